Source: an optimization exercise on an open RTL-to-GDS flow (aim: small area, a short achievable clock period and few clock cycles). Production flows keep margins and buffers that such runs may drop. Where RTL was checked, it was by simulation tests only, not by an equivalence proof against the original. The runs stand in the order in which they began. Some may have run side by side, so a run need not build on the results above it, and the first need not be the original design. The series may have gaps, and a smaller design here may also do less where the tests do not look. Function not checked in runs 2 to 11, 18, 19, 25 and 30 to 32: the RTL went through the layout flow alone. The clock input has no modelled driver; a real chip could not lean on it and would need a root buffer or a full tree. Power is estimated from default activity; no workload was simulated.

<file path="flow/design.v">
`timescale 1ns/1ps
module conv2d_3x3_lb #(
    parameter MAX_W = 16
)(
    input         clk,
    input         reset,
    input         start,
    input  [7:0]  base_a,
    input  [7:0]  base_b,
    input  [7:0]  base_c,
    input  [4:0]  tile_w,    
    input  [4:0]  tile_h,    
    output reg    busy,
    output reg    done,
    output            a_en,
    output            a_we,          
    output reg  [7:0] a_addr,
    output      [31:0] a_di,         
    input       [31:0] a_dout,
    output            b_en,
    output            b_we,          
    output reg  [7:0] b_addr,
    output      [31:0] b_di,         
    input       [31:0] b_dout,
    output            c_en,
    output            c_we,
    output reg  [7:0] c_addr,
    output reg [31:0] c_di,
    input       [31:0] c_dout        
);
    assign a_we = 1'b0;
    assign b_we = 1'b0;
    assign a_di = 32'd0;
    assign b_di = 32'd0;
    reg        rd_en;       
    reg        wr_en;       
    assign a_en = rd_en;
    assign b_en = rd_en;
    assign c_en = wr_en;
    assign c_we = wr_en;
    reg  [7:0] win;         
    reg  [1:0] kj, ki;      
    reg  [4:0] ox_left;     
    reg  [4:0] oy_left;     
    reg        f1, f2;
    reg        l1, l2, l3;
    reg [31:0] A_r, B_r;
    reg [31:0] acc_s, acc_c;
    wire [31:0] nxt_s, nxt_c;
  wire bneg0 = B_r[1];
  wire bone0 = B_r[0] ^ 1'b0;
  wire btwo0 = (B_r[1] & ~B_r[0] & ~1'b0) | (~B_r[1] & B_r[0] & 1'b0);
  wire pp0_0 = (bone0 & A_r[0]) ^ bneg0;
  wire pp0_1 = ((bone0 & A_r[1]) | (btwo0 & A_r[0])) ^ bneg0;
  wire pp0_2 = ((bone0 & A_r[2]) | (btwo0 & A_r[1])) ^ bneg0;
  wire pp0_3 = ((bone0 & A_r[3]) | (btwo0 & A_r[2])) ^ bneg0;
  wire pp0_4 = ((bone0 & A_r[4]) | (btwo0 & A_r[3])) ^ bneg0;
  wire pp0_5 = ((bone0 & A_r[5]) | (btwo0 & A_r[4])) ^ bneg0;
  wire pp0_6 = ((bone0 & A_r[6]) | (btwo0 & A_r[5])) ^ bneg0;
  wire pp0_7 = ((bone0 & A_r[7]) | (btwo0 & A_r[6])) ^ bneg0;
  wire pp0_8 = ((bone0 & A_r[8]) | (btwo0 & A_r[7])) ^ bneg0;
  wire pp0_9 = ((bone0 & A_r[9]) | (btwo0 & A_r[8])) ^ bneg0;
  wire pp0_10 = ((bone0 & A_r[10]) | (btwo0 & A_r[9])) ^ bneg0;
  wire pp0_11 = ((bone0 & A_r[11]) | (btwo0 & A_r[10])) ^ bneg0;
  wire pp0_12 = ((bone0 & A_r[12]) | (btwo0 & A_r[11])) ^ bneg0;
  wire pp0_13 = ((bone0 & A_r[13]) | (btwo0 & A_r[12])) ^ bneg0;
  wire pp0_14 = ((bone0 & A_r[14]) | (btwo0 & A_r[13])) ^ bneg0;
  wire pp0_15 = ((bone0 & A_r[15]) | (btwo0 & A_r[14])) ^ bneg0;
  wire pp0_16 = ((bone0 & A_r[16]) | (btwo0 & A_r[15])) ^ bneg0;
  wire pp0_17 = ((bone0 & A_r[17]) | (btwo0 & A_r[16])) ^ bneg0;
  wire pp0_18 = ((bone0 & A_r[18]) | (btwo0 & A_r[17])) ^ bneg0;
  wire pp0_19 = ((bone0 & A_r[19]) | (btwo0 & A_r[18])) ^ bneg0;
  wire pp0_20 = ((bone0 & A_r[20]) | (btwo0 & A_r[19])) ^ bneg0;
  wire pp0_21 = ((bone0 & A_r[21]) | (btwo0 & A_r[20])) ^ bneg0;
  wire pp0_22 = ((bone0 & A_r[22]) | (btwo0 & A_r[21])) ^ bneg0;
  wire pp0_23 = ((bone0 & A_r[23]) | (btwo0 & A_r[22])) ^ bneg0;
  wire pp0_24 = ((bone0 & A_r[24]) | (btwo0 & A_r[23])) ^ bneg0;
  wire pp0_25 = ((bone0 & A_r[25]) | (btwo0 & A_r[24])) ^ bneg0;
  wire pp0_26 = ((bone0 & A_r[26]) | (btwo0 & A_r[25])) ^ bneg0;
  wire pp0_27 = ((bone0 & A_r[27]) | (btwo0 & A_r[26])) ^ bneg0;
  wire pp0_28 = ((bone0 & A_r[28]) | (btwo0 & A_r[27])) ^ bneg0;
  wire pp0_29 = ((bone0 & A_r[29]) | (btwo0 & A_r[28])) ^ bneg0;
  wire pp0_30 = ((bone0 & A_r[30]) | (btwo0 & A_r[29])) ^ bneg0;
  wire pp0_31 = ((bone0 & A_r[31]) | (btwo0 & A_r[30])) ^ bneg0;
  wire bneg1 = B_r[3];
  wire bone1 = B_r[2] ^ B_r[1];
  wire btwo1 = (B_r[3] & ~B_r[2] & ~B_r[1]) | (~B_r[3] & B_r[2] & B_r[1]);
  wire pp1_0 = (bone1 & A_r[0]) ^ bneg1;
  wire pp1_1 = ((bone1 & A_r[1]) | (btwo1 & A_r[0])) ^ bneg1;
  wire pp1_2 = ((bone1 & A_r[2]) | (btwo1 & A_r[1])) ^ bneg1;
  wire pp1_3 = ((bone1 & A_r[3]) | (btwo1 & A_r[2])) ^ bneg1;
  wire pp1_4 = ((bone1 & A_r[4]) | (btwo1 & A_r[3])) ^ bneg1;
  wire pp1_5 = ((bone1 & A_r[5]) | (btwo1 & A_r[4])) ^ bneg1;
  wire pp1_6 = ((bone1 & A_r[6]) | (btwo1 & A_r[5])) ^ bneg1;
  wire pp1_7 = ((bone1 & A_r[7]) | (btwo1 & A_r[6])) ^ bneg1;
  wire pp1_8 = ((bone1 & A_r[8]) | (btwo1 & A_r[7])) ^ bneg1;
  wire pp1_9 = ((bone1 & A_r[9]) | (btwo1 & A_r[8])) ^ bneg1;
  wire pp1_10 = ((bone1 & A_r[10]) | (btwo1 & A_r[9])) ^ bneg1;
  wire pp1_11 = ((bone1 & A_r[11]) | (btwo1 & A_r[10])) ^ bneg1;
  wire pp1_12 = ((bone1 & A_r[12]) | (btwo1 & A_r[11])) ^ bneg1;
  wire pp1_13 = ((bone1 & A_r[13]) | (btwo1 & A_r[12])) ^ bneg1;
  wire pp1_14 = ((bone1 & A_r[14]) | (btwo1 & A_r[13])) ^ bneg1;
  wire pp1_15 = ((bone1 & A_r[15]) | (btwo1 & A_r[14])) ^ bneg1;
  wire pp1_16 = ((bone1 & A_r[16]) | (btwo1 & A_r[15])) ^ bneg1;
  wire pp1_17 = ((bone1 & A_r[17]) | (btwo1 & A_r[16])) ^ bneg1;
  wire pp1_18 = ((bone1 & A_r[18]) | (btwo1 & A_r[17])) ^ bneg1;
  wire pp1_19 = ((bone1 & A_r[19]) | (btwo1 & A_r[18])) ^ bneg1;
  wire pp1_20 = ((bone1 & A_r[20]) | (btwo1 & A_r[19])) ^ bneg1;
  wire pp1_21 = ((bone1 & A_r[21]) | (btwo1 & A_r[20])) ^ bneg1;
  wire pp1_22 = ((bone1 & A_r[22]) | (btwo1 & A_r[21])) ^ bneg1;
  wire pp1_23 = ((bone1 & A_r[23]) | (btwo1 & A_r[22])) ^ bneg1;
  wire pp1_24 = ((bone1 & A_r[24]) | (btwo1 & A_r[23])) ^ bneg1;
  wire pp1_25 = ((bone1 & A_r[25]) | (btwo1 & A_r[24])) ^ bneg1;
  wire pp1_26 = ((bone1 & A_r[26]) | (btwo1 & A_r[25])) ^ bneg1;
  wire pp1_27 = ((bone1 & A_r[27]) | (btwo1 & A_r[26])) ^ bneg1;
  wire pp1_28 = ((bone1 & A_r[28]) | (btwo1 & A_r[27])) ^ bneg1;
  wire pp1_29 = ((bone1 & A_r[29]) | (btwo1 & A_r[28])) ^ bneg1;
  wire bneg2 = B_r[5];
  wire bone2 = B_r[4] ^ B_r[3];
  wire btwo2 = (B_r[5] & ~B_r[4] & ~B_r[3]) | (~B_r[5] & B_r[4] & B_r[3]);
  wire pp2_0 = (bone2 & A_r[0]) ^ bneg2;
  wire pp2_1 = ((bone2 & A_r[1]) | (btwo2 & A_r[0])) ^ bneg2;
  wire pp2_2 = ((bone2 & A_r[2]) | (btwo2 & A_r[1])) ^ bneg2;
  wire pp2_3 = ((bone2 & A_r[3]) | (btwo2 & A_r[2])) ^ bneg2;
  wire pp2_4 = ((bone2 & A_r[4]) | (btwo2 & A_r[3])) ^ bneg2;
  wire pp2_5 = ((bone2 & A_r[5]) | (btwo2 & A_r[4])) ^ bneg2;
  wire pp2_6 = ((bone2 & A_r[6]) | (btwo2 & A_r[5])) ^ bneg2;
  wire pp2_7 = ((bone2 & A_r[7]) | (btwo2 & A_r[6])) ^ bneg2;
  wire pp2_8 = ((bone2 & A_r[8]) | (btwo2 & A_r[7])) ^ bneg2;
  wire pp2_9 = ((bone2 & A_r[9]) | (btwo2 & A_r[8])) ^ bneg2;
  wire pp2_10 = ((bone2 & A_r[10]) | (btwo2 & A_r[9])) ^ bneg2;
  wire pp2_11 = ((bone2 & A_r[11]) | (btwo2 & A_r[10])) ^ bneg2;
  wire pp2_12 = ((bone2 & A_r[12]) | (btwo2 & A_r[11])) ^ bneg2;
  wire pp2_13 = ((bone2 & A_r[13]) | (btwo2 & A_r[12])) ^ bneg2;
  wire pp2_14 = ((bone2 & A_r[14]) | (btwo2 & A_r[13])) ^ bneg2;
  wire pp2_15 = ((bone2 & A_r[15]) | (btwo2 & A_r[14])) ^ bneg2;
  wire pp2_16 = ((bone2 & A_r[16]) | (btwo2 & A_r[15])) ^ bneg2;
  wire pp2_17 = ((bone2 & A_r[17]) | (btwo2 & A_r[16])) ^ bneg2;
  wire pp2_18 = ((bone2 & A_r[18]) | (btwo2 & A_r[17])) ^ bneg2;
  wire pp2_19 = ((bone2 & A_r[19]) | (btwo2 & A_r[18])) ^ bneg2;
  wire pp2_20 = ((bone2 & A_r[20]) | (btwo2 & A_r[19])) ^ bneg2;
  wire pp2_21 = ((bone2 & A_r[21]) | (btwo2 & A_r[20])) ^ bneg2;
  wire pp2_22 = ((bone2 & A_r[22]) | (btwo2 & A_r[21])) ^ bneg2;
  wire pp2_23 = ((bone2 & A_r[23]) | (btwo2 & A_r[22])) ^ bneg2;
  wire pp2_24 = ((bone2 & A_r[24]) | (btwo2 & A_r[23])) ^ bneg2;
  wire pp2_25 = ((bone2 & A_r[25]) | (btwo2 & A_r[24])) ^ bneg2;
  wire pp2_26 = ((bone2 & A_r[26]) | (btwo2 & A_r[25])) ^ bneg2;
  wire pp2_27 = ((bone2 & A_r[27]) | (btwo2 & A_r[26])) ^ bneg2;
  wire bneg3 = B_r[7];
  wire bone3 = B_r[6] ^ B_r[5];
  wire btwo3 = (B_r[7] & ~B_r[6] & ~B_r[5]) | (~B_r[7] & B_r[6] & B_r[5]);
  wire pp3_0 = (bone3 & A_r[0]) ^ bneg3;
  wire pp3_1 = ((bone3 & A_r[1]) | (btwo3 & A_r[0])) ^ bneg3;
  wire pp3_2 = ((bone3 & A_r[2]) | (btwo3 & A_r[1])) ^ bneg3;
  wire pp3_3 = ((bone3 & A_r[3]) | (btwo3 & A_r[2])) ^ bneg3;
  wire pp3_4 = ((bone3 & A_r[4]) | (btwo3 & A_r[3])) ^ bneg3;
  wire pp3_5 = ((bone3 & A_r[5]) | (btwo3 & A_r[4])) ^ bneg3;
  wire pp3_6 = ((bone3 & A_r[6]) | (btwo3 & A_r[5])) ^ bneg3;
  wire pp3_7 = ((bone3 & A_r[7]) | (btwo3 & A_r[6])) ^ bneg3;
  wire pp3_8 = ((bone3 & A_r[8]) | (btwo3 & A_r[7])) ^ bneg3;
  wire pp3_9 = ((bone3 & A_r[9]) | (btwo3 & A_r[8])) ^ bneg3;
  wire pp3_10 = ((bone3 & A_r[10]) | (btwo3 & A_r[9])) ^ bneg3;
  wire pp3_11 = ((bone3 & A_r[11]) | (btwo3 & A_r[10])) ^ bneg3;
  wire pp3_12 = ((bone3 & A_r[12]) | (btwo3 & A_r[11])) ^ bneg3;
  wire pp3_13 = ((bone3 & A_r[13]) | (btwo3 & A_r[12])) ^ bneg3;
  wire pp3_14 = ((bone3 & A_r[14]) | (btwo3 & A_r[13])) ^ bneg3;
  wire pp3_15 = ((bone3 & A_r[15]) | (btwo3 & A_r[14])) ^ bneg3;
  wire pp3_16 = ((bone3 & A_r[16]) | (btwo3 & A_r[15])) ^ bneg3;
  wire pp3_17 = ((bone3 & A_r[17]) | (btwo3 & A_r[16])) ^ bneg3;
  wire pp3_18 = ((bone3 & A_r[18]) | (btwo3 & A_r[17])) ^ bneg3;
  wire pp3_19 = ((bone3 & A_r[19]) | (btwo3 & A_r[18])) ^ bneg3;
  wire pp3_20 = ((bone3 & A_r[20]) | (btwo3 & A_r[19])) ^ bneg3;
  wire pp3_21 = ((bone3 & A_r[21]) | (btwo3 & A_r[20])) ^ bneg3;
  wire pp3_22 = ((bone3 & A_r[22]) | (btwo3 & A_r[21])) ^ bneg3;
  wire pp3_23 = ((bone3 & A_r[23]) | (btwo3 & A_r[22])) ^ bneg3;
  wire pp3_24 = ((bone3 & A_r[24]) | (btwo3 & A_r[23])) ^ bneg3;
  wire pp3_25 = ((bone3 & A_r[25]) | (btwo3 & A_r[24])) ^ bneg3;
  wire bneg4 = B_r[9];
  wire bone4 = B_r[8] ^ B_r[7];
  wire btwo4 = (B_r[9] & ~B_r[8] & ~B_r[7]) | (~B_r[9] & B_r[8] & B_r[7]);
  wire pp4_0 = (bone4 & A_r[0]) ^ bneg4;
  wire pp4_1 = ((bone4 & A_r[1]) | (btwo4 & A_r[0])) ^ bneg4;
  wire pp4_2 = ((bone4 & A_r[2]) | (btwo4 & A_r[1])) ^ bneg4;
  wire pp4_3 = ((bone4 & A_r[3]) | (btwo4 & A_r[2])) ^ bneg4;
  wire pp4_4 = ((bone4 & A_r[4]) | (btwo4 & A_r[3])) ^ bneg4;
  wire pp4_5 = ((bone4 & A_r[5]) | (btwo4 & A_r[4])) ^ bneg4;
  wire pp4_6 = ((bone4 & A_r[6]) | (btwo4 & A_r[5])) ^ bneg4;
  wire pp4_7 = ((bone4 & A_r[7]) | (btwo4 & A_r[6])) ^ bneg4;
  wire pp4_8 = ((bone4 & A_r[8]) | (btwo4 & A_r[7])) ^ bneg4;
  wire pp4_9 = ((bone4 & A_r[9]) | (btwo4 & A_r[8])) ^ bneg4;
  wire pp4_10 = ((bone4 & A_r[10]) | (btwo4 & A_r[9])) ^ bneg4;
  wire pp4_11 = ((bone4 & A_r[11]) | (btwo4 & A_r[10])) ^ bneg4;
  wire pp4_12 = ((bone4 & A_r[12]) | (btwo4 & A_r[11])) ^ bneg4;
  wire pp4_13 = ((bone4 & A_r[13]) | (btwo4 & A_r[12])) ^ bneg4;
  wire pp4_14 = ((bone4 & A_r[14]) | (btwo4 & A_r[13])) ^ bneg4;
  wire pp4_15 = ((bone4 & A_r[15]) | (btwo4 & A_r[14])) ^ bneg4;
  wire pp4_16 = ((bone4 & A_r[16]) | (btwo4 & A_r[15])) ^ bneg4;
  wire pp4_17 = ((bone4 & A_r[17]) | (btwo4 & A_r[16])) ^ bneg4;
  wire pp4_18 = ((bone4 & A_r[18]) | (btwo4 & A_r[17])) ^ bneg4;
  wire pp4_19 = ((bone4 & A_r[19]) | (btwo4 & A_r[18])) ^ bneg4;
  wire pp4_20 = ((bone4 & A_r[20]) | (btwo4 & A_r[19])) ^ bneg4;
  wire pp4_21 = ((bone4 & A_r[21]) | (btwo4 & A_r[20])) ^ bneg4;
  wire pp4_22 = ((bone4 & A_r[22]) | (btwo4 & A_r[21])) ^ bneg4;
  wire pp4_23 = ((bone4 & A_r[23]) | (btwo4 & A_r[22])) ^ bneg4;
  wire bneg5 = B_r[11];
  wire bone5 = B_r[10] ^ B_r[9];
  wire btwo5 = (B_r[11] & ~B_r[10] & ~B_r[9]) | (~B_r[11] & B_r[10] & B_r[9]);
  wire pp5_0 = (bone5 & A_r[0]) ^ bneg5;
  wire pp5_1 = ((bone5 & A_r[1]) | (btwo5 & A_r[0])) ^ bneg5;
  wire pp5_2 = ((bone5 & A_r[2]) | (btwo5 & A_r[1])) ^ bneg5;
  wire pp5_3 = ((bone5 & A_r[3]) | (btwo5 & A_r[2])) ^ bneg5;
  wire pp5_4 = ((bone5 & A_r[4]) | (btwo5 & A_r[3])) ^ bneg5;
  wire pp5_5 = ((bone5 & A_r[5]) | (btwo5 & A_r[4])) ^ bneg5;
  wire pp5_6 = ((bone5 & A_r[6]) | (btwo5 & A_r[5])) ^ bneg5;
  wire pp5_7 = ((bone5 & A_r[7]) | (btwo5 & A_r[6])) ^ bneg5;
  wire pp5_8 = ((bone5 & A_r[8]) | (btwo5 & A_r[7])) ^ bneg5;
  wire pp5_9 = ((bone5 & A_r[9]) | (btwo5 & A_r[8])) ^ bneg5;
  wire pp5_10 = ((bone5 & A_r[10]) | (btwo5 & A_r[9])) ^ bneg5;
  wire pp5_11 = ((bone5 & A_r[11]) | (btwo5 & A_r[10])) ^ bneg5;
  wire pp5_12 = ((bone5 & A_r[12]) | (btwo5 & A_r[11])) ^ bneg5;
  wire pp5_13 = ((bone5 & A_r[13]) | (btwo5 & A_r[12])) ^ bneg5;
  wire pp5_14 = ((bone5 & A_r[14]) | (btwo5 & A_r[13])) ^ bneg5;
  wire pp5_15 = ((bone5 & A_r[15]) | (btwo5 & A_r[14])) ^ bneg5;
  wire pp5_16 = ((bone5 & A_r[16]) | (btwo5 & A_r[15])) ^ bneg5;
  wire pp5_17 = ((bone5 & A_r[17]) | (btwo5 & A_r[16])) ^ bneg5;
  wire pp5_18 = ((bone5 & A_r[18]) | (btwo5 & A_r[17])) ^ bneg5;
  wire pp5_19 = ((bone5 & A_r[19]) | (btwo5 & A_r[18])) ^ bneg5;
  wire pp5_20 = ((bone5 & A_r[20]) | (btwo5 & A_r[19])) ^ bneg5;
  wire pp5_21 = ((bone5 & A_r[21]) | (btwo5 & A_r[20])) ^ bneg5;
  wire bneg6 = B_r[13];
  wire bone6 = B_r[12] ^ B_r[11];
  wire btwo6 = (B_r[13] & ~B_r[12] & ~B_r[11]) | (~B_r[13] & B_r[12] & B_r[11]);
  wire pp6_0 = (bone6 & A_r[0]) ^ bneg6;
  wire pp6_1 = ((bone6 & A_r[1]) | (btwo6 & A_r[0])) ^ bneg6;
  wire pp6_2 = ((bone6 & A_r[2]) | (btwo6 & A_r[1])) ^ bneg6;
  wire pp6_3 = ((bone6 & A_r[3]) | (btwo6 & A_r[2])) ^ bneg6;
  wire pp6_4 = ((bone6 & A_r[4]) | (btwo6 & A_r[3])) ^ bneg6;
  wire pp6_5 = ((bone6 & A_r[5]) | (btwo6 & A_r[4])) ^ bneg6;
  wire pp6_6 = ((bone6 & A_r[6]) | (btwo6 & A_r[5])) ^ bneg6;
  wire pp6_7 = ((bone6 & A_r[7]) | (btwo6 & A_r[6])) ^ bneg6;
  wire pp6_8 = ((bone6 & A_r[8]) | (btwo6 & A_r[7])) ^ bneg6;
  wire pp6_9 = ((bone6 & A_r[9]) | (btwo6 & A_r[8])) ^ bneg6;
  wire pp6_10 = ((bone6 & A_r[10]) | (btwo6 & A_r[9])) ^ bneg6;
  wire pp6_11 = ((bone6 & A_r[11]) | (btwo6 & A_r[10])) ^ bneg6;
  wire pp6_12 = ((bone6 & A_r[12]) | (btwo6 & A_r[11])) ^ bneg6;
  wire pp6_13 = ((bone6 & A_r[13]) | (btwo6 & A_r[12])) ^ bneg6;
  wire pp6_14 = ((bone6 & A_r[14]) | (btwo6 & A_r[13])) ^ bneg6;
  wire pp6_15 = ((bone6 & A_r[15]) | (btwo6 & A_r[14])) ^ bneg6;
  wire pp6_16 = ((bone6 & A_r[16]) | (btwo6 & A_r[15])) ^ bneg6;
  wire pp6_17 = ((bone6 & A_r[17]) | (btwo6 & A_r[16])) ^ bneg6;
  wire pp6_18 = ((bone6 & A_r[18]) | (btwo6 & A_r[17])) ^ bneg6;
  wire pp6_19 = ((bone6 & A_r[19]) | (btwo6 & A_r[18])) ^ bneg6;
  wire bneg7 = B_r[15];
  wire bone7 = B_r[14] ^ B_r[13];
  wire btwo7 = (B_r[15] & ~B_r[14] & ~B_r[13]) | (~B_r[15] & B_r[14] & B_r[13]);
  wire pp7_0 = (bone7 & A_r[0]) ^ bneg7;
  wire pp7_1 = ((bone7 & A_r[1]) | (btwo7 & A_r[0])) ^ bneg7;
  wire pp7_2 = ((bone7 & A_r[2]) | (btwo7 & A_r[1])) ^ bneg7;
  wire pp7_3 = ((bone7 & A_r[3]) | (btwo7 & A_r[2])) ^ bneg7;
  wire pp7_4 = ((bone7 & A_r[4]) | (btwo7 & A_r[3])) ^ bneg7;
  wire pp7_5 = ((bone7 & A_r[5]) | (btwo7 & A_r[4])) ^ bneg7;
  wire pp7_6 = ((bone7 & A_r[6]) | (btwo7 & A_r[5])) ^ bneg7;
  wire pp7_7 = ((bone7 & A_r[7]) | (btwo7 & A_r[6])) ^ bneg7;
  wire pp7_8 = ((bone7 & A_r[8]) | (btwo7 & A_r[7])) ^ bneg7;
  wire pp7_9 = ((bone7 & A_r[9]) | (btwo7 & A_r[8])) ^ bneg7;
  wire pp7_10 = ((bone7 & A_r[10]) | (btwo7 & A_r[9])) ^ bneg7;
  wire pp7_11 = ((bone7 & A_r[11]) | (btwo7 & A_r[10])) ^ bneg7;
  wire pp7_12 = ((bone7 & A_r[12]) | (btwo7 & A_r[11])) ^ bneg7;
  wire pp7_13 = ((bone7 & A_r[13]) | (btwo7 & A_r[12])) ^ bneg7;
  wire pp7_14 = ((bone7 & A_r[14]) | (btwo7 & A_r[13])) ^ bneg7;
  wire pp7_15 = ((bone7 & A_r[15]) | (btwo7 & A_r[14])) ^ bneg7;
  wire pp7_16 = ((bone7 & A_r[16]) | (btwo7 & A_r[15])) ^ bneg7;
  wire pp7_17 = ((bone7 & A_r[17]) | (btwo7 & A_r[16])) ^ bneg7;
  wire bneg8 = B_r[17];
  wire bone8 = B_r[16] ^ B_r[15];
  wire btwo8 = (B_r[17] & ~B_r[16] & ~B_r[15]) | (~B_r[17] & B_r[16] & B_r[15]);
  wire pp8_0 = (bone8 & A_r[0]) ^ bneg8;
  wire pp8_1 = ((bone8 & A_r[1]) | (btwo8 & A_r[0])) ^ bneg8;
  wire pp8_2 = ((bone8 & A_r[2]) | (btwo8 & A_r[1])) ^ bneg8;
  wire pp8_3 = ((bone8 & A_r[3]) | (btwo8 & A_r[2])) ^ bneg8;
  wire pp8_4 = ((bone8 & A_r[4]) | (btwo8 & A_r[3])) ^ bneg8;
  wire pp8_5 = ((bone8 & A_r[5]) | (btwo8 & A_r[4])) ^ bneg8;
  wire pp8_6 = ((bone8 & A_r[6]) | (btwo8 & A_r[5])) ^ bneg8;
  wire pp8_7 = ((bone8 & A_r[7]) | (btwo8 & A_r[6])) ^ bneg8;
  wire pp8_8 = ((bone8 & A_r[8]) | (btwo8 & A_r[7])) ^ bneg8;
  wire pp8_9 = ((bone8 & A_r[9]) | (btwo8 & A_r[8])) ^ bneg8;
  wire pp8_10 = ((bone8 & A_r[10]) | (btwo8 & A_r[9])) ^ bneg8;
  wire pp8_11 = ((bone8 & A_r[11]) | (btwo8 & A_r[10])) ^ bneg8;
  wire pp8_12 = ((bone8 & A_r[12]) | (btwo8 & A_r[11])) ^ bneg8;
  wire pp8_13 = ((bone8 & A_r[13]) | (btwo8 & A_r[12])) ^ bneg8;
  wire pp8_14 = ((bone8 & A_r[14]) | (btwo8 & A_r[13])) ^ bneg8;
  wire pp8_15 = ((bone8 & A_r[15]) | (btwo8 & A_r[14])) ^ bneg8;
  wire bneg9 = B_r[19];
  wire bone9 = B_r[18] ^ B_r[17];
  wire btwo9 = (B_r[19] & ~B_r[18] & ~B_r[17]) | (~B_r[19] & B_r[18] & B_r[17]);
  wire pp9_0 = (bone9 & A_r[0]) ^ bneg9;
  wire pp9_1 = ((bone9 & A_r[1]) | (btwo9 & A_r[0])) ^ bneg9;
  wire pp9_2 = ((bone9 & A_r[2]) | (btwo9 & A_r[1])) ^ bneg9;
  wire pp9_3 = ((bone9 & A_r[3]) | (btwo9 & A_r[2])) ^ bneg9;
  wire pp9_4 = ((bone9 & A_r[4]) | (btwo9 & A_r[3])) ^ bneg9;
  wire pp9_5 = ((bone9 & A_r[5]) | (btwo9 & A_r[4])) ^ bneg9;
  wire pp9_6 = ((bone9 & A_r[6]) | (btwo9 & A_r[5])) ^ bneg9;
  wire pp9_7 = ((bone9 & A_r[7]) | (btwo9 & A_r[6])) ^ bneg9;
  wire pp9_8 = ((bone9 & A_r[8]) | (btwo9 & A_r[7])) ^ bneg9;
  wire pp9_9 = ((bone9 & A_r[9]) | (btwo9 & A_r[8])) ^ bneg9;
  wire pp9_10 = ((bone9 & A_r[10]) | (btwo9 & A_r[9])) ^ bneg9;
  wire pp9_11 = ((bone9 & A_r[11]) | (btwo9 & A_r[10])) ^ bneg9;
  wire pp9_12 = ((bone9 & A_r[12]) | (btwo9 & A_r[11])) ^ bneg9;
  wire pp9_13 = ((bone9 & A_r[13]) | (btwo9 & A_r[12])) ^ bneg9;
  wire bneg10 = B_r[21];
  wire bone10 = B_r[20] ^ B_r[19];
  wire btwo10 = (B_r[21] & ~B_r[20] & ~B_r[19]) | (~B_r[21] & B_r[20] & B_r[19]);
  wire pp10_0 = (bone10 & A_r[0]) ^ bneg10;
  wire pp10_1 = ((bone10 & A_r[1]) | (btwo10 & A_r[0])) ^ bneg10;
  wire pp10_2 = ((bone10 & A_r[2]) | (btwo10 & A_r[1])) ^ bneg10;
  wire pp10_3 = ((bone10 & A_r[3]) | (btwo10 & A_r[2])) ^ bneg10;
  wire pp10_4 = ((bone10 & A_r[4]) | (btwo10 & A_r[3])) ^ bneg10;
  wire pp10_5 = ((bone10 & A_r[5]) | (btwo10 & A_r[4])) ^ bneg10;
  wire pp10_6 = ((bone10 & A_r[6]) | (btwo10 & A_r[5])) ^ bneg10;
  wire pp10_7 = ((bone10 & A_r[7]) | (btwo10 & A_r[6])) ^ bneg10;
  wire pp10_8 = ((bone10 & A_r[8]) | (btwo10 & A_r[7])) ^ bneg10;
  wire pp10_9 = ((bone10 & A_r[9]) | (btwo10 & A_r[8])) ^ bneg10;
  wire pp10_10 = ((bone10 & A_r[10]) | (btwo10 & A_r[9])) ^ bneg10;
  wire pp10_11 = ((bone10 & A_r[11]) | (btwo10 & A_r[10])) ^ bneg10;
  wire bneg11 = B_r[23];
  wire bone11 = B_r[22] ^ B_r[21];
  wire btwo11 = (B_r[23] & ~B_r[22] & ~B_r[21]) | (~B_r[23] & B_r[22] & B_r[21]);
  wire pp11_0 = (bone11 & A_r[0]) ^ bneg11;
  wire pp11_1 = ((bone11 & A_r[1]) | (btwo11 & A_r[0])) ^ bneg11;
  wire pp11_2 = ((bone11 & A_r[2]) | (btwo11 & A_r[1])) ^ bneg11;
  wire pp11_3 = ((bone11 & A_r[3]) | (btwo11 & A_r[2])) ^ bneg11;
  wire pp11_4 = ((bone11 & A_r[4]) | (btwo11 & A_r[3])) ^ bneg11;
  wire pp11_5 = ((bone11 & A_r[5]) | (btwo11 & A_r[4])) ^ bneg11;
  wire pp11_6 = ((bone11 & A_r[6]) | (btwo11 & A_r[5])) ^ bneg11;
  wire pp11_7 = ((bone11 & A_r[7]) | (btwo11 & A_r[6])) ^ bneg11;
  wire pp11_8 = ((bone11 & A_r[8]) | (btwo11 & A_r[7])) ^ bneg11;
  wire pp11_9 = ((bone11 & A_r[9]) | (btwo11 & A_r[8])) ^ bneg11;
  wire bneg12 = B_r[25];
  wire bone12 = B_r[24] ^ B_r[23];
  wire btwo12 = (B_r[25] & ~B_r[24] & ~B_r[23]) | (~B_r[25] & B_r[24] & B_r[23]);
  wire pp12_0 = (bone12 & A_r[0]) ^ bneg12;
  wire pp12_1 = ((bone12 & A_r[1]) | (btwo12 & A_r[0])) ^ bneg12;
  wire pp12_2 = ((bone12 & A_r[2]) | (btwo12 & A_r[1])) ^ bneg12;
  wire pp12_3 = ((bone12 & A_r[3]) | (btwo12 & A_r[2])) ^ bneg12;
  wire pp12_4 = ((bone12 & A_r[4]) | (btwo12 & A_r[3])) ^ bneg12;
  wire pp12_5 = ((bone12 & A_r[5]) | (btwo12 & A_r[4])) ^ bneg12;
  wire pp12_6 = ((bone12 & A_r[6]) | (btwo12 & A_r[5])) ^ bneg12;
  wire pp12_7 = ((bone12 & A_r[7]) | (btwo12 & A_r[6])) ^ bneg12;
  wire bneg13 = B_r[27];
  wire bone13 = B_r[26] ^ B_r[25];
  wire btwo13 = (B_r[27] & ~B_r[26] & ~B_r[25]) | (~B_r[27] & B_r[26] & B_r[25]);
  wire pp13_0 = (bone13 & A_r[0]) ^ bneg13;
  wire pp13_1 = ((bone13 & A_r[1]) | (btwo13 & A_r[0])) ^ bneg13;
  wire pp13_2 = ((bone13 & A_r[2]) | (btwo13 & A_r[1])) ^ bneg13;
  wire pp13_3 = ((bone13 & A_r[3]) | (btwo13 & A_r[2])) ^ bneg13;
  wire pp13_4 = ((bone13 & A_r[4]) | (btwo13 & A_r[3])) ^ bneg13;
  wire pp13_5 = ((bone13 & A_r[5]) | (btwo13 & A_r[4])) ^ bneg13;
  wire bneg14 = B_r[29];
  wire bone14 = B_r[28] ^ B_r[27];
  wire btwo14 = (B_r[29] & ~B_r[28] & ~B_r[27]) | (~B_r[29] & B_r[28] & B_r[27]);
  wire pp14_0 = (bone14 & A_r[0]) ^ bneg14;
  wire pp14_1 = ((bone14 & A_r[1]) | (btwo14 & A_r[0])) ^ bneg14;
  wire pp14_2 = ((bone14 & A_r[2]) | (btwo14 & A_r[1])) ^ bneg14;
  wire pp14_3 = ((bone14 & A_r[3]) | (btwo14 & A_r[2])) ^ bneg14;
  wire bneg15 = B_r[31];
  wire bone15 = B_r[30] ^ B_r[29];
  wire btwo15 = (B_r[31] & ~B_r[30] & ~B_r[29]) | (~B_r[31] & B_r[30] & B_r[29]);
  wire pp15_0 = (bone15 & A_r[0]) ^ bneg15;
  wire pp15_1 = ((bone15 & A_r[1]) | (btwo15 & A_r[0])) ^ bneg15;
  wire as0 = acc_s[0] & ~f2;
  wire ac0 = acc_c[0] & ~f2;
  wire as1 = acc_s[1] & ~f2;
  wire ac1 = acc_c[1] & ~f2;
  wire as2 = acc_s[2] & ~f2;
  wire ac2 = acc_c[2] & ~f2;
  wire as3 = acc_s[3] & ~f2;
  wire ac3 = acc_c[3] & ~f2;
  wire as4 = acc_s[4] & ~f2;
  wire ac4 = acc_c[4] & ~f2;
  wire as5 = acc_s[5] & ~f2;
  wire ac5 = acc_c[5] & ~f2;
  wire as6 = acc_s[6] & ~f2;
  wire ac6 = acc_c[6] & ~f2;
  wire as7 = acc_s[7] & ~f2;
  wire ac7 = acc_c[7] & ~f2;
  wire as8 = acc_s[8] & ~f2;
  wire ac8 = acc_c[8] & ~f2;
  wire as9 = acc_s[9] & ~f2;
  wire ac9 = acc_c[9] & ~f2;
  wire as10 = acc_s[10] & ~f2;
  wire ac10 = acc_c[10] & ~f2;
  wire as11 = acc_s[11] & ~f2;
  wire ac11 = acc_c[11] & ~f2;
  wire as12 = acc_s[12] & ~f2;
  wire ac12 = acc_c[12] & ~f2;
  wire as13 = acc_s[13] & ~f2;
  wire ac13 = acc_c[13] & ~f2;
  wire as14 = acc_s[14] & ~f2;
  wire ac14 = acc_c[14] & ~f2;
  wire as15 = acc_s[15] & ~f2;
  wire ac15 = acc_c[15] & ~f2;
  wire as16 = acc_s[16] & ~f2;
  wire ac16 = acc_c[16] & ~f2;
  wire as17 = acc_s[17] & ~f2;
  wire ac17 = acc_c[17] & ~f2;
  wire as18 = acc_s[18] & ~f2;
  wire ac18 = acc_c[18] & ~f2;
  wire as19 = acc_s[19] & ~f2;
  wire ac19 = acc_c[19] & ~f2;
  wire as20 = acc_s[20] & ~f2;
  wire ac20 = acc_c[20] & ~f2;
  wire as21 = acc_s[21] & ~f2;
  wire ac21 = acc_c[21] & ~f2;
  wire as22 = acc_s[22] & ~f2;
  wire ac22 = acc_c[22] & ~f2;
  wire as23 = acc_s[23] & ~f2;
  wire ac23 = acc_c[23] & ~f2;
  wire as24 = acc_s[24] & ~f2;
  wire ac24 = acc_c[24] & ~f2;
  wire as25 = acc_s[25] & ~f2;
  wire ac25 = acc_c[25] & ~f2;
  wire as26 = acc_s[26] & ~f2;
  wire ac26 = acc_c[26] & ~f2;
  wire as27 = acc_s[27] & ~f2;
  wire ac27 = acc_c[27] & ~f2;
  wire as28 = acc_s[28] & ~f2;
  wire ac28 = acc_c[28] & ~f2;
  wire as29 = acc_s[29] & ~f2;
  wire ac29 = acc_c[29] & ~f2;
  wire as30 = acc_s[30] & ~f2;
  wire ac30 = acc_c[30] & ~f2;
  wire as31 = acc_s[31] & ~f2;
  wire ac31 = acc_c[31] & ~f2;
  wire s1 = bneg0 ^ ac0 ^ as0;
  wire c2 = (bneg0 & ac0) | (bneg0 & as0) | (ac0 & as0);
  assign nxt_s[0] = pp0_0;
  assign nxt_c[0] = s1;
  wire s3 = ac1 ^ as1 ^ pp0_1;
  wire c4 = (ac1 & as1) | (ac1 & pp0_1) | (as1 & pp0_1);
  assign nxt_s[1] = c2;
  assign nxt_c[1] = s3;
  wire s5 = bneg1 ^ ac2 ^ as2;
  wire c6 = (bneg1 & ac2) | (bneg1 & as2) | (ac2 & as2);
  wire s7 = pp0_2 ^ pp1_0 ^ s5;
  wire c8 = (pp0_2 & pp1_0) | (pp0_2 & s5) | (pp1_0 & s5);
  assign nxt_s[2] = c4;
  assign nxt_c[2] = s7;
  wire s9 = ac3 ^ as3 ^ pp0_3;
  wire c10 = (ac3 & as3) | (ac3 & pp0_3) | (as3 & pp0_3);
  wire s11 = pp1_1 ^ c6 ^ s9;
  wire c12 = (pp1_1 & c6) | (pp1_1 & s9) | (c6 & s9);
  assign nxt_s[3] = c8;
  assign nxt_c[3] = s11;
  wire s13 = bneg2 ^ ac4 ^ as4;
  wire c14 = (bneg2 & ac4) | (bneg2 & as4) | (ac4 & as4);
  wire s15 = pp0_4 ^ pp1_2 ^ pp2_0;
  wire c16 = (pp0_4 & pp1_2) | (pp0_4 & pp2_0) | (pp1_2 & pp2_0);
  wire s17 = s13 ^ c10 ^ s15;
  wire c18 = (s13 & c10) | (s13 & s15) | (c10 & s15);
  assign nxt_s[4] = c12;
  assign nxt_c[4] = s17;
  wire s19 = ac5 ^ as5 ^ pp0_5;
  wire c20 = (ac5 & as5) | (ac5 & pp0_5) | (as5 & pp0_5);
  wire s21 = pp1_3 ^ pp2_1 ^ c14;
  wire c22 = (pp1_3 & pp2_1) | (pp1_3 & c14) | (pp2_1 & c14);
  wire s23 = c16 ^ s19 ^ s21;
  wire c24 = (c16 & s19) | (c16 & s21) | (s19 & s21);
  assign nxt_s[5] = c18;
  assign nxt_c[5] = s23;
  wire s25 = bneg3 ^ ac6 ^ as6;
  wire c26 = (bneg3 & ac6) | (bneg3 & as6) | (ac6 & as6);
  wire s27 = pp0_6 ^ pp1_4 ^ pp2_2;
  wire c28 = (pp0_6 & pp1_4) | (pp0_6 & pp2_2) | (pp1_4 & pp2_2);
  wire s29 = pp3_0 ^ s25 ^ c20;
  wire c30 = (pp3_0 & s25) | (pp3_0 & c20) | (s25 & c20);
  wire s31 = s27 ^ c22 ^ s29;
  wire c32 = (s27 & c22) | (s27 & s29) | (c22 & s29);
  assign nxt_s[6] = c24;
  assign nxt_c[6] = s31;
  wire s33 = ac7 ^ as7 ^ pp0_7;
  wire c34 = (ac7 & as7) | (ac7 & pp0_7) | (as7 & pp0_7);
  wire s35 = pp1_5 ^ pp2_3 ^ pp3_1;
  wire c36 = (pp1_5 & pp2_3) | (pp1_5 & pp3_1) | (pp2_3 & pp3_1);
  wire s37 = c26 ^ c28 ^ s33;
  wire c38 = (c26 & c28) | (c26 & s33) | (c28 & s33);
  wire s39 = s35 ^ c30 ^ s37;
  wire c40 = (s35 & c30) | (s35 & s37) | (c30 & s37);
  assign nxt_s[7] = c32;
  assign nxt_c[7] = s39;
  wire s41 = bneg4 ^ ac8 ^ as8;
  wire c42 = (bneg4 & ac8) | (bneg4 & as8) | (ac8 & as8);
  wire s43 = pp0_8 ^ pp1_6 ^ pp2_4;
  wire c44 = (pp0_8 & pp1_6) | (pp0_8 & pp2_4) | (pp1_6 & pp2_4);
  wire s45 = pp3_2 ^ pp4_0 ^ s41;
  wire c46 = (pp3_2 & pp4_0) | (pp3_2 & s41) | (pp4_0 & s41);
  wire s47 = c34 ^ c36 ^ s43;
  wire c48 = (c34 & c36) | (c34 & s43) | (c36 & s43);
  wire s49 = s45 ^ c38 ^ s47;
  wire c50 = (s45 & c38) | (s45 & s47) | (c38 & s47);
  assign nxt_s[8] = c40;
  assign nxt_c[8] = s49;
  wire s51 = ac9 ^ as9 ^ pp0_9;
  wire c52 = (ac9 & as9) | (ac9 & pp0_9) | (as9 & pp0_9);
  wire s53 = pp1_7 ^ pp2_5 ^ pp3_3;
  wire c54 = (pp1_7 & pp2_5) | (pp1_7 & pp3_3) | (pp2_5 & pp3_3);
  wire s55 = pp4_1 ^ c42 ^ c44;
  wire c56 = (pp4_1 & c42) | (pp4_1 & c44) | (c42 & c44);
  wire s57 = s51 ^ s53 ^ c46;
  wire c58 = (s51 & s53) | (s51 & c46) | (s53 & c46);
  wire s59 = s55 ^ c48 ^ s57;
  wire c60 = (s55 & c48) | (s55 & s57) | (c48 & s57);
  assign nxt_s[9] = c50;
  assign nxt_c[9] = s59;
  wire s61 = bneg5 ^ ac10 ^ as10;
  wire c62 = (bneg5 & ac10) | (bneg5 & as10) | (ac10 & as10);
  wire s63 = pp0_10 ^ pp1_8 ^ pp2_6;
  wire c64 = (pp0_10 & pp1_8) | (pp0_10 & pp2_6) | (pp1_8 & pp2_6);
  wire s65 = pp3_4 ^ pp4_2 ^ pp5_0;
  wire c66 = (pp3_4 & pp4_2) | (pp3_4 & pp5_0) | (pp4_2 & pp5_0);
  wire s67 = s61 ^ c52 ^ c54;
  wire c68 = (s61 & c52) | (s61 & c54) | (c52 & c54);
  wire s69 = s63 ^ s65 ^ c56;
  wire c70 = (s63 & s65) | (s63 & c56) | (s65 & c56);
  wire s71 = s67 ^ c58 ^ s69;
  wire c72 = (s67 & c58) | (s67 & s69) | (c58 & s69);
  assign nxt_s[10] = c60;
  assign nxt_c[10] = s71;
  wire s73 = ac11 ^ as11 ^ pp0_11;
  wire c74 = (ac11 & as11) | (ac11 & pp0_11) | (as11 & pp0_11);
  wire s75 = pp1_9 ^ pp2_7 ^ pp3_5;
  wire c76 = (pp1_9 & pp2_7) | (pp1_9 & pp3_5) | (pp2_7 & pp3_5);
  wire s77 = pp4_3 ^ pp5_1 ^ c62;
  wire c78 = (pp4_3 & pp5_1) | (pp4_3 & c62) | (pp5_1 & c62);
  wire s79 = c64 ^ c66 ^ s73;
  wire c80 = (c64 & c66) | (c64 & s73) | (c66 & s73);
  wire s81 = s75 ^ s77 ^ c68;
  wire c82 = (s75 & s77) | (s75 & c68) | (s77 & c68);
  wire s83 = s79 ^ c70 ^ s81;
  wire c84 = (s79 & c70) | (s79 & s81) | (c70 & s81);
  assign nxt_s[11] = c72;
  assign nxt_c[11] = s83;
  wire s85 = bneg6 ^ ac12 ^ as12;
  wire c86 = (bneg6 & ac12) | (bneg6 & as12) | (ac12 & as12);
  wire s87 = pp0_12 ^ pp1_10 ^ pp2_8;
  wire c88 = (pp0_12 & pp1_10) | (pp0_12 & pp2_8) | (pp1_10 & pp2_8);
  wire s89 = pp3_6 ^ pp4_4 ^ pp5_2;
  wire c90 = (pp3_6 & pp4_4) | (pp3_6 & pp5_2) | (pp4_4 & pp5_2);
  wire s91 = pp6_0 ^ s85 ^ c74;
  wire c92 = (pp6_0 & s85) | (pp6_0 & c74) | (s85 & c74);
  wire s93 = c76 ^ s87 ^ s89;
  wire c94 = (c76 & s87) | (c76 & s89) | (s87 & s89);
  wire s95 = c78 ^ s91 ^ c80;
  wire c96 = (c78 & s91) | (c78 & c80) | (s91 & c80);
  wire s97 = s93 ^ c82 ^ s95;
  wire c98 = (s93 & c82) | (s93 & s95) | (c82 & s95);
  assign nxt_s[12] = c84;
  assign nxt_c[12] = s97;
  wire s99 = ac13 ^ as13 ^ pp0_13;
  wire c100 = (ac13 & as13) | (ac13 & pp0_13) | (as13 & pp0_13);
  wire s101 = pp1_11 ^ pp2_9 ^ pp3_7;
  wire c102 = (pp1_11 & pp2_9) | (pp1_11 & pp3_7) | (pp2_9 & pp3_7);
  wire s103 = pp4_5 ^ pp5_3 ^ pp6_1;
  wire c104 = (pp4_5 & pp5_3) | (pp4_5 & pp6_1) | (pp5_3 & pp6_1);
  wire s105 = c86 ^ c88 ^ c90;
  wire c106 = (c86 & c88) | (c86 & c90) | (c88 & c90);
  wire s107 = s101 ^ s103 ^ s99;
  wire c108 = (s101 & s103) | (s101 & s99) | (s103 & s99);
  wire s109 = c92 ^ s105 ^ c94;
  wire c110 = (c92 & s105) | (c92 & c94) | (s105 & c94);
  wire s111 = s107 ^ c96 ^ s109;
  wire c112 = (s107 & c96) | (s107 & s109) | (c96 & s109);
  assign nxt_s[13] = c98;
  assign nxt_c[13] = s111;
  wire s113 = bneg7 ^ ac14 ^ as14;
  wire c114 = (bneg7 & ac14) | (bneg7 & as14) | (ac14 & as14);
  wire s115 = pp0_14 ^ pp1_12 ^ pp2_10;
  wire c116 = (pp0_14 & pp1_12) | (pp0_14 & pp2_10) | (pp1_12 & pp2_10);
  wire s117 = pp3_8 ^ pp4_6 ^ pp5_4;
  wire c118 = (pp3_8 & pp4_6) | (pp3_8 & pp5_4) | (pp4_6 & pp5_4);
  wire s119 = pp6_2 ^ pp7_0 ^ s113;
  wire c120 = (pp6_2 & pp7_0) | (pp6_2 & s113) | (pp7_0 & s113);
  wire s121 = c100 ^ c102 ^ c104;
  wire c122 = (c100 & c102) | (c100 & c104) | (c102 & c104);
  wire s123 = s115 ^ s117 ^ s119;
  wire c124 = (s115 & s117) | (s115 & s119) | (s117 & s119);
  wire s125 = c106 ^ s121 ^ c108;
  wire c126 = (c106 & s121) | (c106 & c108) | (s121 & c108);
  wire s127 = s123 ^ c110 ^ s125;
  wire c128 = (s123 & c110) | (s123 & s125) | (c110 & s125);
  assign nxt_s[14] = c112;
  assign nxt_c[14] = s127;
  wire s129 = ac15 ^ as15 ^ pp0_15;
  wire c130 = (ac15 & as15) | (ac15 & pp0_15) | (as15 & pp0_15);
  wire s131 = pp1_13 ^ pp2_11 ^ pp3_9;
  wire c132 = (pp1_13 & pp2_11) | (pp1_13 & pp3_9) | (pp2_11 & pp3_9);
  wire s133 = pp4_7 ^ pp5_5 ^ pp6_3;
  wire c134 = (pp4_7 & pp5_5) | (pp4_7 & pp6_3) | (pp5_5 & pp6_3);
  wire s135 = pp7_1 ^ c114 ^ c116;
  wire c136 = (pp7_1 & c114) | (pp7_1 & c116) | (c114 & c116);
  wire s137 = c118 ^ s129 ^ s131;
  wire c138 = (c118 & s129) | (c118 & s131) | (s129 & s131);
  wire s139 = s133 ^ c120 ^ c122;
  wire c140 = (s133 & c120) | (s133 & c122) | (c120 & c122);
  wire s141 = s135 ^ s137 ^ c124;
  wire c142 = (s135 & s137) | (s135 & c124) | (s137 & c124);
  wire s143 = c126 ^ s139 ^ s141;
  wire c144 = (c126 & s139) | (c126 & s141) | (s139 & s141);
  assign nxt_s[15] = c128;
  assign nxt_c[15] = s143;
  wire s145 = bneg8 ^ ac16 ^ as16;
  wire c146 = (bneg8 & ac16) | (bneg8 & as16) | (ac16 & as16);
  wire s147 = pp0_16 ^ pp1_14 ^ pp2_12;
  wire c148 = (pp0_16 & pp1_14) | (pp0_16 & pp2_12) | (pp1_14 & pp2_12);
  wire s149 = pp3_10 ^ pp4_8 ^ pp5_6;
  wire c150 = (pp3_10 & pp4_8) | (pp3_10 & pp5_6) | (pp4_8 & pp5_6);
  wire s151 = pp6_4 ^ pp7_2 ^ pp8_0;
  wire c152 = (pp6_4 & pp7_2) | (pp6_4 & pp8_0) | (pp7_2 & pp8_0);
  wire s153 = s145 ^ c130 ^ c132;
  wire c154 = (s145 & c130) | (s145 & c132) | (c130 & c132);
  wire s155 = c134 ^ s147 ^ s149;
  wire c156 = (c134 & s147) | (c134 & s149) | (s147 & s149);
  wire s157 = s151 ^ c136 ^ s153;
  wire c158 = (s151 & c136) | (s151 & s153) | (c136 & s153);
  wire s159 = c138 ^ s155 ^ c140;
  wire c160 = (c138 & s155) | (c138 & c140) | (s155 & c140);
  wire s161 = s157 ^ c142 ^ s159;
  wire c162 = (s157 & c142) | (s157 & s159) | (c142 & s159);
  assign nxt_s[16] = c144;
  assign nxt_c[16] = s161;
  wire s163 = ac17 ^ as17 ^ pp0_17;
  wire c164 = (ac17 & as17) | (ac17 & pp0_17) | (as17 & pp0_17);
  wire s165 = pp1_15 ^ pp2_13 ^ pp3_11;
  wire c166 = (pp1_15 & pp2_13) | (pp1_15 & pp3_11) | (pp2_13 & pp3_11);
  wire s167 = pp4_9 ^ pp5_7 ^ pp6_5;
  wire c168 = (pp4_9 & pp5_7) | (pp4_9 & pp6_5) | (pp5_7 & pp6_5);
  wire s169 = pp7_3 ^ pp8_1 ^ c146;
  wire c170 = (pp7_3 & pp8_1) | (pp7_3 & c146) | (pp8_1 & c146);
  wire s171 = c148 ^ c150 ^ c152;
  wire c172 = (c148 & c150) | (c148 & c152) | (c150 & c152);
  wire s173 = s163 ^ s165 ^ s167;
  wire c174 = (s163 & s165) | (s163 & s167) | (s165 & s167);
  wire s175 = s169 ^ c154 ^ s171;
  wire c176 = (s169 & c154) | (s169 & s171) | (c154 & s171);
  wire s177 = c156 ^ s173 ^ c158;
  wire c178 = (c156 & s173) | (c156 & c158) | (s173 & c158);
  wire s179 = s175 ^ c160 ^ s177;
  wire c180 = (s175 & c160) | (s175 & s177) | (c160 & s177);
  assign nxt_s[17] = c162;
  assign nxt_c[17] = s179;
  wire s181 = bneg9 ^ ac18 ^ as18;
  wire c182 = (bneg9 & ac18) | (bneg9 & as18) | (ac18 & as18);
  wire s183 = pp0_18 ^ pp1_16 ^ pp2_14;
  wire c184 = (pp0_18 & pp1_16) | (pp0_18 & pp2_14) | (pp1_16 & pp2_14);
  wire s185 = pp3_12 ^ pp4_10 ^ pp5_8;
  wire c186 = (pp3_12 & pp4_10) | (pp3_12 & pp5_8) | (pp4_10 & pp5_8);
  wire s187 = pp6_6 ^ pp7_4 ^ pp8_2;
  wire c188 = (pp6_6 & pp7_4) | (pp6_6 & pp8_2) | (pp7_4 & pp8_2);
  wire s189 = pp9_0 ^ s181 ^ c164;
  wire c190 = (pp9_0 & s181) | (pp9_0 & c164) | (s181 & c164);
  wire s191 = c166 ^ c168 ^ s183;
  wire c192 = (c166 & c168) | (c166 & s183) | (c168 & s183);
  wire s193 = s185 ^ s187 ^ c170;
  wire c194 = (s185 & s187) | (s185 & c170) | (s187 & c170);
  wire s195 = c172 ^ s189 ^ c174;
  wire c196 = (c172 & s189) | (c172 & c174) | (s189 & c174);
  wire s197 = s191 ^ s193 ^ c176;
  wire c198 = (s191 & s193) | (s191 & c176) | (s193 & c176);
  wire s199 = s195 ^ c178 ^ s197;
  wire c200 = (s195 & c178) | (s195 & s197) | (c178 & s197);
  assign nxt_s[18] = c180;
  assign nxt_c[18] = s199;
  wire s201 = ac19 ^ as19 ^ pp0_19;
  wire c202 = (ac19 & as19) | (ac19 & pp0_19) | (as19 & pp0_19);
  wire s203 = pp1_17 ^ pp2_15 ^ pp3_13;
  wire c204 = (pp1_17 & pp2_15) | (pp1_17 & pp3_13) | (pp2_15 & pp3_13);
  wire s205 = pp4_11 ^ pp5_9 ^ pp6_7;
  wire c206 = (pp4_11 & pp5_9) | (pp4_11 & pp6_7) | (pp5_9 & pp6_7);
  wire s207 = pp7_5 ^ pp8_3 ^ pp9_1;
  wire c208 = (pp7_5 & pp8_3) | (pp7_5 & pp9_1) | (pp8_3 & pp9_1);
  wire s209 = c182 ^ c184 ^ c186;
  wire c210 = (c182 & c184) | (c182 & c186) | (c184 & c186);
  wire s211 = c188 ^ s201 ^ s203;
  wire c212 = (c188 & s201) | (c188 & s203) | (s201 & s203);
  wire s213 = s205 ^ s207 ^ c190;
  wire c214 = (s205 & s207) | (s205 & c190) | (s207 & c190);
  wire s215 = s209 ^ c192 ^ c194;
  wire c216 = (s209 & c192) | (s209 & c194) | (c192 & c194);
  wire s217 = s211 ^ c196 ^ s213;
  wire c218 = (s211 & c196) | (s211 & s213) | (c196 & s213);
  wire s219 = s215 ^ c198 ^ s217;
  wire c220 = (s215 & c198) | (s215 & s217) | (c198 & s217);
  assign nxt_s[19] = c200;
  assign nxt_c[19] = s219;
  wire s221 = bneg10 ^ ac20 ^ as20;
  wire c222 = (bneg10 & ac20) | (bneg10 & as20) | (ac20 & as20);
  wire s223 = pp0_20 ^ pp10_0 ^ pp1_18;
  wire c224 = (pp0_20 & pp10_0) | (pp0_20 & pp1_18) | (pp10_0 & pp1_18);
  wire s225 = pp2_16 ^ pp3_14 ^ pp4_12;
  wire c226 = (pp2_16 & pp3_14) | (pp2_16 & pp4_12) | (pp3_14 & pp4_12);
  wire s227 = pp5_10 ^ pp6_8 ^ pp7_6;
  wire c228 = (pp5_10 & pp6_8) | (pp5_10 & pp7_6) | (pp6_8 & pp7_6);
  wire s229 = pp8_4 ^ pp9_2 ^ s221;
  wire c230 = (pp8_4 & pp9_2) | (pp8_4 & s221) | (pp9_2 & s221);
  wire s231 = c202 ^ c204 ^ c206;
  wire c232 = (c202 & c204) | (c202 & c206) | (c204 & c206);
  wire s233 = c208 ^ s223 ^ s225;
  wire c234 = (c208 & s223) | (c208 & s225) | (s223 & s225);
  wire s235 = s227 ^ s229 ^ c210;
  wire c236 = (s227 & s229) | (s227 & c210) | (s229 & c210);
  wire s237 = s231 ^ c212 ^ s233;
  wire c238 = (s231 & c212) | (s231 & s233) | (c212 & s233);
  wire s239 = c214 ^ s235 ^ c216;
  wire c240 = (c214 & s235) | (c214 & c216) | (s235 & c216);
  wire s241 = s237 ^ c218 ^ s239;
  wire c242 = (s237 & c218) | (s237 & s239) | (c218 & s239);
  assign nxt_s[20] = c220;
  assign nxt_c[20] = s241;
  wire s243 = ac21 ^ as21 ^ pp0_21;
  wire c244 = (ac21 & as21) | (ac21 & pp0_21) | (as21 & pp0_21);
  wire s245 = pp10_1 ^ pp1_19 ^ pp2_17;
  wire c246 = (pp10_1 & pp1_19) | (pp10_1 & pp2_17) | (pp1_19 & pp2_17);
  wire s247 = pp3_15 ^ pp4_13 ^ pp5_11;
  wire c248 = (pp3_15 & pp4_13) | (pp3_15 & pp5_11) | (pp4_13 & pp5_11);
  wire s249 = pp6_9 ^ pp7_7 ^ pp8_5;
  wire c250 = (pp6_9 & pp7_7) | (pp6_9 & pp8_5) | (pp7_7 & pp8_5);
  wire s251 = pp9_3 ^ c222 ^ c224;
  wire c252 = (pp9_3 & c222) | (pp9_3 & c224) | (c222 & c224);
  wire s253 = c226 ^ c228 ^ s243;
  wire c254 = (c226 & c228) | (c226 & s243) | (c228 & s243);
  wire s255 = s245 ^ s247 ^ s249;
  wire c256 = (s245 & s247) | (s245 & s249) | (s247 & s249);
  wire s257 = c230 ^ c232 ^ s251;
  wire c258 = (c230 & c232) | (c230 & s251) | (c232 & s251);
  wire s259 = c234 ^ s253 ^ s255;
  wire c260 = (c234 & s253) | (c234 & s255) | (s253 & s255);
  wire s261 = c236 ^ c238 ^ s257;
  wire c262 = (c236 & c238) | (c236 & s257) | (c238 & s257);
  wire s263 = s259 ^ c240 ^ s261;
  wire c264 = (s259 & c240) | (s259 & s261) | (c240 & s261);
  assign nxt_s[21] = c242;
  assign nxt_c[21] = s263;
  wire s265 = bneg11 ^ ac22 ^ as22;
  wire c266 = (bneg11 & ac22) | (bneg11 & as22) | (ac22 & as22);
  wire s267 = pp0_22 ^ pp10_2 ^ pp11_0;
  wire c268 = (pp0_22 & pp10_2) | (pp0_22 & pp11_0) | (pp10_2 & pp11_0);
  wire s269 = pp1_20 ^ pp2_18 ^ pp3_16;
  wire c270 = (pp1_20 & pp2_18) | (pp1_20 & pp3_16) | (pp2_18 & pp3_16);
  wire s271 = pp4_14 ^ pp5_12 ^ pp6_10;
  wire c272 = (pp4_14 & pp5_12) | (pp4_14 & pp6_10) | (pp5_12 & pp6_10);
  wire s273 = pp7_8 ^ pp8_6 ^ pp9_4;
  wire c274 = (pp7_8 & pp8_6) | (pp7_8 & pp9_4) | (pp8_6 & pp9_4);
  wire s275 = s265 ^ c244 ^ c246;
  wire c276 = (s265 & c244) | (s265 & c246) | (c244 & c246);
  wire s277 = c248 ^ c250 ^ s267;
  wire c278 = (c248 & c250) | (c248 & s267) | (c250 & s267);
  wire s279 = s269 ^ s271 ^ s273;
  wire c280 = (s269 & s271) | (s269 & s273) | (s271 & s273);
  wire s281 = c252 ^ s275 ^ c254;
  wire c282 = (c252 & s275) | (c252 & c254) | (s275 & c254);
  wire s283 = c256 ^ s277 ^ s279;
  wire c284 = (c256 & s277) | (c256 & s279) | (s277 & s279);
  wire s285 = c258 ^ c260 ^ s281;
  wire c286 = (c258 & c260) | (c258 & s281) | (c260 & s281);
  wire s287 = s283 ^ c262 ^ s285;
  wire c288 = (s283 & c262) | (s283 & s285) | (c262 & s285);
  assign nxt_s[22] = c264;
  assign nxt_c[22] = s287;
  wire s289 = ac23 ^ as23 ^ pp0_23;
  wire c290 = (ac23 & as23) | (ac23 & pp0_23) | (as23 & pp0_23);
  wire s291 = pp10_3 ^ pp11_1 ^ pp1_21;
  wire c292 = (pp10_3 & pp11_1) | (pp10_3 & pp1_21) | (pp11_1 & pp1_21);
  wire s293 = pp2_19 ^ pp3_17 ^ pp4_15;
  wire c294 = (pp2_19 & pp3_17) | (pp2_19 & pp4_15) | (pp3_17 & pp4_15);
  wire s295 = pp5_13 ^ pp6_11 ^ pp7_9;
  wire c296 = (pp5_13 & pp6_11) | (pp5_13 & pp7_9) | (pp6_11 & pp7_9);
  wire s297 = pp8_7 ^ pp9_5 ^ c266;
  wire c298 = (pp8_7 & pp9_5) | (pp8_7 & c266) | (pp9_5 & c266);
  wire s299 = c268 ^ c270 ^ c272;
  wire c300 = (c268 & c270) | (c268 & c272) | (c270 & c272);
  wire s301 = c274 ^ s289 ^ s291;
  wire c302 = (c274 & s289) | (c274 & s291) | (s289 & s291);
  wire s303 = s293 ^ s295 ^ s297;
  wire c304 = (s293 & s295) | (s293 & s297) | (s295 & s297);
  wire s305 = c276 ^ s299 ^ c278;
  wire c306 = (c276 & s299) | (c276 & c278) | (s299 & c278);
  wire s307 = c280 ^ s301 ^ s303;
  wire c308 = (c280 & s301) | (c280 & s303) | (s301 & s303);
  wire s309 = c282 ^ c284 ^ s305;
  wire c310 = (c282 & c284) | (c282 & s305) | (c284 & s305);
  wire s311 = s307 ^ c286 ^ s309;
  wire c312 = (s307 & c286) | (s307 & s309) | (c286 & s309);
  assign nxt_s[23] = c288;
  assign nxt_c[23] = s311;
  wire s313 = bneg12 ^ ac24 ^ as24;
  wire c314 = (bneg12 & ac24) | (bneg12 & as24) | (ac24 & as24);
  wire s315 = pp0_24 ^ pp10_4 ^ pp11_2;
  wire c316 = (pp0_24 & pp10_4) | (pp0_24 & pp11_2) | (pp10_4 & pp11_2);
  wire s317 = pp12_0 ^ pp1_22 ^ pp2_20;
  wire c318 = (pp12_0 & pp1_22) | (pp12_0 & pp2_20) | (pp1_22 & pp2_20);
  wire s319 = pp3_18 ^ pp4_16 ^ pp5_14;
  wire c320 = (pp3_18 & pp4_16) | (pp3_18 & pp5_14) | (pp4_16 & pp5_14);
  wire s321 = pp6_12 ^ pp7_10 ^ pp8_8;
  wire c322 = (pp6_12 & pp7_10) | (pp6_12 & pp8_8) | (pp7_10 & pp8_8);
  wire s323 = pp9_6 ^ s313 ^ c290;
  wire c324 = (pp9_6 & s313) | (pp9_6 & c290) | (s313 & c290);
  wire s325 = c292 ^ c294 ^ c296;
  wire c326 = (c292 & c294) | (c292 & c296) | (c294 & c296);
  wire s327 = s315 ^ s317 ^ s319;
  wire c328 = (s315 & s317) | (s315 & s319) | (s317 & s319);
  wire s329 = s321 ^ c298 ^ c300;
  wire c330 = (s321 & c298) | (s321 & c300) | (c298 & c300);
  wire s331 = s323 ^ s325 ^ c302;
  wire c332 = (s323 & s325) | (s323 & c302) | (s325 & c302);
  wire s333 = s327 ^ c304 ^ c306;
  wire c334 = (s327 & c304) | (s327 & c306) | (c304 & c306);
  wire s335 = s329 ^ s331 ^ c308;
  wire c336 = (s329 & s331) | (s329 & c308) | (s331 & c308);
  wire s337 = c310 ^ s333 ^ s335;
  wire c338 = (c310 & s333) | (c310 & s335) | (s333 & s335);
  assign nxt_s[24] = c312;
  assign nxt_c[24] = s337;
  wire s339 = ac25 ^ as25 ^ pp0_25;
  wire c340 = (ac25 & as25) | (ac25 & pp0_25) | (as25 & pp0_25);
  wire s341 = pp10_5 ^ pp11_3 ^ pp12_1;
  wire c342 = (pp10_5 & pp11_3) | (pp10_5 & pp12_1) | (pp11_3 & pp12_1);
  wire s343 = pp1_23 ^ pp2_21 ^ pp3_19;
  wire c344 = (pp1_23 & pp2_21) | (pp1_23 & pp3_19) | (pp2_21 & pp3_19);
  wire s345 = pp4_17 ^ pp5_15 ^ pp6_13;
  wire c346 = (pp4_17 & pp5_15) | (pp4_17 & pp6_13) | (pp5_15 & pp6_13);
  wire s347 = pp7_11 ^ pp8_9 ^ pp9_7;
  wire c348 = (pp7_11 & pp8_9) | (pp7_11 & pp9_7) | (pp8_9 & pp9_7);
  wire s349 = c314 ^ c316 ^ c318;
  wire c350 = (c314 & c316) | (c314 & c318) | (c316 & c318);
  wire s351 = c320 ^ c322 ^ s339;
  wire c352 = (c320 & c322) | (c320 & s339) | (c322 & s339);
  wire s353 = s341 ^ s343 ^ s345;
  wire c354 = (s341 & s343) | (s341 & s345) | (s343 & s345);
  wire s355 = s347 ^ c324 ^ c326;
  wire c356 = (s347 & c324) | (s347 & c326) | (c324 & c326);
  wire s357 = s349 ^ c328 ^ s351;
  wire c358 = (s349 & c328) | (s349 & s351) | (c328 & s351);
  wire s359 = s353 ^ c330 ^ c332;
  wire c360 = (s353 & c330) | (s353 & c332) | (c330 & c332);
  wire s361 = s355 ^ s357 ^ c334;
  wire c362 = (s355 & s357) | (s355 & c334) | (s357 & c334);
  wire s363 = s359 ^ c336 ^ s361;
  wire c364 = (s359 & c336) | (s359 & s361) | (c336 & s361);
  assign nxt_s[25] = c338;
  assign nxt_c[25] = s363;
  wire s365 = bneg13 ^ ac26 ^ as26;
  wire c366 = (bneg13 & ac26) | (bneg13 & as26) | (ac26 & as26);
  wire s367 = pp0_26 ^ pp10_6 ^ pp11_4;
  wire c368 = (pp0_26 & pp10_6) | (pp0_26 & pp11_4) | (pp10_6 & pp11_4);
  wire s369 = pp12_2 ^ pp13_0 ^ pp1_24;
  wire c370 = (pp12_2 & pp13_0) | (pp12_2 & pp1_24) | (pp13_0 & pp1_24);
  wire s371 = pp2_22 ^ pp3_20 ^ pp4_18;
  wire c372 = (pp2_22 & pp3_20) | (pp2_22 & pp4_18) | (pp3_20 & pp4_18);
  wire s373 = pp5_16 ^ pp6_14 ^ pp7_12;
  wire c374 = (pp5_16 & pp6_14) | (pp5_16 & pp7_12) | (pp6_14 & pp7_12);
  wire s375 = pp8_10 ^ pp9_8 ^ s365;
  wire c376 = (pp8_10 & pp9_8) | (pp8_10 & s365) | (pp9_8 & s365);
  wire s377 = c340 ^ c342 ^ c344;
  wire c378 = (c340 & c342) | (c340 & c344) | (c342 & c344);
  wire s379 = c346 ^ c348 ^ s367;
  wire c380 = (c346 & c348) | (c346 & s367) | (c348 & s367);
  wire s381 = s369 ^ s371 ^ s373;
  wire c382 = (s369 & s371) | (s369 & s373) | (s371 & s373);
  wire s383 = s375 ^ c350 ^ s377;
  wire c384 = (s375 & c350) | (s375 & s377) | (c350 & s377);
  wire s385 = c352 ^ c354 ^ s379;
  wire c386 = (c352 & c354) | (c352 & s379) | (c354 & s379);
  wire s387 = s381 ^ c356 ^ c358;
  wire c388 = (s381 & c356) | (s381 & c358) | (c356 & c358);
  wire s389 = s383 ^ s385 ^ c360;
  wire c390 = (s383 & s385) | (s383 & c360) | (s385 & c360);
  wire s391 = s387 ^ c362 ^ s389;
  wire c392 = (s387 & c362) | (s387 & s389) | (c362 & s389);
  assign nxt_s[26] = c364;
  assign nxt_c[26] = s391;
  wire s393 = ac27 ^ as27 ^ pp0_27;
  wire c394 = (ac27 & as27) | (ac27 & pp0_27) | (as27 & pp0_27);
  wire s395 = pp10_7 ^ pp11_5 ^ pp12_3;
  wire c396 = (pp10_7 & pp11_5) | (pp10_7 & pp12_3) | (pp11_5 & pp12_3);
  wire s397 = pp13_1 ^ pp1_25 ^ pp2_23;
  wire c398 = (pp13_1 & pp1_25) | (pp13_1 & pp2_23) | (pp1_25 & pp2_23);
  wire s399 = pp3_21 ^ pp4_19 ^ pp5_17;
  wire c400 = (pp3_21 & pp4_19) | (pp3_21 & pp5_17) | (pp4_19 & pp5_17);
  wire s401 = pp6_15 ^ pp7_13 ^ pp8_11;
  wire c402 = (pp6_15 & pp7_13) | (pp6_15 & pp8_11) | (pp7_13 & pp8_11);
  wire s403 = pp9_9 ^ c366 ^ c368;
  wire c404 = (pp9_9 & c366) | (pp9_9 & c368) | (c366 & c368);
  wire s405 = c370 ^ c372 ^ c374;
  wire c406 = (c370 & c372) | (c370 & c374) | (c372 & c374);
  wire s407 = s393 ^ s395 ^ s397;
  wire c408 = (s393 & s395) | (s393 & s397) | (s395 & s397);
  wire s409 = s399 ^ s401 ^ c376;
  wire c410 = (s399 & s401) | (s399 & c376) | (s401 & c376);
  wire s411 = c378 ^ s403 ^ s405;
  wire c412 = (c378 & s403) | (c378 & s405) | (s403 & s405);
  wire s413 = c380 ^ c382 ^ s407;
  wire c414 = (c380 & c382) | (c380 & s407) | (c382 & s407);
  wire s415 = s409 ^ c384 ^ c386;
  wire c416 = (s409 & c384) | (s409 & c386) | (c384 & c386);
  wire s417 = s411 ^ s413 ^ c388;
  wire c418 = (s411 & s413) | (s411 & c388) | (s413 & c388);
  wire s419 = s415 ^ c390 ^ s417;
  wire c420 = (s415 & c390) | (s415 & s417) | (c390 & s417);
  assign nxt_s[27] = c392;
  assign nxt_c[27] = s419;
  wire s421 = bneg14 ^ ac28 ^ as28;
  wire c422 = (bneg14 & ac28) | (bneg14 & as28) | (ac28 & as28);
  wire s423 = pp0_28 ^ pp10_8 ^ pp11_6;
  wire c424 = (pp0_28 & pp10_8) | (pp0_28 & pp11_6) | (pp10_8 & pp11_6);
  wire s425 = pp12_4 ^ pp13_2 ^ pp14_0;
  wire c426 = (pp12_4 & pp13_2) | (pp12_4 & pp14_0) | (pp13_2 & pp14_0);
  wire s427 = pp1_26 ^ pp2_24 ^ pp3_22;
  wire c428 = (pp1_26 & pp2_24) | (pp1_26 & pp3_22) | (pp2_24 & pp3_22);
  wire s429 = pp4_20 ^ pp5_18 ^ pp6_16;
  wire c430 = (pp4_20 & pp5_18) | (pp4_20 & pp6_16) | (pp5_18 & pp6_16);
  wire s431 = pp7_14 ^ pp8_12 ^ pp9_10;
  wire c432 = (pp7_14 & pp8_12) | (pp7_14 & pp9_10) | (pp8_12 & pp9_10);
  wire s433 = s421 ^ c394 ^ c396;
  wire c434 = (s421 & c394) | (s421 & c396) | (c394 & c396);
  wire s435 = c398 ^ c400 ^ c402;
  wire c436 = (c398 & c400) | (c398 & c402) | (c400 & c402);
  wire s437 = s423 ^ s425 ^ s427;
  wire c438 = (s423 & s425) | (s423 & s427) | (s425 & s427);
  wire s439 = s429 ^ s431 ^ c404;
  wire c440 = (s429 & s431) | (s429 & c404) | (s431 & c404);
  wire s441 = c406 ^ s433 ^ s435;
  wire c442 = (c406 & s433) | (c406 & s435) | (s433 & s435);
  wire s443 = c408 ^ s437 ^ c410;
  wire c444 = (c408 & s437) | (c408 & c410) | (s437 & c410);
  wire s445 = c412 ^ s439 ^ c414;
  wire c446 = (c412 & s439) | (c412 & c414) | (s439 & c414);
  wire s447 = s441 ^ s443 ^ c416;
  wire c448 = (s441 & s443) | (s441 & c416) | (s443 & c416);
  wire s449 = s445 ^ c418 ^ s447;
  wire c450 = (s445 & c418) | (s445 & s447) | (c418 & s447);
  assign nxt_s[28] = c420;
  assign nxt_c[28] = s449;
  wire s451 = ac29 ^ as29 ^ pp0_29;
  wire c452 = (ac29 & as29) | (ac29 & pp0_29) | (as29 & pp0_29);
  wire s453 = pp10_9 ^ pp11_7 ^ pp12_5;
  wire c454 = (pp10_9 & pp11_7) | (pp10_9 & pp12_5) | (pp11_7 & pp12_5);
  wire s455 = pp13_3 ^ pp14_1 ^ pp1_27;
  wire c456 = (pp13_3 & pp14_1) | (pp13_3 & pp1_27) | (pp14_1 & pp1_27);
  wire s457 = pp2_25 ^ pp3_23 ^ pp4_21;
  wire c458 = (pp2_25 & pp3_23) | (pp2_25 & pp4_21) | (pp3_23 & pp4_21);
  wire s459 = pp5_19 ^ pp6_17 ^ pp7_15;
  wire c460 = (pp5_19 & pp6_17) | (pp5_19 & pp7_15) | (pp6_17 & pp7_15);
  wire s461 = pp8_13 ^ pp9_11 ^ c422;
  wire c462 = (pp8_13 & pp9_11) | (pp8_13 & c422) | (pp9_11 & c422);
  wire s463 = c424 ^ c426 ^ c428;
  wire c464 = (c424 & c426) | (c424 & c428) | (c426 & c428);
  wire s465 = c430 ^ c432 ^ s451;
  wire c466 = (c430 & c432) | (c430 & s451) | (c432 & s451);
  wire s467 = s453 ^ s455 ^ s457;
  wire c468 = (s453 & s455) | (s453 & s457) | (s455 & s457);
  wire s469 = s459 ^ s461 ^ c434;
  wire c470 = (s459 & s461) | (s459 & c434) | (s461 & c434);
  wire s471 = c436 ^ s463 ^ c438;
  wire c472 = (c436 & s463) | (c436 & c438) | (s463 & c438);
  wire s473 = s465 ^ s467 ^ c440;
  wire c474 = (s465 & s467) | (s465 & c440) | (s467 & c440);
  wire s475 = c442 ^ s469 ^ s471;
  wire c476 = (c442 & s469) | (c442 & s471) | (s469 & s471);
  wire s477 = c444 ^ s473 ^ c446;
  wire c478 = (c444 & s473) | (c444 & c446) | (s473 & c446);
  wire s479 = s475 ^ c448 ^ s477;
  wire c480 = (s475 & c448) | (s475 & s477) | (c448 & s477);
  assign nxt_s[29] = c450;
  assign nxt_c[29] = s479;
  wire s481 = bneg15 ^ ac30 ^ as30;
  wire c482 = (bneg15 & ac30) | (bneg15 & as30) | (ac30 & as30);
  wire s483 = pp0_30 ^ pp10_10 ^ pp11_8;
  wire c484 = (pp0_30 & pp10_10) | (pp0_30 & pp11_8) | (pp10_10 & pp11_8);
  wire s485 = pp12_6 ^ pp13_4 ^ pp14_2;
  wire c486 = (pp12_6 & pp13_4) | (pp12_6 & pp14_2) | (pp13_4 & pp14_2);
  wire s487 = pp15_0 ^ pp1_28 ^ pp2_26;
  wire c488 = (pp15_0 & pp1_28) | (pp15_0 & pp2_26) | (pp1_28 & pp2_26);
  wire s489 = pp3_24 ^ pp4_22 ^ pp5_20;
  wire c490 = (pp3_24 & pp4_22) | (pp3_24 & pp5_20) | (pp4_22 & pp5_20);
  wire s491 = pp6_18 ^ pp7_16 ^ pp8_14;
  wire c492 = (pp6_18 & pp7_16) | (pp6_18 & pp8_14) | (pp7_16 & pp8_14);
  wire s493 = pp9_12 ^ s481 ^ c452;
  wire c494 = (pp9_12 & s481) | (pp9_12 & c452) | (s481 & c452);
  wire s495 = c454 ^ c456 ^ c458;
  wire c496 = (c454 & c456) | (c454 & c458) | (c456 & c458);
  wire s497 = c460 ^ s483 ^ s485;
  wire c498 = (c460 & s483) | (c460 & s485) | (s483 & s485);
  wire s499 = s487 ^ s489 ^ s491;
  wire c500 = (s487 & s489) | (s487 & s491) | (s489 & s491);
  wire s501 = c462 ^ c464 ^ s493;
  wire c502 = (c462 & c464) | (c462 & s493) | (c464 & s493);
  wire s503 = s495 ^ c466 ^ c468;
  wire c504 = (s495 & c466) | (s495 & c468) | (c466 & c468);
  wire s505 = s497 ^ s499 ^ c470;
  wire c506 = (s497 & s499) | (s497 & c470) | (s499 & c470);
  wire s507 = c472 ^ s501 ^ s503;
  wire c508 = (c472 & s501) | (c472 & s503) | (s501 & s503);
  wire s509 = c474 ^ s505 ^ c476;
  wire c510 = (c474 & s505) | (c474 & c476) | (s505 & c476);
  wire s511 = s507 ^ c478 ^ s509;
  wire c512 = (s507 & c478) | (s507 & s509) | (c478 & s509);
  assign nxt_s[30] = c480;
  assign nxt_c[30] = s511;
  wire s513 = ac31 ^ as31 ^ pp0_31;
  wire s515 = pp10_11 ^ pp11_9 ^ pp12_7;
  wire s517 = pp13_5 ^ pp14_3 ^ pp15_1;
  wire s519 = pp1_29 ^ pp2_27 ^ pp3_25;
  wire s521 = pp4_23 ^ pp5_21 ^ pp6_19;
  wire s523 = pp7_17 ^ pp8_15 ^ pp9_13;
  wire s525 = c482 ^ c484 ^ c486;
  wire s527 = c488 ^ c490 ^ c492;
  wire s529 = s513 ^ s515 ^ s517;
  wire s531 = s519 ^ s521 ^ s523;
  wire s533 = c494 ^ c496 ^ s525;
  wire s535 = s527 ^ c498 ^ c500;
  wire s537 = s529 ^ s531 ^ c502;
  wire s539 = c504 ^ s533 ^ s535;
  wire s541 = c506 ^ c508 ^ s537;
  wire s543 = s539 ^ c510 ^ s541;
  assign nxt_s[31] = c512;
  assign nxt_c[31] = s543;
    always @(posedge clk) begin
        A_r   <= a_dout;
        B_r   <= b_dout;
        acc_s <= nxt_s;
        acc_c <= nxt_c;
        c_di  <= acc_s + acc_c;
        f1    <= (kj == 2'd0) && (ki == 2'd0);
        f2    <= f1;
    end
    always @(posedge clk) begin
        if (reset) begin
            busy  <= 1'b0;
            done  <= 1'b0;
            rd_en <= 1'b0;
            wr_en <= 1'b0;
            l1 <= 1'b0; l2 <= 1'b0; l3 <= 1'b0;
        end else begin
            done  <= 1'b0;
            l1    <= rd_en && (kj == 2'd2) && (ki == 2'd2);
            l2    <= l1;
            l3    <= l2;
            wr_en <= l3;
            if (!busy) begin
                if (start) begin
                    busy    <= 1'b1;
                    rd_en   <= 1'b1;
                    a_addr  <= base_a;
                    win     <= base_a;
                    b_addr  <= base_b;
                    c_addr  <= base_c;
                    kj      <= 2'd0;
                    ki      <= 2'd0;
                    ox_left <= tile_w - 5'd3;
                    oy_left <= tile_h - 5'd3;
                end
            end else begin
                if (wr_en) begin
                    c_addr <= c_addr + 8'd1;
                    if (!rd_en && !l3) begin
                        busy <= 1'b0;
                        done <= 1'b1;
                    end
                end
                if (rd_en) begin
                    if (kj != 2'd2) begin
                        kj     <= kj + 2'd1;
                        a_addr <= a_addr + 8'd1;
                        b_addr <= b_addr + 8'd1;
                    end else if (ki != 2'd2) begin
                        kj     <= 2'd0;
                        ki     <= ki + 2'd1;
                        a_addr <= a_addr + {3'd0, tile_w} - 8'd2;
                        b_addr <= b_addr + 8'd1;
                    end else begin
                        kj     <= 2'd0;
                        ki     <= 2'd0;
                        b_addr <= base_b;
                        if (ox_left != 5'd0) begin
                            ox_left <= ox_left - 5'd1;
                            a_addr  <= win + 8'd1;
                            win     <= win + 8'd1;
                        end else begin
                            ox_left <= tile_w - 5'd3;
                            a_addr  <= win + 8'd3;
                            win     <= win + 8'd3;
                            if (oy_left == 5'd0)
                                rd_en <= 1'b0;
                            else
                                oy_left <= oy_left - 5'd1;
                        end
                    end
                end
            end
        end
    end
endmodule
</file>
<file path="flow/run.sh">
#!/bin/bash
# synth_recipe.tcl (not shown) runs the flow's synth.tcl, then flattens the netlist and writes it again
# the make line also repeats each setting of config.mk as NAME=value (left out here)
make -C /OpenROAD-flow-scripts/flow DESIGN_CONFIG=/design/flow/config.mk WORK_HOME=/design/flow/orfs CLKGATE_MAP_FILE= SYNTH_SCRIPT=/design/flow/synth_recipe.tcl finish
</file>
<file path="flow/config.mk">
export PLATFORM = sky130hd
export DESIGN_NAME = conv2d_3x3_lb
export DESIGN_NICKNAME = conv2d_3x3_lb
export VERILOG_FILES = /design/flow/design.v
export SDC_FILE = /design/flow/constraint.sdc
export NUM_CORES = 4
export LEC_CHECK = 0
export CAP_MARGIN = 20
export CORE_MARGIN = 2
export CORE_UTILIZATION = 40
export SLEW_MARGIN = 20
</file>
<file path="flow/constraint.sdc">
create_clock -name core_clock -period 15.0 [get_ports {clk}]
set_input_delay 3.0000 -clock core_clock [delete_from_list [all_inputs] [get_ports {clk}]]
set_output_delay 3.0000 -clock core_clock [all_outputs]
set_load 0.01 [all_outputs]
</file>
==> flow_summary_export.csv, run 1 <==
group,metric,value,unit
timing,rsz0062_at_grt,"no",
setup_path,crit_path_category,"flip-flop to flip-flop",
floorplanning,rows,91,
drt,dr.first_iter.drc_count,2612,
synthesis,syn_area_per_cell,7.98,sq um
setup_path,rr_startpoint,"B_r[3]",
drt,drt_pass1_iterations,6,
floorplanning,die_y,253,um
setup_path,timing.critical_path.fanout_max,76,
floorplanning,area_of_the_core,61500,sq um
setup_path,worstRegToRegCells,20,
worst_hold_path,hp-start,"f1",
synthesis,area_fraction_in_compound_gates_after_synthesis,0.230,
timing,totalNegativeSetupSlack,0,ps
timing,fmaxAchievable,181,MHz
flow_run,cap_viol_max_count,0,
synthesis,largest_family_of_logic_cells_by_synthesized_area,"adder cells",
floorplanning,pin_count,261,
timing,finClkSkew,27.7,ps
clock_tree,clock-sinks,215,
synthesis,synth_enable_flop_cells,46,
drt,drc_errors,0,
synthesis,synth-warning-count,1,
clock_tree,insertion_delay,620,ps
clock_tree,hold_buffers,0,
power_and_ir_drop,static-leakage-power,0.0111,uW
synthesis,share_of_async_settable_or_async_resettable_flops_after_synthesis,0,
synthesis,yosysUniqueCellTypes,64,
clock_tree,post_cts_gate_resize_count,0,
grt,grt_max_degree,77,
timing,maxSlewHeadroom,0.330,
setup_path,critical_path.startpoint_type,"flip-flop",
drt,routedWlPerCell,20.6,um
timing,final_hold_viol_count,0,
synthesis,synthFlopType,"dfxtp_1",
floorplanning,die-width,253,um
drt,antenna_left,0,
finish,layout.filler_cells,6048,
setup_path,startpoint,"B_r[3]",
worst_hold_path,worstHoldPathCells,0,
synthesis,seq_area_frac_synth,0.192,
drt,route.vias.total,22078,
clock_tree,cts-htree-levels,1,
setup_path,worst-endpoint-required,15520,ps
place,dpl.hpwl,56.7,mm
place,placed_cells_incl_taps,3785,
floorplanning,die-area,63900,sq um
setup_path,r2r_slack,9490,ps
timing,fin_crit,5510,ps
setup_path,rr_endpoint,"acc_c[31]",
clock_tree,post-cts-setup-buffer-count,0,
timing,setup_viol,0,
worst_hold_path,min_path_type,"flip-flop to flip-flop",
finish,synthToLayoutAreaGrowth,10.6,%
place,port_buffers,162,
finish,layout_net_count,3474,
place,pre_cts_ws,9080,ps
clock_tree,cts.path.max_buffers,3,
power_and_ir_drop,vdd_ir_drop_max,0.113,mV
timing,final_ws_setup,9490,ps
synthesis,ys_ff_latch,215,
finish,finalNonFillerCells,3841,
place,gp_congestion,0.903,
power_and_ir_drop,powerDensity,194,nW/um^2
finish,utilization_after_layout,0.446,
setup_path,end_kind,"flip-flop",
synthesis,post_synth_xor_area_fraction,0.0518,
grt,number_of_global_route_vias_before_repair,20855,
synthesis,yosys.area_share.simple,0.141,
synthesis,synth_fa_ha_area_frac,0.268,
synthesis,synth.area.mux_share,0.00434,
finish,most_frequent_cells_in_the_layout,"nand2_1 (352), inv_1 (281), a21oi_1 (270)",
timing,worstMarginPinSlew,1000,ps
grt,grt.overflow.total,0,
worst_hold_path,hold_path_end,"f2",
setup_path,critical_path_data_arrival_time,6030,ps
finish,final_layout_size_suffix_gt1_frac,0.0476,
grt,grt_first_pass_wirelength,123,mm
drt,route.final.wire_length,79.0,mm
clock_tree,clock-root-buffer,"clkbuf_16",
floorplanning,initial_standard_cell_utilization_of_the_core,0.403,
clock_tree,tritoncts,"done",
grt,track_usage,0.246,
drt,detail_route.vias_per_cell,5.75,
grt,initial_antenna_violation_count,6,
finish,most_common_library_cell_in_the_layout_ignoring_fill_and_taps,"nand2_1",
run_status,status,"no timing/DRC/antenna violations",
clock_tree,cts_buffers,29,
synthesis,synth_cell_area,24800,sq um
synthesis,post_synth_inst_count,3106,
clock_tree,clk_pin_slew_worst_paths,60,ps
timing,final_max_slew_viol_count,0,
timing,timing.final.crit_share,0.367,
## cells by family (layout without fill, tap and decap cells)
group | Yosys count | after routing
AND/OR/NAND/NOR | 774 | 774
AO/OA/AOI/OAI | 898 | 898
XOR/XNOR | 145 | 145
buffers and inverters | 673 | 551
other | 1 | 68
multiplexers | 10 | 10
adder cells (fa/ha/maj) | 390 | 390
flip-flops | 215 | 215
## critical path: stages (launching register included)
cell	delay [ps]
dfxtp_2	310
buf_4	630
and2_1	600
nand2_1	110
a21oi_1	150
nor2_1	50
a221oi_1	300
fa_1	570
fa_1	450
inv_1	90
fa_1	390
inv_1	110
fa_1	200
inv_1	60
fa_1	450
xnor2_1	180
xnor2_1	150
xnor2_1	160
xnor2_1	150
xnor2_1	150
xnor2_1	140
## sequential cells by signal, summed over array words and instances, names as in the netlist, 2 cells and up
name     count
a_addr       8
ki           2
c_di        32
ox_left      5
acc_c       32
kj           2
win          8
b_addr       8
c_addr       8
A_r         32
acc_s       32
B_r         32
oy_left      5
## metal layers
layer | track usage | vias up | wire, um
met1 | 0.329 | 10603 | 32100
met5 | 0 | - | 51
met3 | 0.0358 | 158 | 6650
li1 | - | 10210 | -
met2 | 0.397 | 1099 | 36800
met4 | 0.102 | 8 | 3460
## report_power, final
group | internal (uW) | switching (uW)
clock network | 458 | 313
registers | 848 | 96.5
logic | 1580 | 2010
## cells in the mapped netlist, drive strengths merged (4+ instances only)
| cell | instances | share of area |
|---|---|---|
| ha | 56 | 0.028 |
| maj3 | 75 | 0.030 |
| mux2 | 6 | 0.0027 |
| dfxtp | 169 | 0.14 |
| xor2 | 53 | 0.019 |
| o21a | 4 | 0.0012 |
| nand3b | 5 | 0.0015 |
| o311a | 16 | 0.0065 |
| nand2 | 353 | 0.053 |
| o31ai | 8 | 0.0024 |
| nor2 | 167 | 0.025 |
| and3 | 14 | 0.0035 |
| a22oi | 121 | 0.037 |
| fa | 259 | 0.21 |
| nor3 | 12 | 0.0024 |
| o211ai | 13 | 0.0041 |
| o21ai | 170 | 0.034 |
| and2 | 25 | 0.0063 |
| a221oi | 61 | 0.022 |
| a31oi | 27 | 0.0074 |
| nand2b | 63 | 0.016 |
| edfxtp | 46 | 0.056 |
| a211oi | 34 | 0.010 |
| inv | 281 | 0.043 |
| nor2b | 84 | 0.021 |
| o22ai | 101 | 0.026 |
| mux2i | 4 | 0.0016 |
| a32oi | 5 | 0.0018 |
| o21bai | 5 | 0.0015 |
| clkbuf | 261 | 0.040 |
| o211a | 4 | 0.0016 |
| xnor2 | 91 | 0.032 |
| o221ai | 24 | 0.0085 |
| buf | 131 | 0.031 |
| nand3 | 42 | 0.0085 |
| a21oi | 273 | 0.056 |
| a21o | 23 | 0.0070 |
## final cells by class
cell class                 instances  area [sq um]  share of cell area
timing repair buffer             216          2030              0.0740
clock inverter                    23           300              0.0110
sequential                       215          4790               0.175
tap                              790           988              0.0361
antenna                            2          5.00            0.000183
multi-input combinational       2283         17500               0.638
clock buffer                      31           754              0.0275
inverter                         281          1050              0.0385
## how the worst max path moves through the flow
stage	endpoint	slack (ps)	cells after the start
final	acc_c[31]	9490	20
after global routing	acc_c[31]	9170	20
after CTS	acc_c[31]	9270	20
after detailed placement	a_addr[7]	9080	16
after global placement	a_addr[7]	9070	16
after floorplan	a_addr[7]	9900	15
## through the flow
step                      hold slack (ps)  cell area, sq um  total power [uW]
after floorplan                       310             25000              3580
after global placement                314             26300              4480
after detailed placement              322             26300              4560
after CTS                             333             27400              5390
after global routing                  339             27400              5960
final                                 330             27400              5300
Testbench counts, summed over its fixed seeds: cycles 205,773.
==> run 2, diff against run 1 <==
--- a/flow/design.v
+++ b/flow/design.v
@@ -38,335 +38,301 @@
     assign b_en = rd_en;
     assign c_en = wr_en;
     assign c_we = wr_en;
-    reg  [7:0] win;         
     reg  [1:0] kj, ki;      
     reg  [4:0] ox_left;     
     reg  [4:0] oy_left;     
     reg        f1, f2;
     reg        l1, l2, l3;
-    reg [31:0] A_r, B_r;
-    reg [31:0] acc_s, acc_c;
+    reg [31:0] A_r;                   
+    reg [15:0] bneg, bone, btwo;      
+    reg [31:0] acc_s, acc_c;          
     wire [31:0] nxt_s, nxt_c;
-  wire bneg0 = B_r[1];
-  wire bone0 = B_r[0] ^ 1'b0;
-  wire btwo0 = (B_r[1] & ~B_r[0] & ~1'b0) | (~B_r[1] & B_r[0] & 1'b0);
-  wire pp0_0 = (bone0 & A_r[0]) ^ bneg0;
-  wire pp0_1 = ((bone0 & A_r[1]) | (btwo0 & A_r[0])) ^ bneg0;
-  wire pp0_2 = ((bone0 & A_r[2]) | (btwo0 & A_r[1])) ^ bneg0;
-  wire pp0_3 = ((bone0 & A_r[3]) | (btwo0 & A_r[2])) ^ bneg0;
-  wire pp0_4 = ((bone0 & A_r[4]) | (btwo0 & A_r[3])) ^ bneg0;
-  wire pp0_5 = ((bone0 & A_r[5]) | (btwo0 & A_r[4])) ^ bneg0;
-  wire pp0_6 = ((bone0 & A_r[6]) | (btwo0 & A_r[5])) ^ bneg0;
-  wire pp0_7 = ((bone0 & A_r[7]) | (btwo0 & A_r[6])) ^ bneg0;
-  wire pp0_8 = ((bone0 & A_r[8]) | (btwo0 & A_r[7])) ^ bneg0;
-  wire pp0_9 = ((bone0 & A_r[9]) | (btwo0 & A_r[8])) ^ bneg0;
-  wire pp0_10 = ((bone0 & A_r[10]) | (btwo0 & A_r[9])) ^ bneg0;
-  wire pp0_11 = ((bone0 & A_r[11]) | (btwo0 & A_r[10])) ^ bneg0;
-  wire pp0_12 = ((bone0 & A_r[12]) | (btwo0 & A_r[11])) ^ bneg0;
-  wire pp0_13 = ((bone0 & A_r[13]) | (btwo0 & A_r[12])) ^ bneg0;
-  wire pp0_14 = ((bone0 & A_r[14]) | (btwo0 & A_r[13])) ^ bneg0;
-  wire pp0_15 = ((bone0 & A_r[15]) | (btwo0 & A_r[14])) ^ bneg0;
-  wire pp0_16 = ((bone0 & A_r[16]) | (btwo0 & A_r[15])) ^ bneg0;
-  wire pp0_17 = ((bone0 & A_r[17]) | (btwo0 & A_r[16])) ^ bneg0;
-  wire pp0_18 = ((bone0 & A_r[18]) | (btwo0 & A_r[17])) ^ bneg0;
-  wire pp0_19 = ((bone0 & A_r[19]) | (btwo0 & A_r[18])) ^ bneg0;
-  wire pp0_20 = ((bone0 & A_r[20]) | (btwo0 & A_r[19])) ^ bneg0;
-  wire pp0_21 = ((bone0 & A_r[21]) | (btwo0 & A_r[20])) ^ bneg0;
-  wire pp0_22 = ((bone0 & A_r[22]) | (btwo0 & A_r[21])) ^ bneg0;
-  wire pp0_23 = ((bone0 & A_r[23]) | (btwo0 & A_r[22])) ^ bneg0;
-  wire pp0_24 = ((bone0 & A_r[24]) | (btwo0 & A_r[23])) ^ bneg0;
-  wire pp0_25 = ((bone0 & A_r[25]) | (btwo0 & A_r[24])) ^ bneg0;
-  wire pp0_26 = ((bone0 & A_r[26]) | (btwo0 & A_r[25])) ^ bneg0;
-  wire pp0_27 = ((bone0 & A_r[27]) | (btwo0 & A_r[26])) ^ bneg0;
-  wire pp0_28 = ((bone0 & A_r[28]) | (btwo0 & A_r[27])) ^ bneg0;
-  wire pp0_29 = ((bone0 & A_r[29]) | (btwo0 & A_r[28])) ^ bneg0;
-  wire pp0_30 = ((bone0 & A_r[30]) | (btwo0 & A_r[29])) ^ bneg0;
-  wire pp0_31 = ((bone0 & A_r[31]) | (btwo0 & A_r[30])) ^ bneg0;
-  wire bneg1 = B_r[3];
-  wire bone1 = B_r[2] ^ B_r[1];
-  wire btwo1 = (B_r[3] & ~B_r[2] & ~B_r[1]) | (~B_r[3] & B_r[2] & B_r[1]);
-  wire pp1_0 = (bone1 & A_r[0]) ^ bneg1;
-  wire pp1_1 = ((bone1 & A_r[1]) | (btwo1 & A_r[0])) ^ bneg1;
-  wire pp1_2 = ((bone1 & A_r[2]) | (btwo1 & A_r[1])) ^ bneg1;
-  wire pp1_3 = ((bone1 & A_r[3]) | (btwo1 & A_r[2])) ^ bneg1;
-  wire pp1_4 = ((bone1 & A_r[4]) | (btwo1 & A_r[3])) ^ bneg1;
-  wire pp1_5 = ((bone1 & A_r[5]) | (btwo1 & A_r[4])) ^ bneg1;
-  wire pp1_6 = ((bone1 & A_r[6]) | (btwo1 & A_r[5])) ^ bneg1;
-  wire pp1_7 = ((bone1 & A_r[7]) | (btwo1 & A_r[6])) ^ bneg1;
-  wire pp1_8 = ((bone1 & A_r[8]) | (btwo1 & A_r[7])) ^ bneg1;
-  wire pp1_9 = ((bone1 & A_r[9]) | (btwo1 & A_r[8])) ^ bneg1;
-  wire pp1_10 = ((bone1 & A_r[10]) | (btwo1 & A_r[9])) ^ bneg1;
-  wire pp1_11 = ((bone1 & A_r[11]) | (btwo1 & A_r[10])) ^ bneg1;
-  wire pp1_12 = ((bone1 & A_r[12]) | (btwo1 & A_r[11])) ^ bneg1;
-  wire pp1_13 = ((bone1 & A_r[13]) | (btwo1 & A_r[12])) ^ bneg1;
-  wire pp1_14 = ((bone1 & A_r[14]) | (btwo1 & A_r[13])) ^ bneg1;
-  wire pp1_15 = ((bone1 & A_r[15]) | (btwo1 & A_r[14])) ^ bneg1;
-  wire pp1_16 = ((bone1 & A_r[16]) | (btwo1 & A_r[15])) ^ bneg1;
-  wire pp1_17 = ((bone1 & A_r[17]) | (btwo1 & A_r[16])) ^ bneg1;
-  wire pp1_18 = ((bone1 & A_r[18]) | (btwo1 & A_r[17])) ^ bneg1;
-  wire pp1_19 = ((bone1 & A_r[19]) | (btwo1 & A_r[18])) ^ bneg1;
-  wire pp1_20 = ((bone1 & A_r[20]) | (btwo1 & A_r[19])) ^ bneg1;
-  wire pp1_21 = ((bone1 & A_r[21]) | (btwo1 & A_r[20])) ^ bneg1;
-  wire pp1_22 = ((bone1 & A_r[22]) | (btwo1 & A_r[21])) ^ bneg1;
-  wire pp1_23 = ((bone1 & A_r[23]) | (btwo1 & A_r[22])) ^ bneg1;
-  wire pp1_24 = ((bone1 & A_r[24]) | (btwo1 & A_r[23])) ^ bneg1;
-  wire pp1_25 = ((bone1 & A_r[25]) | (btwo1 & A_r[24])) ^ bneg1;
-  wire pp1_26 = ((bone1 & A_r[26]) | (btwo1 & A_r[25])) ^ bneg1;
-  wire pp1_27 = ((bone1 & A_r[27]) | (btwo1 & A_r[26])) ^ bneg1;
-  wire pp1_28 = ((bone1 & A_r[28]) | (btwo1 & A_r[27])) ^ bneg1;
-  wire pp1_29 = ((bone1 & A_r[29]) | (btwo1 & A_r[28])) ^ bneg1;
-  wire bneg2 = B_r[5];
-  wire bone2 = B_r[4] ^ B_r[3];
-  wire btwo2 = (B_r[5] & ~B_r[4] & ~B_r[3]) | (~B_r[5] & B_r[4] & B_r[3]);
-  wire pp2_0 = (bone2 & A_r[0]) ^ bneg2;
-  wire pp2_1 = ((bone2 & A_r[1]) | (btwo2 & A_r[0])) ^ bneg2;
-  wire pp2_2 = ((bone2 & A_r[2]) | (btwo2 & A_r[1])) ^ bneg2;
-  wire pp2_3 = ((bone2 & A_r[3]) | (btwo2 & A_r[2])) ^ bneg2;
-  wire pp2_4 = ((bone2 & A_r[4]) | (btwo2 & A_r[3])) ^ bneg2;
-  wire pp2_5 = ((bone2 & A_r[5]) | (btwo2 & A_r[4])) ^ bneg2;
-  wire pp2_6 = ((bone2 & A_r[6]) | (btwo2 & A_r[5])) ^ bneg2;
-  wire pp2_7 = ((bone2 & A_r[7]) | (btwo2 & A_r[6])) ^ bneg2;
-  wire pp2_8 = ((bone2 & A_r[8]) | (btwo2 & A_r[7])) ^ bneg2;
-  wire pp2_9 = ((bone2 & A_r[9]) | (btwo2 & A_r[8])) ^ bneg2;
-  wire pp2_10 = ((bone2 & A_r[10]) | (btwo2 & A_r[9])) ^ bneg2;
-  wire pp2_11 = ((bone2 & A_r[11]) | (btwo2 & A_r[10])) ^ bneg2;
-  wire pp2_12 = ((bone2 & A_r[12]) | (btwo2 & A_r[11])) ^ bneg2;
-  wire pp2_13 = ((bone2 & A_r[13]) | (btwo2 & A_r[12])) ^ bneg2;
-  wire pp2_14 = ((bone2 & A_r[14]) | (btwo2 & A_r[13])) ^ bneg2;
-  wire pp2_15 = ((bone2 & A_r[15]) | (btwo2 & A_r[14])) ^ bneg2;
-  wire pp2_16 = ((bone2 & A_r[16]) | (btwo2 & A_r[15])) ^ bneg2;
-  wire pp2_17 = ((bone2 & A_r[17]) | (btwo2 & A_r[16])) ^ bneg2;
-  wire pp2_18 = ((bone2 & A_r[18]) | (btwo2 & A_r[17])) ^ bneg2;
-  wire pp2_19 = ((bone2 & A_r[19]) | (btwo2 & A_r[18])) ^ bneg2;
-  wire pp2_20 = ((bone2 & A_r[20]) | (btwo2 & A_r[19])) ^ bneg2;
-  wire pp2_21 = ((bone2 & A_r[21]) | (btwo2 & A_r[20])) ^ bneg2;
-  wire pp2_22 = ((bone2 & A_r[22]) | (btwo2 & A_r[21])) ^ bneg2;
-  wire pp2_23 = ((bone2 & A_r[23]) | (btwo2 & A_r[22])) ^ bneg2;
-  wire pp2_24 = ((bone2 & A_r[24]) | (btwo2 & A_r[23])) ^ bneg2;
-  wire pp2_25 = ((bone2 & A_r[25]) | (btwo2 & A_r[24])) ^ bneg2;
-  wire pp2_26 = ((bone2 & A_r[26]) | (btwo2 & A_r[25])) ^ bneg2;
-  wire pp2_27 = ((bone2 & A_r[27]) | (btwo2 & A_r[26])) ^ bneg2;
-  wire bneg3 = B_r[7];
-  wire bone3 = B_r[6] ^ B_r[5];
-  wire btwo3 = (B_r[7] & ~B_r[6] & ~B_r[5]) | (~B_r[7] & B_r[6] & B_r[5]);
-  wire pp3_0 = (bone3 & A_r[0]) ^ bneg3;
-  wire pp3_1 = ((bone3 & A_r[1]) | (btwo3 & A_r[0])) ^ bneg3;
-  wire pp3_2 = ((bone3 & A_r[2]) | (btwo3 & A_r[1])) ^ bneg3;
-  wire pp3_3 = ((bone3 & A_r[3]) | (btwo3 & A_r[2])) ^ bneg3;
-  wire pp3_4 = ((bone3 & A_r[4]) | (btwo3 & A_r[3])) ^ bneg3;
-  wire pp3_5 = ((bone3 & A_r[5]) | (btwo3 & A_r[4])) ^ bneg3;
-  wire pp3_6 = ((bone3 & A_r[6]) | (btwo3 & A_r[5])) ^ bneg3;
-  wire pp3_7 = ((bone3 & A_r[7]) | (btwo3 & A_r[6])) ^ bneg3;
-  wire pp3_8 = ((bone3 & A_r[8]) | (btwo3 & A_r[7])) ^ bneg3;
-  wire pp3_9 = ((bone3 & A_r[9]) | (btwo3 & A_r[8])) ^ bneg3;
-  wire pp3_10 = ((bone3 & A_r[10]) | (btwo3 & A_r[9])) ^ bneg3;
-  wire pp3_11 = ((bone3 & A_r[11]) | (btwo3 & A_r[10])) ^ bneg3;
-  wire pp3_12 = ((bone3 & A_r[12]) | (btwo3 & A_r[11])) ^ bneg3;
-  wire pp3_13 = ((bone3 & A_r[13]) | (btwo3 & A_r[12])) ^ bneg3;
-  wire pp3_14 = ((bone3 & A_r[14]) | (btwo3 & A_r[13])) ^ bneg3;
-  wire pp3_15 = ((bone3 & A_r[15]) | (btwo3 & A_r[14])) ^ bneg3;
-  wire pp3_16 = ((bone3 & A_r[16]) | (btwo3 & A_r[15])) ^ bneg3;
-  wire pp3_17 = ((bone3 & A_r[17]) | (btwo3 & A_r[16])) ^ bneg3;
-  wire pp3_18 = ((bone3 & A_r[18]) | (btwo3 & A_r[17])) ^ bneg3;
-  wire pp3_19 = ((bone3 & A_r[19]) | (btwo3 & A_r[18])) ^ bneg3;
-  wire pp3_20 = ((bone3 & A_r[20]) | (btwo3 & A_r[19])) ^ bneg3;
-  wire pp3_21 = ((bone3 & A_r[21]) | (btwo3 & A_r[20])) ^ bneg3;
-  wire pp3_22 = ((bone3 & A_r[22]) | (btwo3 & A_r[21])) ^ bneg3;
-  wire pp3_23 = ((bone3 & A_r[23]) | (btwo3 & A_r[22])) ^ bneg3;
-  wire pp3_24 = ((bone3 & A_r[24]) | (btwo3 & A_r[23])) ^ bneg3;
-  wire pp3_25 = ((bone3 & A_r[25]) | (btwo3 & A_r[24])) ^ bneg3;
-  wire bneg4 = B_r[9];
-  wire bone4 = B_r[8] ^ B_r[7];
-  wire btwo4 = (B_r[9] & ~B_r[8] & ~B_r[7]) | (~B_r[9] & B_r[8] & B_r[7]);
-  wire pp4_0 = (bone4 & A_r[0]) ^ bneg4;
-  wire pp4_1 = ((bone4 & A_r[1]) | (btwo4 & A_r[0])) ^ bneg4;
-  wire pp4_2 = ((bone4 & A_r[2]) | (btwo4 & A_r[1])) ^ bneg4;
-  wire pp4_3 = ((bone4 & A_r[3]) | (btwo4 & A_r[2])) ^ bneg4;
-  wire pp4_4 = ((bone4 & A_r[4]) | (btwo4 & A_r[3])) ^ bneg4;
-  wire pp4_5 = ((bone4 & A_r[5]) | (btwo4 & A_r[4])) ^ bneg4;
-  wire pp4_6 = ((bone4 & A_r[6]) | (btwo4 & A_r[5])) ^ bneg4;
-  wire pp4_7 = ((bone4 & A_r[7]) | (btwo4 & A_r[6])) ^ bneg4;
-  wire pp4_8 = ((bone4 & A_r[8]) | (btwo4 & A_r[7])) ^ bneg4;
-  wire pp4_9 = ((bone4 & A_r[9]) | (btwo4 & A_r[8])) ^ bneg4;
-  wire pp4_10 = ((bone4 & A_r[10]) | (btwo4 & A_r[9])) ^ bneg4;
-  wire pp4_11 = ((bone4 & A_r[11]) | (btwo4 & A_r[10])) ^ bneg4;
-  wire pp4_12 = ((bone4 & A_r[12]) | (btwo4 & A_r[11])) ^ bneg4;
-  wire pp4_13 = ((bone4 & A_r[13]) | (btwo4 & A_r[12])) ^ bneg4;
-  wire pp4_14 = ((bone4 & A_r[14]) | (btwo4 & A_r[13])) ^ bneg4;
-  wire pp4_15 = ((bone4 & A_r[15]) | (btwo4 & A_r[14])) ^ bneg4;
-  wire pp4_16 = ((bone4 & A_r[16]) | (btwo4 & A_r[15])) ^ bneg4;
-  wire pp4_17 = ((bone4 & A_r[17]) | (btwo4 & A_r[16])) ^ bneg4;
-  wire pp4_18 = ((bone4 & A_r[18]) | (btwo4 & A_r[17])) ^ bneg4;
-  wire pp4_19 = ((bone4 & A_r[19]) | (btwo4 & A_r[18])) ^ bneg4;
-  wire pp4_20 = ((bone4 & A_r[20]) | (btwo4 & A_r[19])) ^ bneg4;
-  wire pp4_21 = ((bone4 & A_r[21]) | (btwo4 & A_r[20])) ^ bneg4;
-  wire pp4_22 = ((bone4 & A_r[22]) | (btwo4 & A_r[21])) ^ bneg4;
-  wire pp4_23 = ((bone4 & A_r[23]) | (btwo4 & A_r[22])) ^ bneg4;
-  wire bneg5 = B_r[11];
-  wire bone5 = B_r[10] ^ B_r[9];
-  wire btwo5 = (B_r[11] & ~B_r[10] & ~B_r[9]) | (~B_r[11] & B_r[10] & B_r[9]);
-  wire pp5_0 = (bone5 & A_r[0]) ^ bneg5;
-  wire pp5_1 = ((bone5 & A_r[1]) | (btwo5 & A_r[0])) ^ bneg5;
-  wire pp5_2 = ((bone5 & A_r[2]) | (btwo5 & A_r[1])) ^ bneg5;
-  wire pp5_3 = ((bone5 & A_r[3]) | (btwo5 & A_r[2])) ^ bneg5;
-  wire pp5_4 = ((bone5 & A_r[4]) | (btwo5 & A_r[3])) ^ bneg5;
-  wire pp5_5 = ((bone5 & A_r[5]) | (btwo5 & A_r[4])) ^ bneg5;
-  wire pp5_6 = ((bone5 & A_r[6]) | (btwo5 & A_r[5])) ^ bneg5;
-  wire pp5_7 = ((bone5 & A_r[7]) | (btwo5 & A_r[6])) ^ bneg5;
-  wire pp5_8 = ((bone5 & A_r[8]) | (btwo5 & A_r[7])) ^ bneg5;
-  wire pp5_9 = ((bone5 & A_r[9]) | (btwo5 & A_r[8])) ^ bneg5;
-  wire pp5_10 = ((bone5 & A_r[10]) | (btwo5 & A_r[9])) ^ bneg5;
-  wire pp5_11 = ((bone5 & A_r[11]) | (btwo5 & A_r[10])) ^ bneg5;
-  wire pp5_12 = ((bone5 & A_r[12]) | (btwo5 & A_r[11])) ^ bneg5;
-  wire pp5_13 = ((bone5 & A_r[13]) | (btwo5 & A_r[12])) ^ bneg5;
-  wire pp5_14 = ((bone5 & A_r[14]) | (btwo5 & A_r[13])) ^ bneg5;
-  wire pp5_15 = ((bone5 & A_r[15]) | (btwo5 & A_r[14])) ^ bneg5;
-  wire pp5_16 = ((bone5 & A_r[16]) | (btwo5 & A_r[15])) ^ bneg5;
-  wire pp5_17 = ((bone5 & A_r[17]) | (btwo5 & A_r[16])) ^ bneg5;
-  wire pp5_18 = ((bone5 & A_r[18]) | (btwo5 & A_r[17])) ^ bneg5;
-  wire pp5_19 = ((bone5 & A_r[19]) | (btwo5 & A_r[18])) ^ bneg5;
-  wire pp5_20 = ((bone5 & A_r[20]) | (btwo5 & A_r[19])) ^ bneg5;
-  wire pp5_21 = ((bone5 & A_r[21]) | (btwo5 & A_r[20])) ^ bneg5;
-  wire bneg6 = B_r[13];
-  wire bone6 = B_r[12] ^ B_r[11];
-  wire btwo6 = (B_r[13] & ~B_r[12] & ~B_r[11]) | (~B_r[13] & B_r[12] & B_r[11]);
-  wire pp6_0 = (bone6 & A_r[0]) ^ bneg6;
-  wire pp6_1 = ((bone6 & A_r[1]) | (btwo6 & A_r[0])) ^ bneg6;
-  wire pp6_2 = ((bone6 & A_r[2]) | (btwo6 & A_r[1])) ^ bneg6;
-  wire pp6_3 = ((bone6 & A_r[3]) | (btwo6 & A_r[2])) ^ bneg6;
-  wire pp6_4 = ((bone6 & A_r[4]) | (btwo6 & A_r[3])) ^ bneg6;
-  wire pp6_5 = ((bone6 & A_r[5]) | (btwo6 & A_r[4])) ^ bneg6;
-  wire pp6_6 = ((bone6 & A_r[6]) | (btwo6 & A_r[5])) ^ bneg6;
-  wire pp6_7 = ((bone6 & A_r[7]) | (btwo6 & A_r[6])) ^ bneg6;
-  wire pp6_8 = ((bone6 & A_r[8]) | (btwo6 & A_r[7])) ^ bneg6;
-  wire pp6_9 = ((bone6 & A_r[9]) | (btwo6 & A_r[8])) ^ bneg6;
-  wire pp6_10 = ((bone6 & A_r[10]) | (btwo6 & A_r[9])) ^ bneg6;
-  wire pp6_11 = ((bone6 & A_r[11]) | (btwo6 & A_r[10])) ^ bneg6;
-  wire pp6_12 = ((bone6 & A_r[12]) | (btwo6 & A_r[11])) ^ bneg6;
-  wire pp6_13 = ((bone6 & A_r[13]) | (btwo6 & A_r[12])) ^ bneg6;
-  wire pp6_14 = ((bone6 & A_r[14]) | (btwo6 & A_r[13])) ^ bneg6;
-  wire pp6_15 = ((bone6 & A_r[15]) | (btwo6 & A_r[14])) ^ bneg6;
-  wire pp6_16 = ((bone6 & A_r[16]) | (btwo6 & A_r[15])) ^ bneg6;
-  wire pp6_17 = ((bone6 & A_r[17]) | (btwo6 & A_r[16])) ^ bneg6;
-  wire pp6_18 = ((bone6 & A_r[18]) | (btwo6 & A_r[17])) ^ bneg6;
-  wire pp6_19 = ((bone6 & A_r[19]) | (btwo6 & A_r[18])) ^ bneg6;
-  wire bneg7 = B_r[15];
-  wire bone7 = B_r[14] ^ B_r[13];
-  wire btwo7 = (B_r[15] & ~B_r[14] & ~B_r[13]) | (~B_r[15] & B_r[14] & B_r[13]);
-  wire pp7_0 = (bone7 & A_r[0]) ^ bneg7;
-  wire pp7_1 = ((bone7 & A_r[1]) | (btwo7 & A_r[0])) ^ bneg7;
-  wire pp7_2 = ((bone7 & A_r[2]) | (btwo7 & A_r[1])) ^ bneg7;
-  wire pp7_3 = ((bone7 & A_r[3]) | (btwo7 & A_r[2])) ^ bneg7;
-  wire pp7_4 = ((bone7 & A_r[4]) | (btwo7 & A_r[3])) ^ bneg7;
-  wire pp7_5 = ((bone7 & A_r[5]) | (btwo7 & A_r[4])) ^ bneg7;
-  wire pp7_6 = ((bone7 & A_r[6]) | (btwo7 & A_r[5])) ^ bneg7;
-  wire pp7_7 = ((bone7 & A_r[7]) | (btwo7 & A_r[6])) ^ bneg7;
-  wire pp7_8 = ((bone7 & A_r[8]) | (btwo7 & A_r[7])) ^ bneg7;
-  wire pp7_9 = ((bone7 & A_r[9]) | (btwo7 & A_r[8])) ^ bneg7;
-  wire pp7_10 = ((bone7 & A_r[10]) | (btwo7 & A_r[9])) ^ bneg7;
-  wire pp7_11 = ((bone7 & A_r[11]) | (btwo7 & A_r[10])) ^ bneg7;
-  wire pp7_12 = ((bone7 & A_r[12]) | (btwo7 & A_r[11])) ^ bneg7;
-  wire pp7_13 = ((bone7 & A_r[13]) | (btwo7 & A_r[12])) ^ bneg7;
-  wire pp7_14 = ((bone7 & A_r[14]) | (btwo7 & A_r[13])) ^ bneg7;
-  wire pp7_15 = ((bone7 & A_r[15]) | (btwo7 & A_r[14])) ^ bneg7;
-  wire pp7_16 = ((bone7 & A_r[16]) | (btwo7 & A_r[15])) ^ bneg7;
-  wire pp7_17 = ((bone7 & A_r[17]) | (btwo7 & A_r[16])) ^ bneg7;
-  wire bneg8 = B_r[17];
-  wire bone8 = B_r[16] ^ B_r[15];
-  wire btwo8 = (B_r[17] & ~B_r[16] & ~B_r[15]) | (~B_r[17] & B_r[16] & B_r[15]);
-  wire pp8_0 = (bone8 & A_r[0]) ^ bneg8;
-  wire pp8_1 = ((bone8 & A_r[1]) | (btwo8 & A_r[0])) ^ bneg8;
-  wire pp8_2 = ((bone8 & A_r[2]) | (btwo8 & A_r[1])) ^ bneg8;
-  wire pp8_3 = ((bone8 & A_r[3]) | (btwo8 & A_r[2])) ^ bneg8;
-  wire pp8_4 = ((bone8 & A_r[4]) | (btwo8 & A_r[3])) ^ bneg8;
-  wire pp8_5 = ((bone8 & A_r[5]) | (btwo8 & A_r[4])) ^ bneg8;
-  wire pp8_6 = ((bone8 & A_r[6]) | (btwo8 & A_r[5])) ^ bneg8;
-  wire pp8_7 = ((bone8 & A_r[7]) | (btwo8 & A_r[6])) ^ bneg8;
-  wire pp8_8 = ((bone8 & A_r[8]) | (btwo8 & A_r[7])) ^ bneg8;
-  wire pp8_9 = ((bone8 & A_r[9]) | (btwo8 & A_r[8])) ^ bneg8;
-  wire pp8_10 = ((bone8 & A_r[10]) | (btwo8 & A_r[9])) ^ bneg8;
-  wire pp8_11 = ((bone8 & A_r[11]) | (btwo8 & A_r[10])) ^ bneg8;
-  wire pp8_12 = ((bone8 & A_r[12]) | (btwo8 & A_r[11])) ^ bneg8;
-  wire pp8_13 = ((bone8 & A_r[13]) | (btwo8 & A_r[12])) ^ bneg8;
-  wire pp8_14 = ((bone8 & A_r[14]) | (btwo8 & A_r[13])) ^ bneg8;
-  wire pp8_15 = ((bone8 & A_r[15]) | (btwo8 & A_r[14])) ^ bneg8;
-  wire bneg9 = B_r[19];
-  wire bone9 = B_r[18] ^ B_r[17];
-  wire btwo9 = (B_r[19] & ~B_r[18] & ~B_r[17]) | (~B_r[19] & B_r[18] & B_r[17]);
-  wire pp9_0 = (bone9 & A_r[0]) ^ bneg9;
-  wire pp9_1 = ((bone9 & A_r[1]) | (btwo9 & A_r[0])) ^ bneg9;
-  wire pp9_2 = ((bone9 & A_r[2]) | (btwo9 & A_r[1])) ^ bneg9;
-  wire pp9_3 = ((bone9 & A_r[3]) | (btwo9 & A_r[2])) ^ bneg9;
-  wire pp9_4 = ((bone9 & A_r[4]) | (btwo9 & A_r[3])) ^ bneg9;
-  wire pp9_5 = ((bone9 & A_r[5]) | (btwo9 & A_r[4])) ^ bneg9;
-  wire pp9_6 = ((bone9 & A_r[6]) | (btwo9 & A_r[5])) ^ bneg9;
-  wire pp9_7 = ((bone9 & A_r[7]) | (btwo9 & A_r[6])) ^ bneg9;
-  wire pp9_8 = ((bone9 & A_r[8]) | (btwo9 & A_r[7])) ^ bneg9;
-  wire pp9_9 = ((bone9 & A_r[9]) | (btwo9 & A_r[8])) ^ bneg9;
-  wire pp9_10 = ((bone9 & A_r[10]) | (btwo9 & A_r[9])) ^ bneg9;
-  wire pp9_11 = ((bone9 & A_r[11]) | (btwo9 & A_r[10])) ^ bneg9;
-  wire pp9_12 = ((bone9 & A_r[12]) | (btwo9 & A_r[11])) ^ bneg9;
-  wire pp9_13 = ((bone9 & A_r[13]) | (btwo9 & A_r[12])) ^ bneg9;
-  wire bneg10 = B_r[21];
-  wire bone10 = B_r[20] ^ B_r[19];
-  wire btwo10 = (B_r[21] & ~B_r[20] & ~B_r[19]) | (~B_r[21] & B_r[20] & B_r[19]);
-  wire pp10_0 = (bone10 & A_r[0]) ^ bneg10;
-  wire pp10_1 = ((bone10 & A_r[1]) | (btwo10 & A_r[0])) ^ bneg10;
-  wire pp10_2 = ((bone10 & A_r[2]) | (btwo10 & A_r[1])) ^ bneg10;
-  wire pp10_3 = ((bone10 & A_r[3]) | (btwo10 & A_r[2])) ^ bneg10;
-  wire pp10_4 = ((bone10 & A_r[4]) | (btwo10 & A_r[3])) ^ bneg10;
-  wire pp10_5 = ((bone10 & A_r[5]) | (btwo10 & A_r[4])) ^ bneg10;
-  wire pp10_6 = ((bone10 & A_r[6]) | (btwo10 & A_r[5])) ^ bneg10;
-  wire pp10_7 = ((bone10 & A_r[7]) | (btwo10 & A_r[6])) ^ bneg10;
-  wire pp10_8 = ((bone10 & A_r[8]) | (btwo10 & A_r[7])) ^ bneg10;
-  wire pp10_9 = ((bone10 & A_r[9]) | (btwo10 & A_r[8])) ^ bneg10;
-  wire pp10_10 = ((bone10 & A_r[10]) | (btwo10 & A_r[9])) ^ bneg10;
-  wire pp10_11 = ((bone10 & A_r[11]) | (btwo10 & A_r[10])) ^ bneg10;
-  wire bneg11 = B_r[23];
-  wire bone11 = B_r[22] ^ B_r[21];
-  wire btwo11 = (B_r[23] & ~B_r[22] & ~B_r[21]) | (~B_r[23] & B_r[22] & B_r[21]);
-  wire pp11_0 = (bone11 & A_r[0]) ^ bneg11;
-  wire pp11_1 = ((bone11 & A_r[1]) | (btwo11 & A_r[0])) ^ bneg11;
-  wire pp11_2 = ((bone11 & A_r[2]) | (btwo11 & A_r[1])) ^ bneg11;
-  wire pp11_3 = ((bone11 & A_r[3]) | (btwo11 & A_r[2])) ^ bneg11;
-  wire pp11_4 = ((bone11 & A_r[4]) | (btwo11 & A_r[3])) ^ bneg11;
-  wire pp11_5 = ((bone11 & A_r[5]) | (btwo11 & A_r[4])) ^ bneg11;
-  wire pp11_6 = ((bone11 & A_r[6]) | (btwo11 & A_r[5])) ^ bneg11;
-  wire pp11_7 = ((bone11 & A_r[7]) | (btwo11 & A_r[6])) ^ bneg11;
-  wire pp11_8 = ((bone11 & A_r[8]) | (btwo11 & A_r[7])) ^ bneg11;
-  wire pp11_9 = ((bone11 & A_r[9]) | (btwo11 & A_r[8])) ^ bneg11;
-  wire bneg12 = B_r[25];
-  wire bone12 = B_r[24] ^ B_r[23];
-  wire btwo12 = (B_r[25] & ~B_r[24] & ~B_r[23]) | (~B_r[25] & B_r[24] & B_r[23]);
-  wire pp12_0 = (bone12 & A_r[0]) ^ bneg12;
-  wire pp12_1 = ((bone12 & A_r[1]) | (btwo12 & A_r[0])) ^ bneg12;
-  wire pp12_2 = ((bone12 & A_r[2]) | (btwo12 & A_r[1])) ^ bneg12;
-  wire pp12_3 = ((bone12 & A_r[3]) | (btwo12 & A_r[2])) ^ bneg12;
-  wire pp12_4 = ((bone12 & A_r[4]) | (btwo12 & A_r[3])) ^ bneg12;
-  wire pp12_5 = ((bone12 & A_r[5]) | (btwo12 & A_r[4])) ^ bneg12;
-  wire pp12_6 = ((bone12 & A_r[6]) | (btwo12 & A_r[5])) ^ bneg12;
-  wire pp12_7 = ((bone12 & A_r[7]) | (btwo12 & A_r[6])) ^ bneg12;
-  wire bneg13 = B_r[27];
-  wire bone13 = B_r[26] ^ B_r[25];
-  wire btwo13 = (B_r[27] & ~B_r[26] & ~B_r[25]) | (~B_r[27] & B_r[26] & B_r[25]);
-  wire pp13_0 = (bone13 & A_r[0]) ^ bneg13;
-  wire pp13_1 = ((bone13 & A_r[1]) | (btwo13 & A_r[0])) ^ bneg13;
-  wire pp13_2 = ((bone13 & A_r[2]) | (btwo13 & A_r[1])) ^ bneg13;
-  wire pp13_3 = ((bone13 & A_r[3]) | (btwo13 & A_r[2])) ^ bneg13;
-  wire pp13_4 = ((bone13 & A_r[4]) | (btwo13 & A_r[3])) ^ bneg13;
-  wire pp13_5 = ((bone13 & A_r[5]) | (btwo13 & A_r[4])) ^ bneg13;
-  wire bneg14 = B_r[29];
-  wire bone14 = B_r[28] ^ B_r[27];
-  wire btwo14 = (B_r[29] & ~B_r[28] & ~B_r[27]) | (~B_r[29] & B_r[28] & B_r[27]);
-  wire pp14_0 = (bone14 & A_r[0]) ^ bneg14;
-  wire pp14_1 = ((bone14 & A_r[1]) | (btwo14 & A_r[0])) ^ bneg14;
-  wire pp14_2 = ((bone14 & A_r[2]) | (btwo14 & A_r[1])) ^ bneg14;
-  wire pp14_3 = ((bone14 & A_r[3]) | (btwo14 & A_r[2])) ^ bneg14;
-  wire bneg15 = B_r[31];
-  wire bone15 = B_r[30] ^ B_r[29];
-  wire btwo15 = (B_r[31] & ~B_r[30] & ~B_r[29]) | (~B_r[31] & B_r[30] & B_r[29]);
-  wire pp15_0 = (bone15 & A_r[0]) ^ bneg15;
-  wire pp15_1 = ((bone15 & A_r[1]) | (btwo15 & A_r[0])) ^ bneg15;
+    wire [31:0] acc_sum;
+    wire [32:0] bx = {b_dout, 1'b0};
+    wire [15:0] enc_neg, enc_one, enc_two;
+    genvar gi;
+    generate for (gi = 0; gi < 16; gi = gi + 1) begin : benc
+        assign enc_neg[gi] = bx[2*gi+2];
+        assign enc_one[gi] = bx[2*gi+1] ^ bx[2*gi];
+        assign enc_two[gi] = (bx[2*gi+2] & ~bx[2*gi+1] & ~bx[2*gi]) |
+                             (~bx[2*gi+2] & bx[2*gi+1] & bx[2*gi]);
+    end endgenerate
+    wire       row_end = (ox_left == 5'd0);
+    wire [7:0] a_step  = (kj != 2'd2) ? 8'd1 :
+                         (ki != 2'd2) ? {3'd0, tile_w} - 8'd2 :
+                         {2'b11, ~tile_w, 1'b1} + {6'd0, row_end, 1'b0};
+  wire pp0_0 = (bone[0] & A_r[0]) ^ bneg[0];
+  wire pp0_1 = ((bone[0] & A_r[1]) | (btwo[0] & A_r[0])) ^ bneg[0];
+  wire pp0_2 = ((bone[0] & A_r[2]) | (btwo[0] & A_r[1])) ^ bneg[0];
+  wire pp0_3 = ((bone[0] & A_r[3]) | (btwo[0] & A_r[2])) ^ bneg[0];
+  wire pp0_4 = ((bone[0] & A_r[4]) | (btwo[0] & A_r[3])) ^ bneg[0];
+  wire pp0_5 = ((bone[0] & A_r[5]) | (btwo[0] & A_r[4])) ^ bneg[0];
+  wire pp0_6 = ((bone[0] & A_r[6]) | (btwo[0] & A_r[5])) ^ bneg[0];
+  wire pp0_7 = ((bone[0] & A_r[7]) | (btwo[0] & A_r[6])) ^ bneg[0];
+  wire pp0_8 = ((bone[0] & A_r[8]) | (btwo[0] & A_r[7])) ^ bneg[0];
+  wire pp0_9 = ((bone[0] & A_r[9]) | (btwo[0] & A_r[8])) ^ bneg[0];
+  wire pp0_10 = ((bone[0] & A_r[10]) | (btwo[0] & A_r[9])) ^ bneg[0];
+  wire pp0_11 = ((bone[0] & A_r[11]) | (btwo[0] & A_r[10])) ^ bneg[0];
+  wire pp0_12 = ((bone[0] & A_r[12]) | (btwo[0] & A_r[11])) ^ bneg[0];
+  wire pp0_13 = ((bone[0] & A_r[13]) | (btwo[0] & A_r[12])) ^ bneg[0];
+  wire pp0_14 = ((bone[0] & A_r[14]) | (btwo[0] & A_r[13])) ^ bneg[0];
+  wire pp0_15 = ((bone[0] & A_r[15]) | (btwo[0] & A_r[14])) ^ bneg[0];
+  wire pp0_16 = ((bone[0] & A_r[16]) | (btwo[0] & A_r[15])) ^ bneg[0];
+  wire pp0_17 = ((bone[0] & A_r[17]) | (btwo[0] & A_r[16])) ^ bneg[0];
+  wire pp0_18 = ((bone[0] & A_r[18]) | (btwo[0] & A_r[17])) ^ bneg[0];
+  wire pp0_19 = ((bone[0] & A_r[19]) | (btwo[0] & A_r[18])) ^ bneg[0];
+  wire pp0_20 = ((bone[0] & A_r[20]) | (btwo[0] & A_r[19])) ^ bneg[0];
+  wire pp0_21 = ((bone[0] & A_r[21]) | (btwo[0] & A_r[20])) ^ bneg[0];
+  wire pp0_22 = ((bone[0] & A_r[22]) | (btwo[0] & A_r[21])) ^ bneg[0];
+  wire pp0_23 = ((bone[0] & A_r[23]) | (btwo[0] & A_r[22])) ^ bneg[0];
+  wire pp0_24 = ((bone[0] & A_r[24]) | (btwo[0] & A_r[23])) ^ bneg[0];
+  wire pp0_25 = ((bone[0] & A_r[25]) | (btwo[0] & A_r[24])) ^ bneg[0];
+  wire pp0_26 = ((bone[0] & A_r[26]) | (btwo[0] & A_r[25])) ^ bneg[0];
+  wire pp0_27 = ((bone[0] & A_r[27]) | (btwo[0] & A_r[26])) ^ bneg[0];
+  wire pp0_28 = ((bone[0] & A_r[28]) | (btwo[0] & A_r[27])) ^ bneg[0];
+  wire pp0_29 = ((bone[0] & A_r[29]) | (btwo[0] & A_r[28])) ^ bneg[0];
+  wire pp0_30 = ((bone[0] & A_r[30]) | (btwo[0] & A_r[29])) ^ bneg[0];
+  wire pp0_31 = ((bone[0] & A_r[31]) | (btwo[0] & A_r[30])) ^ bneg[0];
+  wire pp1_0 = (bone[1] & A_r[0]) ^ bneg[1];
+  wire pp1_1 = ((bone[1] & A_r[1]) | (btwo[1] & A_r[0])) ^ bneg[1];
+  wire pp1_2 = ((bone[1] & A_r[2]) | (btwo[1] & A_r[1])) ^ bneg[1];
+  wire pp1_3 = ((bone[1] & A_r[3]) | (btwo[1] & A_r[2])) ^ bneg[1];
+  wire pp1_4 = ((bone[1] & A_r[4]) | (btwo[1] & A_r[3])) ^ bneg[1];
+  wire pp1_5 = ((bone[1] & A_r[5]) | (btwo[1] & A_r[4])) ^ bneg[1];
+  wire pp1_6 = ((bone[1] & A_r[6]) | (btwo[1] & A_r[5])) ^ bneg[1];
+  wire pp1_7 = ((bone[1] & A_r[7]) | (btwo[1] & A_r[6])) ^ bneg[1];
+  wire pp1_8 = ((bone[1] & A_r[8]) | (btwo[1] & A_r[7])) ^ bneg[1];
+  wire pp1_9 = ((bone[1] & A_r[9]) | (btwo[1] & A_r[8])) ^ bneg[1];
+  wire pp1_10 = ((bone[1] & A_r[10]) | (btwo[1] & A_r[9])) ^ bneg[1];
+  wire pp1_11 = ((bone[1] & A_r[11]) | (btwo[1] & A_r[10])) ^ bneg[1];
+  wire pp1_12 = ((bone[1] & A_r[12]) | (btwo[1] & A_r[11])) ^ bneg[1];
+  wire pp1_13 = ((bone[1] & A_r[13]) | (btwo[1] & A_r[12])) ^ bneg[1];
+  wire pp1_14 = ((bone[1] & A_r[14]) | (btwo[1] & A_r[13])) ^ bneg[1];
+  wire pp1_15 = ((bone[1] & A_r[15]) | (btwo[1] & A_r[14])) ^ bneg[1];
+  wire pp1_16 = ((bone[1] & A_r[16]) | (btwo[1] & A_r[15])) ^ bneg[1];
+  wire pp1_17 = ((bone[1] & A_r[17]) | (btwo[1] & A_r[16])) ^ bneg[1];
+  wire pp1_18 = ((bone[1] & A_r[18]) | (btwo[1] & A_r[17])) ^ bneg[1];
+  wire pp1_19 = ((bone[1] & A_r[19]) | (btwo[1] & A_r[18])) ^ bneg[1];
+  wire pp1_20 = ((bone[1] & A_r[20]) | (btwo[1] & A_r[19])) ^ bneg[1];
+  wire pp1_21 = ((bone[1] & A_r[21]) | (btwo[1] & A_r[20])) ^ bneg[1];
+  wire pp1_22 = ((bone[1] & A_r[22]) | (btwo[1] & A_r[21])) ^ bneg[1];
+  wire pp1_23 = ((bone[1] & A_r[23]) | (btwo[1] & A_r[22])) ^ bneg[1];
+  wire pp1_24 = ((bone[1] & A_r[24]) | (btwo[1] & A_r[23])) ^ bneg[1];
+  wire pp1_25 = ((bone[1] & A_r[25]) | (btwo[1] & A_r[24])) ^ bneg[1];
+  wire pp1_26 = ((bone[1] & A_r[26]) | (btwo[1] & A_r[25])) ^ bneg[1];
+  wire pp1_27 = ((bone[1] & A_r[27]) | (btwo[1] & A_r[26])) ^ bneg[1];
+  wire pp1_28 = ((bone[1] & A_r[28]) | (btwo[1] & A_r[27])) ^ bneg[1];
+  wire pp1_29 = ((bone[1] & A_r[29]) | (btwo[1] & A_r[28])) ^ bneg[1];
+  wire pp2_0 = (bone[2] & A_r[0]) ^ bneg[2];
+  wire pp2_1 = ((bone[2] & A_r[1]) | (btwo[2] & A_r[0])) ^ bneg[2];
+  wire pp2_2 = ((bone[2] & A_r[2]) | (btwo[2] & A_r[1])) ^ bneg[2];
+  wire pp2_3 = ((bone[2] & A_r[3]) | (btwo[2] & A_r[2])) ^ bneg[2];
+  wire pp2_4 = ((bone[2] & A_r[4]) | (btwo[2] & A_r[3])) ^ bneg[2];
+  wire pp2_5 = ((bone[2] & A_r[5]) | (btwo[2] & A_r[4])) ^ bneg[2];
+  wire pp2_6 = ((bone[2] & A_r[6]) | (btwo[2] & A_r[5])) ^ bneg[2];
+  wire pp2_7 = ((bone[2] & A_r[7]) | (btwo[2] & A_r[6])) ^ bneg[2];
+  wire pp2_8 = ((bone[2] & A_r[8]) | (btwo[2] & A_r[7])) ^ bneg[2];
+  wire pp2_9 = ((bone[2] & A_r[9]) | (btwo[2] & A_r[8])) ^ bneg[2];
+  wire pp2_10 = ((bone[2] & A_r[10]) | (btwo[2] & A_r[9])) ^ bneg[2];
+  wire pp2_11 = ((bone[2] & A_r[11]) | (btwo[2] & A_r[10])) ^ bneg[2];
+  wire pp2_12 = ((bone[2] & A_r[12]) | (btwo[2] & A_r[11])) ^ bneg[2];
+  wire pp2_13 = ((bone[2] & A_r[13]) | (btwo[2] & A_r[12])) ^ bneg[2];
+  wire pp2_14 = ((bone[2] & A_r[14]) | (btwo[2] & A_r[13])) ^ bneg[2];
+  wire pp2_15 = ((bone[2] & A_r[15]) | (btwo[2] & A_r[14])) ^ bneg[2];
+  wire pp2_16 = ((bone[2] & A_r[16]) | (btwo[2] & A_r[15])) ^ bneg[2];
+  wire pp2_17 = ((bone[2] & A_r[17]) | (btwo[2] & A_r[16])) ^ bneg[2];
+  wire pp2_18 = ((bone[2] & A_r[18]) | (btwo[2] & A_r[17])) ^ bneg[2];
+  wire pp2_19 = ((bone[2] & A_r[19]) | (btwo[2] & A_r[18])) ^ bneg[2];
+  wire pp2_20 = ((bone[2] & A_r[20]) | (btwo[2] & A_r[19])) ^ bneg[2];
+  wire pp2_21 = ((bone[2] & A_r[21]) | (btwo[2] & A_r[20])) ^ bneg[2];
+  wire pp2_22 = ((bone[2] & A_r[22]) | (btwo[2] & A_r[21])) ^ bneg[2];
+  wire pp2_23 = ((bone[2] & A_r[23]) | (btwo[2] & A_r[22])) ^ bneg[2];
+  wire pp2_24 = ((bone[2] & A_r[24]) | (btwo[2] & A_r[23])) ^ bneg[2];
+  wire pp2_25 = ((bone[2] & A_r[25]) | (btwo[2] & A_r[24])) ^ bneg[2];
+  wire pp2_26 = ((bone[2] & A_r[26]) | (btwo[2] & A_r[25])) ^ bneg[2];
+  wire pp2_27 = ((bone[2] & A_r[27]) | (btwo[2] & A_r[26])) ^ bneg[2];
+  wire pp3_0 = (bone[3] & A_r[0]) ^ bneg[3];
+  wire pp3_1 = ((bone[3] & A_r[1]) | (btwo[3] & A_r[0])) ^ bneg[3];
+  wire pp3_2 = ((bone[3] & A_r[2]) | (btwo[3] & A_r[1])) ^ bneg[3];
+  wire pp3_3 = ((bone[3] & A_r[3]) | (btwo[3] & A_r[2])) ^ bneg[3];
+  wire pp3_4 = ((bone[3] & A_r[4]) | (btwo[3] & A_r[3])) ^ bneg[3];
+  wire pp3_5 = ((bone[3] & A_r[5]) | (btwo[3] & A_r[4])) ^ bneg[3];
+  wire pp3_6 = ((bone[3] & A_r[6]) | (btwo[3] & A_r[5])) ^ bneg[3];
+  wire pp3_7 = ((bone[3] & A_r[7]) | (btwo[3] & A_r[6])) ^ bneg[3];
+  wire pp3_8 = ((bone[3] & A_r[8]) | (btwo[3] & A_r[7])) ^ bneg[3];
+  wire pp3_9 = ((bone[3] & A_r[9]) | (btwo[3] & A_r[8])) ^ bneg[3];
+  wire pp3_10 = ((bone[3] & A_r[10]) | (btwo[3] & A_r[9])) ^ bneg[3];
+  wire pp3_11 = ((bone[3] & A_r[11]) | (btwo[3] & A_r[10])) ^ bneg[3];
+  wire pp3_12 = ((bone[3] & A_r[12]) | (btwo[3] & A_r[11])) ^ bneg[3];
+  wire pp3_13 = ((bone[3] & A_r[13]) | (btwo[3] & A_r[12])) ^ bneg[3];
+  wire pp3_14 = ((bone[3] & A_r[14]) | (btwo[3] & A_r[13])) ^ bneg[3];
+  wire pp3_15 = ((bone[3] & A_r[15]) | (btwo[3] & A_r[14])) ^ bneg[3];
+  wire pp3_16 = ((bone[3] & A_r[16]) | (btwo[3] & A_r[15])) ^ bneg[3];
+  wire pp3_17 = ((bone[3] & A_r[17]) | (btwo[3] & A_r[16])) ^ bneg[3];
+  wire pp3_18 = ((bone[3] & A_r[18]) | (btwo[3] & A_r[17])) ^ bneg[3];
+  wire pp3_19 = ((bone[3] & A_r[19]) | (btwo[3] & A_r[18])) ^ bneg[3];
+  wire pp3_20 = ((bone[3] & A_r[20]) | (btwo[3] & A_r[19])) ^ bneg[3];
+  wire pp3_21 = ((bone[3] & A_r[21]) | (btwo[3] & A_r[20])) ^ bneg[3];
+  wire pp3_22 = ((bone[3] & A_r[22]) | (btwo[3] & A_r[21])) ^ bneg[3];
+  wire pp3_23 = ((bone[3] & A_r[23]) | (btwo[3] & A_r[22])) ^ bneg[3];
+  wire pp3_24 = ((bone[3] & A_r[24]) | (btwo[3] & A_r[23])) ^ bneg[3];
+  wire pp3_25 = ((bone[3] & A_r[25]) | (btwo[3] & A_r[24])) ^ bneg[3];
+  wire pp4_0 = (bone[4] & A_r[0]) ^ bneg[4];
+  wire pp4_1 = ((bone[4] & A_r[1]) | (btwo[4] & A_r[0])) ^ bneg[4];
+  wire pp4_2 = ((bone[4] & A_r[2]) | (btwo[4] & A_r[1])) ^ bneg[4];
+  wire pp4_3 = ((bone[4] & A_r[3]) | (btwo[4] & A_r[2])) ^ bneg[4];
+  wire pp4_4 = ((bone[4] & A_r[4]) | (btwo[4] & A_r[3])) ^ bneg[4];
+  wire pp4_5 = ((bone[4] & A_r[5]) | (btwo[4] & A_r[4])) ^ bneg[4];
+  wire pp4_6 = ((bone[4] & A_r[6]) | (btwo[4] & A_r[5])) ^ bneg[4];
+  wire pp4_7 = ((bone[4] & A_r[7]) | (btwo[4] & A_r[6])) ^ bneg[4];
+  wire pp4_8 = ((bone[4] & A_r[8]) | (btwo[4] & A_r[7])) ^ bneg[4];
+  wire pp4_9 = ((bone[4] & A_r[9]) | (btwo[4] & A_r[8])) ^ bneg[4];
+  wire pp4_10 = ((bone[4] & A_r[10]) | (btwo[4] & A_r[9])) ^ bneg[4];
+  wire pp4_11 = ((bone[4] & A_r[11]) | (btwo[4] & A_r[10])) ^ bneg[4];
+  wire pp4_12 = ((bone[4] & A_r[12]) | (btwo[4] & A_r[11])) ^ bneg[4];
+  wire pp4_13 = ((bone[4] & A_r[13]) | (btwo[4] & A_r[12])) ^ bneg[4];
+  wire pp4_14 = ((bone[4] & A_r[14]) | (btwo[4] & A_r[13])) ^ bneg[4];
+  wire pp4_15 = ((bone[4] & A_r[15]) | (btwo[4] & A_r[14])) ^ bneg[4];
+  wire pp4_16 = ((bone[4] & A_r[16]) | (btwo[4] & A_r[15])) ^ bneg[4];
+  wire pp4_17 = ((bone[4] & A_r[17]) | (btwo[4] & A_r[16])) ^ bneg[4];
+  wire pp4_18 = ((bone[4] & A_r[18]) | (btwo[4] & A_r[17])) ^ bneg[4];
+  wire pp4_19 = ((bone[4] & A_r[19]) | (btwo[4] & A_r[18])) ^ bneg[4];
+  wire pp4_20 = ((bone[4] & A_r[20]) | (btwo[4] & A_r[19])) ^ bneg[4];
+  wire pp4_21 = ((bone[4] & A_r[21]) | (btwo[4] & A_r[20])) ^ bneg[4];
+  wire pp4_22 = ((bone[4] & A_r[22]) | (btwo[4] & A_r[21])) ^ bneg[4];
+  wire pp4_23 = ((bone[4] & A_r[23]) | (btwo[4] & A_r[22])) ^ bneg[4];
+  wire pp5_0 = (bone[5] & A_r[0]) ^ bneg[5];
+  wire pp5_1 = ((bone[5] & A_r[1]) | (btwo[5] & A_r[0])) ^ bneg[5];
+  wire pp5_2 = ((bone[5] & A_r[2]) | (btwo[5] & A_r[1])) ^ bneg[5];
+  wire pp5_3 = ((bone[5] & A_r[3]) | (btwo[5] & A_r[2])) ^ bneg[5];
+  wire pp5_4 = ((bone[5] & A_r[4]) | (btwo[5] & A_r[3])) ^ bneg[5];
+  wire pp5_5 = ((bone[5] & A_r[5]) | (btwo[5] & A_r[4])) ^ bneg[5];
+  wire pp5_6 = ((bone[5] & A_r[6]) | (btwo[5] & A_r[5])) ^ bneg[5];
+  wire pp5_7 = ((bone[5] & A_r[7]) | (btwo[5] & A_r[6])) ^ bneg[5];
+  wire pp5_8 = ((bone[5] & A_r[8]) | (btwo[5] & A_r[7])) ^ bneg[5];
+  wire pp5_9 = ((bone[5] & A_r[9]) | (btwo[5] & A_r[8])) ^ bneg[5];
+  wire pp5_10 = ((bone[5] & A_r[10]) | (btwo[5] & A_r[9])) ^ bneg[5];
+  wire pp5_11 = ((bone[5] & A_r[11]) | (btwo[5] & A_r[10])) ^ bneg[5];
+  wire pp5_12 = ((bone[5] & A_r[12]) | (btwo[5] & A_r[11])) ^ bneg[5];
+  wire pp5_13 = ((bone[5] & A_r[13]) | (btwo[5] & A_r[12])) ^ bneg[5];
+  wire pp5_14 = ((bone[5] & A_r[14]) | (btwo[5] & A_r[13])) ^ bneg[5];
+  wire pp5_15 = ((bone[5] & A_r[15]) | (btwo[5] & A_r[14])) ^ bneg[5];
+  wire pp5_16 = ((bone[5] & A_r[16]) | (btwo[5] & A_r[15])) ^ bneg[5];
+  wire pp5_17 = ((bone[5] & A_r[17]) | (btwo[5] & A_r[16])) ^ bneg[5];
+  wire pp5_18 = ((bone[5] & A_r[18]) | (btwo[5] & A_r[17])) ^ bneg[5];
+  wire pp5_19 = ((bone[5] & A_r[19]) | (btwo[5] & A_r[18])) ^ bneg[5];
+  wire pp5_20 = ((bone[5] & A_r[20]) | (btwo[5] & A_r[19])) ^ bneg[5];
+  wire pp5_21 = ((bone[5] & A_r[21]) | (btwo[5] & A_r[20])) ^ bneg[5];
+  wire pp6_0 = (bone[6] & A_r[0]) ^ bneg[6];
+  wire pp6_1 = ((bone[6] & A_r[1]) | (btwo[6] & A_r[0])) ^ bneg[6];
+  wire pp6_2 = ((bone[6] & A_r[2]) | (btwo[6] & A_r[1])) ^ bneg[6];
+  wire pp6_3 = ((bone[6] & A_r[3]) | (btwo[6] & A_r[2])) ^ bneg[6];
+  wire pp6_4 = ((bone[6] & A_r[4]) | (btwo[6] & A_r[3])) ^ bneg[6];
+  wire pp6_5 = ((bone[6] & A_r[5]) | (btwo[6] & A_r[4])) ^ bneg[6];
+  wire pp6_6 = ((bone[6] & A_r[6]) | (btwo[6] & A_r[5])) ^ bneg[6];
+  wire pp6_7 = ((bone[6] & A_r[7]) | (btwo[6] & A_r[6])) ^ bneg[6];
+  wire pp6_8 = ((bone[6] & A_r[8]) | (btwo[6] & A_r[7])) ^ bneg[6];
+  wire pp6_9 = ((bone[6] & A_r[9]) | (btwo[6] & A_r[8])) ^ bneg[6];
+  wire pp6_10 = ((bone[6] & A_r[10]) | (btwo[6] & A_r[9])) ^ bneg[6];
+  wire pp6_11 = ((bone[6] & A_r[11]) | (btwo[6] & A_r[10])) ^ bneg[6];
+  wire pp6_12 = ((bone[6] & A_r[12]) | (btwo[6] & A_r[11])) ^ bneg[6];
+  wire pp6_13 = ((bone[6] & A_r[13]) | (btwo[6] & A_r[12])) ^ bneg[6];
+  wire pp6_14 = ((bone[6] & A_r[14]) | (btwo[6] & A_r[13])) ^ bneg[6];
+  wire pp6_15 = ((bone[6] & A_r[15]) | (btwo[6] & A_r[14])) ^ bneg[6];
+  wire pp6_16 = ((bone[6] & A_r[16]) | (btwo[6] & A_r[15])) ^ bneg[6];
+  wire pp6_17 = ((bone[6] & A_r[17]) | (btwo[6] & A_r[16])) ^ bneg[6];
+  wire pp6_18 = ((bone[6] & A_r[18]) | (btwo[6] & A_r[17])) ^ bneg[6];
+  wire pp6_19 = ((bone[6] & A_r[19]) | (btwo[6] & A_r[18])) ^ bneg[6];
+  wire pp7_0 = (bone[7] & A_r[0]) ^ bneg[7];
+  wire pp7_1 = ((bone[7] & A_r[1]) | (btwo[7] & A_r[0])) ^ bneg[7];
+  wire pp7_2 = ((bone[7] & A_r[2]) | (btwo[7] & A_r[1])) ^ bneg[7];
+  wire pp7_3 = ((bone[7] & A_r[3]) | (btwo[7] & A_r[2])) ^ bneg[7];
+  wire pp7_4 = ((bone[7] & A_r[4]) | (btwo[7] & A_r[3])) ^ bneg[7];
+  wire pp7_5 = ((bone[7] & A_r[5]) | (btwo[7] & A_r[4])) ^ bneg[7];
+  wire pp7_6 = ((bone[7] & A_r[6]) | (btwo[7] & A_r[5])) ^ bneg[7];
+  wire pp7_7 = ((bone[7] & A_r[7]) | (btwo[7] & A_r[6])) ^ bneg[7];
+  wire pp7_8 = ((bone[7] & A_r[8]) | (btwo[7] & A_r[7])) ^ bneg[7];
+  wire pp7_9 = ((bone[7] & A_r[9]) | (btwo[7] & A_r[8])) ^ bneg[7];
+  wire pp7_10 = ((bone[7] & A_r[10]) | (btwo[7] & A_r[9])) ^ bneg[7];
+  wire pp7_11 = ((bone[7] & A_r[11]) | (btwo[7] & A_r[10])) ^ bneg[7];
+  wire pp7_12 = ((bone[7] & A_r[12]) | (btwo[7] & A_r[11])) ^ bneg[7];
+  wire pp7_13 = ((bone[7] & A_r[13]) | (btwo[7] & A_r[12])) ^ bneg[7];
+  wire pp7_14 = ((bone[7] & A_r[14]) | (btwo[7] & A_r[13])) ^ bneg[7];
+  wire pp7_15 = ((bone[7] & A_r[15]) | (btwo[7] & A_r[14])) ^ bneg[7];
+  wire pp7_16 = ((bone[7] & A_r[16]) | (btwo[7] & A_r[15])) ^ bneg[7];
+  wire pp7_17 = ((bone[7] & A_r[17]) | (btwo[7] & A_r[16])) ^ bneg[7];
+  wire pp8_0 = (bone[8] & A_r[0]) ^ bneg[8];
+  wire pp8_1 = ((bone[8] & A_r[1]) | (btwo[8] & A_r[0])) ^ bneg[8];
+  wire pp8_2 = ((bone[8] & A_r[2]) | (btwo[8] & A_r[1])) ^ bneg[8];
+  wire pp8_3 = ((bone[8] & A_r[3]) | (btwo[8] & A_r[2])) ^ bneg[8];
+  wire pp8_4 = ((bone[8] & A_r[4]) | (btwo[8] & A_r[3])) ^ bneg[8];
+  wire pp8_5 = ((bone[8] & A_r[5]) | (btwo[8] & A_r[4])) ^ bneg[8];
+  wire pp8_6 = ((bone[8] & A_r[6]) | (btwo[8] & A_r[5])) ^ bneg[8];
+  wire pp8_7 = ((bone[8] & A_r[7]) | (btwo[8] & A_r[6])) ^ bneg[8];
+  wire pp8_8 = ((bone[8] & A_r[8]) | (btwo[8] & A_r[7])) ^ bneg[8];
+  wire pp8_9 = ((bone[8] & A_r[9]) | (btwo[8] & A_r[8])) ^ bneg[8];
+  wire pp8_10 = ((bone[8] & A_r[10]) | (btwo[8] & A_r[9])) ^ bneg[8];
+  wire pp8_11 = ((bone[8] & A_r[11]) | (btwo[8] & A_r[10])) ^ bneg[8];
+  wire pp8_12 = ((bone[8] & A_r[12]) | (btwo[8] & A_r[11])) ^ bneg[8];
+  wire pp8_13 = ((bone[8] & A_r[13]) | (btwo[8] & A_r[12])) ^ bneg[8];
+  wire pp8_14 = ((bone[8] & A_r[14]) | (btwo[8] & A_r[13])) ^ bneg[8];
+  wire pp8_15 = ((bone[8] & A_r[15]) | (btwo[8] & A_r[14])) ^ bneg[8];
+  wire pp9_0 = (bone[9] & A_r[0]) ^ bneg[9];
+  wire pp9_1 = ((bone[9] & A_r[1]) | (btwo[9] & A_r[0])) ^ bneg[9];
+  wire pp9_2 = ((bone[9] & A_r[2]) | (btwo[9] & A_r[1])) ^ bneg[9];
+  wire pp9_3 = ((bone[9] & A_r[3]) | (btwo[9] & A_r[2])) ^ bneg[9];
+  wire pp9_4 = ((bone[9] & A_r[4]) | (btwo[9] & A_r[3])) ^ bneg[9];
+  wire pp9_5 = ((bone[9] & A_r[5]) | (btwo[9] & A_r[4])) ^ bneg[9];
+  wire pp9_6 = ((bone[9] & A_r[6]) | (btwo[9] & A_r[5])) ^ bneg[9];
+  wire pp9_7 = ((bone[9] & A_r[7]) | (btwo[9] & A_r[6])) ^ bneg[9];
+  wire pp9_8 = ((bone[9] & A_r[8]) | (btwo[9] & A_r[7])) ^ bneg[9];
+  wire pp9_9 = ((bone[9] & A_r[9]) | (btwo[9] & A_r[8])) ^ bneg[9];
+  wire pp9_10 = ((bone[9] & A_r[10]) | (btwo[9] & A_r[9])) ^ bneg[9];
+  wire pp9_11 = ((bone[9] & A_r[11]) | (btwo[9] & A_r[10])) ^ bneg[9];
+  wire pp9_12 = ((bone[9] & A_r[12]) | (btwo[9] & A_r[11])) ^ bneg[9];
+  wire pp9_13 = ((bone[9] & A_r[13]) | (btwo[9] & A_r[12])) ^ bneg[9];
+  wire pp10_0 = (bone[10] & A_r[0]) ^ bneg[10];
+  wire pp10_1 = ((bone[10] & A_r[1]) | (btwo[10] & A_r[0])) ^ bneg[10];
+  wire pp10_2 = ((bone[10] & A_r[2]) | (btwo[10] & A_r[1])) ^ bneg[10];
+  wire pp10_3 = ((bone[10] & A_r[3]) | (btwo[10] & A_r[2])) ^ bneg[10];
+  wire pp10_4 = ((bone[10] & A_r[4]) | (btwo[10] & A_r[3])) ^ bneg[10];
+  wire pp10_5 = ((bone[10] & A_r[5]) | (btwo[10] & A_r[4])) ^ bneg[10];
+  wire pp10_6 = ((bone[10] & A_r[6]) | (btwo[10] & A_r[5])) ^ bneg[10];
+  wire pp10_7 = ((bone[10] & A_r[7]) | (btwo[10] & A_r[6])) ^ bneg[10];
+  wire pp10_8 = ((bone[10] & A_r[8]) | (btwo[10] & A_r[7])) ^ bneg[10];
+  wire pp10_9 = ((bone[10] & A_r[9]) | (btwo[10] & A_r[8])) ^ bneg[10];
+  wire pp10_10 = ((bone[10] & A_r[10]) | (btwo[10] & A_r[9])) ^ bneg[10];
+  wire pp10_11 = ((bone[10] & A_r[11]) | (btwo[10] & A_r[10])) ^ bneg[10];
+  wire pp11_0 = (bone[11] & A_r[0]) ^ bneg[11];
+  wire pp11_1 = ((bone[11] & A_r[1]) | (btwo[11] & A_r[0])) ^ bneg[11];
+  wire pp11_2 = ((bone[11] & A_r[2]) | (btwo[11] & A_r[1])) ^ bneg[11];
+  wire pp11_3 = ((bone[11] & A_r[3]) | (btwo[11] & A_r[2])) ^ bneg[11];
+  wire pp11_4 = ((bone[11] & A_r[4]) | (btwo[11] & A_r[3])) ^ bneg[11];
+  wire pp11_5 = ((bone[11] & A_r[5]) | (btwo[11] & A_r[4])) ^ bneg[11];
+  wire pp11_6 = ((bone[11] & A_r[6]) | (btwo[11] & A_r[5])) ^ bneg[11];
+  wire pp11_7 = ((bone[11] & A_r[7]) | (btwo[11] & A_r[6])) ^ bneg[11];
+  wire pp11_8 = ((bone[11] & A_r[8]) | (btwo[11] & A_r[7])) ^ bneg[11];
+  wire pp11_9 = ((bone[11] & A_r[9]) | (btwo[11] & A_r[8])) ^ bneg[11];
+  wire pp12_0 = (bone[12] & A_r[0]) ^ bneg[12];
+  wire pp12_1 = ((bone[12] & A_r[1]) | (btwo[12] & A_r[0])) ^ bneg[12];
+  wire pp12_2 = ((bone[12] & A_r[2]) | (btwo[12] & A_r[1])) ^ bneg[12];
+  wire pp12_3 = ((bone[12] & A_r[3]) | (btwo[12] & A_r[2])) ^ bneg[12];
+  wire pp12_4 = ((bone[12] & A_r[4]) | (btwo[12] & A_r[3])) ^ bneg[12];
+  wire pp12_5 = ((bone[12] & A_r[5]) | (btwo[12] & A_r[4])) ^ bneg[12];
+  wire pp12_6 = ((bone[12] & A_r[6]) | (btwo[12] & A_r[5])) ^ bneg[12];
+  wire pp12_7 = ((bone[12] & A_r[7]) | (btwo[12] & A_r[6])) ^ bneg[12];
+  wire pp13_0 = (bone[13] & A_r[0]) ^ bneg[13];
+  wire pp13_1 = ((bone[13] & A_r[1]) | (btwo[13] & A_r[0])) ^ bneg[13];
+  wire pp13_2 = ((bone[13] & A_r[2]) | (btwo[13] & A_r[1])) ^ bneg[13];
+  wire pp13_3 = ((bone[13] & A_r[3]) | (btwo[13] & A_r[2])) ^ bneg[13];
+  wire pp13_4 = ((bone[13] & A_r[4]) | (btwo[13] & A_r[3])) ^ bneg[13];
+  wire pp13_5 = ((bone[13] & A_r[5]) | (btwo[13] & A_r[4])) ^ bneg[13];
+  wire pp14_0 = (bone[14] & A_r[0]) ^ bneg[14];
+  wire pp14_1 = ((bone[14] & A_r[1]) | (btwo[14] & A_r[0])) ^ bneg[14];
+  wire pp14_2 = ((bone[14] & A_r[2]) | (btwo[14] & A_r[1])) ^ bneg[14];
+  wire pp14_3 = ((bone[14] & A_r[3]) | (btwo[14] & A_r[2])) ^ bneg[14];
+  wire pp15_0 = (bone[15] & A_r[0]) ^ bneg[15];
+  wire pp15_1 = ((bone[15] & A_r[1]) | (btwo[15] & A_r[0])) ^ bneg[15];
   wire as0 = acc_s[0] & ~f2;
   wire ac0 = acc_c[0] & ~f2;
   wire as1 = acc_s[1] & ~f2;
@@ -431,16 +397,16 @@
   wire ac30 = acc_c[30] & ~f2;
   wire as31 = acc_s[31] & ~f2;
   wire ac31 = acc_c[31] & ~f2;
-  wire s1 = bneg0 ^ ac0 ^ as0;
-  wire c2 = (bneg0 & ac0) | (bneg0 & as0) | (ac0 & as0);
+  wire s1 = bneg[0] ^ ac0 ^ as0;
+  wire c2 = (bneg[0] & ac0) | (bneg[0] & as0) | (ac0 & as0);
   assign nxt_s[0] = pp0_0;
   assign nxt_c[0] = s1;
   wire s3 = ac1 ^ as1 ^ pp0_1;
   wire c4 = (ac1 & as1) | (ac1 & pp0_1) | (as1 & pp0_1);
   assign nxt_s[1] = c2;
   assign nxt_c[1] = s3;
-  wire s5 = bneg1 ^ ac2 ^ as2;
-  wire c6 = (bneg1 & ac2) | (bneg1 & as2) | (ac2 & as2);
+  wire s5 = bneg[1] ^ ac2 ^ as2;
+  wire c6 = (bneg[1] & ac2) | (bneg[1] & as2) | (ac2 & as2);
   wire s7 = pp0_2 ^ pp1_0 ^ s5;
   wire c8 = (pp0_2 & pp1_0) | (pp0_2 & s5) | (pp1_0 & s5);
   assign nxt_s[2] = c4;
@@ -451,8 +417,8 @@
   wire c12 = (pp1_1 & c6) | (pp1_1 & s9) | (c6 & s9);
   assign nxt_s[3] = c8;
   assign nxt_c[3] = s11;
-  wire s13 = bneg2 ^ ac4 ^ as4;
-  wire c14 = (bneg2 & ac4) | (bneg2 & as4) | (ac4 & as4);
+  wire s13 = bneg[2] ^ ac4 ^ as4;
+  wire c14 = (bneg[2] & ac4) | (bneg[2] & as4) | (ac4 & as4);
   wire s15 = pp0_4 ^ pp1_2 ^ pp2_0;
   wire c16 = (pp0_4 & pp1_2) | (pp0_4 & pp2_0) | (pp1_2 & pp2_0);
   wire s17 = s13 ^ c10 ^ s15;
@@ -467,8 +433,8 @@
   wire c24 = (c16 & s19) | (c16 & s21) | (s19 & s21);
   assign nxt_s[5] = c18;
   assign nxt_c[5] = s23;
-  wire s25 = bneg3 ^ ac6 ^ as6;
-  wire c26 = (bneg3 & ac6) | (bneg3 & as6) | (ac6 & as6);
+  wire s25 = bneg[3] ^ ac6 ^ as6;
+  wire c26 = (bneg[3] & ac6) | (bneg[3] & as6) | (ac6 & as6);
   wire s27 = pp0_6 ^ pp1_4 ^ pp2_2;
   wire c28 = (pp0_6 & pp1_4) | (pp0_6 & pp2_2) | (pp1_4 & pp2_2);
   wire s29 = pp3_0 ^ s25 ^ c20;
@@ -487,8 +453,8 @@
   wire c40 = (s35 & c30) | (s35 & s37) | (c30 & s37);
   assign nxt_s[7] = c32;
   assign nxt_c[7] = s39;
-  wire s41 = bneg4 ^ ac8 ^ as8;
-  wire c42 = (bneg4 & ac8) | (bneg4 & as8) | (ac8 & as8);
+  wire s41 = bneg[4] ^ ac8 ^ as8;
+  wire c42 = (bneg[4] & ac8) | (bneg[4] & as8) | (ac8 & as8);
   wire s43 = pp0_8 ^ pp1_6 ^ pp2_4;
   wire c44 = (pp0_8 & pp1_6) | (pp0_8 & pp2_4) | (pp1_6 & pp2_4);
   wire s45 = pp3_2 ^ pp4_0 ^ s41;
@@ -511,8 +477,8 @@
   wire c60 = (s55 & c48) | (s55 & s57) | (c48 & s57);
   assign nxt_s[9] = c50;
   assign nxt_c[9] = s59;
-  wire s61 = bneg5 ^ ac10 ^ as10;
-  wire c62 = (bneg5 & ac10) | (bneg5 & as10) | (ac10 & as10);
+  wire s61 = bneg[5] ^ ac10 ^ as10;
+  wire c62 = (bneg[5] & ac10) | (bneg[5] & as10) | (ac10 & as10);
   wire s63 = pp0_10 ^ pp1_8 ^ pp2_6;
   wire c64 = (pp0_10 & pp1_8) | (pp0_10 & pp2_6) | (pp1_8 & pp2_6);
   wire s65 = pp3_4 ^ pp4_2 ^ pp5_0;
@@ -539,8 +505,8 @@
   wire c84 = (s79 & c70) | (s79 & s81) | (c70 & s81);
   assign nxt_s[11] = c72;
   assign nxt_c[11] = s83;
-  wire s85 = bneg6 ^ ac12 ^ as12;
-  wire c86 = (bneg6 & ac12) | (bneg6 & as12) | (ac12 & as12);
+  wire s85 = bneg[6] ^ ac12 ^ as12;
+  wire c86 = (bneg[6] & ac12) | (bneg[6] & as12) | (ac12 & as12);
   wire s87 = pp0_12 ^ pp1_10 ^ pp2_8;
   wire c88 = (pp0_12 & pp1_10) | (pp0_12 & pp2_8) | (pp1_10 & pp2_8);
   wire s89 = pp3_6 ^ pp4_4 ^ pp5_2;
@@ -571,8 +537,8 @@
   wire c112 = (s107 & c96) | (s107 & s109) | (c96 & s109);
   assign nxt_s[13] = c98;
   assign nxt_c[13] = s111;
-  wire s113 = bneg7 ^ ac14 ^ as14;
-  wire c114 = (bneg7 & ac14) | (bneg7 & as14) | (ac14 & as14);
+  wire s113 = bneg[7] ^ ac14 ^ as14;
+  wire c114 = (bneg[7] & ac14) | (bneg[7] & as14) | (ac14 & as14);
   wire s115 = pp0_14 ^ pp1_12 ^ pp2_10;
   wire c116 = (pp0_14 & pp1_12) | (pp0_14 & pp2_10) | (pp1_12 & pp2_10);
   wire s117 = pp3_8 ^ pp4_6 ^ pp5_4;
@@ -607,8 +573,8 @@
   wire c144 = (c126 & s139) | (c126 & s141) | (s139 & s141);
   assign nxt_s[15] = c128;
   assign nxt_c[15] = s143;
-  wire s145 = bneg8 ^ ac16 ^ as16;
-  wire c146 = (bneg8 & ac16) | (bneg8 & as16) | (ac16 & as16);
+  wire s145 = bneg[8] ^ ac16 ^ as16;
+  wire c146 = (bneg[8] & ac16) | (bneg[8] & as16) | (ac16 & as16);
   wire s147 = pp0_16 ^ pp1_14 ^ pp2_12;
   wire c148 = (pp0_16 & pp1_14) | (pp0_16 & pp2_12) | (pp1_14 & pp2_12);
   wire s149 = pp3_10 ^ pp4_8 ^ pp5_6;
@@ -647,8 +613,8 @@
   wire c180 = (s175 & c160) | (s175 & s177) | (c160 & s177);
   assign nxt_s[17] = c162;
   assign nxt_c[17] = s179;
-  wire s181 = bneg9 ^ ac18 ^ as18;
-  wire c182 = (bneg9 & ac18) | (bneg9 & as18) | (ac18 & as18);
+  wire s181 = bneg[9] ^ ac18 ^ as18;
+  wire c182 = (bneg[9] & ac18) | (bneg[9] & as18) | (ac18 & as18);
   wire s183 = pp0_18 ^ pp1_16 ^ pp2_14;
   wire c184 = (pp0_18 & pp1_16) | (pp0_18 & pp2_14) | (pp1_16 & pp2_14);
   wire s185 = pp3_12 ^ pp4_10 ^ pp5_8;
@@ -691,8 +657,8 @@
   wire c220 = (s215 & c198) | (s215 & s217) | (c198 & s217);
   assign nxt_s[19] = c200;
   assign nxt_c[19] = s219;
-  wire s221 = bneg10 ^ ac20 ^ as20;
-  wire c222 = (bneg10 & ac20) | (bneg10 & as20) | (ac20 & as20);
+  wire s221 = bneg[10] ^ ac20 ^ as20;
+  wire c222 = (bneg[10] & ac20) | (bneg[10] & as20) | (ac20 & as20);
   wire s223 = pp0_20 ^ pp10_0 ^ pp1_18;
   wire c224 = (pp0_20 & pp10_0) | (pp0_20 & pp1_18) | (pp10_0 & pp1_18);
   wire s225 = pp2_16 ^ pp3_14 ^ pp4_12;
@@ -739,8 +705,8 @@
   wire c264 = (s259 & c240) | (s259 & s261) | (c240 & s261);
   assign nxt_s[21] = c242;
   assign nxt_c[21] = s263;
-  wire s265 = bneg11 ^ ac22 ^ as22;
-  wire c266 = (bneg11 & ac22) | (bneg11 & as22) | (ac22 & as22);
+  wire s265 = bneg[11] ^ ac22 ^ as22;
+  wire c266 = (bneg[11] & ac22) | (bneg[11] & as22) | (ac22 & as22);
   wire s267 = pp0_22 ^ pp10_2 ^ pp11_0;
   wire c268 = (pp0_22 & pp10_2) | (pp0_22 & pp11_0) | (pp10_2 & pp11_0);
   wire s269 = pp1_20 ^ pp2_18 ^ pp3_16;
@@ -791,8 +757,8 @@
   wire c312 = (s307 & c286) | (s307 & s309) | (c286 & s309);
   assign nxt_s[23] = c288;
   assign nxt_c[23] = s311;
-  wire s313 = bneg12 ^ ac24 ^ as24;
-  wire c314 = (bneg12 & ac24) | (bneg12 & as24) | (ac24 & as24);
+  wire s313 = bneg[12] ^ ac24 ^ as24;
+  wire c314 = (bneg[12] & ac24) | (bneg[12] & as24) | (ac24 & as24);
   wire s315 = pp0_24 ^ pp10_4 ^ pp11_2;
   wire c316 = (pp0_24 & pp10_4) | (pp0_24 & pp11_2) | (pp10_4 & pp11_2);
   wire s317 = pp12_0 ^ pp1_22 ^ pp2_20;
@@ -847,8 +813,8 @@
   wire c364 = (s359 & c336) | (s359 & s361) | (c336 & s361);
   assign nxt_s[25] = c338;
   assign nxt_c[25] = s363;
-  wire s365 = bneg13 ^ ac26 ^ as26;
-  wire c366 = (bneg13 & ac26) | (bneg13 & as26) | (ac26 & as26);
+  wire s365 = bneg[13] ^ ac26 ^ as26;
+  wire c366 = (bneg[13] & ac26) | (bneg[13] & as26) | (ac26 & as26);
   wire s367 = pp0_26 ^ pp10_6 ^ pp11_4;
   wire c368 = (pp0_26 & pp10_6) | (pp0_26 & pp11_4) | (pp10_6 & pp11_4);
   wire s369 = pp12_2 ^ pp13_0 ^ pp1_24;
@@ -907,8 +873,8 @@
   wire c420 = (s415 & c390) | (s415 & s417) | (c390 & s417);
   assign nxt_s[27] = c392;
   assign nxt_c[27] = s419;
-  wire s421 = bneg14 ^ ac28 ^ as28;
-  wire c422 = (bneg14 & ac28) | (bneg14 & as28) | (ac28 & as28);
+  wire s421 = bneg[14] ^ ac28 ^ as28;
+  wire c422 = (bneg[14] & ac28) | (bneg[14] & as28) | (ac28 & as28);
   wire s423 = pp0_28 ^ pp10_8 ^ pp11_6;
   wire c424 = (pp0_28 & pp10_8) | (pp0_28 & pp11_6) | (pp10_8 & pp11_6);
   wire s425 = pp12_4 ^ pp13_2 ^ pp14_0;
@@ -971,8 +937,8 @@
   wire c480 = (s475 & c448) | (s475 & s477) | (c448 & s477);
   assign nxt_s[29] = c450;
   assign nxt_c[29] = s479;
-  wire s481 = bneg15 ^ ac30 ^ as30;
-  wire c482 = (bneg15 & ac30) | (bneg15 & as30) | (ac30 & as30);
+  wire s481 = bneg[15] ^ ac30 ^ as30;
+  wire c482 = (bneg[15] & ac30) | (bneg[15] & as30) | (ac30 & as30);
   wire s483 = pp0_30 ^ pp10_10 ^ pp11_8;
   wire c484 = (pp0_30 & pp10_10) | (pp0_30 & pp11_8) | (pp10_10 & pp11_8);
   wire s485 = pp12_6 ^ pp13_4 ^ pp14_2;
@@ -1023,12 +989,100 @@
   wire s543 = s539 ^ c510 ^ s541;
   assign nxt_s[31] = c512;
   assign nxt_c[31] = s543;
+  wire [31:0] ad_p = acc_s ^ acc_c;
+  wire [31:0] ad_g = acc_s & acc_c;
+  wire adG1 = ad_g[1] | (ad_p[1] & ad_g[0]);
+  wire adG2 = ad_g[3] | (ad_p[3] & ad_g[2]);
+  wire adP2 = ad_p[3] & ad_p[2];
+  wire adG3 = ad_g[5] | (ad_p[5] & ad_g[4]);
+  wire adP3 = ad_p[5] & ad_p[4];
+  wire adG4 = ad_g[7] | (ad_p[7] & ad_g[6]);
+  wire adP4 = ad_p[7] & ad_p[6];
+  wire adG5 = ad_g[9] | (ad_p[9] & ad_g[8]);
+  wire adP5 = ad_p[9] & ad_p[8];
+  wire adG6 = ad_g[11] | (ad_p[11] & ad_g[10]);
+  wire adP6 = ad_p[11] & ad_p[10];
+  wire adG7 = ad_g[13] | (ad_p[13] & ad_g[12]);
+  wire adP7 = ad_p[13] & ad_p[12];
+  wire adG8 = ad_g[15] | (ad_p[15] & ad_g[14]);
+  wire adP8 = ad_p[15] & ad_p[14];
+  wire adG9 = ad_g[17] | (ad_p[17] & ad_g[16]);
+  wire adP9 = ad_p[17] & ad_p[16];
+  wire adG10 = ad_g[19] | (ad_p[19] & ad_g[18]);
+  wire adP10 = ad_p[19] & ad_p[18];
+  wire adG11 = ad_g[21] | (ad_p[21] & ad_g[20]);
+  wire adP11 = ad_p[21] & ad_p[20];
+  wire adG12 = ad_g[23] | (ad_p[23] & ad_g[22]);
+  wire adP12 = ad_p[23] & ad_p[22];
+  wire adG13 = ad_g[25] | (ad_p[25] & ad_g[24]);
+  wire adP13 = ad_p[25] & ad_p[24];
+  wire adG14 = ad_g[27] | (ad_p[27] & ad_g[26]);
+  wire adP14 = ad_p[27] & ad_p[26];
+  wire adG15 = ad_g[29] | (ad_p[29] & ad_g[28]);
+  wire adP15 = ad_p[29] & ad_p[28];
+  wire adG16 = ad_g[31] | (ad_p[31] & ad_g[30]);
+  wire adP16 = ad_p[31] & ad_p[30];
+  wire adG17 = adG2 | (adP2 & adG1);
+  wire adG18 = adG4 | (adP4 & adG3);
+  wire adP18 = adP4 & adP3;
+  wire adG19 = adG6 | (adP6 & adG5);
+  wire adP19 = adP6 & adP5;
+  wire adG20 = adG8 | (adP8 & adG7);
+  wire adP20 = adP8 & adP7;
+  wire adG21 = adG10 | (adP10 & adG9);
+  wire adP21 = adP10 & adP9;
+  wire adG22 = adG12 | (adP12 & adG11);
+  wire adP22 = adP12 & adP11;
+  wire adG23 = adG14 | (adP14 & adG13);
+  wire adP23 = adP14 & adP13;
+  wire adG24 = adG16 | (adP16 & adG15);
+  wire adP24 = adP16 & adP15;
+  wire adG25 = adG18 | (adP18 & adG17);
+  wire adG26 = adG20 | (adP20 & adG19);
+  wire adP26 = adP20 & adP19;
+  wire adG27 = adG22 | (adP22 & adG21);
+  wire adP27 = adP22 & adP21;
+  wire adG28 = adG24 | (adP24 & adG23);
+  wire adP28 = adP24 & adP23;
+  wire adG29 = adG26 | (adP26 & adG25);
+  wire adG30 = adG28 | (adP28 & adG27);
+  wire adP30 = adP28 & adP27;
+  wire adG31 = adG30 | (adP30 & adG29);
+  wire adG32 = adG27 | (adP27 & adG29);
+  wire adG33 = adG19 | (adP19 & adG25);
+  wire adG34 = adG21 | (adP21 & adG29);
+  wire adG35 = adG23 | (adP23 & adG32);
+  wire adG36 = adG3 | (adP3 & adG17);
+  wire adG37 = adG5 | (adP5 & adG25);
+  wire adG38 = adG7 | (adP7 & adG33);
+  wire adG39 = adG9 | (adP9 & adG29);
+  wire adG40 = adG11 | (adP11 & adG34);
+  wire adG41 = adG13 | (adP13 & adG32);
+  wire adG42 = adG15 | (adP15 & adG35);
+  wire adG43 = ad_g[2] | (ad_p[2] & adG1);
+  wire adG44 = ad_g[4] | (ad_p[4] & adG17);
+  wire adG45 = ad_g[6] | (ad_p[6] & adG36);
+  wire adG46 = ad_g[8] | (ad_p[8] & adG25);
+  wire adG47 = ad_g[10] | (ad_p[10] & adG37);
+  wire adG48 = ad_g[12] | (ad_p[12] & adG33);
+  wire adG49 = ad_g[14] | (ad_p[14] & adG38);
+  wire adG50 = ad_g[16] | (ad_p[16] & adG29);
+  wire adG51 = ad_g[18] | (ad_p[18] & adG39);
+  wire adG52 = ad_g[20] | (ad_p[20] & adG34);
+  wire adG53 = ad_g[22] | (ad_p[22] & adG40);
+  wire adG54 = ad_g[24] | (ad_p[24] & adG32);
+  wire adG55 = ad_g[26] | (ad_p[26] & adG41);
+  wire adG56 = ad_g[28] | (ad_p[28] & adG35);
+  wire adG57 = ad_g[30] | (ad_p[30] & adG42);
+  assign acc_sum = ad_p ^ {adG57, adG42, adG56, adG35, adG55, adG41, adG54, adG32, adG53, adG40, adG52, adG34, adG51, adG39, adG50, adG29, adG49, adG38, adG48, adG33, adG47, adG37, adG46, adG25, adG45, adG36, adG44, adG17, adG43, adG1, ad_g[0], 1'b0};
     always @(posedge clk) begin
         A_r   <= a_dout;
-        B_r   <= b_dout;
+        bneg  <= enc_neg;
+        bone  <= enc_one;
+        btwo  <= enc_two;
         acc_s <= nxt_s;
         acc_c <= nxt_c;
-        c_di  <= acc_s + acc_c;
+        c_di  <= acc_sum;
         f1    <= (kj == 2'd0) && (ki == 2'd0);
         f2    <= f1;
     end
@@ -1050,7 +1104,6 @@
                     busy    <= 1'b1;
                     rd_en   <= 1'b1;
                     a_addr  <= base_a;
-                    win     <= base_a;
                     b_addr  <= base_b;
                     c_addr  <= base_c;
                     kj      <= 2'd0;
@@ -1067,27 +1120,22 @@
                     end
                 end
                 if (rd_en) begin
+                    a_addr <= a_addr + a_step;
                     if (kj != 2'd2) begin
                         kj     <= kj + 2'd1;
-                        a_addr <= a_addr + 8'd1;
                         b_addr <= b_addr + 8'd1;
                     end else if (ki != 2'd2) begin
                         kj     <= 2'd0;
                         ki     <= ki + 2'd1;
-                        a_addr <= a_addr + {3'd0, tile_w} - 8'd2;
                         b_addr <= b_addr + 8'd1;
                     end else begin
                         kj     <= 2'd0;
                         ki     <= 2'd0;
                         b_addr <= base_b;
-                        if (ox_left != 5'd0) begin
+                        if (!row_end) begin
                             ox_left <= ox_left - 5'd1;
-                            a_addr  <= win + 8'd1;
-                            win     <= win + 8'd1;
                         end else begin
                             ox_left <= tile_w - 5'd3;
-                            a_addr  <= win + 8'd3;
-                            win     <= win + 8'd3;
                             if (oy_left == 5'd0)
                                 rd_en <= 1'b0;
                             else
==> flow_summary_export.csv, run 2 <==
group,metric,value,unit
timing,setup_viol,0,
timing,final_hold_viol_count,0,
grt,grt_first_pass_wirelength,85.2,mm
worst_hold_path,hold_path_end,"f2",
floorplanning,die_y,228,um
grt,track_usage,0.208,
floorplanning,area_of_the_core,49900,sq um
timing,rsz0062_at_grt,"no",
power_and_ir_drop,total_power,5240,uW
clock_tree,tritoncts,"done",
place,dpl.hpwl,39.7,mm
clock_tree,hold_buffers,0,
floorplanning,initial_standard_cell_utilization_of_the_core,0.402,
clock_tree,cts_buffers,27,
power_and_ir_drop,static-leakage-power,0.00955,uW
synthesis,post_synth_inst_count,1976,
drt,drc_errors,0,
synthesis,synth.top_cells.by_area,"fa_1 (27%), dfxtp_1 (18%), a22oi_1 (9.6%), xnor2_1 (9.1%), xor2_1 (7.0%)",
clock_tree,post-cts-setup-buffer-count,0,
drt,detail_route.vias_per_cell,5.11,
grt,initial_antenna_violation_count,4,
setup_path,worstRegToRegCells,12,
clock_tree,cts-htree-levels,1,
drt,dr.first_iter.drc_count,1006,
drt,antenna_left,0,
timing,timing.final.crit_share,0.362,
grt,grt_max_degree,64,
clock_tree,cts.path.max_buffers,3,
clock_tree,insertion_delay,570,ps
setup_path,crit_path_category,"input port to flip-flop",
power_and_ir_drop,power_switching_share,0.453,
place,port_buffers,162,
finish,synthToLayoutAreaGrowth,13.9,%
power_and_ir_drop,clock_power_share,0.125,
worst_hold_path,worstHoldPathCells,0,
power_and_ir_drop,p_comb_frac,0.681,
floorplanning,pin_count,261,
power_and_ir_drop,p_sw,2370,uW
setup_path,worst-endpoint-required,15300,ps
clock_tree,post_cts_gate_resize_count,0,
run_status,status,"no timing/DRC/antenna violations",
timing,fin_crit,5430,ps
drt,drt_pass1_iterations,8,
synthesis,most_numerous_cell_in_the_yosys_netlist,"fa_1",
floorplanning,rows,82,
timing,finClkSkew,11.4,ps
power_and_ir_drop,internal_power,2860,uW
timing,fmaxAchievable,184,MHz
timing,final_max_slew_viol_count,0,
synthesis,synth_area_leader_cell,"fa_1",
synthesis,synth_cell_area,20100,sq um
timing,maxSlewHeadroom,0.326,
clock_tree,clock-root-buffer,"clkbuf_16",
drt,route.final.wire_length,54.0,mm
setup_path,startpoint,"tile_w[0]",
setup_path,r2r_slack,9690,ps
finish,final-seq-area,4850,sq um
synthesis,share_of_async_settable_or_async_resettable_flops_after_synthesis,0,
finish,layout_net_count,2511,
synthesis,synthFlopType,"dfxtp_1",
synthesis,yosysTopAreaCellShare,0.273,
synthesis,ys_ff_latch,223,
worst_hold_path,min_path_type,"flip-flop to flip-flop",
clock_tree,clk_pin_slew_worst_paths,60,ps
synthesis,synth-warning-count,1,
timing,totalNegativeSetupSlack,0,ps
power_and_ir_drop,powerDensity,229,nW/um^2
setup_path,critical_path.startpoint_type,"input port",
synthesis,seq_area_frac_synth,0.242,
grt,number_of_global_route_vias_before_repair,14646,
setup_path,critical_path_data_arrival_time,5730,ps
finish,layout.filler_cells,4796,
timing,worstMarginPinSlew,1010,ps
drt,routedWlPerCell,19.6,um
grt,grt.overflow.total,0,
flow_run,cap_viol_max_count,0,
finish,final_layout_size_suffix_gt1_frac,0.0477,
setup_path,rr_endpoint,"acc_c[31]",
finish,most_common_library_cell_in_the_layout_ignoring_fill_and_taps,"fa_1",
setup_path,timing.critical_path.fanout_max,5,
floorplanning,die-area,51900,sq um
finish,most_frequent_cells_in_the_layout,"fa_1 (273), a22oi_1 (256), inv_1 (256)",
setup_path,end_kind,"flip-flop",
synthesis,yosysUniqueCellTypes,53,
synthesis,syn_area_per_cell,10.1,sq um
drt,route.vias.total,14046,
clock_tree,clock-sinks,223,
place,gp_congestion,0.870,
synthesis,synth_enable_flop_cells,38,
worst_hold_path,hp-start,"f1",
power_and_ir_drop,vdd_ir_drop_max,0.170,mV
setup_path,rr_startpoint,"bneg[6]",
finish,area_of_the_multi_input_gates,13400,sq um
synthesis,synth_commonest_cells,"fa_1 (273), a22oi_1 (256), inv_1 (256)",
power_and_ir_drop,p_seq_frac,0.194,
floorplanning,die-width,228,um
## run 2: cell types whose count changed in the layout (fill, tap and decap cells not counted), moves of 117 or more
cell / previous run / this run
nand2_1: 352 / 35
a21oi_1: 270 / 43
o21ai_0: 168 / 23
a22oi_1: 121 / 256
nor2_1: 163 / 43
xnor2_1: 91 / 208
## run 2: logic make-up after synthesis
group	after synthesis	synth area share
xor+xnor	368	0.161
other cells	1	0.000187
mux	9	0.00499
flops	223	0.242
fa+ha+maj	324	0.304
buf+inv	477	0.104
compound gates	356	0.126
simple gates	218	0.0585
## run 2: worst max-delay path by stage
stage	to
after floorplan	a_addr[7]
after global placement	a_addr[7]
after detailed placement	a_addr[7]
after CTS	a_addr[7]
after global routing	a_addr[7]
final	a_addr[7]
## run 2: power groups by stage
stage | Sequential [uW] | Clock, uW | Combinational [uW]
6_report | 1010 | 657 | 3560
5_1_grt | 1040 | 700 | 4200
4_1_cts | 1020 | 678 | 3670
3_5_place_dp | 1030 | 0 | 3660
3_3_place_gp | 1020 | 0 | 3530
2_1_floorplan | 1000 | 0 | 2660
## run 2: layout make-up
cell class / count / share of cell area
multi-input cells: 1341 / 0.585
clock inverters: 10 / 0.00438
flip-flops and latches: 223 / 0.212
diodes: 3 / 0.000329
inverters: 261 / 0.0429
well taps: 672 / 0.0368
repair buffers: 200 / 0.0835
clock buffers: 39 / 0.0346
## run 2: per-stage QoR
stage	util	std cells	hold slack, ps	setup WS, ps	cell area, sq um
CTS	0.458	2746	335	9580	22800
floorplan	-	2041	310	9740	20300
finish	0.458	2749	332	9570	22800
global route	0.458	2746	340	9370	22800
detailed placement	0.440	2697	320	8990	21900
global placement	0.440	2697	312	8990	21900
## run 2: per-layer routing
metal	GRT usage	wire [um]	vias to the layer above
li1	-	-	6387
met1	0.276	22400	6941
met2	0.341	25100	607
met3	0.0474	4920	107
met4	0.0588	1530	4
met5	0	26	-
## run 2: critical path, stage by stage
cell and delay (ps):
clkdlybuf4s50_1 550, inv_1 60, ha_1 290, nand2_1 60
o21ai_0 90, nand2_1 130, inv_1 50, ha_1 270
a21o_1 170, a21oi_1 200, o21bai_1 90, a21oi_1 240
o21bai_1 90, a21oi_1 180, xnor2_1 150, a21oi_1 80
==> run 3, diff against run 2 <==
==> flow/flow/run.sh (new file) <==
#!/bin/bash
# Standard ORFS layout (standard.sh, unchanged synthesis), with
# timing repair aimed well below the clock period, and plain buffers on the
# ports instead of delay buffers.
set -euo pipefail
bash standard.sh \
  SETUP_SLACK_MARGIN=11 \
  BUFFER_PORTS_ARGS="-buffer_cell sky130_fd_sc_hd__buf_2" \
  finish > standard.log 2>&1
==> flow/standard.sh (new file) <==
#!/bin/bash
# synth_recipe.tcl (not shown) runs the flow's synth.tcl, then flattens the netlist and writes it again
# the make line also repeats each setting of config.mk as NAME=value (left out here)
make -C /OpenROAD-flow-scripts/flow DESIGN_CONFIG=/design/flow/config.mk WORK_HOME=/design/flow/orfs CLKGATE_MAP_FILE= SYNTH_SCRIPT=/design/flow/synth_recipe.tcl "${@:-finish}"
removed: flow/run.sh
==> flow_summary_export.csv, run 3 <==
group,metric,value,unit
power_and_ir_drop,power_switching_share,0.452,
setup_path,r2r_slack,10850,ps
drt,route.final.wire_length,57.6,mm
timing,final_ws_setup,10330,ps
synthesis,yosysUniqueCellTypes,53,
synthesis,synth_cell_area,20100,sq um
drt,met1_length,23.3,mm
floorplanning,pin_count,261,
synthesis,ys_ff_latch,223,
setup_path,worstRegToRegCells,15,
place,port_buffers,162,
floorplanning,die-width,228,um
synthesis,synthFlopType,"dfxtp_1",
finish,most_frequent_cells_in_the_layout,"fa_1 (258), inv_1 (250), a22oi_1 (244)",
run_status,status,"no timing/DRC/antenna violations",
place,placed_cells_incl_taps,2693,
power_and_ir_drop,vdd_ir_drop_max,0.148,mV
power_and_ir_drop,static-leakage-power,0.0102,uW
drt,wl_met2,26.3,mm
clock_tree,clock-root-buffer,"clkbuf_16",
drt,routedWlPerCell,20.5,um
finish,finalNonFillerCells,2810,
synthesis,synth-warning-count,1,
power_and_ir_drop,internal_power,2960,uW
worst_hold_path,worstHoldPathCells,0,
power_and_ir_drop,p_seq_frac,0.192,
setup_path,rr_endpoint,"acc_c[31]",
drt,antenna_left,0,
setup_path,worst_setup_path_endpoint,"a_addr[6]",
clock_tree,hold_buffers,0,
place,pre_cts_ws,9600,ps
floorplanning,die-area,51900,sq um
synthesis,syn_area_per_cell,10.1,sq um
setup_path,rr_startpoint,"A_r[0]",
drt,met3_wirelength,5.42,mm
worst_hold_path,min_path_type,"flip-flop to flip-flop",
power_and_ir_drop,total_power,5400,uW
synthesis,yosysTopAreaCellShare,0.273,
setup_path,timing.critical_path.fanout_max,5,
synthesis,synth_area_leader_cell,"fa_1",
place,dpl.hpwl,40.2,mm
power_and_ir_drop,p_comb_frac,0.675,
finish,final_layout_size_suffix_gt1_frac,0.213,
grt,initial_antenna_violation_count,7,
floorplanning,area_of_the_core,49900,sq um
timing,fmaxAchievable,214,MHz
power_and_ir_drop,clock_power_share,0.132,
timing,finClkSkew,16.2,ps
finish,layout_net_count,2571,
floorplanning,initial_standard_cell_utilization_of_the_core,0.402,
timing,fin_crit,4670,ps
timing,final_max_slew_viol_count,0,
finish,most_common_library_cell_in_the_layout_ignoring_fill_and_taps,"fa_1",
finish,utilization_after_layout,0.476,
synthesis,share_of_async_settable_or_async_resettable_flops_after_synthesis,0,
synthesis,seq_area_frac_synth,0.242,
drt,detail_route.vias_per_cell,5.21,
setup_path,critical_path_data_arrival_time,5010,ps
place,gp_congestion,0.873,
clock_tree,clk_pin_slew_worst_paths,60,ps
drt,dr.first_iter.drc_count,1208,
synthesis,post_synth_inst_count,1976,
grt,grt_first_pass_wirelength,87.2,mm
setup_path,end_kind,"flip-flop",
power_and_ir_drop,p_sw,2440,uW
drt,drt_pass1_iterations,6,
drt,drc_errors,0,
synthesis,synth_enable_flop_cells,38,
clock_tree,clock-sinks,223,
timing,totalNegativeSetupSlack,0,ps
grt,grt_max_degree,33,
synthesis,most_numerous_cell_in_the_yosys_netlist,"fa_1",
finish,synthToLayoutAreaGrowth,18.3,%
synthesis,synth_commonest_cells,"fa_1 (273), a22oi_1 (256), inv_1 (256)",
setup_path,critical_path.startpoint_type,"input port",
setup_path,startpoint,"tile_w[0]",
clock_tree,cts.path.max_buffers,3,
floorplanning,rows,82,
clock_tree,cts-htree-levels,1,
synthesis,synth.top_cells.by_area,"fa_1 (27%), dfxtp_1 (18%), a22oi_1 (9.6%), xnor2_1 (9.1%), xor2_1 (7.0%)",
timing,timing.final.crit_share,0.311,
clock_tree,insertion_delay,590,ps
clock_tree,cts_buffers,27,
timing,worstMarginPinSlew,801,ps
timing,setup_viol,0,
drt,topRoutingLayerUsed,"met5",
timing,rsz0062_at_grt,"yes",
grt,grt.overflow.total,0,
timing,maxSlewHeadroom,0.466,
timing,final_hold_viol_count,0,
clock_tree,tritoncts,"done",
power_and_ir_drop,powerDensity,228,nW/um^2
setup_path,worst-endpoint-required,15340,ps
floorplanning,die_y,228,um
grt,number_of_global_route_vias_before_repair,15467,
flow_run,cap_viol_max_count,0,
drt,route.vias.total,14648,
setup_path,crit_path_category,"input port to flip-flop",
grt,track_usage,0.212,
-- run 3: how the worst min path moves through the flow --
stage          start  slack (ps)  end
2_1_floorplan     f1         310   f2
3_3_place_gp      f1         320   f2
3_5_place_dp      f1         320   f2
4_1_cts           f1         330   f2
5_1_grt           f1         340   f2
6_report          f1         330   f2
-- run 3: critical path, cell delays in order --
cell and delay (ps):
buf_8 90, inv_4 30, ha_4 240, nand2_1 40
o21ai_1 110, nand2_1 90, buf_4 150, fa_2 350
inv_2 50, a21oi_1 60, o21bai_1 190, a21oi_1 90
nor2_1 90, nor2_1 60, xnor2_1 120, mux2_2 260
-- run 3: cell type report --
cell class | count | area, sq um
diodes | 3 | 7.51
clock buffers | 38 | 778
clock inverters | 12 | 193
fillers | 4666 | 26100
inverters | 261 | 1030
multi-input cells | 1341 | 13600
flip-flops and latches | 223 | 5020
well taps | 672 | 841
repair buffers | 260 | 2250
-- run 3: timing repair --
item                                    in CTS  in global routing
cloned                                       3                  6
endpoints found under the setup margin     104                 84
resized for setup                          142                137
setup buffers                               27                 28
pin swaps                                   14                 19
-- run 3: metrics by stage --
stage / hold slack [ps] / instance area, sq um
final: 329 / 23700
after global routing: 345 / 23700
after CTS: 334 / 22900
after detailed placement: 322 / 21200
after global placement: 316 / 21200
after floorplan: 310 / 20500
-- run 3: power groups by stage --
stage               clock (uW)  sequential [uW]  combinational [uW]
global route               756             1060                4300
floorplan                    0             1000                2660
finish                     715             1040                3650
detailed placement           0             1040                3600
global placement             0             1030                3460
CTS                        731             1030                3660
-- run 3: cell families after synthesis --
group,synth area share
muxes,0.00499
adders and majority gates,0.304
AOI/OAI and AO/OA,0.126
and+or+nand+nor,0.0585
DFF,0.242
other,0.000187
buffers and inverters,0.104
xor gates and xnor gates,0.161
-- run 3: routing by layer --
metal	track usage	up-vias
li1	-	6521
met1	0.278	7287
met2	0.349	698
met3	0.0481	136
met4	0.0676	6
met5	0.00276	-
==> run 4, diff against run 3 <==
--- a/flow/design.v
+++ b/flow/design.v
@@ -41,6 +41,7 @@
     reg  [1:0] kj, ki;      
     reg  [4:0] ox_left;     
     reg  [4:0] oy_left;     
+    reg  [4:0] wr;          
     reg        f1, f2;
     reg        l1, l2, l3;
     reg [31:0] A_r;                   
@@ -59,8 +60,8 @@
     end endgenerate
     wire       row_end = (ox_left == 5'd0);
     wire [7:0] a_step  = (kj != 2'd2) ? 8'd1 :
-                         (ki != 2'd2) ? {3'd0, tile_w} - 8'd2 :
-                         {2'b11, ~tile_w, 1'b1} + {6'd0, row_end, 1'b0};
+                         (ki != 2'd2) ? {3'd0, wr} - 8'd2 :
+                         {2'b11, ~wr, 1'b1} + {6'd0, row_end, 1'b0};
   wire pp0_0 = (bone[0] & A_r[0]) ^ bneg[0];
   wire pp0_1 = ((bone[0] & A_r[1]) | (btwo[0] & A_r[0])) ^ bneg[0];
   wire pp0_2 = ((bone[0] & A_r[2]) | (btwo[0] & A_r[1])) ^ bneg[0];
@@ -971,24 +972,40 @@
   wire c512 = (s507 & c478) | (s507 & s509) | (c478 & s509);
   assign nxt_s[30] = c480;
   assign nxt_c[30] = s511;
-  wire s513 = ac31 ^ as31 ^ pp0_31;
-  wire s515 = pp10_11 ^ pp11_9 ^ pp12_7;
-  wire s517 = pp13_5 ^ pp14_3 ^ pp15_1;
-  wire s519 = pp1_29 ^ pp2_27 ^ pp3_25;
-  wire s521 = pp4_23 ^ pp5_21 ^ pp6_19;
-  wire s523 = pp7_17 ^ pp8_15 ^ pp9_13;
-  wire s525 = c482 ^ c484 ^ c486;
-  wire s527 = c488 ^ c490 ^ c492;
-  wire s529 = s513 ^ s515 ^ s517;
-  wire s531 = s519 ^ s521 ^ s523;
-  wire s533 = c494 ^ c496 ^ s525;
-  wire s535 = s527 ^ c498 ^ c500;
-  wire s537 = s529 ^ s531 ^ c502;
-  wire s539 = c504 ^ s533 ^ s535;
-  wire s541 = c506 ^ c508 ^ s537;
-  wire s543 = s539 ^ c510 ^ s541;
-  assign nxt_s[31] = c512;
-  assign nxt_c[31] = s543;
+  wire x513 = ac31 ^ as31;
+  wire x514 = x513 ^ pp0_31;
+  wire x515 = pp10_11 ^ pp11_9;
+  wire x516 = pp12_7 ^ pp13_5;
+  wire x517 = pp14_3 ^ pp15_1;
+  wire x518 = pp1_29 ^ pp2_27;
+  wire x519 = pp3_25 ^ pp4_23;
+  wire x520 = pp5_21 ^ pp6_19;
+  wire x521 = pp7_17 ^ pp8_15;
+  wire x522 = pp9_13 ^ c482;
+  wire x523 = x514 ^ x515;
+  wire x524 = x516 ^ x517;
+  wire x525 = x518 ^ x519;
+  wire x526 = x520 ^ x521;
+  wire x527 = x522 ^ c484;
+  wire x528 = c486 ^ c488;
+  wire x529 = c490 ^ c492;
+  wire x530 = x523 ^ x524;
+  wire x531 = x525 ^ x526;
+  wire x532 = x527 ^ x528;
+  wire x533 = x529 ^ x530;
+  wire x534 = x531 ^ c494;
+  wire x535 = c496 ^ c498;
+  wire x536 = c500 ^ x532;
+  wire x537 = x533 ^ x534;
+  wire x538 = x535 ^ x536;
+  wire x539 = c502 ^ c504;
+  wire x540 = x537 ^ x538;
+  wire x541 = x539 ^ c506;
+  wire x542 = x540 ^ c508;
+  wire x543 = x541 ^ x542;
+  wire x544 = c510 ^ x543;
+  assign nxt_s[31] = x544;
+  assign nxt_c[31] = c512;
   wire [31:0] ad_p = acc_s ^ acc_c;
   wire [31:0] ad_g = acc_s & acc_c;
   wire adG1 = ad_g[1] | (ad_p[1] & ad_g[0]);
@@ -1110,6 +1127,7 @@
                     ki      <= 2'd0;
                     ox_left <= tile_w - 5'd3;
                     oy_left <= tile_h - 5'd3;
+                    wr      <= tile_w;
                 end
             end else begin
                 if (wr_en) begin
@@ -1135,7 +1153,7 @@
                         if (!row_end) begin
                             ox_left <= ox_left - 5'd1;
                         end else begin
-                            ox_left <= tile_w - 5'd3;
+                            ox_left <= wr - 5'd3;
                             if (oy_left == 5'd0)
                                 rd_en <= 1'b0;
                             else
--- a/flow/flow/run.sh
+++ b/flow/flow/run.sh
@@ -6,4 +6,5 @@
 bash standard.sh \
   SETUP_SLACK_MARGIN=11 \
   BUFFER_PORTS_ARGS="-buffer_cell sky130_fd_sc_hd__buf_2" \
+  CTS_CLUSTER_SIZE=40 CTS_CLUSTER_DIAMETER=80 \
   finish > standard.log 2>&1
==> flow_summary_export.csv, run 4 <==
group,metric,value,unit
clock_tree,clk_pin_slew_worst_paths,110,ps
floorplanning,die-area,52700,sq um
finish,layout_net_count,2600,
synthesis,post_synth_inst_count,1997,
synthesis,synth_area_leader_cell,"fa_1",
drt,dr.first_iter.drc_count,1241,
clock_tree,cts_buffers,17,
clock_tree,cts.path.max_buffers,3,
synthesis,synthFlopType,"dfxtp_1",
setup_path,worstRegToRegCells,16,
synthesis,ys_ff_latch,228,
drt,route.vias.total,14846,
clock_tree,clock-sinks,228,
synthesis,most_numerous_cell_in_the_yosys_netlist,"fa_1",
run_status,status,"no timing/DRC/antenna violations",
timing,final_ws_setup,10830,ps
synthesis,synth_enable_flop_cells,43,
grt,number_of_global_route_vias_before_repair,15442,
setup_path,startpoint,"bone[3]",
place,dpl.hpwl,39.9,mm
synthesis,yosysUniqueCellTypes,53,
setup_path,worst-endpoint-required,15440,ps
power_and_ir_drop,vdd_ir_drop_max,0.190,mV
synthesis,synth_commonest_cells,"fa_1 (273), inv_1 (255), a22oi_1 (252)",
drt,drt_pass1_iterations,7,
setup_path,rr_startpoint,"bone[3]",
finish,final_layout_size_suffix_gt1_frac,0.207,
synthesis,yosysTopAreaCellShare,0.268,
drt,route.final.wire_length,58.3,mm
clock_tree,clock-root-buffer,"clkbuf_16",
grt,grt.overflow.total,0,
timing,fmaxAchievable,240,MHz
finish,most_frequent_cells_in_the_layout,"fa_1 (261), inv_1 (252), a22oi_1 (237)",
synthesis,share_of_async_settable_or_async_resettable_flops_after_synthesis,0,
grt,initial_antenna_violation_count,4,
setup_path,critical_path_data_arrival_time,4600,ps
floorplanning,initial_standard_cell_utilization_of_the_core,0.406,
floorplanning,rows,82,
power_and_ir_drop,static-leakage-power,0.0103,uW
drt,antenna_left,0,
grt,grt_first_pass_wirelength,88.7,mm
synthesis,seq_area_frac_synth,0.245,
grt,grt_max_degree,55,
timing,final_hold_viol_count,0,
setup_path,rr_endpoint,"acc_s[31]",
flow_run,cap_viol_max_count,0,
worst_hold_path,min_path_type,"flip-flop to flip-flop",
setup_path,r2r_slack,10830,ps
floorplanning,area_of_the_core,50200,sq um
timing,rsz0062_at_grt,"yes",
setup_path,crit_path_category,"flip-flop to flip-flop",
synthesis,synth_cell_area,20400,sq um
floorplanning,die-width,230,um
clock_tree,cts-htree-levels,1,
timing,final_max_slew_viol_count,0,
timing,setup_viol,0,
setup_path,end_kind,"flip-flop",
synthesis,syn_area_per_cell,10.2,sq um
finish,synthToLayoutAreaGrowth,16.9,%
timing,fin_crit,4170,ps
setup_path,timing.critical_path.fanout_max,13,
synthesis,synth-warning-count,1,
setup_path,critical_path.startpoint_type,"flip-flop",
drt,detail_route.vias_per_cell,5.25,
synthesis,synth.top_cells.by_area,"fa_1 (27%), dfxtp_1 (18%), a22oi_1 (9.3%), xnor2_1 (9.2%), xor2_1 (6.6%)",
drt,routedWlPerCell,20.6,um
clock_tree,tritoncts,"done",
timing,finClkSkew,32.6,ps
timing,worstMarginPinSlew,790,ps
place,pre_cts_ws,9690,ps
place,port_buffers,162,
timing,timing.final.crit_share,0.278,
drt,drc_errors,0,
grt,track_usage,0.215,
place,gp_congestion,0.864,
setup_path,worst_setup_path_endpoint,"acc_s[31]",
floorplanning,pin_count,261,
timing,maxSlewHeadroom,0.473,
power_and_ir_drop,powerDensity,219,nW/um^2
clock_tree,insertion_delay,550,ps
floorplanning,die_y,230,um
timing,totalNegativeSetupSlack,0,ps
finish,most_common_library_cell_in_the_layout_ignoring_fill_and_taps,"fa_1",
-- run 4: cell families after synthesis --
group | share of synthesized area
multiplexers | 0.00596
AO/OA/AOI/OAI | 0.126
buffers and inverters | 0.104
flip-flops | 0.245
AND/OR/NAND/NOR | 0.0578
other | 0.000184
adder cells (fa/ha/maj) | 0.300
XOR/XNOR | 0.160
-- run 4: final cells by class --
type	instances	area, sq um
diodes	2	5.00
clock buffers	17	425
clock inverters	13	165
fillers	4648	26400
inverters	260	1010
multi-input cells	1360	13700
flip-flops and latches	228	5180
well taps	672	841
repair buffers	275	2470
-- run 4: where the power goes --
group / internal, uW / switching (uW)
Sequential: 907 / 137
Clock: 229 / 270
Combinational: 1650 / 2010
Total: 2790 / 2420
-- run 4: per-stage QoR --
stage	instances	util	cell area (sq um)	hold WS [ps]	total power, uW
floorplan	2062	-	20800	310	3700
detailed placement	2716	0.427	21400	314	4680
finish	2827	0.474	23800	327	5210
CTS	2791	0.462	23200	328	5280
global route	2825	0.474	23800	351	5940
global placement	2716	0.427	21400	318	4550
-- run 4: critical path, cell delays in order, from the launching register on --
cell and delay, ps:
dfxtp_4 390, buf_12 160, a22oi_2 170, xor2_2 120, fa_2 540, inv_2 60
fa_2 360, fa_1 480, inv_1 50, fa_2 330, fa_2 360, xnor2_2 140
xnor2_1 210, xnor2_1 160, xnor2_1 160, xnor2_1 110, xnor2_1 240
-- run 4: repair_timing --
item                                    4_1_cts  5_1_grt
endpoints found under the setup margin       83       72
cloned                                       10        5
pin swaps                                    12       20
resized for setup                           178       81
buffers inserted                             35       29
hold buffers                                  0        0
-- run 4: how the worst min path moves through the flow --
stage                     slack [ps]  start  endpoint  depth (start not counted)
after detailed placement         310     f1        f2                          0
after CTS                        330     f1        f2                          0
after floorplan                  310     f1        f2                          0
after global placement           320     f1        f2                          0
final                            330     f1        f2                          0
after global routing             350     f1        f2                          0
-- run 4: per-layer routing --
metal / up-vias / GRT usage / share of wire
met5: - / 0 / 0.00094
met4: 8 / 0.0802 / 0.038
met3: 118 / 0.0426 / 0.084
met2: 691 / 0.361 / 0.48
met1: 7427 / 0.275 / 0.40
li1: 6602 / - / -
==> run 5, diff against run 4 <==
--- a/flow/flow/run.sh
+++ b/flow/flow/run.sh
@@ -6,5 +6,4 @@
 bash standard.sh \
   SETUP_SLACK_MARGIN=11 \
   BUFFER_PORTS_ARGS="-buffer_cell sky130_fd_sc_hd__buf_2" \
-  CTS_CLUSTER_SIZE=40 CTS_CLUSTER_DIAMETER=80 \
   finish > standard.log 2>&1
==> flow_summary_export.csv, run 5 <==
group,metric,value,unit
run_status,status,"no timing/DRC/antenna violations",
floorplanning,die-area,52700,sq um
clock_tree,cts_buffers,27,
floorplanning,rows,82,
setup_path,startpoint,"bone[1]",
synthesis,synth_commonest_cells,"fa_1 (273), inv_1 (255), a22oi_1 (252)",
synthesis,synth_enable_flop_cells,43,
floorplanning,initial_standard_cell_utilization_of_the_core,0.406,
power_and_ir_drop,total_power,5380,uW
setup_path,worst-endpoint-required,15480,ps
drt,routedWlPerCell,20.6,um
setup_path,crit_path_category,"flip-flop to flip-flop",
grt,number_of_global_route_vias_before_repair,15527,
synthesis,post_synth_inst_count,1997,
clock_tree,clk_pin_slew_worst_paths,60,ps
timing,setup_viol,0,
synthesis,ys_ff_latch,228,
finish,finalNonFillerCells,2831,
synthesis,seq_area_frac_synth,0.245,
synthesis,share_of_async_settable_or_async_resettable_flops_after_synthesis,0,
finish,final-seq-area,5180,sq um
finish,layout_net_count,2595,
grt,grt_max_degree,33,
timing,fin_crit,4190,ps
timing,final_ws_setup,10810,ps
worst_hold_path,hp-start,"f1",
timing,rsz0062_at_grt,"yes",
place,placed_cells_incl_taps,2716,
drt,route.final.wire_length,58.3,mm
clock_tree,hold_buffers,0,
setup_path,path_common_cell,"xnor2_1",
grt,grt_first_pass_wirelength,88.3,mm
place,gp_congestion,0.864,
place,pre_cts_ws,9690,ps
floorplanning,die-width,230,um
clock_tree,cts-htree-levels,1,
worst_hold_path,min_path_type,"flip-flop to flip-flop",
clock_tree,tritoncts,"done",
finish,area_of_the_multi_input_gates,13700,sq um
setup_path,timing.critical_path.fanout_max,15,
drt,dr.first_iter.drc_count,1208,
drt,route.vias.total,14803,
timing,final_hold_viol_count,0,
synthesis,synth_area_leader_cell,"fa_1",
finish,most_common_library_cell_in_the_layout_ignoring_fill_and_taps,"fa_1",
power_and_ir_drop,powerDensity,225,nW/um^2
power_and_ir_drop,vdd_ir_drop_max,0.194,mV
flow_run,cap_viol_max_count,0,
place,dpl.hpwl,39.9,mm
drt,drt_pass1_iterations,6,
grt,initial_antenna_violation_count,4,
synthesis,synth_cell_area,20400,sq um
floorplanning,pin_count,261,
clock_tree,insertion_delay,580,ps
synthesis,yosysUniqueCellTypes,53,
clock_tree,clock-root-buffer,"clkbuf_16",
setup_path,end_kind,"flip-flop",
setup_path,worst_path_max_delay_cell,"fa_1",
drt,antenna_left,0,
finish,utilization_after_layout,0.478,
synthesis,synth.top_cells.by_area,"fa_1 (27%), dfxtp_1 (18%), a22oi_1 (9.3%), xnor2_1 (9.2%), xor2_1 (6.6%)",
setup_path,critical_path.max_stage_delay,510,ps
setup_path,rr_startpoint,"bone[1]",
setup_path,critical_path.startpoint_type,"flip-flop",
grt,track_usage,0.214,
power_and_ir_drop,static-leakage-power,0.0103,uW
timing,timing.final.crit_share,0.279,
drt,detail_route.vias_per_cell,5.23,
finish,final_layout_size_suffix_gt1_frac,0.209,
drt,drc_errors,0,
synthesis,yosysTopAreaCellShare,0.268,
synthesis,syn_area_per_cell,10.2,sq um
timing,maxSlewHeadroom,0.477,
timing,totalNegativeSetupSlack,0,ps
floorplanning,die_y,230,um
finish,most_frequent_cells_in_the_layout,"fa_1 (256), inv_1 (254), a22oi_1 (235)",
timing,fmaxAchievable,239,MHz
grt,grt.overflow.total,0,
finish,synthToLayoutAreaGrowth,17.7,%
finish,layout.filler_cells,4621,
synthesis,most_numerous_cell_in_the_yosys_netlist,"fa_1",
synthesis,synth-warning-count,1,
clock_tree,cts.path.max_buffers,3,
floorplanning,area_of_the_core,50200,sq um
timing,final_max_slew_viol_count,0,
clock_tree,clock-sinks,228,
synthesis,synthFlopType,"dfxtp_1",
timing,finClkSkew,14.9,ps
setup_path,critical_path_data_arrival_time,4670,ps
setup_path,crit_chain,"buf_12 -> a22oi_2 -> xor2_1 -> fa_1 -> inv_2 -> fa_1 -> fa_1 -> inv_1 -> fa_2 -> fa_2 -> xnor2_2 -> xnor2_1 -> xnor2_1 -> xnor2_1 -> xnor2_1 -> xnor2_1",
timing,worstMarginPinSlew,784,ps
place,port_buffers,162,
==> run 5: cell counts after synthesis <==
No cell type changed its count.
==> run 5: repair_timing <==
action / CTS / global route
cloned: 7 / 6
pin swaps: 6 / 18
gates resized for setup: 162 / 105
setup buffers: 34 / 17
endpoints found under the setup margin: 97 / 76
==> run 5: final timing paths <==
kind	slack, ps	to	cells after the start
hold / removal	330	f2	0
setup / recovery	10810	acc_s[31]	16
setup reg to reg	10810	acc_s[31]	16
hold reg to reg	330	f2	0
==> run 5: layer usage <==
| layer | vias up | part of all wire | track usage |
|---|---|---|---|
| met5 | - | 0.00086 | 0 |
| met4 | 8 | 0.042 | 0.0842 |
| met3 | 143 | 0.071 | 0.0406 |
| met2 | 605 | 0.48 | 0.358 |
| met1 | 7452 | 0.40 | 0.273 |
| li1 | 6595 | - | - |
==> run 5: critical path: cells and delay by family (launching register included) <==
kind,cells,cell delay [ps]
XOR/XNOR,7,1140
flip-flops,1,370
adder cells (fa/ha/maj),5,2110
AO/OA/AOI/OAI,1,170
buffers and inverters,3,320
==> run 5: cell families after synthesis <==
group,Yosys count,share of synthesized area
flip-flops,228,0.245
XOR/XNOR,371,0.160
other,1,0.000184
AO/OA/AOI/OAI,366,0.126
multiplexers,11,0.00596
buffers and inverters,474,0.104
adder cells (fa/ha/maj),325,0.300
AND/OR/NAND/NOR,221,0.0578
==> run 5: report_power, final <==
part           internal (uW)  switching (uW)
sequential               910             143
clock                    387             273
combinational           1660            2010
total                   2960            2430
==> run 5: area by class of cell <==
class	count	area share
diodes	1	0.000104
clock buffers	36	0.0313
clock inverters	14	0.00600
inverters	260	0.0422
multi-input cells	1360	0.572
flip-flops and latches	228	0.216
well taps	672	0.0351
repair buffers	260	0.0974
==> run 5: through the flow <==
stage	cell area (sq um)	hold slack (ps)
final	24000	328
after global routing	24000	341
after CTS	23300	327
after detailed placement	21400	314
after global placement	21400	318
after floorplan	20800	310
==> run 6: too many edits to list; what changed since run 5 <==
flow/design.v: 1167 -> 1177 lines; modules unchanged: 0
  conv2d_3x3_lb: edited, 1166 -> 1166 lines, not shown
  fa3: new, 10 lines
==> module fa3 as of run 6 <==
module fa3 (
    input  a,
    input  b,
    input  c,
    output s,
    output co
);
    assign s  = a ^ b ^ c;
    assign co = (a & b) | (a & c) | (b & c);
endmodule
--- a/flow/flow/run.sh
+++ b/flow/flow/run.sh
@@ -6,4 +6,5 @@
 bash standard.sh \
   SETUP_SLACK_MARGIN=11 \
   BUFFER_PORTS_ARGS="-buffer_cell sky130_fd_sc_hd__buf_2" \
+  CTS_CLUSTER_SIZE=40 CTS_CLUSTER_DIAMETER=80 \
   finish > standard.log 2>&1
--- a/flow/config.mk
+++ b/flow/config.mk
@@ -9,3 +9,5 @@
 export CORE_MARGIN = 2
 export CORE_UTILIZATION = 40
 export SLEW_MARGIN = 20
+export SYNTH_HIERARCHICAL = 1
+export SYNTH_MINIMUM_KEEP_SIZE = 0
==> flow_summary_export.csv, run 6 <==
group,metric,value,unit
run_status,status,"no timing/DRC/antenna violations",
floorplanning,die_y,225,um
drt,routedWlPerCell,22.4,um
synthesis,synth_commonest_cells,"xnor2_1 (321), fa_1 (273), a22oi_1 (253)",
finish,layout.filler_cells,4445,
synthesis,synth-warning-count,7,
drt,drt_pass1_iterations,8,
clock_tree,clk_pin_slew_worst_paths,80,ps
synthesis,synth.top_cells.by_area,"fa_1 (28%), dfxtp_1 (19%), xnor2_1 (14%), a22oi_1 (9.7%), edfxtp_1 (6.6%)",
floorplanning,initial_standard_cell_utilization_of_the_core,0.402,
timing,fin_crit,4250,ps
clock_tree,cts_buffers,22,
clock_tree,clock-root-buffer,"clkbuf_16",
setup_path,crit_chain,"buf_8 -> xnor2_1 -> fa_1 -> fa_1 -> fa_1 -> fa_2 -> xnor2_2 -> xnor2_1 -> xnor2_1 -> xnor2_1 -> xnor2_1 -> xnor2_1",
drt,antenna_left,0,
synthesis,synth_cell_area,19600,sq um
synthesis,synth_enable_flop_cells,43,
synthesis,syn_area_per_cell,10.9,sq um
synthesis,seq_area_frac_synth,0.255,
timing,fmaxAchievable,235,MHz
synthesis,most_numerous_cell_in_the_yosys_netlist,"xnor2_1",
setup_path,critical_path_data_arrival_time,4700,ps
power_and_ir_drop,static-leakage-power,0.00908,uW
finish,final_layout_size_suffix_gt1_frac,0.236,
grt,track_usage,0.228,
drt,drc_errors,0,
floorplanning,rows,81,
synthesis,synthFlopType,"dfxtp_1",
timing,totalNegativeSetupSlack,0,ps
place,port_buffers,162,
finish,most_frequent_cells_in_the_layout,"xnor2_1 (309), fa_1 (258), a22oi_1 (232)",
synthesis,yosysTopAreaCellShare,0.279,
power_and_ir_drop,vdd_ir_drop_max,0.160,mV
setup_path,worst-endpoint-required,15450,ps
place,gp_congestion,0.942,
drt,detail_route.vias_per_cell,5.59,
setup_path,timing.critical_path.max_delay_family,"adder cells",
setup_path,path_common_cell,"xnor2_1",
worst_hold_path,min_path_type,"flip-flop to flip-flop",
drt,route.final.wire_length,58.0,mm
clock_tree,cts.path.max_buffers,3,
finish,synthToLayoutAreaGrowth,18.4,%
setup_path,critical_path.max_stage_delay,590,ps
drt,dr.first_iter.drc_count,1564,
setup_path,end_kind,"flip-flop",
setup_path,critical_path.startpoint_type,"flip-flop",
timing,worstMarginPinSlew,992,ps
synthesis,yosysUniqueCellTypes,53,
timing,rsz0062_at_grt,"yes",
setup_path,worst_path_max_delay_cell,"dfxtp_2",
setup_path,timing.critical_path.fanout_max,22,
grt,initial_antenna_violation_count,6,
floorplanning,area_of_the_core,48600,sq um
clock_tree,cts-htree-levels,1,
clock_tree,hold_buffers,0,
grt,grt_first_pass_wirelength,88.3,mm
drt,route.vias.total,14458,
clock_tree,insertion_delay,560,ps
floorplanning,die-area,50700,sq um
timing,finClkSkew,15.5,ps
floorplanning,pin_count,261,
grt,number_of_global_route_vias_before_repair,15058,
power_and_ir_drop,powerDensity,226,nW/um^2
synthesis,synth_area_leader_cell,"fa_1",
setup_path,r2r_slack,10750,ps
grt,grt.overflow.total,0,
synthesis,post_synth_inst_count,1794,
timing,maxSlewHeadroom,0.339,
timing,setup_viol,0,
timing,final_max_slew_viol_count,0,
place,dpl.hpwl,38.2,mm
clock_tree,clock-sinks,228,
setup_path,critical_path_buf_inv_count,1,
flow_run,cap_viol_max_count,0,
timing,timing.final.crit_share,0.283,
setup_path,crit_path_category,"flip-flop to flip-flop",
floorplanning,die-width,225,um
clock_tree,tritoncts,"done",
grt,grt_max_degree,64,
synthesis,ys_ff_latch,228,
synthesis,share_of_async_settable_or_async_resettable_flops_after_synthesis,0,
finish,most_common_library_cell_in_the_layout_ignoring_fill_and_taps,"xnor2_1",
timing,hold_slack,328,ps
finish,layout_net_count,2405,
timing,final_hold_viol_count,0,
-- run 6: cell count changes in the layout (fill, tap and decap cells not counted), moves of 11 or more --
cell      delta
a21oi_1     -17
buf_2       +11
buf_4       +25
buf_6       -12
inv_1      -201
nand2b_1    -34
nor2b_1     +16
xnor2_1    +102
xor2_1     -106
-- run 6: through the flow --
stage	setup WS (ps)	area, sq um	total power [uW]	cells	util
floorplan	10970	19900	3610	1859	-
global placement	10210	20600	4460	2462	0.423
detailed placement	10200	20600	4560	2462	0.423
CTS	10730	22800	5310	2560	0.468
global route	10730	23200	5870	2585	0.476
finish	10750	23200	5240	2586	0.477
-- run 6: Yosys stat by module (local to each module, per instance) --
module         flip-flops and latches  cells
conv2d_3x3_lb                     228   1538
fa3                                 0      1
-- run 6: path summary, 6_finish.rpt --
kind,from,end,depth (start not counted)
worst max-delay path,bneg[2],acc_s[31],12
worst min-delay path,f1,f2,0
worst max register to register,bneg[2],acc_s[31],12
worst min register to register,f1,f2,0
-- run 6: cells by family (layout without fill, tap and decap cells) --
family	Yosys count	count (layout)	share of synthesized area
xor gates and xnor gates	371	371	0.167
AOI/OAI and AO/OA	361	361	0.131
adders and majority gates	326	326	0.313
buffers and inverters	275	378	0.0691
DFF	228	228	0.255
and+or+nand+nor	221	221	0.0585
muxes	11	11	0.00614
other	1	68	0.000192
-- run 6: per-layer routing --
metal  part of all wire  GRT usage
met1               0.40      0.300
met2               0.46      0.367
met5            0.00041          0
met4              0.042     0.0848
met3              0.098     0.0533
-- run 6: area by class of cell --
| type | instances | area (sq um) | area share |
|---|---|---|---|
| sequential | 228 | 5160 | 0.223 |
| antenna | 2 | 5.00 | 0.000216 |
| multi-input combinational | 1356 | 13700 | 0.592 |
| inverter | 54 | 206 | 0.00891 |
| clock buffer | 23 | 564 | 0.0243 |
| clock inverter | 17 | 254 | 0.0110 |
| timing repair buffer | 284 | 2480 | 0.107 |
| tap | 622 | 778 | 0.0336 |
-- run 6: report_power, final --
group / total, uW / internal [uW] / leakage, uW / switching (uW)
Sequential: 1030 / 906 / 0.00197 / 124
Clock: 619 / 306 / 0.000390 / 313
Combinational: 3590 / 1740 / 0.00672 / 1850
Total: 5240 / 2950 / 0.00908 / 2290
-- run 6: timing repair --
action	4_1_cts	5_1_grt
buffers inserted	46	22
pin swaps	26	25
endpoints found under the setup margin	78	68
gates resized for setup	201	41
gates cloned	12	2
==> run 7: too many edits to list; what changed since run 6 <==
flow/design.v: 1177 -> 1093 lines; modules unchanged: 1
  conv2d_3x3_lb: edited, 1166 -> 1073 lines, shown in part
  ha2: new, 9 lines
==> module conv2d_3x3_lb as of run 7, first 25 of 1073 lines <==
module conv2d_3x3_lb #(
    parameter MAX_W = 16
)(
    input         clk,
    input         reset,
    input         start,
    input  [7:0]  base_a,
    input  [7:0]  base_b,
    input  [7:0]  base_c,
    input  [4:0]  tile_w,    
    input  [4:0]  tile_h,    
    output reg    busy,
    output reg    done,
    output            a_en,
    output            a_we,          
    output reg  [7:0] a_addr,
    output      [31:0] a_di,         
    input       [31:0] a_dout,
    output            b_en,
    output            b_we,          
    output reg  [7:0] b_addr,
    output      [31:0] b_di,         
    input       [31:0] b_dout,
    output            c_en,
    output            c_we,
==> module ha2 as of run 7 <==
module ha2 (
    input  a,
    input  b,
    output s,
    output co
);
    assign s  = a ^ b;
    assign co = a & b;
endmodule
new, not shown: flow/flow/post_cts.tcl
==> flow/flow/run.sh (replaced) <==
#!/bin/bash
# Standard ORFS layout (standard.sh, unchanged synthesis), with
# timing repair aimed well below the clock period, plain buffers on the ports
# instead of delay buffers, and a two-level clock tree (see post_cts.tcl).
set -euo pipefail
here=$(pwd)
bash standard.sh \
  SETUP_SLACK_MARGIN=11 \
  BUFFER_PORTS_ARGS="-buffer_cell sky130_fd_sc_hd__buf_2" \
  CTS_ARGS="-sink_clustering_enable -repair_clock_nets -sink_clustering_size 30 -sink_clustering_max_diameter 150 -dont_use_dummy_load" \
  POST_CTS_TCL="$here/flow/post_cts.tcl" \
  finish > standard.log 2>&1
==> flow_summary_export.csv, run 7 <==
group,metric,value,unit
run_status,status,"no timing/DRC/antenna violations",
drt,detail_route.vias_per_cell,5.53,
finish,synthToLayoutAreaGrowth,16.8,%
timing,fmaxAchievable,220,MHz
synthesis,yosysUniqueCellTypes,56,
place,placed_cells_incl_taps,2429,
finish,most_frequent_cells_in_the_layout,"xnor2_1 (316), a22oi_1 (231), fa_1 (227)",
power_and_ir_drop,total_power,4980,uW
grt,initial_antenna_violation_count,5,
finish,post-route-cell-area,22300,sq um
synthesis,synth-warning-count,7,
synthesis,synthFlopType,"dfxtp_1",
timing,setup_viol,0,
setup_path,worst-endpoint-required,15340,ps
place,dpl_cell_area,20200,sq um
grt,top_usage_layer,"met2",
synthesis,post_synth_inst_count,1752,
timing,final_hold_viol_count,0,
drt,drc_errors,0,
floorplanning,area_of_the_core,47400,sq um
worst_hold_path,min_path_type,"flip-flop to flip-flop",
timing,timing.final.crit_share,0.303,
synthesis,synth_area_leader_cell,"fa_1",
drt,route.vias.total,13926,
power_and_ir_drop,vdd_ir_drop_max,0.189,mV
timing,final_max_slew_viol_count,0,
synthesis,synth_enable_flop_cells,43,
setup_path,critical_path.startpoint_type,"flip-flop",
timing,fin_crit,4540,ps
clock_tree,clock-sinks,215,
clock_tree,insertion_delay,440,ps
synthesis,synth.top_cells.by_area,"fa_1 (27%), dfxtp_1 (18%), xnor2_1 (15%), a22oi_1 (9.8%), edfxtp_1 (6.8%)",
grt,grt_max_degree,55,
floorplanning,rows,80,
setup_path,crit_path_category,"flip-flop to flip-flop",
floorplanning,initial_standard_cell_utilization_of_the_core,0.403,
place,gp_congestion,0.912,
synthesis,yosysTopAreaCellShare,0.268,
floorplanning,pin_count,261,
finish,finalNonFillerCells,2517,
synthesis,synth_fa_ha_area_frac,0.314,
timing,worstMarginPinSlew,582,ps
place,port_buffers,162,
setup_path,critical_path_data_arrival_time,4880,ps
floorplanning,die-area,49600,sq um
finish,layout_net_count,2359,
grt,grt.overflow.total,0,
grt,globalRouteMet3Util,0.0569,
synthesis,post_synth_xor_area_fraction,0.170,
synthesis,share_of_async_settable_or_async_resettable_flops_after_synthesis,0,
finish,most_common_library_cell_in_the_layout_ignoring_fill_and_taps,"xnor2_1",
grt,grt_first_pass_wirelength,85.7,mm
drt,dr.first_iter.drc_count,1177,
grt,use_met1,0.278,
setup_path,timing.critical_path.fanout_max,12,
synthesis,seq_area_frac_synth,0.248,
floorplanning,die-width,223,um
timing,totalNegativeSetupSlack,0,ps
power_and_ir_drop,static-leakage-power,0.00862,uW
drt,route.final.wire_length,57.0,mm
grt,met2_usage,0.376,
finish,reg.largest.list,"A_r: 32 flops, c_di: 32 flops, p_s: 32 flops",
synthesis,syn_area_per_cell,10.9,sq um
floorplanning,die_y,223,um
drt,antenna_left,0,
synthesis,ys_ff_latch,215,
timing,rsz0062_at_grt,"yes",
clock_tree,clk_pin_slew_worst_paths,110,ps
drt,drt_pass1_iterations,5,
setup_path,end_kind,"flip-flop",
finish,layout.filler_cells,4411,
synthesis,area_fraction_in_compound_gates_after_synthesis,0.138,
grt,track_usage,0.228,
power_and_ir_drop,powerDensity,223,nW/um^2
synthesis,synth.area.mux_share,0.00628,
synthesis,yosys.area_share.simple,0.0540,
finish,final_layout_size_suffix_gt1_frac,0.247,
timing,maxSlewHeadroom,0.612,
synthesis,synth_cell_area,19100,sq um
timing,hold_slack,333,ps
grt,number_of_global_route_vias_before_repair,14586,
synthesis,synth_commonest_cells,"xnor2_1 (323), fa_1 (256), a22oi_1 (249)",
synthesis,largest_family_of_logic_cells_by_synthesized_area,"adder cells",
place,dpl.hpwl,36.3,mm
drt,routedWlPerCell,22.7,um
timing,finClkSkew,69.9,ps
synthesis,most_numerous_cell_in_the_yosys_netlist,"xnor2_1",
flow_run,cap_viol_max_count,0,
run 7: cell types whose count changed in the layout (fill, tap and decap cells not counted), moves of 13 or more:
cell,change
nor2b_1,-24
clkbuf_16,-13
fa_1,-31
nor2_1,-19
fa_2,+14
buf_4,-13
dfxtp_1,-19
conb_1,+14
run 7: routing by layer:
metal | share of wire | routed length (um) | vias to the layer above
met5 | 0 | 0 | -
met4 | 0.048 | 2760 | 0
met3 | 0.089 | 5100 | 171
met2 | 0.47 | 26900 | 725
met1 | 0.39 | 22200 | 6943
li1 | - | - | 6087
run 7: cell type report:
cell class / count / area [sq um] / area share
antenna: 4 / 10.0 / 0.000448
clock buffer: 9 / 225 / 0.0101
inverter: 51 / 195 / 0.00874
multi-input combinational: 1349 / 13800 / 0.616
sequential: 215 / 4920 / 0.220
tap: 615 / 769 / 0.0345
timing repair buffer: 274 / 2460 / 0.110
run 7: logic make-up after synthesis:
logic type | Yosys count
AOI/OAI and AO/OA | 363
adders and majority gates | 326
buffers and inverters | 267
and+or+nand+nor | 197
muxes | 11
other | 1
DFF | 215
xor gates and xnor gates | 372
run 7: critical path, stage by stage, from the launching register on:
cell     delay (ps)
dfxtp_4         370
buf_12          160
a22oi_2         170
xnor2_1         160
fa_1            490
fa_1            480
fa_2            360
fa_2            350
fa_1            470
fa_2            350
xor2_1          160
xnor2_1         140
xnor2_1         230
xnor2_1         190
xnor2_1         190
xnor2_2         180
run 7: report_power, final:
part	switching (uW)	total (uW)	internal, uW
logic	1930	3750	1820
clock network	179	288	109
registers	108	943	835
total	2220	4980	2760
run 7: worst paths after layout:
path,startpoint,endpoint,slack (ps),depth (start not counted)
worst min-delay path,f2,f3,330,0
worst max-delay path,A_r[8],p_s[31],10460,15
worst min register to register,f2,f3,330,0
worst max register to register,A_r[8],p_s[31],10460,15
run 7: Yosys stat by module (local to each module, per instance):
| module | area [sq um] | cells | copies in the design |
|---|---|---|---|
| fa3 | 20.0 | 1 | 240 |
| ha2 | 12.5 | 1 | 16 |
| conv2d_3x3_lb | 14100 | 1496 | 1 |
run 7: per-stage QoR:
step                setup WS [ps]   util
floorplan                   10790      -
global placement             9730  0.426
detailed placement           9710  0.426
global route                10340  0.471
finish                      10460  0.471
==> run 8, diff against run 7 <==
==> flow/flow/run.sh (replaced) <==
#!/bin/bash
# Standard ORFS layout (standard.sh, unchanged synthesis), with
# timing repair aimed well below the clock period, and plain buffers on the
# ports instead of delay buffers.
set -euo pipefail
bash standard.sh \
  SETUP_SLACK_MARGIN=11 \
  BUFFER_PORTS_ARGS="-buffer_cell sky130_fd_sc_hd__buf_2" \
  CTS_CLUSTER_SIZE=40 CTS_CLUSTER_DIAMETER=80 \
  finish > standard.log 2>&1
removed: flow/flow/post_cts.tcl
==> flow_summary_export.csv, run 8 <==
group,metric,value,unit
synthesis,synth_commonest_cells,"xnor2_1 (323), fa_1 (256), a22oi_1 (249)",
grt,grt.overflow.total,0,
synthesis,most_numerous_cell_in_the_yosys_netlist,"xnor2_1",
synthesis,post_synth_inst_count,1752,
drt,drc_errors,0,
timing,setup_viol,0,
timing,final_hold_viol_count,0,
setup_path,crit_chain,"a22oi_1 -> xnor2_1 -> fa_1 -> fa_1 -> fa_2 -> fa_2 -> fa_1 -> fa_2 -> xor2_1 -> xnor2_1 -> xnor2_1 -> xnor2_1 -> xnor2_1 -> xnor2_2",
drt,routedWlPerCell,22.4,um
place,dpl.hpwl,36.3,mm
timing,timing.final.crit_share,0.307,
setup_path,rr_startpoint,"bone[6]",
timing,final_max_slew_viol_count,0,
synthesis,synth.area.mux_share,0.00628,
clock_tree,cts_buffers,15,
synthesis,ys_ff_latch,215,
worst_hold_path,hp-start,"f2",
finish,most_frequent_cells_in_the_layout,"xnor2_1 (314), a22oi_1 (227), fa_1 (224)",
setup_path,crit_path_category,"flip-flop to flip-flop",
finish,reg.largest.list,"A_r: 32 flops, c_di: 32 flops, p_s: 32 flops",
floorplanning,die-area,49600,sq um
setup_path,worst-endpoint-required,15410,ps
grt,track_usage,0.222,
setup_path,critical_path_buf_inv_count,0,
grt,initial_antenna_violation_count,4,
drt,route.vias.total,14051,
synthesis,yosysTopAreaCellShare,0.268,
setup_path,critical_path.max_stage_delay,560,ps
grt,grt_max_degree,55,
clock_tree,clock-root-buffer,"clkbuf_16",
setup_path,worst_path_max_delay_cell,"dfxtp_4",
synthesis,synth_cell_area,19100,sq um
synthesis,synth_area_leader_cell,"fa_1",
setup_path,timing.critical_path.max_delay_family,"adder cells",
worst_hold_path,min_path_type,"flip-flop to flip-flop",
finish,layout_net_count,2368,
setup_path,critical_path.startpoint_type,"flip-flop",
finish,final-seq-area,4940,sq um
clock_tree,insertion_delay,550,ps
setup_path,number_of_cells_on_the_critical_path,14,
setup_path,worstRegToRegCells,14,
synthesis,synth.top_cells.by_area,"fa_1 (27%), dfxtp_1 (18%), xnor2_1 (15%), a22oi_1 (9.8%), edfxtp_1 (6.8%)",
timing,worstMarginPinSlew,811,ps
timing,rsz0062_at_grt,"yes",
synthesis,synth_enable_flop_cells,43,
synthesis,share_of_async_settable_or_async_resettable_flops_after_synthesis,0,
finish,layout.filler_cells,4379,
timing,finClkSkew,44.9,ps
drt,dr.first_iter.drc_count,1056,
flow_run,cap_viol_max_count,0,
setup_path,critical_path_data_arrival_time,5020,ps
clock_tree,cts.path.max_buffers,3,
finish,area_of_the_multi_input_gates,13800,sq um
worst_hold_path,hold_path_end,"f3",
setup_path,r2r_slack,10400,ps
clock_tree,hold_buffers,0,
power_and_ir_drop,static-leakage-power,0.00880,uW
drt,detail_route.vias_per_cell,5.54,
synthesis,synth_fa_ha_area_frac,0.314,
power_and_ir_drop,powerDensity,229,nW/um^2
run_status,status,"no timing/DRC/antenna violations",
power_and_ir_drop,total_power,5200,uW
grt,number_of_global_route_vias_before_repair,14702,
synthesis,area_fraction_in_compound_gates_after_synthesis,0.138,
synthesis,seq_area_frac_synth,0.248,
floorplanning,die_y,223,um
clock_tree,clock-sinks,215,
finish,most_common_library_cell_in_the_layout_ignoring_fill_and_taps,"xnor2_1",
place,gp_congestion,0.912,
setup_path,timing.critical_path.fanout_max,20,
clock_tree,cts-htree-levels,1,
power_and_ir_drop,vdd_ir_drop_max,0.193,mV
floorplanning,pin_count,261,
timing,fmaxAchievable,217,MHz
finish,utilization_after_layout,0.480,
clock_tree,clk_pin_slew_worst_paths,100,ps
floorplanning,rows,80,
finish,final_layout_size_suffix_gt1_frac,0.264,
setup_path,startpoint,"bone[6]",
worst_hold_path,worstHoldPathCells,0,
finish,synthToLayoutAreaGrowth,18.9,%
floorplanning,area_of_the_core,47400,sq um
setup_path,rr_endpoint,"p_s[31]",
synthesis,largest_family_of_logic_cells_by_synthesized_area,"adder cells",
clock_tree,tritoncts,"done",
synthesis,synthFlopType,"dfxtp_1",
synthesis,yosys.area_share.simple,0.0540,
synthesis,synth-warning-count,7,
setup_path,path_common_cell,"xnor2_1",
timing,fin_crit,4600,ps
drt,route.final.wire_length,56.9,mm
timing,maxSlewHeadroom,0.460,
drt,antenna_left,0,
synthesis,post_synth_xor_area_fraction,0.170,
floorplanning,die-width,223,um
grt,grt_first_pass_wirelength,84.8,mm
synthesis,syn_area_per_cell,10.9,sq um
place,port_buffers,162,
drt,drt_pass1_iterations,7,
timing,totalNegativeSetupSlack,0,ps
synthesis,yosysUniqueCellTypes,56,
floorplanning,initial_standard_cell_utilization_of_the_core,0.403,
setup_path,end_kind,"flip-flop",
## run 8: power breakdown
group	internal, uW	leakage, uW	switching (uW)
logic	1830	0.00668	1960
clock network	208	0.000260	255
registers	839	0.00186	114
## run 8: worst max path at each step
stage / slack (ps) / to
global placement: 9730 / p_s[31]
CTS: 10380 / p_s[31]
detailed placement: 9710 / p_s[31]
finish: 10400 / p_s[31]
floorplan: 10790 / p_s[31]
global route: 10320 / p_s[31]
## run 8: kinds of logic (layout without fill, tap and decap cells)
| family | count (synthesis) | in the layout |
|---|---|---|
| XOR/XNOR | 372 | 372 |
| AO/OA/AOI/OAI | 363 | 363 |
| adder cells (fa/ha/maj) | 326 | 326 |
| buffers and inverters | 267 | 354 |
| flip-flops | 215 | 215 |
| AND/OR/NAND/NOR | 197 | 197 |
| multiplexers | 11 | 11 |
| other | 1 | 84 |
## run 8: layout make-up
| class | count | share of cell area |
|---|---|---|
| multi-input cells | 1349 | 0.605 |
| flip-flops and latches | 215 | 0.217 |
| repair buffers | 277 | 0.112 |
| well taps | 615 | 0.0338 |
| clock buffers | 16 | 0.0167 |
| inverters | 51 | 0.00858 |
| clock inverters | 10 | 0.00682 |
| diodes | 4 | 0.000440 |
## run 8: modules after synthesis, one instance, submodules excluded
module         cells  area [sq um]  copies in the design
fa3                1          20.0                   240
ha2                1          12.5                    16
conv2d_3x3_lb   1496         14100                     1
## run 8: metrics by stage
step           setup slack, ps  area (sq um)  hold WS, ps  std cells
2_1_floorplan            10790         19600          310       1831
3_3_place_gp              9730         20200          314       2429
3_5_place_dp              9710         20200          314       2429
4_1_cts                  10380         22000          333       2497
5_1_grt                  10320         22700          337       2535
6_report                 10400         22800          332       2537
## run 8: layer usage
metal  GRT usage  wire [um]  share of wire
met1       0.271      22100           0.39
met2       0.366      26600           0.47
met3      0.0485       5230          0.092
met4       0.121       3020          0.053
met5           0          0              0
## run 8: worst register-to-register path: cells and delay by family (launching register included)
family,cells,cell delay (ps)
adder cells (fa/ha/maj),6,2490
XOR/XNOR,7,1290
flip-flops,1,560
AO/OA/AOI/OAI,1,160
## run 8: what timing repair did
action / 4_1_cts / 5_1_grt
setup buffers: 33 / 31
cloned: 9 / 5
resized for setup: 218 / 100
endpoints found under the setup margin: 101 / 70
pin swaps: 13 / 36
==> run 9, diff against run 8 <==
--- a/flow/design.v
+++ b/flow/design.v
@@ -389,9 +389,9 @@
   wire s35, c36;
   fa3 u_s35 (pp3_3, pp4_1, c26, s35, c36);
   wire s37, c38;
-  fa3 u_s37 (c28, s33, s35, s37, c38);
+  fa3 u_s37 (c28, s33, c30, s37, c38);
   wire s39, c40;
-  fa3 u_s39 (c30, hc32, s37, s39, c40);
+  fa3 u_s39 (s35, hc32, s37, s39, c40);
   assign nxt_s[9] = s39;
   assign nxt_c[9] = 1'b0;
   wire s41, c42;
@@ -414,10 +414,10 @@
   fa3 u_s55 (c42, c44, s51, s55, c56);
   wire s57, c58;
   fa3 u_s57 (s53, c46, s55, s57, c58);
-  wire s59, c60;
-  fa3 u_s59 (c48, s57, c50, s59, c60);
-  assign nxt_s[11] = s59;
-  assign nxt_c[11] = 1'b0;
+  wire h59, hc60;
+  ha2 u_h59 (c48, s57, h59, hc60);
+  assign nxt_s[11] = h59;
+  assign nxt_c[11] = c50;
   wire s61, c62;
   fa3 u_s61 (bneg[6], pp0_12, pp1_10, s61, c62);
   wire s63, c64;
@@ -427,11 +427,11 @@
   wire s67, c68;
   fa3 u_s67 (c54, s61, s63, s67, c68);
   wire s69, c70;
-  fa3 u_s69 (s65, c56, s67, s69, c70);
-  wire h71, hc72;
-  ha2 u_h71 (c58, s69, h71, hc72);
-  assign nxt_s[12] = h71;
-  assign nxt_c[12] = c60;
+  fa3 u_s69 (c56, s65, s67, s69, c70);
+  wire s71, c72;
+  fa3 u_s71 (c58, s69, hc60, s71, c72);
+  assign nxt_s[12] = s71;
+  assign nxt_c[12] = 1'b0;
   wire s73, c74;
   fa3 u_s73 (pp0_13, pp1_11, pp2_9, s73, c74);
   wire s75, c76;
@@ -441,11 +441,11 @@
   wire s79, c80;
   fa3 u_s79 (s73, s75, c66, s79, c80);
   wire s81, c82;
-  fa3 u_s81 (s77, c68, s79, s81, c82);
-  wire s83, c84;
-  fa3 u_s83 (c70, hc72, s81, s83, c84);
-  assign nxt_s[13] = s83;
-  assign nxt_c[13] = 1'b0;
+  fa3 u_s81 (c68, s77, s79, s81, c82);
+  wire h83, hc84;
+  ha2 u_h83 (c70, s81, h83, hc84);
+  assign nxt_s[13] = h83;
+  assign nxt_c[13] = c72;
   wire s85, c86;
   fa3 u_s85 (bneg[7], pp0_14, pp1_12, s85, c86);
   wire s87, c88;
@@ -459,7 +459,7 @@
   wire s95, c96;
   fa3 u_s95 (s91, c80, s93, s95, c96);
   wire s97, c98;
-  fa3 u_s97 (c82, s95, c84, s97, c98);
+  fa3 u_s97 (c82, s95, hc84, s97, c98);
   assign nxt_s[14] = s97;
   assign nxt_c[14] = 1'b0;
   wire s99, c100;
@@ -471,7 +471,7 @@
   wire s105, c106;
   fa3 u_s105 (c88, c90, s101, s105, c106);
   wire s107, c108;
-  fa3 u_s107 (s99, s103, c92, s107, c108);
+  fa3 u_s107 (s99, c92, s103, s107, c108);
   wire s109, c110;
   fa3 u_s109 (s105, c94, s107, s109, c110);
   wire h111, hc112;
@@ -489,13 +489,13 @@
   wire s121, c122;
   fa3 u_s121 (s113, s115, s117, s121, c122);
   wire s123, c124;
-  fa3 u_s123 (c104, s119, c106, s123, c124);
+  fa3 u_s123 (c104, c106, s119, s123, c124);
   wire s125, c126;
   fa3 u_s125 (s121, c108, s123, s125, c126);
-  wire s127, c128;
-  fa3 u_s127 (c110, s125, hc112, s127, c128);
-  assign nxt_s[16] = s127;
-  assign nxt_c[16] = 1'b0;
+  wire h127, hc128;
+  ha2 u_h127 (c110, s125, h127, hc128);
+  assign nxt_s[16] = hc112;
+  assign nxt_c[16] = h127;
   wire s129, c130;
   fa3 u_s129 (pp0_17, pp1_15, pp2_13, s129, c130);
   wire s131, c132;
@@ -507,13 +507,13 @@
   wire s137, c138;
   fa3 u_s137 (s129, s131, s133, s137, c138);
   wire s139, c140;
-  fa3 u_s139 (c120, s135, c122, s139, c140);
+  fa3 u_s139 (c120, c122, s135, s139, c140);
   wire s141, c142;
   fa3 u_s141 (s137, c124, s139, s141, c142);
   wire h143, hc144;
   ha2 u_h143 (c126, s141, h143, hc144);
-  assign nxt_s[17] = h143;
-  assign nxt_c[17] = c128;
+  assign nxt_s[17] = hc128;
+  assign nxt_c[17] = h143;
   wire s145, c146;
   fa3 u_s145 (bneg[9], pp0_18, pp1_16, s145, c146);
   wire s147, c148;
@@ -527,13 +527,13 @@
   wire s155, c156;
   fa3 u_s155 (s147, s149, c136, s155, c156);
   wire s157, c158;
-  fa3 u_s157 (s151, c138, s153, s157, c158);
+  fa3 u_s157 (c138, s151, s153, s157, c158);
   wire s159, c160;
   fa3 u_s159 (c140, s155, s157, s159, c160);
-  wire s161, c162;
-  fa3 u_s161 (c142, s159, hc144, s161, c162);
-  assign nxt_s[18] = s161;
-  assign nxt_c[18] = 1'b0;
+  wire h161, hc162;
+  ha2 u_h161 (c142, s159, h161, hc162);
+  assign nxt_s[18] = hc144;
+  assign nxt_c[18] = h161;
   wire s163, c164;
   fa3 u_s163 (pp0_19, pp1_17, pp2_15, s163, c164);
   wire s165, c166;
@@ -545,15 +545,15 @@
   wire s171, c172;
   fa3 u_s171 (c150, s163, s165, s171, c172);
   wire s173, c174;
-  fa3 u_s173 (s167, c152, s169, s173, c174);
+  fa3 u_s173 (s167, c152, c154, s173, c174);
   wire s175, c176;
-  fa3 u_s175 (c154, s171, c156, s175, c176);
+  fa3 u_s175 (s169, s171, c156, s175, c176);
   wire s177, c178;
   fa3 u_s177 (c158, s173, s175, s177, c178);
   wire h179, hc180;
   ha2 u_h179 (c160, s177, h179, hc180);
-  assign nxt_s[19] = h179;
-  assign nxt_c[19] = c162;
+  assign nxt_s[19] = hc162;
+  assign nxt_c[19] = h179;
   wire s181, c182;
   fa3 u_s181 (bneg[10], pp0_20, pp10_0, s181, c182);
   wire s183, c184;
@@ -567,9 +567,9 @@
   wire s191, c192;
   fa3 u_s191 (s181, s183, s185, s191, c192);
   wire s193, c194;
-  fa3 u_s193 (s187, c170, s189, s193, c194);
+  fa3 u_s193 (s187, c170, c172, s193, c194);
   wire s195, c196;
-  fa3 u_s195 (c172, s191, c174, s195, c196);
+  fa3 u_s195 (s189, s191, c174, s195, c196);
   wire s197, c198;
   fa3 u_s197 (s193, c176, s195, s197, c198);
   wire h199, hc200;
@@ -589,9 +589,9 @@
   wire s211, c212;
   fa3 u_s211 (s201, s203, s205, s211, c212);
   wire s213, c214;
-  fa3 u_s213 (c190, s207, s209, s213, c214);
+  fa3 u_s213 (c190, c192, s207, s213, c214);
   wire s215, c216;
-  fa3 u_s215 (c192, s211, c194, s215, c216);
+  fa3 u_s215 (s209, s211, c194, s215, c216);
   wire s217, c218;
   fa3 u_s217 (s213, c196, s215, s217, c218);
   wire h219, hc220;
@@ -613,7 +613,7 @@
   wire s233, c234;
   fa3 u_s233 (s225, s227, c208, s233, c234);
   wire s235, c236;
-  fa3 u_s235 (c210, s229, c212, s235, c236);
+  fa3 u_s235 (c210, c212, s229, s235, c236);
   wire s237, c238;
   fa3 u_s237 (s231, c214, s233, s237, c238);
   wire s239, c240;
@@ -637,7 +637,7 @@
   wire s255, c256;
   fa3 u_s255 (s247, s249, c230, s255, c256);
   wire s257, c258;
-  fa3 u_s257 (s251, c232, s253, s257, c258);
+  fa3 u_s257 (c232, s251, s253, s257, c258);
   wire s259, c260;
   fa3 u_s259 (c234, c236, s255, s259, c260);
   wire s261, c262;
@@ -661,9 +661,9 @@
   wire s277, c278;
   fa3 u_s277 (s265, s267, s269, s277, c278);
   wire s279, c280;
-  fa3 u_s279 (s271, c252, s273, s279, c280);
+  fa3 u_s279 (s271, c252, c254, s279, c280);
   wire s281, c282;
-  fa3 u_s281 (s275, c254, s277, s281, c282);
+  fa3 u_s281 (s273, s275, s277, s281, c282);
   wire s283, c284;
   fa3 u_s283 (c256, c258, s279, s283, c284);
   wire s285, c286;
@@ -687,9 +687,9 @@
   wire s301, c302;
   fa3 u_s301 (s291, s293, s295, s301, c302);
   wire s303, c304;
-  fa3 u_s303 (c274, c276, s297, s303, c304);
+  fa3 u_s303 (c274, c276, c278, s303, c304);
   wire s305, c306;
-  fa3 u_s305 (c278, s299, s301, s305, c306);
+  fa3 u_s305 (s297, s299, s301, s305, c306);
   wire s307, c308;
   fa3 u_s307 (c280, c282, s303, s307, c308);
   wire s309, c310;
@@ -715,9 +715,9 @@
   wire s327, c328;
   fa3 u_s327 (s317, s319, s321, s327, c328);
   wire s329, c330;
-  fa3 u_s329 (c298, s323, c300, s329, c330);
+  fa3 u_s329 (c298, c300, c302, s329, c330);
   wire s331, c332;
-  fa3 u_s331 (c302, s325, s327, s331, c332);
+  fa3 u_s331 (s323, s325, s327, s331, c332);
   wire s333, c334;
   fa3 u_s333 (c304, c306, s329, s333, c334);
   wire s335, c336;
@@ -743,9 +743,9 @@
   wire s353, c354;
   fa3 u_s353 (s343, s345, c324, s353, c354);
   wire s355, c356;
-  fa3 u_s355 (s347, s349, c326, s355, c356);
+  fa3 u_s355 (c326, c328, s347, s355, c356);
   wire s357, c358;
-  fa3 u_s357 (c328, s351, c330, s357, c358);
+  fa3 u_s357 (s349, s351, c330, s357, c358);
   wire s359, c360;
   fa3 u_s359 (s353, c332, s355, s359, c360);
   wire s361, c362;
@@ -773,7 +773,7 @@
   wire s381, c382;
   fa3 u_s381 (s373, c348, c350, s381, c382);
   wire s383, c384;
-  fa3 u_s383 (s375, c352, s377, s383, c384);
+  fa3 u_s383 (c352, s375, s377, s383, c384);
   wire s385, c386;
   fa3 u_s385 (s379, c354, c356, s385, c386);
   wire s387, c388;
@@ -781,8 +781,8 @@
   wire s389, c390;
   fa3 u_s389 (c360, s385, s387, s389, c390);
   wire h391, hc392;
-  ha2 u_h391 (c362, hc364, h391, hc392);
-  assign nxt_s[28] = s389;
+  ha2 u_h391 (c362, s389, h391, hc392);
+  assign nxt_s[28] = hc364;
   assign nxt_c[28] = h391;
   wire s393, c394;
   fa3 u_s393 (pp0_29, pp10_9, pp11_7, s393, c394);
@@ -801,9 +801,9 @@
   wire s407, c408;
   fa3 u_s407 (s395, s397, s399, s407, c408);
   wire s409, c410;
-  fa3 u_s409 (s401, c376, s403, s409, c410);
+  fa3 u_s409 (s401, c376, c378, s409, c410);
   wire s411, c412;
-  fa3 u_s411 (c378, c380, s405, s411, c412);
+  fa3 u_s411 (c380, s403, s405, s411, c412);
   wire s413, c414;
   fa3 u_s413 (s407, c382, c384, s413, c414);
   wire s415, c416;
@@ -833,9 +833,9 @@
   wire s437, c438;
   fa3 u_s437 (s425, s427, s429, s437, c438);
   wire s439, c440;
-  fa3 u_s439 (c404, s431, s433, s439, c440);
+  fa3 u_s439 (c404, c406, c408, s439, c440);
   wire s441, c442;
-  fa3 u_s441 (c406, c408, s435, s441, c442);
+  fa3 u_s441 (s431, s433, s435, s441, c442);
   wire s443, c444;
   fa3 u_s443 (s437, c410, c412, s443, c444);
   wire s445, c446;
@@ -846,35 +846,64 @@
   ha2 u_h449 (c418, s447, h449, hc450);
   assign nxt_s[30] = hc420;
   assign nxt_c[30] = h449;
-  wire x451 = pp0_31 ^ pp10_11;
-  wire x452 = pp11_9 ^ pp12_7;
-  wire x453 = pp13_5 ^ pp14_3;
-  wire x454 = pp15_1 ^ pp1_29;
-  wire x455 = pp2_27 ^ pp3_25;
-  wire x456 = pp4_23 ^ pp5_21;
-  wire x457 = pp6_19 ^ pp7_17;
-  wire x458 = pp8_15 ^ pp9_13;
-  wire x459 = x451 ^ x452;
-  wire x460 = x453 ^ x454;
-  wire x461 = x455 ^ x456;
-  wire x462 = x457 ^ x458;
-  wire x463 = c422 ^ c424;
-  wire x464 = c426 ^ c428;
-  wire x465 = c430 ^ x459;
-  wire x466 = x460 ^ x461;
-  wire x467 = x462 ^ x463;
-  wire x468 = x464 ^ x465;
-  wire x469 = x466 ^ c432;
-  wire x470 = c434 ^ c436;
-  wire x471 = c438 ^ x467;
-  wire x472 = x468 ^ x469;
-  wire x473 = x470 ^ x471;
-  wire x474 = c440 ^ c442;
-  wire x475 = x472 ^ x473;
-  wire x476 = x474 ^ x475;
-  wire x477 = c444 ^ x476;
-  wire x478 = c446 ^ x477;
-  wire x479 = x478 ^ c448;
+  wire x451;
+  xo2 u_x451 (pp0_31, pp10_11, x451);
+  wire x452;
+  xo2 u_x452 (pp11_9, pp12_7, x452);
+  wire x453;
+  xo2 u_x453 (pp13_5, pp14_3, x453);
+  wire x454;
+  xo2 u_x454 (pp15_1, pp1_29, x454);
+  wire x455;
+  xo2 u_x455 (pp2_27, pp3_25, x455);
+  wire x456;
+  xo2 u_x456 (pp4_23, pp5_21, x456);
+  wire x457;
+  xo2 u_x457 (pp6_19, pp7_17, x457);
+  wire x458;
+  xo2 u_x458 (pp8_15, pp9_13, x458);
+  wire x459;
+  xo2 u_x459 (x451, x452, x459);
+  wire x460;
+  xo2 u_x460 (x453, x454, x460);
+  wire x461;
+  xo2 u_x461 (x455, x456, x461);
+  wire x462;
+  xo2 u_x462 (x457, x458, x462);
+  wire x463;
+  xo2 u_x463 (c422, c424, x463);
+  wire x464;
+  xo2 u_x464 (c426, c428, x464);
+  wire x465;
+  xo2 u_x465 (c430, x459, x465);
+  wire x466;
+  xo2 u_x466 (x460, x461, x466);
+  wire x467;
+  xo2 u_x467 (x462, x463, x467);
+  wire x468;
+  xo2 u_x468 (x464, x465, x468);
+  wire x469;
+  xo2 u_x469 (x466, c432, x469);
+  wire x470;
+  xo2 u_x470 (c434, x467, x470);
+  wire x471;
+  xo2 u_x471 (x468, c436, x471);
+  wire x472;
+  xo2 u_x472 (c438, x469, x472);
+  wire x473;
+  xo2 u_x473 (x470, x471, x473);
+  wire x474;
+  xo2 u_x474 (x472, c440, x474);
+  wire x475;
+  xo2 u_x475 (x473, c442, x475);
+  wire x476;
+  xo2 u_x476 (x474, x475, x476);
+  wire x477;
+  xo2 u_x477 (c444, x476, x477);
+  wire x478;
+  xo2 u_x478 (x477, c446, x478);
+  wire x479;
+  xo2 u_x479 (x478, c448, x479);
   assign nxt_s[31] = x479;
   assign nxt_c[31] = hc450;
   wire [31:0] accm = c_di & {32{~f3}};
@@ -1091,3 +1120,10 @@
     assign s  = a ^ b;
     assign co = a & b;
 endmodule
+module xo2 (
+    input  a,
+    input  b,
+    output y
+);
+    assign y = a ^ b;
+endmodule
==> flow_summary_export.csv, run 9 <==
group,metric,value,unit
synthesis,synthFlopType,"dfxtp_1",
drt,antenna_left,0,
timing,final_max_slew_viol_count,0,
power_and_ir_drop,p_sw,2200,uW
setup_path,startpoint,"c_addr[4]",
power_and_ir_drop,p_seq_frac,0.192,
timing,worstMarginPinSlew,782,ps
floorplanning,die-width,222,um
synthesis,ys_ff_latch,218,
worst_hold_path,min_path_type,"flip-flop to flip-flop",
power_and_ir_drop,power_switching_share,0.444,
setup_path,timing.critical_path.max_delay_family,"flip-flops",
clock_tree,cts_buffers,17,
synthesis,yosysUniqueCellTypes,49,
setup_path,crit_path_category,"flip-flop to output pin",
synthesis,share_of_async_settable_or_async_resettable_flops_after_synthesis,0,
clock_tree,tritoncts,"done",
grt,initial_antenna_violation_count,3,
drt,drc_errors,0,
setup_path,critical_path_buf_inv_count,1,
power_and_ir_drop,p_comb_frac,0.707,
clock_tree,insertion_delay,530,ps
drt,dr.first_iter.drc_count,1160,
worst_hold_path,hp-start,"f2",
setup_path,timing.critical_path.fanout_max,3,
setup_path,crit_chain,"buf_2",
drt,route.vias.total,13946,
finish,most_common_library_cell_in_the_layout_ignoring_fill_and_taps,"xnor2_1",
drt,drt_pass1_iterations,17,
synthesis,yosysTopAreaCellShare,0.267,
finish,reg.largest.list,"A_r: 32 flops, c_di: 32 flops, p_s: 32 flops",
synthesis,syn_area_per_cell,10.9,sq um
drt,routedWlPerCell,21.9,um
place,dpl.hpwl,35.7,mm
setup_path,end_kind,"output pin",
timing,maxSlewHeadroom,0.478,
floorplanning,die-area,49200,sq um
place,gp_congestion,0.873,
power_and_ir_drop,powerDensity,218,nW/um^2
finish,final_layout_size_suffix_gt1_frac,0.247,
floorplanning,rows,79,
clock_tree,cts-htree-levels,1,
synthesis,synth_cell_area,19000,sq um
floorplanning,initial_standard_cell_utilization_of_the_core,0.407,
synthesis,post_synth_inst_count,1744,
clock_tree,clock-root-buffer,"clkbuf_16",
power_and_ir_drop,total_power,4960,uW
power_and_ir_drop,vdd_ir_drop_max,0.160,mV
grt,track_usage,0.216,
power_and_ir_drop,internal_power,2760,uW
grt,number_of_global_route_vias_before_repair,14674,
clock_tree,clk_pin_slew_worst_paths,90,ps
place,port_buffers,162,
timing,timing.final.crit_share,0.275,
flow_run,cap_viol_max_count,0,
finish,utilization_after_layout,0.487,
floorplanning,pin_count,261,
synthesis,synth.top_cells.by_area,"fa_1 (27%), dfxtp_1 (18%), xnor2_1 (14%), a22oi_1 (10%), edfxtp_1 (6.8%)",
setup_path,rr_startpoint,"bneg[0]",
setup_path,critical_path.max_stage_delay,440,ps
grt,grt.overflow.total,0,
setup_path,critical_path.startpoint_type,"flip-flop",
run_status,status,"no timing/DRC/antenna violations",
setup_path,worst-endpoint-required,12000,ps
floorplanning,area_of_the_core,46700,sq um
synthesis,most_numerous_cell_in_the_yosys_netlist,"xnor2_1",
timing,final_hold_viol_count,0,
clock_tree,clock-sinks,218,
synthesis,synth_commonest_cells,"xnor2_1 (301), a22oi_1 (256), fa_1 (253)",
synthesis,synth_area_leader_cell,"fa_1",
timing,rsz0062_at_grt,"yes",
finish,most_frequent_cells_in_the_layout,"xnor2_1 (289), a22oi_1 (236), fa_1 (236)",
setup_path,worst_path_max_delay_cell,"edfxtp_1",
timing,setup_viol,0,
drt,route.final.wire_length,55.2,mm
timing,finClkSkew,23.0,ps
timing,hold_slack,337,ps
finish,layout.filler_cells,4185,
timing,fin_crit,4130,ps
power_and_ir_drop,static-leakage-power,0.00897,uW
clock_tree,hold_buffers,0,
grt,grt_first_pass_wirelength,83.2,mm
finish,synthToLayoutAreaGrowth,19.9,%
grt,grt_max_degree,55,
power_and_ir_drop,clock_power_share,0.101,
timing,totalNegativeSetupSlack,0,ps
timing,fmaxAchievable,242,MHz
finish,layout_net_count,2358,
drt,detail_route.vias_per_cell,5.53,
synthesis,synth_enable_flop_cells,43,
synthesis,synth-warning-count,7,
setup_path,r2r_slack,10980,ps
clock_tree,cts.path.max_buffers,3,
synthesis,seq_area_frac_synth,0.253,
setup_path,critical_path_data_arrival_time,1130,ps
floorplanning,die_y,222,um
==> run 9: cell count changes after synthesis, sizes merged, moves of 3 or more <==
cell / delta
a21o: +5
dfxtp: +3
xnor2: -22
buf: -38
clkbuf: +39
nor3: -5
fa: -3
xor2: +22
o2111ai: -4
ha: +3
nand3: -4
==> run 9: final cells by class <==
type                    instances  area, sq um  area share
inverters                      49          188     0.00825
flip-flops and latches        218         4960       0.218
well taps                     607          759      0.0334
clock buffers                  18          439      0.0193
diodes                          3         7.51    0.000330
repair buffers                277         2660       0.117
multi-input cells            1336        13600       0.596
clock inverters                12          166     0.00732
==> run 9: kinds of logic after synthesis <==
group / after synthesis / share of synthesized area
and+or+nand+nor: 186 / 0.0517
buffers and inverters: 266 / 0.0662
other: 1 / 0.000198
adders and majority gates: 326 / 0.315
muxes: 11 / 0.00633
DFF: 218 / 0.253
AOI/OAI and AO/OA: 364 / 0.136
xor gates and xnor gates: 372 / 0.172
==> run 9: repair_timing <==
action | CTS | global route
gates cloned | 8 | 9
pin swaps | 15 | 27
endpoints found under the setup margin | 91 | 71
resized for setup | 207 | 100
setup buffers | 31 | 28
==> run 9: modules after synthesis (local to each module, per instance) <==
| module | cell area [sq um] | cells | copies in the design | flops+latches |
|---|---|---|---|---|
| ha2 | 12.5 | 1 | 19 | 0 |
| fa3 | 20.0 | 1 | 237 | 0 |
| xo2 | 8.76 | 1 | 29 | 0 |
| conv2d_3x3_lb | 13700 | 1459 | 1 | 218 |
==> run 9: power by group through the flow <==
stage	registers [uW]	logic [uW]	clock network, uW
6_report	955	3510	500
3_5_place_dp	946	3280	0
3_3_place_gp	945	3170	0
4_1_cts	953	3460	514
2_1_floorplan	937	2340	0
5_1_grt	972	4030	537
==> run 9: layer usage <==
| layer | global-route usage | up-vias | wire length (um) |
|---|---|---|---|
| met5 | 0 | - | 13 |
| met4 | 0.0957 | 2 | 2150 |
| met3 | 0.0462 | 153 | 5200 |
| met2 | 0.367 | 734 | 26600 |
| met1 | 0.263 | 6973 | 21200 |
| li1 | - | 6084 | - |
==> run 9: per-stage QoR <==
stage          cells  worst slack [ps]  cell area, sq um
3_5_place_dp    2411             10390             20100
3_3_place_gp    2411             10450             20100
6_report        2520             10870             22700
2_1_floorplan   1820             11000             19300
5_1_grt         2517             10830             22700
4_1_cts         2480             10850             21900
==> run 9: worst paths after layout <==
path / cells past startpoint / to
setup / recovery: 1 / c_addr[4]
hold / removal: 0 / f3
setup reg to reg: 9 / p_c[30]
hold reg to reg: 0 / f3
==> run 10, diff against run 9 <==
==> flow/flow/run.sh (replaced) <==
#!/bin/bash
# Standard ORFS layout (standard.sh, unchanged synthesis), with
# timing repair aimed well below the clock period, plain buffers on the ports
# instead of delay buffers, and a two-level clock tree (see post_cts.tcl).
set -euo pipefail
here=$(pwd)
bash standard.sh \
  SETUP_SLACK_MARGIN=11 \
  BUFFER_PORTS_ARGS="-buffer_cell sky130_fd_sc_hd__buf_2" \
  CTS_ARGS="-sink_clustering_enable -repair_clock_nets -sink_clustering_size 30 -sink_clustering_max_diameter 150 -dont_use_dummy_load" \
  POST_CTS_TCL="$here/flow/post_cts.tcl" \
  finish > standard.log 2>&1
==> flow/flow/post_cts.tcl (new file) <==
# Runs at the end of ORFS's CTS step (POST_CTS_TCL hook).
# TritonCTS builds a root buffer, H-tree buffers and leaf (sink cluster)
# buffers. This design has few registers, so the H-tree level is removed: the
# root buffer drives every leaf buffer directly. Every register's clock still
# comes through two clkbuf_16, with nearly the same latency for all of them.
set block [ord::get_db_block]
set clk_net [[$block findBTerm clk] getNet]
proc is_clkbuf {inst} {
  return [string match "sky130_fd_sc_hd__clkbuf_*" [[$inst getMaster] getName]]
}
set root ""
set leaves {}
set middles {}
foreach inst [$block getInsts] {
  if {![is_clkbuf $inst]} { continue }
  set out [[$inst findITerm X] getNet]
  set in [[$inst findITerm A] getNet]
  if {$out == "NULL" || $in == "NULL"} { continue }
  if {[$out getSigType] != "CLOCK"} { continue }
  if {[$in getName] == [$clk_net getName]} { set root $inst; continue }
  set drives_buf 0
  foreach it [$out getITerms] {
    if {[$it isInputSignal] && [is_clkbuf [$it getInst]]} { set drives_buf 1 }
  }
  if {$drives_buf} { lappend middles $inst } else { lappend leaves $inst }
}
puts "post_cts: root [expr {$root == "" ? "none" : [$root getName]}], [llength $middles] middle buffers, [llength $leaves] leaf buffers"
if {$root != "" && [llength $middles] >= 1 && [llength $leaves] <= 12} {
  set root_net [[$root findITerm X] getNet]
  foreach inst $leaves {
    set a [$inst findITerm A]
    $a disconnect
    $a connect $root_net
  }
  foreach inst $middles {
    set out [[$inst findITerm X] getNet]
    odb::dbInst_destroy $inst
    if {[llength [$out getITerms]] == 0} { odb::dbNet_destroy $out }
  }
  puts "post_cts: the root buffer now drives the leaf buffers directly"
  estimate_parasitics -placement
  repair_timing_helper
  detailed_placement
  check_placement -verbose
  report_clock_latency
}
==> flow_summary_export.csv, run 10 <==
group,metric,value,unit
floorplanning,area_of_the_core,46700,sq um
drt,routedWlPerCell,21.9,um
worst_hold_path,min_path_type,"flip-flop to flip-flop",
setup_path,timing.critical_path.max_delay_family,"flip-flops",
timing,final_max_slew_viol_count,0,
drt,drt_pass1_iterations,18,
synthesis,yosysTopAreaCellShare,0.267,
synthesis,most_numerous_cell_in_the_yosys_netlist,"xnor2_1",
power_and_ir_drop,powerDensity,212,nW/um^2
floorplanning,die-area,49200,sq um
synthesis,share_of_async_settable_or_async_resettable_flops_after_synthesis,0,
finish,layout_net_count,2349,
floorplanning,die_y,222,um
synthesis,synth_commonest_cells,"xnor2_1 (301), a22oi_1 (256), fa_1 (253)",
setup_path,critical_path.max_stage_delay,440,ps
synthesis,synth_cell_area,19000,sq um
timing,final_hold_viol_count,0,
setup_path,timing.critical_path.fanout_max,2,
place,dpl.hpwl,35.7,mm
synthesis,synth_enable_flop_cells,43,
timing,rsz0062_at_grt,"yes",
power_and_ir_drop,total_power,4710,uW
synthesis,seq_area_frac_synth,0.253,
finish,synthToLayoutAreaGrowth,17.2,%
synthesis,synth_area_leader_cell,"fa_1",
grt,track_usage,0.220,
synthesis,syn_area_per_cell,10.9,sq um
grt,grt_first_pass_wirelength,83.6,mm
setup_path,startpoint,"a_addr[2]",
drt,route.final.wire_length,54.6,mm
power_and_ir_drop,static-leakage-power,0.00876,uW
timing,totalNegativeSetupSlack,0,ps
clock_tree,insertion_delay,440,ps
clock_tree,clock-sinks,218,
timing,finClkSkew,49.0,ps
clock_tree,clk_pin_slew_worst_paths,120,ps
setup_path,critical_path_data_arrival_time,1050,ps
setup_path,crit_chain,"buf_2",
drt,route.vias.total,13666,
finish,most_common_library_cell_in_the_layout_ignoring_fill_and_taps,"xnor2_1",
synthesis,ys_ff_latch,218,
finish,layout.filler_cells,4220,
flow_run,cap_viol_max_count,0,
setup_path,worst-endpoint-required,12000,ps
timing,fmaxAchievable,247,MHz
setup_path,crit_path_category,"flip-flop to output pin",
synthesis,synth-warning-count,7,
timing,worstMarginPinSlew,792,ps
floorplanning,initial_standard_cell_utilization_of_the_core,0.407,
finish,final_layout_size_suffix_gt1_frac,0.228,
setup_path,critical_path_buf_inv_count,1,
grt,grt.overflow.total,0,
power_and_ir_drop,vdd_ir_drop_max,0.157,mV
place,port_buffers,162,
floorplanning,pin_count,261,
finish,finalNonFillerCells,2498,
timing,timing.final.crit_share,0.270,
setup_path,end_kind,"output pin",
drt,antenna_left,0,
worst_hold_path,hp-start,"f2",
synthesis,synth.top_cells.by_area,"fa_1 (27%), dfxtp_1 (18%), xnor2_1 (14%), a22oi_1 (10%), edfxtp_1 (6.8%)",
floorplanning,die-width,222,um
place,gp_congestion,0.873,
timing,fin_crit,4050,ps
drt,dr.first_iter.drc_count,1191,
run_status,status,"no timing/DRC/antenna violations",
place,placed_cells_incl_taps,2411,
grt,grt_max_degree,55,
synthesis,yosysUniqueCellTypes,49,
floorplanning,rows,79,
setup_path,worst_path_max_delay_cell,"edfxtp_1",
synthesis,post_synth_inst_count,1744,
grt,number_of_global_route_vias_before_repair,14740,
finish,most_frequent_cells_in_the_layout,"xnor2_1 (290), fa_1 (236), a22oi_1 (234)",
timing,maxSlewHeadroom,0.472,
setup_path,rr_startpoint,"bone[0]",
timing,setup_viol,0,
drt,drc_errors,0,
synthesis,synthFlopType,"dfxtp_1",
grt,initial_antenna_violation_count,1,
setup_path,critical_path.startpoint_type,"flip-flop",
drt,detail_route.vias_per_cell,5.47,
finish,reg.largest.list,"A_r: 32 flops, c_di: 32 flops, p_s: 32 flops",
run 10: metal layers:
layer	track usage	up-vias	routed length, um
li1	-	6054	-
met1	0.264	6834	21300
met2	0.370	622	26400
met3	0.0584	154	4660
met4	0.102	2	2260
met5	0	-	13
run 10: kinds of logic after synthesis:
kind of cell	synth area share
multiplexers	0.00633
XOR/XNOR	0.172
adder cells (fa/ha/maj)	0.315
AND/OR/NAND/NOR	0.0517
flip-flops	0.253
other	0.000198
buffers and inverters	0.0662
AO/OA/AOI/OAI	0.136
run 10: final cells by class:
| class | instances | area (sq um) | share of cell area |
|---|---|---|---|
| multi-input combinational | 1336 | 13600 | 0.610 |
| tap | 607 | 759 | 0.0342 |
| clock buffer | 9 | 225 | 0.0101 |
| timing repair buffer | 276 | 2530 | 0.114 |
| sequential | 218 | 4950 | 0.223 |
| antenna | 3 | 7.51 | 0.000338 |
| inverter | 49 | 188 | 0.00845 |
run 10: per-module statistics from Yosys, one instance, submodules excluded:
| module | flops+latches | cells inside |
|---|---|---|
| conv2d_3x3_lb | 218 | 1459 |
| fa3 | 0 | 1 |
| ha2 | 0 | 1 |
| xo2 | 0 | 1 |
run 10: through the flow:
step / util / worst slack, ps / hold slack, ps / area, sq um
2_1_floorplan: - / 11000 / 310 / 19300
3_3_place_gp: 0.430 / 10450 / 309 / 20100
3_5_place_dp: 0.430 / 10390 / 323 / 20100
5_1_grt: 0.476 / 10900 / 342 / 22200
6_report: 0.476 / 10950 / 340 / 22200
run 10: power by group:
group / switching [uW] / internal [uW]
Clock: 181 / 109
Combinational: 1840 / 1640
Sequential: 96.6 / 844
Total: 2120 / 2590
run 10: path summary, 6_finish.rpt:
check              end  slack, ps  cells past startpoint
max          a_addr[2]      10950                      1
min                 f3        340                      0
max reg2reg    p_c[30]      11010                     10
min reg2reg         f3        340                      0
==> run 11, diff against run 10 <==
--- a/flow/design.v
+++ b/flow/design.v
@@ -1027,6 +1027,13 @@
   wire adG56 = ad_g[28] | (ad_p[28] & adG35);
   wire adG57 = ad_g[30] | (ad_p[30] & adG42);
   assign acc_next = ad_p ^ {adG57, adG42, adG56, adG35, adG55, adG41, adG54, adG32, adG53, adG40, adG52, adG34, adG51, adG39, adG50, adG29, adG49, adG38, adG48, adG33, adG47, adG37, adG46, adG25, adG45, adG36, adG44, adG17, adG43, adG1, ad_g[0], 1'b0};
+    wire go      = !busy && start;
+    wire win_end = (kj == 2'd2) && (ki == 2'd2);
+    always @(posedge clk) begin
+        a_addr <= go ? base_a : a_addr + a_step;
+        b_addr <= (go || win_end) ? base_b : b_addr + 8'd1;
+        c_addr <= go ? base_c : c_addr + {7'd0, wr_en};
+    end
     always @(posedge clk) begin
         A_r   <= a_dout;
         bneg  <= enc_neg;
@@ -1048,7 +1055,7 @@
             l1 <= 1'b0; l2 <= 1'b0; l3 <= 1'b0;
         end else begin
             done  <= 1'b0;
-            l1    <= rd_en && (kj == 2'd2) && (ki == 2'd2);
+            l1    <= rd_en && win_end;
             l2    <= l1;
             l3    <= l2;
             wr_en <= l3;
@@ -1056,9 +1063,6 @@
                 if (start) begin
                     busy    <= 1'b1;
                     rd_en   <= 1'b1;
-                    a_addr  <= base_a;
-                    b_addr  <= base_b;
-                    c_addr  <= base_c;
                     kj      <= 2'd0;
                     ki      <= 2'd0;
                     ox_left <= tile_w - 5'd3;
@@ -1066,26 +1070,19 @@
                     wr      <= tile_w;
                 end
             end else begin
-                if (wr_en) begin
-                    c_addr <= c_addr + 8'd1;
-                    if (!rd_en && !l3) begin
-                        busy <= 1'b0;
-                        done <= 1'b1;
-                    end
+                if (wr_en && !rd_en && !l3) begin
+                    busy <= 1'b0;
+                    done <= 1'b1;
                 end
                 if (rd_en) begin
-                    a_addr <= a_addr + a_step;
                     if (kj != 2'd2) begin
                         kj     <= kj + 2'd1;
-                        b_addr <= b_addr + 8'd1;
                     end else if (ki != 2'd2) begin
                         kj     <= 2'd0;
                         ki     <= ki + 2'd1;
-                        b_addr <= b_addr + 8'd1;
                     end else begin
                         kj     <= 2'd0;
                         ki     <= 2'd0;
-                        b_addr <= base_b;
                         if (!row_end) begin
                             ox_left <= ox_left - 5'd1;
                         end else begin
==> flow_summary_export.csv, run 11 <==
group,metric,value,unit
grt,initial_antenna_violation_count,4,
floorplanning,die_y,221,um
finish,synthToLayoutAreaGrowth,17.7,%
timing,totalNegativeSetupSlack,0,ps
synthesis,ys_ff_latch,218,
setup_path,critical_path.startpoint_type,"flip-flop",
power_and_ir_drop,vdd_ir_drop_max,0.131,mV
worst_hold_path,min_path_type,"flip-flop to flip-flop",
grt,grt_first_pass_wirelength,81.7,mm
floorplanning,rows,79,
synthesis,share_of_async_settable_or_async_resettable_flops_after_synthesis,0,
timing,final_hold_viol_count,0,
setup_path,worstRegToRegCells,10,
setup_path,critical_path.max_stage_delay,520,ps
synthesis,synth_area_leader_cell,"fa_1",
flow_run,cap_viol_max_count,0,
synthesis,synth_cell_area,18800,sq um
clock_tree,clk_pin_slew_worst_paths,120,ps
setup_path,end_kind,"flip-flop",
setup_path,crit_path_category,"flip-flop to flip-flop",
synthesis,most_numerous_cell_in_the_yosys_netlist,"xnor2_1",
setup_path,rr_startpoint,"A_r[0]",
grt,grt.overflow.total,0,
finish,reg.largest.list,"A_r: 32 flops, c_di: 32 flops, p_s: 32 flops",
place,gp_congestion,0.875,
clock_tree,insertion_delay,440,ps
timing,worstMarginPinSlew,608,ps
grt,grt_max_degree,33,
drt,dr.first_iter.drc_count,1217,
timing,final_ws_setup,11010,ps
drt,drc_errors,0,
floorplanning,die-area,48700,sq um
floorplanning,initial_standard_cell_utilization_of_the_core,0.404,
synthesis,yosysUniqueCellTypes,53,
setup_path,crit_chain,"buf_12 -> nand2_1 -> xnor2_1 -> fa_1 -> fa_2 -> fa_1 -> fa_1 -> fa_1 -> fa_1 -> ha_1",
floorplanning,area_of_the_core,46500,sq um
run_status,status,"no timing/DRC/antenna violations",
floorplanning,die-width,221,um
setup_path,worst_path_max_delay_cell,"fa_1",
timing,maxSlewHeadroom,0.595,
finish,most_frequent_cells_in_the_layout,"xnor2_1 (294), fa_1 (243), a22oi_1 (241)",
setup_path,critical_path_data_arrival_time,4330,ps
synthesis,synthFlopType,"dfxtp_1",
drt,antenna_left,0,
worst_hold_path,hold_path_end,"f3",
finish,layout_net_count,2357,
timing,fin_crit,3990,ps
drt,routedWlPerCell,21.6,um
finish,final_layout_size_suffix_gt1_frac,0.235,
setup_path,timing.critical_path.fanout_max,32,
place,pre_cts_ws,10350,ps
timing,final_max_slew_viol_count,0,
synthesis,synth_commonest_cells,"xnor2_1 (299), a22oi_1 (256), fa_1 (253)",
synthesis,synth.top_cells.by_area,"fa_1 (27%), dfxtp_1 (21%), xnor2_1 (14%), a22oi_1 (10%), ha_1 (4.9%)",
drt,route.vias.total,13750,
drt,detail_route.vias_per_cell,5.49,
power_and_ir_drop,static-leakage-power,0.00868,uW
setup_path,path_common_cell,"fa_1",
timing,timing.final.crit_share,0.266,
grt,track_usage,0.223,
setup_path,worst-endpoint-required,15330,ps
power_and_ir_drop,total_power,4810,uW
power_and_ir_drop,powerDensity,218,nW/um^2
synthesis,syn_area_per_cell,10.6,sq um
setup_path,r2r_slack,11010,ps
finish,utilization_after_layout,0.476,
synthesis,post_synth_inst_count,1764,
place,port_buffers,162,
finish,most_common_library_cell_in_the_layout_ignoring_fill_and_taps,"xnor2_1",
place,dpl.hpwl,35.2,mm
synthesis,synth_enable_flop_cells,19,
timing,setup_viol,0,
timing,rsz0062_at_grt,"yes",
floorplanning,pin_count,261,
clock_tree,clock-sinks,218,
worst_hold_path,worstHoldPathCells,0,
timing,hold_slack,323,ps
timing,fmaxAchievable,250,MHz
synthesis,seq_area_frac_synth,0.243,
timing,finClkSkew,53.9,ps
setup_path,rr_endpoint,"p_c[29]",
drt,route.final.wire_length,54.0,mm
drt,drt_pass1_iterations,7,
grt,number_of_global_route_vias_before_repair,14281,
synthesis,yosysTopAreaCellShare,0.270,
synthesis,synth-warning-count,7,
worst_hold_path,hp-start,"f2",
[run 11: changes by cell type after synthesis, sizes merged, moves of 5 or more]
cell	before	now
mux2	8	1
buf	96	91
inv	49	44
o21ai	31	42
dfxtp	175	199
edfxtp	43	19
nand2	47	67
clkbuf	121	128
[run 11: per-layer routing]
metal	global-route usage	up-vias	wire length [um]
met4	0.0829	4	1710
met1	0.292	6880	22100
met3	0.0564	104	5140
met5	0	-	21
li1	-	6046	-
met2	0.355	716	25000
[run 11: worst max-delay path by stage]
stage	start	endpoint	slack [ps]	cells past startpoint
3_3_place_gp	f3	c_di[31]	10370	14
2_1_floorplan	start	oy_left[0]	10700	6
5_1_grt	f3	c_di[31]	10880	15
3_5_place_dp	f3	c_di[31]	10350	14
6_report	A_r[0]	p_c[29]	11010	10
[run 11: layout make-up]
| type | count | area, sq um |
|---|---|---|
| fill | 4278 | 24400 |
| multi-input combinational | 1359 | 13700 |
| sequential | 218 | 4750 |
| timing repair buffer | 265 | 2540 |
| tap | 607 | 759 |
| clock buffer | 9 | 225 |
| inverter | 44 | 165 |
| antenna | 2 | 5.00 |
[run 11: logic make-up (layout without fill, tap and decap cells)]
group	after synthesis	in the layout	share of synthesized area
adders and majority gates	327	327	0.319
muxes	2	2	0.00113
DFF	218	218	0.243
xor gates and xnor gates	369	369	0.172
and+or+nand+nor	213	213	0.0588
other	1	79	0.000200
AOI/OAI and AO/OA	371	371	0.140
buffers and inverters	263	318	0.0662
[run 11: Yosys stat by module, one instance, submodules excluded]
module,cell area [sq um],copies in the design,cells
fa3,20.0,237,1
ha2,12.5,19,1
xo2,8.76,29,1
conv2d_3x3_lb,13500,1,1479
[run 11: critical path: cells and delay by family, from the launching register on]
family	cells	cell delay, ps
fa+ha+maj	7	2920
simple gates	1	90
xor+xnor	1	320
flops	1	350
buf+inv	1	230
[run 11: stage by stage]
| step | std cells | cell area (sq um) |
|---|---|---|
| after global routing | 2504 | 22100 |
| after detailed placement | 2429 | 19900 |
| final | 2504 | 22100 |
| after global placement | 2429 | 19900 |
| after floorplan | 1840 | 19200 |
[run 11: power breakdown]
part	internal, uW	switching [uW]	leakage (uW)
Sequential	852	115	0.00186
Combinational	1740	1810	0.00671
Clock	109	184	0.000111
--- run 12: outline of the changes from run 11 ---
flow/design.v: 1126 -> 1256 lines; modules unchanged: 3
  conv2d_3x3_lb: edited, 1099 -> 1229 lines, shown in part
==> module conv2d_3x3_lb, changes in run 12, first 18 of 717 lines <==
@@ -45,8 +45,8 @@
     reg        l1, l2, l3;
     reg [31:0] A_r;                   
     reg [15:0] bneg, bone, btwo;      
-    reg [31:0] p_s, p_c;              
-    wire [31:0] nxt_s, nxt_c;
+    reg [31:0] p_s, p_c, p_x;         
+    wire [31:0] nxt_s, nxt_c, nxt_x;
     wire [31:0] acc_next;             
     wire [32:0] bx = {b_dout, 1'b0};
     wire [15:0] enc_neg, enc_one, enc_two;
@@ -333,46 +333,30 @@
   wire pp14_3 = ((bone[14] & A_r[3]) | (btwo[14] & A_r[2])) ^ bneg[14];
   wire pp15_0 = (bone[15] & A_r[0]) ^ bneg[15];
   wire pp15_1 = ((bone[15] & A_r[1]) | (btwo[15] & A_r[0])) ^ bneg[15];
-  assign nxt_s[0] = bneg[0];
-  assign nxt_c[0] = pp0_0;
-  assign nxt_s[1] = pp0_1;
==> flow/flow/run.sh (replaced) <==
#!/bin/bash
# Standard ORFS layout (standard.sh, unchanged synthesis), with
#  - timing repair aimed well below the clock period (SETUP_SLACK_MARGIN),
#  - plain buffers on the ports instead of delay buffers,
#  - one tie cell for the constant outputs,
#  - a two-level clock tree (see post_cts.tcl).
# Every tool's output is in standard.log and in orfs/logs/.
set -euo pipefail
here=$(pwd)
bash standard.sh \
  SETUP_SLACK_MARGIN=11 \
  BUFFER_PORTS_ARGS="-buffer_cell sky130_fd_sc_hd__buf_2" \
  SKIP_REPAIR_TIE_FANOUT=1 \
  CTS_ARGS="-sink_clustering_enable -repair_clock_nets -sink_clustering_size 30 -sink_clustering_max_diameter 150 -dont_use_dummy_load" \
  POST_CTS_TCL="$here/flow/post_cts.tcl" \
  finish > standard.log 2>&1
==> flow_summary_export.csv, run 12 <==
group,metric,value,unit
run_status,status,"no timing/DRC/antenna violations",
synthesis,synth.top_cells.by_area,"fa_1 (26%), dfxtp_1 (21%), xnor2_1 (14%), a22oi_1 (10%), ha_1 (5.7%)",
synthesis,largest_family_of_logic_cells_by_synthesized_area,"adder cells",
setup_path,critical_path.max_stage_delay,370,ps
synthesis,yosys.area_share.simple,0.0596,
finish,synthToLayoutAreaGrowth,8.67,%
timing,finClkSkew,43.2,ps
worst_hold_path,worstHoldPathCells,0,
setup_path,timing.critical_path.fanout_max,2,
setup_path,critical_path_data_arrival_time,1030,ps
synthesis,yosysTopAreaCellShare,0.258,
synthesis,synth.area.mux_share,0.00113,
timing,final_max_slew_viol_count,0,
synthesis,synth_enable_flop_cells,19,
setup_path,r2r_slack,11080,ps
timing,timing.final.crit_share,0.269,
finish,most_frequent_cells_in_the_layout,"xnor2_1 (293), a22oi_1 (256), fa_1 (242)",
synthesis,synth_cell_area,18700,sq um
timing,worstMarginPinSlew,598,ps
timing,final_ws_setup,10970,ps
drt,routedWlPerCell,21.5,um
setup_path,crit_path_category,"flip-flop to output pin",
clock_tree,clock-sinks,220,
timing,hold_slack,333,ps
synthesis,syn_area_per_cell,10.7,sq um
timing,setup_viol,0,
drt,route.final.wire_length,51.2,mm
setup_path,crit_chain,"buf_12 -> buf_6",
place,placed_cells_incl_taps,2346,
floorplanning,rows,79,
grt,track_usage,0.216,
power_and_ir_drop,powerDensity,213,nW/um^2
synthesis,synthFlopType,"dfxtp_1",
floorplanning,die-width,221,um
timing,totalNegativeSetupSlack,0,ps
synthesis,synth_fa_ha_area_frac,0.316,
worst_hold_path,hp-start,"f2",
setup_path,critical_path.startpoint_type,"flip-flop",
setup_path,critical_path_buf_inv_count,2,
setup_path,end_kind,"output pin",
setup_path,timing.critical_path.max_delay_family,"flip-flops",
drt,detail_route.vias_per_cell,5.57,
synthesis,share_of_async_settable_or_async_resettable_flops_after_synthesis,0,
synthesis,synth_area_leader_cell,"fa_1",
timing,rsz0062_at_grt,"yes",
floorplanning,die_y,221,um
synthesis,post_synth_xor_area_fraction,0.173,
floorplanning,pin_count,261,
synthesis,seq_area_frac_synth,0.245,
worst_hold_path,hold_path_end,"f3",
timing,fmaxAchievable,248,MHz
timing,maxSlewHeadroom,0.601,
setup_path,rr_endpoint,"p_c[27]",
setup_path,worstRegToRegCells,9,
drt,drt_pass1_iterations,6,
drt,dr.first_iter.drc_count,1238,
synthesis,ys_ff_latch,220,
synthesis,synth-warning-count,7,
finish,reg.largest.list,"A_r: 32 flops, c_di: 32 flops, p_s: 32 flops",
synthesis,yosysUniqueCellTypes,49,
clock_tree,clk_pin_slew_worst_paths,120,ps
drt,antenna_left,0,
drt,drc_errors,0,
finish,layout_net_count,2236,
floorplanning,initial_standard_cell_utilization_of_the_core,0.404,
drt,route.vias.total,13262,
timing,fin_crit,4030,ps
setup_path,number_of_cells_on_the_critical_path,2,
synthesis,area_fraction_in_compound_gates_after_synthesis,0.140,
synthesis,synth_commonest_cells,"xnor2_1 (293), a22oi_1 (256), fa_1 (242)",
finish,finalNonFillerCells,2383,
grt,grt_first_pass_wirelength,79.8,mm
grt,grt.overflow.total,0,
flow_run,cap_viol_max_count,0,
floorplanning,die-area,48600,sq um
power_and_ir_drop,static-leakage-power,0.00792,uW
setup_path,rr_startpoint,"bone[3]",
setup_path,worst-endpoint-required,12000,ps
grt,number_of_global_route_vias_before_repair,13970,
place,pre_cts_ws,10410,ps
synthesis,post_synth_inst_count,1759,
grt,initial_antenna_violation_count,4,
setup_path,worst_path_max_delay_cell,"dfxtp_4",
floorplanning,area_of_the_core,46500,sq um
place,dpl.hpwl,34.7,mm
power_and_ir_drop,vdd_ir_drop_max,0.104,mV
place,port_buffers,162,
grt,grt_max_degree,67,
finish,most_common_library_cell_in_the_layout_ignoring_fill_and_taps,"xnor2_1",
synthesis,most_numerous_cell_in_the_yosys_netlist,"xnor2_1",
worst_hold_path,min_path_type,"flip-flop to flip-flop",
clock_tree,insertion_delay,440,ps
timing,final_hold_viol_count,0,
finish,final_layout_size_suffix_gt1_frac,0.184,
place,gp_congestion,0.838,
## run 12: area by class of cell
class / instances / area, sq um
sequential: 220 / 4730
multi-input combinational: 1288 / 13000
inverter: 33 / 124
clock buffer: 9 / 225
antenna: 3 / 7.51
timing repair buffer: 223 / 1560
tap: 607 / 759
fill: 4423 / 26100
## run 12: logic make-up (layout without fill, tap and decap cells)
logic type | after synthesis | count (layout)
buffers and inverters | 251 | 265
multiplexers | 2 | 2
AO/OA/AOI/OAI | 368 | 368
AND/OR/NAND/NOR | 218 | 218
XOR/XNOR | 371 | 371
flip-flops | 220 | 220
adder cells (fa/ha/maj) | 328 | 328
other | 1 | 4
## run 12: per-stage QoR
step	cell area, sq um	power, uW	utilization
floorplan	18800	3170	-
global placement	19500	3940	0.421
detailed placement	19500	4020	0.421
global route	20400	4900	0.439
finish	20400	4350	0.439
## run 12: how the worst max path moves through the flow
stage | start | to
after global routing | busy | busy
after global placement | start | oy_left[2]
final | busy | busy
after detailed placement | start | oy_left[2]
after floorplan | start | oy_left[0]
## run 12: worst register-to-register path: stages, from the launching register on
cell and delay, ps:
dfxtp_1 320, buf_4 370, a22oi_1 180, xnor2_1 220
fa_1 490, fa_1 530, fa_1 420, fa_1 540
fa_1 420, ha_1 310
## run 12: report_power, final
group | internal (uW) | total (uW) | switching [uW]
logic | 1470 | 3080 | 1610
clock network | 109 | 292 | 183
registers | 854 | 975 | 121
## run 12: per-module statistics from Yosys (local to each module, per instance)
module | cells | cell area [sq um] | flops+latches
conv2d_3x3_lb | 1472 | 13600 | 220
fa3 | 1 | 20.0 | 0
ha2 | 1 | 12.5 | 0
xo2 | 1 | 8.76 | 0
## run 12: per-layer routing
layer	wire, um	track usage	vias up
li1	-	-	5879
met3	4480	0.0421	100
met2	23900	0.350	698
met4	1440	0.0753	2
met1	21300	0.289	6583
met5	13	0	-
Testbench counts for the RTL of run 12, summed over its fixed seeds: cycles 205,773.
==> run 13: too many edits to list; what changed since run 12 <==
flow/design.v: 1256 -> 1126 lines; modules unchanged: 3
  conv2d_3x3_lb: edited, 1229 -> 1099 lines, not shown
==> flow_summary_export.csv, run 13 <==
group,metric,value,unit
run_status,status,"no timing/DRC/antenna violations",
floorplanning,die_y,220,um
timing,fin_crit,3940,ps
synthesis,synth_commonest_cells,"xnor2_1 (299), a22oi_1 (256), fa_1 (242)",
synthesis,post_synth_inst_count,1764,
setup_path,timing.critical_path.max_delay_family,"adder cells",
drt,antenna_left,0,
drt,dr.first_iter.drc_count,1336,
grt,track_usage,0.226,
setup_path,worst-endpoint-required,15320,ps
floorplanning,pin_count,261,
synthesis,synth_area_leader_cell,"fa_1",
grt,number_of_global_route_vias_before_repair,14439,
synthesis,yosysUniqueCellTypes,53,
synthesis,synthFlopType,"dfxtp_1",
setup_path,worstRegToRegCells,10,
synthesis,syn_area_per_cell,10.6,sq um
synthesis,most_numerous_cell_in_the_yosys_netlist,"xnor2_1",
timing,finClkSkew,44.2,ps
timing,fmaxAchievable,254,MHz
timing,hold_slack,339,ps
finish,layout_net_count,2286,
drt,route.final.wire_length,54.7,mm
setup_path,end_kind,"flip-flop",
synthesis,seq_area_frac_synth,0.244,
synthesis,yosysTopAreaCellShare,0.259,
grt,initial_antenna_violation_count,5,
place,dpl.hpwl,34.6,mm
power_and_ir_drop,static-leakage-power,0.00850,uW
setup_path,critical_path.max_stage_delay,580,ps
synthesis,share_of_async_settable_or_async_resettable_flops_after_synthesis,0,
grt,grt_first_pass_wirelength,83.0,mm
setup_path,critical_path.startpoint_type,"flip-flop",
setup_path,critical_path_buf_inv_count,1,
timing,worstMarginPinSlew,635,ps
finish,synthToLayoutAreaGrowth,16.7,%
drt,detail_route.vias_per_cell,5.67,
finish,reg.largest.list,"A_r: 32 flops, c_di: 32 flops, p_s: 32 flops",
setup_path,crit_chain,"buf_12 -> a22oi_2 -> xnor2_2 -> fa_1 -> fa_2 -> fa_2 -> fa_2 -> fa_1 -> fa_1 -> ha_1",
floorplanning,area_of_the_core,46400,sq um
drt,route.vias.total,13788,
setup_path,crit_path_category,"flip-flop to flip-flop",
drt,drt_pass1_iterations,7,
timing,timing.final.crit_share,0.263,
floorplanning,rows,79,
setup_path,critical_path_data_arrival_time,4270,ps
floorplanning,die-width,220,um
flow_run,cap_viol_max_count,0,
grt,grt_max_degree,67,
place,port_buffers,162,
synthesis,synth.top_cells.by_area,"fa_1 (26%), dfxtp_1 (21%), xnor2_1 (14%), a22oi_1 (10%), ha_1 (5.7%)",
clock_tree,clock-sinks,218,
synthesis,ys_ff_latch,218,
timing,maxSlewHeadroom,0.575,
setup_path,number_of_cells_on_the_critical_path,10,
finish,final_layout_size_suffix_gt1_frac,0.251,
timing,setup_viol,0,
power_and_ir_drop,powerDensity,216,nW/um^2
grt,grt.overflow.total,0,
timing,rsz0062_at_grt,"yes",
power_and_ir_drop,vdd_ir_drop_max,0.166,mV
setup_path,timing.critical_path.fanout_max,13,
clock_tree,insertion_delay,430,ps
timing,final_hold_viol_count,0,
drt,routedWlPerCell,22.5,um
timing,totalNegativeSetupSlack,0,ps
synthesis,synth_enable_flop_cells,19,
place,gp_congestion,0.863,
finish,most_common_library_cell_in_the_layout_ignoring_fill_and_taps,"xnor2_1",
worst_hold_path,worstHoldPathCells,0,
floorplanning,initial_standard_cell_utilization_of_the_core,0.403,
drt,drc_errors,0,
floorplanning,die-area,48500,sq um
synthesis,synth_cell_area,18700,sq um
timing,final_max_slew_viol_count,0,
synthesis,synth-warning-count,7,
setup_path,worst_path_max_delay_cell,"fa_1",
worst_hold_path,min_path_type,"flip-flop to flip-flop",
clock_tree,clk_pin_slew_worst_paths,110,ps
finish,most_frequent_cells_in_the_layout,"xnor2_1 (292), a22oi_1 (233), fa_1 (227)",
==> run 13: changes by cell type after synthesis, moves of 3 or more <==
cell,before,now
inv_1,32,43
o21ai_0,29,17
clkbuf_1,108,128
buf_2,19,1
nand2_1,70,67
o21ai_1,15,24
xor2_1,78,70
xnor2_1,293,299
==> run 13: final cells by class <==
class                   instances  area (sq um)
flip-flops and latches        218          4790
diodes                          1          2.50
well taps                     607           759
inverters                      44           165
clock buffers                   9           225
multi-input cells            1283         13300
repair buffers                270          2620
fillers                      4164         24500
==> run 13: logic make-up after synthesis <==
group | count (synthesis) | synth area share
buffers and inverters | 263 | 0.0665
AOI/OAI and AO/OA | 371 | 0.141
muxes | 2 | 0.00114
and+or+nand+nor | 213 | 0.0590
adders and majority gates | 327 | 0.316
other | 1 | 0.000201
DFF | 218 | 0.244
xor gates and xnor gates | 369 | 0.173
==> run 13: stage by stage <==
| stage | setup WS [ps] | cells | util | power, uW | area, sq um |
|---|---|---|---|---|---|
| floorplan | 10700 | 1764 | - | 3260 | 18800 |
| global placement | 10350 | 2351 | 0.421 | 4070 | 19500 |
| detailed placement | 10330 | 2351 | 0.421 | 4170 | 19500 |
| global route | 10980 | 2431 | 0.471 | 5250 | 21800 |
| finish | 11060 | 2432 | 0.471 | 4710 | 21800 |
==> run 13: routing by layer <==
layer | GRT usage | vias to the layer above | share of wire
li1 | - | 5996 | -
met1 | 0.296 | 6867 | 0.41
met2 | 0.363 | 794 | 0.46
met3 | 0.0564 | 125 | 0.098
met4 | 0.0810 | 6 | 0.033
met5 | 0 | - | 0.00071
==> run 13: power breakdown <==
| group | internal, uW | switching (uW) |
|---|---|---|
| Sequential | 849 | 109 |
| Combinational | 1680 | 1790 |
| Clock | 109 | 179 |
==> run 13: path summary, 6_finish.rpt <==
path | startpoint | endpoint | slack [ps]
min | f1 | f2 | 340
max reg2reg | A_r[6] | p_c[29] | 11060
max | A_r[6] | p_c[29] | 11060
min reg2reg | f1 | f2 | 340
==> run 13: per-module statistics from Yosys (local to each module, per instance) <==
| module | flip-flops and latches | times used |
|---|---|---|
| conv2d_3x3_lb | 218 | 1 |
| fa3 | 0 | 226 |
| xo2 | 0 | 29 |
| ha2 | 0 | 30 |
Testbench counts for the RTL of run 13, summed over its fixed seeds: cycles 205,773.
==> run 14, diff against run 13 <==
==> flow/design.v: back to that of run 12 <==
--- a/flow/flow/run.sh
+++ b/flow/flow/run.sh
@@ -8,7 +8,7 @@
 set -euo pipefail
 here=$(pwd)
 bash standard.sh \
-  SETUP_SLACK_MARGIN=11 \
+  SETUP_SLACK_MARGIN=11.3 \
   BUFFER_PORTS_ARGS="-buffer_cell sky130_fd_sc_hd__buf_2" \
   SKIP_REPAIR_TIE_FANOUT=1 \
   CTS_ARGS="-sink_clustering_enable -repair_clock_nets -sink_clustering_size 30 -sink_clustering_max_diameter 150 -dont_use_dummy_load" \
==> flow/flow/post_cts.tcl (replaced) <==
set block [ord::get_db_block]
set clk_net [[$block findBTerm clk] getNet]
proc is_clkbuf {inst} {
  return [string match "sky130_fd_sc_hd__clkbuf_*" [[$inst getMaster] getName]]
}
set leaves {}
set uppers {}
foreach inst [$block getInsts] {
  if {![is_clkbuf $inst]} { continue }
  set out [[$inst findITerm X] getNet]
  set in [[$inst findITerm A] getNet]
  if {$out == "NULL" || $in == "NULL"} { continue }
  if {[$out getSigType] != "CLOCK"} { continue }
  set drives_buf 0
  foreach it [$out getITerms] {
    if {[$it isInputSignal] && [is_clkbuf [$it getInst]]} { set drives_buf 1 }
  }
  if {$drives_buf} { lappend uppers $inst } else { lappend leaves $inst }
}
set nl [llength $leaves]
puts "post_cts: [llength $uppers] upper buffers, $nl leaf buffers"
if {$nl >= 2 && [llength $uppers] >= 1 && $nl <= 16} {
  # leaf centres
  set pts {}
  foreach inst $leaves {
    set bb [$inst getBBox]
    lappend pts [list [expr {([$bb xMin] + [$bb xMax]) / 2}] [expr {([$bb yMin] + [$bb yMax]) / 2}]]
  }
  set k [expr {$nl < 4 ? $nl : 4}]
  # k-means, started from leaves spread through the list sorted by angle
  set cen {}
  set sx 0; set sy 0
  foreach p $pts { set sx [expr {$sx + [lindex $p 0]}]; set sy [expr {$sy + [lindex $p 1]}] }
  set mx [expr {$sx / $nl}]; set my [expr {$sy / $nl}]
  set order [lsort -real -indices [lmap p $pts {expr {atan2([lindex $p 1] - $my, [lindex $p 0] - $mx)}}]]
  for {set i 0} {$i < $k} {incr i} {
    lappend cen [lindex $pts [lindex $order [expr {$i * $nl / $k}]]]
  }
  for {set it 0} {$it < 50} {incr it} {
    set asg {}
    foreach p $pts {
      set best 0; set bd 1e30
      for {set i 0} {$i < $k} {incr i} {
        set c [lindex $cen $i]
        set d [expr {abs([lindex $p 0] - [lindex $c 0]) + abs([lindex $p 1] - [lindex $c 1])}]
        if {$d < $bd} { set bd $d; set best $i }
      }
      lappend asg $best
    }
    set new {}
    for {set i 0} {$i < $k} {incr i} {
      set n 0; set ax 0; set ay 0
      foreach p $pts a $asg { if {$a == $i} { incr n; set ax [expr {$ax + [lindex $p 0]}]; set ay [expr {$ay + [lindex $p 1]}] } }
      if {$n > 0} { lappend new [list [expr {$ax / $n}] [expr {$ay / $n}]] } else { lappend new [lindex $cen $i] }
    }
    set cen $new
  }
  set master [[ord::get_db] findMaster sky130_fd_sc_hd__clkbuf_16]
  foreach inst $uppers {
    set out [[$inst findITerm X] getNet]
    odb::dbInst_destroy $inst
    if {[llength [$out getITerms]] == 0} { odb::dbNet_destroy $out }
  }
  for {set i 0} {$i < $k} {incr i} {
    set members {}
    foreach inst $leaves a $asg { if {$a == $i} { lappend members $inst } }
    if {[llength $members] == 0} { continue }
    set b [odb::dbInst_create $block $master "clkbuf_grp_${i}_clk"]
    set c [lindex $cen $i]
    $b setLocation [expr {int([lindex $c 0])}] [expr {int([lindex $c 1])}]
    $b setPlacementStatus PLACED
    set n [odb::dbNet_create $block "clknet_grp_${i}_clk"]
    $n setSigType CLOCK
    [$b findITerm A] connect $clk_net
    [$b findITerm X] connect $n
    foreach inst $members {
      set a [$inst findITerm A]
      $a disconnect
      $a connect $n
    }
    puts "post_cts: group $i: [llength $members] leaf buffers"
  }
  detailed_placement
  estimate_parasitics -placement
  repair_timing_helper
  detailed_placement
  check_placement -verbose
  report_clock_latency
}
==> flow_summary_export.csv, run 14 <==
group,metric,value,unit
power_and_ir_drop,total_power,4660,uW
finish,reg.largest.list,"A_r: 32 flops, c_di: 32 flops, p_s: 32 flops",
timing,maxSlewHeadroom,0.665,
grt,initial_antenna_violation_count,6,
setup_path,timing.critical_path.fanout_max,2,
synthesis,syn_area_per_cell,10.7,sq um
clock_tree,insertion_delay,330,ps
grt,grt_first_pass_wirelength,84.5,mm
worst_hold_path,min_path_type,"flip-flop to flip-flop",
drt,routedWlPerCell,23.6,um
timing,totalNegativeSetupSlack,0,ps
timing,finClkSkew,52.5,ps
timing,fin_crit,3910,ps
setup_path,rr_endpoint,"p_c[24]",
synthesis,synthFlopType,"dfxtp_1",
synthesis,most_numerous_cell_in_the_yosys_netlist,"xnor2_1",
place,placed_cells_incl_taps,2342,
place,dpl.hpwl,35.4,mm
synthesis,share_of_async_settable_or_async_resettable_flops_after_synthesis,0,
power_and_ir_drop,powerDensity,206,nW/um^2
timing,final_max_slew_viol_count,0,
setup_path,critical_path.max_stage_delay,350,ps
synthesis,synth-warning-count,7,
clock_tree,clock-sinks,220,
synthesis,post_synth_inst_count,1759,
drt,dr.first_iter.drc_count,1582,
grt,grt.overflow.total,0,
synthesis,ys_ff_latch,220,
synthesis,yosysUniqueCellTypes,49,
synthesis,synth.top_cells.by_area,"fa_1 (26%), dfxtp_1 (21%), xnor2_1 (14%), a22oi_1 (10%), ha_1 (5.7%)",
drt,drt_pass1_iterations,7,
drt,route.final.wire_length,58.2,mm
timing,timing.final.crit_share,0.261,
synthesis,synth_area_leader_cell,"fa_1",
synthesis,seq_area_frac_synth,0.245,
setup_path,end_kind,"output pin",
setup_path,worst-endpoint-required,12000,ps
finish,most_frequent_cells_in_the_layout,"xnor2_1 (279), a22oi_1 (217), fa_1 (203)",
floorplanning,pin_count,261,
setup_path,critical_path_data_arrival_time,910,ps
setup_path,critical_path_buf_inv_count,2,
synthesis,yosysTopAreaCellShare,0.258,
power_and_ir_drop,vdd_ir_drop_max,0.132,mV
timing,rsz0062_at_grt,"yes",
finish,finalNonFillerCells,2461,
finish,final_layout_size_suffix_gt1_frac,0.295,
timing,worstMarginPinSlew,501,ps
setup_path,crit_path_category,"flip-flop to output pin",
synthesis,synth_commonest_cells,"xnor2_1 (293), a22oi_1 (256), fa_1 (242)",
timing,setup_viol,0,
clock_tree,clk_pin_slew_worst_paths,110,ps
setup_path,rr_startpoint,"A_r[1]",
floorplanning,rows,79,
drt,antenna_left,0,
setup_path,timing.critical_path.max_delay_family,"flip-flops",
finish,layout_net_count,2316,
floorplanning,initial_standard_cell_utilization_of_the_core,0.404,
grt,track_usage,0.229,
floorplanning,die_y,221,um
place,gp_congestion,0.856,
timing,final_hold_viol_count,0,
floorplanning,die-width,221,um
worst_hold_path,hp-start,"f1",
setup_path,critical_path.startpoint_type,"flip-flop",
place,pre_cts_ws,10410,ps
flow_run,cap_viol_max_count,0,
synthesis,synth_enable_flop_cells,19,
grt,grt_max_degree,67,
grt,number_of_global_route_vias_before_repair,14328,
timing,fmaxAchievable,256,MHz
floorplanning,die-area,48600,sq um
setup_path,r2r_slack,11270,ps
drt,detail_route.vias_per_cell,5.71,
timing,final_ws_setup,11090,ps
place,port_buffers,162,
worst_hold_path,worstHoldPathCells,0,
power_and_ir_drop,static-leakage-power,0.00881,uW
worst_hold_path,hold_path_end,"f2",
setup_path,crit_chain,"buf_12 -> buf_6",
setup_path,worst_path_max_delay_cell,"dfxtp_2",
drt,drc_errors,0,
finish,synthToLayoutAreaGrowth,20.6,%
drt,route.vias.total,14043,
finish,most_common_library_cell_in_the_layout_ignoring_fill_and_taps,"xnor2_1",
floorplanning,area_of_the_core,46500,sq um
run_status,status,"no timing/DRC/antenna violations",
synthesis,synth_cell_area,18700,sq um
setup_path,worstRegToRegCells,9,
-- run 14: cell types whose count changed in the layout (fill, tap and decap cells not counted), sizes merged, moves of 3 or more --
cell and delta:
clkbuf +6, buf +24, xor2 +8, xnor2 -6
nand2 +3, inv -11, o21ai +3
-- run 14: area by class of cell, without the clock buffers --
class / count / area, sq um
tap: 607 / 759
antenna: 3 / 7.51
fill: 4183 / 23900
sequential: 220 / 4860
buffer: 4 / 100
inverter: 33 / 124
timing repair buffer: 298 / 3090
multi-input combinational: 1288 / 13500
-- run 14: worst max-delay path by stage --
stage                     startpoint         end  slack, ps  cells after the start
final                           busy        busy      11090                      2
after detailed placement       start  oy_left[3]      10410                      6
after global placement         start  oy_left[3]      10450                      6
after floorplan                start  oy_left[0]      10700                      6
after global routing            busy        busy      11050                      2
-- run 14: through the flow --
| stage | hold WS, ps | cell area [sq um] | utilization |
|---|---|---|---|
| finish | 342 | 22600 | 0.487 |
| global route | 346 | 22600 | 0.486 |
| detailed placement | 318 | 19600 | 0.421 |
| global placement | 315 | 19600 | 0.421 |
| floorplan | 310 | 18900 | - |
-- run 14: kinds of logic (layout without fill, tap and decap cells) --
logic type               count (synthesis)  after routing  synth area share
adder cells (fa/ha/maj)                328            328             0.316
XOR/XNOR                               371            371             0.173
other                                    1              4          0.000200
buffers and inverters                  251            343            0.0653
flip-flops                             220            220             0.245
AND/OR/NAND/NOR                        218            218            0.0596
AO/OA/AOI/OAI                          368            368             0.140
multiplexers                             2              2           0.00113
-- run 14: per-module statistics from Yosys, one instance, submodules excluded --
module         flops+latches  area, sq um  cells inside  copies in the design
conv2d_3x3_lb            220        13600          1472                     1
fa3                        0         20.0             1                   225
ha2                        0         12.5             1                    31
xo2                        0         8.76             1                    31
-- run 14: where the power goes --
part	internal [uW]	total, uW	switching (uW)
clock network	145	321	176
logic	1660	3350	1690
registers	857	991	135
total	2660	4660	2000
-- run 14: per-layer routing --
layer  part of all wire  track usage  vias to the layer above
met4              0.039       0.0687                        6
met2               0.46        0.377                      837
met1               0.39        0.297                     6961
met5            0.00057            0                        -
li1                   -            -                     6058
met3               0.11       0.0558                      181
Testbench counts for the RTL of run 14, summed over its fixed seeds: cycles 205,773.
==> run 15, diff against run 14 <==
--- a/flow/flow/run.sh
+++ b/flow/flow/run.sh
@@ -8,7 +8,7 @@
 set -euo pipefail
 here=$(pwd)
 bash standard.sh \
-  SETUP_SLACK_MARGIN=11.3 \
+  SETUP_SLACK_MARGIN=11.6 \
   BUFFER_PORTS_ARGS="-buffer_cell sky130_fd_sc_hd__buf_2" \
   SKIP_REPAIR_TIE_FANOUT=1 \
   CTS_ARGS="-sink_clustering_enable -repair_clock_nets -sink_clustering_size 30 -sink_clustering_max_diameter 150 -dont_use_dummy_load" \
==> flow_summary_export.csv, run 15 <==
group,metric,value,unit
run_status,status,"no timing/DRC/antenna violations",
drt,antenna_left,0,
setup_path,worst-endpoint-required,12000,ps
power_and_ir_drop,vdd_ir_drop_max,0.137,mV
timing,final_hold_viol_count,0,
place,placed_cells_incl_taps,2342,
synthesis,synth_commonest_cells,"xnor2_1 (293), a22oi_1 (256), fa_1 (242)",
synthesis,ys_ff_latch,220,
grt,initial_antenna_violation_count,2,
power_and_ir_drop,p_comb_frac,0.743,
place,gp_congestion,0.855,
power_and_ir_drop,p_sw,2160,uW
grt,number_of_global_route_vias_before_repair,15383,
floorplanning,rows,79,
setup_path,rr_endpoint,"p_c[24]",
power_and_ir_drop,clock_power_share,0.063,
floorplanning,pin_count,261,
timing,fin_crit,3920,ps
timing,finClkSkew,47.7,ps
floorplanning,die_y,221,um
power_and_ir_drop,static-leakage-power,0.00955,uW
drt,wl_met2,28.0,mm
power_and_ir_drop,power_switching_share,0.426,
finish,most_common_library_cell_in_the_layout_ignoring_fill_and_taps,"xnor2_1",
drt,drc_errors,0,
worst_hold_path,min_path_type,"flip-flop to flip-flop",
worst_hold_path,hold_path_end,"f3",
place,port_buffers,162,
drt,route.vias.total,14443,
worst_hold_path,worstHoldPathCells,0,
grt,grt.overflow.total,0,
finish,reg.largest.list,"A_r: 32 flops, c_di: 32 flops, p_s: 32 flops",
floorplanning,die-width,221,um
clock_tree,clk_pin_slew_worst_paths,120,ps
grt,grt_max_degree,67,
timing,rsz0062_at_grt,"yes",
timing,totalNegativeSetupSlack,0,ps
finish,synthToLayoutAreaGrowth,32.4,%
power_and_ir_drop,powerDensity,204,nW/um^2
synthesis,synth-warning-count,7,
power_and_ir_drop,p_seq_frac,0.194,
setup_path,startpoint,"busy",
drt,topRoutingLayerUsed,"met5",
floorplanning,area_of_the_core,46500,sq um
synthesis,post_synth_inst_count,1759,
drt,dr.first_iter.drc_count,1308,
flow_run,cap_viol_max_count,0,
setup_path,timing.critical_path.fanout_max,2,
place,dpl.hpwl,35.4,mm
finish,final_layout_size_suffix_gt1_frac,0.454,
floorplanning,die-area,48600,sq um
setup_path,r2r_slack,11250,ps
clock_tree,clock-sinks,220,
floorplanning,initial_standard_cell_utilization_of_the_core,0.404,
timing,maxSlewHeadroom,0.643,
timing,worstMarginPinSlew,536,ps
synthesis,yosysUniqueCellTypes,49,
synthesis,synthFlopType,"dfxtp_1",
clock_tree,insertion_delay,320,ps
drt,route.final.wire_length,61.1,mm
setup_path,rr_startpoint,"bone[2]",
synthesis,synth_enable_flop_cells,19,
setup_path,critical_path.startpoint_type,"flip-flop",
synthesis,synth.top_cells.by_area,"fa_1 (26%), dfxtp_1 (21%), xnor2_1 (14%), a22oi_1 (10%), ha_1 (5.7%)",
synthesis,syn_area_per_cell,10.7,sq um
synthesis,yosysTopAreaCellShare,0.258,
finish,most_frequent_cells_in_the_layout,"xnor2_1 (242), a22oi_1 (140), fa_1 (124)",
synthesis,most_numerous_cell_in_the_yosys_netlist,"xnor2_1",
synthesis,synth_cell_area,18700,sq um
drt,met1_length,24.3,mm
timing,fmaxAchievable,255,MHz
power_and_ir_drop,internal_power,2910,uW
setup_path,critical_path_data_arrival_time,920,ps
timing,final_max_slew_viol_count,0,
drt,routedWlPerCell,24.1,um
timing,hold_slack,335,ps
finish,n_antenna_cell,0,
grt,track_usage,0.250,
finish,finalNonFillerCells,2533,
worst_hold_path,hp-start,"f2",
synthesis,share_of_async_settable_or_async_resettable_flops_after_synthesis,0,
synthesis,synth_area_leader_cell,"fa_1",
drt,met3_wirelength,6.06,mm
setup_path,crit_path_category,"flip-flop to output pin",
finish,layout_net_count,2391,
setup_path,worstRegToRegCells,10,
synthesis,seq_area_frac_synth,0.245,
timing,setup_viol,0,
drt,detail_route.vias_per_cell,5.70,
grt,grt_first_pass_wirelength,91.6,mm
setup_path,end_kind,"output pin",
timing,timing.final.crit_share,0.262,
drt,drt_pass1_iterations,8,
## run 15: cell count changes in the layout (fill, tap and decap cells not counted), moves of 31 or more
| cell | previous run | this run |
|---|---|---|
| a22oi_1 | 217 | 140 |
| fa_1 | 203 | 124 |
| xnor2_1 | 279 | 242 |
| a22oi_2 | 39 | 116 |
| xnor2_2 | 14 | 51 |
| buf_6 | 72 | 103 |
| fa_2 | 39 | 118 |
## run 15: worst max-delay path, stage by stage (launching register included)
cell and delay, ps:
dfxtp_4 370, buf_12 120, buf_6 110
## run 15: how the worst max path moves through the flow
stage	to	slack, ps	cells past startpoint
after global placement	oy_left[0]	10450	6
after detailed placement	oy_left[0]	10410	6
after floorplan	oy_left[0]	10700	6
after global routing	busy	11050	2
final	busy	11080	2
## run 15: modules after synthesis, one instance, submodules excluded
| module | times used | cells inside | cell area, sq um |
|---|---|---|---|
| ha2 | 31 | 1 | 12.5 |
| fa3 | 225 | 1 | 20.0 |
| conv2d_3x3_lb | 1 | 1472 | 13600 |
| xo2 | 31 | 1 | 8.76 |
## run 15: per-stage QoR
| step | power (uW) | cell area (sq um) | util | setup slack [ps] |
|---|---|---|---|---|
| 2_1_floorplan | 3240 | 19600 | - | 10700 |
| 3_3_place_gp | 4020 | 19900 | 0.427 | 10450 |
| 3_5_place_dp | 4120 | 19900 | 0.427 | 10410 |
| 5_1_grt | 5600 | 24800 | 0.534 | 11050 |
| 6_report | 5070 | 24800 | 0.534 | 11080 |
## run 15: area by class of cell, without the clock buffers
type	instances	area (sq um)
Buffer	4	100
Fill cell	3862	21600
Timing Repair Buffer	370	4030
Multi-Input combinational cell	1291	14700
Tap cell	607	759
Inverter	33	124
Sequential cell	220	4880
## run 15: routing by layer
layer,track usage,vias up
li1,-,6212
met1,0.327,7204
met2,0.397,824
met3,0.0606,199
met4,0.105,4
met5,0,-
## run 15: logic make-up after synthesis
| kind of cell | Yosys count | synth area share |
|---|---|---|
| DFF | 220 | 0.245 |
| buffers and inverters | 251 | 0.0653 |
| AOI/OAI and AO/OA | 368 | 0.140 |
| adders and majority gates | 328 | 0.316 |
| other | 1 | 0.000200 |
| and+or+nand+nor | 218 | 0.0596 |
| muxes | 2 | 0.00113 |
| xor gates and xnor gates | 371 | 0.173 |
## run 15: power by group through the flow
stage / Sequential [uW] / Clock (uW) / Combinational (uW)
after floorplan: 959 / 0 / 2280
after global placement: 978 / 0 / 3040
after detailed placement: 981 / 0 / 3130
after global routing: 1000 / 355 / 4250
final: 984 / 321 / 3770
==> run 16, diff against run 15 <==
--- a/flow/flow/run.sh
+++ b/flow/flow/run.sh
@@ -8,7 +8,7 @@
 set -euo pipefail
 here=$(pwd)
 bash standard.sh \
-  SETUP_SLACK_MARGIN=11.6 \
+  SETUP_SLACK_MARGIN=11 \
   BUFFER_PORTS_ARGS="-buffer_cell sky130_fd_sc_hd__buf_2" \
   SKIP_REPAIR_TIE_FANOUT=1 \
   CTS_ARGS="-sink_clustering_enable -repair_clock_nets -sink_clustering_size 30 -sink_clustering_max_diameter 150 -dont_use_dummy_load" \
==> flow_summary_export.csv, run 16 <==
group,metric,value,unit
timing,totalNegativeSetupSlack,0,ps
timing,final_max_slew_viol_count,0,
drt,topRoutingLayerUsed,"met5",
grt,grt.overflow.total,0,
timing,rsz0062_at_grt,"no",
place,port_buffers,162,
setup_path,rr_startpoint,"A_r[4]",
floorplanning,rows,79,
clock_tree,clock-sinks,220,
place,placed_cells_incl_taps,2346,
setup_path,critical_path_data_arrival_time,3920,ps
finish,final-seq-area,4730,sq um
timing,worstMarginPinSlew,609,ps
timing,fmaxAchievable,254,MHz
finish,layout.filler_cells,4408,
synthesis,synth_area_leader_cell,"fa_1",
floorplanning,die_y,221,um
timing,timing.final.crit_share,0.263,
synthesis,yosys.area_share.simple,0.0596,
grt,initial_antenna_violation_count,4,
grt,track_usage,0.214,
clock_tree,clk_pin_slew_worst_paths,110,ps
synthesis,synth-warning-count,7,
power_and_ir_drop,static-leakage-power,0.00797,uW
synthesis,share_of_async_settable_or_async_resettable_flops_after_synthesis,0,
grt,number_of_global_route_vias_before_repair,14035,
clock_tree,insertion_delay,320,ps
setup_path,startpoint,"reset",
worst_hold_path,min_path_type,"flip-flop to flip-flop",
timing,final_hold_viol_count,0,
floorplanning,die-area,48600,sq um
grt,grt_first_pass_wirelength,80.0,mm
synthesis,seq_area_frac_synth,0.245,
drt,drc_errors,0,
synthesis,synth.area.mux_share,0.00113,
synthesis,synthFlopType,"dfxtp_1",
synthesis,synth_enable_flop_cells,19,
drt,route.final.wire_length,51.2,mm
place,gp_congestion,0.838,
setup_path,worst-endpoint-required,14990,ps
power_and_ir_drop,vdd_ir_drop_max,0.109,mV
finish,finalNonFillerCells,2385,
setup_path,end_kind,"flip-flop",
drt,route.vias.total,13230,
synthesis,syn_area_per_cell,10.7,sq um
floorplanning,die-width,221,um
timing,setup_viol,0,
floorplanning,pin_count,261,
timing,maxSlewHeadroom,0.594,
run_status,status,"no timing/DRC/antenna violations",
setup_path,crit_path_category,"input port to flip-flop",
synthesis,synth.top_cells.by_area,"fa_1 (26%), dfxtp_1 (21%), xnor2_1 (14%), a22oi_1 (10%), ha_1 (5.7%)",
synthesis,area_fraction_in_compound_gates_after_synthesis,0.140,
timing,fin_crit,3940,ps
synthesis,synth_fa_ha_area_frac,0.316,
finish,synthToLayoutAreaGrowth,9.30,%
finish,layout_net_count,2240,
drt,detail_route.vias_per_cell,5.55,
floorplanning,initial_standard_cell_utilization_of_the_core,0.404,
drt,dr.first_iter.drc_count,1262,
finish,reg.largest.list,"A_r: 32 flops, c_di: 32 flops, p_s: 32 flops",
drt,met3_wirelength,4.32,mm
flow_run,cap_viol_max_count,0,
grt,grt_max_degree,67,
floorplanning,area_of_the_core,46500,sq um
finish,most_common_library_cell_in_the_layout_ignoring_fill_and_taps,"xnor2_1",
drt,met1_length,21.5,mm
synthesis,ys_ff_latch,220,
synthesis,synth_cell_area,18700,sq um
drt,routedWlPerCell,21.5,um
setup_path,critical_path.startpoint_type,"input port",
synthesis,yosysTopAreaCellShare,0.258,
drt,wl_met2,24.1,mm
finish,most_frequent_cells_in_the_layout,"xnor2_1 (293), a22oi_1 (256), fa_1 (242)",
synthesis,yosysUniqueCellTypes,49,
place,dpl.hpwl,34.7,mm
power_and_ir_drop,powerDensity,213,nW/um^2
timing,finClkSkew,47.0,ps
synthesis,post_synth_xor_area_fraction,0.173,
finish,utilization_after_layout,0.441,
finish,final_layout_size_suffix_gt1_frac,0.185,
worst_hold_path,hp-start,"f2",
drt,antenna_left,0,
setup_path,timing.critical_path.fanout_max,9,
synthesis,most_numerous_cell_in_the_yosys_netlist,"xnor2_1",
synthesis,post_synth_inst_count,1759,
synthesis,synth_commonest_cells,"xnor2_1 (293), a22oi_1 (256), fa_1 (242)",
drt,drt_pass1_iterations,6,
synthesis,largest_family_of_logic_cells_by_synthesized_area,"adder cells",
finish,area_of_the_multi_input_gates,13000,sq um
-- run 16: cell counts after synthesis --
No cell type changed its count.
-- run 16: cells by family (layout without fill, tap and decap cells) --
group | count (synthesis) | after routing
flops | 220 | 220
xor+xnor | 371 | 371
simple gates | 218 | 218
buf+inv | 251 | 267
mux | 2 | 2
other cells | 1 | 4
compound gates | 368 | 368
fa+ha+maj | 328 | 328
-- run 16: layout make-up, without the clock buffers --
cell class,instances,area share
antenna,3,0.000366
buffer,4,0.00488
inverter,33,0.00604
multi-input combinational,1288,0.633
sequential,220,0.231
tap,607,0.0371
timing repair buffer,222,0.0780
-- run 16: metal layers --
metal | up-vias | track usage
met5 | - | 0
met4 | 2 | 0.0649
met3 | 107 | 0.0425
met2 | 639 | 0.350
met1 | 6593 | 0.288
li1 | 5889 | -
-- run 16: worst paths after layout --
kind           endpoint  slack, ps  cells past startpoint
max          oy_left[2]      11060                      5
min                  f3        330                      0
max reg2reg     p_c[27]      11070                      9
min reg2reg          f3        330                      0
-- run 16: metrics by stage --
step	total power [uW]	worst slack, ps	hold slack, ps	area [sq um]
floorplan	3170	10700	310	18800
global placement	3940	10450	310	19500
detailed placement	4020	10410	315	19500
global route	4930	11000	345	20500
finish	4370	11060	333	20500
-- run 16: worst max-delay path, cell delays in order --
cell and delay (ps):
buf_2 170, a21oi_4 150, and2_4 160, a21boi_4 170
a21boi_4 260
-- run 16: modules after synthesis, one instance, submodules excluded --
module | area, sq um | times used | cells
ha2 | 12.5 | 31 | 1
xo2 | 8.76 | 31 | 1
fa3 | 20.0 | 225 | 1
conv2d_3x3_lb | 13600 | 1 | 1472
-- run 16: report_power, final --
| part | total (uW) | switching [uW] | leakage [uW] | internal (uW) |
|---|---|---|---|---|
| clock | 319 | 174 | 0.000148 | 145 |
| sequential | 976 | 122 | 0.00188 | 854 |
| combinational | 3080 | 1610 | 0.00595 | 1470 |
==> run 17, diff against run 16 <==
--- a/flow/config.mk
+++ b/flow/config.mk
@@ -7,7 +7,8 @@
 export LEC_CHECK = 0
 export CAP_MARGIN = 20
 export CORE_MARGIN = 2
-export CORE_UTILIZATION = 40
+export CORE_UTILIZATION = 60
+export PLACE_DENSITY = 0.75
 export SLEW_MARGIN = 20
 export SYNTH_HIERARCHICAL = 1
 export SYNTH_MINIMUM_KEEP_SIZE = 0
==> flow_summary_export.csv, run 17 <==
group,metric,value,unit
run_status,status,"no timing/DRC/antenna violations",
grt,track_usage,0.280,
drt,detail_route.vias_per_cell,6.07,
clock_tree,clock-sinks,220,
clock_tree,insertion_delay,330,ps
synthesis,area_fraction_in_compound_gates_after_synthesis,0.140,
power_and_ir_drop,powerDensity,214,nW/um^2
synthesis,synth_fa_ha_area_frac,0.316,
finish,reg.largest.list,"A_r: 32 flops, c_di: 32 flops, p_s: 32 flops",
setup_path,critical_path.max_stage_delay,270,ps
drt,routedWlPerCell,21.1,um
clock_tree,clk_pin_slew_worst_paths,100,ps
finish,layout_net_count,2226,
setup_path,critical_path_buf_inv_count,1,
finish,most_common_library_cell_in_the_layout_ignoring_fill_and_taps,"xnor2_1",
timing,fin_crit,3960,ps
finish,most_frequent_cells_in_the_layout,"xnor2_1 (293), a22oi_1 (256), fa_1 (242)",
finish,post-route-cell-area,19900,sq um
setup_path,worst-endpoint-required,14960,ps
setup_path,end_kind,"flip-flop",
setup_path,worst_path_max_delay_cell,"a21boi_4",
synthesis,post_synth_xor_area_fraction,0.173,
grt,initial_antenna_violation_count,2,
floorplanning,die-area,32700,sq um
setup_path,path_common_cell,"a21boi_4",
setup_path,timing.critical_path.fanout_max,5,
timing,timing.final.crit_share,0.264,
place,dpl_cell_area,19200,sq um
drt,antenna_left,0,
setup_path,critical_path.startpoint_type,"input port",
synthesis,yosysTopAreaCellShare,0.258,
setup_path,crit_path_category,"input port to flip-flop",
drt,dr.first_iter.drc_count,1090,
timing,fmaxAchievable,253,MHz
timing,final_hold_viol_count,0,
grt,grt.overflow.total,0,
finish,synthToLayoutAreaGrowth,5.97,%
setup_path,critical_path_data_arrival_time,3920,ps
drt,drc_errors,0,
floorplanning,pin_count,261,
flow_run,cap_viol_max_count,0,
setup_path,timing.critical_path.max_delay_family,"compound AO/OA/AOI/OAI gates",
timing,maxSlewHeadroom,0.574,
place,dpl.hpwl,31.6,mm
finish,finalNonFillerCells,2159,
synthesis,synthFlopType,"dfxtp_1",
place,port_buffers,162,
timing,finClkSkew,54.6,ps
synthesis,largest_family_of_logic_cells_by_synthesized_area,"adder cells",
power_and_ir_drop,vdd_ir_drop_max,0.149,mV
synthesis,yosysUniqueCellTypes,49,
synthesis,synth_commonest_cells,"xnor2_1 (293), a22oi_1 (256), fa_1 (242)",
floorplanning,die-width,181,um
synthesis,syn_area_per_cell,10.7,sq um
synthesis,synth.top_cells.by_area,"fa_1 (26%), dfxtp_1 (21%), xnor2_1 (14%), a22oi_1 (10%), ha_1 (5.7%)",
timing,rsz0062_at_grt,"yes",
grt,number_of_global_route_vias_before_repair,13717,
place,placed_cells_incl_taps,2130,
synthesis,most_numerous_cell_in_the_yosys_netlist,"xnor2_1",
drt,route.vias.total,13099,
drt,drt_pass1_iterations,6,
synthesis,synth_area_leader_cell,"fa_1",
synthesis,synth_cell_area,18700,sq um
place,gp_congestion,0.893,
timing,worstMarginPinSlew,638,ps
grt,grt_max_degree,67,
synthesis,synth.area.mux_share,0.00113,
power_and_ir_drop,static-leakage-power,0.00783,uW
synthesis,share_of_async_settable_or_async_resettable_flops_after_synthesis,0,
timing,setup_viol,0,
setup_path,crit_chain,"buf_8 -> nand2b_4 -> a21oi_4 -> and2_4 -> a21boi_4 -> a21boi_4",
drt,route.final.wire_length,45.5,mm
synthesis,synth_enable_flop_cells,19,
finish,final_layout_size_suffix_gt1_frac,0.164,
timing,final_max_slew_viol_count,0,
floorplanning,initial_standard_cell_utilization_of_the_core,0.611,
synthesis,seq_area_frac_synth,0.245,
timing,hold_slack,349,ps
grt,grt_first_pass_wirelength,72.7,mm
power_and_ir_drop,total_power,4260,uW
floorplanning,die_y,181,um
synthesis,yosys.area_share.simple,0.0596,
worst_hold_path,min_path_type,"flip-flop to flip-flop",
floorplanning,area_of_the_core,30700,sq um
synthesis,synth-warning-count,7,
synthesis,ys_ff_latch,220,
synthesis,post_synth_inst_count,1759,
timing,totalNegativeSetupSlack,0,ps
floorplanning,rows,64,
[run 17: changes by cell type in the layout (fill, tap and decap cells not counted)]
cell     before  now
buf_12        2    1
dfxtp_4      14   12
buf_2       128  154
dfxtp_2      66   42
buf_8         4    1
diode_2       3    2
dfxtp_1     121  147
buf_4        41   36
buf_6        46   15
[run 17: final timing paths]
kind                end  startpoint  cells past startpoint  slack (ps)
max          oy_left[3]       start                      6       11040
min                  f3          f2                      0         350
max reg2reg     p_c[26]      A_r[4]                      9       11110
min reg2reg          f3          f2                      0         350
[run 17: layer usage]
metal | global-route usage | share of wire | vias to the layer above
met5 | 0 | 0.00026 | -
met4 | 0.0958 | 0.035 | 2
met3 | 0.0552 | 0.094 | 131
met2 | 0.457 | 0.47 | 687
met1 | 0.374 | 0.40 | 6426
li1 | - | - | 5853
[run 17: logic make-up after synthesis]
family / Yosys count
other: 1
xor gates and xnor gates: 371
buffers and inverters: 251
AOI/OAI and AO/OA: 368
muxes: 2
and+or+nand+nor: 218
adders and majority gates: 328
DFF: 220
[run 17: final cells by class, without the clock buffers]
class                      instances  area, sq um
inverter                          33          124
buffer                             4          100
timing repair buffer             208         1280
fill                            2402        10800
tap                              396          495
antenna                            2         5.00
sequential                       220         4690
multi-input combinational       1288        13000
[run 17: through the flow]
| step | util | worst slack (ps) |
|---|---|---|
| 2_1_floorplan | - | 10700 |
| 3_3_place_gp | 0.627 | 10470 |
| 3_5_place_dp | 0.627 | 10470 |
| 5_1_grt | 0.648 | 10980 |
| 6_report | 0.648 | 11040 |
[run 17: power by group]
part / switching [uW] / total (uW) / internal, uW
Sequential: 123 / 969 / 846
Combinational: 1560 / 2970 / 1410
Clock: 172 / 317 / 145
Total: 1860 / 4260 / 2400
[run 17: Yosys stat by module, one instance, submodules excluded]
module         flip-flops and latches  cell area [sq um]
ha2                                 0               12.5
conv2d_3x3_lb                     220              13600
xo2                                 0               8.76
fa3                                 0               20.0
==> run 18: too many edits to list; what changed since run 17 <==
flow/design.v: 1256 -> 1256 lines; modules unchanged: 3
  conv2d_3x3_lb: edited, 1229 -> 1229 lines, not shown
--- a/flow/config.mk
+++ b/flow/config.mk
@@ -7,8 +7,8 @@
 export LEC_CHECK = 0
 export CAP_MARGIN = 20
 export CORE_MARGIN = 2
-export CORE_UTILIZATION = 60
-export PLACE_DENSITY = 0.75
+export CORE_UTILIZATION = 70
+export PLACE_DENSITY = 0.85
 export SLEW_MARGIN = 20
 export SYNTH_HIERARCHICAL = 1
 export SYNTH_MINIMUM_KEEP_SIZE = 0
==> flow_summary_export.csv, run 18 <==
group,metric,value,unit
run_status,status,"no timing/DRC/antenna violations",
worst_hold_path,worstHoldPathCells,0,
place,port_buffers,162,
finish,most_frequent_cells_in_the_layout,"xnor2_1 (293), a22oi_1 (256), fa_1 (242)",
synthesis,synth-warning-count,7,
setup_path,timing.critical_path.fanout_max,11,
drt,drt_pass1_iterations,7,
synthesis,synth_enable_flop_cells,19,
timing,worstMarginPinSlew,747,ps
timing,totalNegativeSetupSlack,0,ps
setup_path,r2r_slack,10970,ps
timing,setup_viol,0,
place,gp_congestion,0.961,
worst_hold_path,hp-start,"f2",
grt,track_usage,0.345,
setup_path,critical_path_buf_inv_count,0,
setup_path,worst_path_max_delay_cell,"dfxtp_1",
floorplanning,area_of_the_core,26200,sq um
finish,finalNonFillerCells,2105,
place,placed_cells_incl_taps,2075,
finish,final_layout_size_suffix_gt1_frac,0.161,
timing,timing.final.crit_share,0.269,
setup_path,crit_chain,"a22oi_1 -> xnor2_1 -> fa_1 -> fa_1 -> fa_1 -> fa_1 -> fa_1 -> ha_1",
finish,post-route-cell-area,19800,sq um
grt,grt.overflow.total,0,
synthesis,synth_cell_area,18800,sq um
floorplanning,die-area,28200,sq um
timing,final_max_slew_viol_count,0,
setup_path,timing.critical_path.max_delay_family,"adder cells",
timing,rsz0062_at_grt,"yes",
floorplanning,rows,59,
finish,most_common_library_cell_in_the_layout_ignoring_fill_and_taps,"xnor2_1",
finish,reg.largest.list,"A_r: 32 flops, c_di: 32 flops, p_s: 32 flops",
place,dpl_cell_area,19200,sq um
synthesis,most_numerous_cell_in_the_yosys_netlist,"xnor2_1",
clock_tree,clk_pin_slew_worst_paths,110,ps
grt,grt_max_degree,67,
synthesis,ys_ff_latch,222,
worst_hold_path,min_path_type,"flip-flop to flip-flop",
synthesis,synthFlopType,"dfxtp_1",
synthesis,share_of_async_settable_or_async_resettable_flops_after_synthesis,0,
drt,routedWlPerCell,22.6,um
synthesis,synth.top_cells.by_area,"fa_1 (26%), dfxtp_1 (22%), xnor2_1 (14%), a22oi_1 (10%), ha_1 (5.7%)",
power_and_ir_drop,vdd_ir_drop_max,0.141,mV
flow_run,cap_viol_max_count,0,
drt,route.final.wire_length,47.6,mm
timing,fmaxAchievable,248,MHz
timing,final_hold_viol_count,0,
power_and_ir_drop,static-leakage-power,0.00783,uW
setup_path,worst-endpoint-required,15200,ps
setup_path,crit_path_category,"flip-flop to flip-flop",
grt,number_of_global_route_vias_before_repair,14583,
setup_path,critical_path.startpoint_type,"flip-flop",
place,dpl.hpwl,33.1,mm
power_and_ir_drop,powerDensity,218,nW/um^2
timing,fin_crit,4030,ps
finish,layout_net_count,2229,
setup_path,rr_endpoint,"p_c[23]",
timing,finClkSkew,53.4,ps
floorplanning,die_y,168,um
floorplanning,pin_count,261,
setup_path,critical_path.max_stage_delay,700,ps
finish,synthToLayoutAreaGrowth,5.16,%
drt,detail_route.vias_per_cell,6.49,
setup_path,critical_path_data_arrival_time,4240,ps
synthesis,seq_area_frac_synth,0.247,
drt,dr.first_iter.drc_count,1429,
drt,drc_errors,0,
synthesis,yosysUniqueCellTypes,49,
grt,grt_first_pass_wirelength,76.0,mm
floorplanning,initial_standard_cell_utilization_of_the_core,0.717,
clock_tree,clock-sinks,222,
synthesis,synth_commonest_cells,"xnor2_1 (293), a22oi_1 (256), fa_1 (242)",
synthesis,synth_area_leader_cell,"fa_1",
drt,route.vias.total,13662,
grt,initial_antenna_violation_count,7,
worst_hold_path,hold_path_end,"f3",
drt,antenna_left,0,
timing,maxSlewHeadroom,0.501,
floorplanning,die-width,168,um
setup_path,worstRegToRegCells,8,
synthesis,yosysTopAreaCellShare,0.258,
synthesis,syn_area_per_cell,10.7,sq um
synthesis,post_synth_inst_count,1761,
setup_path,rr_startpoint,"A_r[21]",
clock_tree,insertion_delay,320,ps
setup_path,path_common_cell,"fa_1",
setup_path,end_kind,"flip-flop",
==> run 18: through the flow <==
step	util	setup slack [ps]	total power, uW	hold WS (ps)
2_1_floorplan	-	10700	3140	310
6_report	0.754	10970	4300	339
3_3_place_gp	0.734	10490	3740	312
3_5_place_dp	0.734	10440	3970	312
5_1_grt	0.754	10930	4790	343
==> run 18: kinds of logic (layout without fill, tap and decap cells) <==
family / after synthesis / in the layout / share of synthesized area
AOI/OAI and AO/OA: 368 / 368 / 0.139
xor gates and xnor gates: 371 / 371 / 0.173
adders and majority gates: 328 / 328 / 0.315
buffers and inverters: 251 / 254 / 0.0652
DFF: 222 / 222 / 0.247
muxes: 2 / 2 / 0.00113
other: 1 / 7 / 0.000200
and+or+nand+nor: 218 / 218 / 0.0595
==> run 18: routing by layer <==
| metal | wire, um | vias up | global-route usage |
|---|---|---|---|
| li1 | - | 5867 | - |
| met1 | 17300 | 6622 | 0.434 |
| met2 | 22700 | 972 | 0.553 |
| met3 | 5520 | 197 | 0.0929 |
| met4 | 2100 | 4 | 0.172 |
| met5 | 23 | - | 0.0104 |
==> run 18: area by class of cell, without the clock buffers <==
cell class	instances	area [sq um]
Multi-Input combinational cell	1288	13000
Buffer	4	100
Tap cell	335	419
Fill cell	1731	6450
Sequential cell	222	4710
Timing Repair Buffer	209	1220
Inverter	33	124
Antenna cell	6	15.0
==> run 18: worst max path at each step <==
stage	start	to	slack, ps	cells after the start
after detailed placement	start	oy_left[0]	10440	6
after global routing	A_r[21]	p_c[23]	10930	8
after floorplan	start	oy_left[0]	10700	6
final	A_r[21]	p_c[23]	10970	8
after global placement	start	oy_left[0]	10490	6
==> run 18: power by group <==
| group | leakage [uW] | total (uW) | switching [uW] | internal, uW |
|---|---|---|---|---|
| Clock | 0.000148 | 316 | 172 | 145 |
| Combinational | 0.00579 | 3010 | 1610 | 1400 |
| Sequential | 0.00189 | 976 | 126 | 850 |
| Total | 0.00783 | 4300 | 1900 | 2400 |
==> run 18: Yosys stat by module (local to each module, per instance) <==
module,times used,cells
conv2d_3x3_lb,1,1474
ha2,31,1
xo2,31,1
fa3,225,1
==> run 19, diff against run 18 <==
--- a/flow/design.v
+++ b/flow/design.v
@@ -1156,12 +1156,12 @@
   wire adG56 = ad_g[28] | (ad_p[28] & adG35);
   wire adG57 = ad_g[30] | (ad_p[30] & adG42);
   assign acc_next = ad_p ^ {adG57, adG42, adG56, adG35, adG55, adG41, adG54, adG32, adG53, adG40, adG52, adG34, adG51, adG39, adG50, adG29, adG49, adG38, adG48, adG33, adG47, adG37, adG46, adG25, adG45, adG36, adG44, adG17, adG43, adG1, ad_g[0], 1'b0};
-    wire go      = !busy && start;
+    wire running = rd_en | l1 | l2 | l3 | wr_en;
     wire win_end = (kj == 2'd2) && (ki == 2'd2);
     always @(posedge clk) begin
-        a_addr <= go ? base_a : a_addr + a_step;
-        b_addr <= (go || win_end) ? base_b : b_addr + 8'd1;
-        c_addr <= go ? base_c : c_addr + {7'd0, wr_en};
+        a_addr <= !running ? base_a : a_addr + a_step;
+        b_addr <= (!running || win_end) ? base_b : b_addr + 8'd1;
+        c_addr <= !running ? base_c : c_addr + {7'd0, wr_en};
     end
     always @(posedge clk) begin
         A_r   <= a_dout;
@@ -1189,15 +1189,15 @@
             l2    <= l1;
             l3    <= l2;
             wr_en <= l3;
-            if (!busy) begin
+            if (!running) begin
+                kj      <= 2'd0;
+                ki      <= 2'd0;
+                ox_left <= tile_w - 5'd3;
+                oy_left <= tile_h - 5'd3;
+                wr      <= tile_w;
                 if (start) begin
                     busy    <= 1'b1;
                     rd_en   <= 1'b1;
-                    kj      <= 2'd0;
-                    ki      <= 2'd0;
-                    ox_left <= tile_w - 5'd3;
-                    oy_left <= tile_h - 5'd3;
-                    wr      <= tile_w;
                 end
             end else begin
                 if (wr_en && !rd_en && !l3) begin
--- a/flow/config.mk
+++ b/flow/config.mk
@@ -7,8 +7,8 @@
 export LEC_CHECK = 0
 export CAP_MARGIN = 20
 export CORE_MARGIN = 2
-export CORE_UTILIZATION = 70
-export PLACE_DENSITY = 0.85
+export CORE_UTILIZATION = 60
+export PLACE_DENSITY = 0.75
 export SLEW_MARGIN = 20
 export SYNTH_HIERARCHICAL = 1
 export SYNTH_MINIMUM_KEEP_SIZE = 0
==> flow_summary_export.csv, run 19 <==
group,metric,value,unit
grt,track_usage,0.284,
drt,drt_pass1_iterations,6,
clock_tree,clock-sinks,222,
floorplanning,area_of_the_core,30700,sq um
synthesis,synth-warning-count,7,
synthesis,post_synth_xor_area_fraction,0.172,
floorplanning,rows,64,
synthesis,synth_fa_ha_area_frac,0.316,
grt,grt_max_degree,67,
drt,route.final.wire_length,46.3,mm
timing,fin_crit,3980,ps
clock_tree,clk_pin_slew_worst_paths,110,ps
worst_hold_path,hp-start,"f2",
finish,synthToLayoutAreaGrowth,5.91,%
floorplanning,die-width,181,um
grt,grt.overflow.total,0,
synthesis,most_numerous_cell_in_the_yosys_netlist,"xnor2_1",
timing,setup_viol,0,
finish,reg.largest.list,"A_r: 32 flops, c_di: 32 flops, p_s: 32 flops",
setup_path,end_kind,"flip-flop",
floorplanning,initial_standard_cell_utilization_of_the_core,0.611,
power_and_ir_drop,vdd_ir_drop_max,0.0989,mV
setup_path,crit_path_category,"flip-flop to flip-flop",
synthesis,synth_cell_area,18700,sq um
drt,drc_errors,0,
timing,final_hold_viol_count,0,
power_and_ir_drop,powerDensity,210,nW/um^2
setup_path,critical_path.max_stage_delay,550,ps
finish,utilization_after_layout,0.647,
setup_path,critical_path_data_arrival_time,4160,ps
setup_path,critical_path_buf_inv_count,1,
grt,grt_first_pass_wirelength,73.8,mm
synthesis,synth.area.mux_share,0.00114,
synthesis,synth_enable_flop_cells,19,
flow_run,cap_viol_max_count,0,
setup_path,critical_path.startpoint_type,"flip-flop",
synthesis,yosys.area_share.simple,0.0571,
grt,initial_antenna_violation_count,5,
power_and_ir_drop,static-leakage-power,0.00786,uW
timing,final_max_slew_viol_count,0,
finish,final_layout_size_suffix_gt1_frac,0.163,
floorplanning,pin_count,261,
setup_path,path_common_cell,"fa_1",
synthesis,yosysTopAreaCellShare,0.259,
synthesis,area_fraction_in_compound_gates_after_synthesis,0.142,
worst_hold_path,min_path_type,"flip-flop to flip-flop",
setup_path,worst_path_max_delay_cell,"fa_1",
timing,timing.final.crit_share,0.265,
synthesis,share_of_async_settable_or_async_resettable_flops_after_synthesis,0,
drt,detail_route.vias_per_cell,6.14,
timing,totalNegativeSetupSlack,0,ps
synthesis,yosysUniqueCellTypes,46,
drt,routedWlPerCell,21.4,um
setup_path,rr_startpoint,"btwo[3]",
timing,maxSlewHeadroom,0.312,
drt,antenna_left,0,
timing,rsz0062_at_grt,"yes",
finish,layout_net_count,2227,
power_and_ir_drop,total_power,4170,uW
synthesis,synth.top_cells.by_area,"fa_1 (26%), dfxtp_1 (22%), xnor2_1 (14%), a22oi_1 (10%), ha_1 (5.7%)",
timing,worstMarginPinSlew,1030,ps
run_status,status,"no timing/DRC/antenna violations",
setup_path,worst-endpoint-required,15180,ps
drt,route.vias.total,13289,
grt,number_of_global_route_vias_before_repair,13715,
timing,finClkSkew,52.3,ps
floorplanning,die-area,32700,sq um
timing,fmaxAchievable,251,MHz
setup_path,startpoint,"btwo[3]",
drt,dr.first_iter.drc_count,1226,
finish,post-route-cell-area,19800,sq um
setup_path,timing.critical_path.max_delay_family,"adder cells",
synthesis,syn_area_per_cell,10.7,sq um
floorplanning,die_y,181,um
synthesis,post_synth_inst_count,1758,
setup_path,crit_chain,"buf_4 -> a22oi_1 -> xnor2_1 -> fa_1 -> fa_1 -> fa_1 -> fa_1 -> fa_1 -> ha_1",
place,dpl.hpwl,33.0,mm
synthesis,synthFlopType,"dfxtp_1",
synthesis,synth_commonest_cells,"xnor2_1 (296), a22oi_1 (256), fa_1 (242)",
place,dpl_cell_area,19300,sq um
place,port_buffers,162,
finish,most_frequent_cells_in_the_layout,"xnor2_1 (295), a22oi_1 (256), fa_1 (242)",
finish,most_common_library_cell_in_the_layout_ignoring_fill_and_taps,"xnor2_1",
synthesis,seq_area_frac_synth,0.247,
synthesis,synth_area_leader_cell,"fa_1",
timing,hold_slack,333,ps
place,gp_congestion,0.928,
synthesis,ys_ff_latch,222,
synthesis,largest_family_of_logic_cells_by_synthesized_area,"adder cells",
clock_tree,insertion_delay,330,ps
setup_path,timing.critical_path.fanout_max,13,
-- run 19: cell type report, without the clock buffers --
cell class	instances	area [sq um]
Antenna cell	5	12.5
Buffer	4	100
Fill cell	2434	10800
Inverter	36	135
Multi-Input combinational cell	1284	13000
Sequential cell	222	4730
Tap cell	396	495
Timing Repair Buffer	208	1220
-- run 19: cells by family after synthesis --
group           count (synthesis)
buf+inv                       252
simple gates                  209
mux                             2
other cells                     1
compound gates                376
xor+xnor                      368
flops                         222
fa+ha+maj                     328
-- run 19: path summary, 6_finish.rpt --
check	to	slack (ps)	depth (start not counted)
min reg2reg	f3	330	0
max	p_c[22]	11020	9
min	f3	330	0
max reg2reg	p_c[22]	11020	9
-- run 19: power by group --
| group | leakage, uW | switching (uW) | total, uW | internal, uW |
|---|---|---|---|---|
| Combinational | 0.00581 | 1540 | 2900 | 1350 |
| Clock | 0.000148 | 172 | 317 | 144 |
| Sequential | 0.00190 | 115 | 958 | 843 |
-- run 19: Yosys stat by module, one instance, submodules excluded --
| module | cells | flops+latches |
|---|---|---|
| conv2d_3x3_lb | 1471 | 222 |
| fa3 | 1 | 0 |
| ha2 | 1 | 0 |
| xo2 | 1 | 0 |
-- run 19: routing by layer --
metal	up-vias	routed length, um	share of wire	global-route usage
met5	-	26	0.00056	0
met4	4	1500	0.033	0.104
li1	5875	-	-	-
met2	740	21900	0.47	0.467
met3	123	4320	0.093	0.0601
met1	6547	18500	0.40	0.371
-- run 19: stage by stage --
stage          setup WS, ps  cells
6_report              11020   2163
5_1_grt               10930   2161
3_5_place_dp          10640   2135
3_3_place_gp          10710   2135
2_1_floorplan         11000   1758
==> run 20, diff against run 19 <==
--- a/flow/design.v
+++ b/flow/design.v
@@ -1157,11 +1157,12 @@
   wire adG57 = ad_g[30] | (ad_p[30] & adG42);
   assign acc_next = ad_p ^ {adG57, adG42, adG56, adG35, adG55, adG41, adG54, adG32, adG53, adG40, adG52, adG34, adG51, adG39, adG50, adG29, adG49, adG38, adG48, adG33, adG47, adG37, adG46, adG25, adG45, adG36, adG44, adG17, adG43, adG1, ad_g[0], 1'b0};
     wire running = rd_en | l1 | l2 | l3 | wr_en;
+    wire go      = !running && start;
     wire win_end = (kj == 2'd2) && (ki == 2'd2);
     always @(posedge clk) begin
-        a_addr <= !running ? base_a : a_addr + a_step;
-        b_addr <= (!running || win_end) ? base_b : b_addr + 8'd1;
-        c_addr <= !running ? base_c : c_addr + {7'd0, wr_en};
+        a_addr <= go ? base_a : a_addr + a_step;
+        b_addr <= (go || win_end) ? base_b : b_addr + 8'd1;
+        c_addr <= go ? base_c : c_addr + {7'd0, wr_en};
     end
     always @(posedge clk) begin
         A_r   <= a_dout;
@@ -1190,14 +1191,14 @@
             l3    <= l2;
             wr_en <= l3;
             if (!running) begin
-                kj      <= 2'd0;
-                ki      <= 2'd0;
-                ox_left <= tile_w - 5'd3;
-                oy_left <= tile_h - 5'd3;
-                wr      <= tile_w;
                 if (start) begin
                     busy    <= 1'b1;
                     rd_en   <= 1'b1;
+                    kj      <= 2'd0;
+                    ki      <= 2'd0;
+                    ox_left <= tile_w - 5'd3;
+                    oy_left <= tile_h - 5'd3;
+                    wr      <= tile_w;
                 end
             end else begin
                 if (wr_en && !rd_en && !l3) begin
--- a/flow/config.mk
+++ b/flow/config.mk
@@ -5,6 +5,7 @@
 export SDC_FILE = /design/flow/constraint.sdc
 export NUM_CORES = 4
 export LEC_CHECK = 0
+export ABC_CLOCK_PERIOD_IN_PS = 3500
 export CAP_MARGIN = 20
 export CORE_MARGIN = 2
 export CORE_UTILIZATION = 60
==> flow_summary_export.csv, run 20 <==
group,metric,value,unit
finish,most_common_library_cell_in_the_layout_ignoring_fill_and_taps,"xnor2_1",
timing,timing.final.crit_share,0.260,
grt,track_usage,0.284,
drt,drc_errors,0,
synthesis,synthFlopType,"dfxtp_1",
grt,initial_antenna_violation_count,6,
finish,synthToLayoutAreaGrowth,5.51,%
setup_path,timing.critical_path.fanout_max,21,
synthesis,synth_cell_area,18700,sq um
setup_path,worstRegToRegCells,9,
synthesis,most_numerous_cell_in_the_yosys_netlist,"xnor2_1",
place,pre_cts_ws,10360,ps
worst_hold_path,min_path_type,"flip-flop to flip-flop",
timing,totalNegativeSetupSlack,0,ps
timing,finClkSkew,42.2,ps
synthesis,synth_enable_flop_cells,19,
setup_path,worst-endpoint-required,15200,ps
worst_hold_path,hp-start,"f2",
place,gp_congestion,0.920,
setup_path,rr_endpoint,"p_c[22]",
floorplanning,pin_count,261,
clock_tree,clock-sinks,222,
drt,routedWlPerCell,21.3,um
synthesis,seq_area_frac_synth,0.247,
drt,detail_route.vias_per_cell,6.08,
synthesis,synth-warning-count,7,
synthesis,synth.top_cells.by_area,"fa_1 (26%), dfxtp_1 (22%), xnor2_1 (14%), a22oi_1 (10%), ha_1 (5.7%)",
finish,post-route-cell-area,19800,sq um
synthesis,yosysTopAreaCellShare,0.259,
synthesis,ys_ff_latch,222,
timing,setup_viol,0,
power_and_ir_drop,static-leakage-power,0.00786,uW
power_and_ir_drop,powerDensity,213,nW/um^2
setup_path,critical_path_data_arrival_time,4100,ps
power_and_ir_drop,total_power,4210,uW
timing,fmaxAchievable,256,MHz
setup_path,critical_path.startpoint_type,"flip-flop",
finish,utilization_after_layout,0.645,
synthesis,synth_area_leader_cell,"fa_1",
finish,reg.largest.list,"A_r: 32 flops, c_di: 32 flops, p_s: 32 flops",
timing,fin_crit,3900,ps
synthesis,synth_commonest_cells,"xnor2_1 (293), a22oi_1 (256), fa_1 (242)",
drt,route.vias.total,13154,
floorplanning,die-area,32700,sq um
timing,final_hold_viol_count,0,
drt,dr.first_iter.drc_count,1186,
drt,route.final.wire_length,46.1,mm
finish,layout_net_count,2229,
timing,final_max_slew_viol_count,0,
finish,final_layout_size_suffix_gt1_frac,0.161,
clock_tree,insertion_delay,320,ps
setup_path,crit_path_category,"flip-flop to flip-flop",
run_status,status,"no timing/DRC/antenna violations",
grt,number_of_global_route_vias_before_repair,13823,
timing,maxSlewHeadroom,0.426,
drt,antenna_left,0,
synthesis,post_synth_inst_count,1757,
timing,final_ws_setup,11100,ps
floorplanning,die-width,181,um
timing,worstMarginPinSlew,854,ps
grt,grt_first_pass_wirelength,73.5,mm
power_and_ir_drop,vdd_ir_drop_max,0.101,mV
worst_hold_path,hold_path_end,"f3",
setup_path,end_kind,"flip-flop",
grt,grt_max_degree,67,
floorplanning,initial_standard_cell_utilization_of_the_core,0.611,
floorplanning,area_of_the_core,30700,sq um
place,port_buffers,162,
place,dpl_cell_area,19200,sq um
finish,most_frequent_cells_in_the_layout,"xnor2_1 (293), a22oi_1 (256), fa_1 (242)",
setup_path,rr_startpoint,"btwo[1]",
synthesis,yosysUniqueCellTypes,45,
worst_hold_path,worstHoldPathCells,0,
floorplanning,die_y,181,um
timing,rsz0062_at_grt,"no",
clock_tree,clk_pin_slew_worst_paths,110,ps
synthesis,share_of_async_settable_or_async_resettable_flops_after_synthesis,0,
synthesis,syn_area_per_cell,10.7,sq um
drt,drt_pass1_iterations,6,
grt,grt.overflow.total,0,
setup_path,r2r_slack,11100,ps
floorplanning,rows,64,
flow_run,cap_viol_max_count,0,
place,dpl.hpwl,32.8,mm
==> run 20: layer usage <==
metal	global-route usage	up-vias	routed length, um
met5	0	-	30
met1	0.377	6487	18500
li1	-	5853	-
met2	0.464	692	22000
met3	0.0631	118	4180
met4	0.0974	4	1470
==> run 20: area by class of cell, without the clock buffers <==
class	instances	area, sq um
Multi-Input combinational cell	1280	12900
Fill cell	2454	10900
Sequential cell	222	4720
Timing Repair Buffer	210	1220
Tap cell	396	495
Inverter	40	150
Buffer	4	100
Antenna cell	5	12.5
==> run 20: critical path, cell delays in order (launching register included) <==
cell and delay (ps):
dfxtp_2 470, buf_4 300, a22oi_1 140, xnor2_1 200, fa_1 480, fa_1 470, fa_1 480, fa_1 540
fa_1 410, ha_1 280
==> run 20: cells by family (layout without fill, tap and decap cells) <==
logic type,count (synthesis),in the layout,share of synthesized area
adders and majority gates,328,328,0.316
other,1,6,0.000200
xor gates and xnor gates,372,372,0.174
AOI/OAI and AO/OA,369,369,0.137
and+or+nand+nor,208,208,0.0576
DFF,222,222,0.247
buffers and inverters,255,262,0.0668
muxes,2,2,0.00107
==> run 20: modules after synthesis (local to each module, per instance) <==
module,cells,flops+latches,cell area (sq um)
xo2,1,0,8.76
ha2,1,0,12.5
fa3,1,0,20.0
conv2d_3x3_lb,1470,222,13600
==> run 20: worst max-delay path by stage <==
| stage | endpoint | start | depth (start not counted) | slack [ps] |
|---|---|---|---|---|
| final | p_c[22] | btwo[1] | 9 | 11100 |
| after global routing | c_di[31] | f3 | 14 | 11010 |
| after detailed placement | ox_left[2] | start | 4 | 10360 |
| after global placement | ox_left[2] | start | 4 | 10390 |
| after floorplan | ox_left[0] | start | 4 | 11000 |
==> run 20: where the power goes <==
| part | internal, uW | switching, uW |
|---|---|---|
| clock | 145 | 169 |
| combinational | 1360 | 1560 |
| sequential | 853 | 118 |
==> run 20: stage by stage <==
step	instances	hold slack [ps]
6_report	2165	337
3_3_place_gp	2137	313
2_1_floorplan	1757	310
5_1_grt	2164	348
3_5_place_dp	2137	316
Testbench counts for the RTL of run 20, summed over its fixed seeds: cycles 205,773.
==> run 21, diff against run 20 <==
--- a/flow/config.mk
+++ b/flow/config.mk
@@ -5,7 +5,6 @@
 export SDC_FILE = /design/flow/constraint.sdc
 export NUM_CORES = 4
 export LEC_CHECK = 0
-export ABC_CLOCK_PERIOD_IN_PS = 3500
 export CAP_MARGIN = 20
 export CORE_MARGIN = 2
 export CORE_UTILIZATION = 60
==> flow_summary_export.csv, run 21 <==
group,metric,value,unit
run_status,status,"no timing/DRC/antenna violations",
setup_path,worstRegToRegCells,9,
power_and_ir_drop,vdd_ir_drop_max,0.101,mV
drt,routedWlPerCell,21.3,um
setup_path,end_kind,"flip-flop",
setup_path,timing.critical_path.fanout_max,21,
floorplanning,die_y,181,um
setup_path,worst-endpoint-required,15200,ps
clock_tree,clk_pin_slew_worst_paths,110,ps
timing,setup_viol,0,
finish,post-route-cell-area,19800,sq um
finish,synthToLayoutAreaGrowth,5.51,%
floorplanning,area_of_the_core,30700,sq um
place,pre_cts_ws,10360,ps
place,port_buffers,162,
grt,grt_max_degree,67,
synthesis,area_fraction_in_compound_gates_after_synthesis,0.137,
setup_path,crit_path_category,"flip-flop to flip-flop",
timing,totalNegativeSetupSlack,0,ps
floorplanning,die-width,181,um
floorplanning,initial_standard_cell_utilization_of_the_core,0.611,
drt,dr.first_iter.drc_count,1186,
timing,final_max_slew_viol_count,0,
synthesis,post_synth_inst_count,1757,
drt,detail_route.vias_per_cell,6.08,
finish,most_frequent_cells_in_the_layout,"xnor2_1 (293), a22oi_1 (256), fa_1 (242)",
grt,use_met1,0.377,
floorplanning,pin_count,261,
timing,rsz0062_at_grt,"no",
synthesis,seq_area_frac_synth,0.247,
clock_tree,clock-sinks,222,
finish,finalNonFillerCells,2165,
synthesis,synthFlopType,"dfxtp_1",
setup_path,critical_path.startpoint_type,"flip-flop",
synthesis,yosysUniqueCellTypes,45,
synthesis,synth_cell_area,18700,sq um
grt,globalRouteMet3Util,0.0631,
finish,final_layout_size_suffix_gt1_frac,0.161,
synthesis,ys_ff_latch,222,
synthesis,synth_enable_flop_cells,19,
place,placed_cells_incl_taps,2137,
power_and_ir_drop,static-leakage-power,0.00786,uW
worst_hold_path,min_path_type,"flip-flop to flip-flop",
synthesis,synth_fa_ha_area_frac,0.316,
timing,maxSlewHeadroom,0.426,
grt,initial_antenna_violation_count,6,
place,dpl_cell_area,19200,sq um
timing,fmaxAchievable,256,MHz
timing,final_ws_setup,11100,ps
setup_path,critical_path_data_arrival_time,4100,ps
floorplanning,rows,64,
synthesis,synth_area_leader_cell,"fa_1",
grt,number_of_global_route_vias_before_repair,13823,
finish,layout_net_count,2229,
timing,final_hold_viol_count,0,
power_and_ir_drop,powerDensity,213,nW/um^2
drt,route.final.wire_length,46.1,mm
synthesis,synth.area.mux_share,0.00107,
finish,reg.largest.list,"A_r: 32 flops, c_di: 32 flops, p_s: 32 flops",
finish,final-seq-area,4720,sq um
drt,route.vias.total,13154,
grt,met2_usage,0.464,
drt,drt_pass1_iterations,6,
grt,track_usage,0.284,
synthesis,yosys.area_share.simple,0.0576,
flow_run,cap_viol_max_count,0,
synthesis,post_synth_xor_area_fraction,0.174,
place,gp_congestion,0.920,
timing,fin_crit,3900,ps
synthesis,synth-warning-count,7,
floorplanning,die-area,32700,sq um
grt,grt_first_pass_wirelength,73.5,mm
timing,timing.final.crit_share,0.260,
finish,layout.filler_cells,2454,
timing,finClkSkew,42.2,ps
timing,worstMarginPinSlew,854,ps
finish,area_of_the_multi_input_gates,12900,sq um
grt,grt.overflow.total,0,
place,dpl.hpwl,32.8,mm
synthesis,largest_family_of_logic_cells_by_synthesized_area,"adder cells",
synthesis,yosysTopAreaCellShare,0.259,
drt,antenna_left,0,
worst_hold_path,worstHoldPathCells,0,
synthesis,synth_commonest_cells,"xnor2_1 (293), a22oi_1 (256), fa_1 (242)",
synthesis,synth.top_cells.by_area,"fa_1 (26%), dfxtp_1 (22%), xnor2_1 (14%), a22oi_1 (10%), ha_1 (5.7%)",
drt,drc_errors,0,
finish,most_common_library_cell_in_the_layout_ignoring_fill_and_taps,"xnor2_1",
synthesis,share_of_async_settable_or_async_resettable_flops_after_synthesis,0,
clock_tree,insertion_delay,320,ps
synthesis,most_numerous_cell_in_the_yosys_netlist,"xnor2_1",
synthesis,syn_area_per_cell,10.7,sq um
grt,top_usage_layer,"met2",
==> run 21: cell counts after synthesis <==
No cell type changed its count.
==> run 21: per-stage QoR <==
stage                     hold slack [ps]  utilization  total power, uW
after floorplan                       310            -             3110
after global placement                313        0.627             3740
after detailed placement              316        0.627             3910
after global routing                  348        0.645             4690
final                                 337        0.645             4210
==> run 21: critical path, stage by stage (launching register included) <==
cell and delay [ps]:
dfxtp_2 470, buf_4 300, a22oi_1 140, xnor2_1 200, fa_1 480, fa_1 470
fa_1 480, fa_1 540, fa_1 410, ha_1 280
==> run 21: cell families (layout without fill, tap and decap cells) <==
| family | count (synthesis) | count (layout) |
|---|---|---|
| mux | 2 | 2 |
| simple gates | 208 | 208 |
| buf+inv | 255 | 262 |
| xor+xnor | 372 | 372 |
| compound gates | 369 | 369 |
| other cells | 1 | 6 |
| flops | 222 | 222 |
| fa+ha+maj | 328 | 328 |
==> run 21: final cells by class, without the clock buffers <==
cell class,count,share of cell area
Buffer,4,0.00506
Tap cell,396,0.0251
Antenna cell,5,0.000633
Multi-Input combinational cell,1280,0.651
Sequential cell,222,0.239
Inverter,40,0.00759
Timing Repair Buffer,210,0.0618
==> run 21: Yosys stat by module, one instance, submodules excluded <==
module,cell area (sq um),flops+latches,cells
fa3,20.0,0,1
xo2,8.76,0,1
ha2,12.5,0,1
conv2d_3x3_lb,13600,222,1470
==> run 21: worst paths after layout <==
kind | start | end | slack [ps]
setup / recovery | btwo[1] | p_c[22] | 11100
hold reg to reg | f2 | f3 | 340
hold / removal | f2 | f3 | 340
setup reg to reg | btwo[1] | p_c[22] | 11100
==> run 21: where the power goes <==
| part | internal (uW) | switching, uW |
|---|---|---|
| combinational | 1360 | 1560 |
| clock | 145 | 169 |
| sequential | 853 | 118 |
==> run 21: per-layer routing <==
metal	up-vias	wire, um	share of wire
met5	-	30	0.00065
met4	4	1470	0.032
met1	6487	18500	0.40
met3	118	4180	0.091
li1	5853	-	-
met2	692	22000	0.48
==> run 22, diff against run 21 <==
--- a/flow/flow/run.sh
+++ b/flow/flow/run.sh
@@ -8,7 +8,7 @@
 set -euo pipefail
 here=$(pwd)
 bash standard.sh \
-  SETUP_SLACK_MARGIN=11 \
+  SETUP_SLACK_MARGIN=11.15 \
   BUFFER_PORTS_ARGS="-buffer_cell sky130_fd_sc_hd__buf_2" \
   SKIP_REPAIR_TIE_FANOUT=1 \
   CTS_ARGS="-sink_clustering_enable -repair_clock_nets -sink_clustering_size 30 -sink_clustering_max_diameter 150 -dont_use_dummy_load" \
==> flow_summary_export.csv, run 22 <==
group,metric,value,unit
synthesis,share_of_async_settable_or_async_resettable_flops_after_synthesis,0,
timing,maxSlewHeadroom,0.440,
flow_run,cap_viol_max_count,0,
run_status,status,"no timing/DRC/antenna violations",
synthesis,post_synth_inst_count,1757,
finish,layout_net_count,2250,
synthesis,syn_area_per_cell,10.7,sq um
floorplanning,die-area,32700,sq um
timing,rsz0062_at_grt,"no",
synthesis,synth_cell_area,18700,sq um
drt,drc_errors,0,
drt,detail_route.vias_per_cell,6.14,
grt,grt_max_degree,67,
setup_path,critical_path.max_stage_delay,380,ps
worst_hold_path,min_path_type,"flip-flop to flip-flop",
floorplanning,initial_standard_cell_utilization_of_the_core,0.611,
setup_path,timing.critical_path.max_delay_family,"flip-flops",
synthesis,area_fraction_in_compound_gates_after_synthesis,0.137,
synthesis,ys_ff_latch,222,
grt,grt.overflow.total,0,
power_and_ir_drop,powerDensity,211,nW/um^2
drt,antenna_left,0,
timing,setup_viol,0,
timing,worstMarginPinSlew,834,ps
synthesis,synth.area.mux_share,0.00107,
synthesis,yosysUniqueCellTypes,45,
synthesis,synth_area_leader_cell,"fa_1",
timing,final_hold_viol_count,0,
finish,most_frequent_cells_in_the_layout,"xnor2_1 (293), a22oi_1 (253), fa_1 (242)",
place,port_buffers,162,
setup_path,critical_path.startpoint_type,"flip-flop",
power_and_ir_drop,static-leakage-power,0.00815,uW
synthesis,synth-warning-count,7,
clock_tree,insertion_delay,320,ps
synthesis,synth_fa_ha_area_frac,0.316,
grt,grt_first_pass_wirelength,75.0,mm
synthesis,synth.top_cells.by_area,"fa_1 (26%), dfxtp_1 (22%), xnor2_1 (14%), a22oi_1 (10%), ha_1 (5.7%)",
drt,dr.first_iter.drc_count,1277,
floorplanning,rows,64,
timing,timing.final.crit_share,0.254,
timing,fin_crit,3820,ps
finish,final_layout_size_suffix_gt1_frac,0.197,
place,pre_cts_ws,10590,ps
place,gp_congestion,0.900,
floorplanning,die-width,181,um
finish,reg.largest.list,"A_r: 32 flops, c_di: 32 flops, p_s: 32 flops",
timing,finClkSkew,55.7,ps
drt,drt_pass1_iterations,7,
finish,synthToLayoutAreaGrowth,9.88,%
timing,final_max_slew_viol_count,0,
place,dpl.hpwl,32.5,mm
synthesis,seq_area_frac_synth,0.247,
clock_tree,clock-sinks,222,
setup_path,crit_chain,"buf_6",
power_and_ir_drop,total_power,4340,uW
setup_path,critical_path_buf_inv_count,1,
setup_path,worst_path_max_delay_cell,"dfxtp_2",
setup_path,critical_path_data_arrival_time,820,ps
synthesis,synthFlopType,"dfxtp_1",
timing,final_ws_setup,11180,ps
setup_path,worst-endpoint-required,12000,ps
synthesis,yosysTopAreaCellShare,0.259,
synthesis,synth_commonest_cells,"xnor2_1 (293), a22oi_1 (256), fa_1 (242)",
timing,fmaxAchievable,262,MHz
drt,route.final.wire_length,47.2,mm
timing,totalNegativeSetupSlack,0,ps
grt,initial_antenna_violation_count,6,
setup_path,timing.critical_path.fanout_max,3,
grt,track_usage,0.289,
place,dpl_cell_area,19200,sq um
finish,most_common_library_cell_in_the_layout_ignoring_fill_and_taps,"xnor2_1",
synthesis,most_numerous_cell_in_the_yosys_netlist,"xnor2_1",
floorplanning,pin_count,261,
setup_path,crit_path_category,"flip-flop to output pin",
drt,routedWlPerCell,21.6,um
grt,number_of_global_route_vias_before_repair,14122,
setup_path,end_kind,"output pin",
synthesis,largest_family_of_logic_cells_by_synthesized_area,"adder cells",
floorplanning,area_of_the_core,30700,sq um
drt,route.vias.total,13425,
synthesis,post_synth_xor_area_fraction,0.174,
finish,post-route-cell-area,20600,sq um
clock_tree,clk_pin_slew_worst_paths,120,ps
synthesis,yosys.area_share.simple,0.0576,
power_and_ir_drop,vdd_ir_drop_max,0.158,mV
finish,layout.filler_cells,2287,
synthesis,synth_enable_flop_cells,19,
floorplanning,die_y,181,um
## run 22: cell counts after synthesis
No cell type changed its count.
## run 22: where the power goes
group | switching, uW | total (uW) | internal, uW | leakage, uW
Clock | 173 | 317 | 145 | 0.000148
Combinational | 1580 | 3030 | 1460 | 0.00610
Sequential | 129 | 991 | 862 | 0.00190
Total | 1880 | 4340 | 2460 | 0.00815
## run 22: area by class of cell, without the clock buffers
class	count	area [sq um]	area share
Sequential cell	222	4810	0.234
Timing Repair Buffer	231	1900	0.0924
Multi-Input combinational cell	1280	12900	0.627
Antenna cell	5	12.5	0.000608
Buffer	4	100	0.00486
Tap cell	396	495	0.0241
Inverter	40	150	0.00729
## run 22: path summary, 6_finish.rpt
kind | start | to | slack, ps | cells past startpoint
setup / recovery | b_addr[5] | b_addr[5] | 11180 | 1
hold / removal | f2 | f3 | 350 | 0
setup reg to reg | bone[6] | p_c[22] | 11250 | 8
hold reg to reg | f2 | f3 | 350 | 0
## run 22: cells by family after synthesis
family                   count (synthesis)
buffers and inverters                  255
multiplexers                             2
flip-flops                             222
AO/OA/AOI/OAI                          369
other                                    1
adder cells (fa/ha/maj)                328
XOR/XNOR                               372
AND/OR/NAND/NOR                        208
## run 22: through the flow
step,instances,hold slack [ps],util
floorplan,1757,310,-
global placement,2136,311,0.627
finish,2186,346,0.671
global route,2185,358,0.671
detailed placement,2136,324,0.627
## run 22: per-module statistics from Yosys (local to each module, per instance)
module	area [sq um]	cells	times used	flops+latches
conv2d_3x3_lb	13600	1470	1	222
fa3	20.0	1	225	0
ha2	12.5	1	31	0
xo2	8.76	1	31	0
## run 22: per-layer routing
layer  routed length [um]  track usage
met3                 4660       0.0621
met2                21900        0.470
met4                 1790        0.108
met5                   13            0
met1                18800        0.382
==> run 23, diff against run 22 <==
--- a/flow/flow/run.sh
+++ b/flow/flow/run.sh
@@ -8,7 +8,7 @@
 set -euo pipefail
 here=$(pwd)
 bash standard.sh \
-  SETUP_SLACK_MARGIN=11.15 \
+  SETUP_SLACK_MARGIN=11 \
   BUFFER_PORTS_ARGS="-buffer_cell sky130_fd_sc_hd__buf_2" \
   SKIP_REPAIR_TIE_FANOUT=1 \
   CTS_ARGS="-sink_clustering_enable -repair_clock_nets -sink_clustering_size 30 -sink_clustering_max_diameter 150 -dont_use_dummy_load" \
--- a/flow/config.mk
+++ b/flow/config.mk
@@ -7,8 +7,8 @@
 export LEC_CHECK = 0
 export CAP_MARGIN = 20
 export CORE_MARGIN = 2
-export CORE_UTILIZATION = 60
-export PLACE_DENSITY = 0.75
+export CORE_UTILIZATION = 55
+export PLACE_DENSITY = 0.7
 export SLEW_MARGIN = 20
 export SYNTH_HIERARCHICAL = 1
 export SYNTH_MINIMUM_KEEP_SIZE = 0
==> flow_summary_export.csv, run 23 <==
group,metric,value,unit
synthesis,seq_area_frac_synth,0.247,
run_status,status,"no timing/DRC/antenna violations",
synthesis,yosysTopAreaCellShare,0.259,
synthesis,ys_ff_latch,222,
power_and_ir_drop,powerDensity,211,nW/um^2
grt,grt_max_degree,67,
floorplanning,initial_standard_cell_utilization_of_the_core,0.559,
timing,maxSlewHeadroom,0.457,
drt,drc_errors,0,
place,dpl.hpwl,33.4,mm
clock_tree,clock-sinks,222,
setup_path,worst-endpoint-required,15200,ps
grt,number_of_global_route_vias_before_repair,13877,
synthesis,yosysUniqueCellTypes,45,
power_and_ir_drop,static-leakage-power,0.00784,uW
place,pre_cts_ws,10350,ps
grt,initial_antenna_violation_count,4,
power_and_ir_drop,vdd_ir_drop_max,0.127,mV
place,dpl_cell_area,19300,sq um
timing,hold_slack,339,ps
finish,layout.filler_cells,2881,
synthesis,synthFlopType,"dfxtp_1",
worst_hold_path,min_path_type,"flip-flop to flip-flop",
place,port_buffers,162,
timing,totalNegativeSetupSlack,0,ps
finish,final_layout_size_suffix_gt1_frac,0.160,
finish,post-route-cell-area,19800,sq um
drt,routedWlPerCell,21.0,um
finish,most_common_library_cell_in_the_layout_ignoring_fill_and_taps,"xnor2_1",
synthesis,post_synth_inst_count,1757,
timing,rsz0062_at_grt,"yes",
drt,drt_pass1_iterations,6,
synthesis,most_numerous_cell_in_the_yosys_netlist,"xnor2_1",
finish,most_frequent_cells_in_the_layout,"xnor2_1 (293), a22oi_1 (256), fa_1 (242)",
drt,route.final.wire_length,46.4,mm
drt,dr.first_iter.drc_count,1224,
grt,grt.overflow.total,0,
floorplanning,area_of_the_core,33500,sq um
drt,detail_route.vias_per_cell,5.88,
finish,layout_net_count,2224,
synthesis,synth_enable_flop_cells,19,
synthesis,syn_area_per_cell,10.7,sq um
synthesis,synth-warning-count,7,
setup_path,timing.critical_path.fanout_max,17,
setup_path,critical_path_data_arrival_time,4100,ps
timing,worstMarginPinSlew,808,ps
place,gp_congestion,0.933,
drt,route.vias.total,13001,
finish,reg.largest.list,"A_r: 32 flops, c_di: 32 flops, p_s: 32 flops",
synthesis,synth_area_leader_cell,"fa_1",
finish,synthToLayoutAreaGrowth,5.72,%
synthesis,synth_commonest_cells,"xnor2_1 (293), a22oi_1 (256), fa_1 (242)",
synthesis,share_of_async_settable_or_async_resettable_flops_after_synthesis,0,
floorplanning,rows,67,
finish,utilization_after_layout,0.591,
floorplanning,die-width,189,um
timing,timing.final.crit_share,0.260,
floorplanning,pin_count,261,
setup_path,critical_path.startpoint_type,"flip-flop",
timing,fmaxAchievable,256,MHz
timing,setup_viol,0,
synthesis,synth_cell_area,18700,sq um
floorplanning,die_y,189,um
synthesis,synth.top_cells.by_area,"fa_1 (26%), dfxtp_1 (22%), xnor2_1 (14%), a22oi_1 (10%), ha_1 (5.7%)",
drt,antenna_left,0,
setup_path,crit_path_category,"flip-flop to flip-flop",
grt,grt_first_pass_wirelength,74.6,mm
flow_run,cap_viol_max_count,0,
timing,final_hold_viol_count,0,
timing,fin_crit,3900,ps
floorplanning,die-area,35600,sq um
timing,final_ws_setup,11100,ps
timing,final_max_slew_viol_count,0,
clock_tree,clk_pin_slew_worst_paths,110,ps
timing,finClkSkew,32.3,ps
grt,track_usage,0.268,
clock_tree,insertion_delay,310,ps
setup_path,end_kind,"flip-flop",
==> run 23: cell counts after synthesis <==
No cell type changed its count.
==> run 23: path summary, 6_finish.rpt <==
check                               end  startpoint  slack, ps  cells past startpoint
worst min register to register       f2          f1        340                      0
worst max register to register  p_c[21]     bneg[2]      11100                      8
worst min-delay path                 f2          f1        340                      0
worst max-delay path            p_c[21]     bneg[2]      11100                      8
==> run 23: cell type report, without the clock buffers <==
cell class | instances | area, sq um | area share
diodes | 3 | 7.51 | 0.000379
plain buffers | 4 | 100 | 0.00505
inverters | 40 | 150 | 0.00758
multi-input cells | 1280 | 12900 | 0.650
flip-flops and latches | 222 | 4720 | 0.238
well taps | 448 | 561 | 0.0283
repair buffers | 205 | 1200 | 0.0606
==> run 23: per-module statistics from Yosys, one instance, submodules excluded <==
module	cell area, sq um	times used
ha2	12.5	31
conv2d_3x3_lb	13600	1
xo2	8.76	31
fa3	20.0	225
==> run 23: through the flow <==
stage               total power, uW  instances
global route                   4700       2208
floorplan                      3110       1757
global placement               3750       2186
finish                         4180       2210
detailed placement             3910       2186
==> run 23: routing by layer <==
| metal | part of all wire | GRT usage | up-vias |
|---|---|---|---|
| li1 | - | - | 5846 |
| met1 | 0.41 | 0.356 | 6348 |
| met2 | 0.46 | 0.427 | 690 |
| met3 | 0.10 | 0.0657 | 115 |
| met4 | 0.034 | 0.101 | 2 |
| met5 | 0.00028 | 0 | - |
==> run 23: cell families after synthesis <==
group	after synthesis	synth area share
AND/OR/NAND/NOR	208	0.0576
AO/OA/AOI/OAI	369	0.137
buffers and inverters	255	0.0668
multiplexers	2	0.00107
adder cells (fa/ha/maj)	328	0.316
XOR/XNOR	372	0.174
other	1	0.000200
flip-flops	222	0.247
==> run 23: critical path, cell delays in order, from the launching register on <==
cell and delay, ps:
dfxtp_2 650, buf_4 410, xnor2_1 160, fa_1 470, fa_1 440, fa_1 440, fa_1 510, fa_1 410
ha_1 290
==> run 23: power by group <==
group          switching [uW]  internal [uW]
combinational            1540           1360
clock                     171            145
sequential                123            852
total                    1830           2360
==> run 24, diff against run 23 <==
--- a/flow/config.mk
+++ b/flow/config.mk
@@ -7,8 +7,8 @@
 export LEC_CHECK = 0
 export CAP_MARGIN = 20
 export CORE_MARGIN = 2
-export CORE_UTILIZATION = 55
-export PLACE_DENSITY = 0.7
+export CORE_UTILIZATION = 65
+export PLACE_DENSITY = 0.8
 export SLEW_MARGIN = 20
 export SYNTH_HIERARCHICAL = 1
 export SYNTH_MINIMUM_KEEP_SIZE = 0
==> flow_summary_export.csv, run 24 <==
group,metric,value,unit
run_status,status,"no timing/DRC/antenna violations",
place,dpl_cell_area,19200,sq um
timing,rsz0062_at_grt,"yes",
setup_path,crit_path_category,"flip-flop to flip-flop",
synthesis,yosysUniqueCellTypes,45,
synthesis,synth_area_leader_cell,"fa_1",
timing,final_ws_setup,11010,ps
drt,drt_pass1_iterations,7,
grt,grt_first_pass_wirelength,74.3,mm
floorplanning,die-area,30200,sq um
place,port_buffers,162,
floorplanning,rows,62,
grt,initial_antenna_violation_count,5,
synthesis,yosysTopAreaCellShare,0.259,
timing,final_hold_viol_count,0,
place,gp_congestion,0.923,
setup_path,critical_path.startpoint_type,"flip-flop",
synthesis,post_synth_xor_area_fraction,0.174,
synthesis,ys_ff_latch,222,
floorplanning,die_y,174,um
finish,layout_net_count,2227,
finish,most_frequent_cells_in_the_layout,"xnor2_1 (292), a22oi_1 (256), fa_1 (242)",
synthesis,syn_area_per_cell,10.7,sq um
synthesis,synth-warning-count,7,
synthesis,most_numerous_cell_in_the_yosys_netlist,"xnor2_1",
drt,detail_route.vias_per_cell,6.24,
power_and_ir_drop,power_switching_share,0.443,
setup_path,critical_path_data_arrival_time,4190,ps
place,placed_cells_incl_taps,2123,
finish,finalNonFillerCells,2150,
finish,most_common_library_cell_in_the_layout_ignoring_fill_and_taps,"xnor2_1",
synthesis,post_synth_inst_count,1757,
grt,grt.overflow.total,0,
drt,antenna_left,0,
flow_run,cap_viol_max_count,0,
place,dpl.hpwl,32.9,mm
grt,track_usage,0.313,
timing,timing.final.crit_share,0.266,
synthesis,synth.top_cells.by_area,"fa_1 (26%), dfxtp_1 (22%), xnor2_1 (14%), a22oi_1 (10%), ha_1 (5.7%)",
drt,drc_errors,0,
synthesis,synth_fa_ha_area_frac,0.316,
drt,dr.first_iter.drc_count,1330,
power_and_ir_drop,p_sw,1900,uW
clock_tree,insertion_delay,310,ps
setup_path,worst-endpoint-required,15200,ps
finish,synthToLayoutAreaGrowth,5.12,%
setup_path,timing.critical_path.fanout_max,23,
power_and_ir_drop,internal_power,2400,uW
synthesis,yosys.area_share.simple,0.0576,
timing,fin_crit,3990,ps
worst_hold_path,hp-start,"f2",
synthesis,synth_commonest_cells,"xnor2_1 (293), a22oi_1 (256), fa_1 (242)",
drt,route.final.wire_length,46.9,mm
synthesis,share_of_async_settable_or_async_resettable_flops_after_synthesis,0,
power_and_ir_drop,p_seq_frac,0.226,
synthesis,synthFlopType,"dfxtp_1",
setup_path,end_kind,"flip-flop",
floorplanning,die-width,174,um
setup_path,startpoint,"bneg[1]",
power_and_ir_drop,static-leakage-power,0.00785,uW
power_and_ir_drop,vdd_ir_drop_max,0.0984,mV
finish,post-route-cell-area,19700,sq um
drt,route.vias.total,13423,
timing,finClkSkew,42.5,ps
place,pre_cts_ws,10350,ps
finish,final_layout_size_suffix_gt1_frac,0.157,
worst_hold_path,min_path_type,"flip-flop to flip-flop",
finish,layout.filler_cells,2177,
synthesis,synth.area.mux_share,0.00107,
setup_path,rr_startpoint,"bneg[1]",
timing,worstMarginPinSlew,853,ps
synthesis,area_fraction_in_compound_gates_after_synthesis,0.137,
floorplanning,pin_count,261,
grt,number_of_global_route_vias_before_repair,14162,
timing,totalNegativeSetupSlack,0,ps
clock_tree,clock-sinks,222,
clock_tree,clk_pin_slew_worst_paths,110,ps
timing,setup_viol,0,
power_and_ir_drop,clock_power_share,0.073,
floorplanning,initial_standard_cell_utilization_of_the_core,0.656,
drt,routedWlPerCell,21.8,um
grt,grt_max_degree,67,
synthesis,seq_area_frac_synth,0.247,
synthesis,synth_enable_flop_cells,19,
power_and_ir_drop,powerDensity,218,nW/um^2
timing,final_max_slew_viol_count,0,
finish,reg.largest.list,"A_r: 32 flops, c_di: 32 flops, p_s: 32 flops",
floorplanning,area_of_the_core,28500,sq um
power_and_ir_drop,p_comb_frac,0.701,
timing,maxSlewHeadroom,0.427,
synthesis,synth_cell_area,18700,sq um
timing,fmaxAchievable,251,MHz
synthesis,largest_family_of_logic_cells_by_synthesized_area,"adder cells",
finish,utilization_after_layout,0.690,
-- run 24: critical path, cell delays in order (launching register included) --
cell and delay, ps:
dfxtp_2 530, buf_4 440, xnor2_1 190, fa_1 500, fa_1 470, fa_1 470, fa_1 540, fa_1 430
ha_1 310
-- run 24: Yosys stat by module, one instance, submodules excluded --
module | copies in the design | area, sq um | cells inside
conv2d_3x3_lb | 1 | 13600 | 1470
fa3 | 225 | 20.0 | 1
ha2 | 31 | 12.5 | 1
xo2 | 31 | 8.76 | 1
-- run 24: cell families (layout without fill, tap and decap cells) --
kind of cell               after synthesis  in the layout
xor gates and xnor gates               372            372
muxes                                    2              2
AOI/OAI and AO/OA                      369            369
adders and majority gates              328            328
other                                    1              5
and+or+nand+nor                        208            208
DFF                                    222            222
buffers and inverters                  255            260
-- run 24: per-stage QoR --
step | hold slack (ps) | power (uW)
3_3_place_gp | 310 | 3720
3_5_place_dp | 316 | 3950
2_1_floorplan | 310 | 3110
6_report | 339 | 4300
5_1_grt | 343 | 4770
-- run 24: area by class of cell, without the clock buffers --
class | count | area [sq um] | area share
plain buffers | 4 | 100 | 0.00508
inverters | 40 | 150 | 0.00762
well taps | 384 | 480 | 0.0244
flip-flops and latches | 222 | 4700 | 0.239
repair buffers | 208 | 1180 | 0.0599
diodes | 4 | 10.0 | 0.000508
multi-input cells | 1280 | 12900 | 0.654
-- run 24: final timing paths --
check	cells after the start	slack [ps]	to
worst min-delay path	0	340	f3
worst max-delay path	8	11010	p_c[23]
worst min register to register	0	340	f3
worst max register to register	8	11010	p_c[23]
-- run 24: power groups by stage --
stage | clock, uW | combinational (uW) | sequential (uW)
final | 313 | 3020 | 974
after global routing | 344 | 3430 | 992
after detailed placement | 0 | 2960 | 983
after global placement | 0 | 2750 | 977
after floorplan | 0 | 2140 | 968
-- run 24: per-layer routing --
| metal | GRT usage | up-vias | routed length (um) |
|---|---|---|---|
| met5 | 0 | - | 13 |
| met4 | 0.132 | 2 | 1900 |
| met3 | 0.0592 | 160 | 4680 |
| met2 | 0.514 | 883 | 22600 |
| met1 | 0.407 | 6524 | 17700 |
| li1 | - | 5854 | - |
==> run 25, diff against run 24 <==
--- a/flow/design.v
+++ b/flow/design.v
@@ -46,6 +46,7 @@
     reg        l1, l2, l3;
     reg [31:0] A_r;                   
     reg [15:0] bneg, bone, btwo;      
+    reg  [5:0] bneg_n, bone_n, btwo_n;  
     reg [31:0] p_s, p_c, p_x;         
     wire [31:0] nxt_s, nxt_c, nxt_x;
     wire [31:0] acc_next;             
@@ -78,22 +79,22 @@
   wire pp0_13 = ((bone[0] & A_r[13]) | (btwo[0] & A_r[12])) ^ bneg[0];
   wire pp0_14 = ((bone[0] & A_r[14]) | (btwo[0] & A_r[13])) ^ bneg[0];
   wire pp0_15 = ((bone[0] & A_r[15]) | (btwo[0] & A_r[14])) ^ bneg[0];
-  wire pp0_16 = ((bone[0] & A_r[16]) | (btwo[0] & A_r[15])) ^ bneg[0];
-  wire pp0_17 = ((bone[0] & A_r[17]) | (btwo[0] & A_r[16])) ^ bneg[0];
-  wire pp0_18 = ((bone[0] & A_r[18]) | (btwo[0] & A_r[17])) ^ bneg[0];
-  wire pp0_19 = ((bone[0] & A_r[19]) | (btwo[0] & A_r[18])) ^ bneg[0];
-  wire pp0_20 = ((bone[0] & A_r[20]) | (btwo[0] & A_r[19])) ^ bneg[0];
-  wire pp0_21 = ((bone[0] & A_r[21]) | (btwo[0] & A_r[20])) ^ bneg[0];
-  wire pp0_22 = ((bone[0] & A_r[22]) | (btwo[0] & A_r[21])) ^ bneg[0];
-  wire pp0_23 = ((bone[0] & A_r[23]) | (btwo[0] & A_r[22])) ^ bneg[0];
-  wire pp0_24 = ((bone[0] & A_r[24]) | (btwo[0] & A_r[23])) ^ bneg[0];
-  wire pp0_25 = ((bone[0] & A_r[25]) | (btwo[0] & A_r[24])) ^ bneg[0];
-  wire pp0_26 = ((bone[0] & A_r[26]) | (btwo[0] & A_r[25])) ^ bneg[0];
-  wire pp0_27 = ((bone[0] & A_r[27]) | (btwo[0] & A_r[26])) ^ bneg[0];
-  wire pp0_28 = ((bone[0] & A_r[28]) | (btwo[0] & A_r[27])) ^ bneg[0];
-  wire pp0_29 = ((bone[0] & A_r[29]) | (btwo[0] & A_r[28])) ^ bneg[0];
-  wire pp0_30 = ((bone[0] & A_r[30]) | (btwo[0] & A_r[29])) ^ bneg[0];
-  wire pp0_31 = ((bone[0] & A_r[31]) | (btwo[0] & A_r[30])) ^ bneg[0];
+  wire pp0_16 = ((~bone_n[0] & A_r[16]) | (~btwo_n[0] & A_r[15])) ^ ~bneg_n[0];
+  wire pp0_17 = ((~bone_n[0] & A_r[17]) | (~btwo_n[0] & A_r[16])) ^ ~bneg_n[0];
+  wire pp0_18 = ((~bone_n[0] & A_r[18]) | (~btwo_n[0] & A_r[17])) ^ ~bneg_n[0];
+  wire pp0_19 = ((~bone_n[0] & A_r[19]) | (~btwo_n[0] & A_r[18])) ^ ~bneg_n[0];
+  wire pp0_20 = ((~bone_n[0] & A_r[20]) | (~btwo_n[0] & A_r[19])) ^ ~bneg_n[0];
+  wire pp0_21 = ((~bone_n[0] & A_r[21]) | (~btwo_n[0] & A_r[20])) ^ ~bneg_n[0];
+  wire pp0_22 = ((~bone_n[0] & A_r[22]) | (~btwo_n[0] & A_r[21])) ^ ~bneg_n[0];
+  wire pp0_23 = ((~bone_n[0] & A_r[23]) | (~btwo_n[0] & A_r[22])) ^ ~bneg_n[0];
+  wire pp0_24 = ((~bone_n[0] & A_r[24]) | (~btwo_n[0] & A_r[23])) ^ ~bneg_n[0];
+  wire pp0_25 = ((~bone_n[0] & A_r[25]) | (~btwo_n[0] & A_r[24])) ^ ~bneg_n[0];
+  wire pp0_26 = ((~bone_n[0] & A_r[26]) | (~btwo_n[0] & A_r[25])) ^ ~bneg_n[0];
+  wire pp0_27 = ((~bone_n[0] & A_r[27]) | (~btwo_n[0] & A_r[26])) ^ ~bneg_n[0];
+  wire pp0_28 = ((~bone_n[0] & A_r[28]) | (~btwo_n[0] & A_r[27])) ^ ~bneg_n[0];
+  wire pp0_29 = ((~bone_n[0] & A_r[29]) | (~btwo_n[0] & A_r[28])) ^ ~bneg_n[0];
+  wire pp0_30 = ((~bone_n[0] & A_r[30]) | (~btwo_n[0] & A_r[29])) ^ ~bneg_n[0];
+  wire pp0_31 = ((~bone_n[0] & A_r[31]) | (~btwo_n[0] & A_r[30])) ^ ~bneg_n[0];
   wire pp1_0 = (bone[1] & A_r[0]) ^ bneg[1];
   wire pp1_1 = ((bone[1] & A_r[1]) | (btwo[1] & A_r[0])) ^ bneg[1];
   wire pp1_2 = ((bone[1] & A_r[2]) | (btwo[1] & A_r[1])) ^ bneg[1];
@@ -109,21 +110,21 @@
   wire pp1_12 = ((bone[1] & A_r[12]) | (btwo[1] & A_r[11])) ^ bneg[1];
   wire pp1_13 = ((bone[1] & A_r[13]) | (btwo[1] & A_r[12])) ^ bneg[1];
   wire pp1_14 = ((bone[1] & A_r[14]) | (btwo[1] & A_r[13])) ^ bneg[1];
-  wire pp1_15 = ((bone[1] & A_r[15]) | (btwo[1] & A_r[14])) ^ bneg[1];
-  wire pp1_16 = ((bone[1] & A_r[16]) | (btwo[1] & A_r[15])) ^ bneg[1];
-  wire pp1_17 = ((bone[1] & A_r[17]) | (btwo[1] & A_r[16])) ^ bneg[1];
-  wire pp1_18 = ((bone[1] & A_r[18]) | (btwo[1] & A_r[17])) ^ bneg[1];
-  wire pp1_19 = ((bone[1] & A_r[19]) | (btwo[1] & A_r[18])) ^ bneg[1];
-  wire pp1_20 = ((bone[1] & A_r[20]) | (btwo[1] & A_r[19])) ^ bneg[1];
-  wire pp1_21 = ((bone[1] & A_r[21]) | (btwo[1] & A_r[20])) ^ bneg[1];
-  wire pp1_22 = ((bone[1] & A_r[22]) | (btwo[1] & A_r[21])) ^ bneg[1];
-  wire pp1_23 = ((bone[1] & A_r[23]) | (btwo[1] & A_r[22])) ^ bneg[1];
-  wire pp1_24 = ((bone[1] & A_r[24]) | (btwo[1] & A_r[23])) ^ bneg[1];
-  wire pp1_25 = ((bone[1] & A_r[25]) | (btwo[1] & A_r[24])) ^ bneg[1];
-  wire pp1_26 = ((bone[1] & A_r[26]) | (btwo[1] & A_r[25])) ^ bneg[1];
-  wire pp1_27 = ((bone[1] & A_r[27]) | (btwo[1] & A_r[26])) ^ bneg[1];
-  wire pp1_28 = ((bone[1] & A_r[28]) | (btwo[1] & A_r[27])) ^ bneg[1];
-  wire pp1_29 = ((bone[1] & A_r[29]) | (btwo[1] & A_r[28])) ^ bneg[1];
+  wire pp1_15 = ((~bone_n[1] & A_r[15]) | (~btwo_n[1] & A_r[14])) ^ ~bneg_n[1];
+  wire pp1_16 = ((~bone_n[1] & A_r[16]) | (~btwo_n[1] & A_r[15])) ^ ~bneg_n[1];
+  wire pp1_17 = ((~bone_n[1] & A_r[17]) | (~btwo_n[1] & A_r[16])) ^ ~bneg_n[1];
+  wire pp1_18 = ((~bone_n[1] & A_r[18]) | (~btwo_n[1] & A_r[17])) ^ ~bneg_n[1];
+  wire pp1_19 = ((~bone_n[1] & A_r[19]) | (~btwo_n[1] & A_r[18])) ^ ~bneg_n[1];
+  wire pp1_20 = ((~bone_n[1] & A_r[20]) | (~btwo_n[1] & A_r[19])) ^ ~bneg_n[1];
+  wire pp1_21 = ((~bone_n[1] & A_r[21]) | (~btwo_n[1] & A_r[20])) ^ ~bneg_n[1];
+  wire pp1_22 = ((~bone_n[1] & A_r[22]) | (~btwo_n[1] & A_r[21])) ^ ~bneg_n[1];
+  wire pp1_23 = ((~bone_n[1] & A_r[23]) | (~btwo_n[1] & A_r[22])) ^ ~bneg_n[1];
+  wire pp1_24 = ((~bone_n[1] & A_r[24]) | (~btwo_n[1] & A_r[23])) ^ ~bneg_n[1];
+  wire pp1_25 = ((~bone_n[1] & A_r[25]) | (~btwo_n[1] & A_r[24])) ^ ~bneg_n[1];
+  wire pp1_26 = ((~bone_n[1] & A_r[26]) | (~btwo_n[1] & A_r[25])) ^ ~bneg_n[1];
+  wire pp1_27 = ((~bone_n[1] & A_r[27]) | (~btwo_n[1] & A_r[26])) ^ ~bneg_n[1];
+  wire pp1_28 = ((~bone_n[1] & A_r[28]) | (~btwo_n[1] & A_r[27])) ^ ~bneg_n[1];
+  wire pp1_29 = ((~bone_n[1] & A_r[29]) | (~btwo_n[1] & A_r[28])) ^ ~bneg_n[1];
   wire pp2_0 = (bone[2] & A_r[0]) ^ bneg[2];
   wire pp2_1 = ((bone[2] & A_r[1]) | (btwo[2] & A_r[0])) ^ bneg[2];
   wire pp2_2 = ((bone[2] & A_r[2]) | (btwo[2] & A_r[1])) ^ bneg[2];
@@ -138,20 +139,20 @@
   wire pp2_11 = ((bone[2] & A_r[11]) | (btwo[2] & A_r[10])) ^ bneg[2];
   wire pp2_12 = ((bone[2] & A_r[12]) | (btwo[2] & A_r[11])) ^ bneg[2];
   wire pp2_13 = ((bone[2] & A_r[13]) | (btwo[2] & A_r[12])) ^ bneg[2];
-  wire pp2_14 = ((bone[2] & A_r[14]) | (btwo[2] & A_r[13])) ^ bneg[2];
-  wire pp2_15 = ((bone[2] & A_r[15]) | (btwo[2] & A_r[14])) ^ bneg[2];
-  wire pp2_16 = ((bone[2] & A_r[16]) | (btwo[2] & A_r[15])) ^ bneg[2];
-  wire pp2_17 = ((bone[2] & A_r[17]) | (btwo[2] & A_r[16])) ^ bneg[2];
-  wire pp2_18 = ((bone[2] & A_r[18]) | (btwo[2] & A_r[17])) ^ bneg[2];
-  wire pp2_19 = ((bone[2] & A_r[19]) | (btwo[2] & A_r[18])) ^ bneg[2];
-  wire pp2_20 = ((bone[2] & A_r[20]) | (btwo[2] & A_r[19])) ^ bneg[2];
-  wire pp2_21 = ((bone[2] & A_r[21]) | (btwo[2] & A_r[20])) ^ bneg[2];
-  wire pp2_22 = ((bone[2] & A_r[22]) | (btwo[2] & A_r[21])) ^ bneg[2];
-  wire pp2_23 = ((bone[2] & A_r[23]) | (btwo[2] & A_r[22])) ^ bneg[2];
-  wire pp2_24 = ((bone[2] & A_r[24]) | (btwo[2] & A_r[23])) ^ bneg[2];
-  wire pp2_25 = ((bone[2] & A_r[25]) | (btwo[2] & A_r[24])) ^ bneg[2];
-  wire pp2_26 = ((bone[2] & A_r[26]) | (btwo[2] & A_r[25])) ^ bneg[2];
-  wire pp2_27 = ((bone[2] & A_r[27]) | (btwo[2] & A_r[26])) ^ bneg[2];
+  wire pp2_14 = ((~bone_n[2] & A_r[14]) | (~btwo_n[2] & A_r[13])) ^ ~bneg_n[2];
+  wire pp2_15 = ((~bone_n[2] & A_r[15]) | (~btwo_n[2] & A_r[14])) ^ ~bneg_n[2];
+  wire pp2_16 = ((~bone_n[2] & A_r[16]) | (~btwo_n[2] & A_r[15])) ^ ~bneg_n[2];
+  wire pp2_17 = ((~bone_n[2] & A_r[17]) | (~btwo_n[2] & A_r[16])) ^ ~bneg_n[2];
+  wire pp2_18 = ((~bone_n[2] & A_r[18]) | (~btwo_n[2] & A_r[17])) ^ ~bneg_n[2];
+  wire pp2_19 = ((~bone_n[2] & A_r[19]) | (~btwo_n[2] & A_r[18])) ^ ~bneg_n[2];
+  wire pp2_20 = ((~bone_n[2] & A_r[20]) | (~btwo_n[2] & A_r[19])) ^ ~bneg_n[2];
+  wire pp2_21 = ((~bone_n[2] & A_r[21]) | (~btwo_n[2] & A_r[20])) ^ ~bneg_n[2];
+  wire pp2_22 = ((~bone_n[2] & A_r[22]) | (~btwo_n[2] & A_r[21])) ^ ~bneg_n[2];
+  wire pp2_23 = ((~bone_n[2] & A_r[23]) | (~btwo_n[2] & A_r[22])) ^ ~bneg_n[2];
+  wire pp2_24 = ((~bone_n[2] & A_r[24]) | (~btwo_n[2] & A_r[23])) ^ ~bneg_n[2];
+  wire pp2_25 = ((~bone_n[2] & A_r[25]) | (~btwo_n[2] & A_r[24])) ^ ~bneg_n[2];
+  wire pp2_26 = ((~bone_n[2] & A_r[26]) | (~btwo_n[2] & A_r[25])) ^ ~bneg_n[2];
+  wire pp2_27 = ((~bone_n[2] & A_r[27]) | (~btwo_n[2] & A_r[26])) ^ ~bneg_n[2];
   wire pp3_0 = (bone[3] & A_r[0]) ^ bneg[3];
   wire pp3_1 = ((bone[3] & A_r[1]) | (btwo[3] & A_r[0])) ^ bneg[3];
   wire pp3_2 = ((bone[3] & A_r[2]) | (btwo[3] & A_r[1])) ^ bneg[3];
@@ -165,19 +166,19 @@
   wire pp3_10 = ((bone[3] & A_r[10]) | (btwo[3] & A_r[9])) ^ bneg[3];
   wire pp3_11 = ((bone[3] & A_r[11]) | (btwo[3] & A_r[10])) ^ bneg[3];
   wire pp3_12 = ((bone[3] & A_r[12]) | (btwo[3] & A_r[11])) ^ bneg[3];
-  wire pp3_13 = ((bone[3] & A_r[13]) | (btwo[3] & A_r[12])) ^ bneg[3];
-  wire pp3_14 = ((bone[3] & A_r[14]) | (btwo[3] & A_r[13])) ^ bneg[3];
-  wire pp3_15 = ((bone[3] & A_r[15]) | (btwo[3] & A_r[14])) ^ bneg[3];
-  wire pp3_16 = ((bone[3] & A_r[16]) | (btwo[3] & A_r[15])) ^ bneg[3];
-  wire pp3_17 = ((bone[3] & A_r[17]) | (btwo[3] & A_r[16])) ^ bneg[3];
-  wire pp3_18 = ((bone[3] & A_r[18]) | (btwo[3] & A_r[17])) ^ bneg[3];
-  wire pp3_19 = ((bone[3] & A_r[19]) | (btwo[3] & A_r[18])) ^ bneg[3];
-  wire pp3_20 = ((bone[3] & A_r[20]) | (btwo[3] & A_r[19])) ^ bneg[3];
-  wire pp3_21 = ((bone[3] & A_r[21]) | (btwo[3] & A_r[20])) ^ bneg[3];
-  wire pp3_22 = ((bone[3] & A_r[22]) | (btwo[3] & A_r[21])) ^ bneg[3];
-  wire pp3_23 = ((bone[3] & A_r[23]) | (btwo[3] & A_r[22])) ^ bneg[3];
-  wire pp3_24 = ((bone[3] & A_r[24]) | (btwo[3] & A_r[23])) ^ bneg[3];
-  wire pp3_25 = ((bone[3] & A_r[25]) | (btwo[3] & A_r[24])) ^ bneg[3];
+  wire pp3_13 = ((~bone_n[3] & A_r[13]) | (~btwo_n[3] & A_r[12])) ^ ~bneg_n[3];
+  wire pp3_14 = ((~bone_n[3] & A_r[14]) | (~btwo_n[3] & A_r[13])) ^ ~bneg_n[3];
+  wire pp3_15 = ((~bone_n[3] & A_r[15]) | (~btwo_n[3] & A_r[14])) ^ ~bneg_n[3];
+  wire pp3_16 = ((~bone_n[3] & A_r[16]) | (~btwo_n[3] & A_r[15])) ^ ~bneg_n[3];
+  wire pp3_17 = ((~bone_n[3] & A_r[17]) | (~btwo_n[3] & A_r[16])) ^ ~bneg_n[3];
+  wire pp3_18 = ((~bone_n[3] & A_r[18]) | (~btwo_n[3] & A_r[17])) ^ ~bneg_n[3];
+  wire pp3_19 = ((~bone_n[3] & A_r[19]) | (~btwo_n[3] & A_r[18])) ^ ~bneg_n[3];
+  wire pp3_20 = ((~bone_n[3] & A_r[20]) | (~btwo_n[3] & A_r[19])) ^ ~bneg_n[3];
+  wire pp3_21 = ((~bone_n[3] & A_r[21]) | (~btwo_n[3] & A_r[20])) ^ ~bneg_n[3];
+  wire pp3_22 = ((~bone_n[3] & A_r[22]) | (~btwo_n[3] & A_r[21])) ^ ~bneg_n[3];
+  wire pp3_23 = ((~bone_n[3] & A_r[23]) | (~btwo_n[3] & A_r[22])) ^ ~bneg_n[3];
+  wire pp3_24 = ((~bone_n[3] & A_r[24]) | (~btwo_n[3] & A_r[23])) ^ ~bneg_n[3];
+  wire pp3_25 = ((~bone_n[3] & A_r[25]) | (~btwo_n[3] & A_r[24])) ^ ~bneg_n[3];
   wire pp4_0 = (bone[4] & A_r[0]) ^ bneg[4];
   wire pp4_1 = ((bone[4] & A_r[1]) | (btwo[4] & A_r[0])) ^ bneg[4];
   wire pp4_2 = ((bone[4] & A_r[2]) | (btwo[4] & A_r[1])) ^ bneg[4];
@@ -190,18 +191,18 @@
   wire pp4_9 = ((bone[4] & A_r[9]) | (btwo[4] & A_r[8])) ^ bneg[4];
   wire pp4_10 = ((bone[4] & A_r[10]) | (btwo[4] & A_r[9])) ^ bneg[4];
   wire pp4_11 = ((bone[4] & A_r[11]) | (btwo[4] & A_r[10])) ^ bneg[4];
-  wire pp4_12 = ((bone[4] & A_r[12]) | (btwo[4] & A_r[11])) ^ bneg[4];
-  wire pp4_13 = ((bone[4] & A_r[13]) | (btwo[4] & A_r[12])) ^ bneg[4];
-  wire pp4_14 = ((bone[4] & A_r[14]) | (btwo[4] & A_r[13])) ^ bneg[4];
-  wire pp4_15 = ((bone[4] & A_r[15]) | (btwo[4] & A_r[14])) ^ bneg[4];
-  wire pp4_16 = ((bone[4] & A_r[16]) | (btwo[4] & A_r[15])) ^ bneg[4];
-  wire pp4_17 = ((bone[4] & A_r[17]) | (btwo[4] & A_r[16])) ^ bneg[4];
-  wire pp4_18 = ((bone[4] & A_r[18]) | (btwo[4] & A_r[17])) ^ bneg[4];
-  wire pp4_19 = ((bone[4] & A_r[19]) | (btwo[4] & A_r[18])) ^ bneg[4];
-  wire pp4_20 = ((bone[4] & A_r[20]) | (btwo[4] & A_r[19])) ^ bneg[4];
-  wire pp4_21 = ((bone[4] & A_r[21]) | (btwo[4] & A_r[20])) ^ bneg[4];
-  wire pp4_22 = ((bone[4] & A_r[22]) | (btwo[4] & A_r[21])) ^ bneg[4];
-  wire pp4_23 = ((bone[4] & A_r[23]) | (btwo[4] & A_r[22])) ^ bneg[4];
+  wire pp4_12 = ((~bone_n[4] & A_r[12]) | (~btwo_n[4] & A_r[11])) ^ ~bneg_n[4];
+  wire pp4_13 = ((~bone_n[4] & A_r[13]) | (~btwo_n[4] & A_r[12])) ^ ~bneg_n[4];
+  wire pp4_14 = ((~bone_n[4] & A_r[14]) | (~btwo_n[4] & A_r[13])) ^ ~bneg_n[4];
+  wire pp4_15 = ((~bone_n[4] & A_r[15]) | (~btwo_n[4] & A_r[14])) ^ ~bneg_n[4];
+  wire pp4_16 = ((~bone_n[4] & A_r[16]) | (~btwo_n[4] & A_r[15])) ^ ~bneg_n[4];
+  wire pp4_17 = ((~bone_n[4] & A_r[17]) | (~btwo_n[4] & A_r[16])) ^ ~bneg_n[4];
+  wire pp4_18 = ((~bone_n[4] & A_r[18]) | (~btwo_n[4] & A_r[17])) ^ ~bneg_n[4];
+  wire pp4_19 = ((~bone_n[4] & A_r[19]) | (~btwo_n[4] & A_r[18])) ^ ~bneg_n[4];
+  wire pp4_20 = ((~bone_n[4] & A_r[20]) | (~btwo_n[4] & A_r[19])) ^ ~bneg_n[4];
+  wire pp4_21 = ((~bone_n[4] & A_r[21]) | (~btwo_n[4] & A_r[20])) ^ ~bneg_n[4];
+  wire pp4_22 = ((~bone_n[4] & A_r[22]) | (~btwo_n[4] & A_r[21])) ^ ~bneg_n[4];
+  wire pp4_23 = ((~bone_n[4] & A_r[23]) | (~btwo_n[4] & A_r[22])) ^ ~bneg_n[4];
   wire pp5_0 = (bone[5] & A_r[0]) ^ bneg[5];
   wire pp5_1 = ((bone[5] & A_r[1]) | (btwo[5] & A_r[0])) ^ bneg[5];
   wire pp5_2 = ((bone[5] & A_r[2]) | (btwo[5] & A_r[1])) ^ bneg[5];
@@ -213,17 +214,17 @@
   wire pp5_8 = ((bone[5] & A_r[8]) | (btwo[5] & A_r[7])) ^ bneg[5];
   wire pp5_9 = ((bone[5] & A_r[9]) | (btwo[5] & A_r[8])) ^ bneg[5];
   wire pp5_10 = ((bone[5] & A_r[10]) | (btwo[5] & A_r[9])) ^ bneg[5];
-  wire pp5_11 = ((bone[5] & A_r[11]) | (btwo[5] & A_r[10])) ^ bneg[5];
-  wire pp5_12 = ((bone[5] & A_r[12]) | (btwo[5] & A_r[11])) ^ bneg[5];
-  wire pp5_13 = ((bone[5] & A_r[13]) | (btwo[5] & A_r[12])) ^ bneg[5];
-  wire pp5_14 = ((bone[5] & A_r[14]) | (btwo[5] & A_r[13])) ^ bneg[5];
-  wire pp5_15 = ((bone[5] & A_r[15]) | (btwo[5] & A_r[14])) ^ bneg[5];
-  wire pp5_16 = ((bone[5] & A_r[16]) | (btwo[5] & A_r[15])) ^ bneg[5];
-  wire pp5_17 = ((bone[5] & A_r[17]) | (btwo[5] & A_r[16])) ^ bneg[5];
-  wire pp5_18 = ((bone[5] & A_r[18]) | (btwo[5] & A_r[17])) ^ bneg[5];
-  wire pp5_19 = ((bone[5] & A_r[19]) | (btwo[5] & A_r[18])) ^ bneg[5];
-  wire pp5_20 = ((bone[5] & A_r[20]) | (btwo[5] & A_r[19])) ^ bneg[5];
-  wire pp5_21 = ((bone[5] & A_r[21]) | (btwo[5] & A_r[20])) ^ bneg[5];
+  wire pp5_11 = ((~bone_n[5] & A_r[11]) | (~btwo_n[5] & A_r[10])) ^ ~bneg_n[5];
+  wire pp5_12 = ((~bone_n[5] & A_r[12]) | (~btwo_n[5] & A_r[11])) ^ ~bneg_n[5];
+  wire pp5_13 = ((~bone_n[5] & A_r[13]) | (~btwo_n[5] & A_r[12])) ^ ~bneg_n[5];
+  wire pp5_14 = ((~bone_n[5] & A_r[14]) | (~btwo_n[5] & A_r[13])) ^ ~bneg_n[5];
+  wire pp5_15 = ((~bone_n[5] & A_r[15]) | (~btwo_n[5] & A_r[14])) ^ ~bneg_n[5];
+  wire pp5_16 = ((~bone_n[5] & A_r[16]) | (~btwo_n[5] & A_r[15])) ^ ~bneg_n[5];
+  wire pp5_17 = ((~bone_n[5] & A_r[17]) | (~btwo_n[5] & A_r[16])) ^ ~bneg_n[5];
+  wire pp5_18 = ((~bone_n[5] & A_r[18]) | (~btwo_n[5] & A_r[17])) ^ ~bneg_n[5];
+  wire pp5_19 = ((~bone_n[5] & A_r[19]) | (~btwo_n[5] & A_r[18])) ^ ~bneg_n[5];
+  wire pp5_20 = ((~bone_n[5] & A_r[20]) | (~btwo_n[5] & A_r[19])) ^ ~bneg_n[5];
+  wire pp5_21 = ((~bone_n[5] & A_r[21]) | (~btwo_n[5] & A_r[20])) ^ ~bneg_n[5];
   wire pp6_0 = (bone[6] & A_r[0]) ^ bneg[6];
   wire pp6_1 = ((bone[6] & A_r[1]) | (btwo[6] & A_r[0])) ^ bneg[6];
   wire pp6_2 = ((bone[6] & A_r[2]) | (btwo[6] & A_r[1])) ^ bneg[6];
@@ -1169,6 +1170,9 @@
         bneg  <= enc_neg;
         bone  <= enc_one;
         btwo  <= enc_two;
+        bneg_n <= ~enc_neg[5:0];
+        bone_n <= ~enc_one[5:0];
+        btwo_n <= ~enc_two[5:0];
         p_s   <= nxt_s;
         p_c   <= nxt_c;
         p_x   <= nxt_x;
--- a/flow/config.mk
+++ b/flow/config.mk
@@ -7,8 +7,8 @@
 export LEC_CHECK = 0
 export CAP_MARGIN = 20
 export CORE_MARGIN = 2
-export CORE_UTILIZATION = 65
-export PLACE_DENSITY = 0.8
+export CORE_UTILIZATION = 60
+export PLACE_DENSITY = 0.75
 export SLEW_MARGIN = 20
 export SYNTH_HIERARCHICAL = 1
 export SYNTH_MINIMUM_KEEP_SIZE = 0
==> flow_summary_export.csv, run 25 <==
group,metric,value,unit
setup_path,critical_path_data_arrival_time,4200,ps
timing,fin_crit,4010,ps
synthesis,yosys.area_share.simple,0.0550,
power_and_ir_drop,total_power,4250,uW
finish,most_common_library_cell_in_the_layout_ignoring_fill_and_taps,"xnor2_1",
clock_tree,clock-sinks,240,
synthesis,synth_commonest_cells,"xnor2_1 (294), fa_1 (242), dfxtp_1 (221)",
timing,final_hold_viol_count,0,
synthesis,synth-warning-count,7,
synthesis,ys_ff_latch,240,
drt,antenna_left,0,
timing,worstMarginPinSlew,931,ps
finish,synthToLayoutAreaGrowth,5.30,%
floorplanning,initial_standard_cell_utilization_of_the_core,0.607,
synthesis,most_numerous_cell_in_the_yosys_netlist,"xnor2_1",
flow_run,cap_viol_max_count,0,
synthesis,post_synth_xor_area_fraction,0.171,
place,dpl.hpwl,34.1,mm
floorplanning,die_y,182,um
timing,setup_viol,0,
clock_tree,clk_pin_slew_worst_paths,120,ps
worst_hold_path,min_path_type,"flip-flop to flip-flop",
grt,grt_max_degree,67,
power_and_ir_drop,powerDensity,212,nW/um^2
grt,use_met1,0.384,
synthesis,largest_family_of_logic_cells_by_synthesized_area,"adder cells",
grt,globalRouteMet3Util,0.0519,
grt,met2_usage,0.465,
synthesis,synth_cell_area,19100,sq um
drt,dr.first_iter.drc_count,1398,
drt,route.vias.total,13464,
timing,totalNegativeSetupSlack,0,ps
grt,number_of_global_route_vias_before_repair,14104,
grt,grt_first_pass_wirelength,75.1,mm
synthesis,post_synth_inst_count,1797,
run_status,status,"no timing/DRC/antenna violations",
drt,detail_route.vias_per_cell,6.10,
drt,route.final.wire_length,46.7,mm
floorplanning,die-width,182,um
power_and_ir_drop,vdd_ir_drop_max,0.115,mV
timing,final_max_slew_viol_count,0,
floorplanning,die-area,33200,sq um
synthesis,synth_area_leader_cell,"fa_1",
synthesis,synth_fa_ha_area_frac,0.311,
timing,finClkSkew,40.7,ps
synthesis,yosysUniqueCellTypes,49,
grt,initial_antenna_violation_count,8,
timing,hold_slack,343,ps
place,placed_cells_incl_taps,2175,
timing,rsz0062_at_grt,"yes",
grt,top_usage_layer,"met2",
floorplanning,pin_count,261,
grt,grt.overflow.total,0,
finish,layout_net_count,2268,
finish,layout.filler_cells,2566,
finish,final_layout_size_suffix_gt1_frac,0.148,
setup_path,worst-endpoint-required,15190,ps
place,gp_congestion,0.917,
synthesis,synth.area.mux_share,0.00105,
setup_path,startpoint,"bneg_n[3]",
setup_path,crit_path_category,"flip-flop to flip-flop",
finish,final-seq-area,5050,sq um
synthesis,syn_area_per_cell,10.6,sq um
floorplanning,rows,65,
grt,track_usage,0.287,
clock_tree,insertion_delay,320,ps
setup_path,end_kind,"flip-flop",
synthesis,synth_enable_flop_cells,19,
finish,area_of_the_multi_input_gates,12800,sq um
power_and_ir_drop,static-leakage-power,0.00805,uW
timing,timing.final.crit_share,0.267,
setup_path,rr_startpoint,"bneg_n[3]",
finish,most_frequent_cells_in_the_layout,"xnor2_1 (294), fa_1 (242), dfxtp_1 (181)",
timing,maxSlewHeadroom,0.378,
synthesis,synth.top_cells.by_area,"fa_1 (25%), dfxtp_1 (23%), xnor2_1 (14%), a22oi_1 (6.9%), ha_1 (5.6%)",
drt,routedWlPerCell,21.1,um
finish,reg.largest.list,"A_r: 32 flops, c_di: 32 flops, p_s: 32 flops",
finish,finalNonFillerCells,2209,
setup_path,critical_path.startpoint_type,"flip-flop",
synthesis,share_of_async_settable_or_async_resettable_flops_after_synthesis,0,
timing,fmaxAchievable,250,MHz
synthesis,synthFlopType,"dfxtp_1",
drt,drc_errors,0,
floorplanning,area_of_the_core,31400,sq um
place,port_buffers,162,
drt,drt_pass1_iterations,6,
setup_path,timing.critical_path.fanout_max,13,
finish,utilization_after_layout,0.639,
synthesis,seq_area_frac_synth,0.262,
synthesis,yosysTopAreaCellShare,0.254,
synthesis,area_fraction_in_compound_gates_after_synthesis,0.132,
worst_hold_path,hp-start,"f2",
run 25: cell count changes after synthesis, moves of 4 or more:
cell,delta
a22oi_1,-81
o22ai_1,+81
inv_1,+33
dfxtp_1,+18
buf_2,-17
o21ai_0,-9
nand2_1,+8
clkbuf_1,+7
o21a_1,+6
nand3b_1,-5
or3_1,+4
run 25: path summary, 6_finish.rpt:
check                 end  slack [ps]  depth (start not counted)
setup reg to reg  p_c[22]       10990                          7
hold / removal         f3         340                          0
setup / recovery  p_c[22]       10990                          7
hold reg to reg        f3         340                          0
run 25: stage by stage:
step | setup slack, ps | cell area (sq um)
after global placement | 10430 | 19500
after detailed placement | 10370 | 19500
after floorplan | 11010 | 19100
after global routing | 10970 | 20100
final | 10990 | 20100
run 25: worst max-delay path, stage by stage (launching register included):
cell and delay (ps):
dfxtp_1 920, xnor2_1 270, fa_1 520, fa_1 450, fa_1 470, fa_1 540
fa_1 410, ha_1 280
run 25: logic make-up (layout without fill, tap and decap cells):
kind of cell,count (synthesis),count (layout)
other cells,1,5
simple gates,207,207
compound gates,368,368
fa+ha+maj,328,328
flops,240,240
buf+inv,279,285
xor+xnor,372,372
mux,2,2
run 25: power breakdown:
group,switching (uW),internal (uW)
Combinational,1510,1370
Sequential,136,903
Clock,185,145
run 25: cell type report, without the clock buffers:
| class | instances | area share |
|---|---|---|
| plain buffers | 4 | 0.00499 |
| multi-input cells | 1278 | 0.638 |
| flip-flops and latches | 240 | 0.252 |
| repair buffers | 198 | 0.0553 |
| diodes | 4 | 0.000499 |
| well taps | 402 | 0.0251 |
| inverters | 75 | 0.0145 |
run 25: layer usage:
metal | wire (um) | part of all wire | vias to the layer above
li1 | - | - | 5954
met1 | 18600 | 0.40 | 6611
met2 | 21900 | 0.47 | 752
met3 | 4290 | 0.092 | 139
met4 | 1880 | 0.040 | 8
met5 | 55 | 0.0012 | -
run 25: modules after synthesis, one instance, submodules excluded:
module	copies in the design	cells inside	flops+latches
conv2d_3x3_lb	1	1510	240
fa3	225	1	0
ha2	31	1	0
xo2	31	1	0
==> run 26, diff against run 25 <==
==> flow/design.v: back to that of run 20 <==
--- a/flow/flow/run.sh
+++ b/flow/flow/run.sh
@@ -9,7 +9,7 @@
 here=$(pwd)
 bash standard.sh \
   SETUP_SLACK_MARGIN=11 \
-  BUFFER_PORTS_ARGS="-buffer_cell sky130_fd_sc_hd__buf_2" \
+  BUFFER_PORTS_ARGS="-buffer_cell sky130_fd_sc_hd__buf_1" \
   SKIP_REPAIR_TIE_FANOUT=1 \
   CTS_ARGS="-sink_clustering_enable -repair_clock_nets -sink_clustering_size 30 -sink_clustering_max_diameter 150 -dont_use_dummy_load" \
   POST_CTS_TCL="$here/flow/post_cts.tcl" \
==> flow_summary_export.csv, run 26 <==
group,metric,value,unit
finish,final_layout_size_suffix_gt1_frac,0.0898,
worst_hold_path,min_path_type,"flip-flop to flip-flop",
place,port_buffers,162,
drt,detail_route.vias_per_cell,6.15,
floorplanning,pin_count,261,
grt,number_of_global_route_vias_before_repair,13958,
grt,grt_max_degree,67,
synthesis,ys_ff_latch,222,
drt,antenna_left,0,
synthesis,synth_cell_area,18700,sq um
floorplanning,die-area,32700,sq um
drt,drc_errors,0,
grt,initial_antenna_violation_count,5,
setup_path,timing.critical_path.fanout_max,11,
power_and_ir_drop,total_power,4210,uW
floorplanning,area_of_the_core,30700,sq um
floorplanning,die-width,181,um
timing,final_ws_setup,11090,ps
floorplanning,die_y,181,um
synthesis,most_numerous_cell_in_the_yosys_netlist,"xnor2_1",
clock_tree,insertion_delay,320,ps
timing,setup_viol,0,
synthesis,post_synth_inst_count,1757,
floorplanning,rows,64,
synthesis,share_of_async_settable_or_async_resettable_flops_after_synthesis,0,
floorplanning,initial_standard_cell_utilization_of_the_core,0.611,
finish,layout_net_count,2225,
power_and_ir_drop,vdd_ir_drop_max,0.113,mV
setup_path,worst-endpoint-required,15210,ps
place,placed_cells_incl_taps,2135,
drt,route.final.wire_length,46.4,mm
finish,finalNonFillerCells,2160,
finish,reg.largest.list,"A_r: 32 flops, c_di: 32 flops, p_s: 32 flops",
timing,hold_slack,330,ps
drt,topRoutingLayerUsed,"met5",
setup_path,critical_path_data_arrival_time,4120,ps
drt,wl_met2,22.3,mm
grt,track_usage,0.285,
place,pre_cts_ws,10330,ps
timing,rsz0062_at_grt,"yes",
flow_run,cap_viol_max_count,0,
synthesis,seq_area_frac_synth,0.247,
grt,grt_first_pass_wirelength,73.8,mm
clock_tree,clock-sinks,222,
synthesis,syn_area_per_cell,10.7,sq um
setup_path,end_kind,"flip-flop",
synthesis,synth.top_cells.by_area,"fa_1 (26%), dfxtp_1 (22%), xnor2_1 (14%), a22oi_1 (10%), ha_1 (5.7%)",
power_and_ir_drop,powerDensity,216,nW/um^2
timing,fmaxAchievable,256,MHz
synthesis,synth-warning-count,7,
drt,met1_length,18.2,mm
finish,synthToLayoutAreaGrowth,4.27,%
synthesis,synthFlopType,"dfxtp_1",
timing,final_max_slew_viol_count,0,
drt,routedWlPerCell,21.5,um
timing,fin_crit,3910,ps
timing,maxSlewHeadroom,0.424,
place,dpl.hpwl,32.7,mm
timing,final_hold_viol_count,0,
synthesis,yosysUniqueCellTypes,45,
grt,grt.overflow.total,0,
setup_path,crit_path_category,"flip-flop to flip-flop",
clock_tree,clk_pin_slew_worst_paths,110,ps
drt,route.vias.total,13287,
finish,most_frequent_cells_in_the_layout,"xnor2_1 (293), a22oi_1 (256), fa_1 (242)",
timing,totalNegativeSetupSlack,0,ps
synthesis,synth_enable_flop_cells,19,
timing,finClkSkew,42.8,ps
run_status,status,"no timing/DRC/antenna violations",
synthesis,yosysTopAreaCellShare,0.259,
timing,timing.final.crit_share,0.261,
drt,met3_wirelength,4.30,mm
finish,most_common_library_cell_in_the_layout_ignoring_fill_and_taps,"xnor2_1",
timing,worstMarginPinSlew,857,ps
synthesis,synth_area_leader_cell,"fa_1",
synthesis,synth_commonest_cells,"xnor2_1 (293), a22oi_1 (256), fa_1 (242)",
setup_path,critical_path.startpoint_type,"flip-flop",
power_and_ir_drop,static-leakage-power,0.00751,uW
place,gp_congestion,0.923,
drt,dr.first_iter.drc_count,1185,
drt,drt_pass1_iterations,7,
## run 26: changes by cell type after synthesis, sizes merged, moves of 3 or more
cell | before | now
a22oi | 175 | 256
o22ai | 81 | 0
inv | 72 | 40
buf | 92 | 110
dfxtp | 221 | 203
o21ai | 38 | 46
clkbuf | 112 | 105
nand2 | 74 | 68
o21a | 8 | 2
nand3b | 11 | 16
or3 | 4 | 0
a21oi | 34 | 37
clkinv | 3 | 0
nand2b | 13 | 16
## run 26: Yosys stat by module (local to each module, per instance)
| module | cells | flip-flops and latches |
|---|---|---|
| xo2 | 1 | 0 |
| fa3 | 1 | 0 |
| conv2d_3x3_lb | 1470 | 222 |
| ha2 | 1 | 0 |
## run 26: through the flow
step | utilization | cell area (sq um)
2_1_floorplan | - | 18700
3_3_place_gp | 0.620 | 19000
3_5_place_dp | 0.620 | 19000
5_1_grt | 0.637 | 19500
6_report | 0.637 | 19500
## run 26: worst max-delay path, cell delays in order, from the launching register on
cell and delay, ps:
dfxtp_1 690, a22oi_1 210, xnor2_1 190, fa_1 580
fa_1 470, fa_1 430, fa_1 530, fa_1 410
ha_1 280
## run 26: metal layers
layer / vias up / global-route usage
met2: 735 / 0.474
met5: - / 0
met4: 4 / 0.103
met1: 6563 / 0.369
li1: 5845 / -
met3: 140 / 0.0603
## run 26: where the power goes
| group | internal, uW | switching (uW) |
|---|---|---|
| Sequential | 852 | 118 |
| Combinational | 1360 | 1570 |
| Clock | 145 | 170 |
| Total | 2360 | 1850 |
## run 26: final cells by class, without the clock buffers
| class | count | area [sq um] |
|---|---|---|
| buffer | 4 | 100 |
| antenna | 4 | 10.0 |
| multi-input combinational | 1280 | 12900 |
| fill | 2472 | 11100 |
| sequential | 222 | 4700 |
| timing repair buffer | 206 | 1020 |
| tap | 396 | 495 |
| inverter | 40 | 150 |
## run 26: path summary, 6_finish.rpt
kind / from / endpoint / slack [ps] / cells past startpoint
min: f1 / f2 / 330 / 0
max reg2reg: A_r[21] / p_c[23] / 11090 / 8
min reg2reg: f1 / f2 / 330 / 0
max: A_r[21] / p_c[23] / 11090 / 8
## run 26: cells by family after synthesis
| logic type | count (synthesis) | synth area share |
|---|---|---|
| XOR/XNOR | 372 | 0.174 |
| other | 1 | 0.000200 |
| AND/OR/NAND/NOR | 208 | 0.0576 |
| AO/OA/AOI/OAI | 369 | 0.137 |
| adder cells (fa/ha/maj) | 328 | 0.316 |
| buffers and inverters | 255 | 0.0668 |
| flip-flops | 222 | 0.247 |
| multiplexers | 2 | 0.00107 |
Testbench counts for the RTL of run 26, summed over its fixed seeds: cycles 205,773.
==> run 27: too many edits to list; what changed since run 26 <==
flow/design.v: 1257 -> 1257 lines; modules unchanged: 3
  conv2d_3x3_lb: edited, 1230 -> 1230 lines, not shown
--- a/flow/flow/run.sh
+++ b/flow/flow/run.sh
@@ -9,7 +9,7 @@
 here=$(pwd)
 bash standard.sh \
   SETUP_SLACK_MARGIN=11 \
-  BUFFER_PORTS_ARGS="-buffer_cell sky130_fd_sc_hd__buf_1" \
+  BUFFER_PORTS_ARGS="-buffer_cell sky130_fd_sc_hd__buf_2" \
   SKIP_REPAIR_TIE_FANOUT=1 \
   CTS_ARGS="-sink_clustering_enable -repair_clock_nets -sink_clustering_size 30 -sink_clustering_max_diameter 150 -dont_use_dummy_load" \
   POST_CTS_TCL="$here/flow/post_cts.tcl" \
==> flow_summary_export.csv, run 27 <==
group,metric,value,unit
power_and_ir_drop,p_sw,1860,uW
setup_path,worst-endpoint-required,15210,ps
run_status,status,"no timing/DRC/antenna violations",
timing,rsz0062_at_grt,"yes",
grt,grt_first_pass_wirelength,74.9,mm
power_and_ir_drop,p_comb_frac,0.694,
drt,routedWlPerCell,21.6,um
finish,reg.largest.list,"A_r: 32 flops, c_di: 32 flops, p_s: 32 flops",
place,gp_congestion,0.920,
grt,track_usage,0.289,
finish,synthToLayoutAreaGrowth,5.24,%
timing,final_max_slew_viol_count,0,
place,port_buffers,162,
clock_tree,insertion_delay,320,ps
floorplanning,die_y,181,um
power_and_ir_drop,p_seq_frac,0.231,
finish,most_frequent_cells_in_the_layout,"xnor2_1 (293), a22oi_1 (256), fa_1 (242)",
synthesis,yosysUniqueCellTypes,45,
setup_path,end_kind,"flip-flop",
power_and_ir_drop,power_switching_share,0.440,
drt,route.vias.total,13356,
synthesis,synth.top_cells.by_area,"fa_1 (26%), dfxtp_1 (22%), xnor2_1 (14%), a22oi_1 (10%), ha_1 (5.7%)",
timing,fin_crit,3950,ps
timing,setup_viol,0,
finish,final-seq-area,4710,sq um
floorplanning,pin_count,261,
synthesis,ys_ff_latch,223,
synthesis,synth-warning-count,7,
flow_run,cap_viol_max_count,0,
timing,maxSlewHeadroom,0.388,
synthesis,share_of_async_settable_or_async_resettable_flops_after_synthesis,0,
timing,worstMarginPinSlew,916,ps
drt,route.final.wire_length,46.6,mm
place,placed_cells_incl_taps,2133,
floorplanning,die-width,181,um
grt,grt.overflow.total,0,
synthesis,synthFlopType,"dfxtp_1",
finish,area_of_the_multi_input_gates,12900,sq um
floorplanning,initial_standard_cell_utilization_of_the_core,0.612,
power_and_ir_drop,static-leakage-power,0.00786,uW
setup_path,crit_path_category,"flip-flop to flip-flop",
synthesis,post_synth_inst_count,1758,
grt,initial_antenna_violation_count,3,
finish,finalNonFillerCells,2161,
synthesis,yosysTopAreaCellShare,0.258,
setup_path,critical_path.startpoint_type,"flip-flop",
synthesis,most_numerous_cell_in_the_yosys_netlist,"xnor2_1",
grt,grt_max_degree,67,
floorplanning,rows,64,
drt,antenna_left,0,
timing,fmaxAchievable,253,MHz
timing,finClkSkew,39.4,ps
finish,most_common_library_cell_in_the_layout_ignoring_fill_and_taps,"xnor2_1",
synthesis,synth_area_leader_cell,"fa_1",
power_and_ir_drop,clock_power_share,0.074,
finish,layout_net_count,2228,
floorplanning,area_of_the_core,30700,sq um
setup_path,timing.critical_path.fanout_max,27,
drt,detail_route.vias_per_cell,6.18,
synthesis,seq_area_frac_synth,0.248,
synthesis,synth_commonest_cells,"xnor2_1 (293), a22oi_1 (256), fa_1 (242)",
timing,timing.final.crit_share,0.263,
power_and_ir_drop,internal_power,2370,uW
clock_tree,clock-sinks,223,
worst_hold_path,min_path_type,"flip-flop to flip-flop",
finish,final_layout_size_suffix_gt1_frac,0.154,
finish,layout.filler_cells,2458,
floorplanning,die-area,32700,sq um
power_and_ir_drop,vdd_ir_drop_max,0.117,mV
place,dpl.hpwl,32.4,mm
drt,drc_errors,0,
synthesis,syn_area_per_cell,10.7,sq um
synthesis,synth_enable_flop_cells,19,
grt,number_of_global_route_vias_before_repair,14083,
power_and_ir_drop,total_power,4230,uW
setup_path,critical_path_data_arrival_time,4160,ps
drt,drt_pass1_iterations,8,
timing,final_hold_viol_count,0,
timing,totalNegativeSetupSlack,0,ps
synthesis,synth_cell_area,18800,sq um
drt,dr.first_iter.drc_count,1284,
clock_tree,clk_pin_slew_worst_paths,120,ps
power_and_ir_drop,powerDensity,215,nW/um^2
run 27: changes by cell type after synthesis, sizes merged:
cell   previous run  this run
dfxtp           203       204
run 27: final cells by class, without the clock buffers:
class	count	area share
flip-flops and latches	223	0.239
well taps	396	0.0251
diodes	2	0.000254
repair buffers	208	0.0615
multi-input cells	1280	0.652
plain buffers	4	0.00507
inverters	40	0.00761
run 27: per-module statistics from Yosys, one instance, submodules excluded:
module / copies in the design / flops+latches / cell area (sq um) / cells inside
ha2: 31 / 0 / 12.5 / 1
xo2: 31 / 0 / 8.76 / 1
fa3: 225 / 0 / 20.0 / 1
conv2d_3x3_lb: 1 / 223 / 13600 / 1471
run 27: kinds of logic after synthesis:
| group | count (synthesis) | synth area share |
|---|---|---|
| other cells | 1 | 0.000200 |
| flops | 223 | 0.248 |
| fa+ha+maj | 328 | 0.316 |
| compound gates | 369 | 0.137 |
| buf+inv | 255 | 0.0667 |
| simple gates | 208 | 0.0575 |
| xor+xnor | 372 | 0.174 |
| mux | 2 | 0.00107 |
run 27: path summary, 6_finish.rpt:
kind                            from        to  slack (ps)  depth (start not counted)
worst max-delay path              f3  c_di[31]       11050                         14
worst min-delay path              f2        f3         330                          0
worst max register to register    f3  c_di[31]       11050                         14
worst min register to register    f2        f3         330                          0
run 27: worst max-delay path, stage by stage, from the launching register on:
cell and delay [ps]:
dfxtp_2 490, buf_8 250, nor2b_1 100, fa_1 440, ha_1 280, ha_1 360
a21o_1 210, a21o_1 180, a21oi_1 170, o21ai_0 150, nor3_1 190, a21oi_1 200
a31o_2 300, fa_1 370, xnor2_1 130
run 27: power groups by stage:
stage / logic [uW] / clock network (uW) / registers, uW
final: 2940 / 315 / 979
after global routing: 3380 / 346 / 998
after floorplan: 2150 / 0 / 972
after global placement: 2770 / 0 / 982
after detailed placement: 2930 / 0 / 989
run 27: per-layer routing:
layer,part of all wire,up-vias,global-route usage
li1,-,5857,-
met1,0.39,6584,0.378
met2,0.47,775,0.472
met3,0.10,138,0.0677
met4,0.034,2,0.103
met5,0.00028,-,0
run 27: through the flow:
stage                util  setup slack, ps  area [sq um]  hold WS [ps]
finish              0.644            11050         19700           335
global route        0.644            10930         19700           348
detailed placement  0.626            10380         19200           314
global placement    0.626            10380         19200           315
floorplan               -            11000         18800           310
Testbench counts for the RTL of run 27, summed over its fixed seeds: cycles 205,773.
==> run 28, diff against run 27 <==
--- a/flow/flow/run.sh
+++ b/flow/flow/run.sh
@@ -9,7 +9,7 @@
 here=$(pwd)
 bash standard.sh \
   SETUP_SLACK_MARGIN=11 \
-  BUFFER_PORTS_ARGS="-buffer_cell sky130_fd_sc_hd__buf_2" \
+  BUFFER_PORTS_ARGS="-buffer_cell sky130_fd_sc_hd__buf_1" \
   SKIP_REPAIR_TIE_FANOUT=1 \
   CTS_ARGS="-sink_clustering_enable -repair_clock_nets -sink_clustering_size 30 -sink_clustering_max_diameter 150 -dont_use_dummy_load" \
   POST_CTS_TCL="$here/flow/post_cts.tcl" \
==> flow_summary_export.csv, run 28 <==
group,metric,value,unit
run_status,status,"no timing/DRC/antenna violations",
grt,number_of_global_route_vias_before_repair,13828,
worst_hold_path,worstHoldPathCells,0,
synthesis,synth_commonest_cells,"xnor2_1 (293), a22oi_1 (256), fa_1 (242)",
power_and_ir_drop,clock_power_share,0.075,
power_and_ir_drop,vdd_ir_drop_max,0.127,mV
grt,grt_max_degree,67,
setup_path,timing.critical_path.fanout_max,19,
drt,detail_route.vias_per_cell,6.16,
finish,post-route-cell-area,19500,sq um
place,dpl.hpwl,31.8,mm
synthesis,synth_cell_area,18800,sq um
floorplanning,die_y,181,um
clock_tree,clk_pin_slew_worst_paths,120,ps
finish,most_common_library_cell_in_the_layout_ignoring_fill_and_taps,"xnor2_1",
setup_path,crit_chain,"buf_1 -> and2_4 -> o21bai_2 -> a21oi_2",
grt,track_usage,0.286,
worst_hold_path,hp-start,"f1",
worst_hold_path,hold_path_end,"f2",
synthesis,synth-warning-count,7,
finish,layout_net_count,2219,
drt,route.vias.total,13254,
drt,antenna_left,0,
synthesis,most_numerous_cell_in_the_yosys_netlist,"xnor2_1",
timing,fmaxAchievable,257,MHz
timing,final_max_slew_viol_count,0,
setup_path,rr_startpoint,"btwo[7]",
finish,layout.filler_cells,2473,
floorplanning,area_of_the_core,30700,sq um
clock_tree,clock-sinks,223,
drt,route.final.wire_length,46.3,mm
finish,final_layout_size_suffix_gt1_frac,0.0849,
synthesis,synthFlopType,"dfxtp_1",
setup_path,end_kind,"flip-flop",
timing,fin_crit,3890,ps
setup_path,rr_endpoint,"p_c[27]",
timing,final_ws_setup,11110,ps
timing,setup_viol,0,
timing,maxSlewHeadroom,0.322,
drt,drc_errors,0,
setup_path,critical_path_data_arrival_time,3850,ps
synthesis,seq_area_frac_synth,0.248,
floorplanning,pin_count,261,
setup_path,worst_path_max_delay_cell,"a21oi_2",
clock_tree,insertion_delay,320,ps
setup_path,crit_path_category,"input port to flip-flop",
synthesis,ys_ff_latch,223,
floorplanning,rows,64,
flow_run,cap_viol_max_count,0,
timing,final_hold_viol_count,0,
synthesis,synth.top_cells.by_area,"fa_1 (26%), dfxtp_1 (22%), xnor2_1 (14%), a22oi_1 (10%), ha_1 (5.7%)",
finish,synthToLayoutAreaGrowth,3.96,%
drt,routedWlPerCell,21.5,um
synthesis,synth_enable_flop_cells,19,
power_and_ir_drop,p_seq_frac,0.232,
power_and_ir_drop,p_comb_frac,0.693,
place,gp_congestion,0.941,
power_and_ir_drop,power_switching_share,0.441,
synthesis,yosysUniqueCellTypes,45,
synthesis,share_of_async_settable_or_async_resettable_flops_after_synthesis,0,
timing,rsz0062_at_grt,"yes",
finish,utilization_after_layout,0.636,
finish,most_frequent_cells_in_the_layout,"xnor2_1 (293), a22oi_1 (256), fa_1 (242)",
setup_path,r2r_slack,11140,ps
floorplanning,die-width,181,um
drt,dr.first_iter.drc_count,1143,
timing,timing.final.crit_share,0.260,
power_and_ir_drop,static-leakage-power,0.00751,uW
timing,worstMarginPinSlew,1020,ps
timing,finClkSkew,39.9,ps
place,port_buffers,162,
setup_path,worst-endpoint-required,14950,ps
synthesis,yosysTopAreaCellShare,0.258,
setup_path,critical_path.max_stage_delay,300,ps
floorplanning,initial_standard_cell_utilization_of_the_core,0.612,
place,pre_cts_ws,10310,ps
power_and_ir_drop,powerDensity,217,nW/um^2
setup_path,worstRegToRegCells,7,
timing,totalNegativeSetupSlack,0,ps
power_and_ir_drop,internal_power,2360,uW
synthesis,syn_area_per_cell,10.7,sq um
grt,grt_first_pass_wirelength,73.9,mm
synthesis,post_synth_inst_count,1758,
floorplanning,die-area,32700,sq um
grt,grt.overflow.total,0,
place,dpl_cell_area,19000,sq um
power_and_ir_drop,p_sw,1860,uW
drt,drt_pass1_iterations,7,
grt,initial_antenna_violation_count,2,
synthesis,synth_area_leader_cell,"fa_1",
finish,reg.largest.list,"A_r: 32 flops, c_di: 32 flops, p_s: 32 flops",
setup_path,critical_path.startpoint_type,"input port",
worst_hold_path,min_path_type,"flip-flop to flip-flop",
run 28: cell counts after synthesis:
No cell type changed its count.
run 28: cells by family (layout without fill, tap and decap cells):
| kind of cell | count (synthesis) | count (layout) | synth area share |
|---|---|---|---|
| flops | 223 | 223 | 0.248 |
| other cells | 1 | 3 | 0.000200 |
| simple gates | 208 | 208 | 0.0575 |
| xor+xnor | 372 | 372 | 0.174 |
| mux | 2 | 2 | 0.00107 |
| buf+inv | 255 | 251 | 0.0667 |
| compound gates | 369 | 369 | 0.137 |
| fa+ha+maj | 328 | 328 | 0.316 |
run 28: critical path: cells and delay by family:
kind                   cells  cell delay, ps
buffers and inverters      1             120
AND/OR/NAND/NOR            1             280
AO/OA/AOI/OAI              2             440
run 28: power by group through the flow:
stage                     registers (uW)  logic (uW)  clock network [uW]
after detailed placement             993        2900                   0
after global placement               986        2750                   0
after global routing                 999        3390                 345
final                                980        2930                 315
after floorplan                      972        2150                   0
run 28: worst max path at each step:
stage | startpoint | endpoint | slack, ps | depth (start not counted)
floorplan | start | ox_left[0] | 11000 | 4
global placement | start | ox_left[2] | 10360 | 4
detailed placement | start | ox_left[3] | 10310 | 4
global route | f3 | c_di[31] | 10930 | 14
finish | start | ox_left[4] | 11110 | 4
run 28: modules after synthesis, one instance, submodules excluded:
| module | cells inside | area, sq um | times used |
|---|---|---|---|
| conv2d_3x3_lb | 1471 | 13600 | 1 |
| fa3 | 1 | 20.0 | 225 |
| ha2 | 1 | 12.5 | 31 |
| xo2 | 1 | 8.76 | 31 |
run 28: metal layers:
layer	track usage	wire length, um	up-vias
met5	0	0	-
met4	0.106	1630	0
met3	0.0655	4700	131
met2	0.458	21400	752
met1	0.381	18500	6536
li1	-	-	5835
run 28: area by class of cell, without the clock buffers:
cell class / count / area [sq um] / share of cell area
multi-input combinational: 1280 / 12900 / 0.660
sequential: 223 / 4710 / 0.241
timing repair buffer: 199 / 981 / 0.0503
tap: 396 / 495 / 0.0254
inverter: 40 / 150 / 0.00770
buffer: 4 / 100 / 0.00513
antenna: 2 / 5.00 / 0.000257
run 28: per-stage QoR:
step | hold slack, ps | std cells | power (uW)
final | 330 | 2152 | 4230
after global routing | 345 | 2151 | 4730
after detailed placement | 314 | 2130 | 3890
after global placement | 315 | 2130 | 3740
after floorplan | 310 | 1758 | 3120
==> run 29, diff against run 28 <==
--- a/flow/flow/run.sh
+++ b/flow/flow/run.sh
@@ -8,7 +8,7 @@
 set -euo pipefail
 here=$(pwd)
 bash standard.sh \
-  SETUP_SLACK_MARGIN=11 \
+  SETUP_SLACK_MARGIN=10.9 \
   BUFFER_PORTS_ARGS="-buffer_cell sky130_fd_sc_hd__buf_1" \
   SKIP_REPAIR_TIE_FANOUT=1 \
   CTS_ARGS="-sink_clustering_enable -repair_clock_nets -sink_clustering_size 30 -sink_clustering_max_diameter 150 -dont_use_dummy_load" \
==> flow_summary_export.csv, run 29 <==
group,metric,value,unit
run_status,status,"no timing/DRC/antenna violations",
drt,detail_route.vias_per_cell,6.12,
finish,layout_net_count,2212,
grt,track_usage,0.284,
clock_tree,clk_pin_slew_worst_paths,110,ps
drt,drt_pass1_iterations,7,
finish,finalNonFillerCells,2144,
timing,setup_viol,0,
drt,dr.first_iter.drc_count,1228,
grt,grt_first_pass_wirelength,73.3,mm
clock_tree,clock-sinks,223,
grt,grt.overflow.total,0,
setup_path,worst_path_max_delay_cell,"dfxtp_1",
setup_path,critical_path_data_arrival_time,4200,ps
setup_path,crit_path_category,"flip-flop to flip-flop",
synthesis,synth_area_leader_cell,"fa_1",
flow_run,cap_viol_max_count,0,
finish,reg.largest.list,"A_r: 32 flops, c_di: 32 flops, p_s: 32 flops",
timing,timing.final.crit_share,0.266,
floorplanning,die_y,181,um
synthesis,synth-warning-count,7,
synthesis,synth_commonest_cells,"xnor2_1 (293), a22oi_1 (256), fa_1 (242)",
floorplanning,area_of_the_core,30700,sq um
timing,final_max_slew_viol_count,0,
place,port_buffers,162,
place,pre_cts_ws,10310,ps
synthesis,share_of_async_settable_or_async_resettable_flops_after_synthesis,0,
timing,finClkSkew,39.4,ps
power_and_ir_drop,powerDensity,217,nW/um^2
synthesis,post_synth_inst_count,1758,
worst_hold_path,min_path_type,"flip-flop to flip-flop",
drt,antenna_left,0,
synthesis,yosysUniqueCellTypes,45,
place,dpl.hpwl,31.8,mm
grt,number_of_global_route_vias_before_repair,13739,
power_and_ir_drop,internal_power,2340,uW
setup_path,end_kind,"flip-flop",
synthesis,syn_area_per_cell,10.7,sq um
synthesis,most_numerous_cell_in_the_yosys_netlist,"xnor2_1",
setup_path,critical_path.startpoint_type,"flip-flop",
finish,layout.filler_cells,2501,
timing,final_ws_setup,11000,ps
power_and_ir_drop,vdd_ir_drop_max,0.127,mV
finish,synthToLayoutAreaGrowth,3.00,%
synthesis,synth.top_cells.by_area,"fa_1 (26%), dfxtp_1 (22%), xnor2_1 (14%), a22oi_1 (10%), ha_1 (5.7%)",
grt,initial_antenna_violation_count,1,
setup_path,path_common_cell,"fa_1",
synthesis,synthFlopType,"dfxtp_1",
floorplanning,initial_standard_cell_utilization_of_the_core,0.612,
floorplanning,pin_count,261,
floorplanning,die-area,32700,sq um
power_and_ir_drop,p_sw,1860,uW
power_and_ir_drop,static-leakage-power,0.00730,uW
synthesis,synth_cell_area,18800,sq um
power_and_ir_drop,p_comb_frac,0.691,
drt,route.vias.total,13125,
grt,grt_max_degree,67,
drt,routedWlPerCell,21.4,um
setup_path,critical_path.max_stage_delay,1010,ps
power_and_ir_drop,p_seq_frac,0.234,
drt,drc_errors,0,
floorplanning,die-width,181,um
synthesis,yosysTopAreaCellShare,0.258,
setup_path,timing.critical_path.fanout_max,21,
timing,worstMarginPinSlew,1150,ps
setup_path,crit_chain,"a22oi_1 -> xnor2_1 -> fa_1 -> fa_1 -> fa_1 -> fa_1 -> fa_1 -> ha_1",
finish,final_layout_size_suffix_gt1_frac,0.0372,
clock_tree,insertion_delay,320,ps
synthesis,ys_ff_latch,223,
timing,fmaxAchievable,250,MHz
synthesis,seq_area_frac_synth,0.248,
power_and_ir_drop,power_switching_share,0.443,
finish,most_common_library_cell_in_the_layout_ignoring_fill_and_taps,"xnor2_1",
place,gp_congestion,0.941,
floorplanning,rows,64,
power_and_ir_drop,clock_power_share,0.075,
finish,most_frequent_cells_in_the_layout,"xnor2_1 (293), a22oi_1 (256), fa_1 (242)",
timing,final_hold_viol_count,0,
timing,totalNegativeSetupSlack,0,ps
timing,fin_crit,4000,ps
place,placed_cells_incl_taps,2130,
synthesis,synth_enable_flop_cells,19,
timing,rsz0062_at_grt,"yes",
timing,maxSlewHeadroom,0.233,
setup_path,worst-endpoint-required,15200,ps
drt,route.final.wire_length,45.8,mm
==> run 29: cell counts after synthesis <==
Identical to the previous run, type by type.
==> run 29: power groups by stage <==
stage,clock [uW],combinational [uW],sequential [uW]
2_1_floorplan,0,2150,972
3_3_place_gp,0,2750,986
3_5_place_dp,0,2900,993
5_1_grt,347,3360,1000
6_report,316,2900,980
==> run 29: through the flow <==
stage	instance area [sq um]	power (uW)	hold WS, ps	util
after floorplan	18800	3120	310	-
after global placement	19000	3740	315	0.619
after detailed placement	19000	3890	314	0.619
after global routing	19300	4700	346	0.630
final	19300	4200	335	0.630
==> run 29: logic make-up after synthesis <==
kind of cell    after synthesis  synth area share
flops                       223             0.248
xor+xnor                    372             0.174
compound gates              369             0.137
fa+ha+maj                   328             0.316
other cells                   1          0.000200
buf+inv                     255            0.0667
mux                           2           0.00107
simple gates                208            0.0575
==> run 29: per-module statistics from Yosys (local to each module, per instance) <==
module	cells	flip-flops and latches
ha2	1	0
fa3	1	0
xo2	1	0
conv2d_3x3_lb	1471	223
==> run 29: path summary, 6_finish.rpt <==
path         slack (ps)  cells past startpoint     from       to
min                 340                      0       f1       f2
min reg2reg         340                      0       f1       f2
max               11000                      8  btwo[5]  p_x[30]
max reg2reg       11000                      8  btwo[5]  p_x[30]
==> run 29: cell type report, without the clock buffers <==
type,count,area (sq um),area share
plain buffers,4,100,0.00518
multi-input cells,1280,12900,0.666
diodes,1,2.50,0.000130
repair buffers,192,841,0.0435
well taps,396,495,0.0256
inverters,40,150,0.00777
flip-flops and latches,223,4670,0.242
==> run 29: critical path: cells and delay by family, from the launching register on <==
kind                       cells  cell delay [ps]
adders and majority gates      6             2420
xor gates and xnor gates       1              270
AOI/OAI and AO/OA              1              180
DFF                            1             1010
==> run 29: routing by layer <==
metal	share of wire	wire [um]	global-route usage	up-vias
met5	0	0	0	-
met4	0.032	1480	0.0997	0
met3	0.11	4920	0.0659	124
met2	0.46	21200	0.456	727
met1	0.40	18200	0.379	6456
li1	-	-	-	5818
==> run 30, diff against run 29 <==
--- a/flow/design.v
+++ b/flow/design.v
@@ -1157,12 +1157,11 @@
   wire adG57 = ad_g[30] | (ad_p[30] & adG42);
   assign acc_next = ad_p ^ {adG57, adG42, adG56, adG35, adG55, adG41, adG54, adG32, adG53, adG40, adG52, adG34, adG51, adG39, adG50, adG29, adG49, adG38, adG48, adG33, adG47, adG37, adG46, adG25, adG45, adG36, adG44, adG17, adG43, adG1, ad_g[0], 1'b0};
     wire running = rd_en | l1 | l2 | l3 | wr_en;
-    wire go      = !running && start;
     wire win_end = (kj == 2'd2) && (ki == 2'd2);
     always @(posedge clk) begin
-        a_addr <= go ? base_a : a_addr + a_step;
-        b_addr <= (go || win_end) ? base_b : b_addr + 8'd1;
-        c_addr <= go ? base_c : c_addr + {7'd0, wr_en};
+        a_addr <= !running ? base_a : a_addr + a_step;
+        b_addr <= (!running || win_end) ? base_b : b_addr + 8'd1;
+        c_addr <= !running ? base_c : c_addr + {7'd0, wr_en};
     end
     always @(posedge clk) begin
         A_r   <= a_dout;
@@ -1191,14 +1190,14 @@
             l3    <= l2;
             wr_en <= l3;
             if (!running) begin
+                kj      <= 2'd0;
+                ki      <= 2'd0;
+                ox_left <= tile_w - 5'd3;
+                oy_left <= tile_h - 5'd3;
+                wr      <= tile_w;
                 if (start) begin
                     busy    <= 1'b1;
                     rd_en   <= 1'b1;
-                    kj      <= 2'd0;
-                    ki      <= 2'd0;
-                    ox_left <= tile_w - 5'd3;
-                    oy_left <= tile_h - 5'd3;
-                    wr      <= tile_w;
                 end
             end else begin
                 if (wr_en && !rd_en && !l3) begin
--- a/flow/flow/run.sh
+++ b/flow/flow/run.sh
@@ -8,7 +8,7 @@
 set -euo pipefail
 here=$(pwd)
 bash standard.sh \
-  SETUP_SLACK_MARGIN=10.9 \
+  SETUP_SLACK_MARGIN=11 \
   BUFFER_PORTS_ARGS="-buffer_cell sky130_fd_sc_hd__buf_1" \
   SKIP_REPAIR_TIE_FANOUT=1 \
   CTS_ARGS="-sink_clustering_enable -repair_clock_nets -sink_clustering_size 30 -sink_clustering_max_diameter 150 -dont_use_dummy_load" \
==> flow_summary_export.csv, run 30 <==
group,metric,value,unit
synthesis,synth.top_cells.by_area,"fa_1 (26%), dfxtp_1 (22%), xnor2_1 (14%), a22oi_1 (10%), ha_1 (5.7%)",
timing,finClkSkew,47.7,ps
synthesis,post_synth_inst_count,1759,
floorplanning,die_y,181,um
floorplanning,pin_count,261,
finish,synthToLayoutAreaGrowth,4.40,%
timing,hold_slack,329,ps
power_and_ir_drop,powerDensity,213,nW/um^2
place,dpl_cell_area,19000,sq um
worst_hold_path,min_path_type,"flip-flop to flip-flop",
timing,final_max_slew_viol_count,0,
synthesis,seq_area_frac_synth,0.248,
synthesis,share_of_async_settable_or_async_resettable_flops_after_synthesis,0,
finish,utilization_after_layout,0.638,
synthesis,yosysTopAreaCellShare,0.258,
synthesis,most_numerous_cell_in_the_yosys_netlist,"xnor2_1",
drt,drt_pass1_iterations,7,
drt,antenna_left,0,
synthesis,synthFlopType,"dfxtp_1",
setup_path,timing.critical_path.fanout_max,24,
floorplanning,area_of_the_core,30700,sq um
place,gp_congestion,0.927,
timing,setup_viol,0,
drt,detail_route.vias_per_cell,6.15,
power_and_ir_drop,internal_power,2340,uW
timing,maxSlewHeadroom,0.294,
timing,fmaxAchievable,258,MHz
timing,final_hold_viol_count,0,
timing,fin_crit,3870,ps
power_and_ir_drop,power_switching_share,0.440,
clock_tree,clk_pin_slew_worst_paths,120,ps
worst_hold_path,hp-start,"f2",
finish,final-seq-area,4720,sq um
setup_path,critical_path.startpoint_type,"flip-flop",
setup_path,worst-endpoint-required,15180,ps
drt,routedWlPerCell,21.5,um
floorplanning,initial_standard_cell_utilization_of_the_core,0.611,
finish,most_common_library_cell_in_the_layout_ignoring_fill_and_taps,"xnor2_1",
finish,layout_net_count,2219,
setup_path,end_kind,"flip-flop",
power_and_ir_drop,p_seq_frac,0.233,
clock_tree,insertion_delay,320,ps
setup_path,rr_startpoint,"bone[0]",
grt,number_of_global_route_vias_before_repair,13877,
finish,area_of_the_multi_input_gates,12900,sq um
synthesis,synth_enable_flop_cells,19,
synthesis,ys_ff_latch,223,
floorplanning,die-area,32700,sq um
timing,rsz0062_at_grt,"yes",
synthesis,syn_area_per_cell,10.7,sq um
setup_path,critical_path_data_arrival_time,4050,ps
finish,reg.largest.list,"A_r: 32 flops, c_di: 32 flops, p_s: 32 flops",
power_and_ir_drop,p_comb_frac,0.692,
setup_path,startpoint,"bone[0]",
drt,route.final.wire_length,46.2,mm
flow_run,cap_viol_max_count,0,
finish,most_frequent_cells_in_the_layout,"xnor2_1 (296), a22oi_1 (256), fa_1 (242)",
synthesis,synth_cell_area,18800,sq um
finish,post-route-cell-area,19600,sq um
grt,grt.overflow.total,0,
grt,grt_max_degree,67,
drt,route.vias.total,13234,
power_and_ir_drop,p_sw,1840,uW
timing,worstMarginPinSlew,1060,ps
place,port_buffers,162,
finish,final_layout_size_suffix_gt1_frac,0.0884,
power_and_ir_drop,vdd_ir_drop_max,0.141,mV
power_and_ir_drop,clock_power_share,0.075,
timing,totalNegativeSetupSlack,0,ps
synthesis,synth-warning-count,7,
grt,initial_antenna_violation_count,2,
place,dpl.hpwl,32.3,mm
run_status,status,"no timing/DRC/antenna violations",
floorplanning,die-width,181,um
finish,layout.filler_cells,2458,
drt,dr.first_iter.drc_count,1225,
timing,timing.final.crit_share,0.258,
synthesis,synth_commonest_cells,"xnor2_1 (296), a22oi_1 (256), fa_1 (242)",
grt,track_usage,0.287,
grt,grt_first_pass_wirelength,74.4,mm
power_and_ir_drop,static-leakage-power,0.00750,uW
setup_path,crit_path_category,"flip-flop to flip-flop",
synthesis,yosysUniqueCellTypes,46,
clock_tree,clock-sinks,223,
floorplanning,rows,64,
synthesis,synth_area_leader_cell,"fa_1",
drt,drc_errors,0,
==> run 30: changes by cell type in the layout (fill, tap and decap cells not counted), sizes merged, moves of 3 or more <==
cell,previous run,this run
xnor2,293,296
nor2b,37,40
buf,192,198
inv,40,36
and3,7,3
nor2,27,31
nand2,68,65
xor2,79,72
==> run 30: worst paths after layout <==
kind | end | slack, ps | depth (start not counted)
worst min register to register | f3 | 330 | 0
worst max-delay path | p_c[19] | 11130 | 9
worst max register to register | p_c[19] | 11130 | 9
worst min-delay path | f3 | 330 | 0
==> run 30: kinds of logic (layout without fill, tap and decap cells) <==
logic type / count (synthesis) / after routing / synth area share
XOR/XNOR: 368 / 368 / 0.172
multiplexers: 2 / 2 / 0.00113
AND/OR/NAND/NOR: 209 / 209 / 0.0570
flip-flops: 223 / 223 / 0.248
buffers and inverters: 252 / 247 / 0.0640
AO/OA/AOI/OAI: 376 / 376 / 0.142
adder cells (fa/ha/maj): 328 / 328 / 0.316
other: 1 / 2 / 0.000200
==> run 30: power by group through the flow <==
| stage | logic (uW) | registers, uW | clock network [uW] |
|---|---|---|---|
| 2_1_floorplan | 2150 | 954 | 0 |
| 3_3_place_gp | 2720 | 980 | 0 |
| 3_5_place_dp | 2850 | 985 | 0 |
| 5_1_grt | 3330 | 991 | 343 |
| 6_report | 2890 | 973 | 312 |
==> run 30: cell type report, without the clock buffers <==
class | instances | area share
Buffer | 4 | 0.00511
Timing Repair Buffer | 199 | 0.0500
Multi-Input combinational cell | 1284 | 0.661
Tap cell | 396 | 0.0253
Sequential cell | 223 | 0.241
Antenna cell | 1 | 0.000128
Inverter | 36 | 0.00690
==> run 30: metrics by stage <==
step | power, uW | instances | setup WS, ps
after floorplan | 3100 | 1759 | 11000
after global placement | 3700 | 2128 | 10720
after detailed placement | 3840 | 2128 | 10710
after global routing | 4670 | 2151 | 10980
final | 4170 | 2151 | 11130
==> run 30: critical path, cell delays in order (launching register included) <==
cell and delay, ps:
dfxtp_1 520, buf_4 390, a22oi_1 160, xnor2_1 200, fa_1 560, fa_1 460
fa_1 560, fa_1 430, ha_1 200, ha_1 260
==> run 30: per-layer routing <==
metal / up-vias / routed length [um] / GRT usage
li1: 5854 / - / -
met2: 782 / 21100 / 0.458
met3: 139 / 5280 / 0.0685
met5: - / 13 / 0
met4: 2 / 1740 / 0.0948
met1: 6457 / 18100 / 0.386
==> run 30: per-module statistics from Yosys (local to each module, per instance) <==
module | times used | cell area [sq um] | cells inside | flops+latches
conv2d_3x3_lb | 1 | 13600 | 1472 | 223
fa3 | 225 | 20.0 | 1 | 0
ha2 | 31 | 12.5 | 1 | 0
xo2 | 31 | 8.76 | 1 | 0
==> run 31, diff against run 30 <==
--- a/flow/flow/run.sh
+++ b/flow/flow/run.sh
@@ -8,7 +8,7 @@
 set -euo pipefail
 here=$(pwd)
 bash standard.sh \
-  SETUP_SLACK_MARGIN=11 \
+  SETUP_SLACK_MARGIN=11.05 \
   BUFFER_PORTS_ARGS="-buffer_cell sky130_fd_sc_hd__buf_1" \
   SKIP_REPAIR_TIE_FANOUT=1 \
   CTS_ARGS="-sink_clustering_enable -repair_clock_nets -sink_clustering_size 30 -sink_clustering_max_diameter 150 -dont_use_dummy_load" \
==> flow_summary_export.csv, run 31 <==
group,metric,value,unit
run_status,status,"no timing/DRC/antenna violations",
grt,initial_antenna_violation_count,3,
finish,post-route-cell-area,20000,sq um
drt,drc_errors,0,
floorplanning,pin_count,261,
synthesis,share_of_async_settable_or_async_resettable_flops_after_synthesis,0,
grt,grt_max_degree,67,
synthesis,synth_enable_flop_cells,19,
timing,rsz0062_at_grt,"yes",
finish,most_common_library_cell_in_the_layout_ignoring_fill_and_taps,"xnor2_1",
drt,route.vias.total,13434,
place,dpl.hpwl,32.6,mm
grt,track_usage,0.289,
setup_path,r2r_slack,11130,ps
setup_path,rr_startpoint,"btwo[7]",
place,gp_congestion,0.923,
drt,routedWlPerCell,21.7,um
timing,totalNegativeSetupSlack,0,ps
clock_tree,clock-sinks,223,
setup_path,end_kind,"flip-flop",
synthesis,syn_area_per_cell,10.7,sq um
setup_path,rr_endpoint,"p_c[19]",
power_and_ir_drop,vdd_ir_drop_max,0.125,mV
floorplanning,initial_standard_cell_utilization_of_the_core,0.611,
setup_path,critical_path.startpoint_type,"flip-flop",
drt,drt_pass1_iterations,7,
clock_tree,clk_pin_slew_worst_paths,120,ps
setup_path,worstRegToRegCells,8,
synthesis,most_numerous_cell_in_the_yosys_netlist,"xnor2_1",
finish,layout_net_count,2230,
timing,fin_crit,3870,ps
power_and_ir_drop,powerDensity,212,nW/um^2
timing,timing.final.crit_share,0.258,
synthesis,synthFlopType,"dfxtp_1",
synthesis,seq_area_frac_synth,0.248,
place,dpl_cell_area,19000,sq um
drt,antenna_left,0,
floorplanning,die-width,181,um
finish,most_frequent_cells_in_the_layout,"xnor2_1 (296), a22oi_1 (256), fa_1 (242)",
timing,final_max_slew_viol_count,0,
synthesis,synth.top_cells.by_area,"fa_1 (26%), dfxtp_1 (22%), xnor2_1 (14%), a22oi_1 (10%), ha_1 (5.7%)",
worst_hold_path,min_path_type,"flip-flop to flip-flop",
setup_path,crit_path_category,"flip-flop to flip-flop",
timing,worstMarginPinSlew,1040,ps
synthesis,synth_cell_area,18800,sq um
synthesis,synth_commonest_cells,"xnor2_1 (296), a22oi_1 (256), fa_1 (242)",
synthesis,post_synth_inst_count,1759,
timing,finClkSkew,45.0,ps
setup_path,critical_path_data_arrival_time,4070,ps
finish,reg.largest.list,"A_r: 32 flops, c_di: 32 flops, p_s: 32 flops",
power_and_ir_drop,total_power,4250,uW
setup_path,startpoint,"btwo[7]",
floorplanning,rows,64,
setup_path,worst_setup_path_endpoint,"p_c[19]",
grt,grt.overflow.total,0,
synthesis,yosysTopAreaCellShare,0.258,
place,port_buffers,162,
drt,dr.first_iter.drc_count,1262,
finish,synthToLayoutAreaGrowth,6.81,%
floorplanning,die_y,181,um
synthesis,yosysUniqueCellTypes,46,
timing,final_hold_viol_count,0,
power_and_ir_drop,static-leakage-power,0.00769,uW
flow_run,cap_viol_max_count,0,
synthesis,synth-warning-count,7,
synthesis,ys_ff_latch,223,
drt,detail_route.vias_per_cell,6.21,
timing,fmaxAchievable,259,MHz
finish,final_layout_size_suffix_gt1_frac,0.120,
floorplanning,die-area,32700,sq um
setup_path,timing.critical_path.fanout_max,17,
timing,setup_viol,0,
timing,hold_slack,334,ps
synthesis,synth_area_leader_cell,"fa_1",
timing,maxSlewHeadroom,0.304,
drt,route.final.wire_length,46.9,mm
grt,number_of_global_route_vias_before_repair,14258,
grt,grt_first_pass_wirelength,75.0,mm
setup_path,worst-endpoint-required,15210,ps
floorplanning,area_of_the_core,30700,sq um
clock_tree,insertion_delay,320,ps
## run 31: worst min path at each step
stage	from	end	slack [ps]	cells after the start
after floorplan	f1	f2	310	0
after global placement	f2	f3	310	0
after detailed placement	f2	f3	310	0
after global routing	f2	f3	340	0
final	f2	f3	330	0
## run 31: cell type report, without the clock buffers
class	count	area, sq um
Tap cell	396	495
Fill cell	2419	10600
Inverter	36	135
Sequential cell	223	4760
Timing Repair Buffer	210	1390
Multi-Input combinational cell	1284	12900
Buffer	4	100
Antenna cell	3	7.51
## run 31: cell families (layout without fill, tap and decap cells)
| group | after synthesis | after routing | share of synthesized area |
|---|---|---|---|
| flops | 223 | 223 | 0.248 |
| xor+xnor | 368 | 368 | 0.172 |
| mux | 2 | 2 | 0.00113 |
| other cells | 1 | 4 | 0.000200 |
| compound gates | 376 | 376 | 0.142 |
| fa+ha+maj | 328 | 328 | 0.316 |
| simple gates | 209 | 209 | 0.0570 |
| buf+inv | 252 | 258 | 0.0640 |
## run 31: metrics by stage
stage	cells	util	setup WS, ps
floorplan	1759	-	11070
global placement	2128	0.620	10750
detailed placement	2128	0.620	10670
global route	2161	0.653	11010
finish	2164	0.653	11130
## run 31: Yosys stat by module, one instance, submodules excluded
module / times used / area [sq um] / flip-flops and latches / cells
xo2: 31 / 8.76 / 0 / 1
ha2: 31 / 12.5 / 0 / 1
fa3: 225 / 20.0 / 0 / 1
conv2d_3x3_lb: 1 / 13600 / 223 / 1472
## run 31: critical path, cell delays in order, from the launching register on
cell	delay, ps
dfxtp_1	940
a22oi_1	180
xnor2_1	310
fa_1	490
fa_1	410
fa_1	560
fa_1	420
ha_1	200
ha_1	260
## run 31: where the power goes
group	internal, uW	leakage (uW)	switching (uW)
clock network	145	0.000148	172
registers	854	0.00190	139
logic	1410	0.00564	1530
total	2410	0.00769	1840
## run 31: metal layers
| metal | up-vias | GRT usage | wire length (um) |
|---|---|---|---|
| li1 | 5877 | - | - |
| met1 | 6566 | 0.376 | 18300 |
| met2 | 829 | 0.463 | 21600 |
| met3 | 160 | 0.0802 | 5300 |
| met4 | 2 | 0.110 | 1790 |
| met5 | - | 0 | 13 |
==> run 32, diff against run 31 <==
--- a/flow/flow/run.sh
+++ b/flow/flow/run.sh
@@ -8,7 +8,7 @@
 set -euo pipefail
 here=$(pwd)
 bash standard.sh \
-  SETUP_SLACK_MARGIN=11.05 \
+  SETUP_SLACK_MARGIN=11 \
   BUFFER_PORTS_ARGS="-buffer_cell sky130_fd_sc_hd__buf_1" \
   SKIP_REPAIR_TIE_FANOUT=1 \
   CTS_ARGS="-sink_clustering_enable -repair_clock_nets -sink_clustering_size 30 -sink_clustering_max_diameter 150 -dont_use_dummy_load" \
--- a/flow/config.mk
+++ b/flow/config.mk
@@ -8,7 +8,7 @@
 export CAP_MARGIN = 20
 export CORE_MARGIN = 2
 export CORE_UTILIZATION = 60
-export PLACE_DENSITY = 0.75
+export PLACE_DENSITY = 0.7
 export SLEW_MARGIN = 20
 export SYNTH_HIERARCHICAL = 1
 export SYNTH_MINIMUM_KEEP_SIZE = 0
==> flow_summary_export.csv, run 32 <==
group,metric,value,unit
setup_path,worst_path_max_delay_cell,"dfxtp_1",
setup_path,rr_startpoint,"bone[7]",
place,dpl_cell_area,19000,sq um
setup_path,rr_endpoint,"p_x[30]",
synthesis,ys_ff_latch,223,
synthesis,post_synth_inst_count,1759,
power_and_ir_drop,internal_power,2320,uW
clock_tree,clock-sinks,223,
power_and_ir_drop,power_switching_share,0.438,
finish,post-route-cell-area,19600,sq um
setup_path,critical_path_buf_inv_count,0,
synthesis,share_of_async_settable_or_async_resettable_flops_after_synthesis,0,
power_and_ir_drop,vdd_ir_drop_max,0.115,mV
finish,layout.filler_cells,2465,
finish,most_common_library_cell_in_the_layout_ignoring_fill_and_taps,"xnor2_1",
place,gp_congestion,0.891,
place,port_buffers,162,
setup_path,end_kind,"flip-flop",
floorplanning,rows,64,
drt,met3_wirelength,3.99,mm
synthesis,syn_area_per_cell,10.7,sq um
timing,finClkSkew,44.3,ps
synthesis,most_numerous_cell_in_the_yosys_netlist,"xnor2_1",
floorplanning,area_of_the_core,30700,sq um
floorplanning,die_y,181,um
setup_path,crit_path_category,"flip-flop to flip-flop",
power_and_ir_drop,p_sw,1810,uW
worst_hold_path,hold_path_end,"f3",
timing,totalNegativeSetupSlack,0,ps
power_and_ir_drop,p_seq_frac,0.235,
timing,rsz0062_at_grt,"no",
clock_tree,insertion_delay,320,ps
floorplanning,die-area,32700,sq um
grt,track_usage,0.290,
finish,synthToLayoutAreaGrowth,4.51,%
timing,fmaxAchievable,258,MHz
floorplanning,die-width,181,um
setup_path,critical_path_data_arrival_time,4070,ps
grt,grt.overflow.total,0,
place,dpl.hpwl,32.4,mm
synthesis,synth_enable_flop_cells,19,
timing,final_hold_viol_count,0,
setup_path,crit_chain,"a22oi_1 -> xnor2_1 -> fa_1 -> fa_1 -> fa_1 -> fa_1 -> fa_1 -> ha_1",
synthesis,synth-warning-count,7,
power_and_ir_drop,clock_power_share,0.076,
drt,antenna_left,0,
drt,routedWlPerCell,21.5,um
setup_path,startpoint,"bone[7]",
setup_path,timing.critical_path.max_delay_family,"adder cells",
floorplanning,pin_count,261,
power_and_ir_drop,powerDensity,211,nW/um^2
finish,final_layout_size_suffix_gt1_frac,0.0894,
grt,initial_antenna_violation_count,1,
drt,route.final.wire_length,46.4,mm
run_status,status,"no timing/DRC/antenna violations",
grt,number_of_global_route_vias_before_repair,13728,
setup_path,critical_path.startpoint_type,"flip-flop",
drt,drc_errors,0,
synthesis,yosysTopAreaCellShare,0.258,
timing,worstMarginPinSlew,1070,ps
clock_tree,clk_pin_slew_worst_paths,110,ps
flow_run,cap_viol_max_count,0,
drt,met1_length,18.7,mm
synthesis,synth_cell_area,18800,sq um
timing,timing.final.crit_share,0.259,
synthesis,synthFlopType,"dfxtp_1",
synthesis,synth.top_cells.by_area,"fa_1 (26%), dfxtp_1 (22%), xnor2_1 (14%), a22oi_1 (10%), ha_1 (5.7%)",
worst_hold_path,min_path_type,"flip-flop to flip-flop",
timing,maxSlewHeadroom,0.285,
finish,layout_net_count,2222,
finish,reg.largest.list,"A_r: 32 flops, c_di: 32 flops, p_s: 32 flops",
drt,drt_pass1_iterations,6,
worst_hold_path,worstHoldPathCells,0,
setup_path,timing.critical_path.fanout_max,18,
power_and_ir_drop,total_power,4130,uW
drt,topRoutingLayerUsed,"met4",
timing,final_max_slew_viol_count,0,
setup_path,worstRegToRegCells,8,
synthesis,yosysUniqueCellTypes,46,
timing,setup_viol,0,
setup_path,r2r_slack,11120,ps
drt,detail_route.vias_per_cell,6.12,
setup_path,worst-endpoint-required,15190,ps
drt,dr.first_iter.drc_count,1007,
drt,wl_met2,22.0,mm
synthesis,synth_commonest_cells,"xnor2_1 (296), a22oi_1 (256), fa_1 (242)",
grt,grt_first_pass_wirelength,74.7,mm
power_and_ir_drop,static-leakage-power,0.00752,uW
drt,route.vias.total,13173,
synthesis,seq_area_frac_synth,0.248,
power_and_ir_drop,p_comb_frac,0.689,
floorplanning,initial_standard_cell_utilization_of_the_core,0.611,
finish,most_frequent_cells_in_the_layout,"xnor2_1 (296), a22oi_1 (256), fa_1 (242)",
setup_path,critical_path.max_stage_delay,910,ps
synthesis,synth_area_leader_cell,"fa_1",
timing,fin_crit,3880,ps
grt,grt_max_degree,67,
worst_hold_path,hp-start,"f2",
setup_path,path_common_cell,"fa_1",
==> run 32: changes by cell type in the layout (fill, tap and decap cells not counted), sizes merged <==
cell | previous run | this run
buf | 210 | 202
diode | 3 | 1
==> run 32: power groups by stage <==
| stage | Sequential [uW] | Combinational (uW) | Clock, uW |
|---|---|---|---|
| final | 972 | 2850 | 316 |
| after detailed placement | 986 | 2840 | 0 |
| after global routing | 990 | 3320 | 344 |
| after global placement | 981 | 2740 | 0 |
| after floorplan | 954 | 2150 | 0 |
==> run 32: routing by layer <==
metal	up-vias	GRT usage
met1	6490	0.389
li1	5848	-
met2	698	0.476
met3	137	0.0482
met4	0	0.101
met5	-	0
==> run 32: metrics by stage <==
step / cells / util / hold WS, ps / worst slack [ps]
6_report: 2154 / 0.639 / 332 / 11120
5_1_grt: 2154 / 0.639 / 343 / 11020
3_5_place_dp: 2129 / 0.621 / 314 / 10680
3_3_place_gp: 2129 / 0.621 / 310 / 10690
2_1_floorplan: 1759 / - / 310 / 11000
==> run 32: logic make-up after synthesis <==
kind of cell             after synthesis  share of synthesized area
flip-flops                           223                      0.248
other                                  1                   0.000200
XOR/XNOR                             368                      0.172
AO/OA/AOI/OAI                        376                      0.142
AND/OR/NAND/NOR                      209                     0.0570
multiplexers                           2                    0.00113
buffers and inverters                252                     0.0640
adder cells (fa/ha/maj)              328                      0.316
==> run 32: worst max path at each step <==
| stage | end | slack [ps] | depth (start not counted) |
|---|---|---|---|
| 5_1_grt | p_c[19] | 11020 | 8 |
| 6_report | p_x[30] | 11120 | 8 |
| 3_5_place_dp | oy_left[1] | 10680 | 4 |
| 2_1_floorplan | oy_left[0] | 11000 | 4 |
| 3_3_place_gp | oy_left[0] | 10690 | 4 |
==> run 32: cell type report, without the clock buffers <==
class | instances | area (sq um) | share of cell area
diodes | 1 | 2.50 | 0.000128
plain buffers | 4 | 100 | 0.00511
inverters | 36 | 135 | 0.00689
multi-input cells | 1284 | 12900 | 0.659
flip-flops and latches | 223 | 4710 | 0.240
well taps | 396 | 495 | 0.0253
repair buffers | 202 | 1030 | 0.0526
==> run 32: Yosys stat by module (local to each module, per instance) <==
module	flops+latches	copies in the design	cells inside
xo2	0	31	1
ha2	0	31	1
fa3	0	225	1
conv2d_3x3_lb	223	1	1472

afterwards: timing with drivers on the ports:
The results above use ideal ports. As a check the final layouts listed here were re-extracted and re-timed, cells and wires unchanged.
Step 1: set_driving_cell puts a clkbuf_16 on clk and a buf_2 on each other input, an assumption about the parent block.
Step 2 adds t to the input delays and takes it off the output delays; t is the mean of the earliest and latest rising clock arrival at the registers after step 1. Input paths then give back, and output paths get back, about the clock's delay inside the block.
Slacks: ideal ports / drivers / drivers and shift; pairs: ideal ports / drivers.
| run | t (ns) | slack for setup (ns) | worst hold slack (ns) |
|---|---|---|---|
| run 1 | 0.669 | 9.489 / 9.489 / 9.074 | 0.330 / 0.330 / 0.330 |
| run 2 | 0.626 | 9.571 / 9.591 / 8.965 | 0.332 / 0.332 / 0.332 |
| run 3 | 0.637 | 10.332 / 10.342 / 9.705 | 0.329 / 0.329 / 0.329 |
| run 4 | 0.591 | 10.834 / 10.797 / 10.633 | 0.327 / 0.327 / 0.327 |
| run 5 | 0.630 | 10.812 / 10.784 / 10.603 | 0.328 / 0.328 / 0.328 |
| run 6 | 0.611 | 10.749 / 10.749 / 10.599 | 0.328 / 0.328 / 0.328 |
| run 7 | 0.456 | 10.460 / 10.460 / 10.460 | 0.333 / 0.333 / 0.333 |
| run 8 | 0.583 | 10.396 / 10.396 / 10.396 | 0.332 / 0.332 / 0.332 |
| run 9 | 0.581 | 10.870 / 10.813 / 10.769 | 0.337 / 0.337 / 0.337 |
| run 10 | 0.475 | 10.953 / 10.896 / 10.722 | 0.340 / 0.340 / 0.340 |
| run 11 | 0.465 | 11.006 / 11.006 / 10.674 | 0.323 / 0.323 / 0.323 |
| run 12 | 0.471 | 10.968 / 10.912 / 10.645 | 0.333 / 0.333 / 0.333 |
| run 13 | 0.465 | 11.057 / 11.008 / 10.669 | 0.339 / 0.339 / 0.339 |
| run 14 | 0.422 | 11.090 / 10.970 / 10.793 | 0.342 / 0.342 / 0.342 |
| run 15 | 0.420 | 11.077 / 10.956 / 10.770 | 0.335 / 0.335 / 0.335 |
| run 16 | 0.426 | 11.062 / 10.970 / 10.734 | 0.333 / 0.333 / 0.333 |
| run 17 | 0.403 | 11.042 / 10.988 / 10.694 | 0.349 / 0.349 / 0.349 |
| run 18 | 0.411 | 10.965 / 10.965 / 10.695 | 0.339 / 0.339 / 0.339 |
| run 19 | 0.423 | 11.022 / 11.023 / 10.869 | 0.333 / 0.333 / 0.333 |
| run 20 | 0.410 | 11.101 / 11.077 / 10.826 | 0.337 / 0.337 / 0.337 |
| run 21 | 0.410 | 11.101 / 11.077 / 10.826 | 0.337 / 0.337 / 0.337 |
| run 22 | 0.410 | 11.184 / 11.068 / 10.928 | 0.346 / 0.346 / 0.346 |
| run 23 | 0.413 | 11.097 / 11.077 / 10.786 | 0.339 / 0.339 / 0.339 |
| run 24 | 0.393 | 11.013 / 11.013 / 10.836 | 0.339 / 0.339 / 0.339 |
| run 25 | 0.421 | 10.993 / 10.994 / 10.721 | 0.343 / 0.343 / 0.343 |
| run 26 | 0.411 | 11.089 / 11.075 / 10.783 | 0.330 / 0.330 / 0.330 |
| run 27 | 0.412 | 11.054 / 11.054 / 10.806 | 0.335 / 0.335 / 0.335 |
| run 28 | 0.412 | 11.107 / 11.056 / 10.764 | 0.330 / 0.330 / 0.330 |
| run 29 | 0.417 | 11.004 / 10.969 / 10.675 | 0.335 / 0.335 / 0.335 |
| run 30 | 0.413 | 11.130 / 11.074 / 10.865 | 0.329 / 0.329 / 0.329 |
| run 31 | 0.409 | 11.134 / 11.074 / 10.909 | 0.334 / 0.334 / 0.334 |
| run 32 | 0.413 | 11.117 / 11.067 / 10.823 | 0.332 / 0.332 / 0.332 |
After both steps every run listed still meets setup and hold. For run 3, which loses most, drivers alone change the setup slack by +0.010 ns; drivers and shift together by -0.627 ns.
